What follows belongs to an exercise in optimizing a design on an open flow for a short achievable clock period and few clock cycles; a production flow would make more cautious choices. RTL that was checked went through simulation tests only; none was proved equivalent to the original. The runs stand in the order in which they began. Some may have run side by side, so a run need not build on the results above it, and the first need not be the original design. Not every run is shown, and edits may drop behaviour that the tests do not exercise. For runs 6 to 12, 15, 16, 18 to 22 and 25, only the layout was checked, not whether the RTL still works. Power figures rest on the tool's default switching activity, not on a simulated workload.

`design/flow/design.v`:
```
module RegFile(
	rdata1,			 
	rdata2,			 
	clock,		
	wdata,			 
	waddr,			 
	raddr1,			 
	raddr2,			 
	write,			 
	reset
	);			
output [15:0] rdata1, rdata2; 	
input clock;
input reset;
input [15:0] wdata; 			
input [2:0] raddr1, raddr2; 	
input [2:0] waddr; 			
input write;					
reg [15:0] rdata1, rdata2;
reg [15:0] regcell[0:7];		 
always @(posedge clock)
	begin
	if (reset == 1)
		begin
		regcell[0] <= 0;
		regcell[1] <= 0;
		regcell[2] <= 0;
		regcell[3] <= 0;
		regcell[4] <= 0;
		regcell[5] <= 0;
		regcell[6] <= 0;
		regcell[7] <= 0;
		end
	else if (write==1) regcell[waddr]<=wdata;
	end
always @(*) 
	if (raddr1 == 0) 	rdata1 = 0;
	else rdata1 = regcell[raddr1];
always @(*) 
	if (raddr2 == 0) 	rdata2 = 0;
	else rdata2 = regcell[raddr2];
endmodule
module ALU(
	result,			 
	zero_result,	 
	indata0,		 
	indata1,		 
	select			 
	);		
output [15:0] result;
output zero_result;
input [15:0] indata0, indata1;
input [2:0] select;
reg [15:0] result;
reg zero_result;
always @(indata0 or indata1 or select)
	case(select)
	0: result = indata0 + indata1;
	1: result = indata0 - indata1;
	2: result = (indata0 - indata1) >> 15;
	3: result = indata0 | indata1;
	4: result = indata0 & indata1;
	default: result = 0;
	endcase
always @(result)  
	if (result == 0) 	zero_result = 1;
	else 			  	zero_result = 0;
endmodule
module MUX2(
	result,		 
	indata0,	 
	indata1,	 
	select		 
	);	
output [15:0] result;
input [15:0] indata0, indata1;
input select;
reg [15:0] result;
always @(indata0 or indata1 or select)
	case(select)
	0: result = indata0;
	1: result = indata1;
	endcase
endmodule
module MUX2S(
	result,		 
	indata0,	    
	indata1,	    
	select		 
	);	
output [2:0] result;
input [2:0] indata0, indata1;
input select;
reg [2:0] result;
always @(indata0 or indata1 or select)
	case(select)
	0: result = indata0;
	1: result = indata1;
	endcase
endmodule
module MUX4(
	result,		 
	indata0,	 
	indata1,	 
	indata2,	 
	indata3,	 
	select		 
	);	
output [15:0] result;
input [15:0] indata0, indata1, indata2, indata3;
input [1:0] select;
reg [15:0] result;
always @(indata0 or indata1 or indata2 or indata3 or select)
	case(select)
	0: result = indata0;
	1: result = indata1;
	2: result = indata2;
	3: result = indata3;
	endcase
endmodule
module SignExt(
	result,		 
	value		 
	);		
output [15:0] result;
input [6:0] value;
assign result = {{9{value[6]}},value };  
endmodule
module Control(
	PCControl,   
	RegWrite,    
	RegDst,      
	ALUSrc,      
	ALUSelect, 	 
	Branch,		 
	Jump,        
	MemWrite,    
	MemRead,     
	MemtoReg,    
	clock,	    
	OpCode,	    
	reset		    
	);
output [1:0] PCControl;		
output RegWrite;
output RegDst;
output ALUSrc;
output [2:0] ALUSelect;
output Branch;
output Jump;
output MemWrite;
output MemRead;
output MemtoReg;
input  clock;
input  [3:0] OpCode;		
input  reset;		
reg [1:0] PCControl;
reg RegWrite;
reg RegDst;
reg ALUSrc;
reg [2:0] ALUSelect;
reg Branch;
reg Jump;
reg MemWrite;
reg MemRead;
reg MemtoReg;
reg [1:0] state;	
always @(posedge clock)   
	begin
	if (reset == 1) state <= 0;
	else
		case(state)
			0: state <= 1;
			1: state <= 2;
			2: state <= 3;
			default: state <= 0;
		endcase
	end
always @(*)
	case (state)
		0: PCControl = 1;
		1: PCControl = 0;
		2: PCControl = 0;
		3: PCControl = 2;
	endcase
always @(*)
	begin 
	if (state == 1) 
		begin
		case(OpCode)
		0:			 
			begin
				RegDst = 1;     
				Jump = 0;       
				Branch = 0;     
				MemRead = 0;    
				MemtoReg = 0;   
				ALUSelect = 0;  
				MemWrite = 0;   
				ALUSrc = 0;     
				RegWrite = 1;   
			end
		1:			 
			begin
				RegDst = 1;			 
				Jump = 0;			 
				Branch = 0;			 
				MemRead = 0;		 
				MemtoReg = 0;		 
				ALUSelect = 1;	 
				MemWrite = 0;		 
				ALUSrc = 0;			 
				RegWrite = 1;		 
			end
		2:			 
			begin
				RegDst = 1;			 
				Jump = 0;			 
				Branch = 0;			 
				MemRead = 0;		 
				MemtoReg = 0;		 
				ALUSelect = 2;	 
				MemWrite = 0;		 
				ALUSrc = 0;			 
				RegWrite = 1;		 
			end
		3: 		 
			begin
				RegDst = 0;			 
				Jump = 0;			 
				Branch = 0;			 
				MemRead = 1;		 
				MemtoReg = 1;		 
				ALUSelect = 0;	 
				MemWrite = 0;		 
				ALUSrc = 1;			 
				RegWrite = 1;		 
			end
		4:			 
			begin
				RegDst = 0;			 
				Jump = 0;			 
				Branch = 0;			 
				MemRead = 0;		 
				MemtoReg = 0;		 
				ALUSelect = 0;	 
				MemWrite = 1;		 
				ALUSrc = 1;			 
				RegWrite = 0;		 
			end
		5:			 
			begin
				RegDst = 0;			 
				Jump = 0;			 
				Branch = 1;			 
				MemRead = 0;		 
				MemtoReg = 0;		 
				ALUSelect = 1;	 
				MemWrite = 0;		 
				ALUSrc = 0;			 
				RegWrite = 0;		 
			end
		6: 		 
			begin
				RegDst = 0;			 
				Jump = 0;			 
				Branch = 0;			 
				MemRead = 0;		 
				MemtoReg = 0;		 
				ALUSelect = 0;	 
				MemWrite = 0;		 
				ALUSrc = 1;			 
				RegWrite = 1;		 
			end
		7:			 
			begin
				RegDst = 0;			 
				Jump = 0;			 
				Branch = 0;			 
				MemRead = 0;		 
				MemtoReg = 0;		 
				ALUSelect = 4;	 
				MemWrite = 0;		 
				ALUSrc = 1;			 
				RegWrite = 1;		 
			end
		8:			 
			begin 
				RegDst = 0;
				Jump = 1;
				Branch = 0;
				MemRead = 0;
				MemtoReg = 0;
				ALUSelect = 0;
				MemWrite = 0;
				ALUSrc = 0;
				RegWrite = 0;
			end
		9: 		 
			begin
				RegDst = 0;
				Jump = 1;
				Branch = 0;
				MemRead = 0;
				MemtoReg = 0;
				ALUSelect = 0;
				MemWrite = 0;
				ALUSrc = 0;
				RegWrite = 0;
			end
		10: 		 
			begin
				RegDst = 0;
				Jump = 1;
				Branch = 0;
				MemRead = 0;
				MemtoReg = 0;
				ALUSelect = 0;
				MemWrite = 0;
				ALUSrc = 0;
				RegWrite = 0;
			end
		default:			
			begin
				RegDst = 0;
				Jump = 0;
				Branch = 0;
				MemRead = 0;
				MemtoReg = 0;
				ALUSelect = 0;
				MemWrite = 0;
				ALUSrc = 0;
				RegWrite = 0;
			end
		endcase
	end
	else  
		begin
		RegWrite = 0;
		RegDst = 0;
		ALUSrc = 0;
		ALUSelect = 0;
		Branch = 0;
		Jump = 0;
		MemWrite = 0;
		MemRead = 0;
		MemtoReg = 0;
		end
	end
endmodule
module PMIPSL0(
	imemaddr, 	 
	dmemaddr,	 
	dmemwdata,	 
	dmemwrite,	 
	dmemread,	 
	clock,
	imemrdata,	 
	dmemrdata,	 
	reset		 
	);
output [15:0] imemaddr;     
output [15:0] dmemaddr;     
output [15:0] dmemwdata;    
output dmemwrite;	          
output dmemread;	          
input [16:0] imemrdata;	    
input [15:0] dmemrdata;
input clock;
input reset; 
reg	[31:0] PC; 
wire 	[31:0] PCPlus2;
reg [16:0] IFIDInstr; 
reg [15:0] IFIDPCPlus2;
wire [3:0] IFIDOpcode;
wire [2:0] IFIDReadAddr1;
wire [2:0] IFIDReadAddr2;
wire [2:0] IFIDReadAddr3;
wire [6:0] IFIDConst;
wire [15:0] IDJumpAddr;				 
wire [15:0] IDReadData1; 			 
wire [15:0] IDReadData2;			 
wire [15:0] IDSignExt; 				 
wire [1:0] PCControl;	 
wire RegWrite;
wire RegDst;
wire [2:0] ALUSelect;
wire ALUSrc;
wire Branch;
wire Jump;
wire MemWrite;
wire MemRead;
wire MemtoReg;
reg [15:0] IDEXPCPlus2; 
reg [15:0] IDEXReadData1;
reg [15:0] IDEXReadData2;
reg [2:0] IDEXReadAddr2;
reg [2:0] IDEXReadAddr3;
reg [15:0] IDEXSignExtend;
reg [2:0] IDEXALUSelect;
reg [15:0] IDEXJumpAddr;
reg IDEXALUSrc;
reg IDEXRegDst;
reg IDEXJump;
reg IDEXBranch;
reg IDEXMemRead;
reg IDEXMemtoReg;
reg IDEXMemWrite;
reg IDEXRegWrite;
wire [15:0] EXALUSrc;
wire [15:0] EXALUOut;
wire EXALUZero;
wire [15:0] EXBranchAddr;
wire [2:0] EXWriteAddr;
reg [15:0] EXMEMALUOut;
reg EXMEMALUZero;
reg [15:0] EXMEMBranchAddr;
reg EXMEMBranch;
reg EXMEMRegWrite;
reg EXMEMJump;
reg EXMEMMemWrite;
reg EXMEMMemRead;
reg EXMEMMemtoReg;
reg [15:0] EXMEMReadData2;
reg [2:0] EXMEMWriteAddr;
reg [15:0] EXMEMJumpAddr;
reg [15:0] EXMEMPCPlus2;
wire MEMBranch;
reg [15:0] MEMWBMemRead;
reg [2:0] MEMWBWriteAddr;
reg [15:0] MEMWBALUOut;
reg MEMWBRegWrite;
reg MEMWBMemtoReg;
wire [15:0] WBData;
assign PCPlus2 = PC + 2;  
always @(posedge clock)
	begin
	if (reset==1) 	PC <= 0;
	else if (PCControl == 0) PC <= PC;
	else if (PCControl == 1) PC <= PCPlus2;
	else if (PCControl == 2)
		begin
			if(MEMBranch == 1)
				PC <= EXMEMBranchAddr;
			else if (EXMEMJump == 1)
				PC <= EXMEMJumpAddr;
			else
				PC <= PC;
		end
	end
assign imemaddr = PC;  
always @(posedge clock)
	begin
	if (reset == 1)
		begin
		IFIDInstr <= 0;
		IFIDPCPlus2 <= 0;
		end
	else
		begin
		IFIDPCPlus2 <= PCPlus2;
		IFIDInstr <= imemrdata;
		end
	end
assign IFIDOpcode = IFIDInstr[16:13];
assign IFIDReadAddr1 = IFIDInstr[12:10];
assign IFIDReadAddr2 = IFIDInstr[9:7];
assign IFIDReadAddr3 = IFIDInstr[6:4];
assign IFIDConst = IFIDInstr[6:0];
 RegFile RegFile(
 	IDReadData1,		 
	IDReadData2,		 
	clock,		
	WBData,				 
	MEMWBWriteAddr,	 
	IFIDReadAddr1,		 
	IFIDReadAddr2,		 
	MEMWBRegWrite,
	reset
	);			
assign IDSignExt = {{9{IFIDInstr[6]}},IFIDInstr[6:0]};
assign IDJumpAddr = {IFIDPCPlus2[15:14],IFIDInstr[12:0]<<1};
Control Control(
	PCControl,					
	RegWrite,
	RegDst,
	ALUSrc,
	ALUSelect,
	Branch,
	Jump,
	MemWrite,
	MemRead,
	MemtoReg,
	clock,			
	IFIDOpcode,	 
	reset
	);
always @(posedge clock)
	begin
	IDEXPCPlus2 <= IFIDPCPlus2;	   
	IDEXReadData1 <= IDReadData1;		 
	IDEXReadData2 <= IDReadData2;		 
	IDEXSignExtend <= IDSignExt;	    
	IDEXALUSelect <= ALUSelect;	    
	IDEXReadAddr2 <= IFIDReadAddr2;   
	IDEXReadAddr3 <= IFIDReadAddr3;   
	IDEXBranch <= Branch;
	IDEXJump <= Jump;
	IDEXALUSrc <= ALUSrc;
	IDEXRegDst <= RegDst;
	IDEXRegWrite <= RegWrite;
	IDEXMemWrite <= MemWrite;
	IDEXMemRead <= MemRead;
	IDEXMemWrite <= MemWrite;
	IDEXMemtoReg <= MemtoReg;
	IDEXJumpAddr <= IDJumpAddr;
	end
MUX2S RegDstMux(
	EXWriteAddr,		 
	IDEXReadAddr2,	    
	IDEXReadAddr3,	    
	IDEXRegDst			 
	);
MUX2 ALUMux(
	EXALUSrc,			 
	IDEXReadData2,	    
	IDEXSignExtend,	 
	IDEXALUSrc			 
	);	
ALU ALU(
	EXALUOut,			 
	EXALUZero,			 
	IDEXReadData1,	    
	EXALUSrc,			 
	IDEXALUSelect		 
	);		
assign EXBranchAddr = (IDEXSignExtend << 1) + IDEXPCPlus2;  
always @(posedge clock)
 	begin
	EXMEMALUOut <= EXALUOut;
	EXMEMALUZero <= EXALUZero;
	EXMEMMemtoReg <= IDEXMemtoReg;
	EXMEMMemRead <= IDEXMemRead;
	EXMEMMemWrite <= IDEXMemWrite;
	EXMEMJump <= IDEXJump;
	EXMEMRegWrite <= IDEXRegWrite;
	EXMEMBranch <= IDEXBranch;
	EXMEMBranchAddr <= EXBranchAddr;
	EXMEMReadData2 <= IDEXReadData2;
	EXMEMWriteAddr <= EXWriteAddr;
	EXMEMJumpAddr <= IDEXJumpAddr;
	EXMEMPCPlus2 <= IDEXPCPlus2;
	end
assign MEMBranch = (EXMEMBranch&EXMEMALUZero);
assign dmemaddr = EXMEMALUOut;
assign dmemwdata = EXMEMReadData2;
assign dmemwrite = EXMEMMemWrite;	
assign dmemread = EXMEMMemRead;		
always @(posedge clock)
 	begin
	MEMWBMemRead <= dmemrdata;
	MEMWBALUOut <= EXMEMALUOut;
	MEMWBWriteAddr <= EXMEMWriteAddr;
	MEMWBMemtoReg <= EXMEMMemtoReg;
	MEMWBRegWrite <= EXMEMRegWrite;
	end
MUX2 wbmux(  
	WBData,		
	MEMWBALUOut,
	MEMWBMemRead,		
	MEMWBMemtoReg		
	);	
endmodule
```
`design/flow/run.sh`:
```
#!/bin/bash
# synth_recipe.tcl (not shown) runs the flow's synth.tcl, then flattens the netlist and writes it again
# the make line also repeats each setting of config.mk as NAME=value (left out here)
make -C /OpenROAD-flow-scripts/flow DESIGN_CONFIG=/design/flow/config.mk WORK_HOME=/design/flow/orfs CLKGATE_MAP_FILE= SYNTH_SCRIPT=/design/flow/synth_recipe.tcl finish
```
`design/flow/config.mk`:
```
export PLATFORM = sky130hd
export DESIGN_NAME = PMIPSL0
export DESIGN_NICKNAME = PMIPSL0
export VERILOG_FILES = /design/flow/design.v
export SDC_FILE = /design/flow/constraint.sdc
export NUM_CORES = 4
export LEC_CHECK = 0
export CAP_MARGIN = 20
export CORE_MARGIN = 2
export CORE_UTILIZATION = 40
export PLACE_DENSITY = 0.6
export SLEW_MARGIN = 20
```
`design/flow/constraint.sdc`:
```
create_clock -name core_clock -period 8.0 [get_ports {clock}]
set_input_delay 1.6000 -clock core_clock [delete_from_list [all_inputs] [get_ports {clock}]]
set_output_delay 1.6000 -clock core_clock [all_outputs]
set_load 0.01 [all_outputs]
```
==> results of run 1 <==
power groups by stage:
stage	Combinational (µW)	Sequential [µW]	Clock, µW
5_1_grt	1080	2170	1840
3_5_place_dp	976	2180	0
3_3_place_gp	965	2180	0
2_1_floorplan	617	2140	0
6_report	988	2150	1730
4_1_cts	983	2150	1760
registers in the layout, summed over array words and instances (netlist names), 2 cells and up:
name / flops
MEMWBWriteAddr: 3
EXMEMALUOut: 16
RegFile.regcell: 117
IFIDPCPlus2: 16
IDEXReadAddr2: 2
IDEXJumpAddr: 5
IDEXSignExtend: 6
IDEXReadData2: 16
IDEXPCPlus2: 15
EXMEMReadData2: 16
MEMWBALUOut: 16
PC: 16
IFIDInstr: 17
EXMEMBranchAddr: 16
MEMWBMemRead: 16
IDEXReadData1: 16
EXMEMWriteAddr: 3
IDEXALUSelect: 3
EXMEMJumpAddr: 14
Control.state: 2
metal layers:
layer  track usage  vias to the layer above  part of all wire
met3        0.0336                       63             0.049
met2         0.315                      336              0.45
met5             0                        -                 0
met4        0.0738                        0             0.030
met1         0.290                     5122              0.47
li1              -                     4972                 -
final timing paths:
check | start | to
worst max-delay path | IDEXALUSrc | EXMEMALUZero
worst min-delay path | IFIDPCPlus2[13] | IDEXPCPlus2[13]
worst max register to register | IDEXALUSrc | EXMEMALUZero
worst min register to register | IFIDPCPlus2[13] | IDEXPCPlus2[13]
metrics by stage:
stage                      util  cell area [µm²]  worst slack [ps]  hold slack (ps)  power (µW)
after floorplan               -            15100              4710              310        2750
after global placement    0.437            16400              3880              310        3150
after detailed placement  0.437            16400              3780              312        3160
after CTS                 0.471            17600              4200              320        4890
after global routing      0.471            17600              3760              328        5090
final                     0.471            17600              4160              319        4870
cell type report:
class                      count  area (µm²)
sequential                   346        8100
clock inverter                11        88.8
tap                          511         639
multi-input combinational    891        6500
fill                        3451       19800
inverter                      60         225
timing repair buffer          97         933
clock buffer                  58        1160
cell usage after synthesis, types with 22 or more instances:
cell type,n
dfxtp_1,229
nor2_1,186
edfxtp_1,117
nand2_1,92
ha_1,78
o21ai_0,66
inv_1,59
clkbuf_1,51
a21oi_1,47
mux2i_1,47
a22oi_1,40
mux4_2,32
mux2_2,30
nor2b_1,28
nand2b_1,26
nor3_1,23
xnor2_1,22
logic make-up after synthesis:
logic type,Yosys count,share of synthesized area
AOI/OAI and AO/OA,235,0.104
xor gates and xnor gates,37,0.0214
adders and majority gates,81,0.0685
buffers and inverters,129,0.0352
DFF,346,0.536
muxes,109,0.101
and+or+nand+nor,429,0.134
==> flow_summary.json, run 1 <==
{
  "synth_nets": 1482,
  "wl_um": 39300,
  "critPathArrivalTime_ps": 4290,
  "timing.fmax_mhz": 261,
  "postCtsSetupRepairBufs": 0,
  "drt_iter0_markers": 959,
  "cap_viol_max_count": 0,
  "ys_warn_count": 6,
  "worstSetupPathType": "register to register",
  "grt_pass1_vias": 10300,
  "antenna_found_initial": 0,
  "rrSetupSlack_ps": 4160,
  "rows": 71,
  "cp.required_ps": 8450,
  "maxSlewViolCount": 0,
  "grt_use_total": 0.204,
  "start_util": 0.403,
  "drcViolationCount": 0,
  "tightest_slew_ps": 1100,
  "clkSinkCount": 346,
  "slowest_stage": "dfxtp_1",
  "yosysTopAreaCellShare": 0.303,
  "ant_nets": 0,
  "diodes": 0,
  "die_area_um2": 39400,
  "wl_per_cell_um": 19.9,
  "dr.pass1.iters": 5,
  "cts-hold-fix-buffers": 0,
  "ctsLongestPathBuffers": 3,
  "path_cells": "clkinv_1 > a21oi_1 > ha_1 > nor4_2 > nand3_1 > a211oi_1 > o31ai_1 > a21oi_1 > xor2_1 > o221ai_1 > nor4b_2",
  "leakagePower_uw": 0.00678,
  "ir_worst_vdd_uv": 156,
  "p_clk_frac": 0.356,
  "fin_setup_tns_ps": 0,
  "power_frac_seq": 0.441,
  "netSwitchingFraction": 0.295,
  "whs_path_depth": 0,
  "path_max_fanout": 10,
  "critPathTopFamily": "compound AO/OA/AOI/OAI gates",
  "synth_cell_types": 81,
  "synth-async-reset-ratio": 0,
  "dieHeight_um": 198,
  "synth_area_leaders": "dfxtp_1, edfxtp_1, ha_1, mux4_2, nor2_1",
  "syn_avg_cell_area_um2": 11.1,
  "crit_top_cell": "a21oi_1",
  "min_period_over_period": 0.480,
  "area_growth_pct": 16.7,
  "synth_seq_cells": 346,
  "io_pins": 85,
  "nets": 1550,
  "grt_max_degree": 62,
  "path_depth": 11,
  "gp_congestion": 0.863,
  "grt_overflow": 0,
  "cp-start-kind": "register",
  "yosys.area.top_type": "dfxtp_1",
  "cp.buffers_inverters": 1,
  "pwr_density_cell_nw_per_um2": 276,
  "cellInternalPower_uw": 3430,
  "die-width_um": 198,
  "grt_pass1_wl_um": 60700,
  "p_comb_frac": 0.203,
  "synth-edff-count": 117,
  "synthFlopType": "dfxtp_1",
  "h-tree-depth": 2,
  "placed_cells": 1905,
  "finalSetupViolations": 0,
  "switching_power_uw": 1440,
  "netlist_area_um2": 15100,
  "cts_root_buf": "clkbuf_16",
  "coreArea_um2": 37500,
  "rsz0062_at_grt": "no",
  "clk_latency_ps": 540,
  "cts_tree": "yes",
  "drive_gt1_frac": 0.111,
  "hpwl_um": 27800,
  "num_vias": 10500,
  "relSlewSlack": 0.246,
  "final_cell_mix": "dfxtp_1, nor2_1, edfxtp_1",
  "critPathCaptureType": "register",
  "period_minus_slack_ps": 3840,
  "io_buffer_count": 84,
  "hp-class": "register to register",
  "status": "timing/DRC/antenna clean",
  "vias_per_cell": 5.32,
  "clk_pin_slew_ps": 60,
  "mostFrequentLayoutCell": "dfxtp_1",
  "r2r_cells": 11,
  "hold_viol_final": 0,
  "finalNonFillerCells": 1974,
  "ys_seq_area_frac": 0.536,
  "syn_inst": 1366,
  "fin_skew_ps": 21.1,
  "cts_resized": 0,
  "cp_slowest_stage_delay_ps": 610,
  "cts_buffers": 38
}
Testbench counts, summed over its fixed seeds: cycles 414,360.
==> inputs of run 2 (changes only) <==
==> design/flow/design.v (replaced) <==
module PMIPSL0(
	imemaddr,	 
	dmemaddr,	 
	dmemwdata,	 
	dmemwrite,	 
	dmemread,	 
	clock,
	imemrdata,	 
	dmemrdata,	 
	reset		 
	);
output [15:0] imemaddr;
output [15:0] dmemaddr;
output [15:0] dmemwdata;
output dmemwrite;
output dmemread;
input [16:0] imemrdata;
input [15:0] dmemrdata;
input clock;
input reset;
parameter NB = 4;	 
integer i;
reg [15:0] pc;
reg        id_valid;
reg [16:0] id_ins;
reg [15:0] id_pc;
reg [15:0] id_pc2;
reg        id_pred;		 
reg [15:0] id_ptgt;		 
reg        ex_rw;		 
reg        ex_load;
reg        ex_store;
reg [2:0]  ex_dest;
reg        ex_cbeq;		 
reg        ex_fix;		 
reg [15:0] ex_tgt;
reg [15:0] ex_a, ex_b, ex_sd;
reg        ex_fa, ex_fb, ex_fsd;	 
reg        ex_sel_sum, ex_sel_diff, ex_sel_slt, ex_sel_and;
reg        m_rw;
reg        m_load;
reg        m_store;
reg [2:0]  m_dest;
reg [15:0] m_res;
reg [15:0] m_sd;
reg [15:0] rf [1:7];
wire [15:0] m_wdata = m_load ? dmemrdata : m_res;
always @(posedge clock)
	if (reset) begin
		for (i = 1; i < 8; i = i + 1) rf[i] <= 16'd0;
	end else if (m_rw)
		rf[m_dest] <= m_wdata;
wire [3:0] op = id_ins[16:13];
wire [2:0] rs = id_ins[12:10];
wire [2:0] rt = id_ins[9:7];
wire [2:0] rd = id_ins[6:4];
wire [15:0] simm = {{9{id_ins[6]}}, id_ins[6:0]};
wire d_rtype = (op == 4'd0) | (op == 4'd1) | (op == 4'd2);
wire d_lw    = (op == 4'd3);
wire d_sw    = (op == 4'd4);
wire d_beq   = (op == 4'd5);
wire d_addi  = (op == 4'd6);
wire d_andi  = (op == 4'd7);
wire d_j     = (op == 4'd8) | (op == 4'd9) | (op == 4'd10);
wire d_same  = (rs == rt);
wire d_ubeq  = d_beq & d_same;
wire d_cbeq  = d_beq & ~d_same;
wire d_uncond = d_j | d_ubeq;
wire d_use_rs = d_rtype | d_lw | d_sw | d_cbeq | d_addi | d_andi;
wire d_use_rt = d_rtype | d_sw | d_cbeq;
wire [2:0] d_dest = d_rtype ? rd : rt;
wire d_rw = (d_rtype | d_lw | d_addi | d_andi) & (d_dest != 3'd0);
wire [15:0] d_btgt = id_pc2 + {simm[14:0], 1'b0};
wire [15:0] d_jtgt = {1'b0, id_pc2[15:14], id_ins[11:0], 1'b0};
wire [15:0] d_tgt  = d_j ? d_jtgt : d_btgt;
wire stall = id_valid & ex_load & ex_rw &
	((d_use_rs & (rs == ex_dest)) | (d_use_rt & (rt == ex_dest)));
wire id_redirect = id_valid & ~stall & (d_uncond ^ id_pred);
wire [15:0] id_rtgt = d_uncond ? d_tgt : id_pc2;
wire [15:0] rf_a = (rs == 3'd0) ? 16'd0 : rf[rs];
wire [15:0] rf_b = (rt == 3'd0) ? 16'd0 : rf[rt];
wire [15:0] v_a = (m_rw & (m_dest == rs)) ? m_wdata : rf_a;
wire [15:0] v_b = (m_rw & (m_dest == rt)) ? m_wdata : rf_b;
wire f_a = ex_rw & (ex_dest == rs);
wire f_b = ex_rw & (ex_dest == rt);
wire d_imm = d_lw | d_sw | d_addi | d_andi;
wire [15:0] A  = ex_fa  ? m_res : ex_a;
wire [15:0] B  = ex_fb  ? m_res : ex_b;
wire [15:0] SD = ex_fsd ? m_res : ex_sd;
wire [15:0] sum  = A + B;
wire [15:0] diff = A - B;
wire [15:0] alu = ({16{ex_sel_sum}}  & sum)
                | ({16{ex_sel_diff}} & diff)
                | ({16{ex_sel_slt}}  & {15'd0, diff[15]})
                | ({16{ex_sel_and}}  & (A & B));
wire eq = (A == B);
wire ex_redirect = (ex_cbeq & eq) | ex_fix;
reg [15:1] btb_tag [0:NB-1];
reg [15:0] btb_tgt [0:NB-1];
reg [NB-1:0] btb_v;
reg [1:0]  btb_ptr;
reg        btb_hit;
reg [15:0] btb_target;
always @(*) begin
	btb_hit = 1'b0;
	btb_target = 16'd0;
	for (i = 0; i < NB; i = i + 1)
		if (btb_v[i] && btb_tag[i] == pc[15:1]) begin
			btb_hit = 1'b1;
			btb_target = btb_target | btb_tgt[i];
		end
end
wire btb_we = id_valid & ~stall & ~ex_redirect & d_uncond & ~id_pred;
always @(posedge clock)
	if (reset) begin
		btb_v <= 0;
		btb_ptr <= 0;
	end else if (btb_we) begin
		btb_v[btb_ptr] <= 1'b1;
		btb_tag[btb_ptr] <= id_pc[15:1];
		btb_tgt[btb_ptr] <= d_tgt;
		btb_ptr <= btb_ptr + 1'b1;
	end
wire [15:0] pc2 = pc + 16'd2;
always @(posedge clock)
	if (reset) pc <= 16'd0;
	else if (ex_redirect) pc <= ex_tgt;
	else if (id_redirect) pc <= id_rtgt;
	else if (stall) pc <= pc;
	else if (btb_hit) pc <= btb_target;
	else pc <= pc2;
assign imemaddr = pc;
always @(posedge clock)
	if (reset | ex_redirect) id_valid <= 1'b0;
	else if (!stall) id_valid <= ~id_redirect;
always @(posedge clock)
	if (!stall) begin
		id_ins <= imemrdata;
		id_pc <= pc;
		id_pc2 <= pc2;
		id_pred <= btb_hit;
		id_ptgt <= btb_target;
	end
wire id_go = id_valid & ~stall & ~ex_redirect;
always @(posedge clock)
	if (reset | ~id_go) begin
		ex_rw <= 1'b0;
		ex_load <= 1'b0;
		ex_store <= 1'b0;
		ex_cbeq <= 1'b0;
		ex_fix <= 1'b0;
	end else begin
		ex_rw <= d_rw;
		ex_load <= d_lw;
		ex_store <= d_sw;
		ex_cbeq <= d_cbeq;
		ex_fix <= id_pred & d_uncond & (id_ptgt != d_tgt);
	end
always @(posedge clock) begin
	ex_dest <= d_dest;
	ex_tgt <= d_tgt;
	ex_a <= v_a;
	ex_b <= d_imm ? simm : v_b;
	ex_sd <= v_b;
	ex_fa <= f_a;
	ex_fb <= f_b & ~d_imm;
	ex_fsd <= f_b;
	ex_sel_sum  <= (op == 4'd0) | d_lw | d_sw | d_addi;
	ex_sel_diff <= (op == 4'd1);
	ex_sel_slt  <= (op == 4'd2);
	ex_sel_and  <= d_andi;
end
always @(posedge clock)
	if (reset) begin
		m_rw <= 1'b0;
		m_load <= 1'b0;
		m_store <= 1'b0;
	end else begin
		m_rw <= ex_rw;
		m_load <= ex_load;
		m_store <= ex_store;
	end
always @(posedge clock) begin
	m_dest <= ex_dest;
	m_res <= alu;
	m_sd <= SD;
end
assign dmemaddr = m_res;
assign dmemwdata = m_sd;
assign dmemwrite = m_store;
assign dmemread = m_load;
endmodule
==> run 2 against run 1 <==
  * Via count grew 37%
  * Highest routed layer is now met5
  * Count of clock-buffer cells in the layout grew 3
  * Combinational power shrank 23%
  * Largest cell class unchanged
  * Critical endpoint is now btb_tgt[3][10]
  * Total power grew 22%
  * Still clean
==> flow_summary.json, run 2 <==
{
  "ir_worst_vdd_uv": 167,
  "nets": 1865,
  "min_period_over_period": 0.537,
  "fin_setup_tns_ps": 0,
  "layout_setup_ws_ps": 3700,
  "cts_buffers": 50,
  "io_buffer_count": 84,
  "vias_per_cell": 5.71,
  "dieHeight_um": 238,
  "cap_viol_max_count": 0,
  "mostFrequentLayoutCell": "edfxtp_1",
  "cp-start-kind": "register",
  "synth-async-reset-ratio": 0,
  "grt_use_total": 0.204,
  "ctsLongestPathBuffers": 3,
  "reg_top3": "rf: 128 flops, btb_tgt: 64 flops, btb_tag: 60 flops",
  "start_util": 0.405,
  "worstSetupPathType": "register to register",
  "period_minus_slack_ps": 4300,
  "drcViolationCount": 0,
  "h-tree-depth": 2,
  "grt_pass1_vias": 14400,
  "hp-class": "register to register",
  "grt_overflow": 0,
  "leakagePower_uw": 0.00926,
  "finalSetupViolations": 0,
  "drive_gt1_frac": 0.152,
  "ant_nets": 0,
  "clkSinkCount": 463,
  "tightest_slew_ps": 1100,
  "yosys.area.top_type": "edfxtp_1",
  "multi_input_area_um2": 8750,
  "placedInstanceArea_um2": 23400,
  "postCtsSetupRepairBufs": 0,
  "clk_latency_ps": 580,
  "cts-hold-fix-buffers": 0,
  "die-width_um": 238,
  "yosys-top-cells-count": "edfxtp_1, nor2_1, dfxtp_1",
  "relSlewSlack": 0.267,
  "critPathArrivalTime_ps": 4500,
  "nFillCells": 4745,
  "grt_max_degree": 74,
  "final_cell_mix": "edfxtp_1, nor2_1, dfxtp_1",
  "wl_um": 58100,
  "hold_viol_final": 0,
  "hpwl_um": 41000,
  "io_pins": 85,
  "synth_cell_types": 82,
  "cts_tree": "yes",
  "path_max_fanout": 32,
  "synthFlopType": "edfxtp_1",
  "total_power_uw": 5910,
  "ys_seq_area_frac": 0.569,
  "use_met1": 0.259,
  "cp.required_ps": 8200,
  "cts_root_buf": "clkbuf_16",
  "antenna_found_initial": 1,
  "place_ws_ps": 3300,
  "wl_per_cell_um": 23.1,
  "synth_nets": 1804,
  "diodes": 0,
  "met3_usage": 0.0309,
  "pwr_density_cell_nw_per_um2": 236,
  "rows": 85,
  "layout.area.seq_um2": 12400,
  "met2_usage": 0.358,
  "synth_seq_cells": 463,
  "ys_warn_count": 1,
  "synthMostInstantiatedCell": "edfxtp_1",
  "status": "timing/DRC/antenna clean",
  "clk_pin_slew_ps": 60,
  "die_area_um2": 56500,
  "num_vias": 14300,
  "area_growth_pct": 14.6,
  "stdcell_area_um2": 25100,
  "largest_register": "rf",
  "maxSlewViolCount": 0,
  "gp_congestion": 0.861,
  "critPathCaptureType": "register",
  "netlist_area_um2": 21900,
  "synth-edff-count": 317,
  "grt_pass1_wl_um": 87600,
  "coreArea_um2": 53900,
  "busiest_layer": "met2",
  "synth_area_leaders": "edfxtp_1, dfxtp_1, mux4_2, xnor2_1, mux2i_1",
  "yosysTopAreaCellShare": 0.435,
  "syn_avg_cell_area_um2": 12.7,
  "largest_register_ff_count": 128,
  "timing.fmax_mhz": 233,
  "drt_iter0_markers": 1165,
  "syn_inst": 1715,
  "fin_skew_ps": 23.4,
  "cts_resized": 0,
  "rsz0062_at_grt": "no",
  "dr.pass1.iters": 6
}
[run 2: critical path, stage by stage (launching register included)]
cell     delay [ps]
dfxtp_1        1040
mux2i_1         340
ha_1            340
inv_1           190
nor3_1          130
a31o_2          380
nor2_1          250
nand3_1         180
nor3_1          430
and2_1          190
buf_4           420
[run 2: power breakdown]
group	leakage (µW)	switching, µW	total [µW]	internal, µW
Combinational	0.00402	433	757	324
Sequential	0.00441	116	2790	2680
Clock	0.000824	953	2360	1410
Total	0.00926	1500	5910	4410
[run 2: final timing paths]
kind	start	to	slack, ps	cells after the start
worst min register to register	ex_dest[0]	m_dest[0]	390	0
worst max register to register	ex_fb	btb_tgt[3][10]	3700	10
worst min-delay path	ex_dest[0]	m_dest[0]	390	0
worst max-delay path	ex_fb	btb_tgt[3][10]	3700	10
[run 2: cell families (layout without fill, tap and decap cells)]
group	count (synthesis)	after routing	share of synthesized area
mux	202	202	0.133
compound gates	288	288	0.0951
fa+ha+maj	54	54	0.0319
flops	463	463	0.569
buf+inv	174	274	0.0330
xor+xnor	118	118	0.0487
simple gates	416	416	0.0896
[run 2: stage by stage]
step           std cells  hold slack [ps]   util
2_1_floorplan       1715              373      -
3_3_place_gp        2420              389  0.433
3_5_place_dp        2420              390  0.433
4_1_cts             2511              379  0.464
5_1_grt             2511              394  0.465
6_report            2511              390  0.465
[run 2: final cells by class]
class | count | share of cell area
sequential | 463 | 0.497
multi-input combinational | 1078 | 0.349
clock buffer | 61 | 0.0532
timing repair buffer | 113 | 0.0422
tap | 696 | 0.0347
clock inverter | 30 | 0.0138
inverter | 70 | 0.0105
[run 2: layer usage]
metal  wire length (µm)  part of all wire  vias up
li1                   -                 -     6550
met1              23900              0.41     7125
met2              29200              0.50      550
met3               3390             0.058      109
met4               1650             0.028        2
met5                 13           0.00022        -
Testbench counts for the RTL of run 2, summed over its fixed seeds: cycles 113,422.
==> inputs of run 3 (changes only) <==
--- a/design/flow/design.v
+++ b/design/flow/design.v
@@ -110,7 +110,7 @@
 			btb_target = btb_target | btb_tgt[i];
 		end
 end
-wire btb_we = id_valid & ~stall & ~ex_redirect & d_uncond & ~id_pred;
+wire btb_we = id_valid & ~stall & d_uncond & ~id_pred;
 always @(posedge clock)
 	if (reset) begin
 		btb_v <= 0;
--- a/design/flow/config.mk
+++ b/design/flow/config.mk
@@ -5,8 +5,11 @@
 export SDC_FILE = /design/flow/constraint.sdc
 export NUM_CORES = 4
 export LEC_CHECK = 0
+export ABC_CLOCK_PERIOD_IN_PS = 2000
 export CAP_MARGIN = 20
 export CORE_MARGIN = 2
 export CORE_UTILIZATION = 40
 export PLACE_DENSITY = 0.6
+export SETUP_SLACK_MARGIN = 5
 export SLEW_MARGIN = 20
+export TNS_END_PERCENT = 100
==> run 3 against run 2 <==
  * Still clean
  * Register-to-register slack better by 1300 ps
  * Utilization rose by 4.1 points
  * Design area increased by 8.5%
  * Sequential power about the same
  * Die area is 0.67% lower
  * Synthesized cell count is 1.9% lower
  * Wire length rose by 9.0%
  * Largest cell class unchanged
==> flow_summary.json, run 3 <==
{
  "largest_register_ff_count": 128,
  "leakagePower_uw": 0.0103,
  "syn_inst": 1683,
  "clk_latency_ps": 590,
  "synth_cell_types": 81,
  "grt_pass1_vias": 14500,
  "multi_input_area_um2": 9680,
  "startpoint": "ex_fa",
  "io_buffer_count": 84,
  "total_power_uw": 6360,
  "die-width_um": 237,
  "r2r_cells": 12,
  "period_minus_slack_ps": 2990,
  "synth_area_leaders": "edfxtp_1, dfxtp_1, mux4_2, xnor2_1, mux2i_1",
  "reg_top3": "rf: 128 flops, btb_tgt: 64 flops, btb_tag: 60 flops",
  "min_period_over_period": 0.374,
  "cts_buffers": 51,
  "largest_register": "rf",
  "antenna_found_initial": 3,
  "fin_skew_ps": 23.1,
  "cp.required_ps": 8450,
  "ant_nets": 0,
  "hpwl_um": 39800,
  "synth_nets": 1772,
  "synth-edff-count": 317,
  "wl_per_cell_um": 24.2,
  "start_util": 0.404,
  "synthMostInstantiatedCell": "edfxtp_1",
  "clk_pin_slew_ps": 60,
  "dr.pass1.iters": 5,
  "cap_viol_max_count": 0,
  "synth-async-reset-ratio": 0,
  "mostFrequentLayoutCell": "edfxtp_1",
  "hold_viol_final": 0,
  "tightest_slew_ps": 958,
  "critPathCaptureType": "register",
  "grt_use_total": 0.216,
  "pwr_density_cell_nw_per_um2": 234,
  "dieHeight_um": 237,
  "diodes": 0,
  "gp_congestion": 0.846,
  "grt_pass1_wl_um": 91700,
  "nFillCells": 4543,
  "cp-endpoint": "m_res[14]",
  "drcViolationCount": 0,
  "ctsLongestPathBuffers": 3,
  "coreArea_um2": 53700,
  "area_growth_pct": 25.2,
  "layout.area.seq_um2": 12500,
  "rsz0062_at_grt": "yes",
  "rrSetupSlack_ps": 5010,
  "cts_root_buf": "clkbuf_16",
  "grt_overflow": 0,
  "status": "timing/DRC/antenna clean",
  "relSlewSlack": 0.361,
  "vias_per_cell": 5.73,
  "path_max_fanout": 4,
  "synth_seq_cells": 463,
  "rr_endpoint": "m_res[14]",
  "wl_um": 63300,
  "drt_iter0_markers": 1543,
  "netlist_area_um2": 21700,
  "num_vias": 15000,
  "cp-start-kind": "register",
  "critPathArrivalTime_ps": 3440,
  "ys_warn_count": 1,
  "yosys-top-cells-count": "edfxtp_1, nor2_1, dfxtp_1",
  "final_cell_mix": "edfxtp_1, nor2_1, buf_4",
  "hp-class": "register to register",
  "r2r_start": "ex_fa",
  "drive_gt1_frac": 0.292,
  "synthFlopType": "edfxtp_1",
  "finalSetupViolations": 0,
  "ys_seq_area_frac": 0.573,
  "yosysTopAreaCellShare": 0.438,
  "rows": 85,
  "grt_max_degree": 60,
  "maxSlewViolCount": 0,
  "yosys.area.top_type": "edfxtp_1",
  "die_area_um2": 56200,
  "fin_setup_tns_ps": 0,
  "h-tree-depth": 2,
  "nets": 1965,
  "clkSinkCount": 463,
  "cts-hold-fix-buffers": 0,
  "io_pins": 85,
  "ir_worst_vdd_uv": 165,
  "syn_avg_cell_area_um2": 12.9,
  "timing.fmax_mhz": 334,
  "cts_tree": "yes",
  "worstSetupPathType": "register to register"
}
[run 3: changes by cell type after synthesis, moves of 7 or more]
cell / previous run / this run
xnor2_1: 95 / 110
a21oi_1: 41 / 52
nor2_1: 175 / 167
nand2_1: 84 / 70
or3_1: 11 / 3
a21o_1: 23 / 9
and2_1: 18 / 10
nor3_1: 16 / 23
a41oi_1: 8 / 1
a211oi_1: 6 / 26
[run 3: cells by family after synthesis]
logic type	share of synthesized area
and+or+nand+nor	0.0857
buffers and inverters	0.0324
xor gates and xnor gates	0.0528
adders and majority gates	0.0322
muxes	0.134
DFF	0.573
AOI/OAI and AO/OA	0.0900
[run 3: worst max-delay path: stages (launching register included)]
cell and delay (ps):
dfxtp_4 400, mux2_4 350, buf_6 130, fa_2 410
a21o_1 180, a21o_1 190, a221o_1 380, a21oi_2 190
o21ai_1 100, a21oi_2 150, xnor2_1 80, a222oi_1 210
o21ai_1 100
[run 3: how the worst min path moves through the flow]
| stage | startpoint | end | slack, ps | depth (start not counted) |
|---|---|---|---|---|
| 3_3_place_gp | ex_dest[2] | m_dest[2] | 390 | 0 |
| 2_1_floorplan | ex_dest[0] | m_dest[0] | 380 | 0 |
| 4_1_cts | ex_dest[0] | m_dest[0] | 400 | 0 |
| 6_report | ex_dest[1] | m_dest[1] | 400 | 0 |
| 5_1_grt | ex_dest[1] | m_dest[1] | 420 | 0 |
| 3_5_place_dp | ex_dest[0] | m_dest[0] | 400 | 0 |
[run 3: what timing repair did]
item | in CTS | in global routing
setup endpoints to repair | 495 | 217
cloned | 5 | 10
buffers inserted | 60 | 52
pin swaps | 28 | 39
gates resized for setup | 226 | 103
[run 3: where the power goes]
part / internal (µW) / total (µW) / switching (µW)
clock network: 1520 / 2500 / 979
registers: 2700 / 2820 / 120
logic: 464 / 1040 / 579
total: 4680 / 6360 / 1680
[run 3: area by class of cell]
class                   count  share of cell area
flip-flops and latches    463               0.461
multi-input cells        1068               0.356
repair buffers            229              0.0752
clock buffers              63              0.0509
well taps                 696              0.0320
clock inverters            32              0.0152
inverters                  63             0.00930
[run 3: routing by layer]
| layer | GRT usage | up-vias | wire [µm] |
|---|---|---|---|
| met2 | 0.356 | 581 | 30300 |
| met4 | 0.0783 | 2 | 2100 |
| met5 | 0 | - | 11 |
| li1 | - | 6738 | - |
| met3 | 0.0316 | 112 | 4120 |
| met1 | 0.292 | 7556 | 26800 |
[run 3: stage by stage]
step                std cells  instance area [µm²]  utilization  setup slack, ps  hold slack [ps]
finish                   2614                27200        0.506             5010              399
global route             2614                27200        0.506             4900              418
CTS                      2552                26200        0.488             4850              403
detailed placement       2392                23300        0.434             3500              401
global placement         2391                23300        0.434             3580              390
floorplan                1683                21800            -             4940              376
Testbench counts for the RTL of run 3, summed over its fixed seeds: cycles 113,421.
==> inputs of run 4 (changes only) <==
==> design/flow/design.v (replaced) <==
module PMIPSL0(
	imemaddr,	 
	dmemaddr,	 
	dmemwdata,	 
	dmemwrite,	 
	dmemread,	 
	clock,
	imemrdata,	 
	dmemrdata,	 
	reset		 
	);
output [15:0] imemaddr;
output [15:0] dmemaddr;
output [15:0] dmemwdata;
output dmemwrite;
output dmemread;
input [16:0] imemrdata;
input [15:0] dmemrdata;
input clock;
input reset;
integer i;
function [15:0] ksadd;
	input [15:0] a;
	input [15:0] b;
	input cin;
	reg [15:0] g, p, gg, pp, g2, p2;
	integer k, d;
	begin
		g = a & b;
		p = a ^ b;
		gg = g;
		pp = p;
		gg[0] = g[0] | (p[0] & cin);
		for (d = 1; d < 16; d = d * 2) begin
			g2 = gg;
			p2 = pp;
			for (k = d; k < 16; k = k + 1) begin
				g2[k] = gg[k] | (pp[k] & gg[k-d]);
				p2[k] = pp[k] & pp[k-d];
			end
			gg = g2;
			pp = p2;
		end
		ksadd = p ^ {gg[14:0], cin};
	end
endfunction
reg [15:1] pc;
reg        id_valid;
reg [16:0] id_ins;
reg [15:1] id_pc2;
reg        ex_rw;		 
reg        ex_load;
reg        ex_store;
reg [2:0]  ex_dest;
reg        ex_cbeq;		 
reg [15:1] ex_tgt;
reg [15:0] ex_a, ex_b, ex_sd;
reg        ex_fa, ex_fb, ex_fsd;	 
reg        ex_sel_sum, ex_sel_diff, ex_sel_slt, ex_sel_and;
reg        m_rw;
reg        m_load;
reg        m_store;
reg [2:0]  m_dest;
reg [15:0] m_res;
reg [15:0] m_sd;
reg [15:0] rf [1:7];
wire [15:0] m_wdata = m_load ? dmemrdata : m_res;
always @(posedge clock)
	if (reset) begin
		for (i = 1; i < 8; i = i + 1) rf[i] <= 16'd0;
	end else if (m_rw)
		rf[m_dest] <= m_wdata;
wire [3:0] op = id_ins[16:13];
wire [2:0] rs = id_ins[12:10];
wire [2:0] rt = id_ins[9:7];
wire [2:0] rd = id_ins[6:4];
wire [15:0] simm = {{9{id_ins[6]}}, id_ins[6:0]};
wire d_rtype = (op == 4'd0) | (op == 4'd1) | (op == 4'd2);
wire d_lw    = (op == 4'd3);
wire d_sw    = (op == 4'd4);
wire d_beq   = (op == 4'd5);
wire d_addi  = (op == 4'd6);
wire d_andi  = (op == 4'd7);
wire d_cbeq  = d_beq & (rs != rt);
wire d_use_rs = d_rtype | d_lw | d_sw | d_cbeq | d_addi | d_andi;
wire d_use_rt = d_rtype | d_sw | d_cbeq;
wire [2:0] d_dest = d_rtype ? rd : rt;
wire d_rw = (d_rtype | d_lw | d_addi | d_andi) & (d_dest != 3'd0);
wire d_imm = d_lw | d_sw | d_addi | d_andi;
wire [15:1] d_btgt = id_pc2 + simm[14:0];
wire stall = id_valid & ex_load & ex_rw &
	((d_use_rs & (rs == ex_dest)) | (d_use_rt & (rt == ex_dest)));
wire [15:0] rf_a = (rs == 3'd0) ? 16'd0 : rf[rs];
wire [15:0] rf_b = (rt == 3'd0) ? 16'd0 : rf[rt];
wire [15:0] v_a = (m_rw & (m_dest == rs)) ? m_wdata : rf_a;
wire [15:0] v_b = (m_rw & (m_dest == rt)) ? m_wdata : rf_b;
wire f_a = ex_rw & (ex_dest == rs);
wire f_b = ex_rw & (ex_dest == rt);
wire [15:0] A  = ex_fa  ? m_res : ex_a;
wire [15:0] B  = ex_fb  ? m_res : ex_b;
wire [15:0] SD = ex_fsd ? m_res : ex_sd;
wire [15:0] sum  = ksadd(A, B, 1'b0);
wire [15:0] diff = ksadd(A, ~B, 1'b1);
wire [15:0] alu = ({16{ex_sel_sum}}  & sum)
                | ({16{ex_sel_diff}} & diff)
                | ({16{ex_sel_slt}}  & {15'd0, diff[15]})
                | ({16{ex_sel_and}}  & (A & B));
wire eq = (A == B);
wire ex_redirect = ex_cbeq & eq;
wire [15:1] pc2 = pc + 15'd1;
wire [3:0] f_op = imemrdata[16:13];
wire f_j = f_op[3] & ~f_op[2] & ~(f_op[1] & f_op[0]);	 
wire f_ubeq = (f_op == 4'd5) & (imemrdata[12:10] == imemrdata[9:7]);
wire [15:1] f_jtgt = {1'b0, pc2[15:14], imemrdata[11:0]};
wire [7:0] f_lo = {1'b0, pc2[7:1]} + {1'b0, imemrdata[6:0]};
wire [15:8] hi0 = pc2[15:8];
wire [15:8] hip = pc2[15:8] + 8'd1;
wire [15:8] him = pc2[15:8] - 8'd1;
wire [15:8] f_hi = imemrdata[6] ? (f_lo[7] ? hi0 : him) : (f_lo[7] ? hip : hi0);
wire [15:1] f_btgt = {f_hi, f_lo[6:0]};
always @(posedge clock)
	if (reset) pc <= 15'd0;
	else if (ex_redirect) pc <= ex_tgt;
	else if (stall) pc <= pc;
	else if (f_j) pc <= f_jtgt;
	else if (f_ubeq) pc <= f_btgt;
	else pc <= pc2;
assign imemaddr = {pc, 1'b0};
always @(posedge clock)
	if (reset | ex_redirect) id_valid <= 1'b0;
	else if (!stall) id_valid <= 1'b1;
always @(posedge clock)
	if (!stall) begin
		id_ins <= imemrdata;
		id_pc2 <= pc2;
	end
wire id_go = id_valid & ~stall & ~ex_redirect;
always @(posedge clock)
	if (reset | ~id_go) begin
		ex_rw <= 1'b0;
		ex_load <= 1'b0;
		ex_store <= 1'b0;
		ex_cbeq <= 1'b0;
	end else begin
		ex_rw <= d_rw;
		ex_load <= d_lw;
		ex_store <= d_sw;
		ex_cbeq <= d_cbeq;
	end
always @(posedge clock) begin
	ex_dest <= d_dest;
	ex_tgt <= d_btgt;
	ex_a <= v_a;
	ex_b <= d_imm ? simm : v_b;
	ex_sd <= v_b;
	ex_fa <= f_a;
	ex_fb <= f_b & ~d_imm;
	ex_fsd <= f_b;
	ex_sel_sum  <= (op == 4'd0) | d_lw | d_sw | d_addi;
	ex_sel_diff <= (op == 4'd1);
	ex_sel_slt  <= (op == 4'd2);
	ex_sel_and  <= d_andi;
end
always @(posedge clock)
	if (reset) begin
		m_rw <= 1'b0;
		m_load <= 1'b0;
		m_store <= 1'b0;
	end else begin
		m_rw <= ex_rw;
		m_load <= ex_load;
		m_store <= ex_store;
	end
always @(posedge clock) begin
	m_dest <= ex_dest;
	m_res <= alu;
	m_sd <= SD;
end
assign dmemaddr = m_res;
assign dmemwdata = m_sd;
assign dmemwrite = m_store;
assign dmemread = m_load;
endmodule
==> design/flow/flow/run.sh (new file) <==
#!/bin/bash
# Standard ORFS layout, with timing repair aimed below the real clock period
# (the SDC is unchanged; only repair_timing's setup margin is larger).
set -euo pipefail
MARGIN=${MARGIN:-5.6}
bash standard.sh SETUP_SLACK_MARGIN=$MARGIN TNS_END_PERCENT=100 finish > standard_flow.log 2>&1
==> design/flow/standard.sh (new file) <==
#!/bin/bash
# synth_recipe.tcl (not shown) runs the flow's synth.tcl, then flattens the netlist and writes it again
# the make line also repeats each setting of config.mk as NAME=value (left out here)
make -C /OpenROAD-flow-scripts/flow DESIGN_CONFIG=/design/flow/config.mk WORK_HOME=/design/flow/orfs CLKGATE_MAP_FILE= SYNTH_SCRIPT=/design/flow/synth_recipe.tcl "${@:-finish}"
--- a/design/flow/config.mk
+++ b/design/flow/config.mk
@@ -10,6 +10,5 @@
 export CORE_MARGIN = 2
 export CORE_UTILIZATION = 40
 export PLACE_DENSITY = 0.6
-export SETUP_SLACK_MARGIN = 5
 export SLEW_MARGIN = 20
 export TNS_END_PERCENT = 100
removed: design/flow/run.sh
==> run 4 against run 3 <==
  * Count of clock-buffer cells in the layout down 10
  * Highest routed layer is now met4
  * Via count down 18%
  * Area after synthesis down 28%
  * Still clean on timing, DRC and antenna
  * Clock power down 37%
  * Non-clock buffer count up 75
  * Global-route usage up 1.8 points
  * Register-to-register slack worse by 90 ps
  * First-iteration DRC count down 35%
  * Clock skew down 1.6 ps
==> flow_summary.json, run 4 <==
{
  "area_growth_pct": 41.0,
  "h-tree-depth": 2,
  "critPathTopFamily": "compound AO/OA/AOI/OAI gates",
  "path_depth": 9,
  "clkSinkCount": 297,
  "die-width_um": 201,
  "pwr_density_cell_nw_per_um2": 213,
  "start_util": 0.404,
  "slowest_stage": "or3_1",
  "cp.required_ps": 8420,
  "dr.pass1.iters": 5,
  "fin_setup_tns_ps": 0,
  "wl_per_cell_um": 23.1,
  "nets": 1708,
  "ys_seq_area_frac": 0.484,
  "worstSetupPathType": "input port to register",
  "critPathArrivalTime_ps": 3530,
  "grt_overflow": 0,
  "cts-hold-fix-buffers": 0,
  "hold_ws_ps": 393,
  "synth_seq_cells": 297,
  "path_max_fanout": 3,
  "hold_viol_final": 0,
  "io_buffer_count": 83,
  "synth_cell_types": 80,
  "ys_warn_count": 1,
  "grt_pass1_vias": 12200,
  "cap_viol_max_count": 0,
  "finalSetupViolations": 0,
  "grt_max_degree": 42,
  "cp-endpoint": "pc[12]",
  "mostFrequentLayoutCell": "edfxtp_1",
  "ir_worst_vdd_uv": 125,
  "relSlewSlack": 0.329,
  "hp-class": "register to register",
  "netlist_area_um2": 15600,
  "yosys.area.top_type": "edfxtp_1",
  "gp_congestion": 0.835,
  "timing.fmax_mhz": 321,
  "final_cell_mix": "edfxtp_1, buf_4, nor2_1",
  "status": "timing/DRC/antenna clean",
  "tightest_slew_ps": 1010,
  "cts_tree": "yes",
  "leakagePower_uw": 0.00861,
  "min_period_over_period": 0.389,
  "rsz0062_at_grt": "yes",
  "num_vias": 12300,
  "critPathCaptureType": "register",
  "yosys-top-cells-count": "nor2_1, edfxtp_1, dfxtp_1",
  "dieHeight_um": 201,
  "rrSetupSlack_ps": 4920,
  "cts_buffers": 35,
  "clk_pin_slew_ps": 60,
  "wl_um": 49800,
  "cp-start-kind": "input port",
  "diodes": 0,
  "maxSlewViolCount": 0,
  "utilization": 0.570,
  "syn_inst": 1354,
  "reg_top3": "rf: 128 flops, id_ins: 17 flops",
  "largest_register": "rf",
  "period_minus_slack_ps": 3120,
  "startpoint": "imemrdata[5]",
  "die_area_um2": 40600,
  "ctsLongestPathBuffers": 3,
  "synth_area_leaders": "edfxtp_1, dfxtp_1, mux4_2, mux2i_1, ha_1",
  "antenna_found_initial": 0,
  "syn_avg_cell_area_um2": 11.5,
  "path_cells": "clkdlybuf4s15_2 > ha_4 > o21ai_4 > nand2b_4 > a2111oi_4 > a31oi_1 > or3_1 > a211oi_2 > o21ai_1",
  "grt_pass1_wl_um": 73000,
  "r2r_cells": 12,
  "cts_root_buf": "clkbuf_16",
  "r2r_start": "pc[2]",
  "drt_iter0_markers": 997,
  "fin_skew_ps": 21.5,
  "cp.buffers_inverters": 1,
  "synthMostInstantiatedCell": "nor2_1",
  "hpwl_um": 29800,
  "drcViolationCount": 0,
  "clk_latency_ps": 530,
  "synth_nets": 1448,
  "ant_nets": 0,
  "rr_endpoint": "pc[12]",
  "yosysTopAreaCellShare": 0.308,
  "rows": 72,
  "io_pins": 85,
  "synthFlopType": "edfxtp_1",
  "vias_per_cell": 5.69,
  "synth-edff-count": 160,
  "largest_register_ff_count": 128,
  "synth-async-reset-ratio": 0,
  "grt_use_total": 0.234,
  "drive_gt1_frac": 0.451,
  "cp_slowest_stage_delay_ps": 410,
  "coreArea_um2": 38600
}
## run 4: cell types whose count changed after synthesis, sizes merged, moves of 7 or more
| cell | change |
|---|---|
| a22oi | -36 |
| nand4 | -13 |
| edfxtp | -157 |
| nor4 | -8 |
| nand2 | -18 |
| dfxtp | -9 |
| a21oi | -13 |
| nor3 | +7 |
| buf | -23 |
| xnor2 | -77 |
## run 4: cells by family (layout without fill, tap and decap cells)
| group | count (synthesis) | in the layout | synth area share |
|---|---|---|---|
| muxes | 196 | 196 | 0.182 |
| adders and majority gates | 59 | 59 | 0.0493 |
| xor gates and xnor gates | 54 | 54 | 0.0308 |
| AOI/OAI and AO/OA | 229 | 229 | 0.102 |
| buffers and inverters | 147 | 434 | 0.0365 |
| and+or+nand+nor | 371 | 371 | 0.115 |
| DFF | 297 | 297 | 0.484 |
| other | 1 | 1 | 0.000240 |
## run 4: layer usage
metal,up-vias,part of all wire,track usage
li1,5570,-,-
met1,6131,0.42,0.311
met2,493,0.48,0.388
met3,93,0.068,0.0389
met4,0,0.037,0.0811
met5,-,0,0
## run 4: area by class of cell
type	instances	area, µm²
sequential	297	7690
clock inverter	11	104
multi-input combinational	910	9080
timing repair buffer	304	3170
inverter	66	259
clock buffer	53	1030
tap	518	648
fill	3183	16600
## run 4: worst reg2reg max path: stages (launching register included)
cell,delay [ps]
dfxtp_4,370
ha_1,220
and3_1,300
nand3_1,150
xnor2_2,250
ha_1,320
o21ai_4,90
nand2b_4,80
a2111oi_4,390
a31oi_1,120
or3_1,410
a211oi_2,180
o21ai_1,80
## run 4: worst min path at each step
stage | slack (ps) | start | to | cells past startpoint
final | 390 | ex_dest[0] | m_dest[0] | 0
after global routing | 410 | ex_dest[2] | m_dest[2] | 0
after CTS | 390 | ex_dest[0] | m_dest[0] | 0
after detailed placement | 390 | ex_dest[0] | m_dest[0] | 0
after global placement | 380 | ex_dest[0] | m_dest[0] | 0
after floorplan | 370 | ex_dest[0] | m_dest[0] | 0
## run 4: power breakdown
group	switching [µW]	internal (µW)	leakage [µW]	total, µW
logic	629	627	0.00523	1260
registers	95.2	1740	0.00283	1840
clock network	651	931	0.000555	1580
## run 4: timing repair
action / 4_1_cts / 5_1_grt
endpoints found under the setup margin: 381 / 228
gates cloned: 2 / 4
endpoints found under the hold margin: 0 / 0
setup buffers: 130 / 70
pin swaps: 75 / 84
resized for setup: 482 / 160
## run 4: per-stage QoR
step                      power [µW]  instances  area, µm²  worst slack [ps]
after CTS                       4550       2085      20700              4910
after detailed placement        2760       1889      17600              3460
after floorplan                 2450       1354      16500              4660
final                           4680       2159      22000              4880
after global placement          2740       1889      17600              3530
after global routing            4850       2159      22000              4760
Testbench counts for the RTL of run 4, summed over its fixed seeds: cycles 110,208.
==> inputs of run 5 (changes only) <==
==> design/flow/run.sh (new file) <==
#!/bin/bash
# synth_recipe.tcl (not shown) runs the flow's synth.tcl, then flattens the netlist and writes it again
# the make line also repeats each setting of config.mk as NAME=value (left out here)
make -C /OpenROAD-flow-scripts/flow DESIGN_CONFIG=/design/flow/config.mk WORK_HOME=/design/flow/orfs CLKGATE_MAP_FILE= SYNTH_SCRIPT=/design/flow/synth_recipe.tcl finish
--- a/design/flow/config.mk
+++ b/design/flow/config.mk
@@ -10,5 +10,6 @@
 export CORE_MARGIN = 2
 export CORE_UTILIZATION = 40
 export PLACE_DENSITY = 0.6
+export SETUP_SLACK_MARGIN = 5
 export SLEW_MARGIN = 20
 export TNS_END_PERCENT = 100
removed: design/flow/flow/run.sh
removed: design/flow/standard.sh
==> run 5 against run 4 <==
  * Clock power increased by 3%
  * Maximum frequency down 0.98%
  * Global-route usage decreased by 1.5 points
  * Final cell count down 6.8%
  * Design area down 11%
  * Register-to-register slack improved by 130 ps
  * Setup slack worse by 31 ps
  * Critical endpoint is now imemaddr[7]
  * Highest routed layer unchanged
==> flow_summary.json, run 5 <==
{
  "status": "timing/DRC/antenna clean",
  "mostFrequentLayoutCell": "nor2_1",
  "cts_root_buf": "clkbuf_16",
  "path_cells": "clkdlybuf4s50_1",
  "min_from": "ex_dest[2]",
  "cts_buffers": 35,
  "fin_setup_tns_ps": 0,
  "vias_per_cell": 5.73,
  "rsz0062_at_grt": "yes",
  "final_cell_mix": "nor2_1, edfxtp_1, dfxtp_1",
  "path_max_fanout": 5,
  "yosys.area.top_type": "edfxtp_1",
  "slowest_stage": "clkdlybuf4s50_1",
  "drcViolationCount": 0,
  "period_minus_slack_ps": 3150,
  "relSlewSlack": 0.258,
  "synth_cell_types": 80,
  "nets": 1562,
  "netlist_area_um2": 15600,
  "pwr_density_cell_nw_per_um2": 224,
  "holdPathEnd": "m_dest[2]",
  "h-tree-depth": 2,
  "ant_nets": 0,
  "start_util": 0.404,
  "critPathCaptureType": "primary output",
  "total_power_uw": 4390,
  "cp_slowest_stage_delay_ps": 590,
  "ys_warn_count": 1,
  "ctsLongestPathBuffers": 3,
  "r2r_cells": 9,
  "drt_iter0_markers": 1028,
  "multi_input_area_um2": 8360,
  "min_period_over_period": 0.393,
  "grt_use_total": 0.219,
  "syn_avg_cell_area_um2": 11.5,
  "largest_register": "rf",
  "synth_area_leaders": "edfxtp_1, dfxtp_1, mux4_2, mux2i_1, ha_1",
  "io_buffer_count": 83,
  "rows": 72,
  "maxSlewViolCount": 0,
  "synth_nets": 1448,
  "die-width_um": 201,
  "grt_pass1_wl_um": 68600,
  "antenna_found_initial": 1,
  "worstSetupPathType": "register to primary output",
  "wl_per_cell_um": 22.5,
  "grt_max_degree": 44,
  "num_vias": 11500,
  "dr.pass1.iters": 5,
  "ys_seq_area_frac": 0.484,
  "gp_congestion": 0.850,
  "rrSetupSlack_ps": 5050,
  "clk_latency_ps": 520,
  "grt_overflow": 0,
  "cap_viol_max_count": 0,
  "leakagePower_uw": 0.00767,
  "cp.buffers_inverters": 1,
  "cp.required_ps": 6400,
  "syn_inst": 1354,
  "synthFlopType": "edfxtp_1",
  "yosys-top-cells-count": "nor2_1, edfxtp_1, dfxtp_1",
  "diodes": 0,
  "r2r_start": "ex_fa",
  "wl_um": 45200,
  "clkSinkCount": 297,
  "hp-class": "register to register",
  "ir_worst_vdd_uv": 142,
  "critPathTopFamily": "buffers and inverters",
  "utilization": 0.507,
  "drive_gt1_frac": 0.292,
  "cp-start-kind": "register",
  "dieHeight_um": 201,
  "clk_pin_slew_ps": 60,
  "yosysTopAreaCellShare": 0.308,
  "largest_register_ff_count": 128,
  "cts-hold-fix-buffers": 0,
  "rr_endpoint": "m_res[13]",
  "timing.fmax_mhz": 318,
  "reg_top3": "rf: 128 flops, id_ins: 17 flops",
  "synth-edff-count": 160,
  "cts_tree": "yes",
  "fin_skew_ps": 17.4,
  "whs_path_depth": 0,
  "area_growth_pct": 25.4,
  "hpwl_um": 29600,
  "grt_pass1_vias": 11600,
  "critPathArrivalTime_ps": 1550,
  "synthMostInstantiatedCell": "nor2_1",
  "die_area_um2": 40600,
  "hold_viol_final": 0,
  "synth_seq_cells": 297,
  "io_pins": 85,
  "synth-async-reset-ratio": 0,
  "coreArea_um2": 38600,
  "nFillCells": 3413,
  "layout.area.seq_um2": 7600,
  "tightest_slew_ps": 1110,
  "finalSetupViolations": 0
}
[run 5: cell counts after synthesis]
No cell type changed its count.
[run 5: stage by stage]
stage          std cells  area (µm²)  hold slack, ps  setup slack, ps
4_1_cts             1991       19000             396             4840
3_5_place_dp        1888       17100             388             3490
3_3_place_gp        1888       17100             382             3540
2_1_floorplan       1354       15800             373             4660
5_1_grt             2012       19600             403             4770
6_report            2012       19600             394             4850
[run 5: worst max path at each step]
stage                  from     endpoint  slack (ps)  depth (start not counted)
3_5_place_dp   imemrdata[6]       pc[12]        3490                          9
2_1_floorplan  imemrdata[0]        pc[7]        4660                         10
3_3_place_gp   imemrdata[6]       pc[12]        3540                          9
4_1_cts        imemrdata[0]        pc[7]        4840                         11
5_1_grt        imemrdata[1]       pc[12]        4770                         11
6_report              pc[7]  imemaddr[7]        4850                          1
[run 5: timing repair]
action,CTS,global route
cloned,1,0
resized for setup,195,99
setup endpoints to repair,313,137
pin swaps,33,47
buffers inserted,39,21
[run 5: logic make-up (layout without fill, tap and decap cells)]
family | after synthesis | count (layout) | synth area share
adders and majority gates | 59 | 59 | 0.0493
muxes | 196 | 196 | 0.182
other | 1 | 1 | 0.000240
AOI/OAI and AO/OA | 229 | 229 | 0.102
buffers and inverters | 147 | 286 | 0.0365
DFF | 297 | 297 | 0.484
and+or+nand+nor | 371 | 372 | 0.115
xor gates and xnor gates | 54 | 54 | 0.0308
[run 5: report_power, final]
part | total, µW | internal [µW] | switching (µW)
logic | 921 | 416 | 505
registers | 1850 | 1740 | 116
clock network | 1620 | 980 | 636
[run 5: cell type report]
cell class                 instances  area share
multi-input combinational        911       0.428
tap                              518      0.0331
sequential                       297       0.389
clock buffer                      56      0.0563
timing repair buffer             157      0.0781
clock inverter                     7     0.00358
inverter                          66      0.0127
[run 5: routing by layer]
| layer | GRT usage | share of wire |
|---|---|---|
| met3 | 0.0413 | 0.062 |
| met2 | 0.360 | 0.48 |
| met5 | 0 | 0 |
| met4 | 0.0699 | 0.025 |
| met1 | 0.294 | 0.43 |
==> inputs of run 6 (changes only) <==
--- a/design/flow/design.v
+++ b/design/flow/design.v
@@ -18,6 +18,8 @@
 input [15:0] dmemrdata;
 input clock;
 input reset;
+parameter NB = 4;	 
+localparam NBW = (NB > 1) ? $clog2(NB) : 1;
 integer i;
 function [15:0] ksadd;
 	input [15:0] a;
@@ -47,15 +49,19 @@
 reg [15:1] pc;
 reg        id_valid;
 reg [16:0] id_ins;
+reg [15:1] id_pc;
 reg [15:1] id_pc2;
+reg        id_pred;		 
+reg [15:1] id_ptgt;		 
 reg        ex_rw;		 
 reg        ex_load;
 reg        ex_store;
 reg [2:0]  ex_dest;
 reg        ex_cbeq;		 
+reg        ex_chk;		 
 reg [15:1] ex_tgt;
+reg [15:1] ex_ptgt;
 reg [15:0] ex_a, ex_b, ex_sd;
-reg        ex_fa, ex_fb, ex_fsd;	 
 reg        ex_sel_sum, ex_sel_diff, ex_sel_slt, ex_sel_and;
 reg        m_rw;
 reg        m_load;
@@ -81,7 +87,9 @@
 wire d_beq   = (op == 4'd5);
 wire d_addi  = (op == 4'd6);
 wire d_andi  = (op == 4'd7);
-wire d_cbeq  = d_beq & (rs != rt);
+wire d_same  = (rs == rt);
+wire d_ubeq  = d_beq & d_same;
+wire d_cbeq  = d_beq & ~d_same;
 wire d_use_rs = d_rtype | d_lw | d_sw | d_cbeq | d_addi | d_andi;
 wire d_use_rt = d_rtype | d_sw | d_cbeq;
 wire [2:0] d_dest = d_rtype ? rd : rt;
@@ -90,15 +98,16 @@
 wire [15:1] d_btgt = id_pc2 + simm[14:0];
 wire stall = id_valid & ex_load & ex_rw &
 	((d_use_rs & (rs == ex_dest)) | (d_use_rt & (rt == ex_dest)));
+wire id_redirect = id_valid & ~stall & (d_ubeq ^ id_pred);
+wire [15:1] id_rtgt = d_ubeq ? d_btgt : id_pc2;
 wire [15:0] rf_a = (rs == 3'd0) ? 16'd0 : rf[rs];
 wire [15:0] rf_b = (rt == 3'd0) ? 16'd0 : rf[rt];
 wire [15:0] v_a = (m_rw & (m_dest == rs)) ? m_wdata : rf_a;
 wire [15:0] v_b = (m_rw & (m_dest == rt)) ? m_wdata : rf_b;
 wire f_a = ex_rw & (ex_dest == rs);
 wire f_b = ex_rw & (ex_dest == rt);
-wire [15:0] A  = ex_fa  ? m_res : ex_a;
-wire [15:0] B  = ex_fb  ? m_res : ex_b;
-wire [15:0] SD = ex_fsd ? m_res : ex_sd;
+wire [15:0] A = ex_a;
+wire [15:0] B = ex_b;
 wire [15:0] sum  = ksadd(A, B, 1'b0);
 wire [15:0] diff = ksadd(A, ~B, 1'b1);
 wire [15:0] alu = ({16{ex_sel_sum}}  & sum)
@@ -106,33 +115,60 @@
                 | ({16{ex_sel_slt}}  & {15'd0, diff[15]})
                 | ({16{ex_sel_and}}  & (A & B));
 wire eq = (A == B);
-wire ex_redirect = ex_cbeq & eq;
+wire ex_redirect = (ex_cbeq & eq) | (ex_chk & (ex_ptgt != ex_tgt));
+reg [15:1] btb_tag [0:NB-1];
+reg [15:1] btb_tgt [0:NB-1];
+reg [NB-1:0] btb_v;
+reg [NBW-1:0] btb_ptr;
+reg        btb_hit;
+reg [15:1] btb_target;
+always @(*) begin
+	btb_hit = 1'b0;
+	btb_target = 15'd0;
+	for (i = 0; i < NB; i = i + 1)
+		if (btb_v[i] && btb_tag[i] == pc) begin
+			btb_hit = 1'b1;
+			btb_target = btb_target | btb_tgt[i];
+		end
+end
+wire btb_we = id_valid & d_ubeq & ~id_pred;
+always @(posedge clock)
+	if (reset) begin
+		btb_v <= 0;
+		btb_ptr <= 0;
+	end else if (btb_we) begin
+		btb_v[btb_ptr] <= 1'b1;
+		btb_ptr <= btb_ptr + 1'b1;
+	end
+always @(posedge clock)
+	if (btb_we) begin
+		btb_tag[btb_ptr] <= id_pc;
+		btb_tgt[btb_ptr] <= d_btgt;
+	end
 wire [15:1] pc2 = pc + 15'd1;
 wire [3:0] f_op = imemrdata[16:13];
 wire f_j = f_op[3] & ~f_op[2] & ~(f_op[1] & f_op[0]);	 
-wire f_ubeq = (f_op == 4'd5) & (imemrdata[12:10] == imemrdata[9:7]);
 wire [15:1] f_jtgt = {1'b0, pc2[15:14], imemrdata[11:0]};
-wire [7:0] f_lo = {1'b0, pc2[7:1]} + {1'b0, imemrdata[6:0]};
-wire [15:8] hi0 = pc2[15:8];
-wire [15:8] hip = pc2[15:8] + 8'd1;
-wire [15:8] him = pc2[15:8] - 8'd1;
-wire [15:8] f_hi = imemrdata[6] ? (f_lo[7] ? hi0 : him) : (f_lo[7] ? hip : hi0);
-wire [15:1] f_btgt = {f_hi, f_lo[6:0]};
+wire f_pred = btb_hit & ~f_j;
 always @(posedge clock)
 	if (reset) pc <= 15'd0;
 	else if (ex_redirect) pc <= ex_tgt;
+	else if (id_redirect) pc <= id_rtgt;
 	else if (stall) pc <= pc;
 	else if (f_j) pc <= f_jtgt;
-	else if (f_ubeq) pc <= f_btgt;
+	else if (btb_hit) pc <= btb_target;
 	else pc <= pc2;
 assign imemaddr = {pc, 1'b0};
 always @(posedge clock)
 	if (reset | ex_redirect) id_valid <= 1'b0;
-	else if (!stall) id_valid <= 1'b1;
+	else if (!stall) id_valid <= ~id_redirect;
 always @(posedge clock)
 	if (!stall) begin
 		id_ins <= imemrdata;
+		id_pc <= pc;
 		id_pc2 <= pc2;
+		id_pred <= f_pred;
+		id_ptgt <= btb_target;
 	end
 wire id_go = id_valid & ~stall & ~ex_redirect;
 always @(posedge clock)
@@ -141,21 +177,21 @@
 		ex_load <= 1'b0;
 		ex_store <= 1'b0;
 		ex_cbeq <= 1'b0;
+		ex_chk <= 1'b0;
 	end else begin
 		ex_rw <= d_rw;
 		ex_load <= d_lw;
 		ex_store <= d_sw;
 		ex_cbeq <= d_cbeq;
+		ex_chk <= id_pred & d_ubeq;
 	end
 always @(posedge clock) begin
 	ex_dest <= d_dest;
 	ex_tgt <= d_btgt;
-	ex_a <= v_a;
-	ex_b <= d_imm ? simm : v_b;
-	ex_sd <= v_b;
-	ex_fa <= f_a;
-	ex_fb <= f_b & ~d_imm;
-	ex_fsd <= f_b;
+	ex_ptgt <= id_ptgt;
+	ex_a <= f_a ? alu : v_a;
+	ex_b <= d_imm ? simm : (f_b ? alu : v_b);
+	ex_sd <= f_b ? alu : v_b;
 	ex_sel_sum  <= (op == 4'd0) | d_lw | d_sw | d_addi;
 	ex_sel_diff <= (op == 4'd1);
 	ex_sel_slt  <= (op == 4'd2);
@@ -174,7 +210,7 @@
 always @(posedge clock) begin
 	m_dest <= ex_dest;
 	m_res <= alu;
-	m_sd <= SD;
+	m_sd <= ex_sd;
 end
 assign dmemaddr = m_res;
 assign dmemwdata = m_sd;
==> design/flow/flow/run.sh (new file) <==
#!/bin/bash
# Standard ORFS layout, with timing repair aimed below the real clock period
# (the SDC is unchanged; only repair_timing's setup margin is larger).
set -euo pipefail
MARGIN=${MARGIN:-5.6}
bash standard.sh SETUP_SLACK_MARGIN=$MARGIN TNS_END_PERCENT=100 finish > standard_flow.log 2>&1
==> design/flow/standard.sh (new file) <==
#!/bin/bash
# synth_recipe.tcl (not shown) runs the flow's synth.tcl, then flattens the netlist and writes it again
# the make line also repeats each setting of config.mk as NAME=value (left out here)
make -C /OpenROAD-flow-scripts/flow DESIGN_CONFIG=/design/flow/config.mk WORK_HOME=/design/flow/orfs CLKGATE_MAP_FILE= SYNTH_SCRIPT=/design/flow/synth_recipe.tcl "${@:-finish}"
--- a/design/flow/config.mk
+++ b/design/flow/config.mk
@@ -10,6 +10,5 @@
 export CORE_MARGIN = 2
 export CORE_UTILIZATION = 40
 export PLACE_DENSITY = 0.6
-export SETUP_SLACK_MARGIN = 5
 export SLEW_MARGIN = 20
 export TNS_END_PERCENT = 100
removed: design/flow/run.sh
==> run 6 against run 5 <==
  * Still clean
  * Die area rose by 38%
  * Wire length rose by 58%
  * Count of clock-buffer cells in the layout grew 17
  * Via count grew 42%
  * Non-clock buffer count is 228 higher
  * Sequential power grew 54%
==> flow_summary.json, run 6 <==
{
  "ant_nets": 0,
  "die_area_um2": 55900,
  "start_util": 0.403,
  "cp-start-kind": "register",
  "grt_pass1_vias": 15900,
  "clk_latency_ps": 600,
  "finalNonFillerCells": 2804,
  "io_pins": 85,
  "ctsLongestPathBuffers": 3,
  "timing.fmax_mhz": 360,
  "status": "timing/DRC/antenna clean",
  "rr_endpoint": "pc[15]",
  "dr.pass1.iters": 6,
  "cts_buffers": 49,
  "num_vias": 16300,
  "pwr_density_cell_nw_per_um2": 222,
  "min_from": "ex_sd[11]",
  "grt_use_total": 0.243,
  "grt_pass1_wl_um": 102000,
  "netlist_area_um2": 21600,
  "finalSetupViolations": 0,
  "cts_root_buf": "clkbuf_16",
  "whs_path_depth": 0,
  "vias_per_cell": 5.83,
  "yosysTopAreaCellShare": 0.432,
  "clkSinkCount": 467,
  "synthMuxAreaShare": 0.104,
  "synth_top_family_by_area": "multiplexers",
  "drive_gt1_frac": 0.427,
  "synthMostInstantiatedCell": "edfxtp_1",
  "synth_seq_cells": 467,
  "rrSetupSlack_ps": 5220,
  "ys_seq_area_frac": 0.577,
  "slowest_stage": "edfxtp_1",
  "worstSetupPathType": "register to register",
  "hold_viol_final": 0,
  "maxSlewViolCount": 0,
  "placedInstanceArea_um2": 23400,
  "placed_cells": 2403,
  "gp_congestion": 0.875,
  "drt_iter0_markers": 1740,
  "cp.required_ps": 8530,
  "yosys.area.top_type": "edfxtp_1",
  "drcViolationCount": 0,
  "largest_register": "rf",
  "synth_area_leaders": "edfxtp_1, dfxtp_1, mux4_2, xnor2_1, nor2_1",
  "die-width_um": 236,
  "synth_compound_area_frac": 0.103,
  "ir_worst_vdd_uv": 169,
  "final_cell_mix": "edfxtp_1, buf_4, nor2_1",
  "r2r_cells": 9,
  "critPathCaptureType": "register",
  "grt_overflow": 0,
  "area_growth_pct": 38.8,
  "reg_top3": "rf: 128 flops, btb_tag: 60 flops, btb_tgt: 60 flops",
  "ys_warn_count": 1,
  "cts_tree": "yes",
  "dieHeight_um": 236,
  "critPathArrivalTime_ps": 3310,
  "yosys.area_share.simple": 0.0947,
  "hp-class": "register to register",
  "io_buffer_count": 83,
  "tightest_slew_ps": 1170,
  "period_minus_slack_ps": 2780,
  "synth-edff-count": 311,
  "wl_um": 71700,
  "synth-async-reset-ratio": 0,
  "syn_avg_cell_area_um2": 12.6,
  "path_max_fanout": 9,
  "mostFrequentLayoutCell": "edfxtp_1",
  "path_cells": "nand2b_1 > or3_4 > inv_12 > ha_4 > nand2_4 > a41o_4 > or4_4 > or4_4 > nand3_1",
  "rows": 85,
  "min_period_over_period": 0.347,
  "holdPathEnd": "m_sd[11]",
  "antenna_found_initial": 1,
  "clk_pin_slew_ps": 60,
  "syn_inst": 1714,
  "synth_nets": 1805,
  "hpwl_um": 41600,
  "synth-xor-area-share": 0.0487,
  "stdcell_area_um2": 30000,
  "fin_setup_tns_ps": 0,
  "crit_top_cell": "or4_4",
  "rsz0062_at_grt": "yes",
  "total_power_uw": 6660,
  "h-tree-depth": 2,
  "wl_per_cell_um": 25.6,
  "coreArea_um2": 53600,
  "synthAdderAreaFrac": 0.0335,
  "fin_skew_ps": 25.1,
  "cap_viol_max_count": 0,
  "r2r_start": "id_ins[15]",
  "synth_cell_types": 90,
  "cp_slowest_stage_delay_ps": 520,
  "nets": 2157,
  "yosys-top-cells-count": "edfxtp_1, nor2_1, dfxtp_1",
  "grt_max_degree": 72,
  "synthFlopType": "edfxtp_1",
  "largest_register_ff_count": 128,
  "relSlewSlack": 0.220,
  "leakagePower_uw": 0.0113
}
run 6: changes by cell type after synthesis, moves of 15 or more:
cell      delta
mux2_2      -33
nand4_1     +15
nor2_1      +28
buf_2       +21
a22oi_1     +32
o22ai_1     -24
nand2_1     +33
edfxtp_1   +151
xnor2_1     +68
mux2i_1     -22
a21oi_1     +34
dfxtp_1     +19
run 6: per-stage QoR:
step	utilization	setup WS [ps]	hold WS, ps
after floorplan	-	5170	310
after global placement	0.437	4360	313
after detailed placement	0.437	4330	312
after CTS	0.529	5160	326
after global routing	0.559	5110	330
final	0.559	5220	326
run 6: cell families after synthesis:
logic type / count (synthesis)
buf+inv: 188
simple gates: 433
mux: 141
compound gates: 308
flops: 467
fa+ha+maj: 56
other cells: 1
xor+xnor: 120
run 6: repair_timing:
action                     4_1_cts  5_1_grt
resized for setup              554      178
hold buffers                     0        0
setup endpoints to repair      608      389
pin swaps                       80      105
buffers inserted               195       85
cloned                          19        9
run 6: layout make-up:
cell class / instances / area (µm²)
Timing Repair inverter: 6 / 88.8
Tap cell: 696 / 871
Fill cell: 4306 / 23600
Clock inverter: 19 / 178
Clock buffer: 73 / 1480
Multi-Input combinational cell: 1075 / 10400
Inverter: 82 / 354
Sequential cell: 467 / 12600
Antenna cell: 1 / 2.50
Timing Repair Buffer: 385 / 3950
run 6: critical path: cells and delay by family (launching register included):
family	cells	cell delay, ps
compound gates	1	240
fa+ha+maj	1	130
simple gates	6	1740
buf+inv	1	80
flops	1	520
run 6: worst max path at each step:
stage          startpoint         to  slack (ps)  cells past startpoint
2_1_floorplan   id_ins[7]      pc[8]        5170                     14
3_3_place_gp        reset  rf[7][14]        4360                      5
3_5_place_dp        reset  rf[7][14]        4330                      5
4_1_cts        id_ins[12]     pc[15]        5160                     10
5_1_grt        id_ins[15]     pc[15]        5110                      9
6_report       id_ins[15]     pc[15]        5220                      9
run 6: report_power, final:
| part | internal (µW) | switching (µW) |
|---|---|---|
| clock | 1380 | 958 |
| combinational | 711 | 759 |
| sequential | 2730 | 121 |
run 6: metal layers:
metal	global-route usage	vias to the layer above	wire (µm)
met5	0	-	0
met4	0.0967	0	3120
met3	0.0365	173	5380
met2	0.411	857	34900
met1	0.313	8204	28300
li1	-	7106	-
==> inputs of run 7 (changes only) <==
==> design/flow/run.sh (new file) <==
#!/bin/bash
# synth_recipe.tcl (not shown) runs the flow's synth.tcl, then flattens the netlist and writes it again
# the make line also repeats each setting of config.mk as NAME=value (left out here)
make -C /OpenROAD-flow-scripts/flow DESIGN_CONFIG=/design/flow/config.mk WORK_HOME=/design/flow/orfs CLKGATE_MAP_FILE= SYNTH_SCRIPT=/design/flow/synth_recipe.tcl finish
--- a/design/flow/config.mk
+++ b/design/flow/config.mk
@@ -10,5 +10,6 @@
 export CORE_MARGIN = 2
 export CORE_UTILIZATION = 40
 export PLACE_DENSITY = 0.6
+export SETUP_SLACK_MARGIN = 5
 export SLEW_MARGIN = 20
 export TNS_END_PERCENT = 100
removed: design/flow/flow/run.sh
removed: design/flow/standard.sh
==> run 7 against run 6 <==
  * Final cell count decreased by 8.4%
  * Total power shrank 6.2%
  * Sequential power is essentially flat
  * Design area fell by 14%
  * Count of clock-buffer cells in the layout down 4
  * Die area did not move
  * Register-to-register slack lost 170 ps
  * Sequential cell count unchanged
  * Clock power is 5% higher
  * Utilization is 7.9 points lower
  * Combinational power fell by 34%
  * Critical path type is now input port to register
  * Largest cell class unchanged
  * Highest routed layer is now met5
==> flow_summary.json, run 7 <==
{
  "netlist_area_um2": 21600,
  "ys_seq_area_frac": 0.577,
  "finalNonFillerCells": 2569,
  "min_from": "ex_sd[0]",
  "nets": 1920,
  "yosysTopAreaCellShare": 0.432,
  "leakagePower_uw": 0.00964,
  "stdcell_area_um2": 25700,
  "min_period_over_period": 0.373,
  "timing.fmax_mhz": 335,
  "multi_input_area_um2": 8740,
  "rrSetupSlack_ps": 5050,
  "maxSlewViolCount": 0,
  "cts_buffers": 50,
  "total_power_uw": 6240,
  "wl_um": 61300,
  "yosys.area.top_type": "edfxtp_1",
  "period_minus_slack_ps": 2990,
  "gp_congestion": 0.872,
  "hold_ws_ps": 298,
  "synth_seq_cells": 467,
  "largest_register_ff_count": 128,
  "cap_viol_max_count": 0,
  "die-width_um": 236,
  "hpwl_um": 40000,
  "syn_inst": 1714,
  "largest_register": "rf",
  "syn_avg_cell_area_um2": 12.6,
  "ys_warn_count": 1,
  "synth_nets": 1805,
  "placed_cells": 2417,
  "die_area_um2": 55900,
  "clkSinkCount": 467,
  "grt_pass1_wl_um": 91300,
  "rr_endpoint": "ex_b[0]",
  "worstSetupPathType": "input port to register",
  "cp.required_ps": 8310,
  "fin_setup_tns_ps": 0,
  "synth-async-reset-ratio": 0,
  "tightest_slew_ps": 1010,
  "cts_tree": "yes",
  "coreArea_um2": 53600,
  "area_growth_pct": 19.2,
  "whs_path_depth": 0,
  "r2r_start": "ex_b[12]",
  "vias_per_cell": 5.70,
  "drive_gt1_frac": 0.201,
  "ant_nets": 0,
  "grt_pass1_vias": 14700,
  "drt_iter0_markers": 1170,
  "hold_viol_final": 0,
  "reg_top3": "rf: 128 flops, btb_tag: 60 flops, btb_tgt: 60 flops",
  "num_vias": 14600,
  "mostFrequentLayoutCell": "edfxtp_1",
  "io_buffer_count": 83,
  "critPathArrivalTime_ps": 3290,
  "layout.area.seq_um2": 12500,
  "r2r_cells": 11,
  "path_max_fanout": 41,
  "synth-edff-count": 311,
  "fin_skew_ps": 37.0,
  "cts_root_buf": "clkbuf_16",
  "dr.pass1.iters": 6,
  "h-tree-depth": 2,
  "synthMostInstantiatedCell": "edfxtp_1",
  "status": "timing/DRC/antenna clean",
  "cp-start-kind": "input port",
  "hp-class": "register to register",
  "synth_cell_types": 90,
  "grt_use_total": 0.217,
  "clk_latency_ps": 620,
  "finalSetupViolations": 0,
  "start_util": 0.403,
  "cp-endpoint": "rf[3][0]",
  "synth_area_leaders": "edfxtp_1, dfxtp_1, mux4_2, xnor2_1, nor2_1",
  "yosys-top-cells-count": "edfxtp_1, nor2_1, dfxtp_1",
  "nFillCells": 4799,
  "rsz0062_at_grt": "yes",
  "synthFlopType": "edfxtp_1",
  "drcViolationCount": 0,
  "clk_pin_slew_ps": 60,
  "rows": 85,
  "pwr_density_cell_nw_per_um2": 243,
  "critPathCaptureType": "register",
  "startpoint": "reset",
  "grt_overflow": 0,
  "dieHeight_um": 236,
  "io_pins": 85,
  "ctsLongestPathBuffers": 3,
  "placedInstanceArea_um2": 23000,
  "final_cell_mix": "edfxtp_1, nor2_1, dfxtp_1",
  "ir_worst_vdd_uv": 207,
  "relSlewSlack": 0.326,
  "antenna_found_initial": 3,
  "wl_per_cell_um": 23.9,
  "grt_max_degree": 45
}
## run 7: changes by cell type in the layout (fill, tap and decap cells not counted), sizes merged, moves of 4 or more
cell / before / now
clkbuf: 75 / 69
buf: 348 / 81
dlygate4sd2: 5 / 49
clkinvlp: 1 / 5
clkdlybuf4s50: 27 / 34
and2: 16 / 9
inv: 86 / 80
## run 7: worst min path at each step
stage and end:
2_1_floorplan m_sd[0], 3_3_place_gp m_sd[10], 3_5_place_dp m_sd[8], 4_1_cts m_sd[0], 5_1_grt m_sd[0], 6_report m_sd[0]
## run 7: layer usage
metal  part of all wire  GRT usage
met1               0.41      0.275
met2               0.49      0.370
met3              0.058     0.0356
met4              0.042     0.0865
met5            0.00067          0
## run 7: cell type report
| class | count | share of cell area |
|---|---|---|
| Sequential cell | 467 | 0.487 |
| Multi-Input combinational cell | 1063 | 0.340 |
| Timing Repair Buffer | 164 | 0.0576 |
| Clock buffer | 69 | 0.0566 |
| Tap cell | 696 | 0.0338 |
| Inverter | 82 | 0.0131 |
| Clock inverter | 25 | 0.0121 |
| Timing Repair inverter | 1 | 0.000292 |
| Antenna cell | 2 | 0.000194 |
## run 7: what timing repair did
action / in CTS / in global routing
resized for setup: 140 / 47
gates cloned: 3 / 2
hold endpoints to repair: 0 / 0
setup endpoints to repair: 457 / 235
pin swaps: 6 / 10
buffers inserted: 33 / 18
hold buffers: 0 / 0
## run 7: critical path, cell delays in order
cell             delay, ps
clkdlybuf4s50_1        460
buf_8                  220
nor3b_4                260
buf_4                  160
nand3_4                200
nand2b_4               170
buf_12                 160
## run 7: cells by family (layout without fill, tap and decap cells)
family,Yosys count,after routing,share of synthesized area
AOI/OAI and AO/OA,308,308,0.103
xor gates and xnor gates,120,120,0.0487
adders and majority gates,56,56,0.0335
buffers and inverters,188,341,0.0390
DFF,467,467,0.577
muxes,141,141,0.104
other,1,3,0.000174
and+or+nand+nor,433,437,0.0947
## run 7: where the power goes
part           switching [µW]  internal (µW)  total (µW)
clock network            1010           1450        2450
registers                 102           2720        2830
logic                     580            384         963
## run 7: stage by stage
step           setup WS [ps]   util
6_report                5010  0.480
4_1_cts                 4880  0.473
3_5_place_dp            3750  0.430
5_1_grt                 4940  0.480
3_3_place_gp            3800  0.429
2_1_floorplan           5020      -
==> inputs of run 8 (changes only) <==
==> design/flow/flow/run.sh (new file) <==
#!/bin/bash
# Standard ORFS layout (standard.sh), with timing repair aimed below
# the real clock period (the SDC is unchanged; only repair_timing's setup
# margin is larger), port buffers of a plain buffer cell, and resizing not
# limited to cells of the same footprint.
set -euo pipefail
bash standard.sh SETUP_SLACK_MARGIN=5.6 TNS_END_PERCENT=100 \
  "BUFFER_PORTS_ARGS=-buffer_cell sky130_fd_sc_hd__buf_4" MATCH_CELL_FOOTPRINT=0 \
  finish > standard_flow.log 2>&1
==> design/flow/standard.sh (new file) <==
#!/bin/bash
# synth_recipe.tcl (not shown) runs the flow's synth.tcl, then flattens the netlist and writes it again
# the make line also repeats each setting of config.mk as NAME=value (left out here)
make -C /OpenROAD-flow-scripts/flow DESIGN_CONFIG=/design/flow/config.mk WORK_HOME=/design/flow/orfs CLKGATE_MAP_FILE= SYNTH_SCRIPT=/design/flow/synth_recipe.tcl "${@:-finish}"
--- a/design/flow/config.mk
+++ b/design/flow/config.mk
@@ -10,6 +10,5 @@
 export CORE_MARGIN = 2
 export CORE_UTILIZATION = 40
 export PLACE_DENSITY = 0.6
-export SETUP_SLACK_MARGIN = 5
 export SLEW_MARGIN = 20
 export TNS_END_PERCENT = 100
removed: design/flow/run.sh
==> run 8 against run 7 <==
  * Critical path type is now register to register
  * Wire length is 12% higher
  * Critical path depth is 3 higher
  * Setup slack better by 150 ps
  * Sequential share of layout area fell by 5.6 points
  * Area after synthesis is the same
  * Register-to-register slack gained 110 ps
  * Clock skew is 16 ps lower
  * Critical endpoint is now pc[15]
  * Final cell count grew 7.9%
  * Design area is 14% higher
==> flow_summary.json, run 8 <==
{
  "largest_register_ff_count": 128,
  "synth_area_leaders": "edfxtp_1, dfxtp_1, mux4_2, xnor2_1, nor2_1",
  "drive_gt1_frac": 0.437,
  "leakagePower_uw": 0.0110,
  "synthMostInstantiatedCell": "edfxtp_1",
  "total_power_uw": 6590,
  "grt_overflow": 0,
  "p_comb_frac": 0.217,
  "nets": 2128,
  "diodes": 0,
  "switching_power_uw": 1870,
  "hold_viol_final": 0,
  "cts_root_buf": "clkbuf_16",
  "syn_avg_cell_area_um2": 12.6,
  "synthFlopType": "edfxtp_1",
  "cp.required_ps": 8550,
  "fin_skew_ps": 21.1,
  "wl_um": 68700,
  "cp-start-kind": "register",
  "largest_register": "rf",
  "nFillCells": 4345,
  "synth-async-reset-ratio": 0,
  "stdcell_area_um2": 29300,
  "critPathCaptureType": "register",
  "yosysTopAreaCellShare": 0.432,
  "min_period_over_period": 0.355,
  "hp-class": "register to register",
  "path_max_fanout": 5,
  "timing.fmax_mhz": 352,
  "worstSetupPathType": "register to register",
  "netlist_area_um2": 21600,
  "start_util": 0.403,
  "dieHeight_um": 236,
  "ys_warn_count": 1,
  "netSwitchingFraction": 0.283,
  "cts_tree": "yes",
  "utilization": 0.547,
  "power_frac_seq": 0.433,
  "reg_top3": "rf: 128 flops, btb_tag: 60 flops, btb_tgt: 60 flops",
  "hold_ws_ps": 326,
  "cap_viol_max_count": 0,
  "critPathArrivalTime_ps": 3390,
  "wl_per_cell_um": 24.8,
  "p_clk_frac": 0.351,
  "area_growth_pct": 35.8,
  "dr.pass1.iters": 6,
  "num_vias": 16000,
  "vias_per_cell": 5.78,
  "mostFrequentLayoutCell": "edfxtp_1",
  "final_cell_mix": "edfxtp_1, buf_4, nor2_1",
  "clk_latency_ps": 610,
  "grt_max_degree": 50,
  "pwr_density_cell_nw_per_um2": 225,
  "io_pins": 85,
  "grt_use_total": 0.234,
  "grt_pass1_vias": 15600,
  "synth_nets": 1805,
  "yosys.area.top_type": "edfxtp_1",
  "period_minus_slack_ps": 2840,
  "maxSlewViolCount": 0,
  "gp_congestion": 0.896,
  "relSlewSlack": 0.260,
  "synth_cell_types": 90,
  "syn_inst": 1714,
  "clkSinkCount": 467,
  "fin_setup_tns_ps": 0,
  "cts-hold-fix-buffers": 0,
  "cts_buffers": 50,
  "hpwl_um": 40500,
  "antenna_found_initial": 1,
  "rsz0062_at_grt": "yes",
  "synth-edff-count": 311,
  "ys_seq_area_frac": 0.577,
  "placedInstanceArea_um2": 23200,
  "coreArea_um2": 53600,
  "drcViolationCount": 0,
  "drt_iter0_markers": 1490,
  "status": "timing/DRC/antenna clean",
  "die-width_um": 236,
  "synth_seq_cells": 467,
  "yosys-top-cells-count": "edfxtp_1, nor2_1, dfxtp_1",
  "grt_pass1_wl_um": 98300,
  "die_area_um2": 55900,
  "io_buffer_count": 83,
  "ctsLongestPathBuffers": 3,
  "rows": 85,
  "h-tree-depth": 2,
  "finalSetupViolations": 0,
  "cellInternalPower_uw": 4730,
  "ant_nets": 0,
  "tightest_slew_ps": 1110,
  "clk_pin_slew_ps": 70,
  "ir_worst_vdd_uv": 190
}
## run 8: cell types whose count changed in the layout (fill, tap and decap cells not counted), sizes merged
| cell | change |
|---|---|
| buf | +279 |
| dlygate4sd2 | -49 |
| clkdlybuf4s50 | -34 |
| and2 | +5 |
| clkinvlp | +4 |
| bufinv | -2 |
| diode | -2 |
| inv | +2 |
| clkbuf | -1 |
| clkinv | +1 |
| nand2b | +1 |
## run 8: final cells by class
cell class | count | area (µm²) | area share
Inverter | 82 | 332 | 0.0113
Clock buffer | 62 | 1360 | 0.0463
Tap cell | 696 | 871 | 0.0297
Timing Repair inverter | 1 | 7.51 | 0.000256
Clock inverter | 30 | 274 | 0.00934
Multi-Input combinational cell | 1069 | 10300 | 0.352
Timing Repair Buffer | 366 | 3550 | 0.121
Sequential cell | 467 | 12600 | 0.430
## run 8: worst paths after layout
path | from | to | slack [ps] | depth (start not counted)
setup reg to reg | id_ins[9] | pc[15] | 5160 | 10
setup / recovery | id_ins[9] | pc[15] | 5160 | 10
hold reg to reg | ex_sd[8] | m_sd[8] | 330 | 0
hold / removal | ex_sd[8] | m_sd[8] | 330 | 0
## run 8: cells by family (layout without fill, tap and decap cells)
logic type | after synthesis | after routing | share of synthesized area
other | 1 | 1 | 0.000174
AND/OR/NAND/NOR | 433 | 443 | 0.0947
multiplexers | 141 | 141 | 0.104
flip-flops | 467 | 467 | 0.577
adder cells (fa/ha/maj) | 56 | 56 | 0.0335
AO/OA/AOI/OAI | 308 | 308 | 0.103
buffers and inverters | 188 | 541 | 0.0390
XOR/XNOR | 120 | 120 | 0.0487
## run 8: through the flow
step | setup slack, ps | std cells
3_5_place_dp | 4480 | 2408
5_1_grt | 5120 | 2773
2_1_floorplan | 5130 | 1714
4_1_cts | 5150 | 2678
6_report | 5160 | 2773
3_3_place_gp | 4520 | 2408
## run 8: worst max-delay path: stages, from the launching register on
cell and delay (ps):
edfxtp_1 430, xnor2_1 220, nand3_2 130, or3_4 400
clkinv_8 70, ha_4 120, nand2_2 60, a41o_2 300
or4_4 530, or4_4 440, nand3_2 80
## run 8: per-layer routing
| layer | wire length [µm] | vias up | global-route usage |
|---|---|---|---|
| met1 | 27400 | 8081 | 0.301 |
| met4 | 3130 | 2 | 0.0934 |
| met3 | 4900 | 156 | 0.0359 |
| met2 | 33200 | 752 | 0.395 |
| met5 | 13 | - | 0 |
| li1 | - | 7034 | - |
## run 8: what timing repair did
| item | in CTS | in global routing |
|---|---|---|
| pin swaps | 105 | 87 |
| cloned | 10 | 7 |
| resized for setup | 347 | 174 |
| endpoints found under the setup margin | 540 | 370 |
| buffers inserted | 168 | 88 |
## run 8: power by group through the flow
stage / Clock (µW) / Sequential, µW / Combinational, µW
global route: 2430 / 2860 / 1510
global placement: 0 / 2900 / 889
finish: 2310 / 2850 / 1430
floorplan: 0 / 2850 / 616
CTS: 2340 / 2850 / 1220
detailed placement: 0 / 2910 / 900
==> inputs of run 9 (changes only) <==
--- a/design/flow/design.v
+++ b/design/flow/design.v
@@ -19,7 +19,7 @@
 input clock;
 input reset;
 parameter NB = 4;	 
-localparam NBW = (NB > 1) ? $clog2(NB) : 1;
+localparam NBW = 2;	 
 integer i;
 function [15:0] ksadd;
 	input [15:0] a;
@@ -46,11 +46,22 @@
 		ksadd = p ^ {gg[14:0], cin};
 	end
 endfunction
+function [7:1] onehot;
+	input [2:0] r;
+	integer k;
+	begin
+		for (k = 1; k < 8; k = k + 1) onehot[k] = (r == k);
+	end
+endfunction
 reg [15:1] pc;
 reg        id_valid;
 reg [16:0] id_ins;
 reg [15:1] id_pc;
 reg [15:1] id_pc2;
+reg [15:1] id_btgt;	 
+reg        id_ubeq;	 
+reg        id_cbeq;	 
+reg [7:1]  id_rs1h, id_rt1h;
 reg        id_pred;		 
 reg [15:1] id_ptgt;		 
 reg        ex_rw;		 
@@ -70,12 +81,14 @@
 reg [15:0] m_res;
 reg [15:0] m_sd;
 reg [15:0] rf [1:7];
-wire [15:0] m_wdata = m_load ? dmemrdata : m_res;
-always @(posedge clock)
-	if (reset) begin
-		for (i = 1; i < 8; i = i + 1) rf[i] <= 16'd0;
-	end else if (m_rw)
-		rf[m_dest] <= m_wdata;
+reg [7:1]  rvalid;
+wire [7:1] m_we = m_rw ? onehot(m_dest) : 7'd0;
+always @(posedge clock)
+	if (reset) rvalid <= 7'd0;
+	else rvalid <= rvalid | m_we;
+always @(posedge clock)
+	for (i = 1; i < 8; i = i + 1)
+		if (m_we[i]) rf[i] <= m_load ? dmemrdata : m_res;
 wire [3:0] op = id_ins[16:13];
 wire [2:0] rs = id_ins[12:10];
 wire [2:0] rt = id_ins[9:7];
@@ -84,38 +97,59 @@
 wire d_rtype = (op == 4'd0) | (op == 4'd1) | (op == 4'd2);
 wire d_lw    = (op == 4'd3);
 wire d_sw    = (op == 4'd4);
-wire d_beq   = (op == 4'd5);
 wire d_addi  = (op == 4'd6);
 wire d_andi  = (op == 4'd7);
-wire d_same  = (rs == rt);
-wire d_ubeq  = d_beq & d_same;
-wire d_cbeq  = d_beq & ~d_same;
-wire d_use_rs = d_rtype | d_lw | d_sw | d_cbeq | d_addi | d_andi;
-wire d_use_rt = d_rtype | d_sw | d_cbeq;
+wire d_use_rs = d_rtype | d_lw | d_sw | id_cbeq | d_addi | d_andi;
+wire d_use_rt = d_rtype | d_sw | id_cbeq;
 wire [2:0] d_dest = d_rtype ? rd : rt;
 wire d_rw = (d_rtype | d_lw | d_addi | d_andi) & (d_dest != 3'd0);
 wire d_imm = d_lw | d_sw | d_addi | d_andi;
-wire [15:1] d_btgt = id_pc2 + simm[14:0];
 wire stall = id_valid & ex_load & ex_rw &
 	((d_use_rs & (rs == ex_dest)) | (d_use_rt & (rt == ex_dest)));
-wire id_redirect = id_valid & ~stall & (d_ubeq ^ id_pred);
-wire [15:1] id_rtgt = d_ubeq ? d_btgt : id_pc2;
-wire [15:0] rf_a = (rs == 3'd0) ? 16'd0 : rf[rs];
-wire [15:0] rf_b = (rt == 3'd0) ? 16'd0 : rf[rt];
-wire [15:0] v_a = (m_rw & (m_dest == rs)) ? m_wdata : rf_a;
-wire [15:0] v_b = (m_rw & (m_dest == rt)) ? m_wdata : rf_b;
-wire f_a = ex_rw & (ex_dest == rs);
-wire f_b = ex_rw & (ex_dest == rt);
+wire id_redirect = id_valid & ~stall & (id_ubeq ^ id_pred);
+wire [15:1] id_rtgt = id_ubeq ? id_btgt : id_pc2;
 wire [15:0] A = ex_a;
 wire [15:0] B = ex_b;
 wire [15:0] sum  = ksadd(A, B, 1'b0);
 wire [15:0] diff = ksadd(A, ~B, 1'b1);
+wire [15:0] andv = A & B;
+wire [15:0] sltv = {15'd0, diff[15]};
 wire [15:0] alu = ({16{ex_sel_sum}}  & sum)
                 | ({16{ex_sel_diff}} & diff)
-                | ({16{ex_sel_slt}}  & {15'd0, diff[15]})
-                | ({16{ex_sel_and}}  & (A & B));
+                | ({16{ex_sel_slt}}  & sltv)
+                | ({16{ex_sel_and}}  & andv);
 wire eq = (A == B);
 wire ex_redirect = (ex_cbeq & eq) | (ex_chk & (ex_ptgt != ex_tgt));
+wire a_ex = ex_rw & (ex_dest == rs);
+wire b_ex = ex_rw & (ex_dest == rt);
+wire a_m = ~a_ex & m_rw & (m_dest == rs);
+wire b_m = ~b_ex & m_rw & (m_dest == rt);
+wire [7:1] a_rf = (a_ex | a_m) ? 7'd0 : (id_rs1h & rvalid);
+wire [7:1] b_rf = (b_ex | b_m) ? 7'd0 : (id_rt1h & rvalid);
+function [15:0] opnd;
+	input m;
+	input [7:1] sel;
+	reg [15:0] v;
+	integer k;
+	begin
+		v = ({16{m & m_load}} & dmemrdata) | ({16{m & ~m_load}} & m_res);
+		for (k = 1; k < 8; k = k + 1) v = v | ({16{sel[k]}} & rf[k]);
+		opnd = v;
+	end
+endfunction
+function [15:0] fwd;
+	input f;
+	begin
+		fwd = ({16{f & ex_sel_sum}}  & sum)
+		    | ({16{f & ex_sel_diff}} & diff)
+		    | ({16{f & ex_sel_slt}}  & sltv)
+		    | ({16{f & ex_sel_and}}  & andv);
+	end
+endfunction
+wire [15:0] v_a  = fwd(a_ex) | opnd(a_m, a_rf);
+wire [15:0] v_b  = fwd(b_ex & ~d_imm) | opnd(b_m & ~d_imm, d_imm ? 7'd0 : b_rf)
+                 | ({16{d_imm}} & simm);
+wire [15:0] v_sd = fwd(b_ex) | opnd(b_m, b_rf);
 reg [15:1] btb_tag [0:NB-1];
 reg [15:1] btb_tgt [0:NB-1];
 reg [NB-1:0] btb_v;
@@ -131,7 +165,7 @@
 			btb_target = btb_target | btb_tgt[i];
 		end
 end
-wire btb_we = id_valid & d_ubeq & ~id_pred;
+wire btb_we = id_valid & id_ubeq & ~id_pred;
 always @(posedge clock)
 	if (reset) begin
 		btb_v <= 0;
@@ -143,21 +177,33 @@
 always @(posedge clock)
 	if (btb_we) begin
 		btb_tag[btb_ptr] <= id_pc;
-		btb_tgt[btb_ptr] <= d_btgt;
+		btb_tgt[btb_ptr] <= id_btgt;
 	end
 wire [15:1] pc2 = pc + 15'd1;
 wire [3:0] f_op = imemrdata[16:13];
 wire f_j = f_op[3] & ~f_op[2] & ~(f_op[1] & f_op[0]);	 
+wire f_beq = (f_op == 4'd5);
+wire f_same = (imemrdata[12:10] == imemrdata[9:7]);
 wire [15:1] f_jtgt = {1'b0, pc2[15:14], imemrdata[11:0]};
+wire [7:0] f_lo = {1'b0, pc2[7:1]} + {1'b0, imemrdata[6:0]};
+wire [15:8] hip = pc2[15:8] + 8'd1;
+wire [15:8] him = pc2[15:8] - 8'd1;
+wire [15:8] f_hi = imemrdata[6] ? (f_lo[7] ? pc2[15:8] : him) : (f_lo[7] ? hip : pc2[15:8]);
+wire [15:1] f_btgt = {f_hi, f_lo[6:0]};
 wire f_pred = btb_hit & ~f_j;
+wire s_ex   = ex_redirect;
+wire s_id   = ~s_ex & id_redirect;
+wire s_hold = ~s_ex & ~id_redirect & stall;
+wire s_f    = ~s_ex & ~id_redirect & ~stall;
+wire [15:1] pc_next = ({15{s_ex}} & ex_tgt)
+                    | ({15{s_id}} & id_rtgt)
+                    | ({15{s_hold}} & pc)
+                    | ({15{s_f & f_j}} & f_jtgt)
+                    | ({15{s_f & ~f_j & btb_hit}} & btb_target)
+                    | ({15{s_f & ~f_j & ~btb_hit}} & pc2);
 always @(posedge clock)
 	if (reset) pc <= 15'd0;
-	else if (ex_redirect) pc <= ex_tgt;
-	else if (id_redirect) pc <= id_rtgt;
-	else if (stall) pc <= pc;
-	else if (f_j) pc <= f_jtgt;
-	else if (btb_hit) pc <= btb_target;
-	else pc <= pc2;
+	else pc <= pc_next;
 assign imemaddr = {pc, 1'b0};
 always @(posedge clock)
 	if (reset | ex_redirect) id_valid <= 1'b0;
@@ -167,6 +213,11 @@
 		id_ins <= imemrdata;
 		id_pc <= pc;
 		id_pc2 <= pc2;
+		id_btgt <= f_btgt;
+		id_ubeq <= f_beq & f_same;
+		id_cbeq <= f_beq & ~f_same;
+		id_rs1h <= onehot(imemrdata[12:10]);
+		id_rt1h <= onehot(imemrdata[9:7]);
 		id_pred <= f_pred;
 		id_ptgt <= btb_target;
 	end
@@ -182,16 +233,16 @@
 		ex_rw <= d_rw;
 		ex_load <= d_lw;
 		ex_store <= d_sw;
-		ex_cbeq <= d_cbeq;
-		ex_chk <= id_pred & d_ubeq;
+		ex_cbeq <= id_cbeq;
+		ex_chk <= id_pred & id_ubeq;
 	end
 always @(posedge clock) begin
 	ex_dest <= d_dest;
-	ex_tgt <= d_btgt;
+	ex_tgt <= id_btgt;
 	ex_ptgt <= id_ptgt;
-	ex_a <= f_a ? alu : v_a;
-	ex_b <= d_imm ? simm : (f_b ? alu : v_b);
-	ex_sd <= f_b ? alu : v_b;
+	ex_a <= v_a;
+	ex_b <= v_b;
+	ex_sd <= v_sd;
 	ex_sel_sum  <= (op == 4'd0) | d_lw | d_sw | d_addi;
 	ex_sel_diff <= (op == 4'd1);
 	ex_sel_slt  <= (op == 4'd2);
==> run 9 against run 8 <==
  * Sequential cell count increased by 16
  * Count of clock-buffer cells in the layout up 12
  * Sequential power is 2% higher
  * Sequential share of layout area is 2.4 points higher
  * Design area is 1.9% lower
  * Register-to-register slack lost 150 ps
  * Non-clock buffer count fell by 47
  * Area after synthesis decreased by 2.0%
  * Clock skew is 36 ps higher
  * Via count rose by 2.5%
  * Largest power group unchanged
  * Die area is 2.0% lower
==> flow_summary.json, run 9 <==
{
  "status": "timing/DRC/antenna clean",
  "grt_use_total": 0.243,
  "yosys.area.top_type": "edfxtp_1",
  "synth_cell_types": 83,
  "coreArea_um2": 52400,
  "drt_iter0_markers": 2101,
  "largest_register_ff_count": 112,
  "yosys-top-cells-count": "edfxtp_1, dfxtp_1, nand2_1",
  "synth_nets": 1771,
  "finalSetupViolations": 0,
  "place_ws_ps": 3850,
  "r2r_cells": 12,
  "layout_setup_ws_ps": 4960,
  "fin_setup_tns_ps": 0,
  "clk_latency_ps": 630,
  "worstSetupPathType": "input port to register",
  "start_util": 0.403,
  "whs_path_depth": 0,
  "antenna_found_initial": 1,
  "io_pins": 85,
  "clkSinkCount": 483,
  "syn_avg_cell_area_um2": 12.6,
  "relSlewSlack": 0.246,
  "placedInstanceArea_um2": 22800,
  "grt_overflow": 0,
  "stdcell_area_um2": 28800,
  "clk_pin_slew_ps": 60,
  "ant_nets": 0,
  "ir_worst_vdd_uv": 158,
  "critPathArrivalTime_ps": 3390,
  "num_vias": 16400,
  "cts_root_buf": "clkbuf_16",
  "rows": 84,
  "rsz0062_at_grt": "yes",
  "timing.fmax_mhz": 329,
  "nets": 2056,
  "fin_skew_ps": 56.7,
  "holdPathEnd": "m_sd[2]",
  "vias_per_cell": 6.08,
  "cp.required_ps": 8350,
  "synthFlopType": "edfxtp_1",
  "synth_seq_cells": 483,
  "netlist_area_um2": 21200,
  "grt_pass1_wl_um": 98700,
  "wl_um": 70000,
  "layout.area.seq_um2": 13100,
  "h-tree-depth": 2,
  "diodes": 0,
  "synth-async-reset-ratio": 0,
  "synth_area_leaders": "edfxtp_1, dfxtp_1, xnor2_1, a22oi_1, ha_1",
  "period_minus_slack_ps": 3040,
  "die_area_um2": 54700,
  "mostFrequentLayoutCell": "edfxtp_1",
  "syn_inst": 1685,
  "final_cell_mix": "edfxtp_1, buf_4, nand2_1",
  "min_from": "ex_sd[2]",
  "dieHeight_um": 234,
  "gp_congestion": 0.889,
  "ys_warn_count": 2,
  "leakagePower_uw": 0.0108,
  "critPathCaptureType": "register",
  "hold_ws_ps": 318,
  "cp-start-kind": "input port",
  "reg_top3": "rf: 112 flops, btb_tag: 60 flops, btb_tgt: 60 flops",
  "hold_viol_final": 0,
  "synthMostInstantiatedCell": "edfxtp_1",
  "path_max_fanout": 5,
  "hp-class": "register to register",
  "rrSetupSlack_ps": 5010,
  "synth-edff-count": 326,
  "ys_seq_area_frac": 0.611,
  "die-width_um": 234,
  "total_power_uw": 6190,
  "io_buffer_count": 83,
  "area_growth_pct": 36.0,
  "maxSlewViolCount": 0,
  "multi_input_area_um2": 9480,
  "hpwl_um": 40300,
  "dr.pass1.iters": 7,
  "tightest_slew_ps": 1130,
  "ctsLongestPathBuffers": 3,
  "nFillCells": 4163,
  "wl_per_cell_um": 25.9,
  "cts_tree": "yes",
  "yosysTopAreaCellShare": 0.463,
  "min_period_over_period": 0.380,
  "r2r_start": "pc[2]",
  "largest_register": "rf",
  "cts_buffers": 52,
  "cap_viol_max_count": 0,
  "pwr_density_cell_nw_per_um2": 215,
  "grt_max_degree": 33,
  "drive_gt1_frac": 0.382,
  "drcViolationCount": 0,
  "grt_pass1_vias": 15700,
  "rr_endpoint": "id_btgt[14]"
}
==> run 9: cell count changes after synthesis, sizes merged, moves of 17 or more <==
cell	previous run	this run
nor2	195	78
a22oi	34	86
a222oi	3	24
nand2	85	115
mux4	64	0
inv	80	63
a22o	0	26
==> run 9: final cells by class <==
type                    instances  share of cell area
inverters                      64             0.00870
repair buffers                319               0.114
clock buffers                  74              0.0538
clock inverters                24             0.00961
multi-input cells            1050               0.330
flip-flops and latches        483               0.455
well taps                     688              0.0299
==> run 9: critical path, cell delays in order <==
cell	delay [ps]
buf_8	100
ha_4	210
a21oi_4	120
o211ai_1	110
buf_4	160
o41ai_4	440
and3_1	250
nand3_2	110
o22ai_2	220
xnor2_1	80
==> run 9: worst max-delay path by stage <==
stage | startpoint | endpoint | slack [ps] | cells past startpoint
after floorplan | imemrdata[1] | id_btgt[14] | 4630 | 9
after global placement | imemrdata[1] | id_btgt[14] | 3910 | 9
after detailed placement | imemrdata[1] | id_btgt[14] | 3850 | 9
after CTS | imemrdata[1] | id_btgt[14] | 5050 | 10
after global routing | imemrdata[1] | id_btgt[14] | 4900 | 10
final | imemrdata[1] | id_btgt[14] | 4960 | 10
==> run 9: cell families after synthesis <==
| kind of cell | Yosys count | synth area share |
|---|---|---|
| compound gates | 403 | 0.143 |
| other cells | 1 | 0.000177 |
| xor+xnor | 125 | 0.0518 |
| mux | 58 | 0.0290 |
| simple gates | 403 | 0.101 |
| buf+inv | 160 | 0.0320 |
| flops | 483 | 0.611 |
| fa+ha+maj | 52 | 0.0317 |
==> run 9: repair_timing <==
action,4_1_cts,5_1_grt
hold buffers,0,0
gates resized for setup,376,165
cloned,9,7
setup buffers,136,61
endpoints found under the setup margin,341,172
pin swaps,112,117
==> run 9: power by group <==
part	internal, µW	total, µW	leakage [µW]	switching [µW]
clock network	1490	2530	0.000905	1040
registers	2790	2900	0.00453	103
logic	347	762	0.00537	415
total	4630	6190	0.0108	1560
==> run 9: per-stage QoR <==
step / instances / utilization
6_report: 2702 / 0.548
5_1_grt: 2702 / 0.548
4_1_cts: 2634 / 0.521
3_5_place_dp: 2391 / 0.435
3_3_place_gp: 2391 / 0.435
2_1_floorplan: 1685 / -
==> run 9: routing by layer <==
layer / track usage / part of all wire / routed length [µm]
met1: 0.341 / 0.42 / 29200
met2: 0.367 / 0.44 / 30800
met3: 0.0482 / 0.10 / 7080
met4: 0.101 / 0.041 / 2900
met5: 0 / 0.00019 / 13
==> inputs of run 10 (changes only) <==
--- a/design/flow/design.v
+++ b/design/flow/design.v
@@ -18,8 +18,8 @@
 input [15:0] dmemrdata;
 input clock;
 input reset;
-parameter NB = 4;	 
-localparam NBW = 2;	 
+parameter NB = 2;	 
+localparam NBW = 1;	 
 integer i;
 function [15:0] ksadd;
 	input [15:0] a;
@@ -53,32 +53,37 @@
 		for (k = 1; k < 8; k = k + 1) onehot[k] = (r == k);
 	end
 endfunction
-reg [15:1] pc;
+reg [15:1] pc_o;
+reg [15:1] pc_n;
+wire [15:1] pc = ~pc_n;
 reg        id_valid;
 reg [16:0] id_ins;
 reg [15:1] id_pc;
-reg [15:1] id_pc2;
-reg [15:1] id_btgt;	 
+reg [7:0]  id_blo;	 
+reg [15:8] id_phi;	 
 reg        id_ubeq;	 
 reg        id_cbeq;	 
 reg [7:1]  id_rs1h, id_rt1h;
 reg        id_pred;		 
 reg [15:1] id_ptgt;		 
+reg        ex_bad;		 
 reg        ex_rw;		 
 reg        ex_load;
 reg        ex_store;
 reg [2:0]  ex_dest;
 reg        ex_cbeq;		 
-reg        ex_chk;		 
 reg [15:1] ex_tgt;
-reg [15:1] ex_ptgt;
 reg [15:0] ex_a, ex_b, ex_sd;
 reg        ex_sel_sum, ex_sel_diff, ex_sel_slt, ex_sel_and;
 reg        m_rw;
-reg        m_load;
+reg        m_read;
+reg        m_load_n;
+wire       m_load = ~m_load_n;
 reg        m_store;
 reg [2:0]  m_dest;
-reg [15:0] m_res;
+reg [15:0] m_addr;
+reg [15:0] m_res_n;
+wire [15:0] m_res = ~m_res_n;
 reg [15:0] m_sd;
 reg [15:0] rf [1:7];
 reg [7:1]  rvalid;
@@ -104,10 +109,15 @@
 wire [2:0] d_dest = d_rtype ? rd : rt;
 wire d_rw = (d_rtype | d_lw | d_addi | d_andi) & (d_dest != 3'd0);
 wire d_imm = d_lw | d_sw | d_addi | d_andi;
+wire [15:8] id_hip = id_phi + 8'd1;
+wire [15:8] id_him = id_phi - 8'd1;
+wire [15:8] id_bhi = id_ins[6] ? (id_blo[7] ? id_phi : id_him)
+                               : (id_blo[7] ? id_hip : id_phi);
+wire [15:1] id_btgt = {id_bhi, id_blo[6:0]};
 wire stall = id_valid & ex_load & ex_rw &
 	((d_use_rs & (rs == ex_dest)) | (d_use_rt & (rt == ex_dest)));
 wire id_redirect = id_valid & ~stall & (id_ubeq ^ id_pred);
-wire [15:1] id_rtgt = id_ubeq ? id_btgt : id_pc2;
+wire [15:1] id_rtgt = id_ubeq ? id_btgt : (id_pc + 15'd1);
 wire [15:0] A = ex_a;
 wire [15:0] B = ex_b;
 wire [15:0] sum  = ksadd(A, B, 1'b0);
@@ -119,7 +129,7 @@
                 | ({16{ex_sel_slt}}  & sltv)
                 | ({16{ex_sel_and}}  & andv);
 wire eq = (A == B);
-wire ex_redirect = (ex_cbeq & eq) | (ex_chk & (ex_ptgt != ex_tgt));
+wire ex_redirect = (ex_cbeq & eq) | ex_bad;
 wire a_ex = ex_rw & (ex_dest == rs);
 wire b_ex = ex_rw & (ex_dest == rt);
 wire a_m = ~a_ex & m_rw & (m_dest == rs);
@@ -186,10 +196,6 @@
 wire f_same = (imemrdata[12:10] == imemrdata[9:7]);
 wire [15:1] f_jtgt = {1'b0, pc2[15:14], imemrdata[11:0]};
 wire [7:0] f_lo = {1'b0, pc2[7:1]} + {1'b0, imemrdata[6:0]};
-wire [15:8] hip = pc2[15:8] + 8'd1;
-wire [15:8] him = pc2[15:8] - 8'd1;
-wire [15:8] f_hi = imemrdata[6] ? (f_lo[7] ? pc2[15:8] : him) : (f_lo[7] ? hip : pc2[15:8]);
-wire [15:1] f_btgt = {f_hi, f_lo[6:0]};
 wire f_pred = btb_hit & ~f_j;
 wire s_ex   = ex_redirect;
 wire s_id   = ~s_ex & id_redirect;
@@ -202,9 +208,14 @@
                     | ({15{s_f & ~f_j & btb_hit}} & btb_target)
                     | ({15{s_f & ~f_j & ~btb_hit}} & pc2);
 always @(posedge clock)
-	if (reset) pc <= 15'd0;
-	else pc <= pc_next;
-assign imemaddr = {pc, 1'b0};
+	if (reset) begin
+		pc_o <= 15'd0;
+		pc_n <= 15'h7fff;
+	end else begin
+		pc_o <= pc_next;
+		pc_n <= ~pc_next;
+	end
+assign imemaddr = {pc_o, 1'b0};
 always @(posedge clock)
 	if (reset | ex_redirect) id_valid <= 1'b0;
 	else if (!stall) id_valid <= ~id_redirect;
@@ -212,8 +223,8 @@
 	if (!stall) begin
 		id_ins <= imemrdata;
 		id_pc <= pc;
-		id_pc2 <= pc2;
-		id_btgt <= f_btgt;
+		id_blo <= f_lo;
+		id_phi <= pc2[15:8];
 		id_ubeq <= f_beq & f_same;
 		id_cbeq <= f_beq & ~f_same;
 		id_rs1h <= onehot(imemrdata[12:10]);
@@ -224,22 +235,21 @@
 wire id_go = id_valid & ~stall & ~ex_redirect;
 always @(posedge clock)
 	if (reset | ~id_go) begin
+		ex_bad <= 1'b0;
 		ex_rw <= 1'b0;
 		ex_load <= 1'b0;
 		ex_store <= 1'b0;
 		ex_cbeq <= 1'b0;
-		ex_chk <= 1'b0;
 	end else begin
+		ex_bad <= id_pred & id_ubeq & (id_ptgt != id_btgt);
 		ex_rw <= d_rw;
 		ex_load <= d_lw;
 		ex_store <= d_sw;
 		ex_cbeq <= id_cbeq;
-		ex_chk <= id_pred & id_ubeq;
 	end
 always @(posedge clock) begin
 	ex_dest <= d_dest;
 	ex_tgt <= id_btgt;
-	ex_ptgt <= id_ptgt;
 	ex_a <= v_a;
 	ex_b <= v_b;
 	ex_sd <= v_sd;
@@ -251,20 +261,23 @@
 always @(posedge clock)
 	if (reset) begin
 		m_rw <= 1'b0;
-		m_load <= 1'b0;
+		m_read <= 1'b0;
+		m_load_n <= 1'b1;
 		m_store <= 1'b0;
 	end else begin
 		m_rw <= ex_rw;
-		m_load <= ex_load;
+		m_read <= ex_load;
+		m_load_n <= ~ex_load;
 		m_store <= ex_store;
 	end
 always @(posedge clock) begin
 	m_dest <= ex_dest;
-	m_res <= alu;
+	m_addr <= alu;
+	m_res_n <= ~alu;
 	m_sd <= ex_sd;
 end
-assign dmemaddr = m_res;
+assign dmemaddr = m_addr;
 assign dmemwdata = m_sd;
 assign dmemwrite = m_store;
-assign dmemread = m_load;
+assign dmemread = m_read;
 endmodule
==> run 10 against run 9 <==
  * Design area decreased by 12%
  * Critical endpoint is now ex_b[8]
  * Combinational power fell by 14%
  * Highest routed layer is now met4
  * Critical path type is now register to register
  * Final cell count is 8.7% lower
  * Still clean
==> flow_summary.json, run 10 <==
{
  "antenna_found_initial": 0,
  "place_ws_ps": 4480,
  "timing.fmax_mhz": 358,
  "grt_pass1_vias": 14200,
  "dr.pass1.iters": 6,
  "cp_slowest_stage_delay_ps": 510,
  "wl_per_cell_um": 24.7,
  "busiest_layer": "met2",
  "maxSlewViolCount": 0,
  "cap_viol_max_count": 0,
  "synth-edff-count": 252,
  "synth_nets": 1650,
  "coreArea_um2": 45500,
  "die-width_um": 219,
  "rrSetupSlack_ps": 5210,
  "yosysTopAreaCellShare": 0.410,
  "fin_setup_tns_ps": 0,
  "placedInstanceArea_um2": 20200,
  "cts_tree": "yes",
  "ys_warn_count": 2,
  "hold_viol_final": 0,
  "relSlewSlack": 0.419,
  "worstSetupPathType": "register to register",
  "stdcell_area_um2": 25400,
  "placed_cells": 2187,
  "netlist_area_um2": 18500,
  "num_vias": 14800,
  "r2r_start": "ex_b[0]",
  "path_cells": "ha_4 > fa_2 > nor2b_4 > o21ai_2 > buf_4 > buf_6 > a311oi_4 > or4_4 > a32oi_4 > a21oi_4 > o21ai_4 > o21a_1",
  "fin_skew_ps": 20.0,
  "final_cell_mix": "edfxtp_1, buf_4, dfxtp_1",
  "h-tree-depth": 2,
  "hp-class": "register to register",
  "largest_register": "rf",
  "synth-async-reset-ratio": 0,
  "pwr_density_cell_nw_per_um2": 207,
  "synth_compound_area_frac": 0.166,
  "drcViolationCount": 0,
  "met2_usage": 0.381,
  "grt_pass1_wl_um": 86300,
  "ant_nets": 0,
  "largest_register_ff_count": 112,
  "die_area_um2": 47900,
  "yosys-top-cells-count": "edfxtp_1, dfxtp_1, nand2_1",
  "grt_overflow": 0,
  "drive_gt1_frac": 0.401,
  "synth_area_leaders": "edfxtp_1, dfxtp_1, ha_1, xor2_1, xnor2_1",
  "synth_cell_types": 75,
  "start_util": 0.406,
  "period_minus_slack_ps": 2790,
  "min_period_over_period": 0.349,
  "r2r_cells": 12,
  "path_max_fanout": 2,
  "slowest_stage": "or4_4",
  "critPathCaptureType": "register",
  "cp-start-kind": "register",
  "rows": 78,
  "hpwl_um": 35700,
  "syn_inst": 1569,
  "nets": 1911,
  "total_power_uw": 5260,
  "whs_path_depth": 0,
  "grt_max_degree": 41,
  "vias_per_cell": 5.98,
  "clk_pin_slew_ps": 60,
  "cts_buffers": 45,
  "min_from": "ex_sd[14]",
  "cts_root_buf": "clkbuf_16",
  "reg_top3": "rf: 112 flops, btb_tag: 30 flops, btb_tgt: 30 flops",
  "synth_seq_cells": 423,
  "clk_latency_ps": 580,
  "synthMuxAreaShare": 0.00820,
  "ys_seq_area_frac": 0.595,
  "finalSetupViolations": 0,
  "synthFlopType": "edfxtp_1",
  "critPathTopFamily": "compound AO/OA/AOI/OAI gates",
  "dieHeight_um": 219,
  "gp_congestion": 0.877,
  "grt_use_total": 0.241,
  "synthAdderAreaFrac": 0.0324,
  "rsz0062_at_grt": "yes",
  "rr_endpoint": "ex_b[8]",
  "layout_setup_ws_ps": 5210,
  "critPathArrivalTime_ps": 3300,
  "path_depth": 12,
  "cp.buffers_inverters": 2,
  "mostFrequentLayoutCell": "edfxtp_1",
  "clkSinkCount": 423,
  "cp.required_ps": 8510,
  "wl_um": 60900,
  "finalNonFillerCells": 2467,
  "tightest_slew_ps": 867,
  "yosys.area.top_type": "edfxtp_1",
  "io_pins": 85,
  "drt_iter0_markers": 1597,
  "use_met1": 0.327,
  "ctsLongestPathBuffers": 3,
  "holdPathEnd": "m_sd[14]",
  "ir_worst_vdd_uv": 179,
  "synth-xor-area-share": 0.0517,
  "met3_usage": 0.0363,
  "synthMostInstantiatedCell": "edfxtp_1",
  "cts-hold-fix-buffers": 0,
  "leakagePower_uw": 0.00963,
  "area_growth_pct": 37.7,
  "yosys.area_share.simple": 0.110,
  "io_buffer_count": 83,
  "status": "timing/DRC/antenna clean",
  "syn_avg_cell_area_um2": 11.8,
  "synth_top_family_by_area": "compound AO/OA/AOI/OAI gates"
}
-- run 10: cell types whose count changed after synthesis, moves of 20 or more --
cell | before | now
a21oi_1 | 70 | 47
a22oi_1 | 86 | 57
buf_2 | 37 | 17
edfxtp_1 | 326 | 252
mux2i_1 | 34 | 5
o21ai_0 | 29 | 56
xnor2_1 | 101 | 53
xor2_1 | 24 | 56
-- run 10: power by group --
part,leakage [µW],internal [µW],total [µW],switching (µW)
sequential,0.00393,2420,2500,84.4
combinational,0.00495,311,657,346
clock,0.000749,1230,2100,873
-- run 10: metal layers --
metal / vias to the layer above / share of wire
met4: 0 / 0.045
met2: 817 / 0.46
met5: - / 0
met1: 7291 / 0.41
met3: 181 / 0.081
li1: 6464 / -
-- run 10: what timing repair did --
action,CTS,global route
endpoints found under the setup margin,218,154
gates cloned,6,4
buffers inserted,107,79
gates resized for setup,294,200
pin swaps,105,116
-- run 10: layout make-up --
cell class              instances  area [µm²]
clock inverters                23         174
inverters                      76         329
flip-flops and latches        423       11100
diodes                          1        2.50
well taps                     600         751
repair buffers                302        3050
multi-input cells             982        8720
clock buffers                  60        1330
fillers                      3698       20000
-- run 10: metrics by stage --
| step | hold WS [ps] | util |
|---|---|---|
| global route | 318 | 0.559 |
| global placement | 311 | 0.443 |
| floorplan | 310 | - |
| finish | 328 | 0.559 |
| detailed placement | 312 | 0.443 |
| CTS | 322 | 0.523 |
-- run 10: kinds of logic after synthesis --
group / count (synthesis)
AOI/OAI and AO/OA: 412
and+or+nand+nor: 396
buffers and inverters: 168
DFF: 423
xor gates and xnor gates: 109
other: 1
muxes: 14
adders and majority gates: 46
-- run 10: how the worst max path moves through the flow --
| stage | start | to | slack [ps] |
|---|---|---|---|
| floorplan | imemrdata[0] | id_blo[6] | 5000 |
| global placement | imemrdata[16] | pc_n[13] | 4490 |
| detailed placement | imemrdata[16] | pc_n[13] | 4480 |
| CTS | ex_a[0] | ex_b[14] | 5120 |
| global route | ex_a[0] | ex_b[14] | 5180 |
| finish | ex_b[0] | ex_b[8] | 5210 |
-- run 10: worst register-to-register path: stages (launching register included) --
cell and delay (ps):
dfxtp_4 360, ha_4 160, fa_2 350, nor2b_4 150, o21ai_2 140, buf_4 130, buf_6 90, a311oi_4 90
or4_4 510, a32oi_4 300, a21oi_4 70, o21ai_4 240, o21a_1 130
==> inputs of run 11 (changes only) <==
--- a/design/flow/flow/run.sh
+++ b/design/flow/flow/run.sh
@@ -4,6 +4,6 @@
 # margin is larger), port buffers of a plain buffer cell, and resizing not
 # limited to cells of the same footprint.
 set -euo pipefail
-bash standard.sh SETUP_SLACK_MARGIN=5.6 TNS_END_PERCENT=100 \
+bash standard.sh SETUP_SLACK_MARGIN=6.0 TNS_END_PERCENT=100 \
   "BUFFER_PORTS_ARGS=-buffer_cell sky130_fd_sc_hd__buf_4" MATCH_CELL_FOOTPRINT=0 \
   finish > standard_flow.log 2>&1
==> run 11 against run 10 <==
  * Setup slack worse by 25 ps
  * First-iteration DRC count grew 17%
  * Global-route usage up 1.8 points
  * Hold slack worse by 13 ps
  * Sequential share of layout area decreased by 1.6 points
  * Design area up 4.1%
  * Combinational power grew 7.9%
  * Synthesized cell count did not move
  * Clock power is 4% lower
  * Total power down 0.56%
  * Area after synthesis is the same
  * Wire length increased by 4.9%
==> flow_summary.json, run 11 <==
{
  "dieHeight_um": 219,
  "whs_path_depth": 0,
  "critPathCaptureType": "register",
  "synthFlopType": "edfxtp_1",
  "rsz0062_at_grt": "yes",
  "clk_latency_ps": 600,
  "grt_overflow": 0,
  "path_max_fanout": 5,
  "grt_pass1_wl_um": 91800,
  "rrSetupSlack_ps": 5180,
  "fin_setup_tns_ps": 0,
  "cts-hold-fix-buffers": 0,
  "coreArea_um2": 45500,
  "nets": 1963,
  "ant_nets": 0,
  "syn_inst": 1569,
  "syn_avg_cell_area_um2": 11.8,
  "nFillCells": 3583,
  "cts_root_buf": "clkbuf_16",
  "hp-class": "register to register",
  "synth_nets": 1650,
  "rr_endpoint": "ex_sd[15]",
  "hold_viol_final": 0,
  "status": "timing/DRC/antenna clean",
  "cp.required_ps": 8460,
  "vias_per_cell": 6.03,
  "final_cell_mix": "edfxtp_1, buf_4, buf_6",
  "area_growth_pct": 43.4,
  "num_vias": 15200,
  "yosys.area.top_type": "edfxtp_1",
  "pwr_density_cell_nw_per_um2": 198,
  "drt_iter0_markers": 1864,
  "min_from": "ex_sd[4]",
  "synth_seq_cells": 423,
  "cap_viol_max_count": 0,
  "drcViolationCount": 0,
  "critPathArrivalTime_ps": 3280,
  "rows": 78,
  "synth-edff-count": 252,
  "ctsLongestPathBuffers": 3,
  "start_util": 0.406,
  "die_area_um2": 47900,
  "grt_use_total": 0.259,
  "grt_pass1_vias": 14700,
  "cts_tree": "yes",
  "maxSlewViolCount": 0,
  "io_buffer_count": 83,
  "leakagePower_uw": 0.0100,
  "yosys-top-cells-count": "edfxtp_1, dfxtp_1, nand2_1",
  "die-width_um": 219,
  "reg_top3": "rf: 112 flops, btb_tag: 30 flops, btb_tgt: 30 flops",
  "gp_congestion": 0.869,
  "mostFrequentLayoutCell": "edfxtp_1",
  "ir_worst_vdd_uv": 158,
  "relSlewSlack": 0.387,
  "netlist_area_um2": 18500,
  "fin_skew_ps": 35.7,
  "cp-start-kind": "register",
  "wl_per_cell_um": 25.4,
  "timing.fmax_mhz": 355,
  "antenna_found_initial": 1,
  "synth_area_leaders": "edfxtp_1, dfxtp_1, ha_1, xor2_1, xnor2_1",
  "synth-async-reset-ratio": 0,
  "tightest_slew_ps": 919,
  "wl_um": 63900,
  "r2r_cells": 12,
  "largest_register_ff_count": 112,
  "ys_seq_area_frac": 0.595,
  "synth_cell_types": 75,
  "clk_pin_slew_ps": 60,
  "diodes": 0,
  "utilization": 0.583,
  "drive_gt1_frac": 0.449,
  "h-tree-depth": 2,
  "dr.pass1.iters": 7,
  "grt_max_degree": 41,
  "finalSetupViolations": 0,
  "hpwl_um": 36200,
  "r2r_start": "id_ins[7]",
  "period_minus_slack_ps": 2820,
  "synthMostInstantiatedCell": "edfxtp_1",
  "worstSetupPathType": "register to register",
  "ys_warn_count": 2,
  "io_pins": 85,
  "holdPathEnd": "m_sd[4]",
  "yosysTopAreaCellShare": 0.410,
  "clkSinkCount": 423,
  "cts_buffers": 44,
  "min_period_over_period": 0.352,
  "largest_register": "rf"
}
## run 11: cell counts after synthesis
No cell type changed its count.
## run 11: worst max-delay path by stage
| stage | from | endpoint | slack (ps) | cells past startpoint |
|---|---|---|---|---|
| after CTS | ex_a[0] | ex_b[14] | 5230 | 12 |
| after global placement | id_ins[8] | pc_n[13] | 4140 | 8 |
| after floorplan | imemrdata[0] | id_blo[6] | 5000 | 7 |
| after detailed placement | id_ins[8] | pc_n[13] | 4060 | 8 |
| after global routing | ex_a[0] | ex_b[14] | 5110 | 12 |
| final | id_ins[7] | ex_sd[15] | 5180 | 12 |
## run 11: kinds of logic (layout without fill, tap and decap cells)
logic type	after synthesis	after routing	synth area share
AOI/OAI and AO/OA	412	415	0.166
adders and majority gates	46	46	0.0324
muxes	14	14	0.00820
other	1	1	0.000203
buffers and inverters	168	507	0.0362
xor gates and xnor gates	109	109	0.0517
and+or+nand+nor	396	403	0.110
DFF	423	423	0.595
## run 11: cell type report
type | instances | area (µm²) | share of cell area
clock buffers | 67 | 1270 | 0.0478
well taps | 600 | 751 | 0.0283
inverters | 76 | 334 | 0.0126
multi-input cells | 988 | 9250 | 0.349
clock inverters | 15 | 140 | 0.00529
repair buffers | 349 | 3640 | 0.137
flip-flops and latches | 423 | 11100 | 0.419
## run 11: routing by layer
layer	global-route usage	vias up	share of wire
li1	-	6572	-
met1	0.341	7560	0.40
met2	0.411	857	0.46
met3	0.0567	191	0.095
met4	0.113	2	0.045
met5	0	-	0.00013
## run 11: where the power goes
part           leakage (µW)  internal, µW  switching [µW]  total [µW]
clock              0.000687          1140             884        2020
sequential          0.00393          2420            84.2        2500
combinational       0.00539           340             369         709
total                0.0100          3900            1340        5230
## run 11: worst max-delay path, cell delays in order, from the launching register on
cell and delay (ps):
edfxtp_1 430, xor2_2 190, nor4b_4 290, buf_4 170, buf_12 110, buf_6 100
nor2b_4 40, buf_6 130, buf_4 140, a222oi_1 280, nand4_1 250, a211o_1 310
or2_4 240
## run 11: metrics by stage
| step | hold slack (ps) | setup WS [ps] | cells | power (µW) | instance area, µm² |
|---|---|---|---|---|---|
| 2_1_floorplan | 310 | 5000 | 1569 | 2830 | 19300 |
| 3_3_place_gp | 312 | 4140 | 2180 | 3000 | 20400 |
| 3_5_place_dp | 313 | 4060 | 2180 | 3010 | 20400 |
| 4_1_cts | 314 | 5230 | 2447 | 5180 | 25200 |
| 5_1_grt | 330 | 5110 | 2518 | 5400 | 26500 |
| 6_report | 315 | 5180 | 2518 | 5230 | 26500 |
## run 11: timing repair
| item | in CTS | in global routing |
|---|---|---|
| pin swaps | 134 | 128 |
| cloned | 20 | 5 |
| gates resized for setup | 411 | 178 |
| setup buffers | 165 | 66 |
| setup endpoints to repair | 290 | 276 |
==> inputs of run 12 (changes only) <==
--- a/design/flow/design.v
+++ b/design/flow/design.v
@@ -46,6 +46,39 @@
 		ksadd = p ^ {gg[14:0], cin};
 	end
 endfunction
+function [15:1] inc15;
+	input [15:1] a;
+	reg [15:1] c;
+	integer k;
+	begin
+		c[1] = 1'b1;
+		for (k = 2; k < 16; k = k + 1) c[k] = c[k-1] & a[k-1];
+		inc15 = a ^ c;
+	end
+endfunction
+function [8:0] ksadd8;
+	input [7:0] a;
+	input [7:0] b;
+	reg [7:0] g, p, gg, pp, g2, p2;
+	integer k, d;
+	begin
+		g = a & b;
+		p = a ^ b;
+		gg = g;
+		pp = p;
+		for (d = 1; d < 8; d = d * 2) begin
+			g2 = gg;
+			p2 = pp;
+			for (k = d; k < 8; k = k + 1) begin
+				g2[k] = gg[k] | (pp[k] & gg[k-d]);
+				p2[k] = pp[k] & pp[k-d];
+			end
+			gg = g2;
+			pp = p2;
+		end
+		ksadd8 = {gg[7], p ^ {gg[6:0], 1'b0}};
+	end
+endfunction
 function [7:1] onehot;
 	input [2:0] r;
 	integer k;
@@ -59,8 +92,7 @@
 reg        id_valid;
 reg [16:0] id_ins;
 reg [15:1] id_pc;
-reg [7:0]  id_blo;	 
-reg [15:8] id_phi;	 
+reg [15:1] id_pc2;
 reg        id_ubeq;	 
 reg        id_cbeq;	 
 reg [7:1]  id_rs1h, id_rt1h;
@@ -109,15 +141,18 @@
 wire [2:0] d_dest = d_rtype ? rd : rt;
 wire d_rw = (d_rtype | d_lw | d_addi | d_andi) & (d_dest != 3'd0);
 wire d_imm = d_lw | d_sw | d_addi | d_andi;
-wire [15:8] id_hip = id_phi + 8'd1;
-wire [15:8] id_him = id_phi - 8'd1;
+wire [8:0] id_bsum = ksadd8({1'b0, id_pc2[7:1]}, {1'b0, id_ins[6:0]});
+wire [7:0] id_blo = id_bsum[7:0];
+wire [15:8] id_phi = id_pc2[15:8];
+wire [15:8] id_hip = ksadd8(id_phi, 8'h01);
+wire [15:8] id_him = ksadd8(id_phi, 8'hff);
 wire [15:8] id_bhi = id_ins[6] ? (id_blo[7] ? id_phi : id_him)
                                : (id_blo[7] ? id_hip : id_phi);
 wire [15:1] id_btgt = {id_bhi, id_blo[6:0]};
-wire stall = id_valid & ex_load & ex_rw &
-	((d_use_rs & (rs == ex_dest)) | (d_use_rt & (rt == ex_dest)));
+reg stall_r;
+wire stall = id_valid & stall_r;
 wire id_redirect = id_valid & ~stall & (id_ubeq ^ id_pred);
-wire [15:1] id_rtgt = id_ubeq ? id_btgt : (id_pc + 15'd1);
+wire [15:1] id_rtgt = id_ubeq ? id_btgt : inc15(id_pc);
 wire [15:0] A = ex_a;
 wire [15:0] B = ex_b;
 wire [15:0] sum  = ksadd(A, B, 1'b0);
@@ -189,13 +224,12 @@
 		btb_tag[btb_ptr] <= id_pc;
 		btb_tgt[btb_ptr] <= id_btgt;
 	end
-wire [15:1] pc2 = pc + 15'd1;
+wire [15:1] pc2 = inc15(pc);
 wire [3:0] f_op = imemrdata[16:13];
 wire f_j = f_op[3] & ~f_op[2] & ~(f_op[1] & f_op[0]);	 
 wire f_beq = (f_op == 4'd5);
 wire f_same = (imemrdata[12:10] == imemrdata[9:7]);
 wire [15:1] f_jtgt = {1'b0, pc2[15:14], imemrdata[11:0]};
-wire [7:0] f_lo = {1'b0, pc2[7:1]} + {1'b0, imemrdata[6:0]};
 wire f_pred = btb_hit & ~f_j;
 wire s_ex   = ex_redirect;
 wire s_id   = ~s_ex & id_redirect;
@@ -223,8 +257,7 @@
 	if (!stall) begin
 		id_ins <= imemrdata;
 		id_pc <= pc;
-		id_blo <= f_lo;
-		id_phi <= pc2[15:8];
+		id_pc2 <= pc2;
 		id_ubeq <= f_beq & f_same;
 		id_cbeq <= f_beq & ~f_same;
 		id_rs1h <= onehot(imemrdata[12:10]);
@@ -233,6 +266,15 @@
 		id_ptgt <= btb_target;
 	end
 wire id_go = id_valid & ~stall & ~ex_redirect;
+wire [2:0] f_rs = imemrdata[12:10];
+wire [2:0] f_rt = imemrdata[9:7];
+wire f_rtype = (f_op == 4'd0) | (f_op == 4'd1) | (f_op == 4'd2);
+wire f_use_rs = ~f_op[3] & ~(f_beq & f_same);
+wire f_use_rt = f_rtype | (f_op == 4'd4) | (f_beq & ~f_same);
+always @(posedge clock)
+	if (reset) stall_r <= 1'b0;
+	else stall_r <= id_go & d_lw & d_rw &
+		((f_use_rs & (f_rs == d_dest)) | (f_use_rt & (f_rt == d_dest)));
 always @(posedge clock)
 	if (reset | ~id_go) begin
 		ex_bad <= 1'b0;
==> design/flow/flow/run.sh (replaced) <==
#!/bin/bash
# Standard ORFS layout (standard.sh), with timing repair aimed below
# the real clock period (the SDC is unchanged; only repair_timing's setup
# margin is larger), port buffers of a plain buffer cell, and resizing not
# limited to cells of the same footprint.
set -euo pipefail
bash standard.sh SETUP_SLACK_MARGIN=5.6 TNS_END_PERCENT=100 \
  "BUFFER_PORTS_ARGS=-buffer_cell sky130_fd_sc_hd__buf_4" MATCH_CELL_FOOTPRINT=0 ADDER_MAP_FILE= \
  finish > standard_flow.log 2>&1
==> run 12 against run 11 <==
  * Die area up 2.4%
  * Maximum frequency down 5.2%
  * Synthesized cell count up 5.7%
  * Sequential power up 4%
  * Sequential cell count unchanged
  * Non-clock buffer count down 68
  * Clock power up 8%
  * Highest routed layer is now met4
==> flow_summary.json, run 12 <==
{
  "h-tree-depth": 2,
  "startpoint": "ex_a[0]",
  "fin_setup_tns_ps": 0,
  "nets": 1920,
  "cp.required_ps": 8440,
  "dieHeight_um": 222,
  "synth-edff-count": 251,
  "ant_nets": 0,
  "antenna_found_initial": 2,
  "cap_viol_max_count": 0,
  "yosys.area.top_type": "edfxtp_1",
  "critPathCaptureType": "register",
  "stdcell_area_um2": 25200,
  "netlist_area_um2": 18900,
  "rrSetupSlack_ps": 5030,
  "largest_register": "rf",
  "total_power_uw": 5940,
  "power_frac_seq": 0.437,
  "rr_endpoint": "ex_a[9]",
  "cp-endpoint": "ex_a[9]",
  "finalNonFillerCells": 2529,
  "hpwl_um": 38500,
  "ir_worst_vdd_uv": 149,
  "ys_warn_count": 2,
  "status": "timing/DRC/antenna clean",
  "period_minus_slack_ps": 2970,
  "drive_gt1_frac": 0.381,
  "drcViolationCount": 0,
  "min_period_over_period": 0.371,
  "finalSetupViolations": 0,
  "cts_tree": "yes",
  "grt_pass1_vias": 14600,
  "grt_max_degree": 61,
  "placedInstanceArea_um2": 20300,
  "diodes": 0,
  "maxSlewViolCount": 0,
  "synth_area_leaders": "edfxtp_1, dfxtp_1, xor2_1, xnor2_1, a22oi_1",
  "num_vias": 15100,
  "largest_register_ff_count": 112,
  "path_max_fanout": 5,
  "met3_usage": 0.0513,
  "clk_pin_slew_ps": 60,
  "io_pins": 85,
  "cts_buffers": 45,
  "coreArea_um2": 46700,
  "rsz0062_at_grt": "yes",
  "busiest_layer": "met2",
  "cellInternalPower_uw": 4310,
  "mostFrequentLayoutCell": "edfxtp_1",
  "r2r_cells": 10,
  "relSlewSlack": 0.449,
  "grt_pass1_wl_um": 91200,
  "hold_ws_ps": 318,
  "vias_per_cell": 5.96,
  "syn_avg_cell_area_um2": 11.4,
  "area_growth_pct": 33.1,
  "grt_overflow": 0,
  "final_cell_mix": "edfxtp_1, buf_4, buf_6",
  "hp-class": "register to register",
  "synth_cell_types": 103,
  "ctsLongestPathBuffers": 3,
  "r2r_start": "ex_a[0]",
  "synth_seq_cells": 423,
  "die-width_um": 222,
  "start_util": 0.406,
  "placed_cells": 2267,
  "grt_use_total": 0.244,
  "tightest_slew_ps": 827,
  "cts_root_buf": "clkbuf_16",
  "reg_top3": "rf: 112 flops, btb_tag: 30 flops, btb_tgt: 30 flops",
  "syn_inst": 1659,
  "p_clk_frac": 0.366,
  "yosysTopAreaCellShare": 0.398,
  "wl_um": 62000,
  "clk_latency_ps": 600,
  "fin_skew_ps": 40.6,
  "ys_seq_area_frac": 0.580,
  "gp_congestion": 0.870,
  "synthFlopType": "edfxtp_1",
  "netSwitchingFraction": 0.275,
  "wl_per_cell_um": 24.5,
  "dr.pass1.iters": 17,
  "timing.fmax_mhz": 337,
  "p_comb_frac": 0.197,
  "rows": 79,
  "worstSetupPathType": "register to register",
  "yosys-top-cells-count": "edfxtp_1, dfxtp_1, nand2_1",
  "cp-start-kind": "register",
  "switching_power_uw": 1630,
  "clkSinkCount": 423,
  "io_buffer_count": 83,
  "use_met1": 0.344,
  "hold_viol_final": 0,
  "drt_iter0_markers": 1630,
  "pwr_density_cell_nw_per_um2": 236,
  "leakagePower_uw": 0.00949,
  "synth-async-reset-ratio": 0,
  "critPathArrivalTime_ps": 3410,
  "die_area_um2": 49100,
  "met2_usage": 0.370,
  "synthMostInstantiatedCell": "edfxtp_1",
  "synth_nets": 1694
}
## run 12: repair_timing
item / CTS / global route
hold buffers: 0 / 0
resized for setup: 370 / 103
endpoints found under the setup margin: 194 / 193
pin swaps: 125 / 70
setup buffers: 127 / 44
gates cloned: 7 / 0
## run 12: how the worst min path moves through the flow
stage / slack, ps / cells after the start / end / start
2_1_floorplan: 310 / 0 / m_sd[0] / ex_sd[0]
3_3_place_gp: 310 / 0 / m_sd[6] / ex_sd[6]
3_5_place_dp: 310 / 0 / m_sd[10] / ex_sd[10]
4_1_cts: 320 / 0 / m_sd[9] / ex_sd[9]
5_1_grt: 330 / 0 / m_sd[10] / ex_sd[10]
6_report: 320 / 0 / m_sd[9] / ex_sd[9]
## run 12: cells by family after synthesis
group	share of synthesized area
xor gates and xnor gates	0.0740
AOI/OAI and AO/OA	0.161
muxes	0.0140
buffers and inverters	0.0430
DFF	0.580
adders and majority gates	0.00945
other	0.000198
and+or+nand+nor	0.118
## run 12: through the flow
stage / worst slack (ps) / util
6_report: 5030 / 0.540
5_1_grt: 5010 / 0.540
4_1_cts: 5070 / 0.524
3_5_place_dp: 4000 / 0.436
3_3_place_gp: 4150 / 0.436
2_1_floorplan: 5090 / -
## run 12: critical path, stage by stage (launching register included)
cell      delay (ps)
dfxtp_4          370
a31oi_4          260
o311ai_2         120
a22oi_2          330
nand2_2          120
maj3_2           350
maj3_2           370
maj3_2           360
a22o_1           200
o21ai_2          180
nand4_1          160
## run 12: layer usage
metal / share of wire / wire length (µm)
met1: 0.43 / 26500
met2: 0.44 / 27400
met3: 0.094 / 5810
met4: 0.036 / 2260
met5: 0 / 0
## run 12: final cells by class
cell class,instances,area [µm²]
multi-input cells,1046,8810
inverters,88,337
clock buffers,67,1330
repair buffers,281,2630
clock inverters,17,215
flip-flops and latches,423,11100
fillers,3900,21500
well taps,607,759
## run 12: power groups by stage
stage	registers, µW	clock network [µW]	logic, µW
after floorplan	2540	0	642
after global placement	2610	0	796
after detailed placement	2610	0	806
after CTS	2590	2200	1070
after global routing	2610	2300	1230
final	2590	2180	1170
==> inputs of run 13 (changes only) <==
==> design/flow/design.v (replaced) <==
module PMIPSL0(
	imemaddr,	 
	dmemaddr,	 
	dmemwdata,	 
	dmemwrite,	 
	dmemread,	 
	clock,
	imemrdata,	 
	dmemrdata,	 
	reset		 
	);
output [15:0] imemaddr;
output [15:0] dmemaddr;
output [15:0] dmemwdata;
output dmemwrite;
output dmemread;
input [16:0] imemrdata;
input [15:0] dmemrdata;
input clock;
input reset;
parameter NB = 4;	 
localparam NBW = 2;	 
integer i;
function [15:0] ksadd;
	input [15:0] a;
	input [15:0] b;
	input cin;
	reg [15:0] g, p, gg, pp, g2, p2;
	integer k, d;
	begin
		g = a & b;
		p = a ^ b;
		gg = g;
		pp = p;
		gg[0] = g[0] | (p[0] & cin);
		for (d = 1; d < 16; d = d * 2) begin
			g2 = gg;
			p2 = pp;
			for (k = d; k < 16; k = k + 1) begin
				g2[k] = gg[k] | (pp[k] & gg[k-d]);
				p2[k] = pp[k] & pp[k-d];
			end
			gg = g2;
			pp = p2;
		end
		ksadd = p ^ {gg[14:0], cin};
	end
endfunction
reg [15:1] pc;
reg        id_valid;
reg [16:0] id_ins;
reg [15:1] id_pc;
reg [15:1] id_pc2;
reg        id_pred;		 
reg [15:1] id_ptgt;		 
reg        ex_rw;		 
reg        ex_load;
reg        ex_store;
reg [2:0]  ex_dest;
reg        ex_cbeq;		 
reg        ex_chk;		 
reg [15:1] ex_tgt;
reg [15:1] ex_ptgt;
reg [15:0] ex_a, ex_b, ex_sd;
reg        ex_sel_sum, ex_sel_diff, ex_sel_slt, ex_sel_and;
reg        m_rw;
reg        m_load;
reg        m_store;
reg [2:0]  m_dest;
reg [15:0] m_res;
reg [15:0] m_sd;
reg [15:0] rf [1:7];
wire [15:0] m_wdata = m_load ? dmemrdata : m_res;
always @(posedge clock)
	if (reset) begin
		for (i = 1; i < 8; i = i + 1) rf[i] <= 16'd0;
	end else if (m_rw)
		rf[m_dest] <= m_wdata;
wire [3:0] op = id_ins[16:13];
wire [2:0] rs = id_ins[12:10];
wire [2:0] rt = id_ins[9:7];
wire [2:0] rd = id_ins[6:4];
wire [15:0] simm = {{9{id_ins[6]}}, id_ins[6:0]};
wire d_rtype = (op == 4'd0) | (op == 4'd1) | (op == 4'd2);
wire d_lw    = (op == 4'd3);
wire d_sw    = (op == 4'd4);
wire d_beq   = (op == 4'd5);
wire d_addi  = (op == 4'd6);
wire d_andi  = (op == 4'd7);
wire d_same  = (rs == rt);
wire d_ubeq  = d_beq & d_same;
wire d_cbeq  = d_beq & ~d_same;
wire d_use_rs = d_rtype | d_lw | d_sw | d_cbeq | d_addi | d_andi;
wire d_use_rt = d_rtype | d_sw | d_cbeq;
wire [2:0] d_dest = d_rtype ? rd : rt;
wire d_rw = (d_rtype | d_lw | d_addi | d_andi) & (d_dest != 3'd0);
wire d_imm = d_lw | d_sw | d_addi | d_andi;
wire [15:1] d_btgt = id_pc2 + simm[14:0];
wire stall = id_valid & ex_load & ex_rw &
	((d_use_rs & (rs == ex_dest)) | (d_use_rt & (rt == ex_dest)));
wire id_redirect = id_valid & ~stall & (d_ubeq ^ id_pred);
wire [15:1] id_rtgt = d_ubeq ? d_btgt : id_pc2;
wire [15:0] rf_a = (rs == 3'd0) ? 16'd0 : rf[rs];
wire [15:0] rf_b = (rt == 3'd0) ? 16'd0 : rf[rt];
wire [15:0] v_a = (m_rw & (m_dest == rs)) ? m_wdata : rf_a;
wire [15:0] v_b = (m_rw & (m_dest == rt)) ? m_wdata : rf_b;
wire f_a = ex_rw & (ex_dest == rs);
wire f_b = ex_rw & (ex_dest == rt);
wire [15:0] A = ex_a;
wire [15:0] B = ex_b;
wire [15:0] sum  = ksadd(A, B, 1'b0);
wire [15:0] diff = ksadd(A, ~B, 1'b1);
wire [15:0] alu = ({16{ex_sel_sum}}  & sum)
                | ({16{ex_sel_diff}} & diff)
                | ({16{ex_sel_slt}}  & {15'd0, diff[15]})
                | ({16{ex_sel_and}}  & (A & B));
wire eq = (A == B);
wire ex_redirect = (ex_cbeq & eq) | (ex_chk & (ex_ptgt != ex_tgt));
reg [15:1] btb_tag [0:NB-1];
reg [15:1] btb_tgt [0:NB-1];
reg [NB-1:0] btb_v;
reg [NBW-1:0] btb_ptr;
reg        btb_hit;
reg [15:1] btb_target;
always @(*) begin
	btb_hit = 1'b0;
	btb_target = 15'd0;
	for (i = 0; i < NB; i = i + 1)
		if (btb_v[i] && btb_tag[i] == pc) begin
			btb_hit = 1'b1;
			btb_target = btb_target | btb_tgt[i];
		end
end
wire btb_we = id_valid & d_ubeq & ~id_pred;
always @(posedge clock)
	if (reset) begin
		btb_v <= 0;
		btb_ptr <= 0;
	end else if (btb_we) begin
		btb_v[btb_ptr] <= 1'b1;
		btb_ptr <= btb_ptr + 1'b1;
	end
always @(posedge clock)
	if (btb_we) begin
		btb_tag[btb_ptr] <= id_pc;
		btb_tgt[btb_ptr] <= d_btgt;
	end
wire [15:1] pc2 = pc + 15'd1;
wire [3:0] f_op = imemrdata[16:13];
wire f_j = f_op[3] & ~f_op[2] & ~(f_op[1] & f_op[0]);	 
wire [15:1] f_jtgt = {1'b0, pc2[15:14], imemrdata[11:0]};
wire f_pred = btb_hit & ~f_j;
always @(posedge clock)
	if (reset) pc <= 15'd0;
	else if (ex_redirect) pc <= ex_tgt;
	else if (id_redirect) pc <= id_rtgt;
	else if (stall) pc <= pc;
	else if (f_j) pc <= f_jtgt;
	else if (btb_hit) pc <= btb_target;
	else pc <= pc2;
assign imemaddr = {pc, 1'b0};
always @(posedge clock)
	if (reset | ex_redirect) id_valid <= 1'b0;
	else if (!stall) id_valid <= ~id_redirect;
always @(posedge clock)
	if (!stall) begin
		id_ins <= imemrdata;
		id_pc <= pc;
		id_pc2 <= pc2;
		id_pred <= f_pred;
		id_ptgt <= btb_target;
	end
wire id_go = id_valid & ~stall & ~ex_redirect;
always @(posedge clock)
	if (reset | ~id_go) begin
		ex_rw <= 1'b0;
		ex_load <= 1'b0;
		ex_store <= 1'b0;
		ex_cbeq <= 1'b0;
		ex_chk <= 1'b0;
	end else begin
		ex_rw <= d_rw;
		ex_load <= d_lw;
		ex_store <= d_sw;
		ex_cbeq <= d_cbeq;
		ex_chk <= id_pred & d_ubeq;
	end
always @(posedge clock) begin
	ex_dest <= d_dest;
	ex_tgt <= d_btgt;
	ex_ptgt <= id_ptgt;
	ex_a <= f_a ? alu : v_a;
	ex_b <= d_imm ? simm : (f_b ? alu : v_b);
	ex_sd <= f_b ? alu : v_b;
	ex_sel_sum  <= (op == 4'd0) | d_lw | d_sw | d_addi;
	ex_sel_diff <= (op == 4'd1);
	ex_sel_slt  <= (op == 4'd2);
	ex_sel_and  <= d_andi;
end
always @(posedge clock)
	if (reset) begin
		m_rw <= 1'b0;
		m_load <= 1'b0;
		m_store <= 1'b0;
	end else begin
		m_rw <= ex_rw;
		m_load <= ex_load;
		m_store <= ex_store;
	end
always @(posedge clock) begin
	m_dest <= ex_dest;
	m_res <= alu;
	m_sd <= ex_sd;
end
assign dmemaddr = m_res;
assign dmemwdata = m_sd;
assign dmemwrite = m_store;
assign dmemread = m_load;
endmodule
==> design/flow/flow/run.sh (replaced) <==
#!/bin/bash
# Standard ORFS layout, with timing repair aimed below the real clock period
# (the SDC is unchanged; only repair_timing's setup margin is larger).
set -euo pipefail
MARGIN=${MARGIN:-5.6}
bash standard.sh SETUP_SLACK_MARGIN=$MARGIN TNS_END_PERCENT=100 finish > standard_flow.log 2>&1
==> run 13 against run 12 <==
  * Synthesized cell count rose by 3.3%
  * Sequential power grew about 10%
  * Still clean
  * Count of clock-buffer cells in the layout grew 6
  * Maximum frequency up 6.9%
  * Hold slack improved by 8.2 ps
  * Clock skew down 15 ps
==> flow_summary.json, run 13 <==
{
  "ant_nets": 0,
  "period_minus_slack_ps": 2780,
  "rr_endpoint": "pc[15]",
  "ctsLongestPathBuffers": 3,
  "dr.pass1.iters": 6,
  "clk_latency_ps": 600,
  "placed_cells": 2403,
  "utilization": 0.559,
  "timing.fmax_mhz": 360,
  "critPathArrivalTime_ps": 3310,
  "wl_per_cell_um": 25.6,
  "yosysTopAreaCellShare": 0.432,
  "grt_max_degree": 72,
  "min_period_over_period": 0.347,
  "h-tree-depth": 2,
  "r2r_start": "id_ins[15]",
  "whs_path_depth": 0,
  "fin_skew_ps": 25.1,
  "hold_viol_final": 0,
  "coreArea_um2": 53600,
  "die_area_um2": 55900,
  "drt_iter0_markers": 1740,
  "grt_overflow": 0,
  "synthFlopType": "edfxtp_1",
  "yosys-top-cells-count": "edfxtp_1, nor2_1, dfxtp_1",
  "maxSlewViolCount": 0,
  "synth_seq_cells": 467,
  "finalNonFillerCells": 2804,
  "cap_viol_max_count": 0,
  "reg_top3": "rf: 128 flops, btb_tag: 60 flops, btb_tgt: 60 flops",
  "cts_tree": "yes",
  "cts_buffers": 49,
  "nFillCells": 4306,
  "largest_register_ff_count": 128,
  "total_power_uw": 6660,
  "synth_cell_types": 90,
  "gp_congestion": 0.875,
  "status": "timing/DRC/antenna clean",
  "min_from": "ex_sd[11]",
  "synthMostInstantiatedCell": "edfxtp_1",
  "cts_root_buf": "clkbuf_16",
  "stdcell_area_um2": 30000,
  "cp-start-kind": "register",
  "yosys.area.top_type": "edfxtp_1",
  "hp-class": "register to register",
  "grt_use_total": 0.243,
  "cts-hold-fix-buffers": 0,
  "rows": 85,
  "netlist_area_um2": 21600,
  "start_util": 0.403,
  "die-width_um": 236,
  "placedInstanceArea_um2": 23400,
  "mostFrequentLayoutCell": "edfxtp_1",
  "fin_setup_tns_ps": 0,
  "leakagePower_uw": 0.0113,
  "r2r_cells": 9,
  "tightest_slew_ps": 1170,
  "relSlewSlack": 0.220,
  "clk_pin_slew_ps": 60,
  "num_vias": 16300,
  "ys_warn_count": 1,
  "synth-async-reset-ratio": 0,
  "synth_area_leaders": "edfxtp_1, dfxtp_1, mux4_2, xnor2_1, nor2_1",
  "grt_pass1_vias": 15900,
  "holdPathEnd": "m_sd[11]",
  "critPathCaptureType": "register",
  "final_cell_mix": "edfxtp_1, buf_4, nor2_1",
  "synth_nets": 1805,
  "synth-edff-count": 311,
  "drive_gt1_frac": 0.427,
  "ys_seq_area_frac": 0.577,
  "nets": 2157,
  "io_pins": 85,
  "antenna_found_initial": 1,
  "pwr_density_cell_nw_per_um2": 222,
  "rrSetupSlack_ps": 5220,
  "io_buffer_count": 83,
  "rsz0062_at_grt": "yes",
  "largest_register": "rf",
  "path_max_fanout": 9,
  "dieHeight_um": 236,
  "area_growth_pct": 38.8,
  "syn_inst": 1714,
  "cp.required_ps": 8530,
  "grt_pass1_wl_um": 102000,
  "vias_per_cell": 5.83,
  "finalSetupViolations": 0,
  "clkSinkCount": 467,
  "hpwl_um": 41600,
  "worstSetupPathType": "register to register",
  "drcViolationCount": 0,
  "wl_um": 71700,
  "syn_avg_cell_area_um2": 12.6,
  "ir_worst_vdd_uv": 169
}
run 13: cell types whose count changed after synthesis, sizes merged, moves of 21 or more:
| cell | before | now |
|---|---|---|
| xor2 | 84 | 19 |
| a221oi | 43 | 22 |
| ha | 0 | 53 |
| and3 | 35 | 7 |
| mux2i | 13 | 50 |
| mux4 | 0 | 64 |
| a211oi | 5 | 27 |
| a22o | 31 | 0 |
| nor2 | 104 | 195 |
| xnor2 | 70 | 101 |
| a22oi | 66 | 34 |
| nand2 | 122 | 85 |
| edfxtp | 251 | 311 |
run 13: worst max-delay path by stage:
stage,startpoint,end,slack [ps],cells past startpoint
after floorplan,id_ins[7],pc[8],5170,14
after global placement,reset,rf[7][14],4360,5
after detailed placement,reset,rf[7][14],4330,5
after CTS,id_ins[12],pc[15],5160,10
after global routing,id_ins[15],pc[15],5110,9
final,id_ins[15],pc[15],5220,9
run 13: kinds of logic (layout without fill, tap and decap cells):
family	after synthesis	count (layout)	synth area share
flip-flops	467	467	0.577
AND/OR/NAND/NOR	433	449	0.0947
AO/OA/AOI/OAI	308	308	0.103
buffers and inverters	188	565	0.0390
multiplexers	141	141	0.104
XOR/XNOR	120	120	0.0487
adder cells (fa/ha/maj)	56	56	0.0335
other	1	2	0.000174
run 13: final cells by class:
| class | instances | area (µm²) | share of cell area |
|---|---|---|---|
| Sequential cell | 467 | 12600 | 0.421 |
| Multi-Input combinational cell | 1075 | 10400 | 0.348 |
| Timing Repair Buffer | 385 | 3950 | 0.132 |
| Clock buffer | 73 | 1480 | 0.0494 |
| Tap cell | 696 | 871 | 0.0291 |
| Inverter | 82 | 354 | 0.0118 |
| Clock inverter | 19 | 178 | 0.00593 |
| Timing Repair inverter | 6 | 88.8 | 0.00296 |
| Antenna cell | 1 | 2.50 | 0.0000835 |
run 13: what timing repair did:
action,CTS,global route
pin swaps,80,105
setup buffers,195,85
gates resized for setup,554,178
endpoints found under the setup margin,608,389
cloned,19,9
run 13: power by group:
part / total (µW) / leakage [µW] / internal, µW / switching, µW
logic: 1470 / 0.00608 / 711 / 759
registers: 2850 / 0.00444 / 2730 / 121
clock network: 2340 / 0.000822 / 1380 / 958
run 13: worst max-delay path, stage by stage (launching register included):
cell and delay [ps]:
edfxtp_1 520, nand2b_1 190, or3_4 470, inv_12 80, ha_4 130, nand2_4 50, a41o_4 240, or4_4 510
or4_4 430, nand3_1 90
run 13: metal layers:
| layer | vias up | GRT usage | share of wire |
|---|---|---|---|
| li1 | 7106 | - | - |
| met1 | 8204 | 0.313 | 0.39 |
| met2 | 857 | 0.411 | 0.49 |
| met3 | 173 | 0.0365 | 0.075 |
| met4 | 0 | 0.0967 | 0.044 |
| met5 | - | 0 | 0 |
run 13: through the flow:
| step | hold slack, ps | worst slack [ps] |
|---|---|---|
| final | 326 | 5220 |
| after global routing | 330 | 5110 |
| after CTS | 326 | 5160 |
| after detailed placement | 312 | 4330 |
| after global placement | 313 | 4360 |
| after floorplan | 310 | 5170 |
Testbench counts for the RTL of run 13, summed over its fixed seeds: cycles 111,632.
==> inputs of run 14 (changes only) <==
==> design/flow/design.v (replaced) <==
module PMIPSL0(
	imemaddr,	 
	dmemaddr,	 
	dmemwdata,	 
	dmemwrite,	 
	dmemread,	 
	clock,
	imemrdata,	 
	dmemrdata,	 
	reset		 
	);
output [15:0] imemaddr;
output [15:0] dmemaddr;
output [15:0] dmemwdata;
output dmemwrite;
output dmemread;
input [16:0] imemrdata;
input [15:0] dmemrdata;
input clock;
input reset;
parameter NB = 2;	 
localparam NBW = 1;	 
integer i;
function [15:0] ksadd;
	input [15:0] a;
	input [15:0] b;
	input cin;
	reg [15:0] g, p, gg, pp, g2, p2;
	integer k, d;
	begin
		g = a & b;
		p = a ^ b;
		gg = g;
		pp = p;
		gg[0] = g[0] | (p[0] & cin);
		for (d = 1; d < 16; d = d * 2) begin
			g2 = gg;
			p2 = pp;
			for (k = d; k < 16; k = k + 1) begin
				g2[k] = gg[k] | (pp[k] & gg[k-d]);
				p2[k] = pp[k] & pp[k-d];
			end
			gg = g2;
			pp = p2;
		end
		ksadd = p ^ {gg[14:0], cin};
	end
endfunction
function [15:1] inc15;
	input [15:1] a;
	reg [15:1] c;
	integer k;
	begin
		c[1] = 1'b1;
		for (k = 2; k < 16; k = k + 1) c[k] = c[k-1] & a[k-1];
		inc15 = a ^ c;
	end
endfunction
function [8:0] ksadd8;
	input [7:0] a;
	input [7:0] b;
	reg [7:0] g, p, gg, pp, g2, p2;
	integer k, d;
	begin
		g = a & b;
		p = a ^ b;
		gg = g;
		pp = p;
		for (d = 1; d < 8; d = d * 2) begin
			g2 = gg;
			p2 = pp;
			for (k = d; k < 8; k = k + 1) begin
				g2[k] = gg[k] | (pp[k] & gg[k-d]);
				p2[k] = pp[k] & pp[k-d];
			end
			gg = g2;
			pp = p2;
		end
		ksadd8 = {gg[7], p ^ {gg[6:0], 1'b0}};
	end
endfunction
function [7:1] onehot;
	input [2:0] r;
	integer k;
	begin
		for (k = 1; k < 8; k = k + 1) onehot[k] = (r == k);
	end
endfunction
reg [15:1] pc_o;
reg [15:1] pc_n;
wire [15:1] pc = ~pc_n;
reg        id_valid;
reg [16:0] id_ins;
reg [15:1] id_pc;
reg [15:1] id_pc2;
reg        id_ubeq;	 
reg        id_cbeq;	 
reg [7:1]  id_rs1h, id_rt1h;
reg        id_pred;		 
reg [15:1] id_ptgt;		 
reg        ex_bad;		 
reg        ex_rw;		 
reg        ex_load;
reg        ex_store;
reg [2:0]  ex_dest;
reg        ex_cbeq;		 
reg [15:1] ex_tgt;
reg [15:0] ex_a, ex_b, ex_sd;
reg        ex_sel_sum, ex_sel_diff, ex_sel_slt, ex_sel_and;
reg        m_rw;
reg        m_read;
reg        m_load_n;
wire       m_load = ~m_load_n;
reg        m_store;
reg [2:0]  m_dest;
reg [15:0] m_addr;
reg [15:0] m_res_n;
wire [15:0] m_res = ~m_res_n;
reg [15:0] m_sd;
reg [15:0] rf [1:7];
reg [7:1]  rvalid;
wire [7:1] m_we = m_rw ? onehot(m_dest) : 7'd0;
always @(posedge clock)
	if (reset) rvalid <= 7'd0;
	else rvalid <= rvalid | m_we;
always @(posedge clock)
	for (i = 1; i < 8; i = i + 1)
		if (m_we[i]) rf[i] <= m_load ? dmemrdata : m_res;
wire [3:0] op = id_ins[16:13];
wire [2:0] rs = id_ins[12:10];
wire [2:0] rt = id_ins[9:7];
wire [2:0] rd = id_ins[6:4];
wire [15:0] simm = {{9{id_ins[6]}}, id_ins[6:0]};
wire d_rtype = (op == 4'd0) | (op == 4'd1) | (op == 4'd2);
wire d_lw    = (op == 4'd3);
wire d_sw    = (op == 4'd4);
wire d_addi  = (op == 4'd6);
wire d_andi  = (op == 4'd7);
wire d_use_rs = d_rtype | d_lw | d_sw | id_cbeq | d_addi | d_andi;
wire d_use_rt = d_rtype | d_sw | id_cbeq;
wire [2:0] d_dest = d_rtype ? rd : rt;
wire d_rw = (d_rtype | d_lw | d_addi | d_andi) & (d_dest != 3'd0);
wire d_imm = d_lw | d_sw | d_addi | d_andi;
wire [8:0] id_bsum = {1'b0, id_pc2[7:1]} + {2'b0, id_ins[6:0]};
wire [7:0] id_blo = id_bsum[7:0];
wire [15:8] id_phi = id_pc2[15:8];
wire [15:8] id_hip = id_phi + 8'd1;
wire [15:8] id_him = id_phi - 8'd1;
wire [15:8] id_bhi = id_ins[6] ? (id_blo[7] ? id_phi : id_him)
                               : (id_blo[7] ? id_hip : id_phi);
wire [15:1] id_btgt = {id_bhi, id_blo[6:0]};
reg stall_r;
wire stall = id_valid & stall_r;
wire [15:0] A = ex_a;
wire [15:0] B = ex_b;
wire [15:0] sum  = ksadd(A, B, 1'b0);
wire [15:0] diff = ksadd(A, ~B, 1'b1);
wire [15:0] andv = A & B;
wire [15:0] sltv = {15'd0, diff[15]};
wire [15:0] alu = ({16{ex_sel_sum}}  & sum)
                | ({16{ex_sel_diff}} & diff)
                | ({16{ex_sel_slt}}  & sltv)
                | ({16{ex_sel_and}}  & andv);
wire eq = (A == B);
wire ex_redirect = (ex_cbeq & eq) | ex_bad;
wire a_ex = ex_rw & (ex_dest == rs);
wire b_ex = ex_rw & (ex_dest == rt);
wire a_m = ~a_ex & m_rw & (m_dest == rs);
wire b_m = ~b_ex & m_rw & (m_dest == rt);
wire [7:1] a_rf = (a_ex | a_m) ? 7'd0 : (id_rs1h & rvalid);
wire [7:1] b_rf = (b_ex | b_m) ? 7'd0 : (id_rt1h & rvalid);
function [15:0] opnd;
	input m;
	input [7:1] sel;
	reg [15:0] v;
	integer k;
	begin
		v = ({16{m & m_load}} & dmemrdata) | ({16{m & ~m_load}} & m_res);
		for (k = 1; k < 8; k = k + 1) v = v | ({16{sel[k]}} & rf[k]);
		opnd = v;
	end
endfunction
function [15:0] fwd;
	input f;
	begin
		fwd = ({16{f & ex_sel_sum}}  & sum)
		    | ({16{f & ex_sel_diff}} & diff)
		    | ({16{f & ex_sel_slt}}  & sltv)
		    | ({16{f & ex_sel_and}}  & andv);
	end
endfunction
reg e_fwd;
wire z_sum = ((A ^ B) == {A[14:0] | B[14:0], 1'b0});
wire e_ok = e_fwd & (ex_sel_sum | ex_sel_diff);
wire e_taken = e_ok & (ex_sel_sum ? z_sum : eq);
wire id_redirect = id_valid & ~stall & ((id_ubeq ^ id_pred) | e_taken);
wire [15:1] id_rtgt = (id_ubeq | e_taken) ? id_btgt : id_pc2;
wire [15:0] v_a  = fwd(a_ex) | opnd(a_m, a_rf);
wire [15:0] v_b  = fwd(b_ex & ~d_imm) | opnd(b_m & ~d_imm, d_imm ? 7'd0 : b_rf)
                 | ({16{d_imm}} & simm);
wire [15:0] v_sd = fwd(b_ex) | opnd(b_m, b_rf);
reg [15:1] btb_tag [0:NB-1];
reg [15:1] btb_tgt [0:NB-1];
reg [NB-1:0] btb_v;
reg [NBW-1:0] btb_ptr;
reg        btb_hit;
reg [15:1] btb_target;
always @(*) begin
	btb_hit = 1'b0;
	btb_target = 15'd0;
	for (i = 0; i < NB; i = i + 1)
		if (btb_v[i] && btb_tag[i] == pc) begin
			btb_hit = 1'b1;
			btb_target = btb_target | btb_tgt[i];
		end
end
wire btb_we = id_valid & id_ubeq & ~id_pred;
always @(posedge clock)
	if (reset) begin
		btb_v <= 0;
		btb_ptr <= 0;
	end else if (btb_we) begin
		btb_v[btb_ptr] <= 1'b1;
		btb_ptr <= btb_ptr + 1'b1;
	end
always @(posedge clock)
	if (btb_we) begin
		btb_tag[btb_ptr] <= id_pc;
		btb_tgt[btb_ptr] <= id_btgt;
	end
wire [15:1] pc2 = pc + 15'd1;
wire [3:0] f_op = imemrdata[16:13];
wire f_j = f_op[3] & ~f_op[2] & ~(f_op[1] & f_op[0]);	 
wire f_beq = (f_op == 4'd5);
wire f_same = (imemrdata[12:10] == imemrdata[9:7]);
wire [15:1] f_jtgt = {1'b0, pc2[15:14], imemrdata[11:0]};
wire f_pred = btb_hit & ~f_j;
wire s_ex   = ex_redirect;
wire s_id   = ~s_ex & id_redirect;
wire s_hold = ~s_ex & ~id_redirect & stall;
wire s_f    = ~s_ex & ~id_redirect & ~stall;
wire [15:1] pc_next = ({15{s_ex}} & ex_tgt)
                    | ({15{s_id}} & id_rtgt)
                    | ({15{s_hold}} & pc)
                    | ({15{s_f & f_j}} & f_jtgt)
                    | ({15{s_f & ~f_j & btb_hit}} & btb_target)
                    | ({15{s_f & ~f_j & ~btb_hit}} & pc2);
always @(posedge clock)
	if (reset) begin
		pc_o <= 15'd0;
		pc_n <= 15'h7fff;
	end else begin
		pc_o <= pc_next;
		pc_n <= ~pc_next;
	end
assign imemaddr = {pc_o, 1'b0};
always @(posedge clock)
	if (reset | ex_redirect) id_valid <= 1'b0;
	else if (!stall) id_valid <= ~id_redirect;
always @(posedge clock)
	if (!stall) begin
		id_ins <= imemrdata;
		id_pc <= pc;
		id_pc2 <= pc2;
		id_ubeq <= f_beq & f_same;
		id_cbeq <= f_beq & ~f_same;
		id_rs1h <= onehot(imemrdata[12:10]);
		id_rt1h <= onehot(imemrdata[9:7]);
		id_pred <= f_pred;
		id_ptgt <= btb_target;
	end
wire id_go = id_valid & ~stall & ~ex_redirect;
wire [2:0] f_rs = imemrdata[12:10];
wire [2:0] f_rt = imemrdata[9:7];
wire f_rtype = (f_op == 4'd0) | (f_op == 4'd1) | (f_op == 4'd2);
wire f_use_rs = ~f_op[3] & ~(f_beq & f_same);
wire f_use_rt = f_rtype | (f_op == 4'd4) | (f_beq & ~f_same);
wire f_rs0 = (f_rs == 3'd0);
wire f_rt0 = (f_rt == 3'd0);
wire f_ecand = f_beq & (f_rs0 ^ f_rt0);
wire [2:0] f_er = f_rs0 ? f_rt : f_rs;
always @(posedge clock)
	if (reset) e_fwd <= 1'b0;
	else e_fwd <= id_go & d_rw & ~d_lw & f_ecand & (f_er == d_dest);
always @(posedge clock)
	if (reset) stall_r <= 1'b0;
	else stall_r <= id_go & d_lw & d_rw &
		((f_use_rs & (f_rs == d_dest)) | (f_use_rt & (f_rt == d_dest)));
always @(posedge clock)
	if (reset | ~id_go) begin
		ex_bad <= 1'b0;
		ex_rw <= 1'b0;
		ex_load <= 1'b0;
		ex_store <= 1'b0;
		ex_cbeq <= 1'b0;
	end else begin
		ex_bad <= id_pred & id_ubeq & (id_ptgt != id_btgt);
		ex_rw <= d_rw;
		ex_load <= d_lw;
		ex_store <= d_sw;
		ex_cbeq <= id_cbeq & ~e_ok;
	end
always @(posedge clock) begin
	ex_dest <= d_dest;
	ex_tgt <= id_btgt;
	ex_a <= v_a;
	ex_b <= v_b;
	ex_sd <= v_sd;
	ex_sel_sum  <= (op == 4'd0) | d_lw | d_sw | d_addi;
	ex_sel_diff <= (op == 4'd1);
	ex_sel_slt  <= (op == 4'd2);
	ex_sel_and  <= d_andi;
end
always @(posedge clock)
	if (reset) begin
		m_rw <= 1'b0;
		m_read <= 1'b0;
		m_load_n <= 1'b1;
		m_store <= 1'b0;
	end else begin
		m_rw <= ex_rw;
		m_read <= ex_load;
		m_load_n <= ~ex_load;
		m_store <= ex_store;
	end
always @(posedge clock) begin
	m_dest <= ex_dest;
	m_addr <= alu;
	m_res_n <= ~alu;
	m_sd <= ex_sd;
end
assign dmemaddr = m_addr;
assign dmemwdata = m_sd;
assign dmemwrite = m_store;
assign dmemread = m_read;
endmodule
==> run 14 against run 13 <==
  * Critical path depth up 4
  * Die area down 8.4%
  * Maximum frequency down 3.6%
  * Sequential share of layout area down 1.4 points
  * Still clean on timing, DRC and antenna
  * First-iteration DRC count up 11%
  * Total power down 11%
==> flow_summary.json, run 14 <==
{
  "h-tree-depth": 2,
  "ctsLongestPathBuffers": 3,
  "hpwl_um": 41500,
  "clk_pin_slew_ps": 70,
  "start_util": 0.404,
  "synth_area_leaders": "edfxtp_1, dfxtp_1, ha_1, xor2_1, a22oi_1",
  "pwr_density_cell_nw_per_um2": 216,
  "synthFlopType": "edfxtp_1",
  "largest_register_ff_count": 112,
  "critPathCaptureType": "register",
  "status": "timing/DRC/antenna clean",
  "syn_inst": 1725,
  "timing.fmax_mhz": 347,
  "io_buffer_count": 83,
  "synth-edff-count": 251,
  "final_cell_mix": "edfxtp_1, buf_4, dfxtp_1",
  "synthAdderAreaFrac": 0.0392,
  "synthMuxAreaShare": 0.0131,
  "grt_pass1_wl_um": 100000,
  "cts_root_buf": "clkbuf_16",
  "cts_buffers": 45,
  "grt_use_total": 0.264,
  "hold_viol_final": 0,
  "ant_nets": 0,
  "grt_pass1_vias": 16100,
  "reg_top3": "rf: 112 flops, btb_tag: 30 flops, btb_tgt: 30 flops",
  "rows": 81,
  "finalSetupViolations": 0,
  "yosysTopAreaCellShare": 0.382,
  "tightest_slew_ps": 1150,
  "synth_nets": 1820,
  "r2r_cells": 13,
  "min_period_over_period": 0.360,
  "gp_congestion": 0.930,
  "wl_um": 69200,
  "wl_per_cell_um": 25.5,
  "cp_slowest_stage_delay_ps": 530,
  "slowest_stage": "or4_4",
  "cts_tree": "yes",
  "drcViolationCount": 0,
  "antenna_found_initial": 0,
  "area_growth_pct": 38.2,
  "synth-async-reset-ratio": 0,
  "drive_gt1_frac": 0.397,
  "fin_setup_tns_ps": 0,
  "synth_cell_types": 89,
  "dieHeight_um": 226,
  "die_area_um2": 51200,
  "largest_register": "rf",
  "clk_latency_ps": 590,
  "place_ws_ps": 3860,
  "vias_per_cell": 6.06,
  "cp-start-kind": "register",
  "fin_skew_ps": 17.8,
  "netlist_area_um2": 19700,
  "worstSetupPathType": "register to register",
  "synth-xor-area-share": 0.0560,
  "drt_iter0_markers": 1939,
  "hp-class": "register to register",
  "rsz0062_at_grt": "yes",
  "die-width_um": 226,
  "synth_top_family_by_area": "compound AO/OA/AOI/OAI gates",
  "critPathTopFamily": "buffers and inverters",
  "layout_setup_ws_ps": 5120,
  "ir_worst_vdd_uv": 146,
  "path_max_fanout": 5,
  "dr.pass1.iters": 6,
  "grt_overflow": 0,
  "synthMostInstantiatedCell": "edfxtp_1",
  "period_minus_slack_ps": 2880,
  "whs_path_depth": 0,
  "syn_avg_cell_area_um2": 11.4,
  "ys_seq_area_frac": 0.557,
  "relSlewSlack": 0.235,
  "path_depth": 13,
  "num_vias": 16500,
  "synth_compound_area_frac": 0.180,
  "ys_warn_count": 2,
  "coreArea_um2": 48800,
  "synth_seq_cells": 424,
  "cap_viol_max_count": 0,
  "critPathArrivalTime_ps": 3320,
  "io_pins": 85,
  "leakagePower_uw": 0.0102,
  "mostFrequentLayoutCell": "edfxtp_1",
  "clkSinkCount": 424,
  "nets": 2110,
  "yosys-top-cells-count": "edfxtp_1, dfxtp_1, nand2_1",
  "grt_max_degree": 75,
  "maxSlewViolCount": 0,
  "yosys.area.top_type": "edfxtp_1",
  "yosys.area_share.simple": 0.116,
  "path_cells": "inv_2 > ha_4 > or4_4 > buf_4 > buf_6 > o211ai_1 > buf_4 > buf_6 > a21oi_4 > xnor2_1 > a222oi_1 > buf_4 > o211ai_1",
  "cp.required_ps": 8430,
  "diodes": 0,
  "crit_top_cell": "buf_4",
  "cp.buffers_inverters": 6
}
## run 14: stage by stage
step            util  instance area, µm²  cells  total power (µW)  hold WS [ps]
6_report       0.559               27300   2716              5910           324
5_1_grt        0.559               27300   2716              6080           326
3_3_place_gp   0.446               21800   2405              3400           311
4_1_cts        0.539               26300   2670              5820           323
2_1_floorplan      -               20200   1725              3110           310
3_5_place_dp   0.446               21800   2405              3400           312
## run 14: cell type report
type	count	area [µm²]
clock buffer	66	1280
clock inverter	18	165
fill	4020	21600
inverter	96	372
multi-input combinational	1112	10400
sequential	424	11100
tap	664	831
timing repair buffer	336	3140
## run 14: worst paths after layout
kind,start,end,slack (ps)
max reg2reg,ex_b[6],ex_b[12],5120
min,ex_sd[2],m_sd[2],320
min reg2reg,ex_sd[2],m_sd[2],320
max,ex_b[6],ex_b[12],5120
## run 14: kinds of logic after synthesis
group                      after synthesis
DFF                                    424
and+or+nand+nor                        437
other                                    1
AOI/OAI and AO/OA                      464
buffers and inverters                  192
muxes                                   24
xor gates and xnor gates               123
adders and majority gates               60
## run 14: per-layer routing
metal | vias to the layer above | share of wire | global-route usage
li1 | 7176 | - | -
met1 | 8177 | 0.40 | 0.351
met2 | 918 | 0.46 | 0.417
met3 | 201 | 0.088 | 0.0479
met4 | 0 | 0.051 | 0.127
met5 | - | 0 | 0
## run 14: worst reg2reg max path: cells and delay by family (launching register included)
family,cells,cell delay [ps]
buf+inv,6,820
compound gates,4,630
simple gates,1,530
flops,1,340
fa+ha+maj,1,260
xor+xnor,1,140
## run 14: timing repair
action,in CTS,in global routing
gates cloned,6,2
setup buffers,175,44
pin swaps,155,82
hold endpoints to repair,0,0
hold buffers,0,0
gates resized for setup,635,131
setup endpoints to repair,180,171
## run 14: report_power, final
group	switching [µW]	internal (µW)	total (µW)
logic	717	600	1320
clock network	895	1190	2080
registers	77.7	2430	2510
total	1690	4220	5910
Testbench counts for the RTL of run 14, summed over its fixed seeds: cycles 110,368.
==> inputs of run 15 (changes only) <==
--- a/design/flow/design.v
+++ b/design/flow/design.v
@@ -153,8 +153,8 @@
 wire stall = id_valid & stall_r;
 wire [15:0] A = ex_a;
 wire [15:0] B = ex_b;
-wire [15:0] sum  = ksadd(A, B, 1'b0);
-wire [15:0] diff = ksadd(A, ~B, 1'b1);
+wire [15:0] sum  = A + B;
+wire [15:0] diff = A - B;
 wire [15:0] andv = A & B;
 wire [15:0] sltv = {15'd0, diff[15]};
 wire [15:0] alu = ({16{ex_sel_sum}}  & sum)
==> run 15 against run 14 <==
  * Still clean
  * Non-clock buffer count unchanged
  * Final cell count decreased by 4.5%
  * Clock power increased by 3%
  * Sequential share of layout area increased by 0.62 points
  * Total power decreased by 11%
  * Wire length decreased by 7.7%
  * Area after synthesis decreased by 2.1%
  * Setup slack got worse by 39 ps
  * Design area decreased by 1.4%
  * Critical path type unchanged
==> flow_summary.json, run 15 <==
{
  "status": "timing/DRC/antenna clean",
  "rr_endpoint": "pc_n[1]",
  "r2r_cells": 13,
  "nets": 2038,
  "cp-start-kind": "register",
  "largest_register": "rf",
  "dr.pass1.iters": 8,
  "grt_pass1_vias": 15200,
  "relSlewSlack": 0.222,
  "maxSlewViolCount": 0,
  "wl_um": 63900,
  "placedInstanceArea_um2": 21400,
  "synthFlopType": "edfxtp_1",
  "hold_viol_final": 0,
  "synth-async-reset-ratio": 0,
  "io_pins": 85,
  "synth-edff-count": 251,
  "syn_avg_cell_area_um2": 11.6,
  "cellInternalPower_uw": 3980,
  "io_buffer_count": 83,
  "placed_cells": 2283,
  "synth_cell_types": 86,
  "stdcell_area_um2": 26900,
  "critPathArrivalTime_ps": 3390,
  "gp_congestion": 0.888,
  "antenna_found_initial": 0,
  "p_comb_frac": 0.128,
  "dieHeight_um": 224,
  "cp_slowest_stage_delay_ps": 510,
  "yosys.area.top_type": "edfxtp_1",
  "synthMostInstantiatedCell": "edfxtp_1",
  "busiest_layer": "met2",
  "ant_nets": 0,
  "layout_setup_ws_ps": 5080,
  "p_clk_frac": 0.407,
  "met2_usage": 0.395,
  "pwr_density_cell_nw_per_um2": 195,
  "met3_usage": 0.0422,
  "wl_per_cell_um": 24.6,
  "cts-hold-fix-buffers": 0,
  "vias_per_cell": 5.94,
  "cp.required_ps": 8470,
  "yosys-top-cells-count": "edfxtp_1, dfxtp_1, nand2_1",
  "cts_root_buf": "clkbuf_16",
  "fin_setup_tns_ps": 0,
  "clk_pin_slew_ps": 60,
  "num_vias": 15400,
  "finalNonFillerCells": 2595,
  "final_cell_mix": "edfxtp_1, buf_4, dfxtp_1",
  "slowest_stage": "or4_4",
  "die_area_um2": 50100,
  "ctsLongestPathBuffers": 3,
  "largest_register_ff_count": 112,
  "nFillCells": 3820,
  "rsz0062_at_grt": "yes",
  "hp-class": "register to register",
  "drt_iter0_markers": 1665,
  "holdPathEnd": "m_sd[4]",
  "synth_seq_cells": 424,
  "ir_worst_vdd_uv": 163,
  "reg_top3": "rf: 112 flops, btb_tag: 30 flops, btb_tgt: 30 flops",
  "clk_latency_ps": 590,
  "place_ws_ps": 3980,
  "cap_viol_max_count": 0,
  "coreArea_um2": 47700,
  "synth_area_leaders": "edfxtp_1, dfxtp_1, ha_1, xnor2_1, xor2_1",
  "leakagePower_uw": 0.0102,
  "diodes": 0,
  "total_power_uw": 5260,
  "mostFrequentLayoutCell": "edfxtp_1",
  "clkSinkCount": 424,
  "netlist_area_um2": 19300,
  "min_from": "ex_sd[4]",
  "cts_buffers": 46,
  "grt_overflow": 0,
  "grt_use_total": 0.246,
  "use_met1": 0.328,
  "min_period_over_period": 0.365,
  "timing.fmax_mhz": 342,
  "die-width_um": 224,
  "finalSetupViolations": 0,
  "h-tree-depth": 2,
  "drcViolationCount": 0,
  "whs_path_depth": 0,
  "ys_seq_area_frac": 0.569,
  "synth_nets": 1756,
  "syn_inst": 1661,
  "period_minus_slack_ps": 2920,
  "ys_warn_count": 2,
  "rows": 80,
  "grt_pass1_wl_um": 93100,
  "hpwl_um": 38500,
  "tightest_slew_ps": 1170,
  "area_growth_pct": 39.3,
  "path_cells": "inv_2 > ha_4 > or3_4 > nand4bb_4 > nor4_4 > buf_4 > or4_4 > a21o_4 > buf_6 > nor2_4 > clkbuf_16 > nand2_1 > a31o_1",
  "yosysTopAreaCellShare": 0.390,
  "rrSetupSlack_ps": 5080,
  "path_max_fanout": 7,
  "startpoint": "ex_b[9]",
  "critPathCaptureType": "register",
  "r2r_start": "ex_b[9]",
  "fin_skew_ps": 26.5,
  "power_frac_seq": 0.465,
  "drive_gt1_frac": 0.399,
  "switching_power_uw": 1280,
  "netSwitchingFraction": 0.243,
  "start_util": 0.405,
  "grt_max_degree": 66,
  "cts_tree": "yes",
  "worstSetupPathType": "register to register"
}
-- run 15: changes by cell type after synthesis, moves of 9 or more --
cell and delta:
o211ai_1 -10, and3_1 +13, xnor2_1 +19, a21oi_1 -20, inv_1 -10, o21ai_0 -10, a22oi_1 -12, nor4_1 +9
a211o_1 -9
-- run 15: stage by stage --
stage	hold slack, ps	util
CTS	325	0.541
global placement	310	0.447
floorplan	310	-
detailed placement	312	0.448
global route	329	0.564
finish	322	0.564
-- run 15: worst max-delay path: cells and delay by family, from the launching register on --
kind	cells	cell delay, ps
AO/OA/AOI/OAI	2	480
adder cells (fa/ha/maj)	1	270
buffers and inverters	4	560
flip-flops	1	360
AND/OR/NAND/NOR	6	1130
-- run 15: cell type report --
type                            count  area [µm²]  area share
Timing Repair Buffer              336        3230       0.120
Multi-Input combinational cell   1049        9980       0.371
Sequential cell                   424       11100       0.412
Inverter                           86         333      0.0124
Tap cell                          615         769      0.0286
Clock inverter                     16         190     0.00707
Clock buffer                       69        1320      0.0490
-- run 15: power by group through the flow --
stage / sequential, µW / clock, µW / combinational (µW)
2_1_floorplan: 2470 / 0 / 307
3_3_place_gp: 2480 / 0 / 427
3_5_place_dp: 2480 / 0 / 433
4_1_cts: 2440 / 2170 / 596
5_1_grt: 2450 / 2250 / 710
6_report: 2450 / 2140 / 673
-- run 15: worst max-delay path by stage --
| stage | endpoint | slack [ps] |
|---|---|---|
| after detailed placement | pc_n[1] | 3980 |
| after floorplan | ex_b[5] | 5250 |
| after CTS | pc_n[6] | 5110 |
| after global placement | pc_n[1] | 3990 |
| after global routing | m_res_n[14] | 5020 |
| final | pc_n[1] | 5080 |
-- run 15: repair_timing --
item                                    CTS  global route
buffers inserted                        177            44
gates cloned                              5             1
pin swaps                               153           114
gates resized for setup                 608           144
endpoints found under the setup margin  192           169
-- run 15: cells by family (layout without fill, tap and decap cells) --
group           Yosys count  after routing  share of synthesized area
simple gates            446            446                      0.121
flops                   424            424                      0.569
compound gates          377            378                      0.153
buf+inv                 189            507                     0.0396
xor+xnor                141            141                     0.0639
fa+ha+maj                60             60                     0.0400
mux                      23             23                     0.0128
other cells               1              1                   0.000194
-- run 15: layer usage --
metal  wire length [µm]  vias to the layer above
met3               5130                      174
li1                   -                     6801
met4               2790                        0
met1              26400                     7688
met2              29600                      764
met5                  0                        -
==> inputs of run 16 (changes only) <==
==> design/flow/design.v: back to that of run 10 <==
==> design/flow/flow/run.sh (replaced) <==
#!/bin/bash
# Standard ORFS layout (standard.sh) with two changes to how it is
# made, none to the constraints (the SDC is the standard flow's, unchanged):
#  - timing repair aims below the real clock period (a larger setup margin);
#  - slow wide OR/NOR cells are added to the platform's don't-use list, so
#    synthesis and repair build that logic from faster cells.
set -euo pipefail
PLATFORM_DONT_USE="sky130_fd_sc_hd__probe_p_8 sky130_fd_sc_hd__probec_p_8
 sky130_fd_sc_hd__lpflow_bleeder_1
 sky130_fd_sc_hd__lpflow_clkbufkapwr_1 sky130_fd_sc_hd__lpflow_clkbufkapwr_16
 sky130_fd_sc_hd__lpflow_clkbufkapwr_2 sky130_fd_sc_hd__lpflow_clkbufkapwr_4
 sky130_fd_sc_hd__lpflow_clkbufkapwr_8
 sky130_fd_sc_hd__lpflow_clkinvkapwr_1 sky130_fd_sc_hd__lpflow_clkinvkapwr_16
 sky130_fd_sc_hd__lpflow_clkinvkapwr_2 sky130_fd_sc_hd__lpflow_clkinvkapwr_4
 sky130_fd_sc_hd__lpflow_clkinvkapwr_8
 sky130_fd_sc_hd__lpflow_decapkapwr_12 sky130_fd_sc_hd__lpflow_decapkapwr_3
 sky130_fd_sc_hd__lpflow_decapkapwr_4 sky130_fd_sc_hd__lpflow_decapkapwr_6
 sky130_fd_sc_hd__lpflow_decapkapwr_8
 sky130_fd_sc_hd__lpflow_inputiso0n_1 sky130_fd_sc_hd__lpflow_inputiso0p_1
 sky130_fd_sc_hd__lpflow_inputiso1n_1 sky130_fd_sc_hd__lpflow_inputiso1p_1
 sky130_fd_sc_hd__lpflow_inputisolatch_1
 sky130_fd_sc_hd__lpflow_isobufsrc_1 sky130_fd_sc_hd__lpflow_isobufsrc_16
 sky130_fd_sc_hd__lpflow_isobufsrc_2 sky130_fd_sc_hd__lpflow_isobufsrc_4
 sky130_fd_sc_hd__lpflow_isobufsrc_8 sky130_fd_sc_hd__lpflow_isobufsrckapwr_16
 sky130_fd_sc_hd__lpflow_lsbuf_lh_hl_isowell_tap_1
 sky130_fd_sc_hd__lpflow_lsbuf_lh_hl_isowell_tap_2
 sky130_fd_sc_hd__lpflow_lsbuf_lh_hl_isowell_tap_4
 sky130_fd_sc_hd__lpflow_lsbuf_lh_isowell_4
 sky130_fd_sc_hd__lpflow_lsbuf_lh_isowell_tap_1
 sky130_fd_sc_hd__lpflow_lsbuf_lh_isowell_tap_2
 sky130_fd_sc_hd__lpflow_lsbuf_lh_isowell_tap_4"
SLOW="sky130_fd_sc_hd__or4_1 sky130_fd_sc_hd__or4_2 sky130_fd_sc_hd__or4_4
 sky130_fd_sc_hd__or4b_1 sky130_fd_sc_hd__or4b_2 sky130_fd_sc_hd__or4b_4
 sky130_fd_sc_hd__or4bb_1 sky130_fd_sc_hd__or4bb_2 sky130_fd_sc_hd__or4bb_4
 sky130_fd_sc_hd__nor4_1 sky130_fd_sc_hd__nor4_2 sky130_fd_sc_hd__nor4_4
 sky130_fd_sc_hd__nor4b_1 sky130_fd_sc_hd__nor4b_2 sky130_fd_sc_hd__nor4b_4
 sky130_fd_sc_hd__nor4bb_1 sky130_fd_sc_hd__nor4bb_2 sky130_fd_sc_hd__nor4bb_4
 sky130_fd_sc_hd__o41a_1 sky130_fd_sc_hd__o41a_2 sky130_fd_sc_hd__o41a_4
 sky130_fd_sc_hd__o41ai_1 sky130_fd_sc_hd__o41ai_2 sky130_fd_sc_hd__o41ai_4"
DONT_USE=$(echo $PLATFORM_DONT_USE $SLOW)
bash standard.sh SETUP_SLACK_MARGIN=5.6 TNS_END_PERCENT=100 \
  "DONT_USE_CELLS=$DONT_USE" finish > standard_flow.log 2>&1
==> run 16 against run 15 <==
  * Area after synthesis fell by 3.2%
  * Register-to-register slack better by 140 ps
  * Setup slack better by 140 ps
  * Largest cell class unchanged
  * Highest routed layer unchanged
  * Non-clock buffer count down 35
  * Sequential power rose by 2%
  * Largest power group unchanged
  * Critical path type unchanged
  * Still clean on timing, DRC and antenna
==> flow_summary.json, run 16 <==
{
  "slowest_stage": "fa_2",
  "synth-async-reset-ratio": 0,
  "layout_setup_ws_ps": 5220,
  "syn_inst": 1563,
  "clk_pin_slew_ps": 60,
  "largest_register": "rf",
  "finalSetupViolations": 0,
  "cts_tree": "yes",
  "yosys.area.top_type": "edfxtp_1",
  "die_area_um2": 48500,
  "clkSinkCount": 423,
  "r2r_start": "ex_a[0]",
  "rrSetupSlack_ps": 5220,
  "grt_pass1_vias": 13900,
  "ir_worst_vdd_uv": 237,
  "path_cells": "inv_2 > ha_4 > inv_2 > fa_2 > a211oi_4 > o21a_1 > nor2_2 > a311oi_2 > o21ai_2 > buf_4 > a221o_2 > o21ai_2 > nand4_1",
  "fin_skew_ps": 27.9,
  "cts_root_buf": "clkbuf_16",
  "drcViolationCount": 0,
  "rsz0062_at_grt": "yes",
  "cap_viol_max_count": 0,
  "cp_slowest_stage_delay_ps": 360,
  "drt_iter0_markers": 1675,
  "timing.fmax_mhz": 360,
  "antenna_found_initial": 0,
  "pwr_density_cell_nw_per_um2": 213,
  "reg_top3": "rf: 112 flops, btb_tag: 30 flops, btb_tgt: 30 flops",
  "tightest_slew_ps": 977,
  "cts_buffers": 46,
  "ctsLongestPathBuffers": 3,
  "fin_setup_tns_ps": 0,
  "cp.buffers_inverters": 3,
  "final_cell_mix": "edfxtp_1, buf_4, dfxtp_1",
  "wl_per_cell_um": 24.8,
  "dieHeight_um": 220,
  "path_max_fanout": 4,
  "diodes": 0,
  "h-tree-depth": 2,
  "yosys-top-cells-count": "edfxtp_1, dfxtp_1, nand2_1",
  "ys_warn_count": 2,
  "hp-class": "register to register",
  "r2r_cells": 13,
  "nets": 1907,
  "nFillCells": 3767,
  "maxSlewViolCount": 0,
  "clk_latency_ps": 590,
  "synth-edff-count": 252,
  "grt_max_degree": 39,
  "grt_overflow": 0,
  "coreArea_um2": 46400,
  "netlist_area_um2": 18700,
  "drive_gt1_frac": 0.390,
  "critPathTopFamily": "compound AO/OA/AOI/OAI gates",
  "whs_path_depth": 0,
  "grt_pass1_wl_um": 86800,
  "vias_per_cell": 5.93,
  "ys_seq_area_frac": 0.587,
  "rows": 79,
  "mostFrequentLayoutCell": "edfxtp_1",
  "start_util": 0.404,
  "wl_um": 61300,
  "synth_nets": 1644,
  "largest_register_ff_count": 112,
  "holdPathEnd": "m_sd[14]",
  "min_from": "ex_sd[14]",
  "critPathArrivalTime_ps": 3210,
  "leakagePower_uw": 0.00979,
  "synthMostInstantiatedCell": "edfxtp_1",
  "hold_viol_final": 0,
  "synthFlopType": "edfxtp_1",
  "relSlewSlack": 0.346,
  "hpwl_um": 36600,
  "placedInstanceArea_um2": 20400,
  "dr.pass1.iters": 7,
  "io_pins": 85,
  "io_buffer_count": 83,
  "period_minus_slack_ps": 2780,
  "synth_cell_types": 89,
  "synth_area_leaders": "edfxtp_1, dfxtp_1, xnor2_1, ha_1, a22oi_1",
  "grt_use_total": 0.242,
  "die-width_um": 220,
  "path_depth": 13,
  "worstSetupPathType": "register to register",
  "hold_ws_ps": 322,
  "place_ws_ps": 3880,
  "min_period_over_period": 0.348,
  "area_growth_pct": 36.0,
  "ant_nets": 0,
  "cp.required_ps": 8430,
  "num_vias": 14600,
  "synth_seq_cells": 423,
  "status": "timing/DRC/antenna clean",
  "rr_endpoint": "ex_a[14]",
  "cp-start-kind": "register",
  "yosysTopAreaCellShare": 0.404,
  "syn_avg_cell_area_um2": 12.0,
  "stdcell_area_um2": 25400,
  "gp_congestion": 0.893,
  "critPathCaptureType": "register"
}
-- run 16: what timing repair did --
| action | CTS | global route |
|---|---|---|
| pin swaps | 101 | 125 |
| gates cloned | 6 | 4 |
| endpoints found under the setup margin | 217 | 156 |
| gates resized for setup | 455 | 273 |
| buffers inserted | 99 | 87 |
| hold buffers | 0 | 0 |
-- run 16: report_power, final --
part | total (µW) | leakage (µW) | switching, µW | internal (µW)
clock | 2280 | 0.000816 | 912 | 1360
sequential | 2500 | 0.00393 | 83.1 | 2420
combinational | 648 | 0.00505 | 337 | 311
-- run 16: kinds of logic (layout without fill, tap and decap cells) --
| kind of cell | count (synthesis) | count (layout) | synth area share |
|---|---|---|---|
| AND/OR/NAND/NOR | 399 | 399 | 0.110 |
| buffers and inverters | 157 | 455 | 0.0429 |
| adder cells (fa/ha/maj) | 46 | 46 | 0.0320 |
| XOR/XNOR | 109 | 109 | 0.0510 |
| other | 1 | 1 | 0.000200 |
| flip-flops | 423 | 423 | 0.587 |
| AO/OA/AOI/OAI | 413 | 416 | 0.168 |
| multiplexers | 15 | 15 | 0.00863 |
-- run 16: layer usage --
metal | up-vias | share of wire | GRT usage
li1 | 6455 | - | -
met1 | 7300 | 0.41 | 0.332
met2 | 741 | 0.46 | 0.376
met3 | 145 | 0.083 | 0.0445
met4 | 0 | 0.041 | 0.102
met5 | - | 0 | 0
-- run 16: cell type report --
| class | instances | area, µm² | share of cell area |
|---|---|---|---|
| multi-input cells | 986 | 8770 | 0.345 |
| inverters | 68 | 269 | 0.0106 |
| clock inverters | 22 | 241 | 0.00949 |
| repair buffers | 301 | 2930 | 0.115 |
| clock buffers | 64 | 1400 | 0.0552 |
| well taps | 607 | 759 | 0.0298 |
| flip-flops and latches | 423 | 11100 | 0.435 |
-- run 16: metrics by stage --
stage,cells,power [µW],utilization
after CTS,2380,5350,0.508
after floorplan,1563,2830,-
final,2471,5430,0.549
after detailed placement,2189,3000,0.440
after global routing,2471,5590,0.549
after global placement,2189,2990,0.440
-- run 16: worst max-delay path by stage --
stage	slack, ps	startpoint	endpoint
after floorplan	5000	imemrdata[0]	id_blo[6]
after global placement	3970	imemrdata[16]	pc_n[14]
after detailed placement	3880	imemrdata[16]	pc_n[14]
after CTS	5200	ex_a[0]	ex_b[14]
after global routing	5140	ex_a[0]	ex_b[14]
final	5220	ex_a[0]	ex_a[14]
==> inputs of run 17 (changes only) <==
==> design/flow/design.v: back to that of run 14 <==
==> run 17 against run 16 <==
  * Clock power shrank 5%
  * Register-to-register slack lost 30 ps
  * Combinational power increased by 120%
  * Largest power group unchanged
==> flow_summary.json, run 17 <==
{
  "switching_power_uw": 1770,
  "netlist_area_um2": 20000,
  "timing.fmax_mhz": 356,
  "rr_endpoint": "ex_b[2]",
  "finalSetupViolations": 0,
  "cts_buffers": 46,
  "wirelength_met1_um": 28400,
  "path_max_fanout": 2,
  "clkSinkCount": 424,
  "cp-endpoint": "ex_b[2]",
  "vias_per_cell": 6.00,
  "route.met2.wl_um": 32900,
  "clk_latency_ps": 610,
  "rrSetupSlack_ps": 5190,
  "ys_seq_area_frac": 0.549,
  "hpwl_um": 44300,
  "synth-edff-count": 251,
  "synth_area_leaders": "edfxtp_1, dfxtp_1, ha_1, xnor2_1, xor2_1",
  "h-tree-depth": 2,
  "total_power_uw": 6100,
  "drt_iter0_markers": 1869,
  "synthFlopType": "edfxtp_1",
  "power_frac_seq": 0.411,
  "grt_pass1_wl_um": 102000,
  "die-width_um": 228,
  "die_area_um2": 51900,
  "cts_root_buf": "clkbuf_16",
  "io_buffer_count": 83,
  "cts_tree": "yes",
  "ctsLongestPathBuffers": 3,
  "largest_register": "rf",
  "leakagePower_uw": 0.0106,
  "syn_avg_cell_area_um2": 11.5,
  "cts-hold-fix-buffers": 0,
  "hp-class": "register to register",
  "synth_nets": 1843,
  "critPathCaptureType": "register",
  "grt_use_total": 0.258,
  "start_util": 0.403,
  "area_growth_pct": 40.5,
  "nets": 2139,
  "dieHeight_um": 228,
  "yosysTopAreaCellShare": 0.376,
  "wl_per_cell_um": 25.9,
  "wl_met3_um": 5800,
  "largest_register_ff_count": 112,
  "hold_ws_ps": 326,
  "dr.pass1.iters": 9,
  "fin_skew_ps": 41.2,
  "hold_viol_final": 0,
  "synth-async-reset-ratio": 0,
  "wl_um": 71300,
  "cellInternalPower_uw": 4330,
  "final_cell_mix": "edfxtp_1, buf_4, dfxtp_1",
  "min_period_over_period": 0.351,
  "cp-start-kind": "register",
  "worstSetupPathType": "register to register",
  "num_vias": 16500,
  "synth_seq_cells": 424,
  "grt_pass1_vias": 16200,
  "ys_warn_count": 2,
  "syn_inst": 1748,
  "cp.required_ps": 8480,
  "startpoint": "ex_a[0]",
  "clk_pin_slew_ps": 60,
  "period_minus_slack_ps": 2810,
  "io_pins": 85,
  "coreArea_um2": 49800,
  "maxSlewViolCount": 0,
  "p_clk_frac": 0.355,
  "rows": 82,
  "ant_nets": 0,
  "grt_max_degree": 70,
  "yosys-top-cells-count": "edfxtp_1, dfxtp_1, nor2_1",
  "mostFrequentLayoutCell": "edfxtp_1",
  "netSwitchingFraction": 0.290,
  "synth_cell_types": 90,
  "synthMostInstantiatedCell": "edfxtp_1",
  "cap_viol_max_count": 0,
  "yosys.area.top_type": "edfxtp_1",
  "relSlewSlack": 0.312,
  "r2r_cells": 11,
  "gp_congestion": 0.927,
  "drive_gt1_frac": 0.426,
  "drcViolationCount": 0,
  "reg_top3": "rf: 112 flops, btb_tag: 30 flops, btb_tgt: 30 flops",
  "whs_path_depth": 0,
  "tightest_slew_ps": 1030,
  "ir_worst_vdd_uv": 163,
  "status": "timing/DRC/antenna clean",
  "top_layer": "met4",
  "antenna_found_initial": 1,
  "p_comb_frac": 0.234,
  "diodes": 0,
  "r2r_start": "ex_a[0]",
  "fin_setup_tns_ps": 0,
  "rsz0062_at_grt": "yes",
  "pwr_density_cell_nw_per_um2": 217,
  "grt_overflow": 0,
  "critPathArrivalTime_ps": 3290
}
run 17: final cells by class:
class,instances,area [µm²]
Fill cell,4006,21600
Clock buffer,64,1300
Multi-Input combinational cell,1125,10900
Timing Repair Buffer,353,3350
Tap cell,672,841
Sequential cell,424,11100
Clock inverter,22,249
Inverter,94,388
run 17: kinds of logic after synthesis:
family          share of synthesized area
compound gates                      0.183
xor+xnor                           0.0551
fa+ha+maj                          0.0386
buf+inv                            0.0423
flops                               0.549
mux                                0.0142
other cells                      0.000187
simple gates                        0.117
run 17: worst max-delay path, cell delays in order (launching register included):
cell	delay (ps)
dfxtp_4	370
inv_4	40
ha_4	160
fa_2	360
buf_6	130
xor2_1	130
a222oi_1	310
buf_4	230
inv_4	40
a222oi_1	360
nand3_2	260
mux2_4	320
run 17: worst min path at each step:
stage	startpoint	end
after floorplan	ex_sd[0]	m_sd[0]
after global placement	ex_sd[1]	m_sd[1]
after detailed placement	ex_sd[15]	m_sd[15]
after CTS	ex_sd[15]	m_sd[15]
after global routing	ex_sd[15]	m_sd[15]
final	ex_sd[9]	m_sd[9]
run 17: what timing repair did:
item,in CTS,in global routing
setup endpoints to repair,189,161
resized for setup,664,260
pin swaps,152,150
endpoints found under the hold margin,0,0
gates cloned,4,5
buffers inserted,138,91
run 17: power groups by stage:
| stage | sequential, µW | clock [µW] | combinational [µW] |
|---|---|---|---|
| after floorplan | 2520 | 0 | 580 |
| after global placement | 2540 | 0 | 867 |
| after detailed placement | 2540 | 0 | 865 |
| after CTS | 2500 | 2190 | 1230 |
| after global routing | 2520 | 2290 | 1500 |
| final | 2510 | 2160 | 1430 |
run 17: stage by stage:
step,setup WS [ps],cells,utilization,area (µm²)
after detailed placement,4340,2430,0.443,22000
after CTS,5230,2658,0.528,26300
after floorplan,5270,1748,-,20600
after global placement,4350,2430,0.443,22000
after global routing,5110,2754,0.566,28200
final,5190,2754,0.566,28200
run 17: per-layer routing:
layer | up-vias | GRT usage
met3 | 217 | 0.0478
met1 | 8134 | 0.331
met4 | 0 | 0.148
met5 | - | 0
met2 | 896 | 0.409
li1 | 7283 | -
Testbench counts for the RTL of run 17, summed over its fixed seeds: cycles 110,368.
==> inputs of run 18 (changes only) <==
--- a/design/flow/design.v
+++ b/design/flow/design.v
@@ -97,8 +97,9 @@
 reg        id_cbeq;	 
 reg [7:1]  id_rs1h, id_rt1h;
 reg        id_pred;		 
-reg [15:1] id_ptgt;		 
+reg [6:0]  id_pimm;		 
 reg        ex_bad;		 
+reg [15:8] id_hip, id_him;	 
 reg        ex_rw;		 
 reg        ex_load;
 reg        ex_store;
@@ -144,8 +145,6 @@
 wire [8:0] id_bsum = {1'b0, id_pc2[7:1]} + {2'b0, id_ins[6:0]};
 wire [7:0] id_blo = id_bsum[7:0];
 wire [15:8] id_phi = id_pc2[15:8];
-wire [15:8] id_hip = id_phi + 8'd1;
-wire [15:8] id_him = id_phi - 8'd1;
 wire [15:8] id_bhi = id_ins[6] ? (id_blo[7] ? id_phi : id_him)
                                : (id_blo[7] ? id_hip : id_phi);
 wire [15:1] id_btgt = {id_bhi, id_blo[6:0]};
@@ -180,38 +179,33 @@
 		opnd = v;
 	end
 endfunction
-function [15:0] fwd;
-	input f;
-	begin
-		fwd = ({16{f & ex_sel_sum}}  & sum)
-		    | ({16{f & ex_sel_diff}} & diff)
-		    | ({16{f & ex_sel_slt}}  & sltv)
-		    | ({16{f & ex_sel_and}}  & andv);
-	end
-endfunction
 reg e_fwd;
 wire z_sum = ((A ^ B) == {A[14:0] | B[14:0], 1'b0});
 wire e_ok = e_fwd & (ex_sel_sum | ex_sel_diff);
 wire e_taken = e_ok & (ex_sel_sum ? z_sum : eq);
 wire id_redirect = id_valid & ~stall & ((id_ubeq ^ id_pred) | e_taken);
 wire [15:1] id_rtgt = (id_ubeq | e_taken) ? id_btgt : id_pc2;
-wire [15:0] v_a  = fwd(a_ex) | opnd(a_m, a_rf);
-wire [15:0] v_b  = fwd(b_ex & ~d_imm) | opnd(b_m & ~d_imm, d_imm ? 7'd0 : b_rf)
-                 | ({16{d_imm}} & simm);
-wire [15:0] v_sd = fwd(b_ex) | opnd(b_m, b_rf);
+wire [15:0] o_b = d_imm ? simm : opnd(b_m, b_rf);
+wire [15:0] v_a  = a_ex ? alu : opnd(a_m, a_rf);
+wire [15:0] v_b  = (b_ex & ~d_imm) ? alu : o_b;
+wire [15:0] v_sd = b_ex ? alu : opnd(b_m, b_rf);
 reg [15:1] btb_tag [0:NB-1];
 reg [15:1] btb_tgt [0:NB-1];
+reg [6:0]  btb_imm [0:NB-1];
 reg [NB-1:0] btb_v;
 reg [NBW-1:0] btb_ptr;
 reg        btb_hit;
 reg [15:1] btb_target;
+reg [6:0]  btb_pimm;
 always @(*) begin
 	btb_hit = 1'b0;
 	btb_target = 15'd0;
+	btb_pimm = 7'd0;
 	for (i = 0; i < NB; i = i + 1)
 		if (btb_v[i] && btb_tag[i] == pc) begin
 			btb_hit = 1'b1;
 			btb_target = btb_target | btb_tgt[i];
+			btb_pimm = btb_pimm | btb_imm[i];
 		end
 end
 wire btb_we = id_valid & id_ubeq & ~id_pred;
@@ -227,6 +221,7 @@
 	if (btb_we) begin
 		btb_tag[btb_ptr] <= id_pc;
 		btb_tgt[btb_ptr] <= id_btgt;
+		btb_imm[btb_ptr] <= id_ins[6:0];
 	end
 wire [15:1] pc2 = pc + 15'd1;
 wire [3:0] f_op = imemrdata[16:13];
@@ -267,7 +262,9 @@
 		id_rs1h <= onehot(imemrdata[12:10]);
 		id_rt1h <= onehot(imemrdata[9:7]);
 		id_pred <= f_pred;
-		id_ptgt <= btb_target;
+		id_pimm <= btb_pimm;
+		id_hip <= pc2[15:8] + 8'd1;
+		id_him <= pc2[15:8] - 8'd1;
 	end
 wire id_go = id_valid & ~stall & ~ex_redirect;
 wire [2:0] f_rs = imemrdata[12:10];
@@ -294,7 +291,7 @@
 		ex_store <= 1'b0;
 		ex_cbeq <= 1'b0;
 	end else begin
-		ex_bad <= id_pred & id_ubeq & (id_ptgt != id_btgt);
+		ex_bad <= id_pred & id_ubeq & (id_pimm != id_ins[6:0]);
 		ex_rw <= d_rw;
 		ex_load <= d_lw;
 		ex_store <= d_sw;
==> run 18 against run 17 <==
  * Setup slack worse by 110 ps
  * First-iteration DRC count down 18%
  * Register-to-register slack worse by 110 ps
  * Sequential share of layout area rose by 2.1 points
  * Wire length is 9.0% lower
  * Sequential cell count up 21
  * Combinational power fell by 53%
  * Largest power group unchanged
  * Largest cell class unchanged
  * Critical endpoint is now ex_a[12]
  * Maximum frequency is 3.8% lower
  * Die area is 1.0% lower
==> flow_summary.json, run 18 <==
{
  "synth_cell_types": 90,
  "die-width_um": 227,
  "h-tree-depth": 2,
  "rows": 81,
  "antenna_found_initial": 3,
  "whs_path_depth": 0,
  "fin_skew_ps": 40.7,
  "cts-hold-fix-buffers": 0,
  "path_max_fanout": 4,
  "rr_endpoint": "ex_a[12]",
  "syn_inst": 1642,
  "use_met1": 0.338,
  "synth_area_leaders": "edfxtp_1, dfxtp_1, ha_1, xor2_1, a221oi_1",
  "min_from": "ex_sd[2]",
  "nFillCells": 3830,
  "cts_root_buf": "clkbuf_16",
  "grt_use_total": 0.246,
  "pwr_density_cell_nw_per_um2": 195,
  "final_cell_mix": "edfxtp_1, buf_4, dfxtp_1",
  "hpwl_um": 37600,
  "vias_per_cell": 5.83,
  "rsz0062_at_grt": "yes",
  "ir_worst_vdd_uv": 173,
  "synth_seq_cells": 445,
  "synth-async-reset-ratio": 0,
  "synth_nets": 1737,
  "grt_overflow": 0,
  "gp_congestion": 0.919,
  "critPathCaptureType": "register",
  "clkSinkCount": 445,
  "grt_pass1_vias": 15200,
  "wl_um": 64900,
  "synthMostInstantiatedCell": "edfxtp_1",
  "drt_iter0_markers": 1525,
  "yosys-top-cells-count": "edfxtp_1, dfxtp_1, nor2_1",
  "busiest_layer": "met2",
  "grt_max_degree": 58,
  "period_minus_slack_ps": 2920,
  "diodes": 0,
  "io_buffer_count": 83,
  "clk_latency_ps": 610,
  "finalSetupViolations": 0,
  "fin_setup_tns_ps": 0,
  "largest_register": "rf",
  "holdPathEnd": "m_sd[2]",
  "synth-edff-count": 272,
  "nets": 2077,
  "drcViolationCount": 0,
  "netlist_area_um2": 19800,
  "ys_warn_count": 2,
  "largest_register_ff_count": 112,
  "status": "timing/DRC/antenna clean",
  "timing.fmax_mhz": 343,
  "start_util": 0.405,
  "num_vias": 15600,
  "clk_pin_slew_ps": 70,
  "wl_per_cell_um": 24.2,
  "layout.area.seq_um2": 11700,
  "utilization": 0.575,
  "io_pins": 85,
  "grt_pass1_wl_um": 94400,
  "hold_viol_final": 0,
  "worstSetupPathType": "register to register",
  "reg_top3": "rf: 112 flops, btb_tag: 30 flops, btb_tgt: 30 flops",
  "syn_avg_cell_area_um2": 12.1,
  "ctsLongestPathBuffers": 3,
  "r2r_start": "ex_a[0]",
  "cts_tree": "yes",
  "relSlewSlack": 0.260,
  "rrSetupSlack_ps": 5080,
  "r2r_cells": 14,
  "die_area_um2": 51400,
  "leakagePower_uw": 0.0106,
  "hp-class": "register to register",
  "yosys.area.top_type": "edfxtp_1",
  "met2_usage": 0.390,
  "cap_viol_max_count": 0,
  "synthFlopType": "edfxtp_1",
  "dieHeight_um": 227,
  "cts_buffers": 47,
  "ys_seq_area_frac": 0.587,
  "met3_usage": 0.0381,
  "yosysTopAreaCellShare": 0.412,
  "maxSlewViolCount": 0,
  "cp.required_ps": 8490,
  "critPathArrivalTime_ps": 3400,
  "area_growth_pct": 42.1,
  "cp-start-kind": "register",
  "dr.pass1.iters": 6,
  "coreArea_um2": 49000,
  "min_period_over_period": 0.365,
  "tightest_slew_ps": 1110,
  "hold_ws_ps": 301,
  "drive_gt1_frac": 0.445,
  "mostFrequentLayoutCell": "edfxtp_1",
  "ant_nets": 0,
  "multi_input_area_um2": 10000
}
run 18: cell types whose count changed after synthesis, moves of 13 or more:
| cell | change |
|---|---|
| nand2_1 | -18 |
| edfxtp_1 | +21 |
| xnor2_1 | -13 |
| buf_2 | -18 |
| a221o_1 | +22 |
| nor3_1 | +13 |
| and4_1 | -21 |
| a222oi_1 | -23 |
| nand3_1 | -21 |
| a221oi_1 | +23 |
| a32oi_1 | +14 |
run 18: worst max path at each step:
| stage | start | cells past startpoint | to |
|---|---|---|---|
| after global placement | imemrdata[13] | 7 | pc_n[14] |
| after global routing | ex_a[0] | 13 | ex_b[8] |
| after floorplan | dmemrdata[4] | 6 | ex_b[4] |
| after detailed placement | imemrdata[13] | 7 | pc_n[13] |
| after CTS | ex_a[12] | 10 | pc_o[2] |
| final | ex_a[0] | 14 | ex_a[12] |
run 18: report_power, final:
part / switching, µW / leakage, µW / internal (µW)
Clock: 948 / 0.000794 / 1290
Sequential: 58.8 / 0.00413 / 2510
Combinational: 345 / 0.00572 / 328
Total: 1350 / 0.0106 / 4130
run 18: worst max-delay path, stage by stage, from the launching register on:
cell and delay (ps):
dfxtp_2 330, inv_2 80, ha_4 140, fa_2 230
nor3_2 40, or3_4 400, buf_6 140, a211oi_4 290
buf_4 180, nor2_4 40, o32a_1 290, nor2_2 160
a211oi_4 60, buf_12 190, a22oi_2 230
run 18: cell families after synthesis:
| logic type | count (synthesis) | share of synthesized area |
|---|---|---|
| simple gates | 375 | 0.101 |
| flops | 445 | 0.587 |
| other cells | 1 | 0.000189 |
| buf+inv | 193 | 0.0396 |
| mux | 21 | 0.0115 |
| compound gates | 430 | 0.169 |
| fa+ha+maj | 60 | 0.0390 |
| xor+xnor | 117 | 0.0521 |
run 18: metrics by stage:
stage / instances / total power (µW) / instance area [µm²] / worst slack (ps)
final: 2684 / 5490 / 28200 / 5080
after global routing: 2684 / 5640 / 28200 / 5030
after CTS: 2594 / 5410 / 26700 / 5100
after detailed placement: 2316 / 3030 / 21900 / 4250
after global placement: 2316 / 3030 / 21900 / 4300
after floorplan: 1642 / 2880 / 20500 / 5260
run 18: final cells by class:
type,instances,share of cell area
inverters,95,0.0134
repair buffers,387,0.129
clock inverters,21,0.00724
flip-flops and latches,445,0.416
clock buffers,66,0.0494
multi-input cells,1006,0.356
well taps,664,0.0295
run 18: routing by layer:
metal | part of all wire | wire [µm]
met5 | 0.00017 | 11
met4 | 0.037 | 2370
met3 | 0.076 | 4910
met2 | 0.47 | 30300
met1 | 0.42 | 27300
run 18: repair_timing:
action                                  in CTS  in global routing
setup buffers                              186                 89
endpoints found under the setup margin     199                191
cloned                                       5                  1
pin swaps                                  163                113
resized for setup                          626                157
==> inputs of run 19 (changes only) <==
--- a/design/flow/design.v
+++ b/design/flow/design.v
@@ -99,6 +99,7 @@
 reg        id_pred;		 
 reg [6:0]  id_pimm;		 
 reg        ex_bad;		 
+reg        ex_sdld;		 
 reg [15:8] id_hip, id_him;	 
 reg        ex_rw;		 
 reg        ex_load;
@@ -150,6 +151,7 @@
 wire [15:1] id_btgt = {id_bhi, id_blo[6:0]};
 reg stall_r;
 wire stall = id_valid & stall_r;
+reg sdld_r;
 wire [15:0] A = ex_a;
 wire [15:0] B = ex_b;
 wire [15:0] sum  = ksadd(A, B, 1'b0);
@@ -271,7 +273,7 @@
 wire [2:0] f_rt = imemrdata[9:7];
 wire f_rtype = (f_op == 4'd0) | (f_op == 4'd1) | (f_op == 4'd2);
 wire f_use_rs = ~f_op[3] & ~(f_beq & f_same);
-wire f_use_rt = f_rtype | (f_op == 4'd4) | (f_beq & ~f_same);
+wire f_use_rt = f_rtype | (f_beq & ~f_same);
 wire f_rs0 = (f_rs == 3'd0);
 wire f_rt0 = (f_rt == 3'd0);
 wire f_ecand = f_beq & (f_rs0 ^ f_rt0);
@@ -280,18 +282,25 @@
 	if (reset) e_fwd <= 1'b0;
 	else e_fwd <= id_go & d_rw & ~d_lw & f_ecand & (f_er == d_dest);
 always @(posedge clock)
-	if (reset) stall_r <= 1'b0;
-	else stall_r <= id_go & d_lw & d_rw &
-		((f_use_rs & (f_rs == d_dest)) | (f_use_rt & (f_rt == d_dest)));
+	if (reset) begin
+		stall_r <= 1'b0;
+		sdld_r <= 1'b0;
+	end else begin
+		stall_r <= id_go & d_lw & d_rw &
+			((f_use_rs & (f_rs == d_dest)) | (f_use_rt & (f_rt == d_dest)));
+		sdld_r <= id_go & d_lw & d_rw & (f_op == 4'd4) & (f_rt == d_dest);
+	end
 always @(posedge clock)
 	if (reset | ~id_go) begin
 		ex_bad <= 1'b0;
+		ex_sdld <= 1'b0;
 		ex_rw <= 1'b0;
 		ex_load <= 1'b0;
 		ex_store <= 1'b0;
 		ex_cbeq <= 1'b0;
 	end else begin
 		ex_bad <= id_pred & id_ubeq & (id_pimm != id_ins[6:0]);
+		ex_sdld <= sdld_r;
 		ex_rw <= d_rw;
 		ex_load <= d_lw;
 		ex_store <= d_sw;
@@ -324,7 +333,7 @@
 	m_dest <= ex_dest;
 	m_addr <= alu;
 	m_res_n <= ~alu;
-	m_sd <= ex_sd;
+	m_sd <= ex_sdld ? dmemrdata : ex_sd;
 end
 assign dmemaddr = m_addr;
 assign dmemwdata = m_sd;
--- a/design/flow/flow/run.sh
+++ b/design/flow/flow/run.sh
@@ -2,8 +2,9 @@
 # Standard ORFS layout (standard.sh) with two changes to how it is
 # made, none to the constraints (the SDC is the standard flow's, unchanged):
 #  - timing repair aims below the real clock period (a larger setup margin);
-#  - slow wide OR/NOR cells are added to the platform's don't-use list, so
-#    synthesis and repair build that logic from faster cells.
+#  - slow wide OR/NOR cells, and the adder and majority cells, are added to
+#    the platform's don't-use list, so synthesis and repair build that logic
+#    (adders included) from faster gates.
 set -euo pipefail
 PLATFORM_DONT_USE="sky130_fd_sc_hd__probe_p_8 sky130_fd_sc_hd__probec_p_8
  sky130_fd_sc_hd__lpflow_bleeder_1
@@ -36,7 +37,10 @@
  sky130_fd_sc_hd__nor4b_1 sky130_fd_sc_hd__nor4b_2 sky130_fd_sc_hd__nor4b_4
  sky130_fd_sc_hd__nor4bb_1 sky130_fd_sc_hd__nor4bb_2 sky130_fd_sc_hd__nor4bb_4
  sky130_fd_sc_hd__o41a_1 sky130_fd_sc_hd__o41a_2 sky130_fd_sc_hd__o41a_4
- sky130_fd_sc_hd__o41ai_1 sky130_fd_sc_hd__o41ai_2 sky130_fd_sc_hd__o41ai_4"
+ sky130_fd_sc_hd__o41ai_1 sky130_fd_sc_hd__o41ai_2 sky130_fd_sc_hd__o41ai_4
+ sky130_fd_sc_hd__fa_1 sky130_fd_sc_hd__fa_2 sky130_fd_sc_hd__fa_4
+ sky130_fd_sc_hd__ha_1 sky130_fd_sc_hd__ha_2 sky130_fd_sc_hd__ha_4
+ sky130_fd_sc_hd__maj3_1 sky130_fd_sc_hd__maj3_2 sky130_fd_sc_hd__maj3_4"
 DONT_USE=$(echo $PLATFORM_DONT_USE $SLOW)
 bash standard.sh SETUP_SLACK_MARGIN=5.6 TNS_END_PERCENT=100 \
   "DONT_USE_CELLS=$DONT_USE" finish > standard_flow.log 2>&1
==> run 19 against run 18 <==
  * Still clean on timing, DRC and antenna
  * Clock skew fell by 1.9 ps
  * Count of clock-buffer cells in the layout up 1
  * Setup slack got worse by 36 ps
  * First-iteration DRC count grew 39%
  * Wire length rose by 3.9%
  * Maximum frequency is 1.2% lower
  * Sequential power hardly changed
  * Register-to-register slack worse by 40 ps
  * Sequential cell count up 2
==> flow_summary.json, run 19 <==
{
  "ys_warn_count": 2,
  "dieHeight_um": 227,
  "rr_endpoint": "pc_n[10]",
  "slowest_stage": "dfxtp_4",
  "finalSetupViolations": 0,
  "synth_nets": 1777,
  "relSlewSlack": 0.275,
  "synth-edff-count": 272,
  "hp-class": "register to register",
  "grt_max_degree": 80,
  "synth_area_leaders": "edfxtp_1, dfxtp_1, xnor2_1, a221oi_1, nor2_1",
  "cts_tree": "yes",
  "cts-hold-fix-buffers": 0,
  "io_pins": 85,
  "clk_latency_ps": 610,
  "syn_avg_cell_area_um2": 11.4,
  "synth_seq_cells": 447,
  "min_from": "ex_dest[0]",
  "largest_register": "rf",
  "start_util": 0.406,
  "yosys.area.top_type": "edfxtp_1",
  "nFillCells": 3891,
  "gp_congestion": 0.897,
  "grt_pass1_wl_um": 98100,
  "area_growth_pct": 40.3,
  "synthFlopType": "edfxtp_1",
  "synthAdderAreaFrac": 0,
  "yosysTopAreaCellShare": 0.411,
  "drive_gt1_frac": 0.418,
  "fin_setup_tns_ps": 0,
  "h-tree-depth": 2,
  "cp_slowest_stage_delay_ps": 360,
  "wl_um": 67400,
  "placed_cells": 2397,
  "nets": 2074,
  "maxSlewViolCount": 0,
  "synthMostInstantiatedCell": "edfxtp_1",
  "cts_buffers": 48,
  "critPathTopFamily": "compound AO/OA/AOI/OAI gates",
  "synth-async-reset-ratio": 0,
  "die-width_um": 227,
  "rows": 81,
  "final_cell_mix": "edfxtp_1, buf_4, nand2_1",
  "clkSinkCount": 447,
  "yosys-top-cells-count": "edfxtp_1, dfxtp_1, nor2_1",
  "path_cells": "xor2_2 > or3_4 > a31oi_4 > nand4_1 > or2_4 > a31o_4 > and3_4 > a221o_1 > a211oi_2 > o32a_1",
  "tightest_slew_ps": 1090,
  "vias_per_cell": 5.95,
  "fin_skew_ps": 38.8,
  "critPathArrivalTime_ps": 3490,
  "synth_top_family_by_area": "compound AO/OA/AOI/OAI gates",
  "netlist_area_um2": 19900,
  "cp.required_ps": 8540,
  "whs_path_depth": 0,
  "r2r_start": "ex_b[10]",
  "ant_nets": 0,
  "rsz0062_at_grt": "yes",
  "reg_top3": "rf: 112 flops, btb_tag: 30 flops, btb_tgt: 30 flops",
  "coreArea_um2": 49000,
  "io_buffer_count": 83,
  "status": "timing/DRC/antenna clean",
  "wl_per_cell_um": 24.6,
  "yosys.area_share.simple": 0.113,
  "syn_inst": 1742,
  "r2r_cells": 10,
  "pwr_density_cell_nw_per_um2": 197,
  "critPathCaptureType": "register",
  "grt_use_total": 0.255,
  "diodes": 0,
  "worstSetupPathType": "register to register",
  "cp.buffers_inverters": 0,
  "timing.fmax_mhz": 338,
  "drt_iter0_markers": 2124,
  "cp-start-kind": "register",
  "path_max_fanout": 6,
  "hpwl_um": 38700,
  "synth_cell_types": 89,
  "ctsLongestPathBuffers": 3,
  "grt_pass1_vias": 15900,
  "synth-xor-area-share": 0.0677,
  "dr.pass1.iters": 6,
  "ys_seq_area_frac": 0.587,
  "cap_viol_max_count": 0,
  "mostFrequentLayoutCell": "edfxtp_1",
  "die_area_um2": 51500,
  "clk_pin_slew_ps": 60,
  "rrSetupSlack_ps": 5040,
  "synthMuxAreaShare": 0.0184,
  "num_vias": 16300,
  "period_minus_slack_ps": 2960,
  "cts_root_buf": "clkbuf_16",
  "leakagePower_uw": 0.0104,
  "drcViolationCount": 0,
  "hold_viol_final": 0,
  "synth_compound_area_frac": 0.177,
  "finalNonFillerCells": 2743,
  "ir_worst_vdd_uv": 176,
  "antenna_found_initial": 1,
  "holdPathEnd": "m_dest[0]",
  "min_period_over_period": 0.369,
  "grt_overflow": 0,
  "largest_register_ff_count": 112
}
run 19: logic make-up (layout without fill, tap and decap cells):
kind of cell	after synthesis	count (layout)
other cells	1	1
flops	447	447
xor+xnor	151	151
simple gates	462	466
mux	34	34
buf+inv	179	510
compound gates	468	470
run 19: final cells by class:
| type | instances | area, µm² | area share |
|---|---|---|---|
| clock buffer | 67 | 1450 | 0.0519 |
| clock inverter | 23 | 240 | 0.00861 |
| inverter | 62 | 256 | 0.00920 |
| multi-input combinational | 1122 | 9960 | 0.357 |
| sequential | 447 | 11800 | 0.424 |
| tap | 664 | 831 | 0.0298 |
| timing repair buffer | 358 | 3320 | 0.119 |
run 19: where the power goes:
| part | leakage (µW) | switching (µW) | internal, µW |
|---|---|---|---|
| Sequential | 0.00416 | 74.6 | 2510 |
| Combinational | 0.00539 | 304 | 282 |
| Clock | 0.000828 | 960 | 1370 |
run 19: timing repair:
item | in CTS | in global routing
cloned | 13 | 2
pin swaps | 157 | 103
resized for setup | 634 | 155
endpoints found under the hold margin | 0 | 0
endpoints found under the setup margin | 207 | 188
setup buffers | 175 | 66
run 19: routing by layer:
metal  part of all wire  GRT usage  vias to the layer above
met3              0.090     0.0391                      190
met2               0.45      0.405                      889
li1                   -          -                     7155
met5                  0          0                        -
met4              0.044      0.108                        0
met1               0.41      0.348                     8090
run 19: worst max-delay path by stage:
stage	start	endpoint	slack, ps	cells after the start
after global routing	ex_b[10]	pc_n[10]	5010	10
after detailed placement	ex_b[1]	pc_n[13]	4200	9
after floorplan	imemrdata[13]	pc_o[15]	5190	8
after global placement	imemrdata[13]	pc_n[11]	4300	8
after CTS	ex_b[10]	pc_o[13]	5160	10
final	ex_b[10]	pc_n[10]	5040	10
run 19: through the flow:
stage / total power (µW) / hold slack, ps / util / area (µm²) / worst slack [ps]
2_1_floorplan: 2860 / 375 / - / 20600 / 5190
6_report: 5500 / 392 / 0.570 / 27900 / 5040
3_5_place_dp: 3000 / 396 / 0.448 / 21900 / 4200
5_1_grt: 5660 / 405 / 0.570 / 27900 / 5010
3_3_place_gp: 2990 / 393 / 0.448 / 21900 / 4300
4_1_cts: 5440 / 378 / 0.545 / 26700 / 5160
==> inputs of run 20 (changes only) <==
--- a/design/flow/design.v
+++ b/design/flow/design.v
@@ -97,10 +97,9 @@
 reg        id_cbeq;	 
 reg [7:1]  id_rs1h, id_rt1h;
 reg        id_pred;		 
-reg [6:0]  id_pimm;		 
+reg [15:1] id_ptgt;		 
 reg        ex_bad;		 
 reg        ex_sdld;		 
-reg [15:8] id_hip, id_him;	 
 reg        ex_rw;		 
 reg        ex_load;
 reg        ex_store;
@@ -146,6 +145,8 @@
 wire [8:0] id_bsum = {1'b0, id_pc2[7:1]} + {2'b0, id_ins[6:0]};
 wire [7:0] id_blo = id_bsum[7:0];
 wire [15:8] id_phi = id_pc2[15:8];
+wire [15:8] id_hip = id_phi + 8'd1;
+wire [15:8] id_him = id_phi - 8'd1;
 wire [15:8] id_bhi = id_ins[6] ? (id_blo[7] ? id_phi : id_him)
                                : (id_blo[7] ? id_hip : id_phi);
 wire [15:1] id_btgt = {id_bhi, id_blo[6:0]};
@@ -181,33 +182,38 @@
 		opnd = v;
 	end
 endfunction
+function [15:0] fwd;
+	input f;
+	begin
+		fwd = ({16{f & ex_sel_sum}}  & sum)
+		    | ({16{f & ex_sel_diff}} & diff)
+		    | ({16{f & ex_sel_slt}}  & sltv)
+		    | ({16{f & ex_sel_and}}  & andv);
+	end
+endfunction
 reg e_fwd;
 wire z_sum = ((A ^ B) == {A[14:0] | B[14:0], 1'b0});
 wire e_ok = e_fwd & (ex_sel_sum | ex_sel_diff);
 wire e_taken = e_ok & (ex_sel_sum ? z_sum : eq);
 wire id_redirect = id_valid & ~stall & ((id_ubeq ^ id_pred) | e_taken);
 wire [15:1] id_rtgt = (id_ubeq | e_taken) ? id_btgt : id_pc2;
-wire [15:0] o_b = d_imm ? simm : opnd(b_m, b_rf);
-wire [15:0] v_a  = a_ex ? alu : opnd(a_m, a_rf);
-wire [15:0] v_b  = (b_ex & ~d_imm) ? alu : o_b;
-wire [15:0] v_sd = b_ex ? alu : opnd(b_m, b_rf);
+wire [15:0] v_a  = fwd(a_ex) | opnd(a_m, a_rf);
+wire [15:0] v_b  = fwd(b_ex & ~d_imm) | opnd(b_m & ~d_imm, d_imm ? 7'd0 : b_rf)
+                 | ({16{d_imm}} & simm);
+wire [15:0] v_sd = fwd(b_ex) | opnd(b_m, b_rf);
 reg [15:1] btb_tag [0:NB-1];
 reg [15:1] btb_tgt [0:NB-1];
-reg [6:0]  btb_imm [0:NB-1];
 reg [NB-1:0] btb_v;
 reg [NBW-1:0] btb_ptr;
 reg        btb_hit;
 reg [15:1] btb_target;
-reg [6:0]  btb_pimm;
 always @(*) begin
 	btb_hit = 1'b0;
 	btb_target = 15'd0;
-	btb_pimm = 7'd0;
 	for (i = 0; i < NB; i = i + 1)
 		if (btb_v[i] && btb_tag[i] == pc) begin
 			btb_hit = 1'b1;
 			btb_target = btb_target | btb_tgt[i];
-			btb_pimm = btb_pimm | btb_imm[i];
 		end
 end
 wire btb_we = id_valid & id_ubeq & ~id_pred;
@@ -223,7 +229,6 @@
 	if (btb_we) begin
 		btb_tag[btb_ptr] <= id_pc;
 		btb_tgt[btb_ptr] <= id_btgt;
-		btb_imm[btb_ptr] <= id_ins[6:0];
 	end
 wire [15:1] pc2 = pc + 15'd1;
 wire [3:0] f_op = imemrdata[16:13];
@@ -264,9 +269,7 @@
 		id_rs1h <= onehot(imemrdata[12:10]);
 		id_rt1h <= onehot(imemrdata[9:7]);
 		id_pred <= f_pred;
-		id_pimm <= btb_pimm;
-		id_hip <= pc2[15:8] + 8'd1;
-		id_him <= pc2[15:8] - 8'd1;
+		id_ptgt <= btb_target;
 	end
 wire id_go = id_valid & ~stall & ~ex_redirect;
 wire [2:0] f_rs = imemrdata[12:10];
@@ -299,7 +302,7 @@
 		ex_store <= 1'b0;
 		ex_cbeq <= 1'b0;
 	end else begin
-		ex_bad <= id_pred & id_ubeq & (id_pimm != id_ins[6:0]);
+		ex_bad <= id_pred & id_ubeq & (id_ptgt != id_btgt);
 		ex_sdld <= sdld_r;
 		ex_rw <= d_rw;
 		ex_load <= d_lw;
--- a/design/flow/flow/run.sh
+++ b/design/flow/flow/run.sh
@@ -2,9 +2,8 @@
 # Standard ORFS layout (standard.sh) with two changes to how it is
 # made, none to the constraints (the SDC is the standard flow's, unchanged):
 #  - timing repair aims below the real clock period (a larger setup margin);
-#  - slow wide OR/NOR cells, and the adder and majority cells, are added to
-#    the platform's don't-use list, so synthesis and repair build that logic
-#    (adders included) from faster gates.
+#  - slow wide OR/NOR cells are added to the platform's don't-use list, so
+#    synthesis and repair build that logic from faster cells.
 set -euo pipefail
 PLATFORM_DONT_USE="sky130_fd_sc_hd__probe_p_8 sky130_fd_sc_hd__probec_p_8
  sky130_fd_sc_hd__lpflow_bleeder_1
@@ -37,10 +36,7 @@
  sky130_fd_sc_hd__nor4b_1 sky130_fd_sc_hd__nor4b_2 sky130_fd_sc_hd__nor4b_4
  sky130_fd_sc_hd__nor4bb_1 sky130_fd_sc_hd__nor4bb_2 sky130_fd_sc_hd__nor4bb_4
  sky130_fd_sc_hd__o41a_1 sky130_fd_sc_hd__o41a_2 sky130_fd_sc_hd__o41a_4
- sky130_fd_sc_hd__o41ai_1 sky130_fd_sc_hd__o41ai_2 sky130_fd_sc_hd__o41ai_4
- sky130_fd_sc_hd__fa_1 sky130_fd_sc_hd__fa_2 sky130_fd_sc_hd__fa_4
- sky130_fd_sc_hd__ha_1 sky130_fd_sc_hd__ha_2 sky130_fd_sc_hd__ha_4
- sky130_fd_sc_hd__maj3_1 sky130_fd_sc_hd__maj3_2 sky130_fd_sc_hd__maj3_4"
+ sky130_fd_sc_hd__o41ai_1 sky130_fd_sc_hd__o41ai_2 sky130_fd_sc_hd__o41ai_4"
 DONT_USE=$(echo $PLATFORM_DONT_USE $SLOW)
 bash standard.sh SETUP_SLACK_MARGIN=5.6 TNS_END_PERCENT=100 \
   "DONT_USE_CELLS=$DONT_USE" finish > standard_flow.log 2>&1
==> run 20 against run 19 <==
  * Sequential share of layout area up 0.43 points
  * Still clean
  * Non-clock buffer count down 81
  * Global-route usage down 0.56 points
  * Clock skew down 9.7 ps
  * Final cell count down 7.3%
  * First-iteration DRC count down 18%
  * Maximum frequency up 1.3%
  * Count of clock-buffer cells in the layout up 1
==> flow_summary.json, run 20 <==
{
  "status": "timing/DRC/antenna clean",
  "critPathTopFamily": "compound AO/OA/AOI/OAI gates",
  "num_vias": 15100,
  "tightest_slew_ps": 1240,
  "syn_avg_cell_area_um2": 11.6,
  "stdcell_area_um2": 25900,
  "largest_register_ff_count": 112,
  "clk_latency_ps": 590,
  "synth_nets": 1756,
  "cts_tree": "yes",
  "vias_per_cell": 5.95,
  "ant_nets": 0,
  "synthFlopType": "edfxtp_1",
  "gp_congestion": 0.897,
  "cts_root_buf": "clkbuf_16",
  "leakagePower_uw": 0.00988,
  "clk_pin_slew_ps": 60,
  "ir_worst_vdd_uv": 168,
  "antenna_found_initial": 2,
  "reg_top3": "rf: 112 flops, btb_tag: 30 flops, btb_tgt: 30 flops",
  "critPathArrivalTime_ps": 3400,
  "drcViolationCount": 0,
  "drt_iter0_markers": 1732,
  "synth-async-reset-ratio": 0,
  "drive_gt1_frac": 0.358,
  "wl_um": 64100,
  "maxSlewViolCount": 0,
  "slowest_stage": "fa_2",
  "synth_area_leaders": "edfxtp_1, dfxtp_1, ha_1, xor2_1, xnor2_1",
  "grt_use_total": 0.249,
  "netlist_area_um2": 19300,
  "largest_register": "rf",
  "diodes": 0,
  "final_cell_mix": "edfxtp_1, buf_4, dfxtp_1",
  "wl_per_cell_um": 25.2,
  "ctsLongestPathBuffers": 3,
  "layout.area.seq_um2": 11100,
  "io_buffer_count": 83,
  "cp_slowest_stage_delay_ps": 340,
  "area_growth_pct": 34.0,
  "relSlewSlack": 0.174,
  "hold_viol_final": 0,
  "path_cells": "inv_2 > ha_4 > fa_2 > or2_4 > a221oi_4 > o21ai_2 > o221a_4 > xnor2_4 > a222oi_1 > buf_4 > o211ai_1 > o21a_1",
  "path_max_fanout": 3,
  "grt_pass1_wl_um": 93100,
  "multi_input_area_um2": 9580,
  "fin_setup_tns_ps": 0,
  "die_area_um2": 50100,
  "synthMostInstantiatedCell": "edfxtp_1",
  "grt_max_degree": 51,
  "die-width_um": 224,
  "worstSetupPathType": "register to register",
  "yosys-top-cells-count": "edfxtp_1, dfxtp_1, nor2_1",
  "ys_seq_area_frac": 0.571,
  "cp.buffers_inverters": 2,
  "yosys.area.top_type": "edfxtp_1",
  "hpwl_um": 39900,
  "h-tree-depth": 2,
  "rsz0062_at_grt": "yes",
  "cap_viol_max_count": 0,
  "io_pins": 85,
  "yosysTopAreaCellShare": 0.390,
  "rows": 80,
  "critPathCaptureType": "register",
  "grt_overflow": 0,
  "mostFrequentLayoutCell": "edfxtp_1",
  "dr.pass1.iters": 8,
  "coreArea_um2": 47700,
  "rrSetupSlack_ps": 5080,
  "nFillCells": 3979,
  "placedInstanceArea_um2": 21400,
  "clkSinkCount": 426,
  "synth_cell_types": 79,
  "timing.fmax_mhz": 343,
  "pwr_density_cell_nw_per_um2": 205,
  "hp-class": "register to register",
  "cp-start-kind": "register",
  "syn_inst": 1661,
  "cp.required_ps": 8480,
  "synth_seq_cells": 426,
  "period_minus_slack_ps": 2920,
  "cts-hold-fix-buffers": 0,
  "start_util": 0.405,
  "grt_pass1_vias": 14800,
  "synth-edff-count": 251,
  "total_power_uw": 5320,
  "dieHeight_um": 224,
  "min_period_over_period": 0.365,
  "finalSetupViolations": 0,
  "fin_skew_ps": 29.1,
  "cts_buffers": 48,
  "ys_warn_count": 2,
  "nets": 1982
}
==> run 20: cell count changes after synthesis, sizes merged, moves of 25 or more <==
cell / delta
ha: +57
nand2: -43
o21ai: -37
xnor2: -30
a221oi: -25
a222oi: +25
inv: +26
==> run 20: cell families (layout without fill, tap and decap cells) <==
logic type | after synthesis | after routing | synth area share
other | 1 | 1 | 0.000194
DFF | 426 | 426 | 0.571
xor gates and xnor gates | 136 | 136 | 0.0616
muxes | 41 | 41 | 0.0230
AOI/OAI and AO/OA | 404 | 405 | 0.157
and+or+nand+nor | 400 | 402 | 0.107
adders and majority gates | 61 | 61 | 0.0405
buffers and inverters | 192 | 455 | 0.0401
==> run 20: area by class of cell <==
type | count | area share
Sequential cell | 426 | 0.429
Multi-Input combinational cell | 1046 | 0.370
Timing Repair Buffer | 277 | 0.0974
Clock buffer | 68 | 0.0556
Tap cell | 615 | 0.0297
Inverter | 88 | 0.0128
Clock inverter | 22 | 0.00623
==> run 20: report_power, final <==
group          switching (µW)  total (µW)  internal, µW  leakage [µW]
clock                     915        2210          1290      0.000790
combinational             337         629           292       0.00513
sequential               65.6        2480          2410       0.00396
==> run 20: worst paths after layout <==
kind,start,to,cells after the start
worst max-delay path,ex_a[0],ex_b[12],12
worst min-delay path,ex_dest[0],m_dest[0],0
worst max register to register,ex_a[0],ex_b[12],12
worst min register to register,ex_dest[0],m_dest[0],0
==> run 20: per-stage QoR <==
stage	utilization	worst slack (ps)	hold slack (ps)	cells
after floorplan	-	5120	375	1661
after CTS	0.521	5050	401	2497
after global routing	0.543	4970	431	2542
after global placement	0.448	4250	388	2285
final	0.543	5080	418	2542
after detailed placement	0.448	4210	386	2285
==> run 20: timing repair <==
action	in CTS	in global routing
pin swaps	128	93
endpoints found under the setup margin	193	182
setup buffers	118	43
endpoints found under the hold margin	0	0
gates cloned	4	2
gates resized for setup	476	155
==> run 20: routing by layer <==
metal,routed length [µm],GRT usage
met1,26300,0.341
met2,28800,0.380
met3,6000,0.0453
met4,3030,0.123
met5,0,0
==> inputs of run 21 (changes only) <==
--- a/design/flow/design.v
+++ b/design/flow/design.v
@@ -97,9 +97,8 @@
 reg        id_cbeq;	 
 reg [7:1]  id_rs1h, id_rt1h;
 reg        id_pred;		 
-reg [15:1] id_ptgt;		 
+reg [6:0]  id_pimm;		 
 reg        ex_bad;		 
-reg        ex_sdld;		 
 reg        ex_rw;		 
 reg        ex_load;
 reg        ex_store;
@@ -152,7 +151,6 @@
 wire [15:1] id_btgt = {id_bhi, id_blo[6:0]};
 reg stall_r;
 wire stall = id_valid & stall_r;
-reg sdld_r;
 wire [15:0] A = ex_a;
 wire [15:0] B = ex_b;
 wire [15:0] sum  = ksadd(A, B, 1'b0);
@@ -203,17 +201,21 @@
 wire [15:0] v_sd = fwd(b_ex) | opnd(b_m, b_rf);
 reg [15:1] btb_tag [0:NB-1];
 reg [15:1] btb_tgt [0:NB-1];
+reg [6:0]  btb_imm [0:NB-1];
 reg [NB-1:0] btb_v;
 reg [NBW-1:0] btb_ptr;
 reg        btb_hit;
 reg [15:1] btb_target;
+reg [6:0]  btb_pimm;
 always @(*) begin
 	btb_hit = 1'b0;
 	btb_target = 15'd0;
+	btb_pimm = 7'd0;
 	for (i = 0; i < NB; i = i + 1)
 		if (btb_v[i] && btb_tag[i] == pc) begin
 			btb_hit = 1'b1;
 			btb_target = btb_target | btb_tgt[i];
+			btb_pimm = btb_pimm | btb_imm[i];
 		end
 end
 wire btb_we = id_valid & id_ubeq & ~id_pred;
@@ -229,6 +231,7 @@
 	if (btb_we) begin
 		btb_tag[btb_ptr] <= id_pc;
 		btb_tgt[btb_ptr] <= id_btgt;
+		btb_imm[btb_ptr] <= id_ins[6:0];
 	end
 wire [15:1] pc2 = pc + 15'd1;
 wire [3:0] f_op = imemrdata[16:13];
@@ -269,14 +272,14 @@
 		id_rs1h <= onehot(imemrdata[12:10]);
 		id_rt1h <= onehot(imemrdata[9:7]);
 		id_pred <= f_pred;
-		id_ptgt <= btb_target;
+		id_pimm <= btb_pimm;
 	end
 wire id_go = id_valid & ~stall & ~ex_redirect;
 wire [2:0] f_rs = imemrdata[12:10];
 wire [2:0] f_rt = imemrdata[9:7];
 wire f_rtype = (f_op == 4'd0) | (f_op == 4'd1) | (f_op == 4'd2);
 wire f_use_rs = ~f_op[3] & ~(f_beq & f_same);
-wire f_use_rt = f_rtype | (f_beq & ~f_same);
+wire f_use_rt = f_rtype | (f_op == 4'd4) | (f_beq & ~f_same);
 wire f_rs0 = (f_rs == 3'd0);
 wire f_rt0 = (f_rt == 3'd0);
 wire f_ecand = f_beq & (f_rs0 ^ f_rt0);
@@ -285,25 +288,18 @@
 	if (reset) e_fwd <= 1'b0;
 	else e_fwd <= id_go & d_rw & ~d_lw & f_ecand & (f_er == d_dest);
 always @(posedge clock)
-	if (reset) begin
-		stall_r <= 1'b0;
-		sdld_r <= 1'b0;
-	end else begin
-		stall_r <= id_go & d_lw & d_rw &
-			((f_use_rs & (f_rs == d_dest)) | (f_use_rt & (f_rt == d_dest)));
-		sdld_r <= id_go & d_lw & d_rw & (f_op == 4'd4) & (f_rt == d_dest);
-	end
+	if (reset) stall_r <= 1'b0;
+	else stall_r <= id_go & d_lw & d_rw &
+		((f_use_rs & (f_rs == d_dest)) | (f_use_rt & (f_rt == d_dest)));
 always @(posedge clock)
 	if (reset | ~id_go) begin
 		ex_bad <= 1'b0;
-		ex_sdld <= 1'b0;
 		ex_rw <= 1'b0;
 		ex_load <= 1'b0;
 		ex_store <= 1'b0;
 		ex_cbeq <= 1'b0;
 	end else begin
-		ex_bad <= id_pred & id_ubeq & (id_ptgt != id_btgt);
-		ex_sdld <= sdld_r;
+		ex_bad <= id_pred & id_ubeq & (id_pimm != id_ins[6:0]);
 		ex_rw <= d_rw;
 		ex_load <= d_lw;
 		ex_store <= d_sw;
@@ -336,7 +332,7 @@
 	m_dest <= ex_dest;
 	m_addr <= alu;
 	m_res_n <= ~alu;
-	m_sd <= ex_sdld ? dmemrdata : ex_sd;
+	m_sd <= ex_sd;
 end
 assign dmemaddr = m_addr;
 assign dmemwdata = m_sd;
==> run 21 against run 20 <==
  * Still clean on timing, DRC and antenna
  * Wire length is 3.2% higher
  * Setup slack better by 94 ps
  * Synthesized cell count hardly changed
  * Sequential share of layout area is 0.62 points lower
  * Area after synthesis is 2.0% higher
  * Final cell count is 3.7% higher
  * Sequential cell count is 4 higher
  * Total power is 4.6% lower
  * Hold slack worse by 92 ps
  * Combinational power is 13% lower
  * Highest routed layer is now met5
==> flow_summary.json, run 21 <==
{
  "status": "timing/DRC/antenna clean",
  "nFillCells": 4044,
  "cts_buffers": 47,
  "wl_um": 66200,
  "gp_congestion": 0.878,
  "rows": 81,
  "dr.pass1.iters": 7,
  "p_comb_frac": 0.108,
  "largest_register_ff_count": 112,
  "ant_nets": 0,
  "finalSetupViolations": 0,
  "grt_use_total": 0.249,
  "ir_worst_vdd_uv": 150,
  "wirelength_met1_um": 27900,
  "synth-edff-count": 257,
  "wl_per_cell_um": 25.1,
  "coreArea_um2": 48800,
  "period_minus_slack_ps": 2820,
  "hp-class": "register to register",
  "pwr_density_cell_nw_per_um2": 190,
  "crit_top_cell": "buf_4",
  "critPathArrivalTime_ps": 3300,
  "synthAdderAreaFrac": 0.0392,
  "cts_root_buf": "clkbuf_16",
  "cp_slowest_stage_delay_ps": 430,
  "diodes": 0,
  "switching_power_uw": 1260,
  "synthMostInstantiatedCell": "edfxtp_1",
  "finalNonFillerCells": 2635,
  "placed_cells": 2330,
  "critPathTopFamily": "compound AO/OA/AOI/OAI gates",
  "leakagePower_uw": 0.00988,
  "tightest_slew_ps": 1090,
  "hold_viol_final": 0,
  "dieHeight_um": 226,
  "wl_met3_um": 6370,
  "yosys-top-cells-count": "edfxtp_1, dfxtp_1, nor2_1",
  "die_area_um2": 51100,
  "start_util": 0.404,
  "cp.required_ps": 8480,
  "utilization": 0.546,
  "drt_iter0_markers": 2284,
  "hpwl_um": 38800,
  "synth_seq_cells": 430,
  "drcViolationCount": 0,
  "clk_latency_ps": 620,
  "ys_warn_count": 2,
  "grt_pass1_wl_um": 94900,
  "grt_pass1_vias": 15200,
  "cap_viol_max_count": 0,
  "final_cell_mix": "edfxtp_1, buf_4, dfxtp_1",
  "route.met2.wl_um": 29300,
  "reg_top3": "rf: 112 flops, btb_tag: 30 flops, btb_tgt: 30 flops",
  "grt_overflow": 0,
  "fin_setup_tns_ps": 0,
  "die-width_um": 226,
  "ctsLongestPathBuffers": 3,
  "mostFrequentLayoutCell": "edfxtp_1",
  "clkSinkCount": 430,
  "synth_nets": 1757,
  "cp.buffers_inverters": 3,
  "path_max_fanout": 3,
  "grt_max_degree": 48,
  "yosys.area.top_type": "edfxtp_1",
  "top_layer": "met5",
  "netlist_area_um2": 19700,
  "num_vias": 15700,
  "relSlewSlack": 0.270,
  "largest_register": "rf",
  "drive_gt1_frac": 0.380,
  "synth-async-reset-ratio": 0,
  "timing.fmax_mhz": 354,
  "antenna_found_initial": 1,
  "synthMuxAreaShare": 0.0140,
  "nets": 2029,
  "syn_avg_cell_area_um2": 11.9,
  "rsz0062_at_grt": "yes",
  "critPathCaptureType": "register",
  "maxSlewViolCount": 0,
  "vias_per_cell": 5.95,
  "worstSetupPathType": "register to register",
  "fin_skew_ps": 32.1,
  "min_period_over_period": 0.353,
  "clk_pin_slew_ps": 60,
  "cts_tree": "yes",
  "synth_top_family_by_area": "compound AO/OA/AOI/OAI gates",
  "slowest_stage": "a222oi_1",
  "synth_cell_types": 96,
  "h-tree-depth": 2,
  "netSwitchingFraction": 0.249,
  "power_frac_seq": 0.486,
  "io_buffer_count": 83,
  "ys_seq_area_frac": 0.566,
  "synthFlopType": "edfxtp_1",
  "synth_area_leaders": "edfxtp_1, dfxtp_1, ha_1, xor2_1, a22oi_1",
  "cp-start-kind": "register",
  "syn_inst": 1662,
  "yosysTopAreaCellShare": 0.391,
  "synth_compound_area_frac": 0.169,
  "cellInternalPower_uw": 3810,
  "path_cells": "inv_2 > ha_4 > fa_2 > o21bai_1 > a21oi_2 > buf_4 > xnor2_1 > a222oi_1 > buf_4 > o2111ai_2 > mux2_4",
  "p_clk_frac": 0.406,
  "yosys.area_share.simple": 0.113,
  "synth-xor-area-share": 0.0541,
  "io_pins": 85,
  "area_growth_pct": 35.2
}
==> run 21: logic make-up (layout without fill, tap and decap cells) <==
group                      after synthesis  in the layout
AOI/OAI and AO/OA                      427            429
other                                    1              1
muxes                                   26             26
buffers and inverters                  189            483
adders and majority gates               60             60
xor gates and xnor gates               121            121
DFF                                    430            430
and+or+nand+nor                        408            421
==> run 21: power groups by stage <==
stage,sequential [µW],combinational (µW),clock [µW]
after floorplan,2490,230,0
after global placement,2510,343,0
after detailed placement,2510,348,0
after CTS,2460,472,2090
after global routing,2470,575,2170
final,2470,547,2060
==> run 21: final timing paths <==
check            start  endpoint  slack, ps  cells past startpoint
max            ex_a[0]   ex_b[4]       5180                     11
min          ex_sd[10]  m_sd[10]        330                      0
min reg2reg  ex_sd[10]  m_sd[10]        330                      0
max reg2reg    ex_a[0]   ex_b[4]       5180                     11
==> run 21: routing by layer <==
metal / vias to the layer above / global-route usage
li1: 6841 / -
met1: 7721 / 0.344
met2: 933 / 0.379
met3: 183 / 0.0562
met4: 2 / 0.101
met5: - / 0
==> run 21: through the flow <==
step           hold slack [ps]  power [µW]  cell area, µm²  setup WS (ps)
2_1_floorplan              310        2720           20100           5220
3_3_place_gp               312        2850           21400           4420
3_5_place_dp               312        2860           21400           4380
4_1_cts                    326        5020           25400           5280
5_1_grt                    330        5220           26700           5080
6_report                   326        5070           26700           5180
==> run 21: worst register-to-register path, stage by stage (launching register included) <==
cell,delay (ps)
dfxtp_2,370
inv_2,70
ha_4,160
fa_2,340
o21bai_1,240
a21oi_2,150
buf_4,160
xnor2_1,120
a222oi_1,430
buf_4,240
o2111ai_2,150
mux2_4,280
==> run 21: final cells by class <==
type	count	area, µm²	share of cell area
flip-flops and latches	430	11300	0.422
multi-input cells	1058	9990	0.374
repair buffers	308	2790	0.105
clock buffers	63	1260	0.0471
well taps	664	831	0.0311
inverters	89	345	0.0129
clock inverters	23	201	0.00755
==> run 21: what timing repair did <==
action                     in CTS  in global routing
cloned                         14                  3
hold buffers                    0                  0
setup buffers                 126                 76
setup endpoints to repair     185                163
resized for setup             618                149
pin swaps                     133                101
==> inputs of run 22 (changes only) <==
--- a/design/flow/design.v
+++ b/design/flow/design.v
@@ -99,6 +99,7 @@
 reg        id_pred;		 
 reg [6:0]  id_pimm;		 
 reg        ex_bad;		 
+reg        ex_sdld;		 
 reg        ex_rw;		 
 reg        ex_load;
 reg        ex_store;
@@ -151,6 +152,7 @@
 wire [15:1] id_btgt = {id_bhi, id_blo[6:0]};
 reg stall_r;
 wire stall = id_valid & stall_r;
+reg sdld_r;
 wire [15:0] A = ex_a;
 wire [15:0] B = ex_b;
 wire [15:0] sum  = ksadd(A, B, 1'b0);
@@ -180,25 +182,16 @@
 		opnd = v;
 	end
 endfunction
-function [15:0] fwd;
-	input f;
-	begin
-		fwd = ({16{f & ex_sel_sum}}  & sum)
-		    | ({16{f & ex_sel_diff}} & diff)
-		    | ({16{f & ex_sel_slt}}  & sltv)
-		    | ({16{f & ex_sel_and}}  & andv);
-	end
-endfunction
 reg e_fwd;
 wire z_sum = ((A ^ B) == {A[14:0] | B[14:0], 1'b0});
 wire e_ok = e_fwd & (ex_sel_sum | ex_sel_diff);
 wire e_taken = e_ok & (ex_sel_sum ? z_sum : eq);
 wire id_redirect = id_valid & ~stall & ((id_ubeq ^ id_pred) | e_taken);
 wire [15:1] id_rtgt = (id_ubeq | e_taken) ? id_btgt : id_pc2;
-wire [15:0] v_a  = fwd(a_ex) | opnd(a_m, a_rf);
-wire [15:0] v_b  = fwd(b_ex & ~d_imm) | opnd(b_m & ~d_imm, d_imm ? 7'd0 : b_rf)
-                 | ({16{d_imm}} & simm);
-wire [15:0] v_sd = fwd(b_ex) | opnd(b_m, b_rf);
+wire [15:0] o_b = d_imm ? simm : opnd(b_m, b_rf);
+wire [15:0] v_a  = a_ex ? alu : opnd(a_m, a_rf);
+wire [15:0] v_b  = (b_ex & ~d_imm) ? alu : o_b;
+wire [15:0] v_sd = b_ex ? alu : opnd(b_m, b_rf);
 reg [15:1] btb_tag [0:NB-1];
 reg [15:1] btb_tgt [0:NB-1];
 reg [6:0]  btb_imm [0:NB-1];
@@ -240,16 +233,14 @@
 wire f_same = (imemrdata[12:10] == imemrdata[9:7]);
 wire [15:1] f_jtgt = {1'b0, pc2[15:14], imemrdata[11:0]};
 wire f_pred = btb_hit & ~f_j;
-wire s_ex   = ex_redirect;
-wire s_id   = ~s_ex & id_redirect;
-wire s_hold = ~s_ex & ~id_redirect & stall;
-wire s_f    = ~s_ex & ~id_redirect & ~stall;
-wire [15:1] pc_next = ({15{s_ex}} & ex_tgt)
-                    | ({15{s_id}} & id_rtgt)
-                    | ({15{s_hold}} & pc)
-                    | ({15{s_f & f_j}} & f_jtgt)
-                    | ({15{s_f & ~f_j & btb_hit}} & btb_target)
-                    | ({15{s_f & ~f_j & ~btb_hit}} & pc2);
+wire id_redir0 = id_valid & ~stall & (id_ubeq ^ id_pred);
+wire [15:1] pc_rest = id_redir0 ? (id_ubeq ? id_btgt : id_pc2)
+                    : stall ? pc
+                    : f_j ? f_jtgt
+                    : btb_hit ? btb_target
+                    : pc2;
+wire e_take = id_valid & ~stall & e_taken;
+wire [15:1] pc_next = ex_redirect ? ex_tgt : (e_take ? id_btgt : pc_rest);
 always @(posedge clock)
 	if (reset) begin
 		pc_o <= 15'd0;
@@ -279,7 +270,7 @@
 wire [2:0] f_rt = imemrdata[9:7];
 wire f_rtype = (f_op == 4'd0) | (f_op == 4'd1) | (f_op == 4'd2);
 wire f_use_rs = ~f_op[3] & ~(f_beq & f_same);
-wire f_use_rt = f_rtype | (f_op == 4'd4) | (f_beq & ~f_same);
+wire f_use_rt = f_rtype | (f_beq & ~f_same);
 wire f_rs0 = (f_rs == 3'd0);
 wire f_rt0 = (f_rt == 3'd0);
 wire f_ecand = f_beq & (f_rs0 ^ f_rt0);
@@ -288,18 +279,25 @@
 	if (reset) e_fwd <= 1'b0;
 	else e_fwd <= id_go & d_rw & ~d_lw & f_ecand & (f_er == d_dest);
 always @(posedge clock)
-	if (reset) stall_r <= 1'b0;
-	else stall_r <= id_go & d_lw & d_rw &
-		((f_use_rs & (f_rs == d_dest)) | (f_use_rt & (f_rt == d_dest)));
+	if (reset) begin
+		stall_r <= 1'b0;
+		sdld_r <= 1'b0;
+	end else begin
+		stall_r <= id_go & d_lw & d_rw &
+			((f_use_rs & (f_rs == d_dest)) | (f_use_rt & (f_rt == d_dest)));
+		sdld_r <= id_go & d_lw & d_rw & (f_op == 4'd4) & (f_rt == d_dest);
+	end
 always @(posedge clock)
 	if (reset | ~id_go) begin
 		ex_bad <= 1'b0;
+		ex_sdld <= 1'b0;
 		ex_rw <= 1'b0;
 		ex_load <= 1'b0;
 		ex_store <= 1'b0;
 		ex_cbeq <= 1'b0;
 	end else begin
 		ex_bad <= id_pred & id_ubeq & (id_pimm != id_ins[6:0]);
+		ex_sdld <= sdld_r;
 		ex_rw <= d_rw;
 		ex_load <= d_lw;
 		ex_store <= d_sw;
@@ -332,7 +330,7 @@
 	m_dest <= ex_dest;
 	m_addr <= alu;
 	m_res_n <= ~alu;
-	m_sd <= ex_sd;
+	m_sd <= ex_sdld ? dmemrdata : ex_sd;
 end
 assign dmemaddr = m_addr;
 assign dmemwdata = m_sd;
--- a/design/flow/flow/run.sh
+++ b/design/flow/flow/run.sh
@@ -2,8 +2,9 @@
 # Standard ORFS layout (standard.sh) with two changes to how it is
 # made, none to the constraints (the SDC is the standard flow's, unchanged):
 #  - timing repair aims below the real clock period (a larger setup margin);
-#  - slow wide OR/NOR cells are added to the platform's don't-use list, so
-#    synthesis and repair build that logic from faster cells.
+#  - slow wide OR/NOR cells, and the adder and majority cells, are added to
+#    the platform's don't-use list, so synthesis and repair build that logic
+#    (adders included) from faster gates.
 set -euo pipefail
 PLATFORM_DONT_USE="sky130_fd_sc_hd__probe_p_8 sky130_fd_sc_hd__probec_p_8
  sky130_fd_sc_hd__lpflow_bleeder_1
@@ -36,7 +37,10 @@
  sky130_fd_sc_hd__nor4b_1 sky130_fd_sc_hd__nor4b_2 sky130_fd_sc_hd__nor4b_4
  sky130_fd_sc_hd__nor4bb_1 sky130_fd_sc_hd__nor4bb_2 sky130_fd_sc_hd__nor4bb_4
  sky130_fd_sc_hd__o41a_1 sky130_fd_sc_hd__o41a_2 sky130_fd_sc_hd__o41a_4
- sky130_fd_sc_hd__o41ai_1 sky130_fd_sc_hd__o41ai_2 sky130_fd_sc_hd__o41ai_4"
+ sky130_fd_sc_hd__o41ai_1 sky130_fd_sc_hd__o41ai_2 sky130_fd_sc_hd__o41ai_4
+ sky130_fd_sc_hd__fa_1 sky130_fd_sc_hd__fa_2 sky130_fd_sc_hd__fa_4
+ sky130_fd_sc_hd__ha_1 sky130_fd_sc_hd__ha_2 sky130_fd_sc_hd__ha_4
+ sky130_fd_sc_hd__maj3_1 sky130_fd_sc_hd__maj3_2 sky130_fd_sc_hd__maj3_4"
 DONT_USE=$(echo $PLATFORM_DONT_USE $SLOW)
 bash standard.sh SETUP_SLACK_MARGIN=5.6 TNS_END_PERCENT=100 \
   "DONT_USE_CELLS=$DONT_USE" finish > standard_flow.log 2>&1
==> run 22 against run 21 <==
  * Setup slack lost 260 ps
  * Sequential share of layout area grew 1.7 points
  * Final cell count shrank 1.8%
  * Non-clock buffer count shrank 20
  * Critical path type unchanged
  * Area after synthesis shrank 2.5%
  * Clock power grew 8%
  * Largest power group unchanged
  * Still clean
==> flow_summary.json, run 22 <==
{
  "cp-start-kind": "register",
  "hp-class": "register to register",
  "area_growth_pct": 34.3,
  "path_cells": "a21oi_1 > o311ai_0 > o2111ai_2 > nand4b_4 > buf_4 > nor2_1 > a211o_1 > a41o_1 > a311oi_4 > inv_2 > a21oi_4 > a21oi_1",
  "p_comb_frac": 0.103,
  "die-width_um": 223,
  "period_minus_slack_ps": 3080,
  "synth_area_leaders": "edfxtp_1, dfxtp_1, xnor2_1, nor2_1, xor2_1",
  "nets": 1969,
  "synth_cell_types": 94,
  "critPathCaptureType": "register",
  "hold_viol_final": 0,
  "cp_slowest_stage_delay_ps": 560,
  "grt_max_degree": 68,
  "grt_pass1_wl_um": 90300,
  "ys_warn_count": 2,
  "yosys-top-cells-count": "edfxtp_1, dfxtp_1, nor2_1",
  "netSwitchingFraction": 0.245,
  "io_pins": 85,
  "synth-edff-count": 257,
  "num_vias": 15400,
  "ys_seq_area_frac": 0.583,
  "yosysTopAreaCellShare": 0.401,
  "stdcell_area_um2": 25900,
  "h-tree-depth": 2,
  "worstSetupPathType": "register to register",
  "gp_congestion": 0.898,
  "timing.fmax_mhz": 325,
  "cp.required_ps": 8460,
  "synthFlopType": "edfxtp_1",
  "cellInternalPower_uw": 3980,
  "synth_seq_cells": 432,
  "ant_nets": 0,
  "critPathArrivalTime_ps": 3540,
  "netlist_area_um2": 19300,
  "ctsLongestPathBuffers": 3,
  "leakagePower_uw": 0.00974,
  "die_area_um2": 49900,
  "coreArea_um2": 47600,
  "synth_nets": 1742,
  "clk_pin_slew_ps": 60,
  "slowest_stage": "o311ai_0",
  "largest_register_ff_count": 112,
  "tightest_slew_ps": 1160,
  "yosys.area.top_type": "edfxtp_1",
  "drt_iter0_markers": 1720,
  "dieHeight_um": 223,
  "final_cell_mix": "edfxtp_1, buf_4, nand2_1",
  "grt_use_total": 0.242,
  "hold_ws_ps": 397,
  "drive_gt1_frac": 0.358,
  "mostFrequentLayoutCell": "edfxtp_1",
  "multi_input_area_um2": 9270,
  "antenna_found_initial": 0,
  "nFillCells": 3986,
  "finalSetupViolations": 0,
  "critPathTopFamily": "compound AO/OA/AOI/OAI gates",
  "cts-hold-fix-buffers": 0,
  "cts_tree": "yes",
  "cp.buffers_inverters": 2,
  "cts_root_buf": "clkbuf_16",
  "hpwl_um": 36700,
  "placedInstanceArea_um2": 21200,
  "cts_buffers": 47,
  "syn_inst": 1707,
  "rows": 80,
  "syn_avg_cell_area_um2": 11.3,
  "grt_pass1_vias": 14500,
  "clk_latency_ps": 590,
  "switching_power_uw": 1290,
  "largest_register": "rf",
  "wl_um": 63500,
  "start_util": 0.404,
  "fin_setup_tns_ps": 0,
  "synth-async-reset-ratio": 0,
  "min_period_over_period": 0.385,
  "reg_top3": "rf: 112 flops, btb_tag: 30 flops, btb_tgt: 30 flops",
  "path_max_fanout": 7,
  "pwr_density_cell_nw_per_um2": 204,
  "vias_per_cell": 5.95,
  "wl_per_cell_um": 24.5,
  "power_frac_seq": 0.477,
  "drcViolationCount": 0,
  "rsz0062_at_grt": "yes",
  "status": "timing/DRC/antenna clean",
  "dr.pass1.iters": 7,
  "cap_viol_max_count": 0,
  "io_buffer_count": 83,
  "fin_skew_ps": 30.5,
  "grt_overflow": 0,
  "crit_top_cell": "a21oi_1",
  "relSlewSlack": 0.223,
  "layout.area.seq_um2": 11400,
  "p_clk_frac": 0.420,
  "ir_worst_vdd_uv": 210,
  "maxSlewViolCount": 0,
  "synthMostInstantiatedCell": "edfxtp_1",
  "clkSinkCount": 432
}
-- run 22: changes by cell type in the layout (fill, tap and decap cells not counted), sizes merged, moves of 11 or more --
cell and delta:
nand3 +12, nor2b +14, ha -57, a32oi +15, a222oi -26, a221o +11
and4 -13, buf -27, a221oi +28, inv -36, nand2 +47, xnor2 +17
nand4 -16, nor2 +46
-- run 22: stage by stage --
stage	instances	utilization	power [µW]	setup WS (ps)
floorplan	1707	-	2800	4930
global placement	2323	0.444	2940	3810
detailed placement	2323	0.444	2940	3820
CTS	2533	0.520	5220	5070
global route	2587	0.543	5420	4870
finish	2588	0.543	5280	4920
-- run 22: metal layers --
metal | up-vias | share of wire | GRT usage
met2 | 817 | 0.46 | 0.381
li1 | 6826 | - | -
met3 | 158 | 0.090 | 0.0379
met4 | 0 | 0.044 | 0.108
met1 | 7608 | 0.41 | 0.330
met5 | - | 0 | 0
-- run 22: worst paths after layout --
kind	cells after the start	endpoint	from	slack (ps)
hold reg to reg	0	m_dest[0]	ex_dest[0]	400
hold / removal	0	m_dest[0]	ex_dest[0]	400
setup / recovery	12	ex_b[12]	ex_b[0]	4920
setup reg to reg	12	ex_b[12]	ex_b[0]	4920
-- run 22: what timing repair did --
item,in CTS,in global routing
gates resized for setup,546,132
endpoints found under the setup margin,202,185
gates cloned,7,3
buffers inserted,116,51
pin swaps,97,57
-- run 22: layout make-up --
cell class                      instances  area share
Multi-Input combinational cell       1113       0.358
Tap cell                              615      0.0298
Clock buffer                           55      0.0486
Clock inverter                         32      0.0119
Inverter                               52     0.00827
Sequential cell                       432       0.440
Timing Repair Buffer                  288       0.104
Antenna cell                            1   0.0000968
-- run 22: power by group through the flow --
stage / Sequential [µW] / Clock [µW] / Combinational (µW)
6_report: 2520 / 2220 / 545
3_3_place_gp: 2560 / 0 / 376
5_1_grt: 2520 / 2310 / 580
2_1_floorplan: 2530 / 0 / 275
4_1_cts: 2510 / 2230 / 474
3_5_place_dp: 2560 / 0 / 381
-- run 22: kinds of logic after synthesis --
| kind of cell | count (synthesis) | synth area share |
|---|---|---|
| muxes | 28 | 0.0159 |
| buffers and inverters | 165 | 0.0358 |
| AOI/OAI and AO/OA | 430 | 0.168 |
| other | 1 | 0.000195 |
| xor gates and xnor gates | 139 | 0.0666 |
| and+or+nand+nor | 512 | 0.131 |
| DFF | 432 | 0.583 |
==> inputs of run 23 (changes only) <==
--- a/design/flow/design.v
+++ b/design/flow/design.v
@@ -99,7 +99,6 @@
 reg        id_pred;		 
 reg [6:0]  id_pimm;		 
 reg        ex_bad;		 
-reg        ex_sdld;		 
 reg        ex_rw;		 
 reg        ex_load;
 reg        ex_store;
@@ -152,7 +151,6 @@
 wire [15:1] id_btgt = {id_bhi, id_blo[6:0]};
 reg stall_r;
 wire stall = id_valid & stall_r;
-reg sdld_r;
 wire [15:0] A = ex_a;
 wire [15:0] B = ex_b;
 wire [15:0] sum  = ksadd(A, B, 1'b0);
@@ -270,7 +268,7 @@
 wire [2:0] f_rt = imemrdata[9:7];
 wire f_rtype = (f_op == 4'd0) | (f_op == 4'd1) | (f_op == 4'd2);
 wire f_use_rs = ~f_op[3] & ~(f_beq & f_same);
-wire f_use_rt = f_rtype | (f_beq & ~f_same);
+wire f_use_rt = f_rtype | (f_op == 4'd4) | (f_beq & ~f_same);
 wire f_rs0 = (f_rs == 3'd0);
 wire f_rt0 = (f_rt == 3'd0);
 wire f_ecand = f_beq & (f_rs0 ^ f_rt0);
@@ -279,25 +277,18 @@
 	if (reset) e_fwd <= 1'b0;
 	else e_fwd <= id_go & d_rw & ~d_lw & f_ecand & (f_er == d_dest);
 always @(posedge clock)
-	if (reset) begin
-		stall_r <= 1'b0;
-		sdld_r <= 1'b0;
-	end else begin
-		stall_r <= id_go & d_lw & d_rw &
-			((f_use_rs & (f_rs == d_dest)) | (f_use_rt & (f_rt == d_dest)));
-		sdld_r <= id_go & d_lw & d_rw & (f_op == 4'd4) & (f_rt == d_dest);
-	end
+	if (reset) stall_r <= 1'b0;
+	else stall_r <= id_go & d_lw & d_rw &
+		((f_use_rs & (f_rs == d_dest)) | (f_use_rt & (f_rt == d_dest)));
 always @(posedge clock)
 	if (reset | ~id_go) begin
 		ex_bad <= 1'b0;
-		ex_sdld <= 1'b0;
 		ex_rw <= 1'b0;
 		ex_load <= 1'b0;
 		ex_store <= 1'b0;
 		ex_cbeq <= 1'b0;
 	end else begin
 		ex_bad <= id_pred & id_ubeq & (id_pimm != id_ins[6:0]);
-		ex_sdld <= sdld_r;
 		ex_rw <= d_rw;
 		ex_load <= d_lw;
 		ex_store <= d_sw;
@@ -330,7 +321,7 @@
 	m_dest <= ex_dest;
 	m_addr <= alu;
 	m_res_n <= ~alu;
-	m_sd <= ex_sdld ? dmemrdata : ex_sd;
+	m_sd <= ex_sd;
 end
 assign dmemaddr = m_addr;
 assign dmemwdata = m_sd;
==> run 23 against run 22 <==
  * Clock skew down 18 ps
  * Wire length rose by 5.4%
  * Register-to-register slack better by 420 ps
  * Sequential power about the same
  * Utilization increased by 2.5 points
  * Count of clock-buffer cells in the layout is 6 higher
  * Clock power is 5% lower
  * Maximum frequency is 15% higher
  * Sequential cell count shrank 2
  * Combinational power up 19%
  * Synthesized cell count is 0.23% lower
  * Die area is 1.3% higher
  * Critical path type is now input port to register
  * Highest routed layer unchanged
==> flow_summary.json, run 23 <==
{
  "largest_register_ff_count": 112,
  "h-tree-depth": 2,
  "antenna_found_initial": 0,
  "utilization": 0.568,
  "cp.required_ps": 8460,
  "gp_congestion": 0.902,
  "grt_overflow": 0,
  "final_cell_mix": "edfxtp_1, buf_4, dfxtp_1",
  "synth_cell_types": 99,
  "worstSetupPathType": "input port to register",
  "largest_register": "rf",
  "leakagePower_uw": 0.0102,
  "clkSinkCount": 430,
  "synth-edff-count": 257,
  "drt_iter0_markers": 1736,
  "cts-hold-fix-buffers": 0,
  "grt_pass1_wl_um": 96700,
  "die_area_um2": 50600,
  "yosysTopAreaCellShare": 0.396,
  "hpwl_um": 37600,
  "area_growth_pct": 39.6,
  "ys_seq_area_frac": 0.573,
  "synth_seq_cells": 430,
  "syn_inst": 1703,
  "ys_warn_count": 2,
  "dr.pass1.iters": 5,
  "hp-class": "register to register",
  "cp-start-kind": "input port",
  "cap_viol_max_count": 0,
  "relSlewSlack": 0.383,
  "tightest_slew_ps": 925,
  "rows": 80,
  "cts_buffers": 46,
  "clk_latency_ps": 580,
  "grt_pass1_vias": 15600,
  "mostFrequentLayoutCell": "edfxtp_1",
  "synth_nets": 1738,
  "start_util": 0.407,
  "ctsLongestPathBuffers": 3,
  "min_period_over_period": 0.335,
  "timing.fmax_mhz": 373,
  "maxSlewViolCount": 0,
  "synth-async-reset-ratio": 0,
  "critPathCaptureType": "register",
  "cts_root_buf": "clkbuf_16",
  "grt_max_degree": 68,
  "grt_use_total": 0.252,
  "drcViolationCount": 0,
  "io_buffer_count": 83,
  "fin_skew_ps": 12.0,
  "wl_um": 66900,
  "period_minus_slack_ps": 2680,
  "syn_avg_cell_area_um2": 11.5,
  "yosys.area.top_type": "edfxtp_1",
  "hold_viol_final": 0,
  "ir_worst_vdd_uv": 158,
  "yosys-top-cells-count": "edfxtp_1, dfxtp_1, nor2_1",
  "pwr_density_cell_nw_per_um2": 194,
  "num_vias": 16300,
  "nets": 2045,
  "wl_per_cell_um": 25.1,
  "io_pins": 85,
  "finalSetupViolations": 0,
  "synth_area_leaders": "edfxtp_1, dfxtp_1, xnor2_1, xor2_1, a22oi_1",
  "critPathArrivalTime_ps": 3140,
  "coreArea_um2": 47900,
  "reg_top3": "rf: 112 flops, btb_tag: 30 flops, btb_tgt: 30 flops",
  "cts_tree": "yes",
  "drive_gt1_frac": 0.412,
  "synthMostInstantiatedCell": "edfxtp_1",
  "die-width_um": 225,
  "vias_per_cell": 6.13,
  "rsz0062_at_grt": "yes",
  "clk_pin_slew_ps": 60,
  "netlist_area_um2": 19500,
  "fin_setup_tns_ps": 0,
  "dieHeight_um": 225,
  "ant_nets": 0,
  "synthFlopType": "edfxtp_1",
  "path_max_fanout": 6,
  "status": "timing/DRC/antenna clean"
}
-- run 23: metrics by stage --
stage	area (µm²)	power [µW]	worst slack (ps)	hold slack (ps)	std cells
floorplan	19900	2840	4940	310	1703
global placement	21100	2980	4170	311	2303
detailed placement	21100	2990	4140	312	2303
CTS	26000	5240	5330	325	2595
global route	27200	5450	5270	335	2662
finish	27200	5290	5320	325	2664
-- run 23: final timing paths --
check | depth (start not counted) | slack (ps) | from | endpoint
max | 10 | 5320 | imemrdata[15] | pc_n[10]
min reg2reg | 0 | 330 | ex_sd[12] | m_sd[12]
max reg2reg | 11 | 5340 | id_pc2[4] | pc_n[14]
min | 0 | 330 | ex_sd[12] | m_sd[12]
-- run 23: area by class of cell --
| type | count | area [µm²] |
|---|---|---|
| Sequential cell | 430 | 11400 |
| Timing Repair Buffer | 374 | 3540 |
| Clock buffer | 61 | 1280 |
| Fill cell | 3782 | 20700 |
| Antenna cell | 2 | 5.00 |
| Inverter | 68 | 273 |
| Multi-Input combinational cell | 1090 | 9790 |
| Clock inverter | 24 | 201 |
| Tap cell | 615 | 769 |
-- run 23: critical path: stages --
cell and delay [ps]:
buf_8 100, nand3b_1 160, buf_6 150, buf_12 140
nand2_8 80, a221o_1 130, a21oi_1 60, a2111oi_2 250
o21ai_1 150, a311o_1 320
-- run 23: routing by layer --
layer	track usage	wire, µm
met4	0.0936	2690
met5	0	0
met2	0.395	30600
met1	0.351	27900
met3	0.0434	5730
-- run 23: power by group --
part           switching, µW  internal (µW)  total [µW]
combinational            338            313         651
sequential              91.5           2440        2530
clock                    886           1230        2110
total                   1310           3980        5290
-- run 23: timing repair --
action                                  4_1_cts  5_1_grt
gates resized for setup                     715      149
endpoints found under the setup margin      319      157
pin swaps                                   158      114
setup buffers                               202       62
gates cloned                                  5        5
-- run 23: cell families after synthesis --
group / share of synthesized area
flip-flops: 0.573
multiplexers: 0.0111
AO/OA/AOI/OAI: 0.191
AND/OR/NAND/NOR: 0.122
other: 0.000192
XOR/XNOR: 0.0613
buffers and inverters: 0.0410
Testbench counts for the RTL of run 23, summed over its fixed seeds: cycles 110,368.
==> inputs of run 24 (changes only) <==
--- a/design/flow/flow/run.sh
+++ b/design/flow/flow/run.sh
@@ -4,7 +4,9 @@
 #  - timing repair aims below the real clock period (a larger setup margin);
 #  - slow wide OR/NOR cells, and the adder and majority cells, are added to
 #    the platform's don't-use list, so synthesis and repair build that logic
-#    (adders included) from faster gates.
+#    (adders included) from faster gates;
+#  - the port buffers are a plain buffer cell, and resizing may change a
+#    cell's footprint.
 set -euo pipefail
 PLATFORM_DONT_USE="sky130_fd_sc_hd__probe_p_8 sky130_fd_sc_hd__probec_p_8
  sky130_fd_sc_hd__lpflow_bleeder_1
@@ -43,4 +45,6 @@
  sky130_fd_sc_hd__maj3_1 sky130_fd_sc_hd__maj3_2 sky130_fd_sc_hd__maj3_4"
 DONT_USE=$(echo $PLATFORM_DONT_USE $SLOW)
 bash standard.sh SETUP_SLACK_MARGIN=5.6 TNS_END_PERCENT=100 \
-  "DONT_USE_CELLS=$DONT_USE" finish > standard_flow.log 2>&1
+  "DONT_USE_CELLS=$DONT_USE" \
+  "BUFFER_PORTS_ARGS=-buffer_cell sky130_fd_sc_hd__buf_4" MATCH_CELL_FOOTPRINT=0 \
+  finish > standard_flow.log 2>&1
==> run 24 against run 23 <==
  * Hold slack about the same
  * Sequential power about the same
  * Count of clock-buffer cells in the layout up 4
  * Maximum frequency down 0.98%
  * Utilization down 0.21 points
  * Design area down 0.38%
  * Still clean
  * Total power up 0.60%
  * Area after synthesis unchanged
  * Wire length down 1.6%
  * Register-to-register slack about the same
  * Non-clock buffer count down 23
==> flow_summary.json, run 24 <==
{
  "ys_seq_area_frac": 0.573,
  "synthFlopType": "edfxtp_1",
  "synthMostInstantiatedCell": "edfxtp_1",
  "fin_setup_tns_ps": 0,
  "syn_avg_cell_area_um2": 11.5,
  "synth_top_family_by_area": "compound AO/OA/AOI/OAI gates",
  "synthAdderAreaFrac": 0,
  "status": "timing/DRC/antenna clean",
  "coreArea_um2": 47900,
  "start_util": 0.407,
  "path_max_fanout": 3,
  "hp-class": "register to register",
  "timing.fmax_mhz": 369,
  "netSwitchingFraction": 0.248,
  "fin_skew_ps": 25.1,
  "switching_power_uw": 1320,
  "drive_gt1_frac": 0.427,
  "hpwl_um": 37800,
  "cts-hold-fix-buffers": 0,
  "worstSetupPathType": "input port to register",
  "drt_iter0_markers": 1952,
  "netlist_area_um2": 19500,
  "cellInternalPower_uw": 4010,
  "yosys.area.top_type": "edfxtp_1",
  "maxSlewViolCount": 0,
  "largest_register_ff_count": 112,
  "synth_nets": 1738,
  "cap_viol_max_count": 0,
  "clk_latency_ps": 590,
  "ir_worst_vdd_uv": 189,
  "hold_viol_final": 0,
  "ant_nets": 0,
  "die-width_um": 225,
  "p_comb_frac": 0.124,
  "wl_per_cell_um": 24.9,
  "grt_use_total": 0.248,
  "critPathArrivalTime_ps": 3140,
  "area_growth_pct": 39.0,
  "tightest_slew_ps": 1040,
  "multi_input_area_um2": 9810,
  "dieHeight_um": 225,
  "clk_pin_slew_ps": 60,
  "yosys-top-cells-count": "edfxtp_1, dfxtp_1, nor2_1",
  "synth_seq_cells": 430,
  "synthMuxAreaShare": 0.0111,
  "cts_tree": "yes",
  "h-tree-depth": 2,
  "dr.pass1.iters": 6,
  "gp_congestion": 0.902,
  "ctsLongestPathBuffers": 3,
  "die_area_um2": 50600,
  "drcViolationCount": 0,
  "layout_setup_ws_ps": 5290,
  "ys_warn_count": 2,
  "leakagePower_uw": 0.0100,
  "cts_buffers": 46,
  "mostFrequentLayoutCell": "edfxtp_1",
  "rows": 80,
  "wl_um": 65800,
  "synth-xor-area-share": 0.0613,
  "relSlewSlack": 0.308,
  "yosys.area_share.simple": 0.122,
  "final_cell_mix": "edfxtp_1, buf_4, buf_6",
  "io_pins": 85,
  "power_frac_seq": 0.475,
  "grt_max_degree": 58,
  "p_clk_frac": 0.401,
  "cp.required_ps": 8430,
  "num_vias": 16200,
  "synth-edff-count": 257,
  "synth-async-reset-ratio": 0,
  "synth_compound_area_frac": 0.191,
  "syn_inst": 1703,
  "io_buffer_count": 83,
  "nFillCells": 3835,
  "place_ws_ps": 4020,
  "finalSetupViolations": 0,
  "cp-start-kind": "input port",
  "nets": 2022,
  "reg_top3": "rf: 112 flops, btb_tag: 30 flops, btb_tgt: 30 flops",
  "pwr_density_cell_nw_per_um2": 196,
  "rsz0062_at_grt": "yes",
  "largest_register": "rf",
  "clkSinkCount": 430,
  "min_period_over_period": 0.339,
  "period_minus_slack_ps": 2710,
  "grt_pass1_vias": 15600,
  "synth_area_leaders": "edfxtp_1, dfxtp_1, xnor2_1, xor2_1, a22oi_1",
  "grt_pass1_wl_um": 95300,
  "utilization": 0.566,
  "cts_root_buf": "clkbuf_16",
  "synth_cell_types": 99,
  "yosysTopAreaCellShare": 0.396,
  "layout.area.seq_um2": 11400,
  "antenna_found_initial": 2,
  "critPathCaptureType": "register",
  "vias_per_cell": 6.14,
  "grt_overflow": 0
}
[run 24: final timing paths]
| kind | from | end | slack (ps) | cells after the start |
|---|---|---|---|---|
| setup / recovery | imemrdata[15] | pc_o[9] | 5290 | 9 |
| hold / removal | ex_sd[15] | m_sd[15] | 330 | 0 |
| setup reg to reg | id_pc2[4] | pc_n[11] | 5340 | 9 |
| hold reg to reg | ex_sd[15] | m_sd[15] | 330 | 0 |
[run 24: routing by layer]
layer | vias up | GRT usage | part of all wire
li1 | 7086 | - | -
met1 | 7967 | 0.339 | 0.41
met2 | 956 | 0.395 | 0.46
met3 | 201 | 0.0423 | 0.090
met4 | 0 | 0.0949 | 0.042
met5 | - | 0 | 0
[run 24: logic make-up after synthesis]
kind of cell | Yosys count
compound gates | 486
simple gates | 447
flops | 430
buf+inv | 187
xor+xnor | 131
mux | 21
other cells | 1
[run 24: what timing repair did]
action	4_1_cts	5_1_grt
gates cloned	6	3
pin swaps	131	129
gates resized for setup	456	170
setup endpoints to repair	305	151
buffers inserted	160	79
[run 24: worst max-delay path, cell delays in order]
cell	delay [ps]
buf_8	100
nand3b_1	250
buf_4	200
buf_6	120
o311ai_4	240
a21oi_1	70
o21a_1	130
a311oi_2	290
a311oi_1	150
[run 24: per-stage QoR]
stage	power, µW	hold WS (ps)	area, µm²	instances
floorplan	2830	310	19900	1703
CTS	5230	328	25600	2557
detailed placement	2980	315	20900	2306
finish	5330	326	27100	2640
global placement	2980	312	20900	2306
global route	5480	331	27100	2639
[run 24: cell type report]
class | instances | area share
inverters | 68 | 0.00996
clock buffers | 65 | 0.0496
diodes | 1 | 0.0000923
repair buffers | 351 | 0.124
well taps | 615 | 0.0284
multi-input cells | 1090 | 0.362
clock inverters | 20 | 0.00655
flip-flops and latches | 430 | 0.420
[run 24: power by group through the flow]
stage / Combinational (µW) / Clock (µW) / Sequential, µW
floorplan: 308 / 0 / 2530
global placement: 407 / 0 / 2570
detailed placement: 412 / 0 / 2570
CTS: 563 / 2150 / 2520
global route: 699 / 2250 / 2540
finish: 660 / 2140 / 2530
==> inputs of run 25 (changes only) <==
--- a/design/flow/design.v
+++ b/design/flow/design.v
@@ -1,26 +1,19 @@
-module PMIPSL0(
-	imemaddr,	 
-	dmemaddr,	 
-	dmemwdata,	 
-	dmemwrite,	 
-	dmemread,	 
-	clock,
-	imemrdata,	 
-	dmemrdata,	 
-	reset		 
+module ALU(
+	result,
+	eq,
+	zsum,
+	a,
+	b,
+	sel_sum,
+	sel_diff,
+	sel_slt,
+	sel_and
 	);
-output [15:0] imemaddr;
-output [15:0] dmemaddr;
-output [15:0] dmemwdata;
-output dmemwrite;
-output dmemread;
-input [16:0] imemrdata;
-input [15:0] dmemrdata;
-input clock;
-input reset;
-parameter NB = 2;	 
-localparam NBW = 1;	 
-integer i;
+output [15:0] result;
+output eq;
+output zsum;
+input [15:0] a, b;
+input sel_sum, sel_diff, sel_slt, sel_and;
 function [15:0] ksadd;
 	input [15:0] a;
 	input [15:0] b;
@@ -46,6 +39,38 @@
 		ksadd = p ^ {gg[14:0], cin};
 	end
 endfunction
+wire [15:0] sum  = ksadd(a, b, 1'b0);
+wire [15:0] diff = ksadd(a, ~b, 1'b1);
+assign result = ({16{sel_sum}}  & sum)
+              | ({16{sel_diff}} & diff)
+              | ({16{sel_slt}}  & {15'd0, diff[15]})
+              | ({16{sel_and}}  & (a & b));
+assign eq = (a == b);
+assign zsum = ((a ^ b) == {a[14:0] | b[14:0], 1'b0});
+endmodule
+module PMIPSL0(
+	imemaddr,	 
+	dmemaddr,	 
+	dmemwdata,	 
+	dmemwrite,	 
+	dmemread,	 
+	clock,
+	imemrdata,	 
+	dmemrdata,	 
+	reset		 
+	);
+output [15:0] imemaddr;
+output [15:0] dmemaddr;
+output [15:0] dmemwdata;
+output dmemwrite;
+output dmemread;
+input [16:0] imemrdata;
+input [15:0] dmemrdata;
+input clock;
+input reset;
+parameter NB = 2;	 
+localparam NBW = 1;	 
+integer i;
 function [15:1] inc15;
 	input [15:1] a;
 	reg [15:1] c;
@@ -99,6 +124,7 @@
 reg        id_pred;		 
 reg [6:0]  id_pimm;		 
 reg        ex_bad;		 
+reg        ex_sdld;		 
 reg        ex_rw;		 
 reg        ex_load;
 reg        ex_store;
@@ -151,17 +177,22 @@
 wire [15:1] id_btgt = {id_bhi, id_blo[6:0]};
 reg stall_r;
 wire stall = id_valid & stall_r;
+reg sdld_r;
 wire [15:0] A = ex_a;
 wire [15:0] B = ex_b;
-wire [15:0] sum  = ksadd(A, B, 1'b0);
-wire [15:0] diff = ksadd(A, ~B, 1'b1);
-wire [15:0] andv = A & B;
-wire [15:0] sltv = {15'd0, diff[15]};
-wire [15:0] alu = ({16{ex_sel_sum}}  & sum)
-                | ({16{ex_sel_diff}} & diff)
-                | ({16{ex_sel_slt}}  & sltv)
-                | ({16{ex_sel_and}}  & andv);
-wire eq = (A == B);
+wire [15:0] alu;
+wire eq, z_sum;
+ALU ALU(
+	alu,		 
+	eq,		 
+	z_sum,		 
+	A,
+	B,
+	ex_sel_sum,
+	ex_sel_diff,
+	ex_sel_slt,
+	ex_sel_and
+	);
 wire ex_redirect = (ex_cbeq & eq) | ex_bad;
 wire a_ex = ex_rw & (ex_dest == rs);
 wire b_ex = ex_rw & (ex_dest == rt);
@@ -181,7 +212,6 @@
 	end
 endfunction
 reg e_fwd;
-wire z_sum = ((A ^ B) == {A[14:0] | B[14:0], 1'b0});
 wire e_ok = e_fwd & (ex_sel_sum | ex_sel_diff);
 wire e_taken = e_ok & (ex_sel_sum ? z_sum : eq);
 wire id_redirect = id_valid & ~stall & ((id_ubeq ^ id_pred) | e_taken);
@@ -268,7 +298,7 @@
 wire [2:0] f_rt = imemrdata[9:7];
 wire f_rtype = (f_op == 4'd0) | (f_op == 4'd1) | (f_op == 4'd2);
 wire f_use_rs = ~f_op[3] & ~(f_beq & f_same);
-wire f_use_rt = f_rtype | (f_op == 4'd4) | (f_beq & ~f_same);
+wire f_use_rt = f_rtype | (f_beq & ~f_same);
 wire f_rs0 = (f_rs == 3'd0);
 wire f_rt0 = (f_rt == 3'd0);
 wire f_ecand = f_beq & (f_rs0 ^ f_rt0);
@@ -277,18 +307,25 @@
 	if (reset) e_fwd <= 1'b0;
 	else e_fwd <= id_go & d_rw & ~d_lw & f_ecand & (f_er == d_dest);
 always @(posedge clock)
-	if (reset) stall_r <= 1'b0;
-	else stall_r <= id_go & d_lw & d_rw &
-		((f_use_rs & (f_rs == d_dest)) | (f_use_rt & (f_rt == d_dest)));
+	if (reset) begin
+		stall_r <= 1'b0;
+		sdld_r <= 1'b0;
+	end else begin
+		stall_r <= id_go & d_lw & d_rw &
+			((f_use_rs & (f_rs == d_dest)) | (f_use_rt & (f_rt == d_dest)));
+		sdld_r <= id_go & d_lw & d_rw & (f_op == 4'd4) & (f_rt == d_dest);
+	end
 always @(posedge clock)
 	if (reset | ~id_go) begin
 		ex_bad <= 1'b0;
+		ex_sdld <= 1'b0;
 		ex_rw <= 1'b0;
 		ex_load <= 1'b0;
 		ex_store <= 1'b0;
 		ex_cbeq <= 1'b0;
 	end else begin
 		ex_bad <= id_pred & id_ubeq & (id_pimm != id_ins[6:0]);
+		ex_sdld <= sdld_r;
 		ex_rw <= d_rw;
 		ex_load <= d_lw;
 		ex_store <= d_sw;
@@ -321,7 +358,7 @@
 	m_dest <= ex_dest;
 	m_addr <= alu;
 	m_res_n <= ~alu;
-	m_sd <= ex_sd;
+	m_sd <= ex_sdld ? dmemrdata : ex_sd;
 end
 assign dmemaddr = m_addr;
 assign dmemwdata = m_sd;
--- a/design/flow/flow/run.sh
+++ b/design/flow/flow/run.sh
@@ -1,12 +1,12 @@
 #!/bin/bash
-# Standard ORFS layout (standard.sh) with two changes to how it is
+# Standard ORFS layout (standard.sh) with these changes to how it is
 # made, none to the constraints (the SDC is the standard flow's, unchanged):
 #  - timing repair aims below the real clock period (a larger setup margin);
 #  - slow wide OR/NOR cells, and the adder and majority cells, are added to
 #    the platform's don't-use list, so synthesis and repair build that logic
 #    (adders included) from faster gates;
-#  - the port buffers are a plain buffer cell, and resizing may change a
-#    cell's footprint.
+#  - modules are synthesized separately (then flattened, as standard.sh
+#    does), so the ALU is mapped on its own.
 set -euo pipefail
 PLATFORM_DONT_USE="sky130_fd_sc_hd__probe_p_8 sky130_fd_sc_hd__probec_p_8
  sky130_fd_sc_hd__lpflow_bleeder_1
@@ -45,6 +45,4 @@
  sky130_fd_sc_hd__maj3_1 sky130_fd_sc_hd__maj3_2 sky130_fd_sc_hd__maj3_4"
 DONT_USE=$(echo $PLATFORM_DONT_USE $SLOW)
 bash standard.sh SETUP_SLACK_MARGIN=5.6 TNS_END_PERCENT=100 \
-  "DONT_USE_CELLS=$DONT_USE" \
-  "BUFFER_PORTS_ARGS=-buffer_cell sky130_fd_sc_hd__buf_4" MATCH_CELL_FOOTPRINT=0 \
-  finish > standard_flow.log 2>&1
+  "DONT_USE_CELLS=$DONT_USE" SYNTH_HIERARCHICAL=1 finish > standard_flow.log 2>&1
==> run 25 against run 24 <==
  * Maximum frequency shrank 17%
  * Setup slack got worse by 550 ps
  * Area after synthesis is 0.58% lower
  * Critical path depth increased by 3
  * Non-clock buffer count fell by 37
  * Via count decreased by 5.2%
  * Sequential power hardly changed
  * Synthesized cell count shrank 1.0%
  * Largest power group unchanged
  * Total power fell by 0.58%
  * Wire length is 4.3% lower
  * Highest routed layer unchanged
  * Sequential share of layout area rose by 1.5 points
==> flow_summary.json, run 25 <==
{
  "reg_top3": "rf: 112 flops, btb_tag: 30 flops, btb_tgt: 30 flops",
  "wl_um": 63000,
  "slowest_stage": "a221o_2",
  "crit_top_cell": "o31ai_2",
  "cts_buffers": 46,
  "synth-async-reset-ratio": 0,
  "synth_top_family_by_area": "compound AO/OA/AOI/OAI gates",
  "area_growth_pct": 34.7,
  "grt_pass1_vias": 14800,
  "vias_per_cell": 5.96,
  "syn_inst": 1686,
  "timing.fmax_mhz": 307,
  "r2r_cells": 12,
  "nets": 1962,
  "largest_register": "rf",
  "grt_overflow": 0,
  "critPathArrivalTime_ps": 3730,
  "io_pins": 85,
  "period_minus_slack_ps": 3250,
  "cp-start-kind": "register",
  "place_ws_ps": 3910,
  "status": "timing/DRC/antenna clean",
  "ys_seq_area_frac": 0.579,
  "gp_congestion": 0.884,
  "cts_tree": "yes",
  "antenna_found_initial": 1,
  "utilization": 0.546,
  "dieHeight_um": 224,
  "netlist_area_um2": 19400,
  "min_from": "ex_dest[1]",
  "r2r_start": "ex_b[0]",
  "synth_area_leaders": "edfxtp_1, dfxtp_1, a22oi_1, xor2_1, xnor2_1",
  "clk_latency_ps": 600,
  "leakagePower_uw": 0.00965,
  "cp.required_ps": 8470,
  "num_vias": 15400,
  "tightest_slew_ps": 1100,
  "io_buffer_count": 83,
  "synth_cell_types": 90,
  "cts_root_buf": "clkbuf_16",
  "mostFrequentLayoutCell": "edfxtp_1",
  "synthMostInstantiatedCell": "edfxtp_1",
  "yosys-top-cells-count": "edfxtp_1, dfxtp_1, nor2_1",
  "critPathCaptureType": "register",
  "die-width_um": 224,
  "largest_register_ff_count": 112,
  "hp-class": "register to register",
  "drt_iter0_markers": 1807,
  "synth-xor-area-share": 0.0663,
  "yosys.area.top_type": "edfxtp_1",
  "fin_skew_ps": 23.9,
  "rrSetupSlack_ps": 4750,
  "syn_avg_cell_area_um2": 11.5,
  "finalSetupViolations": 0,
  "ys_warn_count": 9,
  "cts-hold-fix-buffers": 0,
  "rows": 80,
  "drive_gt1_frac": 0.382,
  "ant_nets": 0,
  "hpwl_um": 36600,
  "cp.buffers_inverters": 1,
  "synth_nets": 1721,
  "final_cell_mix": "edfxtp_1, buf_4, dfxtp_1",
  "fin_setup_tns_ps": 0,
  "coreArea_um2": 47800,
  "rr_endpoint": "ex_b[13]",
  "whs_path_depth": 0,
  "synth-edff-count": 257,
  "relSlewSlack": 0.265,
  "pwr_density_cell_nw_per_um2": 203,
  "min_period_over_period": 0.407,
  "die_area_um2": 50300,
  "clkSinkCount": 432,
  "path_cells": "buf_4 > a21oi_4 > o31ai_2 > or2_4 > a32oi_4 > o31ai_2 > nor2_2 > xor2_1 > a221o_2 > a222oi_1 > nand4_1 > mux2_4",
  "maxSlewViolCount": 0,
  "grt_use_total": 0.242,
  "synth_compound_area_frac": 0.174,
  "synthFlopType": "edfxtp_1",
  "yosys.area_share.simple": 0.115,
  "wl_per_cell_um": 24.4,
  "drcViolationCount": 0,
  "dr.pass1.iters": 5,
  "grt_max_degree": 43,
  "start_util": 0.405,
  "path_max_fanout": 4,
  "clk_pin_slew_ps": 70,
  "h-tree-depth": 2,
  "yosysTopAreaCellShare": 0.398,
  "holdPathEnd": "m_dest[1]",
  "synthAdderAreaFrac": 0,
  "cap_viol_max_count": 0,
  "critPathTopFamily": "compound AO/OA/AOI/OAI gates",
  "ir_worst_vdd_uv": 179,
  "synthMuxAreaShare": 0.0258,
  "hold_viol_final": 0,
  "worstSetupPathType": "register to register",
  "cp_slowest_stage_delay_ps": 430,
  "synth_seq_cells": 432,
  "grt_pass1_wl_um": 91600,
  "ctsLongestPathBuffers": 3,
  "rsz0062_at_grt": "yes",
  "layout_setup_ws_ps": 4750,
  "diodes": 0
}
[run 25: cell types whose count changed in the layout (fill, tap and decap cells not counted), moves of 12 or more]
cell,change
dfxtp_1,+34
a22o_1,-13
xor2_1,+21
clkdlybuf4s50_1,+12
a22oi_1,+28
a32oi_2,+12
and2_1,-15
mux2_2,+20
dfxtp_2,-22
nand2_1,+15
buf_6,-49
buf_2,+31
buf_4,-30
[run 25: metal layers]
metal / GRT usage / routed length (µm) / vias to the layer above
li1: - / - / 6857
met1: 0.327 / 25800 / 7562
met2: 0.389 / 29100 / 792
met3: 0.0445 / 5590 / 159
met4: 0.0925 / 2470 / 0
met5: 0 / 0 / -
[run 25: final cells by class]
type / count / area (µm²)
Fill cell: 3967 / 21700
Inverter: 61 / 265
Sequential cell: 432 / 11400
Clock buffer: 67 / 1360
Tap cell: 615 / 769
Clock inverter: 19 / 243
Timing Repair Buffer: 314 / 2830
Multi-Input combinational cell: 1072 / 9310
[run 25: cells by family (layout without fill, tap and decap cells)]
group           after synthesis  in the layout
mux                          46             46
compound gates              445            445
xor+xnor                    140            140
buf+inv                     183            461
flops                       432            432
other cells                   1              1
simple gates                439            440
[run 25: how the worst max path moves through the flow]
stage | from | to | slack (ps) | cells after the start
finish | ex_b[0] | ex_b[13] | 4750 | 12
global route | ex_b[0] | ex_b[13] | 4650 | 12
detailed placement | imemrdata[13] | pc_n[11] | 3910 | 9
CTS | ex_b[0] | ex_b[13] | 4800 | 12
global placement | imemrdata[13] | pc_n[11] | 3920 | 9
floorplan | imemrdata[15] | pc_n[11] | 5050 | 7
[run 25: worst reg2reg max path: cells and delay by family (launching register included)]
family          cells  cell delay [ps]
compound gates      6             1480
mux                 1              350
flops               1              370
xor+xnor            1               80
buf+inv             1              150
simple gates        3              730
[run 25: modules after synthesis (local to each module, per instance)]
module   flops+latches  cell area (µm²)  copies in the design  cells inside
PMIPSL0            432            17000                     1          1315
ALU                  0             2390                     1           371
[run 25: per-stage QoR]
step                hold slack, ps  instance area [µm²]  cells  power [µW]
detailed placement             400                21400   2292        2950
finish                         397                26100   2580        5290
CTS                            399                25000   2515        5250
global placement               396                21400   2292        2950
floorplan                      375                20100   1686        2810
global route                   410                26100   2580        5450
[run 25: repair_timing]
action	CTS	global route
setup endpoints to repair	259	247
pin swaps	110	59
buffers inserted	131	65
gates cloned	6	0
endpoints found under the hold margin	0	0
gates resized for setup	565	127
[run 25: report_power, final]
| part | switching [µW] | leakage (µW) | internal, µW | total [µW] |
|---|---|---|---|---|
| combinational | 293 | 0.00486 | 261 | 554 |
| sequential | 77.1 | 0.00400 | 2430 | 2510 |
| clock | 908 | 0.000790 | 1320 | 2230 |
| total | 1280 | 0.00965 | 4020 | 5290 |
==> inputs of run 26 (changes only) <==
==> design/flow/design.v: back to that of run 23 <==
--- a/design/flow/flow/run.sh
+++ b/design/flow/flow/run.sh
@@ -1,12 +1,9 @@
 #!/bin/bash
-# Standard ORFS layout (standard.sh) with these changes to how it is
+# Standard ORFS layout (standard.sh) with two changes to how it is
 # made, none to the constraints (the SDC is the standard flow's, unchanged):
 #  - timing repair aims below the real clock period (a larger setup margin);
-#  - slow wide OR/NOR cells, and the adder and majority cells, are added to
-#    the platform's don't-use list, so synthesis and repair build that logic
-#    (adders included) from faster gates;
-#  - modules are synthesized separately (then flattened, as standard.sh
-#    does), so the ALU is mapped on its own.
+#  - slow wide OR/NOR cells are added to the platform's don't-use list, so
+#    synthesis and repair build that logic from faster cells.
 set -euo pipefail
 PLATFORM_DONT_USE="sky130_fd_sc_hd__probe_p_8 sky130_fd_sc_hd__probec_p_8
  sky130_fd_sc_hd__lpflow_bleeder_1
@@ -39,10 +36,7 @@
  sky130_fd_sc_hd__nor4b_1 sky130_fd_sc_hd__nor4b_2 sky130_fd_sc_hd__nor4b_4
  sky130_fd_sc_hd__nor4bb_1 sky130_fd_sc_hd__nor4bb_2 sky130_fd_sc_hd__nor4bb_4
  sky130_fd_sc_hd__o41a_1 sky130_fd_sc_hd__o41a_2 sky130_fd_sc_hd__o41a_4
- sky130_fd_sc_hd__o41ai_1 sky130_fd_sc_hd__o41ai_2 sky130_fd_sc_hd__o41ai_4
- sky130_fd_sc_hd__fa_1 sky130_fd_sc_hd__fa_2 sky130_fd_sc_hd__fa_4
- sky130_fd_sc_hd__ha_1 sky130_fd_sc_hd__ha_2 sky130_fd_sc_hd__ha_4
- sky130_fd_sc_hd__maj3_1 sky130_fd_sc_hd__maj3_2 sky130_fd_sc_hd__maj3_4"
+ sky130_fd_sc_hd__o41ai_1 sky130_fd_sc_hd__o41ai_2 sky130_fd_sc_hd__o41ai_4"
 DONT_USE=$(echo $PLATFORM_DONT_USE $SLOW)
 bash standard.sh SETUP_SLACK_MARGIN=5.6 TNS_END_PERCENT=100 \
-  "DONT_USE_CELLS=$DONT_USE" SYNTH_HIERARCHICAL=1 finish > standard_flow.log 2>&1
+  "DONT_USE_CELLS=$DONT_USE" finish > standard_flow.log 2>&1
==> run 26 against run 25 <==
  * Still clean
  * Register-to-register slack better by 440 ps
  * Final cell count fell by 2.3%
  * Wire length fell by 0.49%
  * Maximum frequency is 16% higher
  * Combinational power rose by 18%
  * Design area grew 1.5%
  * Largest cell class unchanged
==> flow_summary.json, run 26 <==
{
  "status": "timing/DRC/antenna clean",
  "synthAdderAreaFrac": 0.0404,
  "drt_iter0_markers": 1592,
  "critPathTopFamily": "compound AO/OA/AOI/OAI gates",
  "diodes": 0,
  "drive_gt1_frac": 0.410,
  "timing.fmax_mhz": 356,
  "ir_worst_vdd_uv": 152,
  "vias_per_cell": 5.95,
  "hold_viol_final": 0,
  "num_vias": 15000,
  "path_cells": "ha_4 > fa_2 > a21oi_4 > o211ai_4 > a2111oi_4 > nor3_2 > a221o_1 > a22oi_2 > a22oi_2 > mux2_4",
  "critPathArrivalTime_ps": 3290,
  "grt_pass1_wl_um": 92000,
  "cp.required_ps": 8480,
  "largest_register": "rf",
  "synth_seq_cells": 430,
  "cp-start-kind": "register",
  "io_pins": 85,
  "cts_tree": "yes",
  "rsz0062_at_grt": "yes",
  "synthMuxAreaShare": 0.0113,
  "clk_pin_slew_ps": 60,
  "grt_max_degree": 49,
  "synth_nets": 1682,
  "mostFrequentLayoutCell": "edfxtp_1",
  "h-tree-depth": 2,
  "fin_skew_ps": 21.4,
  "die-width_um": 223,
  "drcViolationCount": 0,
  "tightest_slew_ps": 957,
  "ant_nets": 0,
  "yosys.area_share.simple": 0.0948,
  "slowest_stage": "fa_2",
  "synth_cell_types": 92,
  "leakagePower_uw": 0.0101,
  "power_frac_seq": 0.466,
  "maxSlewViolCount": 0,
  "io_buffer_count": 83,
  "ys_warn_count": 2,
  "synth-async-reset-ratio": 0,
  "largest_register_ff_count": 112,
  "pwr_density_cell_nw_per_um2": 201,
  "period_minus_slack_ps": 2810,
  "cp_slowest_stage_delay_ps": 390,
  "grt_pass1_vias": 14900,
  "wl_um": 62700,
  "die_area_um2": 49700,
  "grt_overflow": 0,
  "p_comb_frac": 0.123,
  "cp.buffers_inverters": 0,
  "wl_per_cell_um": 24.9,
  "p_clk_frac": 0.411,
  "antenna_found_initial": 1,
  "gp_congestion": 0.871,
  "path_max_fanout": 3,
  "synth_compound_area_frac": 0.173,
  "yosys.area.top_type": "edfxtp_1",
  "clk_latency_ps": 580,
  "switching_power_uw": 1310,
  "relSlewSlack": 0.361,
  "ctsLongestPathBuffers": 3,
  "clkSinkCount": 430,
  "cts_buffers": 47,
  "synth_area_leaders": "edfxtp_1, dfxtp_1, ha_1, xor2_1, xnor2_1",
  "cap_viol_max_count": 0,
  "coreArea_um2": 47500,
  "layout_setup_ws_ps": 5190,
  "min_period_over_period": 0.352,
  "start_util": 0.403,
  "ys_seq_area_frac": 0.584,
  "synthMostInstantiatedCell": "edfxtp_1",
  "dr.pass1.iters": 5,
  "netSwitchingFraction": 0.245,
  "hpwl_um": 36300,
  "nFillCells": 3802,
  "yosysTopAreaCellShare": 0.403,
  "fin_setup_tns_ps": 0,
  "synthFlopType": "edfxtp_1",
  "critPathCaptureType": "register",
  "crit_top_cell": "a22oi_2",
  "area_growth_pct": 38.5,
  "dieHeight_um": 223,
  "reg_top3": "rf: 112 flops, btb_tag: 30 flops, btb_tgt: 30 flops",
  "netlist_area_um2": 19200,
  "synth_top_family_by_area": "compound AO/OA/AOI/OAI gates",
  "worstSetupPathType": "register to register",
  "synth-xor-area-share": 0.0562,
  "yosys-top-cells-count": "edfxtp_1, dfxtp_1, nor2_1",
  "cellInternalPower_uw": 4030,
  "final_cell_mix": "edfxtp_1, buf_4, dfxtp_1",
  "hp-class": "register to register",
  "nets": 1962,
  "synth-edff-count": 257,
  "finalSetupViolations": 0,
  "rows": 80,
  "syn_inst": 1587,
  "grt_use_total": 0.244,
  "syn_avg_cell_area_um2": 12.1,
  "place_ws_ps": 3780,
  "cts_root_buf": "clkbuf_16"
}
## run 26: logic make-up after synthesis
logic type	after synthesis
other cells	1
mux	20
flops	430
compound gates	422
xor+xnor	122
buf+inv	183
fa+ha+maj	60
simple gates	349
## run 26: routing by layer
layer  GRT usage  up-vias  share of wire
li1            -     6579              -
met1       0.332     7483           0.41
met2       0.388      780           0.47
met3      0.0398      158          0.085
met4       0.103        0          0.041
met5           0        -              0
## run 26: per-stage QoR
stage	std cells	utilization	total power (µW)	area [µm²]	hold WS, ps
after floorplan	1587	-	2800	19900	310
after global placement	2217	0.446	2940	21200	310
after detailed placement	2217	0.446	2950	21200	312
after CTS	2468	0.537	5280	25500	326
after global routing	2521	0.558	5500	26500	330
final	2521	0.558	5340	26500	327
## run 26: layout make-up
class	instances	area [µm²]	share of cell area
Clock buffer	66	1350	0.0509
Inverter	89	364	0.0137
Clock inverter	22	213	0.00802
Sequential cell	430	11300	0.424
Timing Repair Buffer	323	3080	0.116
Multi-Input combinational cell	976	9500	0.358
Tap cell	615	769	0.0290
## run 26: path summary, 6_finish.rpt
kind | to | cells past startpoint | slack [ps] | from
max | ex_b[12] | 10 | 5190 | ex_b[0]
min | m_sd[15] | 0 | 330 | ex_sd[15]
max reg2reg | ex_b[12] | 10 | 5190 | ex_b[0]
min reg2reg | m_sd[15] | 0 | 330 | ex_sd[15]
## run 26: power groups by stage
stage / Combinational, µW / Sequential [µW] / Clock (µW)
3_5_place_dp: 417 / 2530 / 0
5_1_grt: 695 / 2500 / 2310
6_report: 656 / 2490 / 2190
4_1_cts: 565 / 2490 / 2220
3_3_place_gp: 411 / 2530 / 0
2_1_floorplan: 284 / 2510 / 0
## run 26: repair_timing
action,4_1_cts,5_1_grt
pin swaps,155,103
cloned,6,1
resized for setup,645,128
setup buffers,157,52
hold buffers,0,0
endpoints found under the setup margin,260,166
Testbench counts for the RTL of run 26, summed over its fixed seeds: cycles 110,368.
==> inputs of run 27 (changes only) <==
--- a/design/flow/flow/run.sh
+++ b/design/flow/flow/run.sh
@@ -2,8 +2,9 @@
 # Standard ORFS layout (standard.sh) with two changes to how it is
 # made, none to the constraints (the SDC is the standard flow's, unchanged):
 #  - timing repair aims below the real clock period (a larger setup margin);
-#  - slow wide OR/NOR cells are added to the platform's don't-use list, so
-#    synthesis and repair build that logic from faster cells.
+#  - slow wide OR/NOR cells, and the adder and majority cells, are added to
+#    the platform's don't-use list, so synthesis and repair build that logic
+#    (adders included) from faster gates.
 set -euo pipefail
 PLATFORM_DONT_USE="sky130_fd_sc_hd__probe_p_8 sky130_fd_sc_hd__probec_p_8
  sky130_fd_sc_hd__lpflow_bleeder_1
@@ -36,7 +37,10 @@
  sky130_fd_sc_hd__nor4b_1 sky130_fd_sc_hd__nor4b_2 sky130_fd_sc_hd__nor4b_4
  sky130_fd_sc_hd__nor4bb_1 sky130_fd_sc_hd__nor4bb_2 sky130_fd_sc_hd__nor4bb_4
  sky130_fd_sc_hd__o41a_1 sky130_fd_sc_hd__o41a_2 sky130_fd_sc_hd__o41a_4
- sky130_fd_sc_hd__o41ai_1 sky130_fd_sc_hd__o41ai_2 sky130_fd_sc_hd__o41ai_4"
+ sky130_fd_sc_hd__o41ai_1 sky130_fd_sc_hd__o41ai_2 sky130_fd_sc_hd__o41ai_4
+ sky130_fd_sc_hd__fa_1 sky130_fd_sc_hd__fa_2 sky130_fd_sc_hd__fa_4
+ sky130_fd_sc_hd__ha_1 sky130_fd_sc_hd__ha_2 sky130_fd_sc_hd__ha_4
+ sky130_fd_sc_hd__maj3_1 sky130_fd_sc_hd__maj3_2 sky130_fd_sc_hd__maj3_4"
 DONT_USE=$(echo $PLATFORM_DONT_USE $SLOW)
-bash standard.sh SETUP_SLACK_MARGIN=5.6 TNS_END_PERCENT=100 \
+bash standard.sh SETUP_SLACK_MARGIN=5.4 TNS_END_PERCENT=100 \
   "DONT_USE_CELLS=$DONT_USE" finish > standard_flow.log 2>&1
==> run 27 against run 26 <==
  * Global-route usage down 0.20 points
  * Design area down 4.5%
  * Wire length grew 0.77%
  * Area after synthesis up 1.8%
  * Non-clock buffer count decreased by 53
  * Clock power fell by 5%
  * Sequential share of layout area up 2.3 points
  * Critical path type is now register to primary output
  * Register-to-register slack gained 160 ps
  * Die area rose by 1.8%
  * First-iteration DRC count is 4.5% higher
==> flow_summary.json, run 27 <==
{
  "yosys.area_share.simple": 0.122,
  "pwr_density_cell_nw_per_um2": 205,
  "cap_viol_max_count": 0,
  "grt_use_total": 0.242,
  "ctsLongestPathBuffers": 3,
  "vias_per_cell": 6.18,
  "h-tree-depth": 2,
  "synth_compound_area_frac": 0.191,
  "dieHeight_um": 225,
  "worstSetupPathType": "register to primary output",
  "cts_buffers": 46,
  "fin_setup_tns_ps": 0,
  "cp_slowest_stage_delay_ps": 360,
  "syn_inst": 1703,
  "ys_seq_area_frac": 0.573,
  "yosys.area.top_type": "edfxtp_1",
  "rows": 80,
  "dr.pass1.iters": 7,
  "clk_pin_slew_ps": 60,
  "layout_setup_ws_ps": 5340,
  "timing.fmax_mhz": 377,
  "finalNonFillerCells": 2559,
  "busiest_layer": "met2",
  "reg_top3": "rf: 112 flops, btb_tag: 30 flops, btb_tgt: 30 flops",
  "synth_area_leaders": "edfxtp_1, dfxtp_1, xnor2_1, xor2_1, a22oi_1",
  "drive_gt1_frac": 0.333,
  "nFillCells": 4039,
  "synth-async-reset-ratio": 0,
  "io_buffer_count": 83,
  "clkSinkCount": 430,
  "grt_pass1_vias": 15100,
  "nets": 1941,
  "period_minus_slack_ps": 2660,
  "grt_overflow": 0,
  "start_util": 0.407,
  "synth_cell_types": 99,
  "fin_skew_ps": 18.7,
  "coreArea_um2": 47900,
  "largest_register": "rf",
  "synth-xor-area-share": 0.0613,
  "synth_top_family_by_area": "compound AO/OA/AOI/OAI gates",
  "mostFrequentLayoutCell": "edfxtp_1",
  "clk_latency_ps": 590,
  "hpwl_um": 37900,
  "yosysTopAreaCellShare": 0.396,
  "critPathTopFamily": "flip-flops",
  "grt_pass1_wl_um": 92700,
  "tightest_slew_ps": 1050,
  "antenna_found_initial": 1,
  "hp-class": "register to register",
  "syn_avg_cell_area_um2": 11.5,
  "met2_usage": 0.371,
  "use_met1": 0.336,
  "hold_viol_final": 0,
  "yosys-top-cells-count": "edfxtp_1, dfxtp_1, nor2_1",
  "final_cell_mix": "edfxtp_1, buf_4, dfxtp_1",
  "num_vias": 15800,
  "gp_congestion": 0.891,
  "relSlewSlack": 0.301,
  "total_power_uw": 5200,
  "grt_max_degree": 65,
  "met3_usage": 0.0438,
  "synthFlopType": "edfxtp_1",
  "critPathCaptureType": "primary output",
  "placed_cells": 2310,
  "utilization": 0.529,
  "ant_nets": 0,
  "ys_warn_count": 2,
  "cp-start-kind": "register",
  "die-width_um": 225,
  "netlist_area_um2": 19500,
  "cts_tree": "yes",
  "wl_um": 63100,
  "leakagePower_uw": 0.00939,
  "finalSetupViolations": 0,
  "maxSlewViolCount": 0,
  "die_area_um2": 50600,
  "drt_iter0_markers": 1664,
  "synth_nets": 1738,
  "synth_seq_cells": 430,
  "rsz0062_at_grt": "yes",
  "place_ws_ps": 4150,
  "min_period_over_period": 0.332,
  "slowest_stage": "dfxtp_2",
  "path_cells": "buf_6",
  "io_pins": 85,
  "critPathArrivalTime_ps": 1060,
  "cts_root_buf": "clkbuf_16",
  "synthAdderAreaFrac": 0,
  "synth-edff-count": 257,
  "cts-hold-fix-buffers": 0,
  "area_growth_pct": 29.9,
  "cp.required_ps": 6400,
  "path_max_fanout": 1,
  "diodes": 0,
  "drcViolationCount": 0,
  "synthMostInstantiatedCell": "edfxtp_1",
  "cp.buffers_inverters": 1,
  "synthMuxAreaShare": 0.0111,
  "wl_per_cell_um": 24.7,
  "status": "timing/DRC/antenna clean",
  "ir_worst_vdd_uv": 133,
  "largest_register_ff_count": 112
}
[run 27: power by group]
part | leakage, µW | internal [µW] | total, µW | switching [µW]
registers | 0.00397 | 2440 | 2530 | 92.3
clock network | 0.000725 | 1210 | 2090 | 886
logic | 0.00469 | 266 | 573 | 307
[run 27: cell type report]
| class | instances | area, µm² | area share |
|---|---|---|---|
| inverter | 68 | 260 | 0.0103 |
| sequential | 430 | 11300 | 0.447 |
| timing repair buffer | 270 | 2330 | 0.0919 |
| clock inverter | 16 | 118 | 0.00464 |
| multi-input combinational | 1090 | 9180 | 0.362 |
| tap | 615 | 769 | 0.0304 |
| clock buffer | 70 | 1360 | 0.0536 |
[run 27: layer usage]
layer | vias up | share of wire | wire length (µm)
met1 | 7740 | 0.41 | 26200
met2 | 939 | 0.45 | 28500
met5 | - | 0 | 0
met3 | 186 | 0.091 | 5740
li1 | 6938 | - | -
met4 | 0 | 0.043 | 2710
[run 27: final timing paths]
kind | depth (start not counted) | slack, ps | end | startpoint
max reg2reg | 8 | 5340 | pc_n[10] | ex_a[12]
min | 0 | 320 | m_sd[10] | ex_sd[10]
max | 1 | 5340 | imemaddr[6] | pc_o[6]
min reg2reg | 0 | 320 | m_sd[10] | ex_sd[10]
[run 27: cell families (layout without fill, tap and decap cells)]
logic type,Yosys count,count (layout)
AO/OA/AOI/OAI,486,486
XOR/XNOR,131,131
buffers and inverters,187,424
flip-flops,430,430
multiplexers,21,21
other,1,1
AND/OR/NAND/NOR,447,451
[run 27: timing repair]
item,CTS,global route
setup endpoints to repair,277,138
resized for setup,501,166
setup buffers,90,67
pin swaps,76,91
cloned,4,2
[run 27: metrics by stage]
step	hold slack (ps)	cell area [µm²]
CTS	324	24100
finish	324	25300
detailed placement	312	21000
global route	331	25300
global placement	312	21000
floorplan	310	19700
==> inputs of run 28 (changes only) <==
--- a/design/flow/flow/run.sh
+++ b/design/flow/flow/run.sh
@@ -42,5 +42,5 @@
  sky130_fd_sc_hd__ha_1 sky130_fd_sc_hd__ha_2 sky130_fd_sc_hd__ha_4
  sky130_fd_sc_hd__maj3_1 sky130_fd_sc_hd__maj3_2 sky130_fd_sc_hd__maj3_4"
 DONT_USE=$(echo $PLATFORM_DONT_USE $SLOW)
-bash standard.sh SETUP_SLACK_MARGIN=5.4 TNS_END_PERCENT=100 \
+bash standard.sh SETUP_SLACK_MARGIN=5.3 TNS_END_PERCENT=100 \
   "DONT_USE_CELLS=$DONT_USE" finish > standard_flow.log 2>&1
==> run 28 against run 27 <==
  * Still clean
  * Total power grew 0.35%
  * Non-clock buffer count shrank 44
  * Global-route usage shrank 0.64 points
  * Synthesized cell count is the same
  * Setup slack lost 120 ps
  * Critical path type is now input port to register
  * Largest cell class unchanged
  * Highest routed layer unchanged
==> flow_summary.json, run 28 <==
{
  "ys_seq_area_frac": 0.573,
  "finalNonFillerCells": 2515,
  "start_util": 0.407,
  "rows": 80,
  "layout.area.seq_um2": 11300,
  "ir_worst_vdd_uv": 159,
  "drcViolationCount": 0,
  "multi_input_area_um2": 8690,
  "syn_avg_cell_area_um2": 11.5,
  "relSlewSlack": 0.240,
  "ctsLongestPathBuffers": 3,
  "area_growth_pct": 25.1,
  "hold_ws_ps": 324,
  "hold_viol_final": 0,
  "layout_setup_ws_ps": 5230,
  "dr.pass1.iters": 6,
  "synth_top_family_by_area": "compound AO/OA/AOI/OAI gates",
  "synth-async-reset-ratio": 0,
  "grt_pass1_wl_um": 90100,
  "worstSetupPathType": "input port to register",
  "synth-xor-area-share": 0.0613,
  "wl_per_cell_um": 24.8,
  "cp.buffers_inverters": 2,
  "largest_register": "rf",
  "yosys.area.top_type": "edfxtp_1",
  "synthMostInstantiatedCell": "edfxtp_1",
  "synthFlopType": "edfxtp_1",
  "placed_cells": 2304,
  "cts-hold-fix-buffers": 0,
  "slowest_stage": "o311ai_0",
  "yosysTopAreaCellShare": 0.396,
  "path_cells": "buf_6 > nand2_4 > nand3b_1 > buf_12 > o311ai_0 > a21oi_2 > nand2b_1 > a21o_1 > a22o_1",
  "coreArea_um2": 47900,
  "maxSlewViolCount": 0,
  "grt_pass1_vias": 14700,
  "synthMuxAreaShare": 0.0111,
  "synth_cell_types": 99,
  "fin_setup_tns_ps": 0,
  "cp_slowest_stage_delay_ps": 510,
  "final_cell_mix": "edfxtp_1, buf_4, dfxtp_1",
  "critPathTopFamily": "compound AO/OA/AOI/OAI gates",
  "cts_tree": "yes",
  "rsz0062_at_grt": "yes",
  "clk_latency_ps": 610,
  "die_area_um2": 50600,
  "grt_max_degree": 50,
  "ys_warn_count": 2,
  "hpwl_um": 37800,
  "antenna_found_initial": 0,
  "cts_root_buf": "clkbuf_16",
  "yosys-top-cells-count": "edfxtp_1, dfxtp_1, nor2_1",
  "status": "timing/DRC/antenna clean",
  "io_buffer_count": 83,
  "critPathCaptureType": "register",
  "critPathArrivalTime_ps": 3270,
  "dieHeight_um": 225,
  "largest_register_ff_count": 112,
  "fin_skew_ps": 28.4,
  "finalSetupViolations": 0,
  "nets": 1897,
  "num_vias": 15500,
  "wl_um": 62400,
  "synth_seq_cells": 430,
  "path_max_fanout": 6,
  "hp-class": "register to register",
  "syn_inst": 1703,
  "grt_use_total": 0.236,
  "nFillCells": 4133,
  "pwr_density_cell_nw_per_um2": 214,
  "synthAdderAreaFrac": 0,
  "yosys.area_share.simple": 0.122,
  "clk_pin_slew_ps": 60,
  "drive_gt1_frac": 0.275,
  "tightest_slew_ps": 1140,
  "mostFrequentLayoutCell": "edfxtp_1",
  "cap_viol_max_count": 0,
  "ant_nets": 0,
  "min_period_over_period": 0.347,
  "reg_top3": "rf: 112 flops, btb_tag: 30 flops, btb_tgt: 30 flops",
  "clkSinkCount": 430,
  "place_ws_ps": 4140,
  "grt_overflow": 0,
  "synth_compound_area_frac": 0.191,
  "timing.fmax_mhz": 360,
  "die-width_um": 225,
  "leakagePower_uw": 0.00909,
  "total_power_uw": 5220,
  "cp-start-kind": "input port",
  "synth_nets": 1738,
  "drt_iter0_markers": 1835,
  "cts_buffers": 46,
  "synth-edff-count": 257,
  "cp.required_ps": 8490,
  "io_pins": 85,
  "period_minus_slack_ps": 2780,
  "synth_area_leaders": "edfxtp_1, dfxtp_1, xnor2_1, xor2_1, a22oi_1",
  "gp_congestion": 0.891,
  "vias_per_cell": 6.15,
  "netlist_area_um2": 19500,
  "h-tree-depth": 2
}
## run 28: cell types whose count changed in the layout (fill, tap and decap cells not counted), sizes merged, moves of 4 or more
cell and delta:
clkinv +7, buf -46, dlymetal6s2s +4, clkbuf -10, clkdlybuf4s50 +6, dlygate4sd2 -8
## run 28: cell type report
| class | count | share of cell area |
|---|---|---|
| Sequential cell | 430 | 0.463 |
| Multi-Input combinational cell | 1090 | 0.356 |
| Timing Repair Buffer | 226 | 0.0763 |
| Clock buffer | 59 | 0.0512 |
| Tap cell | 615 | 0.0315 |
| Clock inverter | 26 | 0.0112 |
| Inverter | 68 | 0.0110 |
| Antenna cell | 1 | 0.000103 |
## run 28: where the power goes
group          switching (µW)  internal, µW
Sequential               87.7          2440
Combinational             292           238
Clock                     914          1240
Total                    1290          3920
## run 28: repair_timing
item / CTS / global route
resized for setup: 361 / 154
endpoints found under the setup margin: 266 / 92
pin swaps: 25 / 62
gates cloned: 3 / 5
setup buffers: 50 / 67
## run 28: path summary, 6_finish.rpt
| kind | start | cells after the start | end | slack [ps] |
|---|---|---|---|---|
| setup / recovery | imemrdata[13] | 9 | pc_o[12] | 5230 |
| hold / removal | ex_sd[12] | 0 | m_sd[12] | 320 |
| setup reg to reg | id_ins[2] | 9 | btb_tgt[1][14] | 5240 |
| hold reg to reg | ex_sd[12] | 0 | m_sd[12] | 320 |
## run 28: worst reg2reg max path, stage by stage (launching register included)
cell and delay, ps:
edfxtp_1 520, a21oi_2 200, o221ai_2 140, a311o_2 490, a211oi_4 390, buf_4 190, nand3_2 70, a21boi_4 190
xnor2_2 180, buf_4 150
## run 28: cells by family (layout without fill, tap and decap cells)
kind of cell	count (synthesis)	in the layout
XOR/XNOR	131	131
buffers and inverters	187	379
other	1	2
multiplexers	21	21
flip-flops	430	430
AND/OR/NAND/NOR	447	451
AO/OA/AOI/OAI	486	486
## run 28: layer usage
layer	part of all wire	GRT usage	vias up	wire [µm]
met4	0.042	0.0893	0	2600
met2	0.45	0.364	868	28000
li1	-	-	6827	-
met1	0.42	0.332	7589	26100
met5	0	0	-	0
met3	0.091	0.0391	180	5700
## run 28: through the flow
| step | utilization | cell area (µm²) |
|---|---|---|
| after detailed placement | 0.435 | 20900 |
| after global placement | 0.435 | 20900 |
| after CTS | 0.482 | 23100 |
| final | 0.509 | 24400 |
| after global routing | 0.509 | 24400 |
| after floorplan | - | 19600 |

==> static timing again, ports no longer ideal <==
The results above use ideal ports. As a check the final layouts listed here were re-extracted and re-timed, cells and wires unchanged. Step 1: set_driving_cell puts a clkbuf_16 on clock and a buf_2 on each other input, an assumption about the parent block. Step 2, shift: input delay + t, output delay - t, t = (earliest + latest rising clock arrival at the registers) / 2. This alone moves slack from input paths to output paths. Three values: ideal ports, drivers, drivers and shift; two values: the first two.
run	shift t [ns]	setup slack, ns	latest minus earliest clock arrival (ns)	slew at the worst register clock pin (ns)	worst data-port slew with drivers (ns)
run 1	0.591	4.162 / 4.162 / 3.747	0.025 / 0.025	0.07 / 0.07	0.04
run 2	0.627	3.704 / 3.704 / 3.229	0.024 / 0.024	0.06 / 0.06	0.10
run 3	0.638	5.008 / 5.008 / 4.468	0.023 / 0.024	0.06 / 0.06	0.05
run 4	0.578	4.884 / 4.902 / 4.324	0.022 / 0.022	0.06 / 0.06	0.06
run 5	0.565	4.853 / 4.798 / 4.364	0.018 / 0.018	0.06 / 0.06	0.05
run 6	0.643	5.221 / 5.196 / 4.769	0.027 / 0.027	0.07 / 0.07	0.07
run 7	0.661	5.013 / 4.994 / 4.388	0.037 / 0.038	0.07 / 0.07	0.11
run 8	0.652	5.160 / 5.153 / 4.801	0.022 / 0.022	0.07 / 0.07	0.18
run 9	0.659	4.959 / 4.982 / 4.323	0.057 / 0.057	0.07 / 0.07	0.05
run 10	0.627	5.210 / 5.210 / 4.786	0.021 / 0.021	0.07 / 0.07	0.05
run 11	0.643	5.184 / 5.184 / 4.797	0.037 / 0.037	0.07 / 0.07	0.06
run 12	0.636	5.029 / 5.029 / 4.766	0.042 / 0.042	0.07 / 0.07	0.04
run 13	0.643	5.221 / 5.196 / 4.769	0.027 / 0.027	0.07 / 0.07	0.07
run 14	0.645	5.118 / 5.118 / 4.643	0.019 / 0.019	0.07 / 0.07	0.04
run 15	0.633	5.079 / 5.079 / 4.707	0.027 / 0.028	0.07 / 0.07	0.06
run 16	0.639	5.219 / 5.219 / 4.773	0.029 / 0.030	0.06 / 0.06	0.05
run 17	0.645	5.192 / 5.192 / 4.639	0.041 / 0.042	0.06 / 0.06	0.05
run 18	0.648	5.081 / 5.081 / 4.522	0.042 / 0.042	0.07 / 0.07	0.03
run 19	0.651	5.045 / 5.045 / 4.617	0.039 / 0.038	0.07 / 0.07	0.05
run 20	0.633	5.082 / 5.082 / 4.551	0.029 / 0.029	0.06 / 0.06	0.05
run 21	0.661	5.177 / 5.177 / 4.698	0.037 / 0.038	0.06 / 0.06	0.04
run 22	0.635	4.919 / 4.919 / 4.583	0.030 / 0.031	0.07 / 0.07	0.04
run 23	0.631	5.318 / 5.283 / 4.711	0.013 / 0.013	0.07 / 0.07	0.06
run 24	0.641	5.291 / 5.273 / 4.673	0.031 / 0.030	0.07 / 0.07	0.05
run 25	0.643	4.745 / 4.745 / 4.557	0.025 / 0.025	0.07 / 0.07	0.05
run 26	0.630	5.187 / 5.187 / 4.654	0.024 / 0.024	0.06 / 0.06	0.05
run 27	0.634	5.345 / 5.290 / 4.778	0.018 / 0.018	0.07 / 0.07	0.04
run 28	0.653	5.225 / 5.239 / 4.593	0.029 / 0.029	0.07 / 0.07	0.05
After both steps setup and hold are still met in every run listed. The setup slack of run 9, which loses most, moves by +0.023 ns with the drivers and by -0.636 ns with both steps.
